Background: an optimization exercise with open tools, aiming at small area. Do not read the settings as production practice.
RTL that was checked went through simulation tests only; none was proved equivalent to the original.
The runs stand in the order in which they began. Some may have run side by side, so a run need not build on the results above it, and the first need not be the original design.
Not every run is shown, and edits may drop behaviour that the tests do not exercise.
No functional check of the RTL was part of runs 2 to 6.
Power is estimated from default activity; no workload was simulated.

[flow/config.mk]
export PLATFORM = sky130hd
export DESIGN_NAME = NV_soDLA_CACC_calculator_gate
export DESIGN_NICKNAME = NV_soDLA_CACC_calculator_gate
export VERILOG_FILES = /design/flow/design.v
export SDC_FILE = /design/flow/constraint.sdc
export NUM_CORES = 8
export LEC_CHECK = 0
export CAP_MARGIN = 20
export CORE_AREA = 4 4 1396 1396
export DIE_AREA = 0 0 1400 1400
export PLACE_DENSITY = 0.3
export SLEW_MARGIN = 20
[flow/run.sh]
#!/bin/bash
# synth_recipe.tcl (not shown) runs the flow's synth.tcl, then flattens the netlist and writes it again
# the make line also repeats each setting of config.mk as NAME=value (left out here)
make -C /OpenROAD-flow-scripts/flow DESIGN_CONFIG=/design/flow/config.mk WORK_HOME=/design/flow/orfs CLKGATE_MAP_FILE= SYNTH_SCRIPT=/design/flow/synth_recipe.tcl finish
[flow/design.v]
module NV_soDLA_CACC_CALC_int8_gate(  
  input         io_nvdla_core_clk,  
  input         io_nvdla_core_rstn,  
  input  [4:0]  io_cfg_truncate,  
  input  [21:0] io_in_data,  
  input  [33:0] io_in_op,  
  input         io_in_op_valid,  
  input         io_in_sel,  
  input         io_in_valid,  
  output [31:0] io_out_final_data,  
  output        io_out_final_sat,  
  output        io_out_final_valid,  
  output [33:0] io_out_partial_data,  
  output        io_out_partial_valid  
);
  wire  _T_32;  
  reg  i_sat_vld;  
  reg [31:0] _RAND_0;
  reg  i_sat_sel;  
  reg [31:0] _RAND_1;
  reg [34:0] i_sum_pd;  
  reg [63:0] _RAND_2;
  wire [21:0] _T_38;  
  wire [33:0] _T_40;  
  wire [33:0] _T_41;  
  wire [33:0] _GEN_5;  
  wire [34:0] _T_42;  
  wire [34:0] _T_43;  
  wire  _GEN_0;  
  wire  i_sum_sign;  
  wire  i_sum_msb;  
  wire  _T_46;  
  wire  _T_47;  
  wire [32:0] _T_51;  
  wire [32:0] _T_52;  
  wire [32:0] i_sat_bits;  
  wire [33:0] i_sat_pd;  
  wire [33:0] i_pre_sft_pd;  
  wire [49:0] _T_61;  
  wire [49:0] _T_62;  
  wire [49:0] i_pre_sft_pd_pack;  
  wire [49:0] _T_63;  
  wire [33:0] i_sft_pd;  
  wire  i_guide;  
  wire [14:0] i_stick;  
  wire [1:0] _T_66;  
  wire [1:0] _T_67;  
  wire  _T_69;  
  wire  _T_70;  
  wire  _T_71;  
  wire  _T_75;  
  wire  _T_76;  
  wire  _T_77;  
  wire [30:0] _T_79;  
  wire  _T_92;  
  wire  _T_95;  
  wire  _T_96;  
  wire  i_point5;  
  wire [31:0] _T_80;  
  wire [31:0] _T_81;  
  wire  _T_83;  
  wire  _T_84;  
  wire  i_sft_need_sat;  
  wire [31:0] i_sft_max;  
  wire [31:0] _T_98;  
  wire [31:0] _GEN_6;  
  wire [32:0] _T_99;  
  wire [31:0] i_pos_pd;  
  wire [31:0] i_final_result;  
  wire  _T_100;  
  wire  i_partial_vld;  
  wire  i_final_vld;  
  reg  _T_103;  
  reg [31:0] _RAND_3;
  reg [33:0] _T_105;  
  reg [63:0] _RAND_4;
  reg  _T_108;  
  reg [31:0] _RAND_5;
  wire  _T_109;  
  reg  _T_112;  
  reg [31:0] _RAND_6;
  reg [31:0] _T_114;  
  reg [31:0] _RAND_7;
  assign _T_32 = io_nvdla_core_rstn == 1'h0;  
  assign _T_38 = $signed(io_in_data);  
  assign _T_40 = io_in_op_valid ? io_in_op : 34'h0;  
  assign _T_41 = $signed(_T_40);  
  assign _GEN_5 = {{12{_T_38[21]}},_T_38};  
  assign _T_42 = $signed(_GEN_5) + $signed(_T_41);  
  assign _T_43 = $unsigned(_T_42);  
  assign _GEN_0 = io_in_valid ? io_in_sel : i_sat_sel;  
  assign i_sum_sign = i_sum_pd[34];  
  assign i_sum_msb = i_sum_pd[33];  
  assign _T_46 = i_sum_sign ^ i_sum_msb;  
  assign _T_47 = ~ i_sum_sign;  
  assign _T_51 = _T_47 ? 33'h1ffffffff : 33'h0;  
  assign _T_52 = i_sum_pd[32:0];  
  assign i_sat_bits = _T_46 ? _T_51 : _T_52;  
  assign i_sat_pd = {i_sum_sign,i_sat_bits};  
  assign i_pre_sft_pd = i_sat_sel ? i_sat_pd : 34'h0;  
  assign _T_61 = {i_pre_sft_pd,16'h0};  
  assign _T_62 = $signed(_T_61);  
  assign i_pre_sft_pd_pack = $signed(_T_62) >>> io_cfg_truncate;  
  assign _T_63 = $unsigned(i_pre_sft_pd_pack);  
  assign i_sft_pd = _T_63[49:16];  
  assign i_guide = _T_63[15];  
  assign i_stick = _T_63[14:0];  
  assign _T_66 = i_sft_pd[32:31];  
  assign _T_67 = ~ _T_66;  
  assign _T_69 = _T_67 == 2'h0;  
  assign _T_70 = ~ _T_69;  
  assign _T_71 = i_sum_sign & _T_70;  
  assign _T_75 = _T_66 != 2'h0;  
  assign _T_76 = _T_47 & _T_75;  
  assign _T_77 = _T_71 | _T_76;  
  assign _T_79 = i_sft_pd[30:0];  
  assign _T_92 = i_sat_sel & i_guide;  
  assign _T_95 = i_stick != 15'h0;  
  assign _T_96 = _T_47 | _T_95;  
  assign i_point5 = _T_92 & _T_96;  
  assign _T_80 = {_T_79,i_point5};  
  assign _T_81 = ~ _T_80;  
  assign _T_83 = _T_81 == 32'h0;  
  assign _T_84 = _T_47 & _T_83;  
  assign i_sft_need_sat = _T_77 | _T_84;  
  assign i_sft_max = i_sum_sign ? 32'h80000000 : 32'h7fffffff;  
  assign _T_98 = i_sft_pd[31:0];  
  assign _GEN_6 = {{31'd0}, i_point5};  
  assign _T_99 = _T_98 + _GEN_6;  
  assign i_pos_pd = _T_98 + _GEN_6;  
  assign i_final_result = i_sft_need_sat ? i_sft_max : i_pos_pd;  
  assign _T_100 = ~ i_sat_sel;  
  assign i_partial_vld = i_sat_vld & _T_100;  
  assign i_final_vld = i_sat_vld & i_sat_sel;  
  assign _T_109 = i_final_vld & i_sft_need_sat;  
  assign io_out_final_data = _T_114;  
  assign io_out_final_sat = _T_112;  
  assign io_out_final_valid = _T_108;  
  assign io_out_partial_data = _T_105;  
  assign io_out_partial_valid = _T_103;  
  always @(posedge io_nvdla_core_clk) begin
    if (_T_32) begin
      i_sat_vld <= 1'h0;
    end else begin
      i_sat_vld <= io_in_valid;
    end
    if (_T_32) begin
      i_sat_sel <= 1'h0;
    end else begin
      if (io_in_valid) begin
        i_sat_sel <= io_in_sel;
      end
    end
    if (io_in_valid) begin
      i_sum_pd <= _T_43;
    end
    if (_T_32) begin
      _T_103 <= 1'h0;
    end else begin
      _T_103 <= i_partial_vld;
    end
    if (i_partial_vld) begin
      _T_105 <= i_sat_pd;
    end
    if (_T_32) begin
      _T_108 <= 1'h0;
    end else begin
      _T_108 <= i_final_vld;
    end
    if (_T_32) begin
      _T_112 <= 1'h0;
    end else begin
      _T_112 <= _T_109;
    end
    if (i_final_vld) begin
      if (i_sft_need_sat) begin
        if (i_sum_sign) begin
          _T_114 <= 32'h80000000;
        end else begin
          _T_114 <= 32'h7fffffff;
        end
      end else begin
        _T_114 <= i_pos_pd;
      end
    end
  end
endmodule
module NV_soDLA_CACC_calculator_gate(  
  input           io_nvdla_core_clk,  
  input           io_nvdla_core_rstn,  
  input  [1087:0] io_abuf_rd_data,  
  output          io_abuf_wr_addr_valid,  
  output [5:0]    io_abuf_wr_addr_bits,  
  output [1087:0] io_abuf_wr_data,  
  output          io_dlv_valid,  
  output          io_dlv_mask,  
  output [1023:0] io_dlv_data,  
  output [1:0]    io_dlv_pd,  
  input           io_accu_ctrl_valid,  
  input  [12:0]   io_accu_ctrl_pd,  
  input           io_accu_ctrl_ram_valid,  
  input  [4:0]    io_cfg_truncate,  
  input  [21:0]   io_mac_a2accu_data_0,  
  input  [21:0]   io_mac_a2accu_data_1,  
  input  [21:0]   io_mac_a2accu_data_2,  
  input  [21:0]   io_mac_a2accu_data_3,  
  input  [21:0]   io_mac_a2accu_data_4,  
  input  [21:0]   io_mac_a2accu_data_5,  
  input  [21:0]   io_mac_a2accu_data_6,  
  input  [21:0]   io_mac_a2accu_data_7,  
  input  [21:0]   io_mac_a2accu_data_8,  
  input  [21:0]   io_mac_a2accu_data_9,  
  input  [21:0]   io_mac_a2accu_data_10,  
  input  [21:0]   io_mac_a2accu_data_11,  
  input  [21:0]   io_mac_a2accu_data_12,  
  input  [21:0]   io_mac_a2accu_data_13,  
  input  [21:0]   io_mac_a2accu_data_14,  
  input  [21:0]   io_mac_a2accu_data_15,  
  input  [15:0]   io_mac_a2accu_mask,  
  input           io_mac_a2accu_pvld,  
  input  [21:0]   io_mac_b2accu_data_0,  
  input  [21:0]   io_mac_b2accu_data_1,  
  input  [21:0]   io_mac_b2accu_data_2,  
  input  [21:0]   io_mac_b2accu_data_3,  
  input  [21:0]   io_mac_b2accu_data_4,  
  input  [21:0]   io_mac_b2accu_data_5,  
  input  [21:0]   io_mac_b2accu_data_6,  
  input  [21:0]   io_mac_b2accu_data_7,  
  input  [21:0]   io_mac_b2accu_data_8,  
  input  [21:0]   io_mac_b2accu_data_9,  
  input  [21:0]   io_mac_b2accu_data_10,  
  input  [21:0]   io_mac_b2accu_data_11,  
  input  [21:0]   io_mac_b2accu_data_12,  
  input  [21:0]   io_mac_b2accu_data_13,  
  input  [21:0]   io_mac_b2accu_data_14,  
  input  [21:0]   io_mac_b2accu_data_15,  
  input  [15:0]   io_mac_b2accu_mask,  
  input           io_mac_b2accu_pvld,  
  output [31:0]   io_dp2reg_sat_count  
);
  wire  NV_soDLA_CACC_CALC_int8_gate_io_nvdla_core_clk;  
  wire  NV_soDLA_CACC_CALC_int8_gate_io_nvdla_core_rstn;  
  wire [4:0] NV_soDLA_CACC_CALC_int8_gate_io_cfg_truncate;  
  wire [21:0] NV_soDLA_CACC_CALC_int8_gate_io_in_data;  
  wire [33:0] NV_soDLA_CACC_CALC_int8_gate_io_in_op;  
  wire  NV_soDLA_CACC_CALC_int8_gate_io_in_op_valid;  
  wire  NV_soDLA_CACC_CALC_int8_gate_io_in_sel;  
  wire  NV_soDLA_CACC_CALC_int8_gate_io_in_valid;  
  wire [31:0] NV_soDLA_CACC_CALC_int8_gate_io_out_final_data;  
  wire  NV_soDLA_CACC_CALC_int8_gate_io_out_final_sat;  
  wire  NV_soDLA_CACC_CALC_int8_gate_io_out_final_valid;  
  wire [33:0] NV_soDLA_CACC_CALC_int8_gate_io_out_partial_data;  
  wire  NV_soDLA_CACC_CALC_int8_gate_io_out_partial_valid;  
  wire  NV_soDLA_CACC_CALC_int8_gate_1_io_nvdla_core_clk;  
  wire  NV_soDLA_CACC_CALC_int8_gate_1_io_nvdla_core_rstn;  
  wire [4:0] NV_soDLA_CACC_CALC_int8_gate_1_io_cfg_truncate;  
  wire [21:0] NV_soDLA_CACC_CALC_int8_gate_1_io_in_data;  
  wire [33:0] NV_soDLA_CACC_CALC_int8_gate_1_io_in_op;  
  wire  NV_soDLA_CACC_CALC_int8_gate_1_io_in_op_valid;  
  wire  NV_soDLA_CACC_CALC_int8_gate_1_io_in_sel;  
  wire  NV_soDLA_CACC_CALC_int8_gate_1_io_in_valid;  
  wire [31:0] NV_soDLA_CACC_CALC_int8_gate_1_io_out_final_data;  
  wire  NV_soDLA_CACC_CALC_int8_gate_1_io_out_final_sat;  
  wire  NV_soDLA_CACC_CALC_int8_gate_1_io_out_final_valid;  
  wire [33:0] NV_soDLA_CACC_CALC_int8_gate_1_io_out_partial_data;  
  wire  NV_soDLA_CACC_CALC_int8_gate_1_io_out_partial_valid;  
  wire  NV_soDLA_CACC_CALC_int8_gate_2_io_nvdla_core_clk;  
  wire  NV_soDLA_CACC_CALC_int8_gate_2_io_nvdla_core_rstn;  
  wire [4:0] NV_soDLA_CACC_CALC_int8_gate_2_io_cfg_truncate;  
  wire [21:0] NV_soDLA_CACC_CALC_int8_gate_2_io_in_data;  
  wire [33:0] NV_soDLA_CACC_CALC_int8_gate_2_io_in_op;  
  wire  NV_soDLA_CACC_CALC_int8_gate_2_io_in_op_valid;  
  wire  NV_soDLA_CACC_CALC_int8_gate_2_io_in_sel;  
  wire  NV_soDLA_CACC_CALC_int8_gate_2_io_in_valid;  
  wire [31:0] NV_soDLA_CACC_CALC_int8_gate_2_io_out_final_data;  
  wire  NV_soDLA_CACC_CALC_int8_gate_2_io_out_final_sat;  
  wire  NV_soDLA_CACC_CALC_int8_gate_2_io_out_final_valid;  
  wire [33:0] NV_soDLA_CACC_CALC_int8_gate_2_io_out_partial_data;  
  wire  NV_soDLA_CACC_CALC_int8_gate_2_io_out_partial_valid;  
  wire  NV_soDLA_CACC_CALC_int8_gate_3_io_nvdla_core_clk;  
  wire  NV_soDLA_CACC_CALC_int8_gate_3_io_nvdla_core_rstn;  
  wire [4:0] NV_soDLA_CACC_CALC_int8_gate_3_io_cfg_truncate;  
  wire [21:0] NV_soDLA_CACC_CALC_int8_gate_3_io_in_data;  
  wire [33:0] NV_soDLA_CACC_CALC_int8_gate_3_io_in_op;  
  wire  NV_soDLA_CACC_CALC_int8_gate_3_io_in_op_valid;  
  wire  NV_soDLA_CACC_CALC_int8_gate_3_io_in_sel;  
  wire  NV_soDLA_CACC_CALC_int8_gate_3_io_in_valid;  
  wire [31:0] NV_soDLA_CACC_CALC_int8_gate_3_io_out_final_data;  
  wire  NV_soDLA_CACC_CALC_int8_gate_3_io_out_final_sat;  
  wire  NV_soDLA_CACC_CALC_int8_gate_3_io_out_final_valid;  
  wire [33:0] NV_soDLA_CACC_CALC_int8_gate_3_io_out_partial_data;  
  wire  NV_soDLA_CACC_CALC_int8_gate_3_io_out_partial_valid;  
  wire  NV_soDLA_CACC_CALC_int8_gate_4_io_nvdla_core_clk;  
  wire  NV_soDLA_CACC_CALC_int8_gate_4_io_nvdla_core_rstn;  
  wire [4:0] NV_soDLA_CACC_CALC_int8_gate_4_io_cfg_truncate;  
  wire [21:0] NV_soDLA_CACC_CALC_int8_gate_4_io_in_data;  
  wire [33:0] NV_soDLA_CACC_CALC_int8_gate_4_io_in_op;  
  wire  NV_soDLA_CACC_CALC_int8_gate_4_io_in_op_valid;  
  wire  NV_soDLA_CACC_CALC_int8_gate_4_io_in_sel;  
  wire  NV_soDLA_CACC_CALC_int8_gate_4_io_in_valid;  
  wire [31:0] NV_soDLA_CACC_CALC_int8_gate_4_io_out_final_data;  
  wire  NV_soDLA_CACC_CALC_int8_gate_4_io_out_final_sat;  
  wire  NV_soDLA_CACC_CALC_int8_gate_4_io_out_final_valid;  
  wire [33:0] NV_soDLA_CACC_CALC_int8_gate_4_io_out_partial_data;  
  wire  NV_soDLA_CACC_CALC_int8_gate_4_io_out_partial_valid;  
  wire  NV_soDLA_CACC_CALC_int8_gate_5_io_nvdla_core_clk;  
  wire  NV_soDLA_CACC_CALC_int8_gate_5_io_nvdla_core_rstn;  
  wire [4:0] NV_soDLA_CACC_CALC_int8_gate_5_io_cfg_truncate;  
  wire [21:0] NV_soDLA_CACC_CALC_int8_gate_5_io_in_data;  
  wire [33:0] NV_soDLA_CACC_CALC_int8_gate_5_io_in_op;  
  wire  NV_soDLA_CACC_CALC_int8_gate_5_io_in_op_valid;  
  wire  NV_soDLA_CACC_CALC_int8_gate_5_io_in_sel;  
  wire  NV_soDLA_CACC_CALC_int8_gate_5_io_in_valid;  
  wire [31:0] NV_soDLA_CACC_CALC_int8_gate_5_io_out_final_data;  
  wire  NV_soDLA_CACC_CALC_int8_gate_5_io_out_final_sat;  
  wire  NV_soDLA_CACC_CALC_int8_gate_5_io_out_final_valid;  
  wire [33:0] NV_soDLA_CACC_CALC_int8_gate_5_io_out_partial_data;  
  wire  NV_soDLA_CACC_CALC_int8_gate_5_io_out_partial_valid;  
  wire  NV_soDLA_CACC_CALC_int8_gate_6_io_nvdla_core_clk;  
  wire  NV_soDLA_CACC_CALC_int8_gate_6_io_nvdla_core_rstn;  
  wire [4:0] NV_soDLA_CACC_CALC_int8_gate_6_io_cfg_truncate;  
  wire [21:0] NV_soDLA_CACC_CALC_int8_gate_6_io_in_data;  
  wire [33:0] NV_soDLA_CACC_CALC_int8_gate_6_io_in_op;  
  wire  NV_soDLA_CACC_CALC_int8_gate_6_io_in_op_valid;  
  wire  NV_soDLA_CACC_CALC_int8_gate_6_io_in_sel;  
  wire  NV_soDLA_CACC_CALC_int8_gate_6_io_in_valid;  
  wire [31:0] NV_soDLA_CACC_CALC_int8_gate_6_io_out_final_data;  
  wire  NV_soDLA_CACC_CALC_int8_gate_6_io_out_final_sat;  
  wire  NV_soDLA_CACC_CALC_int8_gate_6_io_out_final_valid;  
  wire [33:0] NV_soDLA_CACC_CALC_int8_gate_6_io_out_partial_data;  
  wire  NV_soDLA_CACC_CALC_int8_gate_6_io_out_partial_valid;  
  wire  NV_soDLA_CACC_CALC_int8_gate_7_io_nvdla_core_clk;  
  wire  NV_soDLA_CACC_CALC_int8_gate_7_io_nvdla_core_rstn;  
  wire [4:0] NV_soDLA_CACC_CALC_int8_gate_7_io_cfg_truncate;  
  wire [21:0] NV_soDLA_CACC_CALC_int8_gate_7_io_in_data;  
  wire [33:0] NV_soDLA_CACC_CALC_int8_gate_7_io_in_op;  
  wire  NV_soDLA_CACC_CALC_int8_gate_7_io_in_op_valid;  
  wire  NV_soDLA_CACC_CALC_int8_gate_7_io_in_sel;  
  wire  NV_soDLA_CACC_CALC_int8_gate_7_io_in_valid;  
  wire [31:0] NV_soDLA_CACC_CALC_int8_gate_7_io_out_final_data;  
  wire  NV_soDLA_CACC_CALC_int8_gate_7_io_out_final_sat;  
  wire  NV_soDLA_CACC_CALC_int8_gate_7_io_out_final_valid;  
  wire [33:0] NV_soDLA_CACC_CALC_int8_gate_7_io_out_partial_data;  
  wire  NV_soDLA_CACC_CALC_int8_gate_7_io_out_partial_valid;  
  wire  NV_soDLA_CACC_CALC_int8_gate_8_io_nvdla_core_clk;  
  wire  NV_soDLA_CACC_CALC_int8_gate_8_io_nvdla_core_rstn;  
  wire [4:0] NV_soDLA_CACC_CALC_int8_gate_8_io_cfg_truncate;  
  wire [21:0] NV_soDLA_CACC_CALC_int8_gate_8_io_in_data;  
  wire [33:0] NV_soDLA_CACC_CALC_int8_gate_8_io_in_op;  
  wire  NV_soDLA_CACC_CALC_int8_gate_8_io_in_op_valid;  
  wire  NV_soDLA_CACC_CALC_int8_gate_8_io_in_sel;  
  wire  NV_soDLA_CACC_CALC_int8_gate_8_io_in_valid;  
  wire [31:0] NV_soDLA_CACC_CALC_int8_gate_8_io_out_final_data;  
  wire  NV_soDLA_CACC_CALC_int8_gate_8_io_out_final_sat;  
  wire  NV_soDLA_CACC_CALC_int8_gate_8_io_out_final_valid;  
  wire [33:0] NV_soDLA_CACC_CALC_int8_gate_8_io_out_partial_data;  
  wire  NV_soDLA_CACC_CALC_int8_gate_8_io_out_partial_valid;  
  wire  NV_soDLA_CACC_CALC_int8_gate_9_io_nvdla_core_clk;  
  wire  NV_soDLA_CACC_CALC_int8_gate_9_io_nvdla_core_rstn;  
  wire [4:0] NV_soDLA_CACC_CALC_int8_gate_9_io_cfg_truncate;  
  wire [21:0] NV_soDLA_CACC_CALC_int8_gate_9_io_in_data;  
  wire [33:0] NV_soDLA_CACC_CALC_int8_gate_9_io_in_op;  
  wire  NV_soDLA_CACC_CALC_int8_gate_9_io_in_op_valid;  
  wire  NV_soDLA_CACC_CALC_int8_gate_9_io_in_sel;  
  wire  NV_soDLA_CACC_CALC_int8_gate_9_io_in_valid;  
  wire [31:0] NV_soDLA_CACC_CALC_int8_gate_9_io_out_final_data;  
  wire  NV_soDLA_CACC_CALC_int8_gate_9_io_out_final_sat;  
  wire  NV_soDLA_CACC_CALC_int8_gate_9_io_out_final_valid;  
  wire [33:0] NV_soDLA_CACC_CALC_int8_gate_9_io_out_partial_data;  
  wire  NV_soDLA_CACC_CALC_int8_gate_9_io_out_partial_valid;  
  wire  NV_soDLA_CACC_CALC_int8_gate_10_io_nvdla_core_clk;  
  wire  NV_soDLA_CACC_CALC_int8_gate_10_io_nvdla_core_rstn;  
  wire [4:0] NV_soDLA_CACC_CALC_int8_gate_10_io_cfg_truncate;  
  wire [21:0] NV_soDLA_CACC_CALC_int8_gate_10_io_in_data;  
  wire [33:0] NV_soDLA_CACC_CALC_int8_gate_10_io_in_op;  
  wire  NV_soDLA_CACC_CALC_int8_gate_10_io_in_op_valid;  
  wire  NV_soDLA_CACC_CALC_int8_gate_10_io_in_sel;  
  wire  NV_soDLA_CACC_CALC_int8_gate_10_io_in_valid;  
  wire [31:0] NV_soDLA_CACC_CALC_int8_gate_10_io_out_final_data;  
  wire  NV_soDLA_CACC_CALC_int8_gate_10_io_out_final_sat;  
  wire  NV_soDLA_CACC_CALC_int8_gate_10_io_out_final_valid;  
  wire [33:0] NV_soDLA_CACC_CALC_int8_gate_10_io_out_partial_data;  
  wire  NV_soDLA_CACC_CALC_int8_gate_10_io_out_partial_valid;  
  wire  NV_soDLA_CACC_CALC_int8_gate_11_io_nvdla_core_clk;  
  wire  NV_soDLA_CACC_CALC_int8_gate_11_io_nvdla_core_rstn;  
  wire [4:0] NV_soDLA_CACC_CALC_int8_gate_11_io_cfg_truncate;  
  wire [21:0] NV_soDLA_CACC_CALC_int8_gate_11_io_in_data;  
  wire [33:0] NV_soDLA_CACC_CALC_int8_gate_11_io_in_op;  
  wire  NV_soDLA_CACC_CALC_int8_gate_11_io_in_op_valid;  
  wire  NV_soDLA_CACC_CALC_int8_gate_11_io_in_sel;  
  wire  NV_soDLA_CACC_CALC_int8_gate_11_io_in_valid;  
  wire [31:0] NV_soDLA_CACC_CALC_int8_gate_11_io_out_final_data;  
  wire  NV_soDLA_CACC_CALC_int8_gate_11_io_out_final_sat;  
  wire  NV_soDLA_CACC_CALC_int8_gate_11_io_out_final_valid;  
  wire [33:0] NV_soDLA_CACC_CALC_int8_gate_11_io_out_partial_data;  
  wire  NV_soDLA_CACC_CALC_int8_gate_11_io_out_partial_valid;  
  wire  NV_soDLA_CACC_CALC_int8_gate_12_io_nvdla_core_clk;  
  wire  NV_soDLA_CACC_CALC_int8_gate_12_io_nvdla_core_rstn;  
  wire [4:0] NV_soDLA_CACC_CALC_int8_gate_12_io_cfg_truncate;  
  wire [21:0] NV_soDLA_CACC_CALC_int8_gate_12_io_in_data;  
  wire [33:0] NV_soDLA_CACC_CALC_int8_gate_12_io_in_op;  
  wire  NV_soDLA_CACC_CALC_int8_gate_12_io_in_op_valid;  
  wire  NV_soDLA_CACC_CALC_int8_gate_12_io_in_sel;  
  wire  NV_soDLA_CACC_CALC_int8_gate_12_io_in_valid;  
  wire [31:0] NV_soDLA_CACC_CALC_int8_gate_12_io_out_final_data;  
  wire  NV_soDLA_CACC_CALC_int8_gate_12_io_out_final_sat;  
  wire  NV_soDLA_CACC_CALC_int8_gate_12_io_out_final_valid;  
  wire [33:0] NV_soDLA_CACC_CALC_int8_gate_12_io_out_partial_data;  
  wire  NV_soDLA_CACC_CALC_int8_gate_12_io_out_partial_valid;  
  wire  NV_soDLA_CACC_CALC_int8_gate_13_io_nvdla_core_clk;  
  wire  NV_soDLA_CACC_CALC_int8_gate_13_io_nvdla_core_rstn;  
  wire [4:0] NV_soDLA_CACC_CALC_int8_gate_13_io_cfg_truncate;  
  wire [21:0] NV_soDLA_CACC_CALC_int8_gate_13_io_in_data;  
  wire [33:0] NV_soDLA_CACC_CALC_int8_gate_13_io_in_op;  
  wire  NV_soDLA_CACC_CALC_int8_gate_13_io_in_op_valid;  
  wire  NV_soDLA_CACC_CALC_int8_gate_13_io_in_sel;  
  wire  NV_soDLA_CACC_CALC_int8_gate_13_io_in_valid;  
  wire [31:0] NV_soDLA_CACC_CALC_int8_gate_13_io_out_final_data;  
  wire  NV_soDLA_CACC_CALC_int8_gate_13_io_out_final_sat;  
  wire  NV_soDLA_CACC_CALC_int8_gate_13_io_out_final_valid;  
  wire [33:0] NV_soDLA_CACC_CALC_int8_gate_13_io_out_partial_data;  
  wire  NV_soDLA_CACC_CALC_int8_gate_13_io_out_partial_valid;  
  wire  NV_soDLA_CACC_CALC_int8_gate_14_io_nvdla_core_clk;  
  wire  NV_soDLA_CACC_CALC_int8_gate_14_io_nvdla_core_rstn;  
  wire [4:0] NV_soDLA_CACC_CALC_int8_gate_14_io_cfg_truncate;  
  wire [21:0] NV_soDLA_CACC_CALC_int8_gate_14_io_in_data;  
  wire [33:0] NV_soDLA_CACC_CALC_int8_gate_14_io_in_op;  
  wire  NV_soDLA_CACC_CALC_int8_gate_14_io_in_op_valid;  
  wire  NV_soDLA_CACC_CALC_int8_gate_14_io_in_sel;  
  wire  NV_soDLA_CACC_CALC_int8_gate_14_io_in_valid;  
  wire [31:0] NV_soDLA_CACC_CALC_int8_gate_14_io_out_final_data;  
  wire  NV_soDLA_CACC_CALC_int8_gate_14_io_out_final_sat;  
  wire  NV_soDLA_CACC_CALC_int8_gate_14_io_out_final_valid;  
  wire [33:0] NV_soDLA_CACC_CALC_int8_gate_14_io_out_partial_data;  
  wire  NV_soDLA_CACC_CALC_int8_gate_14_io_out_partial_valid;  
  wire  NV_soDLA_CACC_CALC_int8_gate_15_io_nvdla_core_clk;  
  wire  NV_soDLA_CACC_CALC_int8_gate_15_io_nvdla_core_rstn;  
  wire [4:0] NV_soDLA_CACC_CALC_int8_gate_15_io_cfg_truncate;  
  wire [21:0] NV_soDLA_CACC_CALC_int8_gate_15_io_in_data;  
  wire [33:0] NV_soDLA_CACC_CALC_int8_gate_15_io_in_op;  
  wire  NV_soDLA_CACC_CALC_int8_gate_15_io_in_op_valid;  
  wire  NV_soDLA_CACC_CALC_int8_gate_15_io_in_sel;  
  wire  NV_soDLA_CACC_CALC_int8_gate_15_io_in_valid;  
  wire [31:0] NV_soDLA_CACC_CALC_int8_gate_15_io_out_final_data;  
  wire  NV_soDLA_CACC_CALC_int8_gate_15_io_out_final_sat;  
  wire  NV_soDLA_CACC_CALC_int8_gate_15_io_out_final_valid;  
  wire [33:0] NV_soDLA_CACC_CALC_int8_gate_15_io_out_partial_data;  
  wire  NV_soDLA_CACC_CALC_int8_gate_15_io_out_partial_valid;  
  wire  NV_soDLA_CACC_CALC_int8_gate_16_io_nvdla_core_clk;  
  wire  NV_soDLA_CACC_CALC_int8_gate_16_io_nvdla_core_rstn;  
  wire [4:0] NV_soDLA_CACC_CALC_int8_gate_16_io_cfg_truncate;  
  wire [21:0] NV_soDLA_CACC_CALC_int8_gate_16_io_in_data;  
  wire [33:0] NV_soDLA_CACC_CALC_int8_gate_16_io_in_op;  
  wire  NV_soDLA_CACC_CALC_int8_gate_16_io_in_op_valid;  
  wire  NV_soDLA_CACC_CALC_int8_gate_16_io_in_sel;  
  wire  NV_soDLA_CACC_CALC_int8_gate_16_io_in_valid;  
  wire [31:0] NV_soDLA_CACC_CALC_int8_gate_16_io_out_final_data;  
  wire  NV_soDLA_CACC_CALC_int8_gate_16_io_out_final_sat;  
  wire  NV_soDLA_CACC_CALC_int8_gate_16_io_out_final_valid;  
  wire [33:0] NV_soDLA_CACC_CALC_int8_gate_16_io_out_partial_data;  
  wire  NV_soDLA_CACC_CALC_int8_gate_16_io_out_partial_valid;  
  wire  NV_soDLA_CACC_CALC_int8_gate_17_io_nvdla_core_clk;  
  wire  NV_soDLA_CACC_CALC_int8_gate_17_io_nvdla_core_rstn;  
  wire [4:0] NV_soDLA_CACC_CALC_int8_gate_17_io_cfg_truncate;  
  wire [21:0] NV_soDLA_CACC_CALC_int8_gate_17_io_in_data;  
  wire [33:0] NV_soDLA_CACC_CALC_int8_gate_17_io_in_op;  
  wire  NV_soDLA_CACC_CALC_int8_gate_17_io_in_op_valid;  
  wire  NV_soDLA_CACC_CALC_int8_gate_17_io_in_sel;  
  wire  NV_soDLA_CACC_CALC_int8_gate_17_io_in_valid;  
  wire [31:0] NV_soDLA_CACC_CALC_int8_gate_17_io_out_final_data;  
  wire  NV_soDLA_CACC_CALC_int8_gate_17_io_out_final_sat;  
  wire  NV_soDLA_CACC_CALC_int8_gate_17_io_out_final_valid;  
  wire [33:0] NV_soDLA_CACC_CALC_int8_gate_17_io_out_partial_data;  
  wire  NV_soDLA_CACC_CALC_int8_gate_17_io_out_partial_valid;  
  wire  NV_soDLA_CACC_CALC_int8_gate_18_io_nvdla_core_clk;  
  wire  NV_soDLA_CACC_CALC_int8_gate_18_io_nvdla_core_rstn;  
  wire [4:0] NV_soDLA_CACC_CALC_int8_gate_18_io_cfg_truncate;  
  wire [21:0] NV_soDLA_CACC_CALC_int8_gate_18_io_in_data;  
  wire [33:0] NV_soDLA_CACC_CALC_int8_gate_18_io_in_op;  
  wire  NV_soDLA_CACC_CALC_int8_gate_18_io_in_op_valid;  
  wire  NV_soDLA_CACC_CALC_int8_gate_18_io_in_sel;  
  wire  NV_soDLA_CACC_CALC_int8_gate_18_io_in_valid;  
  wire [31:0] NV_soDLA_CACC_CALC_int8_gate_18_io_out_final_data;  
  wire  NV_soDLA_CACC_CALC_int8_gate_18_io_out_final_sat;  
  wire  NV_soDLA_CACC_CALC_int8_gate_18_io_out_final_valid;  
  wire [33:0] NV_soDLA_CACC_CALC_int8_gate_18_io_out_partial_data;  
  wire  NV_soDLA_CACC_CALC_int8_gate_18_io_out_partial_valid;  
  wire  NV_soDLA_CACC_CALC_int8_gate_19_io_nvdla_core_clk;  
  wire  NV_soDLA_CACC_CALC_int8_gate_19_io_nvdla_core_rstn;  
  wire [4:0] NV_soDLA_CACC_CALC_int8_gate_19_io_cfg_truncate;  
  wire [21:0] NV_soDLA_CACC_CALC_int8_gate_19_io_in_data;  
  wire [33:0] NV_soDLA_CACC_CALC_int8_gate_19_io_in_op;  
  wire  NV_soDLA_CACC_CALC_int8_gate_19_io_in_op_valid;  
  wire  NV_soDLA_CACC_CALC_int8_gate_19_io_in_sel;  
  wire  NV_soDLA_CACC_CALC_int8_gate_19_io_in_valid;  
  wire [31:0] NV_soDLA_CACC_CALC_int8_gate_19_io_out_final_data;  
  wire  NV_soDLA_CACC_CALC_int8_gate_19_io_out_final_sat;  
  wire  NV_soDLA_CACC_CALC_int8_gate_19_io_out_final_valid;  
  wire [33:0] NV_soDLA_CACC_CALC_int8_gate_19_io_out_partial_data;  
  wire  NV_soDLA_CACC_CALC_int8_gate_19_io_out_partial_valid;  
  wire  NV_soDLA_CACC_CALC_int8_gate_20_io_nvdla_core_clk;  
  wire  NV_soDLA_CACC_CALC_int8_gate_20_io_nvdla_core_rstn;  
  wire [4:0] NV_soDLA_CACC_CALC_int8_gate_20_io_cfg_truncate;  
  wire [21:0] NV_soDLA_CACC_CALC_int8_gate_20_io_in_data;  
  wire [33:0] NV_soDLA_CACC_CALC_int8_gate_20_io_in_op;  
  wire  NV_soDLA_CACC_CALC_int8_gate_20_io_in_op_valid;  
  wire  NV_soDLA_CACC_CALC_int8_gate_20_io_in_sel;  
  wire  NV_soDLA_CACC_CALC_int8_gate_20_io_in_valid;  
  wire [31:0] NV_soDLA_CACC_CALC_int8_gate_20_io_out_final_data;  
  wire  NV_soDLA_CACC_CALC_int8_gate_20_io_out_final_sat;  
  wire  NV_soDLA_CACC_CALC_int8_gate_20_io_out_final_valid;  
  wire [33:0] NV_soDLA_CACC_CALC_int8_gate_20_io_out_partial_data;  
  wire  NV_soDLA_CACC_CALC_int8_gate_20_io_out_partial_valid;  
  wire  NV_soDLA_CACC_CALC_int8_gate_21_io_nvdla_core_clk;  
  wire  NV_soDLA_CACC_CALC_int8_gate_21_io_nvdla_core_rstn;  
  wire [4:0] NV_soDLA_CACC_CALC_int8_gate_21_io_cfg_truncate;  
  wire [21:0] NV_soDLA_CACC_CALC_int8_gate_21_io_in_data;  
  wire [33:0] NV_soDLA_CACC_CALC_int8_gate_21_io_in_op;  
  wire  NV_soDLA_CACC_CALC_int8_gate_21_io_in_op_valid;  
  wire  NV_soDLA_CACC_CALC_int8_gate_21_io_in_sel;  
  wire  NV_soDLA_CACC_CALC_int8_gate_21_io_in_valid;  
  wire [31:0] NV_soDLA_CACC_CALC_int8_gate_21_io_out_final_data;  
  wire  NV_soDLA_CACC_CALC_int8_gate_21_io_out_final_sat;  
  wire  NV_soDLA_CACC_CALC_int8_gate_21_io_out_final_valid;  
  wire [33:0] NV_soDLA_CACC_CALC_int8_gate_21_io_out_partial_data;  
  wire  NV_soDLA_CACC_CALC_int8_gate_21_io_out_partial_valid;  
  wire  NV_soDLA_CACC_CALC_int8_gate_22_io_nvdla_core_clk;  
  wire  NV_soDLA_CACC_CALC_int8_gate_22_io_nvdla_core_rstn;  
  wire [4:0] NV_soDLA_CACC_CALC_int8_gate_22_io_cfg_truncate;  
  wire [21:0] NV_soDLA_CACC_CALC_int8_gate_22_io_in_data;  
  wire [33:0] NV_soDLA_CACC_CALC_int8_gate_22_io_in_op;  
  wire  NV_soDLA_CACC_CALC_int8_gate_22_io_in_op_valid;  
  wire  NV_soDLA_CACC_CALC_int8_gate_22_io_in_sel;  
  wire  NV_soDLA_CACC_CALC_int8_gate_22_io_in_valid;  
  wire [31:0] NV_soDLA_CACC_CALC_int8_gate_22_io_out_final_data;  
  wire  NV_soDLA_CACC_CALC_int8_gate_22_io_out_final_sat;  
  wire  NV_soDLA_CACC_CALC_int8_gate_22_io_out_final_valid;  
  wire [33:0] NV_soDLA_CACC_CALC_int8_gate_22_io_out_partial_data;  
  wire  NV_soDLA_CACC_CALC_int8_gate_22_io_out_partial_valid;  
  wire  NV_soDLA_CACC_CALC_int8_gate_23_io_nvdla_core_clk;  
  wire  NV_soDLA_CACC_CALC_int8_gate_23_io_nvdla_core_rstn;  
  wire [4:0] NV_soDLA_CACC_CALC_int8_gate_23_io_cfg_truncate;  
  wire [21:0] NV_soDLA_CACC_CALC_int8_gate_23_io_in_data;  
  wire [33:0] NV_soDLA_CACC_CALC_int8_gate_23_io_in_op;  
  wire  NV_soDLA_CACC_CALC_int8_gate_23_io_in_op_valid;  
  wire  NV_soDLA_CACC_CALC_int8_gate_23_io_in_sel;  
  wire  NV_soDLA_CACC_CALC_int8_gate_23_io_in_valid;  
  wire [31:0] NV_soDLA_CACC_CALC_int8_gate_23_io_out_final_data;  
  wire  NV_soDLA_CACC_CALC_int8_gate_23_io_out_final_sat;  
  wire  NV_soDLA_CACC_CALC_int8_gate_23_io_out_final_valid;  
  wire [33:0] NV_soDLA_CACC_CALC_int8_gate_23_io_out_partial_data;  
  wire  NV_soDLA_CACC_CALC_int8_gate_23_io_out_partial_valid;  
  wire  NV_soDLA_CACC_CALC_int8_gate_24_io_nvdla_core_clk;  
  wire  NV_soDLA_CACC_CALC_int8_gate_24_io_nvdla_core_rstn;  
  wire [4:0] NV_soDLA_CACC_CALC_int8_gate_24_io_cfg_truncate;  
  wire [21:0] NV_soDLA_CACC_CALC_int8_gate_24_io_in_data;  
  wire [33:0] NV_soDLA_CACC_CALC_int8_gate_24_io_in_op;  
  wire  NV_soDLA_CACC_CALC_int8_gate_24_io_in_op_valid;  
  wire  NV_soDLA_CACC_CALC_int8_gate_24_io_in_sel;  
  wire  NV_soDLA_CACC_CALC_int8_gate_24_io_in_valid;  
  wire [31:0] NV_soDLA_CACC_CALC_int8_gate_24_io_out_final_data;  
  wire  NV_soDLA_CACC_CALC_int8_gate_24_io_out_final_sat;  
  wire  NV_soDLA_CACC_CALC_int8_gate_24_io_out_final_valid;  
  wire [33:0] NV_soDLA_CACC_CALC_int8_gate_24_io_out_partial_data;  
  wire  NV_soDLA_CACC_CALC_int8_gate_24_io_out_partial_valid;  
  wire  NV_soDLA_CACC_CALC_int8_gate_25_io_nvdla_core_clk;  
  wire  NV_soDLA_CACC_CALC_int8_gate_25_io_nvdla_core_rstn;  
  wire [4:0] NV_soDLA_CACC_CALC_int8_gate_25_io_cfg_truncate;  
  wire [21:0] NV_soDLA_CACC_CALC_int8_gate_25_io_in_data;  
  wire [33:0] NV_soDLA_CACC_CALC_int8_gate_25_io_in_op;  
  wire  NV_soDLA_CACC_CALC_int8_gate_25_io_in_op_valid;  
  wire  NV_soDLA_CACC_CALC_int8_gate_25_io_in_sel;  
  wire  NV_soDLA_CACC_CALC_int8_gate_25_io_in_valid;  
  wire [31:0] NV_soDLA_CACC_CALC_int8_gate_25_io_out_final_data;  
  wire  NV_soDLA_CACC_CALC_int8_gate_25_io_out_final_sat;  
  wire  NV_soDLA_CACC_CALC_int8_gate_25_io_out_final_valid;  
  wire [33:0] NV_soDLA_CACC_CALC_int8_gate_25_io_out_partial_data;  
  wire  NV_soDLA_CACC_CALC_int8_gate_25_io_out_partial_valid;  
  wire  NV_soDLA_CACC_CALC_int8_gate_26_io_nvdla_core_clk;  
  wire  NV_soDLA_CACC_CALC_int8_gate_26_io_nvdla_core_rstn;  
  wire [4:0] NV_soDLA_CACC_CALC_int8_gate_26_io_cfg_truncate;  
  wire [21:0] NV_soDLA_CACC_CALC_int8_gate_26_io_in_data;  
  wire [33:0] NV_soDLA_CACC_CALC_int8_gate_26_io_in_op;  
  wire  NV_soDLA_CACC_CALC_int8_gate_26_io_in_op_valid;  
  wire  NV_soDLA_CACC_CALC_int8_gate_26_io_in_sel;  
  wire  NV_soDLA_CACC_CALC_int8_gate_26_io_in_valid;  
  wire [31:0] NV_soDLA_CACC_CALC_int8_gate_26_io_out_final_data;  
  wire  NV_soDLA_CACC_CALC_int8_gate_26_io_out_final_sat;  
  wire  NV_soDLA_CACC_CALC_int8_gate_26_io_out_final_valid;  
  wire [33:0] NV_soDLA_CACC_CALC_int8_gate_26_io_out_partial_data;  
  wire  NV_soDLA_CACC_CALC_int8_gate_26_io_out_partial_valid;  
  wire  NV_soDLA_CACC_CALC_int8_gate_27_io_nvdla_core_clk;  
  wire  NV_soDLA_CACC_CALC_int8_gate_27_io_nvdla_core_rstn;  
  wire [4:0] NV_soDLA_CACC_CALC_int8_gate_27_io_cfg_truncate;  
  wire [21:0] NV_soDLA_CACC_CALC_int8_gate_27_io_in_data;  
  wire [33:0] NV_soDLA_CACC_CALC_int8_gate_27_io_in_op;  
  wire  NV_soDLA_CACC_CALC_int8_gate_27_io_in_op_valid;  
  wire  NV_soDLA_CACC_CALC_int8_gate_27_io_in_sel;  
  wire  NV_soDLA_CACC_CALC_int8_gate_27_io_in_valid;  
  wire [31:0] NV_soDLA_CACC_CALC_int8_gate_27_io_out_final_data;  
  wire  NV_soDLA_CACC_CALC_int8_gate_27_io_out_final_sat;  
  wire  NV_soDLA_CACC_CALC_int8_gate_27_io_out_final_valid;  
  wire [33:0] NV_soDLA_CACC_CALC_int8_gate_27_io_out_partial_data;  
  wire  NV_soDLA_CACC_CALC_int8_gate_27_io_out_partial_valid;  
  wire  NV_soDLA_CACC_CALC_int8_gate_28_io_nvdla_core_clk;  
  wire  NV_soDLA_CACC_CALC_int8_gate_28_io_nvdla_core_rstn;  
  wire [4:0] NV_soDLA_CACC_CALC_int8_gate_28_io_cfg_truncate;  
  wire [21:0] NV_soDLA_CACC_CALC_int8_gate_28_io_in_data;  
  wire [33:0] NV_soDLA_CACC_CALC_int8_gate_28_io_in_op;  
  wire  NV_soDLA_CACC_CALC_int8_gate_28_io_in_op_valid;  
  wire  NV_soDLA_CACC_CALC_int8_gate_28_io_in_sel;  
  wire  NV_soDLA_CACC_CALC_int8_gate_28_io_in_valid;  
  wire [31:0] NV_soDLA_CACC_CALC_int8_gate_28_io_out_final_data;  
  wire  NV_soDLA_CACC_CALC_int8_gate_28_io_out_final_sat;  
  wire  NV_soDLA_CACC_CALC_int8_gate_28_io_out_final_valid;  
  wire [33:0] NV_soDLA_CACC_CALC_int8_gate_28_io_out_partial_data;  
  wire  NV_soDLA_CACC_CALC_int8_gate_28_io_out_partial_valid;  
  wire  NV_soDLA_CACC_CALC_int8_gate_29_io_nvdla_core_clk;  
  wire  NV_soDLA_CACC_CALC_int8_gate_29_io_nvdla_core_rstn;  
  wire [4:0] NV_soDLA_CACC_CALC_int8_gate_29_io_cfg_truncate;  
  wire [21:0] NV_soDLA_CACC_CALC_int8_gate_29_io_in_data;  
  wire [33:0] NV_soDLA_CACC_CALC_int8_gate_29_io_in_op;  
  wire  NV_soDLA_CACC_CALC_int8_gate_29_io_in_op_valid;  
  wire  NV_soDLA_CACC_CALC_int8_gate_29_io_in_sel;  
  wire  NV_soDLA_CACC_CALC_int8_gate_29_io_in_valid;  
  wire [31:0] NV_soDLA_CACC_CALC_int8_gate_29_io_out_final_data;  
  wire  NV_soDLA_CACC_CALC_int8_gate_29_io_out_final_sat;  
  wire  NV_soDLA_CACC_CALC_int8_gate_29_io_out_final_valid;  
  wire [33:0] NV_soDLA_CACC_CALC_int8_gate_29_io_out_partial_data;  
  wire  NV_soDLA_CACC_CALC_int8_gate_29_io_out_partial_valid;  
  wire  NV_soDLA_CACC_CALC_int8_gate_30_io_nvdla_core_clk;  
  wire  NV_soDLA_CACC_CALC_int8_gate_30_io_nvdla_core_rstn;  
  wire [4:0] NV_soDLA_CACC_CALC_int8_gate_30_io_cfg_truncate;  
  wire [21:0] NV_soDLA_CACC_CALC_int8_gate_30_io_in_data;  
  wire [33:0] NV_soDLA_CACC_CALC_int8_gate_30_io_in_op;  
  wire  NV_soDLA_CACC_CALC_int8_gate_30_io_in_op_valid;  
  wire  NV_soDLA_CACC_CALC_int8_gate_30_io_in_sel;  
  wire  NV_soDLA_CACC_CALC_int8_gate_30_io_in_valid;  
  wire [31:0] NV_soDLA_CACC_CALC_int8_gate_30_io_out_final_data;  
  wire  NV_soDLA_CACC_CALC_int8_gate_30_io_out_final_sat;  
  wire  NV_soDLA_CACC_CALC_int8_gate_30_io_out_final_valid;  
  wire [33:0] NV_soDLA_CACC_CALC_int8_gate_30_io_out_partial_data;  
  wire  NV_soDLA_CACC_CALC_int8_gate_30_io_out_partial_valid;  
  wire  NV_soDLA_CACC_CALC_int8_gate_31_io_nvdla_core_clk;  
  wire  NV_soDLA_CACC_CALC_int8_gate_31_io_nvdla_core_rstn;  
  wire [4:0] NV_soDLA_CACC_CALC_int8_gate_31_io_cfg_truncate;  
  wire [21:0] NV_soDLA_CACC_CALC_int8_gate_31_io_in_data;  
  wire [33:0] NV_soDLA_CACC_CALC_int8_gate_31_io_in_op;  
  wire  NV_soDLA_CACC_CALC_int8_gate_31_io_in_op_valid;  
  wire  NV_soDLA_CACC_CALC_int8_gate_31_io_in_sel;  
  wire  NV_soDLA_CACC_CALC_int8_gate_31_io_in_valid;  
  wire [31:0] NV_soDLA_CACC_CALC_int8_gate_31_io_out_final_data;  
  wire  NV_soDLA_CACC_CALC_int8_gate_31_io_out_final_sat;  
  wire  NV_soDLA_CACC_CALC_int8_gate_31_io_out_final_valid;  
  wire [33:0] NV_soDLA_CACC_CALC_int8_gate_31_io_out_partial_data;  
  wire  NV_soDLA_CACC_CALC_int8_gate_31_io_out_partial_valid;  
  wire  _T_130;  
  reg [12:0] accu_ctrl_pd_d1;  
  reg [31:0] _RAND_0;
  wire [12:0] _GEN_0;  
  reg  _T_204;  
  reg [31:0] _RAND_1;
  reg  _T_206;  
  reg [31:0] _RAND_2;
  reg  calc_valid;  
  reg [31:0] _RAND_3;
  wire [5:0] calc_addr;  
  wire  calc_stripe_end;  
  wire  calc_channel_end;  
  wire  calc_layer_end;  
  wire  calc_in_mask_0;  
  wire  calc_in_mask_16;  
  wire  calc_in_mask_1;  
  wire  calc_in_mask_17;  
  wire  calc_in_mask_2;  
  wire  calc_in_mask_18;  
  wire  calc_in_mask_3;  
  wire  calc_in_mask_19;  
  wire  calc_in_mask_4;  
  wire  calc_in_mask_20;  
  wire  calc_in_mask_5;  
  wire  calc_in_mask_21;  
  wire  calc_in_mask_6;  
  wire  calc_in_mask_22;  
  wire  calc_in_mask_7;  
  wire  calc_in_mask_23;  
  wire  calc_in_mask_8;  
  wire  calc_in_mask_24;  
  wire  calc_in_mask_9;  
  wire  calc_in_mask_25;  
  wire  calc_in_mask_10;  
  wire  calc_in_mask_26;  
  wire  calc_in_mask_11;  
  wire  calc_in_mask_27;  
  wire  calc_in_mask_12;  
  wire  calc_in_mask_28;  
  wire  calc_in_mask_13;  
  wire  calc_in_mask_29;  
  wire  calc_in_mask_14;  
  wire  calc_in_mask_30;  
  wire  calc_in_mask_15;  
  wire  calc_in_mask_31;  
  wire  calc_dlv_valid;  
  wire  _T_420;  
  wire  calc_wr_en;  
  reg  _T_610;  
  reg [31:0] _RAND_4;
  reg  _T_617;  
  reg [31:0] _RAND_5;
  reg  calc_wr_en_out;  
  reg [31:0] _RAND_6;
  reg [5:0] _T_624;  
  reg [31:0] _RAND_7;
  reg [5:0] calc_addr_out;  
  reg [31:0] _RAND_8;
  wire [5:0] _GEN_4;  
  wire [5:0] _GEN_5;  
  reg  _T_631;  
  reg [31:0] _RAND_9;
  reg  calc_dlv_valid_out;  
  reg [31:0] _RAND_10;
  reg  _T_638;  
  reg [31:0] _RAND_11;
  reg  calc_stripe_end_out;  
  reg [31:0] _RAND_12;
  reg  _T_645;  
  reg [31:0] _RAND_13;
  reg  calc_layer_end_out;  
  reg [31:0] _RAND_14;
  wire  _GEN_6;  
  wire  _GEN_7;  
  wire  _GEN_8;  
  wire  _GEN_9;  
  wire  calc_pout_vld_0;  
  wire [33:0] _T_688;  
  wire [33:0] calc_pout_sum_0;  
  wire [33:0] calc_pout_0;  
  wire  calc_pout_vld_1;  
  wire [33:0] _T_693;  
  wire [33:0] calc_pout_sum_1;  
  wire [33:0] calc_pout_1;  
  wire  calc_pout_vld_2;  
  wire [33:0] _T_698;  
  wire [33:0] calc_pout_sum_2;  
  wire [33:0] calc_pout_2;  
  wire  calc_pout_vld_3;  
  wire [33:0] _T_703;  
  wire [33:0] calc_pout_sum_3;  
  wire [33:0] calc_pout_3;  
  wire  calc_pout_vld_4;  
  wire [33:0] _T_708;  
  wire [33:0] calc_pout_sum_4;  
  wire [33:0] calc_pout_4;  
  wire  calc_pout_vld_5;  
  wire [33:0] _T_713;  
  wire [33:0] calc_pout_sum_5;  
  wire [33:0] calc_pout_5;  
  wire  calc_pout_vld_6;  
  wire [33:0] _T_718;  
  wire [33:0] calc_pout_sum_6;  
  wire [33:0] calc_pout_6;  
  wire  calc_pout_vld_7;  
  wire [33:0] _T_723;  
  wire [33:0] calc_pout_sum_7;  
  wire [33:0] calc_pout_7;  
  wire  calc_pout_vld_8;  
  wire [33:0] _T_728;  
  wire [33:0] calc_pout_sum_8;  
  wire [33:0] calc_pout_8;  
  wire  calc_pout_vld_9;  
  wire [33:0] _T_733;  
  wire [33:0] calc_pout_sum_9;  
  wire [33:0] calc_pout_9;  
  wire  calc_pout_vld_10;  
  wire [33:0] _T_738;  
  wire [33:0] calc_pout_sum_10;  
  wire [33:0] calc_pout_10;  
  wire  calc_pout_vld_11;  
  wire [33:0] _T_743;  
  wire [33:0] calc_pout_sum_11;  
  wire [33:0] calc_pout_11;  
  wire  calc_pout_vld_12;  
  wire [33:0] _T_748;  
  wire [33:0] calc_pout_sum_12;  
  wire [33:0] calc_pout_12;  
  wire  calc_pout_vld_13;  
  wire [33:0] _T_753;  
  wire [33:0] calc_pout_sum_13;  
  wire [33:0] calc_pout_13;  
  wire  calc_pout_vld_14;  
  wire [33:0] _T_758;  
  wire [33:0] calc_pout_sum_14;  
  wire [33:0] calc_pout_14;  
  wire  calc_pout_vld_15;  
  wire [33:0] _T_763;  
  wire [33:0] calc_pout_sum_15;  
  wire [33:0] calc_pout_15;  
  wire  calc_pout_vld_16;  
  wire [33:0] _T_768;  
  wire [33:0] calc_pout_sum_16;  
  wire [33:0] calc_pout_16;  
  wire  calc_pout_vld_17;  
  wire [33:0] _T_773;  
  wire [33:0] calc_pout_sum_17;  
  wire [33:0] calc_pout_17;  
  wire  calc_pout_vld_18;  
  wire [33:0] _T_778;  
  wire [33:0] calc_pout_sum_18;  
  wire [33:0] calc_pout_18;  
  wire  calc_pout_vld_19;  
  wire [33:0] _T_783;  
  wire [33:0] calc_pout_sum_19;  
  wire [33:0] calc_pout_19;  
  wire  calc_pout_vld_20;  
  wire [33:0] _T_788;  
  wire [33:0] calc_pout_sum_20;  
  wire [33:0] calc_pout_20;  
  wire  calc_pout_vld_21;  
  wire [33:0] _T_793;  
  wire [33:0] calc_pout_sum_21;  
  wire [33:0] calc_pout_21;  
  wire  calc_pout_vld_22;  
  wire [33:0] _T_798;  
  wire [33:0] calc_pout_sum_22;  
  wire [33:0] calc_pout_22;  
  wire  calc_pout_vld_23;  
  wire [33:0] _T_803;  
  wire [33:0] calc_pout_sum_23;  
  wire [33:0] calc_pout_23;  
  wire  calc_pout_vld_24;  
  wire [33:0] _T_808;  
  wire [33:0] calc_pout_sum_24;  
  wire [33:0] calc_pout_24;  
  wire  calc_pout_vld_25;  
  wire [33:0] _T_813;  
  wire [33:0] calc_pout_sum_25;  
  wire [33:0] calc_pout_25;  
  wire  calc_pout_vld_26;  
  wire [33:0] _T_818;  
  wire [33:0] calc_pout_sum_26;  
  wire [33:0] calc_pout_26;  
  wire  calc_pout_vld_27;  
  wire [33:0] _T_823;  
  wire [33:0] calc_pout_sum_27;  
  wire [33:0] calc_pout_27;  
  wire  calc_pout_vld_28;  
  wire [33:0] _T_828;  
  wire [33:0] calc_pout_sum_28;  
  wire [33:0] calc_pout_28;  
  wire  calc_pout_vld_29;  
  wire [33:0] _T_833;  
  wire [33:0] calc_pout_sum_29;  
  wire [33:0] calc_pout_29;  
  wire  calc_pout_vld_30;  
  wire [33:0] _T_838;  
  wire [33:0] calc_pout_sum_30;  
  wire [33:0] calc_pout_30;  
  wire  calc_pout_vld_31;  
  wire [33:0] _T_843;  
  wire [33:0] calc_pout_sum_31;  
  wire [33:0] calc_pout_31;  
  wire  calc_fout_vld_0;  
  wire [31:0] _T_885;  
  wire [31:0] calc_fout_sum_0;  
  wire [31:0] calc_fout_0;  
  wire  calc_fout_vld_1;  
  wire [31:0] _T_890;  
  wire [31:0] calc_fout_sum_1;  
  wire [31:0] calc_fout_1;  
  wire  calc_fout_vld_2;  
  wire [31:0] _T_895;  
  wire [31:0] calc_fout_sum_2;  
  wire [31:0] calc_fout_2;  
  wire  calc_fout_vld_3;  
  wire [31:0] _T_900;  
  wire [31:0] calc_fout_sum_3;  
  wire [31:0] calc_fout_3;  
  wire  calc_fout_vld_4;  
  wire [31:0] _T_905;  
  wire [31:0] calc_fout_sum_4;  
  wire [31:0] calc_fout_4;  
  wire  calc_fout_vld_5;  
  wire [31:0] _T_910;  
  wire [31:0] calc_fout_sum_5;  
  wire [31:0] calc_fout_5;  
  wire  calc_fout_vld_6;  
  wire [31:0] _T_915;  
  wire [31:0] calc_fout_sum_6;  
  wire [31:0] calc_fout_6;  
  wire  calc_fout_vld_7;  
  wire [31:0] _T_920;  
  wire [31:0] calc_fout_sum_7;  
  wire [31:0] calc_fout_7;  
  wire  calc_fout_vld_8;  
  wire [31:0] _T_925;  
  wire [31:0] calc_fout_sum_8;  
  wire [31:0] calc_fout_8;  
  wire  calc_fout_vld_9;  
  wire [31:0] _T_930;  
  wire [31:0] calc_fout_sum_9;  
  wire [31:0] calc_fout_9;  
  wire  calc_fout_vld_10;  
  wire [31:0] _T_935;  
  wire [31:0] calc_fout_sum_10;  
  wire [31:0] calc_fout_10;  
  wire  calc_fout_vld_11;  
  wire [31:0] _T_940;  
  wire [31:0] calc_fout_sum_11;  
  wire [31:0] calc_fout_11;  
  wire  calc_fout_vld_12;  
  wire [31:0] _T_945;  
  wire [31:0] calc_fout_sum_12;  
  wire [31:0] calc_fout_12;  
  wire  calc_fout_vld_13;  
  wire [31:0] _T_950;  
  wire [31:0] calc_fout_sum_13;  
  wire [31:0] calc_fout_13;  
  wire  calc_fout_vld_14;  
  wire [31:0] _T_955;  
  wire [31:0] calc_fout_sum_14;  
  wire [31:0] calc_fout_14;  
  wire  calc_fout_vld_15;  
  wire [31:0] _T_960;  
  wire [31:0] calc_fout_sum_15;  
  wire [31:0] calc_fout_15;  
  wire  calc_fout_vld_16;  
  wire [31:0] _T_965;  
  wire [31:0] calc_fout_sum_16;  
  wire [31:0] calc_fout_16;  
  wire  calc_fout_vld_17;  
  wire [31:0] _T_970;  
  wire [31:0] calc_fout_sum_17;  
  wire [31:0] calc_fout_17;  
  wire  calc_fout_vld_18;  
  wire [31:0] _T_975;  
  wire [31:0] calc_fout_sum_18;  
  wire [31:0] calc_fout_18;  
  wire  calc_fout_vld_19;  
  wire [31:0] _T_980;  
  wire [31:0] calc_fout_sum_19;  
  wire [31:0] calc_fout_19;  
  wire  calc_fout_vld_20;  
  wire [31:0] _T_985;  
  wire [31:0] calc_fout_sum_20;  
  wire [31:0] calc_fout_20;  
  wire  calc_fout_vld_21;  
  wire [31:0] _T_990;  
  wire [31:0] calc_fout_sum_21;  
  wire [31:0] calc_fout_21;  
  wire  calc_fout_vld_22;  
  wire [31:0] _T_995;  
  wire [31:0] calc_fout_sum_22;  
  wire [31:0] calc_fout_22;  
  wire  calc_fout_vld_23;  
  wire [31:0] _T_1000;  
  wire [31:0] calc_fout_sum_23;  
  wire [31:0] calc_fout_23;  
  wire  calc_fout_vld_24;  
  wire [31:0] _T_1005;  
  wire [31:0] calc_fout_sum_24;  
  wire [31:0] calc_fout_24;  
  wire  calc_fout_vld_25;  
  wire [31:0] _T_1010;  
  wire [31:0] calc_fout_sum_25;  
  wire [31:0] calc_fout_25;  
  wire  calc_fout_vld_26;  
  wire [31:0] _T_1015;  
  wire [31:0] calc_fout_sum_26;  
  wire [31:0] calc_fout_26;  
  wire  calc_fout_vld_27;  
  wire [31:0] _T_1020;  
  wire [31:0] calc_fout_sum_27;  
  wire [31:0] calc_fout_27;  
  wire  calc_fout_vld_28;  
  wire [31:0] _T_1025;  
  wire [31:0] calc_fout_sum_28;  
  wire [31:0] calc_fout_28;  
  wire  calc_fout_vld_29;  
  wire [31:0] _T_1030;  
  wire [31:0] calc_fout_sum_29;  
  wire [31:0] calc_fout_29;  
  wire  calc_fout_vld_30;  
  wire [31:0] _T_1035;  
  wire [31:0] calc_fout_sum_30;  
  wire [31:0] calc_fout_30;  
  wire  calc_fout_vld_31;  
  wire [31:0] _T_1040;  
  wire [31:0] calc_fout_sum_31;  
  wire [31:0] calc_fout_31;  
  reg  _T_1044;  
  reg [31:0] _RAND_15;
  reg [5:0] _T_1047;  
  reg [31:0] _RAND_16;
  wire [5:0] _GEN_10;  
  wire [271:0] _T_1054;  
  wire [543:0] _T_1062;  
  wire [271:0] _T_1069;  
  wire [1087:0] _T_1078;  
  reg [1087:0] _T_1080;  
  reg [1087:0] _RAND_17;
  wire [255:0] _T_1087;  
  wire [511:0] _T_1095;  
  wire [255:0] _T_1102;  
  wire [1023:0] _T_1111;  
  reg [1023:0] _T_1113;  
  reg [1023:0] _RAND_18;
  reg  _T_1116;  
  reg [31:0] _RAND_19;
  reg  _T_1119;  
  reg [31:0] _RAND_20;
  reg  dlv_stripe_end;  
  reg [31:0] _RAND_21;
  wire  _GEN_13;  
  reg  dlv_layer_end;  
  reg [31:0] _RAND_22;
  wire  _GEN_14;  
  reg  dlv_sat_vld_d1;  
  reg [31:0] _RAND_23;
  reg  dlv_sat_end_d1;  
  reg [31:0] _RAND_24;
  reg  dlv_sat_bit_d1_0;  
  reg [31:0] _RAND_25;
  reg  dlv_sat_bit_d1_1;  
  reg [31:0] _RAND_26;
  reg  dlv_sat_bit_d1_2;  
  reg [31:0] _RAND_27;
  reg  dlv_sat_bit_d1_3;  
  reg [31:0] _RAND_28;
  reg  dlv_sat_bit_d1_4;  
  reg [31:0] _RAND_29;
  reg  dlv_sat_bit_d1_5;  
  reg [31:0] _RAND_30;
  reg  dlv_sat_bit_d1_6;  
  reg [31:0] _RAND_31;
  reg  dlv_sat_bit_d1_7;  
  reg [31:0] _RAND_32;
  reg  dlv_sat_bit_d1_8;  
  reg [31:0] _RAND_33;
  reg  dlv_sat_bit_d1_9;  
  reg [31:0] _RAND_34;
  reg  dlv_sat_bit_d1_10;  
  reg [31:0] _RAND_35;
  reg  dlv_sat_bit_d1_11;  
  reg [31:0] _RAND_36;
  reg  dlv_sat_bit_d1_12;  
  reg [31:0] _RAND_37;
  reg  dlv_sat_bit_d1_13;  
  reg [31:0] _RAND_38;
  reg  dlv_sat_bit_d1_14;  
  reg [31:0] _RAND_39;
  reg  dlv_sat_bit_d1_15;  
  reg [31:0] _RAND_40;
  reg  dlv_sat_bit_d1_16;  
  reg [31:0] _RAND_41;
  reg  dlv_sat_bit_d1_17;  
  reg [31:0] _RAND_42;
  reg  dlv_sat_bit_d1_18;  
  reg [31:0] _RAND_43;
  reg  dlv_sat_bit_d1_19;  
  reg [31:0] _RAND_44;
  reg  dlv_sat_bit_d1_20;  
  reg [31:0] _RAND_45;
  reg  dlv_sat_bit_d1_21;  
  reg [31:0] _RAND_46;
  reg  dlv_sat_bit_d1_22;  
  reg [31:0] _RAND_47;
  reg  dlv_sat_bit_d1_23;  
  reg [31:0] _RAND_48;
  reg  dlv_sat_bit_d1_24;  
  reg [31:0] _RAND_49;
  reg  dlv_sat_bit_d1_25;  
  reg [31:0] _RAND_50;
  reg  dlv_sat_bit_d1_26;  
  reg [31:0] _RAND_51;
  reg  dlv_sat_bit_d1_27;  
  reg [31:0] _RAND_52;
  reg  dlv_sat_bit_d1_28;  
  reg [31:0] _RAND_53;
  reg  dlv_sat_bit_d1_29;  
  reg [31:0] _RAND_54;
  reg  dlv_sat_bit_d1_30;  
  reg [31:0] _RAND_55;
  reg  dlv_sat_bit_d1_31;  
  reg [31:0] _RAND_56;
  reg  dlv_sat_clr_d1;  
  reg [31:0] _RAND_57;
  wire  dlv_sat_end;  
  wire  _T_1369;  
  wire  _T_1370;  
  wire  dlv_sat_clr;  
  wire  _GEN_15;  
  wire  calc_fout_sat_0;  
  wire  _GEN_16;  
  wire  calc_fout_sat_1;  
  wire  _GEN_17;  
  wire  calc_fout_sat_2;  
  wire  _GEN_18;  
  wire  calc_fout_sat_3;  
  wire  _GEN_19;  
  wire  calc_fout_sat_4;  
  wire  _GEN_20;  
  wire  calc_fout_sat_5;  
  wire  _GEN_21;  
  wire  calc_fout_sat_6;  
  wire  _GEN_22;  
  wire  calc_fout_sat_7;  
  wire  _GEN_23;  
  wire  calc_fout_sat_8;  
  wire  _GEN_24;  
  wire  calc_fout_sat_9;  
  wire  _GEN_25;  
  wire  calc_fout_sat_10;  
  wire  _GEN_26;  
  wire  calc_fout_sat_11;  
  wire  _GEN_27;  
  wire  calc_fout_sat_12;  
  wire  _GEN_28;  
  wire  calc_fout_sat_13;  
  wire  _GEN_29;  
  wire  calc_fout_sat_14;  
  wire  _GEN_30;  
  wire  calc_fout_sat_15;  
  wire  _GEN_31;  
  wire  calc_fout_sat_16;  
  wire  _GEN_32;  
  wire  calc_fout_sat_17;  
  wire  _GEN_33;  
  wire  calc_fout_sat_18;  
  wire  _GEN_34;  
  wire  calc_fout_sat_19;  
  wire  _GEN_35;  
  wire  calc_fout_sat_20;  
  wire  _GEN_36;  
  wire  calc_fout_sat_21;  
  wire  _GEN_37;  
  wire  calc_fout_sat_22;  
  wire  _GEN_38;  
  wire  calc_fout_sat_23;  
  wire  _GEN_39;  
  wire  calc_fout_sat_24;  
  wire  _GEN_40;  
  wire  calc_fout_sat_25;  
  wire  _GEN_41;  
  wire  calc_fout_sat_26;  
  wire  _GEN_42;  
  wire  calc_fout_sat_27;  
  wire  _GEN_43;  
  wire  calc_fout_sat_28;  
  wire  _GEN_44;  
  wire  calc_fout_sat_29;  
  wire  _GEN_45;  
  wire  calc_fout_sat_30;  
  wire  _GEN_46;  
  wire  calc_fout_sat_31;  
  wire  _GEN_47;  
  wire [1:0] _T_1409;  
  wire [1:0] _GEN_49;  
  wire [2:0] _T_1410;  
  wire [2:0] _GEN_50;  
  wire [3:0] _T_1411;  
  wire [3:0] _GEN_51;  
  wire [4:0] _T_1412;  
  wire [4:0] _GEN_52;  
  wire [5:0] _T_1413;  
  wire [5:0] _GEN_53;  
  wire [6:0] _T_1414;  
  wire [6:0] _GEN_54;  
  wire [7:0] _T_1415;  
  wire [7:0] _GEN_55;  
  wire [8:0] _T_1416;  
  wire [8:0] _GEN_56;  
  wire [9:0] _T_1417;  
  wire [9:0] _GEN_57;  
  wire [10:0] _T_1418;  
  wire [10:0] _GEN_58;  
  wire [11:0] _T_1419;  
  wire [11:0] _GEN_59;  
  wire [12:0] _T_1420;  
  wire [12:0] _GEN_60;  
  wire [13:0] _T_1421;  
  wire [13:0] _GEN_61;  
  wire [14:0] _T_1422;  
  wire [14:0] _GEN_62;  
  wire [15:0] _T_1423;  
  wire [15:0] _GEN_63;  
  wire [16:0] _T_1424;  
  wire [16:0] _GEN_64;  
  wire [17:0] _T_1425;  
  wire [17:0] _GEN_65;  
  wire [18:0] _T_1426;  
  wire [18:0] _GEN_66;  
  wire [19:0] _T_1427;  
  wire [19:0] _GEN_67;  
  wire [20:0] _T_1428;  
  wire [20:0] _GEN_68;  
  wire [21:0] _T_1429;  
  wire [21:0] _GEN_69;  
  wire [22:0] _T_1430;  
  wire [22:0] _GEN_70;  
  wire [23:0] _T_1431;  
  wire [23:0] _GEN_71;  
  wire [24:0] _T_1432;  
  wire [24:0] _GEN_72;  
  wire [25:0] _T_1433;  
  wire [25:0] _GEN_73;  
  wire [26:0] _T_1434;  
  wire [26:0] _GEN_74;  
  wire [27:0] _T_1435;  
  wire [27:0] _GEN_75;  
  wire [28:0] _T_1436;  
  wire [28:0] _GEN_76;  
  wire [29:0] _T_1437;  
  wire [29:0] _GEN_77;  
  wire [30:0] _T_1438;  
  wire [30:0] _GEN_78;  
  wire [31:0] sat_sum;  
  reg [31:0] sat_count;  
  reg [31:0] _RAND_58;
  wire [32:0] _T_1441;  
  wire [31:0] sat_count_inc;  
  wire  sat_carry;  
  wire [31:0] _T_1448;  
  wire [31:0] sat_count_w;  
  wire  _T_1450;  
  wire  _T_1451;  
  wire  sat_reg_en;  
  wire [31:0] _GEN_48;  
  NV_soDLA_CACC_CALC_int8_gate NV_soDLA_CACC_CALC_int8_gate (  
    .io_nvdla_core_clk(NV_soDLA_CACC_CALC_int8_gate_io_nvdla_core_clk),
    .io_nvdla_core_rstn(NV_soDLA_CACC_CALC_int8_gate_io_nvdla_core_rstn),
    .io_cfg_truncate(NV_soDLA_CACC_CALC_int8_gate_io_cfg_truncate),
    .io_in_data(NV_soDLA_CACC_CALC_int8_gate_io_in_data),
    .io_in_op(NV_soDLA_CACC_CALC_int8_gate_io_in_op),
    .io_in_op_valid(NV_soDLA_CACC_CALC_int8_gate_io_in_op_valid),
    .io_in_sel(NV_soDLA_CACC_CALC_int8_gate_io_in_sel),
    .io_in_valid(NV_soDLA_CACC_CALC_int8_gate_io_in_valid),
    .io_out_final_data(NV_soDLA_CACC_CALC_int8_gate_io_out_final_data),
    .io_out_final_sat(NV_soDLA_CACC_CALC_int8_gate_io_out_final_sat),
    .io_out_final_valid(NV_soDLA_CACC_CALC_int8_gate_io_out_final_valid),
    .io_out_partial_data(NV_soDLA_CACC_CALC_int8_gate_io_out_partial_data),
    .io_out_partial_valid(NV_soDLA_CACC_CALC_int8_gate_io_out_partial_valid)
  );
  NV_soDLA_CACC_CALC_int8_gate NV_soDLA_CACC_CALC_int8_gate_1 (  
    .io_nvdla_core_clk(NV_soDLA_CACC_CALC_int8_gate_1_io_nvdla_core_clk),
    .io_nvdla_core_rstn(NV_soDLA_CACC_CALC_int8_gate_1_io_nvdla_core_rstn),
    .io_cfg_truncate(NV_soDLA_CACC_CALC_int8_gate_1_io_cfg_truncate),
    .io_in_data(NV_soDLA_CACC_CALC_int8_gate_1_io_in_data),
    .io_in_op(NV_soDLA_CACC_CALC_int8_gate_1_io_in_op),
    .io_in_op_valid(NV_soDLA_CACC_CALC_int8_gate_1_io_in_op_valid),
    .io_in_sel(NV_soDLA_CACC_CALC_int8_gate_1_io_in_sel),
    .io_in_valid(NV_soDLA_CACC_CALC_int8_gate_1_io_in_valid),
    .io_out_final_data(NV_soDLA_CACC_CALC_int8_gate_1_io_out_final_data),
    .io_out_final_sat(NV_soDLA_CACC_CALC_int8_gate_1_io_out_final_sat),
    .io_out_final_valid(NV_soDLA_CACC_CALC_int8_gate_1_io_out_final_valid),
    .io_out_partial_data(NV_soDLA_CACC_CALC_int8_gate_1_io_out_partial_data),
    .io_out_partial_valid(NV_soDLA_CACC_CALC_int8_gate_1_io_out_partial_valid)
  );
  NV_soDLA_CACC_CALC_int8_gate NV_soDLA_CACC_CALC_int8_gate_2 (  
    .io_nvdla_core_clk(NV_soDLA_CACC_CALC_int8_gate_2_io_nvdla_core_clk),
    .io_nvdla_core_rstn(NV_soDLA_CACC_CALC_int8_gate_2_io_nvdla_core_rstn),
    .io_cfg_truncate(NV_soDLA_CACC_CALC_int8_gate_2_io_cfg_truncate),
    .io_in_data(NV_soDLA_CACC_CALC_int8_gate_2_io_in_data),
    .io_in_op(NV_soDLA_CACC_CALC_int8_gate_2_io_in_op),
    .io_in_op_valid(NV_soDLA_CACC_CALC_int8_gate_2_io_in_op_valid),
    .io_in_sel(NV_soDLA_CACC_CALC_int8_gate_2_io_in_sel),
    .io_in_valid(NV_soDLA_CACC_CALC_int8_gate_2_io_in_valid),
    .io_out_final_data(NV_soDLA_CACC_CALC_int8_gate_2_io_out_final_data),
    .io_out_final_sat(NV_soDLA_CACC_CALC_int8_gate_2_io_out_final_sat),
    .io_out_final_valid(NV_soDLA_CACC_CALC_int8_gate_2_io_out_final_valid),
    .io_out_partial_data(NV_soDLA_CACC_CALC_int8_gate_2_io_out_partial_data),
    .io_out_partial_valid(NV_soDLA_CACC_CALC_int8_gate_2_io_out_partial_valid)
  );
  NV_soDLA_CACC_CALC_int8_gate NV_soDLA_CACC_CALC_int8_gate_3 (  
    .io_nvdla_core_clk(NV_soDLA_CACC_CALC_int8_gate_3_io_nvdla_core_clk),
    .io_nvdla_core_rstn(NV_soDLA_CACC_CALC_int8_gate_3_io_nvdla_core_rstn),
    .io_cfg_truncate(NV_soDLA_CACC_CALC_int8_gate_3_io_cfg_truncate),
    .io_in_data(NV_soDLA_CACC_CALC_int8_gate_3_io_in_data),
    .io_in_op(NV_soDLA_CACC_CALC_int8_gate_3_io_in_op),
    .io_in_op_valid(NV_soDLA_CACC_CALC_int8_gate_3_io_in_op_valid),
    .io_in_sel(NV_soDLA_CACC_CALC_int8_gate_3_io_in_sel),
    .io_in_valid(NV_soDLA_CACC_CALC_int8_gate_3_io_in_valid),
    .io_out_final_data(NV_soDLA_CACC_CALC_int8_gate_3_io_out_final_data),
    .io_out_final_sat(NV_soDLA_CACC_CALC_int8_gate_3_io_out_final_sat),
    .io_out_final_valid(NV_soDLA_CACC_CALC_int8_gate_3_io_out_final_valid),
    .io_out_partial_data(NV_soDLA_CACC_CALC_int8_gate_3_io_out_partial_data),
    .io_out_partial_valid(NV_soDLA_CACC_CALC_int8_gate_3_io_out_partial_valid)
  );
  NV_soDLA_CACC_CALC_int8_gate NV_soDLA_CACC_CALC_int8_gate_4 (  
    .io_nvdla_core_clk(NV_soDLA_CACC_CALC_int8_gate_4_io_nvdla_core_clk),
    .io_nvdla_core_rstn(NV_soDLA_CACC_CALC_int8_gate_4_io_nvdla_core_rstn),
    .io_cfg_truncate(NV_soDLA_CACC_CALC_int8_gate_4_io_cfg_truncate),
    .io_in_data(NV_soDLA_CACC_CALC_int8_gate_4_io_in_data),
    .io_in_op(NV_soDLA_CACC_CALC_int8_gate_4_io_in_op),
    .io_in_op_valid(NV_soDLA_CACC_CALC_int8_gate_4_io_in_op_valid),
    .io_in_sel(NV_soDLA_CACC_CALC_int8_gate_4_io_in_sel),
    .io_in_valid(NV_soDLA_CACC_CALC_int8_gate_4_io_in_valid),
    .io_out_final_data(NV_soDLA_CACC_CALC_int8_gate_4_io_out_final_data),
    .io_out_final_sat(NV_soDLA_CACC_CALC_int8_gate_4_io_out_final_sat),
    .io_out_final_valid(NV_soDLA_CACC_CALC_int8_gate_4_io_out_final_valid),
    .io_out_partial_data(NV_soDLA_CACC_CALC_int8_gate_4_io_out_partial_data),
    .io_out_partial_valid(NV_soDLA_CACC_CALC_int8_gate_4_io_out_partial_valid)
  );
  NV_soDLA_CACC_CALC_int8_gate NV_soDLA_CACC_CALC_int8_gate_5 (  
    .io_nvdla_core_clk(NV_soDLA_CACC_CALC_int8_gate_5_io_nvdla_core_clk),
    .io_nvdla_core_rstn(NV_soDLA_CACC_CALC_int8_gate_5_io_nvdla_core_rstn),
    .io_cfg_truncate(NV_soDLA_CACC_CALC_int8_gate_5_io_cfg_truncate),
    .io_in_data(NV_soDLA_CACC_CALC_int8_gate_5_io_in_data),
    .io_in_op(NV_soDLA_CACC_CALC_int8_gate_5_io_in_op),
    .io_in_op_valid(NV_soDLA_CACC_CALC_int8_gate_5_io_in_op_valid),
    .io_in_sel(NV_soDLA_CACC_CALC_int8_gate_5_io_in_sel),
    .io_in_valid(NV_soDLA_CACC_CALC_int8_gate_5_io_in_valid),
    .io_out_final_data(NV_soDLA_CACC_CALC_int8_gate_5_io_out_final_data),
    .io_out_final_sat(NV_soDLA_CACC_CALC_int8_gate_5_io_out_final_sat),
    .io_out_final_valid(NV_soDLA_CACC_CALC_int8_gate_5_io_out_final_valid),
    .io_out_partial_data(NV_soDLA_CACC_CALC_int8_gate_5_io_out_partial_data),
    .io_out_partial_valid(NV_soDLA_CACC_CALC_int8_gate_5_io_out_partial_valid)
  );
  NV_soDLA_CACC_CALC_int8_gate NV_soDLA_CACC_CALC_int8_gate_6 (  
    .io_nvdla_core_clk(NV_soDLA_CACC_CALC_int8_gate_6_io_nvdla_core_clk),
    .io_nvdla_core_rstn(NV_soDLA_CACC_CALC_int8_gate_6_io_nvdla_core_rstn),
    .io_cfg_truncate(NV_soDLA_CACC_CALC_int8_gate_6_io_cfg_truncate),
    .io_in_data(NV_soDLA_CACC_CALC_int8_gate_6_io_in_data),
    .io_in_op(NV_soDLA_CACC_CALC_int8_gate_6_io_in_op),
    .io_in_op_valid(NV_soDLA_CACC_CALC_int8_gate_6_io_in_op_valid),
    .io_in_sel(NV_soDLA_CACC_CALC_int8_gate_6_io_in_sel),
    .io_in_valid(NV_soDLA_CACC_CALC_int8_gate_6_io_in_valid),
    .io_out_final_data(NV_soDLA_CACC_CALC_int8_gate_6_io_out_final_data),
    .io_out_final_sat(NV_soDLA_CACC_CALC_int8_gate_6_io_out_final_sat),
    .io_out_final_valid(NV_soDLA_CACC_CALC_int8_gate_6_io_out_final_valid),
    .io_out_partial_data(NV_soDLA_CACC_CALC_int8_gate_6_io_out_partial_data),
    .io_out_partial_valid(NV_soDLA_CACC_CALC_int8_gate_6_io_out_partial_valid)
  );
  NV_soDLA_CACC_CALC_int8_gate NV_soDLA_CACC_CALC_int8_gate_7 (  
    .io_nvdla_core_clk(NV_soDLA_CACC_CALC_int8_gate_7_io_nvdla_core_clk),
    .io_nvdla_core_rstn(NV_soDLA_CACC_CALC_int8_gate_7_io_nvdla_core_rstn),
    .io_cfg_truncate(NV_soDLA_CACC_CALC_int8_gate_7_io_cfg_truncate),
    .io_in_data(NV_soDLA_CACC_CALC_int8_gate_7_io_in_data),
    .io_in_op(NV_soDLA_CACC_CALC_int8_gate_7_io_in_op),
    .io_in_op_valid(NV_soDLA_CACC_CALC_int8_gate_7_io_in_op_valid),
    .io_in_sel(NV_soDLA_CACC_CALC_int8_gate_7_io_in_sel),
    .io_in_valid(NV_soDLA_CACC_CALC_int8_gate_7_io_in_valid),
    .io_out_final_data(NV_soDLA_CACC_CALC_int8_gate_7_io_out_final_data),
    .io_out_final_sat(NV_soDLA_CACC_CALC_int8_gate_7_io_out_final_sat),
    .io_out_final_valid(NV_soDLA_CACC_CALC_int8_gate_7_io_out_final_valid),
    .io_out_partial_data(NV_soDLA_CACC_CALC_int8_gate_7_io_out_partial_data),
    .io_out_partial_valid(NV_soDLA_CACC_CALC_int8_gate_7_io_out_partial_valid)
  );
  NV_soDLA_CACC_CALC_int8_gate NV_soDLA_CACC_CALC_int8_gate_8 (  
    .io_nvdla_core_clk(NV_soDLA_CACC_CALC_int8_gate_8_io_nvdla_core_clk),
    .io_nvdla_core_rstn(NV_soDLA_CACC_CALC_int8_gate_8_io_nvdla_core_rstn),
    .io_cfg_truncate(NV_soDLA_CACC_CALC_int8_gate_8_io_cfg_truncate),
    .io_in_data(NV_soDLA_CACC_CALC_int8_gate_8_io_in_data),
    .io_in_op(NV_soDLA_CACC_CALC_int8_gate_8_io_in_op),
    .io_in_op_valid(NV_soDLA_CACC_CALC_int8_gate_8_io_in_op_valid),
    .io_in_sel(NV_soDLA_CACC_CALC_int8_gate_8_io_in_sel),
    .io_in_valid(NV_soDLA_CACC_CALC_int8_gate_8_io_in_valid),
    .io_out_final_data(NV_soDLA_CACC_CALC_int8_gate_8_io_out_final_data),
    .io_out_final_sat(NV_soDLA_CACC_CALC_int8_gate_8_io_out_final_sat),
    .io_out_final_valid(NV_soDLA_CACC_CALC_int8_gate_8_io_out_final_valid),
    .io_out_partial_data(NV_soDLA_CACC_CALC_int8_gate_8_io_out_partial_data),
    .io_out_partial_valid(NV_soDLA_CACC_CALC_int8_gate_8_io_out_partial_valid)
  );
  NV_soDLA_CACC_CALC_int8_gate NV_soDLA_CACC_CALC_int8_gate_9 (  
    .io_nvdla_core_clk(NV_soDLA_CACC_CALC_int8_gate_9_io_nvdla_core_clk),
    .io_nvdla_core_rstn(NV_soDLA_CACC_CALC_int8_gate_9_io_nvdla_core_rstn),
    .io_cfg_truncate(NV_soDLA_CACC_CALC_int8_gate_9_io_cfg_truncate),
    .io_in_data(NV_soDLA_CACC_CALC_int8_gate_9_io_in_data),
    .io_in_op(NV_soDLA_CACC_CALC_int8_gate_9_io_in_op),
    .io_in_op_valid(NV_soDLA_CACC_CALC_int8_gate_9_io_in_op_valid),
    .io_in_sel(NV_soDLA_CACC_CALC_int8_gate_9_io_in_sel),
    .io_in_valid(NV_soDLA_CACC_CALC_int8_gate_9_io_in_valid),
    .io_out_final_data(NV_soDLA_CACC_CALC_int8_gate_9_io_out_final_data),
    .io_out_final_sat(NV_soDLA_CACC_CALC_int8_gate_9_io_out_final_sat),
    .io_out_final_valid(NV_soDLA_CACC_CALC_int8_gate_9_io_out_final_valid),
    .io_out_partial_data(NV_soDLA_CACC_CALC_int8_gate_9_io_out_partial_data),
    .io_out_partial_valid(NV_soDLA_CACC_CALC_int8_gate_9_io_out_partial_valid)
  );
  NV_soDLA_CACC_CALC_int8_gate NV_soDLA_CACC_CALC_int8_gate_10 (  
    .io_nvdla_core_clk(NV_soDLA_CACC_CALC_int8_gate_10_io_nvdla_core_clk),
    .io_nvdla_core_rstn(NV_soDLA_CACC_CALC_int8_gate_10_io_nvdla_core_rstn),
    .io_cfg_truncate(NV_soDLA_CACC_CALC_int8_gate_10_io_cfg_truncate),
    .io_in_data(NV_soDLA_CACC_CALC_int8_gate_10_io_in_data),
    .io_in_op(NV_soDLA_CACC_CALC_int8_gate_10_io_in_op),
    .io_in_op_valid(NV_soDLA_CACC_CALC_int8_gate_10_io_in_op_valid),
    .io_in_sel(NV_soDLA_CACC_CALC_int8_gate_10_io_in_sel),
    .io_in_valid(NV_soDLA_CACC_CALC_int8_gate_10_io_in_valid),
    .io_out_final_data(NV_soDLA_CACC_CALC_int8_gate_10_io_out_final_data),
    .io_out_final_sat(NV_soDLA_CACC_CALC_int8_gate_10_io_out_final_sat),
    .io_out_final_valid(NV_soDLA_CACC_CALC_int8_gate_10_io_out_final_valid),
    .io_out_partial_data(NV_soDLA_CACC_CALC_int8_gate_10_io_out_partial_data),
    .io_out_partial_valid(NV_soDLA_CACC_CALC_int8_gate_10_io_out_partial_valid)
  );
  NV_soDLA_CACC_CALC_int8_gate NV_soDLA_CACC_CALC_int8_gate_11 (  
    .io_nvdla_core_clk(NV_soDLA_CACC_CALC_int8_gate_11_io_nvdla_core_clk),
    .io_nvdla_core_rstn(NV_soDLA_CACC_CALC_int8_gate_11_io_nvdla_core_rstn),
    .io_cfg_truncate(NV_soDLA_CACC_CALC_int8_gate_11_io_cfg_truncate),
    .io_in_data(NV_soDLA_CACC_CALC_int8_gate_11_io_in_data),
    .io_in_op(NV_soDLA_CACC_CALC_int8_gate_11_io_in_op),
    .io_in_op_valid(NV_soDLA_CACC_CALC_int8_gate_11_io_in_op_valid),
    .io_in_sel(NV_soDLA_CACC_CALC_int8_gate_11_io_in_sel),
    .io_in_valid(NV_soDLA_CACC_CALC_int8_gate_11_io_in_valid),
    .io_out_final_data(NV_soDLA_CACC_CALC_int8_gate_11_io_out_final_data),
    .io_out_final_sat(NV_soDLA_CACC_CALC_int8_gate_11_io_out_final_sat),
    .io_out_final_valid(NV_soDLA_CACC_CALC_int8_gate_11_io_out_final_valid),
    .io_out_partial_data(NV_soDLA_CACC_CALC_int8_gate_11_io_out_partial_data),
    .io_out_partial_valid(NV_soDLA_CACC_CALC_int8_gate_11_io_out_partial_valid)
  );
  NV_soDLA_CACC_CALC_int8_gate NV_soDLA_CACC_CALC_int8_gate_12 (  
    .io_nvdla_core_clk(NV_soDLA_CACC_CALC_int8_gate_12_io_nvdla_core_clk),
    .io_nvdla_core_rstn(NV_soDLA_CACC_CALC_int8_gate_12_io_nvdla_core_rstn),
    .io_cfg_truncate(NV_soDLA_CACC_CALC_int8_gate_12_io_cfg_truncate),
    .io_in_data(NV_soDLA_CACC_CALC_int8_gate_12_io_in_data),
    .io_in_op(NV_soDLA_CACC_CALC_int8_gate_12_io_in_op),
    .io_in_op_valid(NV_soDLA_CACC_CALC_int8_gate_12_io_in_op_valid),
    .io_in_sel(NV_soDLA_CACC_CALC_int8_gate_12_io_in_sel),
    .io_in_valid(NV_soDLA_CACC_CALC_int8_gate_12_io_in_valid),
    .io_out_final_data(NV_soDLA_CACC_CALC_int8_gate_12_io_out_final_data),
    .io_out_final_sat(NV_soDLA_CACC_CALC_int8_gate_12_io_out_final_sat),
    .io_out_final_valid(NV_soDLA_CACC_CALC_int8_gate_12_io_out_final_valid),
    .io_out_partial_data(NV_soDLA_CACC_CALC_int8_gate_12_io_out_partial_data),
    .io_out_partial_valid(NV_soDLA_CACC_CALC_int8_gate_12_io_out_partial_valid)
  );
  NV_soDLA_CACC_CALC_int8_gate NV_soDLA_CACC_CALC_int8_gate_13 (  
    .io_nvdla_core_clk(NV_soDLA_CACC_CALC_int8_gate_13_io_nvdla_core_clk),
    .io_nvdla_core_rstn(NV_soDLA_CACC_CALC_int8_gate_13_io_nvdla_core_rstn),
    .io_cfg_truncate(NV_soDLA_CACC_CALC_int8_gate_13_io_cfg_truncate),
    .io_in_data(NV_soDLA_CACC_CALC_int8_gate_13_io_in_data),
    .io_in_op(NV_soDLA_CACC_CALC_int8_gate_13_io_in_op),
    .io_in_op_valid(NV_soDLA_CACC_CALC_int8_gate_13_io_in_op_valid),
    .io_in_sel(NV_soDLA_CACC_CALC_int8_gate_13_io_in_sel),
    .io_in_valid(NV_soDLA_CACC_CALC_int8_gate_13_io_in_valid),
    .io_out_final_data(NV_soDLA_CACC_CALC_int8_gate_13_io_out_final_data),
    .io_out_final_sat(NV_soDLA_CACC_CALC_int8_gate_13_io_out_final_sat),
    .io_out_final_valid(NV_soDLA_CACC_CALC_int8_gate_13_io_out_final_valid),
    .io_out_partial_data(NV_soDLA_CACC_CALC_int8_gate_13_io_out_partial_data),
    .io_out_partial_valid(NV_soDLA_CACC_CALC_int8_gate_13_io_out_partial_valid)
  );
  NV_soDLA_CACC_CALC_int8_gate NV_soDLA_CACC_CALC_int8_gate_14 (  
    .io_nvdla_core_clk(NV_soDLA_CACC_CALC_int8_gate_14_io_nvdla_core_clk),
    .io_nvdla_core_rstn(NV_soDLA_CACC_CALC_int8_gate_14_io_nvdla_core_rstn),
    .io_cfg_truncate(NV_soDLA_CACC_CALC_int8_gate_14_io_cfg_truncate),
    .io_in_data(NV_soDLA_CACC_CALC_int8_gate_14_io_in_data),
    .io_in_op(NV_soDLA_CACC_CALC_int8_gate_14_io_in_op),
    .io_in_op_valid(NV_soDLA_CACC_CALC_int8_gate_14_io_in_op_valid),
    .io_in_sel(NV_soDLA_CACC_CALC_int8_gate_14_io_in_sel),
    .io_in_valid(NV_soDLA_CACC_CALC_int8_gate_14_io_in_valid),
    .io_out_final_data(NV_soDLA_CACC_CALC_int8_gate_14_io_out_final_data),
    .io_out_final_sat(NV_soDLA_CACC_CALC_int8_gate_14_io_out_final_sat),
    .io_out_final_valid(NV_soDLA_CACC_CALC_int8_gate_14_io_out_final_valid),
    .io_out_partial_data(NV_soDLA_CACC_CALC_int8_gate_14_io_out_partial_data),
    .io_out_partial_valid(NV_soDLA_CACC_CALC_int8_gate_14_io_out_partial_valid)
  );
  NV_soDLA_CACC_CALC_int8_gate NV_soDLA_CACC_CALC_int8_gate_15 (  
    .io_nvdla_core_clk(NV_soDLA_CACC_CALC_int8_gate_15_io_nvdla_core_clk),
    .io_nvdla_core_rstn(NV_soDLA_CACC_CALC_int8_gate_15_io_nvdla_core_rstn),
    .io_cfg_truncate(NV_soDLA_CACC_CALC_int8_gate_15_io_cfg_truncate),
    .io_in_data(NV_soDLA_CACC_CALC_int8_gate_15_io_in_data),
    .io_in_op(NV_soDLA_CACC_CALC_int8_gate_15_io_in_op),
    .io_in_op_valid(NV_soDLA_CACC_CALC_int8_gate_15_io_in_op_valid),
    .io_in_sel(NV_soDLA_CACC_CALC_int8_gate_15_io_in_sel),
    .io_in_valid(NV_soDLA_CACC_CALC_int8_gate_15_io_in_valid),
    .io_out_final_data(NV_soDLA_CACC_CALC_int8_gate_15_io_out_final_data),
    .io_out_final_sat(NV_soDLA_CACC_CALC_int8_gate_15_io_out_final_sat),
    .io_out_final_valid(NV_soDLA_CACC_CALC_int8_gate_15_io_out_final_valid),
    .io_out_partial_data(NV_soDLA_CACC_CALC_int8_gate_15_io_out_partial_data),
    .io_out_partial_valid(NV_soDLA_CACC_CALC_int8_gate_15_io_out_partial_valid)
  );
  NV_soDLA_CACC_CALC_int8_gate NV_soDLA_CACC_CALC_int8_gate_16 (  
    .io_nvdla_core_clk(NV_soDLA_CACC_CALC_int8_gate_16_io_nvdla_core_clk),
    .io_nvdla_core_rstn(NV_soDLA_CACC_CALC_int8_gate_16_io_nvdla_core_rstn),
    .io_cfg_truncate(NV_soDLA_CACC_CALC_int8_gate_16_io_cfg_truncate),
    .io_in_data(NV_soDLA_CACC_CALC_int8_gate_16_io_in_data),
    .io_in_op(NV_soDLA_CACC_CALC_int8_gate_16_io_in_op),
    .io_in_op_valid(NV_soDLA_CACC_CALC_int8_gate_16_io_in_op_valid),
    .io_in_sel(NV_soDLA_CACC_CALC_int8_gate_16_io_in_sel),
    .io_in_valid(NV_soDLA_CACC_CALC_int8_gate_16_io_in_valid),
    .io_out_final_data(NV_soDLA_CACC_CALC_int8_gate_16_io_out_final_data),
    .io_out_final_sat(NV_soDLA_CACC_CALC_int8_gate_16_io_out_final_sat),
    .io_out_final_valid(NV_soDLA_CACC_CALC_int8_gate_16_io_out_final_valid),
    .io_out_partial_data(NV_soDLA_CACC_CALC_int8_gate_16_io_out_partial_data),
    .io_out_partial_valid(NV_soDLA_CACC_CALC_int8_gate_16_io_out_partial_valid)
  );
  NV_soDLA_CACC_CALC_int8_gate NV_soDLA_CACC_CALC_int8_gate_17 (  
    .io_nvdla_core_clk(NV_soDLA_CACC_CALC_int8_gate_17_io_nvdla_core_clk),
    .io_nvdla_core_rstn(NV_soDLA_CACC_CALC_int8_gate_17_io_nvdla_core_rstn),
    .io_cfg_truncate(NV_soDLA_CACC_CALC_int8_gate_17_io_cfg_truncate),
    .io_in_data(NV_soDLA_CACC_CALC_int8_gate_17_io_in_data),
    .io_in_op(NV_soDLA_CACC_CALC_int8_gate_17_io_in_op),
    .io_in_op_valid(NV_soDLA_CACC_CALC_int8_gate_17_io_in_op_valid),
    .io_in_sel(NV_soDLA_CACC_CALC_int8_gate_17_io_in_sel),
    .io_in_valid(NV_soDLA_CACC_CALC_int8_gate_17_io_in_valid),
    .io_out_final_data(NV_soDLA_CACC_CALC_int8_gate_17_io_out_final_data),
    .io_out_final_sat(NV_soDLA_CACC_CALC_int8_gate_17_io_out_final_sat),
    .io_out_final_valid(NV_soDLA_CACC_CALC_int8_gate_17_io_out_final_valid),
    .io_out_partial_data(NV_soDLA_CACC_CALC_int8_gate_17_io_out_partial_data),
    .io_out_partial_valid(NV_soDLA_CACC_CALC_int8_gate_17_io_out_partial_valid)
  );
  NV_soDLA_CACC_CALC_int8_gate NV_soDLA_CACC_CALC_int8_gate_18 (  
    .io_nvdla_core_clk(NV_soDLA_CACC_CALC_int8_gate_18_io_nvdla_core_clk),
    .io_nvdla_core_rstn(NV_soDLA_CACC_CALC_int8_gate_18_io_nvdla_core_rstn),
    .io_cfg_truncate(NV_soDLA_CACC_CALC_int8_gate_18_io_cfg_truncate),
    .io_in_data(NV_soDLA_CACC_CALC_int8_gate_18_io_in_data),
    .io_in_op(NV_soDLA_CACC_CALC_int8_gate_18_io_in_op),
    .io_in_op_valid(NV_soDLA_CACC_CALC_int8_gate_18_io_in_op_valid),
    .io_in_sel(NV_soDLA_CACC_CALC_int8_gate_18_io_in_sel),
    .io_in_valid(NV_soDLA_CACC_CALC_int8_gate_18_io_in_valid),
    .io_out_final_data(NV_soDLA_CACC_CALC_int8_gate_18_io_out_final_data),
    .io_out_final_sat(NV_soDLA_CACC_CALC_int8_gate_18_io_out_final_sat),
    .io_out_final_valid(NV_soDLA_CACC_CALC_int8_gate_18_io_out_final_valid),
    .io_out_partial_data(NV_soDLA_CACC_CALC_int8_gate_18_io_out_partial_data),
    .io_out_partial_valid(NV_soDLA_CACC_CALC_int8_gate_18_io_out_partial_valid)
  );
  NV_soDLA_CACC_CALC_int8_gate NV_soDLA_CACC_CALC_int8_gate_19 (  
    .io_nvdla_core_clk(NV_soDLA_CACC_CALC_int8_gate_19_io_nvdla_core_clk),
    .io_nvdla_core_rstn(NV_soDLA_CACC_CALC_int8_gate_19_io_nvdla_core_rstn),
    .io_cfg_truncate(NV_soDLA_CACC_CALC_int8_gate_19_io_cfg_truncate),
    .io_in_data(NV_soDLA_CACC_CALC_int8_gate_19_io_in_data),
    .io_in_op(NV_soDLA_CACC_CALC_int8_gate_19_io_in_op),
    .io_in_op_valid(NV_soDLA_CACC_CALC_int8_gate_19_io_in_op_valid),
    .io_in_sel(NV_soDLA_CACC_CALC_int8_gate_19_io_in_sel),
    .io_in_valid(NV_soDLA_CACC_CALC_int8_gate_19_io_in_valid),
    .io_out_final_data(NV_soDLA_CACC_CALC_int8_gate_19_io_out_final_data),
    .io_out_final_sat(NV_soDLA_CACC_CALC_int8_gate_19_io_out_final_sat),
    .io_out_final_valid(NV_soDLA_CACC_CALC_int8_gate_19_io_out_final_valid),
    .io_out_partial_data(NV_soDLA_CACC_CALC_int8_gate_19_io_out_partial_data),
    .io_out_partial_valid(NV_soDLA_CACC_CALC_int8_gate_19_io_out_partial_valid)
  );
  NV_soDLA_CACC_CALC_int8_gate NV_soDLA_CACC_CALC_int8_gate_20 (  
    .io_nvdla_core_clk(NV_soDLA_CACC_CALC_int8_gate_20_io_nvdla_core_clk),
    .io_nvdla_core_rstn(NV_soDLA_CACC_CALC_int8_gate_20_io_nvdla_core_rstn),
    .io_cfg_truncate(NV_soDLA_CACC_CALC_int8_gate_20_io_cfg_truncate),
    .io_in_data(NV_soDLA_CACC_CALC_int8_gate_20_io_in_data),
    .io_in_op(NV_soDLA_CACC_CALC_int8_gate_20_io_in_op),
    .io_in_op_valid(NV_soDLA_CACC_CALC_int8_gate_20_io_in_op_valid),
    .io_in_sel(NV_soDLA_CACC_CALC_int8_gate_20_io_in_sel),
    .io_in_valid(NV_soDLA_CACC_CALC_int8_gate_20_io_in_valid),
    .io_out_final_data(NV_soDLA_CACC_CALC_int8_gate_20_io_out_final_data),
    .io_out_final_sat(NV_soDLA_CACC_CALC_int8_gate_20_io_out_final_sat),
    .io_out_final_valid(NV_soDLA_CACC_CALC_int8_gate_20_io_out_final_valid),
    .io_out_partial_data(NV_soDLA_CACC_CALC_int8_gate_20_io_out_partial_data),
    .io_out_partial_valid(NV_soDLA_CACC_CALC_int8_gate_20_io_out_partial_valid)
  );
  NV_soDLA_CACC_CALC_int8_gate NV_soDLA_CACC_CALC_int8_gate_21 (  
    .io_nvdla_core_clk(NV_soDLA_CACC_CALC_int8_gate_21_io_nvdla_core_clk),
    .io_nvdla_core_rstn(NV_soDLA_CACC_CALC_int8_gate_21_io_nvdla_core_rstn),
    .io_cfg_truncate(NV_soDLA_CACC_CALC_int8_gate_21_io_cfg_truncate),
    .io_in_data(NV_soDLA_CACC_CALC_int8_gate_21_io_in_data),
    .io_in_op(NV_soDLA_CACC_CALC_int8_gate_21_io_in_op),
    .io_in_op_valid(NV_soDLA_CACC_CALC_int8_gate_21_io_in_op_valid),
    .io_in_sel(NV_soDLA_CACC_CALC_int8_gate_21_io_in_sel),
    .io_in_valid(NV_soDLA_CACC_CALC_int8_gate_21_io_in_valid),
    .io_out_final_data(NV_soDLA_CACC_CALC_int8_gate_21_io_out_final_data),
    .io_out_final_sat(NV_soDLA_CACC_CALC_int8_gate_21_io_out_final_sat),
    .io_out_final_valid(NV_soDLA_CACC_CALC_int8_gate_21_io_out_final_valid),
    .io_out_partial_data(NV_soDLA_CACC_CALC_int8_gate_21_io_out_partial_data),
    .io_out_partial_valid(NV_soDLA_CACC_CALC_int8_gate_21_io_out_partial_valid)
  );
  NV_soDLA_CACC_CALC_int8_gate NV_soDLA_CACC_CALC_int8_gate_22 (  
    .io_nvdla_core_clk(NV_soDLA_CACC_CALC_int8_gate_22_io_nvdla_core_clk),
    .io_nvdla_core_rstn(NV_soDLA_CACC_CALC_int8_gate_22_io_nvdla_core_rstn),
    .io_cfg_truncate(NV_soDLA_CACC_CALC_int8_gate_22_io_cfg_truncate),
    .io_in_data(NV_soDLA_CACC_CALC_int8_gate_22_io_in_data),
    .io_in_op(NV_soDLA_CACC_CALC_int8_gate_22_io_in_op),
    .io_in_op_valid(NV_soDLA_CACC_CALC_int8_gate_22_io_in_op_valid),
    .io_in_sel(NV_soDLA_CACC_CALC_int8_gate_22_io_in_sel),
    .io_in_valid(NV_soDLA_CACC_CALC_int8_gate_22_io_in_valid),
    .io_out_final_data(NV_soDLA_CACC_CALC_int8_gate_22_io_out_final_data),
    .io_out_final_sat(NV_soDLA_CACC_CALC_int8_gate_22_io_out_final_sat),
    .io_out_final_valid(NV_soDLA_CACC_CALC_int8_gate_22_io_out_final_valid),
    .io_out_partial_data(NV_soDLA_CACC_CALC_int8_gate_22_io_out_partial_data),
    .io_out_partial_valid(NV_soDLA_CACC_CALC_int8_gate_22_io_out_partial_valid)
  );
  NV_soDLA_CACC_CALC_int8_gate NV_soDLA_CACC_CALC_int8_gate_23 (  
    .io_nvdla_core_clk(NV_soDLA_CACC_CALC_int8_gate_23_io_nvdla_core_clk),
    .io_nvdla_core_rstn(NV_soDLA_CACC_CALC_int8_gate_23_io_nvdla_core_rstn),
    .io_cfg_truncate(NV_soDLA_CACC_CALC_int8_gate_23_io_cfg_truncate),
    .io_in_data(NV_soDLA_CACC_CALC_int8_gate_23_io_in_data),
    .io_in_op(NV_soDLA_CACC_CALC_int8_gate_23_io_in_op),
    .io_in_op_valid(NV_soDLA_CACC_CALC_int8_gate_23_io_in_op_valid),
    .io_in_sel(NV_soDLA_CACC_CALC_int8_gate_23_io_in_sel),
    .io_in_valid(NV_soDLA_CACC_CALC_int8_gate_23_io_in_valid),
    .io_out_final_data(NV_soDLA_CACC_CALC_int8_gate_23_io_out_final_data),
    .io_out_final_sat(NV_soDLA_CACC_CALC_int8_gate_23_io_out_final_sat),
    .io_out_final_valid(NV_soDLA_CACC_CALC_int8_gate_23_io_out_final_valid),
    .io_out_partial_data(NV_soDLA_CACC_CALC_int8_gate_23_io_out_partial_data),
    .io_out_partial_valid(NV_soDLA_CACC_CALC_int8_gate_23_io_out_partial_valid)
  );
  NV_soDLA_CACC_CALC_int8_gate NV_soDLA_CACC_CALC_int8_gate_24 (  
    .io_nvdla_core_clk(NV_soDLA_CACC_CALC_int8_gate_24_io_nvdla_core_clk),
    .io_nvdla_core_rstn(NV_soDLA_CACC_CALC_int8_gate_24_io_nvdla_core_rstn),
    .io_cfg_truncate(NV_soDLA_CACC_CALC_int8_gate_24_io_cfg_truncate),
    .io_in_data(NV_soDLA_CACC_CALC_int8_gate_24_io_in_data),
    .io_in_op(NV_soDLA_CACC_CALC_int8_gate_24_io_in_op),
    .io_in_op_valid(NV_soDLA_CACC_CALC_int8_gate_24_io_in_op_valid),
    .io_in_sel(NV_soDLA_CACC_CALC_int8_gate_24_io_in_sel),
    .io_in_valid(NV_soDLA_CACC_CALC_int8_gate_24_io_in_valid),
    .io_out_final_data(NV_soDLA_CACC_CALC_int8_gate_24_io_out_final_data),
    .io_out_final_sat(NV_soDLA_CACC_CALC_int8_gate_24_io_out_final_sat),
    .io_out_final_valid(NV_soDLA_CACC_CALC_int8_gate_24_io_out_final_valid),
    .io_out_partial_data(NV_soDLA_CACC_CALC_int8_gate_24_io_out_partial_data),
    .io_out_partial_valid(NV_soDLA_CACC_CALC_int8_gate_24_io_out_partial_valid)
  );
  NV_soDLA_CACC_CALC_int8_gate NV_soDLA_CACC_CALC_int8_gate_25 (  
    .io_nvdla_core_clk(NV_soDLA_CACC_CALC_int8_gate_25_io_nvdla_core_clk),
    .io_nvdla_core_rstn(NV_soDLA_CACC_CALC_int8_gate_25_io_nvdla_core_rstn),
    .io_cfg_truncate(NV_soDLA_CACC_CALC_int8_gate_25_io_cfg_truncate),
    .io_in_data(NV_soDLA_CACC_CALC_int8_gate_25_io_in_data),
    .io_in_op(NV_soDLA_CACC_CALC_int8_gate_25_io_in_op),
    .io_in_op_valid(NV_soDLA_CACC_CALC_int8_gate_25_io_in_op_valid),
    .io_in_sel(NV_soDLA_CACC_CALC_int8_gate_25_io_in_sel),
    .io_in_valid(NV_soDLA_CACC_CALC_int8_gate_25_io_in_valid),
    .io_out_final_data(NV_soDLA_CACC_CALC_int8_gate_25_io_out_final_data),
    .io_out_final_sat(NV_soDLA_CACC_CALC_int8_gate_25_io_out_final_sat),
    .io_out_final_valid(NV_soDLA_CACC_CALC_int8_gate_25_io_out_final_valid),
    .io_out_partial_data(NV_soDLA_CACC_CALC_int8_gate_25_io_out_partial_data),
    .io_out_partial_valid(NV_soDLA_CACC_CALC_int8_gate_25_io_out_partial_valid)
  );
  NV_soDLA_CACC_CALC_int8_gate NV_soDLA_CACC_CALC_int8_gate_26 (  
    .io_nvdla_core_clk(NV_soDLA_CACC_CALC_int8_gate_26_io_nvdla_core_clk),
    .io_nvdla_core_rstn(NV_soDLA_CACC_CALC_int8_gate_26_io_nvdla_core_rstn),
    .io_cfg_truncate(NV_soDLA_CACC_CALC_int8_gate_26_io_cfg_truncate),
    .io_in_data(NV_soDLA_CACC_CALC_int8_gate_26_io_in_data),
    .io_in_op(NV_soDLA_CACC_CALC_int8_gate_26_io_in_op),
    .io_in_op_valid(NV_soDLA_CACC_CALC_int8_gate_26_io_in_op_valid),
    .io_in_sel(NV_soDLA_CACC_CALC_int8_gate_26_io_in_sel),
    .io_in_valid(NV_soDLA_CACC_CALC_int8_gate_26_io_in_valid),
    .io_out_final_data(NV_soDLA_CACC_CALC_int8_gate_26_io_out_final_data),
    .io_out_final_sat(NV_soDLA_CACC_CALC_int8_gate_26_io_out_final_sat),
    .io_out_final_valid(NV_soDLA_CACC_CALC_int8_gate_26_io_out_final_valid),
    .io_out_partial_data(NV_soDLA_CACC_CALC_int8_gate_26_io_out_partial_data),
    .io_out_partial_valid(NV_soDLA_CACC_CALC_int8_gate_26_io_out_partial_valid)
  );
  NV_soDLA_CACC_CALC_int8_gate NV_soDLA_CACC_CALC_int8_gate_27 (  
    .io_nvdla_core_clk(NV_soDLA_CACC_CALC_int8_gate_27_io_nvdla_core_clk),
    .io_nvdla_core_rstn(NV_soDLA_CACC_CALC_int8_gate_27_io_nvdla_core_rstn),
    .io_cfg_truncate(NV_soDLA_CACC_CALC_int8_gate_27_io_cfg_truncate),
    .io_in_data(NV_soDLA_CACC_CALC_int8_gate_27_io_in_data),
    .io_in_op(NV_soDLA_CACC_CALC_int8_gate_27_io_in_op),
    .io_in_op_valid(NV_soDLA_CACC_CALC_int8_gate_27_io_in_op_valid),
    .io_in_sel(NV_soDLA_CACC_CALC_int8_gate_27_io_in_sel),
    .io_in_valid(NV_soDLA_CACC_CALC_int8_gate_27_io_in_valid),
    .io_out_final_data(NV_soDLA_CACC_CALC_int8_gate_27_io_out_final_data),
    .io_out_final_sat(NV_soDLA_CACC_CALC_int8_gate_27_io_out_final_sat),
    .io_out_final_valid(NV_soDLA_CACC_CALC_int8_gate_27_io_out_final_valid),
    .io_out_partial_data(NV_soDLA_CACC_CALC_int8_gate_27_io_out_partial_data),
    .io_out_partial_valid(NV_soDLA_CACC_CALC_int8_gate_27_io_out_partial_valid)
  );
  NV_soDLA_CACC_CALC_int8_gate NV_soDLA_CACC_CALC_int8_gate_28 (  
    .io_nvdla_core_clk(NV_soDLA_CACC_CALC_int8_gate_28_io_nvdla_core_clk),
    .io_nvdla_core_rstn(NV_soDLA_CACC_CALC_int8_gate_28_io_nvdla_core_rstn),
    .io_cfg_truncate(NV_soDLA_CACC_CALC_int8_gate_28_io_cfg_truncate),
    .io_in_data(NV_soDLA_CACC_CALC_int8_gate_28_io_in_data),
    .io_in_op(NV_soDLA_CACC_CALC_int8_gate_28_io_in_op),
    .io_in_op_valid(NV_soDLA_CACC_CALC_int8_gate_28_io_in_op_valid),
    .io_in_sel(NV_soDLA_CACC_CALC_int8_gate_28_io_in_sel),
    .io_in_valid(NV_soDLA_CACC_CALC_int8_gate_28_io_in_valid),
    .io_out_final_data(NV_soDLA_CACC_CALC_int8_gate_28_io_out_final_data),
    .io_out_final_sat(NV_soDLA_CACC_CALC_int8_gate_28_io_out_final_sat),
    .io_out_final_valid(NV_soDLA_CACC_CALC_int8_gate_28_io_out_final_valid),
    .io_out_partial_data(NV_soDLA_CACC_CALC_int8_gate_28_io_out_partial_data),
    .io_out_partial_valid(NV_soDLA_CACC_CALC_int8_gate_28_io_out_partial_valid)
  );
  NV_soDLA_CACC_CALC_int8_gate NV_soDLA_CACC_CALC_int8_gate_29 (  
    .io_nvdla_core_clk(NV_soDLA_CACC_CALC_int8_gate_29_io_nvdla_core_clk),
    .io_nvdla_core_rstn(NV_soDLA_CACC_CALC_int8_gate_29_io_nvdla_core_rstn),
    .io_cfg_truncate(NV_soDLA_CACC_CALC_int8_gate_29_io_cfg_truncate),
    .io_in_data(NV_soDLA_CACC_CALC_int8_gate_29_io_in_data),
    .io_in_op(NV_soDLA_CACC_CALC_int8_gate_29_io_in_op),
    .io_in_op_valid(NV_soDLA_CACC_CALC_int8_gate_29_io_in_op_valid),
    .io_in_sel(NV_soDLA_CACC_CALC_int8_gate_29_io_in_sel),
    .io_in_valid(NV_soDLA_CACC_CALC_int8_gate_29_io_in_valid),
    .io_out_final_data(NV_soDLA_CACC_CALC_int8_gate_29_io_out_final_data),
    .io_out_final_sat(NV_soDLA_CACC_CALC_int8_gate_29_io_out_final_sat),
    .io_out_final_valid(NV_soDLA_CACC_CALC_int8_gate_29_io_out_final_valid),
    .io_out_partial_data(NV_soDLA_CACC_CALC_int8_gate_29_io_out_partial_data),
    .io_out_partial_valid(NV_soDLA_CACC_CALC_int8_gate_29_io_out_partial_valid)
  );
  NV_soDLA_CACC_CALC_int8_gate NV_soDLA_CACC_CALC_int8_gate_30 (  
    .io_nvdla_core_clk(NV_soDLA_CACC_CALC_int8_gate_30_io_nvdla_core_clk),
    .io_nvdla_core_rstn(NV_soDLA_CACC_CALC_int8_gate_30_io_nvdla_core_rstn),
    .io_cfg_truncate(NV_soDLA_CACC_CALC_int8_gate_30_io_cfg_truncate),
    .io_in_data(NV_soDLA_CACC_CALC_int8_gate_30_io_in_data),
    .io_in_op(NV_soDLA_CACC_CALC_int8_gate_30_io_in_op),
    .io_in_op_valid(NV_soDLA_CACC_CALC_int8_gate_30_io_in_op_valid),
    .io_in_sel(NV_soDLA_CACC_CALC_int8_gate_30_io_in_sel),
    .io_in_valid(NV_soDLA_CACC_CALC_int8_gate_30_io_in_valid),
    .io_out_final_data(NV_soDLA_CACC_CALC_int8_gate_30_io_out_final_data),
    .io_out_final_sat(NV_soDLA_CACC_CALC_int8_gate_30_io_out_final_sat),
    .io_out_final_valid(NV_soDLA_CACC_CALC_int8_gate_30_io_out_final_valid),
    .io_out_partial_data(NV_soDLA_CACC_CALC_int8_gate_30_io_out_partial_data),
    .io_out_partial_valid(NV_soDLA_CACC_CALC_int8_gate_30_io_out_partial_valid)
  );
  NV_soDLA_CACC_CALC_int8_gate NV_soDLA_CACC_CALC_int8_gate_31 (  
    .io_nvdla_core_clk(NV_soDLA_CACC_CALC_int8_gate_31_io_nvdla_core_clk),
    .io_nvdla_core_rstn(NV_soDLA_CACC_CALC_int8_gate_31_io_nvdla_core_rstn),
    .io_cfg_truncate(NV_soDLA_CACC_CALC_int8_gate_31_io_cfg_truncate),
    .io_in_data(NV_soDLA_CACC_CALC_int8_gate_31_io_in_data),
    .io_in_op(NV_soDLA_CACC_CALC_int8_gate_31_io_in_op),
    .io_in_op_valid(NV_soDLA_CACC_CALC_int8_gate_31_io_in_op_valid),
    .io_in_sel(NV_soDLA_CACC_CALC_int8_gate_31_io_in_sel),
    .io_in_valid(NV_soDLA_CACC_CALC_int8_gate_31_io_in_valid),
    .io_out_final_data(NV_soDLA_CACC_CALC_int8_gate_31_io_out_final_data),
    .io_out_final_sat(NV_soDLA_CACC_CALC_int8_gate_31_io_out_final_sat),
    .io_out_final_valid(NV_soDLA_CACC_CALC_int8_gate_31_io_out_final_valid),
    .io_out_partial_data(NV_soDLA_CACC_CALC_int8_gate_31_io_out_partial_data),
    .io_out_partial_valid(NV_soDLA_CACC_CALC_int8_gate_31_io_out_partial_valid)
  );
  assign _T_130 = io_nvdla_core_rstn == 1'h0;  
  assign _GEN_0 = io_accu_ctrl_valid ? io_accu_ctrl_pd : accu_ctrl_pd_d1;  
  assign calc_addr = accu_ctrl_pd_d1[5:0];  
  assign calc_stripe_end = accu_ctrl_pd_d1[9];  
  assign calc_channel_end = accu_ctrl_pd_d1[10];  
  assign calc_layer_end = accu_ctrl_pd_d1[11];  
  assign calc_in_mask_0 = io_mac_a2accu_mask[0];  
  assign calc_in_mask_16 = io_mac_b2accu_mask[0];  
  assign calc_in_mask_1 = io_mac_a2accu_mask[1];  
  assign calc_in_mask_17 = io_mac_b2accu_mask[1];  
  assign calc_in_mask_2 = io_mac_a2accu_mask[2];  
  assign calc_in_mask_18 = io_mac_b2accu_mask[2];  
  assign calc_in_mask_3 = io_mac_a2accu_mask[3];  
  assign calc_in_mask_19 = io_mac_b2accu_mask[3];  
  assign calc_in_mask_4 = io_mac_a2accu_mask[4];  
  assign calc_in_mask_20 = io_mac_b2accu_mask[4];  
  assign calc_in_mask_5 = io_mac_a2accu_mask[5];  
  assign calc_in_mask_21 = io_mac_b2accu_mask[5];  
  assign calc_in_mask_6 = io_mac_a2accu_mask[6];  
  assign calc_in_mask_22 = io_mac_b2accu_mask[6];  
  assign calc_in_mask_7 = io_mac_a2accu_mask[7];  
  assign calc_in_mask_23 = io_mac_b2accu_mask[7];  
  assign calc_in_mask_8 = io_mac_a2accu_mask[8];  
  assign calc_in_mask_24 = io_mac_b2accu_mask[8];  
  assign calc_in_mask_9 = io_mac_a2accu_mask[9];  
  assign calc_in_mask_25 = io_mac_b2accu_mask[9];  
  assign calc_in_mask_10 = io_mac_a2accu_mask[10];  
  assign calc_in_mask_26 = io_mac_b2accu_mask[10];  
  assign calc_in_mask_11 = io_mac_a2accu_mask[11];  
  assign calc_in_mask_27 = io_mac_b2accu_mask[11];  
  assign calc_in_mask_12 = io_mac_a2accu_mask[12];  
  assign calc_in_mask_28 = io_mac_b2accu_mask[12];  
  assign calc_in_mask_13 = io_mac_a2accu_mask[13];  
  assign calc_in_mask_29 = io_mac_b2accu_mask[13];  
  assign calc_in_mask_14 = io_mac_a2accu_mask[14];  
  assign calc_in_mask_30 = io_mac_b2accu_mask[14];  
  assign calc_in_mask_15 = io_mac_a2accu_mask[15];  
  assign calc_in_mask_31 = io_mac_b2accu_mask[15];  
  assign calc_dlv_valid = calc_valid & calc_channel_end;  
  assign _T_420 = ~ calc_channel_end;  
  assign calc_wr_en = calc_valid & _T_420;  
  assign _GEN_4 = calc_valid ? calc_addr : _T_624;  
  assign _GEN_5 = _T_610 ? _T_624 : calc_addr_out;  
  assign _GEN_6 = calc_dlv_valid ? calc_stripe_end : _T_638;  
  assign _GEN_7 = calc_dlv_valid ? calc_layer_end : _T_645;  
  assign _GEN_8 = _T_631 ? _T_638 : calc_stripe_end_out;  
  assign _GEN_9 = _T_631 ? _T_645 : calc_layer_end_out;  
  assign calc_pout_vld_0 = NV_soDLA_CACC_CALC_int8_gate_io_out_partial_valid;  
  assign _T_688 = calc_pout_vld_0 ? 34'h3ffffffff : 34'h0;  
  assign calc_pout_sum_0 = NV_soDLA_CACC_CALC_int8_gate_io_out_partial_data;  
  assign calc_pout_0 = _T_688 & calc_pout_sum_0;  
  assign calc_pout_vld_1 = NV_soDLA_CACC_CALC_int8_gate_1_io_out_partial_valid;  
  assign _T_693 = calc_pout_vld_1 ? 34'h3ffffffff : 34'h0;  
  assign calc_pout_sum_1 = NV_soDLA_CACC_CALC_int8_gate_1_io_out_partial_data;  
  assign calc_pout_1 = _T_693 & calc_pout_sum_1;  
  assign calc_pout_vld_2 = NV_soDLA_CACC_CALC_int8_gate_2_io_out_partial_valid;  
  assign _T_698 = calc_pout_vld_2 ? 34'h3ffffffff : 34'h0;  
  assign calc_pout_sum_2 = NV_soDLA_CACC_CALC_int8_gate_2_io_out_partial_data;  
  assign calc_pout_2 = _T_698 & calc_pout_sum_2;  
  assign calc_pout_vld_3 = NV_soDLA_CACC_CALC_int8_gate_3_io_out_partial_valid;  
  assign _T_703 = calc_pout_vld_3 ? 34'h3ffffffff : 34'h0;  
  assign calc_pout_sum_3 = NV_soDLA_CACC_CALC_int8_gate_3_io_out_partial_data;  
  assign calc_pout_3 = _T_703 & calc_pout_sum_3;  
  assign calc_pout_vld_4 = NV_soDLA_CACC_CALC_int8_gate_4_io_out_partial_valid;  
  assign _T_708 = calc_pout_vld_4 ? 34'h3ffffffff : 34'h0;  
  assign calc_pout_sum_4 = NV_soDLA_CACC_CALC_int8_gate_4_io_out_partial_data;  
  assign calc_pout_4 = _T_708 & calc_pout_sum_4;  
  assign calc_pout_vld_5 = NV_soDLA_CACC_CALC_int8_gate_5_io_out_partial_valid;  
  assign _T_713 = calc_pout_vld_5 ? 34'h3ffffffff : 34'h0;  
  assign calc_pout_sum_5 = NV_soDLA_CACC_CALC_int8_gate_5_io_out_partial_data;  
  assign calc_pout_5 = _T_713 & calc_pout_sum_5;  
  assign calc_pout_vld_6 = NV_soDLA_CACC_CALC_int8_gate_6_io_out_partial_valid;  
  assign _T_718 = calc_pout_vld_6 ? 34'h3ffffffff : 34'h0;  
  assign calc_pout_sum_6 = NV_soDLA_CACC_CALC_int8_gate_6_io_out_partial_data;  
  assign calc_pout_6 = _T_718 & calc_pout_sum_6;  
  assign calc_pout_vld_7 = NV_soDLA_CACC_CALC_int8_gate_7_io_out_partial_valid;  
  assign _T_723 = calc_pout_vld_7 ? 34'h3ffffffff : 34'h0;  
  assign calc_pout_sum_7 = NV_soDLA_CACC_CALC_int8_gate_7_io_out_partial_data;  
  assign calc_pout_7 = _T_723 & calc_pout_sum_7;  
  assign calc_pout_vld_8 = NV_soDLA_CACC_CALC_int8_gate_8_io_out_partial_valid;  
  assign _T_728 = calc_pout_vld_8 ? 34'h3ffffffff : 34'h0;  
  assign calc_pout_sum_8 = NV_soDLA_CACC_CALC_int8_gate_8_io_out_partial_data;  
  assign calc_pout_8 = _T_728 & calc_pout_sum_8;  
  assign calc_pout_vld_9 = NV_soDLA_CACC_CALC_int8_gate_9_io_out_partial_valid;  
  assign _T_733 = calc_pout_vld_9 ? 34'h3ffffffff : 34'h0;  
  assign calc_pout_sum_9 = NV_soDLA_CACC_CALC_int8_gate_9_io_out_partial_data;  
  assign calc_pout_9 = _T_733 & calc_pout_sum_9;  
  assign calc_pout_vld_10 = NV_soDLA_CACC_CALC_int8_gate_10_io_out_partial_valid;  
  assign _T_738 = calc_pout_vld_10 ? 34'h3ffffffff : 34'h0;  
  assign calc_pout_sum_10 = NV_soDLA_CACC_CALC_int8_gate_10_io_out_partial_data;  
  assign calc_pout_10 = _T_738 & calc_pout_sum_10;  
  assign calc_pout_vld_11 = NV_soDLA_CACC_CALC_int8_gate_11_io_out_partial_valid;  
  assign _T_743 = calc_pout_vld_11 ? 34'h3ffffffff : 34'h0;  
  assign calc_pout_sum_11 = NV_soDLA_CACC_CALC_int8_gate_11_io_out_partial_data;  
  assign calc_pout_11 = _T_743 & calc_pout_sum_11;  
  assign calc_pout_vld_12 = NV_soDLA_CACC_CALC_int8_gate_12_io_out_partial_valid;  
  assign _T_748 = calc_pout_vld_12 ? 34'h3ffffffff : 34'h0;  
  assign calc_pout_sum_12 = NV_soDLA_CACC_CALC_int8_gate_12_io_out_partial_data;  
  assign calc_pout_12 = _T_748 & calc_pout_sum_12;  
  assign calc_pout_vld_13 = NV_soDLA_CACC_CALC_int8_gate_13_io_out_partial_valid;  
  assign _T_753 = calc_pout_vld_13 ? 34'h3ffffffff : 34'h0;  
  assign calc_pout_sum_13 = NV_soDLA_CACC_CALC_int8_gate_13_io_out_partial_data;  
  assign calc_pout_13 = _T_753 & calc_pout_sum_13;  
  assign calc_pout_vld_14 = NV_soDLA_CACC_CALC_int8_gate_14_io_out_partial_valid;  
  assign _T_758 = calc_pout_vld_14 ? 34'h3ffffffff : 34'h0;  
  assign calc_pout_sum_14 = NV_soDLA_CACC_CALC_int8_gate_14_io_out_partial_data;  
  assign calc_pout_14 = _T_758 & calc_pout_sum_14;  
  assign calc_pout_vld_15 = NV_soDLA_CACC_CALC_int8_gate_15_io_out_partial_valid;  
  assign _T_763 = calc_pout_vld_15 ? 34'h3ffffffff : 34'h0;  
  assign calc_pout_sum_15 = NV_soDLA_CACC_CALC_int8_gate_15_io_out_partial_data;  
  assign calc_pout_15 = _T_763 & calc_pout_sum_15;  
  assign calc_pout_vld_16 = NV_soDLA_CACC_CALC_int8_gate_16_io_out_partial_valid;  
  assign _T_768 = calc_pout_vld_16 ? 34'h3ffffffff : 34'h0;  
  assign calc_pout_sum_16 = NV_soDLA_CACC_CALC_int8_gate_16_io_out_partial_data;  
  assign calc_pout_16 = _T_768 & calc_pout_sum_16;  
  assign calc_pout_vld_17 = NV_soDLA_CACC_CALC_int8_gate_17_io_out_partial_valid;  
  assign _T_773 = calc_pout_vld_17 ? 34'h3ffffffff : 34'h0;  
  assign calc_pout_sum_17 = NV_soDLA_CACC_CALC_int8_gate_17_io_out_partial_data;  
  assign calc_pout_17 = _T_773 & calc_pout_sum_17;  
  assign calc_pout_vld_18 = NV_soDLA_CACC_CALC_int8_gate_18_io_out_partial_valid;  
  assign _T_778 = calc_pout_vld_18 ? 34'h3ffffffff : 34'h0;  
  assign calc_pout_sum_18 = NV_soDLA_CACC_CALC_int8_gate_18_io_out_partial_data;  
  assign calc_pout_18 = _T_778 & calc_pout_sum_18;  
  assign calc_pout_vld_19 = NV_soDLA_CACC_CALC_int8_gate_19_io_out_partial_valid;  
  assign _T_783 = calc_pout_vld_19 ? 34'h3ffffffff : 34'h0;  
  assign calc_pout_sum_19 = NV_soDLA_CACC_CALC_int8_gate_19_io_out_partial_data;  
  assign calc_pout_19 = _T_783 & calc_pout_sum_19;  
  assign calc_pout_vld_20 = NV_soDLA_CACC_CALC_int8_gate_20_io_out_partial_valid;  
  assign _T_788 = calc_pout_vld_20 ? 34'h3ffffffff : 34'h0;  
  assign calc_pout_sum_20 = NV_soDLA_CACC_CALC_int8_gate_20_io_out_partial_data;  
  assign calc_pout_20 = _T_788 & calc_pout_sum_20;  
  assign calc_pout_vld_21 = NV_soDLA_CACC_CALC_int8_gate_21_io_out_partial_valid;  
  assign _T_793 = calc_pout_vld_21 ? 34'h3ffffffff : 34'h0;  
  assign calc_pout_sum_21 = NV_soDLA_CACC_CALC_int8_gate_21_io_out_partial_data;  
  assign calc_pout_21 = _T_793 & calc_pout_sum_21;  
  assign calc_pout_vld_22 = NV_soDLA_CACC_CALC_int8_gate_22_io_out_partial_valid;  
  assign _T_798 = calc_pout_vld_22 ? 34'h3ffffffff : 34'h0;  
  assign calc_pout_sum_22 = NV_soDLA_CACC_CALC_int8_gate_22_io_out_partial_data;  
  assign calc_pout_22 = _T_798 & calc_pout_sum_22;  
  assign calc_pout_vld_23 = NV_soDLA_CACC_CALC_int8_gate_23_io_out_partial_valid;  
  assign _T_803 = calc_pout_vld_23 ? 34'h3ffffffff : 34'h0;  
  assign calc_pout_sum_23 = NV_soDLA_CACC_CALC_int8_gate_23_io_out_partial_data;  
  assign calc_pout_23 = _T_803 & calc_pout_sum_23;  
  assign calc_pout_vld_24 = NV_soDLA_CACC_CALC_int8_gate_24_io_out_partial_valid;  
  assign _T_808 = calc_pout_vld_24 ? 34'h3ffffffff : 34'h0;  
  assign calc_pout_sum_24 = NV_soDLA_CACC_CALC_int8_gate_24_io_out_partial_data;  
  assign calc_pout_24 = _T_808 & calc_pout_sum_24;  
  assign calc_pout_vld_25 = NV_soDLA_CACC_CALC_int8_gate_25_io_out_partial_valid;  
  assign _T_813 = calc_pout_vld_25 ? 34'h3ffffffff : 34'h0;  
  assign calc_pout_sum_25 = NV_soDLA_CACC_CALC_int8_gate_25_io_out_partial_data;  
  assign calc_pout_25 = _T_813 & calc_pout_sum_25;  
  assign calc_pout_vld_26 = NV_soDLA_CACC_CALC_int8_gate_26_io_out_partial_valid;  
  assign _T_818 = calc_pout_vld_26 ? 34'h3ffffffff : 34'h0;  
  assign calc_pout_sum_26 = NV_soDLA_CACC_CALC_int8_gate_26_io_out_partial_data;  
  assign calc_pout_26 = _T_818 & calc_pout_sum_26;  
  assign calc_pout_vld_27 = NV_soDLA_CACC_CALC_int8_gate_27_io_out_partial_valid;  
  assign _T_823 = calc_pout_vld_27 ? 34'h3ffffffff : 34'h0;  
  assign calc_pout_sum_27 = NV_soDLA_CACC_CALC_int8_gate_27_io_out_partial_data;  
  assign calc_pout_27 = _T_823 & calc_pout_sum_27;  
  assign calc_pout_vld_28 = NV_soDLA_CACC_CALC_int8_gate_28_io_out_partial_valid;  
  assign _T_828 = calc_pout_vld_28 ? 34'h3ffffffff : 34'h0;  
  assign calc_pout_sum_28 = NV_soDLA_CACC_CALC_int8_gate_28_io_out_partial_data;  
  assign calc_pout_28 = _T_828 & calc_pout_sum_28;  
  assign calc_pout_vld_29 = NV_soDLA_CACC_CALC_int8_gate_29_io_out_partial_valid;  
  assign _T_833 = calc_pout_vld_29 ? 34'h3ffffffff : 34'h0;  
  assign calc_pout_sum_29 = NV_soDLA_CACC_CALC_int8_gate_29_io_out_partial_data;  
  assign calc_pout_29 = _T_833 & calc_pout_sum_29;  
  assign calc_pout_vld_30 = NV_soDLA_CACC_CALC_int8_gate_30_io_out_partial_valid;  
  assign _T_838 = calc_pout_vld_30 ? 34'h3ffffffff : 34'h0;  
  assign calc_pout_sum_30 = NV_soDLA_CACC_CALC_int8_gate_30_io_out_partial_data;  
  assign calc_pout_30 = _T_838 & calc_pout_sum_30;  
  assign calc_pout_vld_31 = NV_soDLA_CACC_CALC_int8_gate_31_io_out_partial_valid;  
  assign _T_843 = calc_pout_vld_31 ? 34'h3ffffffff : 34'h0;  
  assign calc_pout_sum_31 = NV_soDLA_CACC_CALC_int8_gate_31_io_out_partial_data;  
  assign calc_pout_31 = _T_843 & calc_pout_sum_31;  
  assign calc_fout_vld_0 = NV_soDLA_CACC_CALC_int8_gate_io_out_final_valid;  
  assign _T_885 = calc_fout_vld_0 ? 32'hffffffff : 32'h0;  
  assign calc_fout_sum_0 = NV_soDLA_CACC_CALC_int8_gate_io_out_final_data;  
  assign calc_fout_0 = _T_885 & calc_fout_sum_0;  
  assign calc_fout_vld_1 = NV_soDLA_CACC_CALC_int8_gate_1_io_out_final_valid;  
  assign _T_890 = calc_fout_vld_1 ? 32'hffffffff : 32'h0;  
  assign calc_fout_sum_1 = NV_soDLA_CACC_CALC_int8_gate_1_io_out_final_data;  
  assign calc_fout_1 = _T_890 & calc_fout_sum_1;  
  assign calc_fout_vld_2 = NV_soDLA_CACC_CALC_int8_gate_2_io_out_final_valid;  
  assign _T_895 = calc_fout_vld_2 ? 32'hffffffff : 32'h0;  
  assign calc_fout_sum_2 = NV_soDLA_CACC_CALC_int8_gate_2_io_out_final_data;  
  assign calc_fout_2 = _T_895 & calc_fout_sum_2;  
  assign calc_fout_vld_3 = NV_soDLA_CACC_CALC_int8_gate_3_io_out_final_valid;  
  assign _T_900 = calc_fout_vld_3 ? 32'hffffffff : 32'h0;  
  assign calc_fout_sum_3 = NV_soDLA_CACC_CALC_int8_gate_3_io_out_final_data;  
  assign calc_fout_3 = _T_900 & calc_fout_sum_3;  
  assign calc_fout_vld_4 = NV_soDLA_CACC_CALC_int8_gate_4_io_out_final_valid;  
  assign _T_905 = calc_fout_vld_4 ? 32'hffffffff : 32'h0;  
  assign calc_fout_sum_4 = NV_soDLA_CACC_CALC_int8_gate_4_io_out_final_data;  
  assign calc_fout_4 = _T_905 & calc_fout_sum_4;  
  assign calc_fout_vld_5 = NV_soDLA_CACC_CALC_int8_gate_5_io_out_final_valid;  
  assign _T_910 = calc_fout_vld_5 ? 32'hffffffff : 32'h0;  
  assign calc_fout_sum_5 = NV_soDLA_CACC_CALC_int8_gate_5_io_out_final_data;  
  assign calc_fout_5 = _T_910 & calc_fout_sum_5;  
  assign calc_fout_vld_6 = NV_soDLA_CACC_CALC_int8_gate_6_io_out_final_valid;  
  assign _T_915 = calc_fout_vld_6 ? 32'hffffffff : 32'h0;  
  assign calc_fout_sum_6 = NV_soDLA_CACC_CALC_int8_gate_6_io_out_final_data;  
  assign calc_fout_6 = _T_915 & calc_fout_sum_6;  
  assign calc_fout_vld_7 = NV_soDLA_CACC_CALC_int8_gate_7_io_out_final_valid;  
  assign _T_920 = calc_fout_vld_7 ? 32'hffffffff : 32'h0;  
  assign calc_fout_sum_7 = NV_soDLA_CACC_CALC_int8_gate_7_io_out_final_data;  
  assign calc_fout_7 = _T_920 & calc_fout_sum_7;  
  assign calc_fout_vld_8 = NV_soDLA_CACC_CALC_int8_gate_8_io_out_final_valid;  
  assign _T_925 = calc_fout_vld_8 ? 32'hffffffff : 32'h0;  
  assign calc_fout_sum_8 = NV_soDLA_CACC_CALC_int8_gate_8_io_out_final_data;  
  assign calc_fout_8 = _T_925 & calc_fout_sum_8;  
  assign calc_fout_vld_9 = NV_soDLA_CACC_CALC_int8_gate_9_io_out_final_valid;  
  assign _T_930 = calc_fout_vld_9 ? 32'hffffffff : 32'h0;  
  assign calc_fout_sum_9 = NV_soDLA_CACC_CALC_int8_gate_9_io_out_final_data;  
  assign calc_fout_9 = _T_930 & calc_fout_sum_9;  
  assign calc_fout_vld_10 = NV_soDLA_CACC_CALC_int8_gate_10_io_out_final_valid;  
  assign _T_935 = calc_fout_vld_10 ? 32'hffffffff : 32'h0;  
  assign calc_fout_sum_10 = NV_soDLA_CACC_CALC_int8_gate_10_io_out_final_data;  
  assign calc_fout_10 = _T_935 & calc_fout_sum_10;  
  assign calc_fout_vld_11 = NV_soDLA_CACC_CALC_int8_gate_11_io_out_final_valid;  
  assign _T_940 = calc_fout_vld_11 ? 32'hffffffff : 32'h0;  
  assign calc_fout_sum_11 = NV_soDLA_CACC_CALC_int8_gate_11_io_out_final_data;  
  assign calc_fout_11 = _T_940 & calc_fout_sum_11;  
  assign calc_fout_vld_12 = NV_soDLA_CACC_CALC_int8_gate_12_io_out_final_valid;  
  assign _T_945 = calc_fout_vld_12 ? 32'hffffffff : 32'h0;  
  assign calc_fout_sum_12 = NV_soDLA_CACC_CALC_int8_gate_12_io_out_final_data;  
  assign calc_fout_12 = _T_945 & calc_fout_sum_12;  
  assign calc_fout_vld_13 = NV_soDLA_CACC_CALC_int8_gate_13_io_out_final_valid;  
  assign _T_950 = calc_fout_vld_13 ? 32'hffffffff : 32'h0;  
  assign calc_fout_sum_13 = NV_soDLA_CACC_CALC_int8_gate_13_io_out_final_data;  
  assign calc_fout_13 = _T_950 & calc_fout_sum_13;  
  assign calc_fout_vld_14 = NV_soDLA_CACC_CALC_int8_gate_14_io_out_final_valid;  
  assign _T_955 = calc_fout_vld_14 ? 32'hffffffff : 32'h0;  
  assign calc_fout_sum_14 = NV_soDLA_CACC_CALC_int8_gate_14_io_out_final_data;  
  assign calc_fout_14 = _T_955 & calc_fout_sum_14;  
  assign calc_fout_vld_15 = NV_soDLA_CACC_CALC_int8_gate_15_io_out_final_valid;  
  assign _T_960 = calc_fout_vld_15 ? 32'hffffffff : 32'h0;  
  assign calc_fout_sum_15 = NV_soDLA_CACC_CALC_int8_gate_15_io_out_final_data;  
  assign calc_fout_15 = _T_960 & calc_fout_sum_15;  
  assign calc_fout_vld_16 = NV_soDLA_CACC_CALC_int8_gate_16_io_out_final_valid;  
  assign _T_965 = calc_fout_vld_16 ? 32'hffffffff : 32'h0;  
  assign calc_fout_sum_16 = NV_soDLA_CACC_CALC_int8_gate_16_io_out_final_data;  
  assign calc_fout_16 = _T_965 & calc_fout_sum_16;  
  assign calc_fout_vld_17 = NV_soDLA_CACC_CALC_int8_gate_17_io_out_final_valid;  
  assign _T_970 = calc_fout_vld_17 ? 32'hffffffff : 32'h0;  
  assign calc_fout_sum_17 = NV_soDLA_CACC_CALC_int8_gate_17_io_out_final_data;  
  assign calc_fout_17 = _T_970 & calc_fout_sum_17;  
  assign calc_fout_vld_18 = NV_soDLA_CACC_CALC_int8_gate_18_io_out_final_valid;  
  assign _T_975 = calc_fout_vld_18 ? 32'hffffffff : 32'h0;  
  assign calc_fout_sum_18 = NV_soDLA_CACC_CALC_int8_gate_18_io_out_final_data;  
  assign calc_fout_18 = _T_975 & calc_fout_sum_18;  
  assign calc_fout_vld_19 = NV_soDLA_CACC_CALC_int8_gate_19_io_out_final_valid;  
  assign _T_980 = calc_fout_vld_19 ? 32'hffffffff : 32'h0;  
  assign calc_fout_sum_19 = NV_soDLA_CACC_CALC_int8_gate_19_io_out_final_data;  
  assign calc_fout_19 = _T_980 & calc_fout_sum_19;  
  assign calc_fout_vld_20 = NV_soDLA_CACC_CALC_int8_gate_20_io_out_final_valid;  
  assign _T_985 = calc_fout_vld_20 ? 32'hffffffff : 32'h0;  
  assign calc_fout_sum_20 = NV_soDLA_CACC_CALC_int8_gate_20_io_out_final_data;  
  assign calc_fout_20 = _T_985 & calc_fout_sum_20;  
  assign calc_fout_vld_21 = NV_soDLA_CACC_CALC_int8_gate_21_io_out_final_valid;  
  assign _T_990 = calc_fout_vld_21 ? 32'hffffffff : 32'h0;  
  assign calc_fout_sum_21 = NV_soDLA_CACC_CALC_int8_gate_21_io_out_final_data;  
  assign calc_fout_21 = _T_990 & calc_fout_sum_21;  
  assign calc_fout_vld_22 = NV_soDLA_CACC_CALC_int8_gate_22_io_out_final_valid;  
  assign _T_995 = calc_fout_vld_22 ? 32'hffffffff : 32'h0;  
  assign calc_fout_sum_22 = NV_soDLA_CACC_CALC_int8_gate_22_io_out_final_data;  
  assign calc_fout_22 = _T_995 & calc_fout_sum_22;  
  assign calc_fout_vld_23 = NV_soDLA_CACC_CALC_int8_gate_23_io_out_final_valid;  
  assign _T_1000 = calc_fout_vld_23 ? 32'hffffffff : 32'h0;  
  assign calc_fout_sum_23 = NV_soDLA_CACC_CALC_int8_gate_23_io_out_final_data;  
  assign calc_fout_23 = _T_1000 & calc_fout_sum_23;  
  assign calc_fout_vld_24 = NV_soDLA_CACC_CALC_int8_gate_24_io_out_final_valid;  
  assign _T_1005 = calc_fout_vld_24 ? 32'hffffffff : 32'h0;  
  assign calc_fout_sum_24 = NV_soDLA_CACC_CALC_int8_gate_24_io_out_final_data;  
  assign calc_fout_24 = _T_1005 & calc_fout_sum_24;  
  assign calc_fout_vld_25 = NV_soDLA_CACC_CALC_int8_gate_25_io_out_final_valid;  
  assign _T_1010 = calc_fout_vld_25 ? 32'hffffffff : 32'h0;  
  assign calc_fout_sum_25 = NV_soDLA_CACC_CALC_int8_gate_25_io_out_final_data;  
  assign calc_fout_25 = _T_1010 & calc_fout_sum_25;  
  assign calc_fout_vld_26 = NV_soDLA_CACC_CALC_int8_gate_26_io_out_final_valid;  
  assign _T_1015 = calc_fout_vld_26 ? 32'hffffffff : 32'h0;  
  assign calc_fout_sum_26 = NV_soDLA_CACC_CALC_int8_gate_26_io_out_final_data;  
  assign calc_fout_26 = _T_1015 & calc_fout_sum_26;  
  assign calc_fout_vld_27 = NV_soDLA_CACC_CALC_int8_gate_27_io_out_final_valid;  
  assign _T_1020 = calc_fout_vld_27 ? 32'hffffffff : 32'h0;  
  assign calc_fout_sum_27 = NV_soDLA_CACC_CALC_int8_gate_27_io_out_final_data;  
  assign calc_fout_27 = _T_1020 & calc_fout_sum_27;  
  assign calc_fout_vld_28 = NV_soDLA_CACC_CALC_int8_gate_28_io_out_final_valid;  
  assign _T_1025 = calc_fout_vld_28 ? 32'hffffffff : 32'h0;  
  assign calc_fout_sum_28 = NV_soDLA_CACC_CALC_int8_gate_28_io_out_final_data;  
  assign calc_fout_28 = _T_1025 & calc_fout_sum_28;  
  assign calc_fout_vld_29 = NV_soDLA_CACC_CALC_int8_gate_29_io_out_final_valid;  
  assign _T_1030 = calc_fout_vld_29 ? 32'hffffffff : 32'h0;  
  assign calc_fout_sum_29 = NV_soDLA_CACC_CALC_int8_gate_29_io_out_final_data;  
  assign calc_fout_29 = _T_1030 & calc_fout_sum_29;  
  assign calc_fout_vld_30 = NV_soDLA_CACC_CALC_int8_gate_30_io_out_final_valid;  
  assign _T_1035 = calc_fout_vld_30 ? 32'hffffffff : 32'h0;  
  assign calc_fout_sum_30 = NV_soDLA_CACC_CALC_int8_gate_30_io_out_final_data;  
  assign calc_fout_30 = _T_1035 & calc_fout_sum_30;  
  assign calc_fout_vld_31 = NV_soDLA_CACC_CALC_int8_gate_31_io_out_final_valid;  
  assign _T_1040 = calc_fout_vld_31 ? 32'hffffffff : 32'h0;  
  assign calc_fout_sum_31 = NV_soDLA_CACC_CALC_int8_gate_31_io_out_final_data;  
  assign calc_fout_31 = _T_1040 & calc_fout_sum_31;  
  assign _GEN_10 = calc_wr_en_out ? calc_addr_out : _T_1047;  
  assign _T_1054 = {calc_pout_7,calc_pout_6,calc_pout_5,calc_pout_4,calc_pout_3,calc_pout_2,calc_pout_1,calc_pout_0};  
  assign _T_1062 = {calc_pout_15,calc_pout_14,calc_pout_13,calc_pout_12,calc_pout_11,calc_pout_10,calc_pout_9,calc_pout_8,_T_1054};  
  assign _T_1069 = {calc_pout_23,calc_pout_22,calc_pout_21,calc_pout_20,calc_pout_19,calc_pout_18,calc_pout_17,calc_pout_16};  
  assign _T_1078 = {calc_pout_31,calc_pout_30,calc_pout_29,calc_pout_28,calc_pout_27,calc_pout_26,calc_pout_25,calc_pout_24,_T_1069,_T_1062};  
  assign _T_1087 = {calc_fout_7,calc_fout_6,calc_fout_5,calc_fout_4,calc_fout_3,calc_fout_2,calc_fout_1,calc_fout_0};  
  assign _T_1095 = {calc_fout_15,calc_fout_14,calc_fout_13,calc_fout_12,calc_fout_11,calc_fout_10,calc_fout_9,calc_fout_8,_T_1087};  
  assign _T_1102 = {calc_fout_23,calc_fout_22,calc_fout_21,calc_fout_20,calc_fout_19,calc_fout_18,calc_fout_17,calc_fout_16};  
  assign _T_1111 = {calc_fout_31,calc_fout_30,calc_fout_29,calc_fout_28,calc_fout_27,calc_fout_26,calc_fout_25,calc_fout_24,_T_1102,_T_1095};  
  assign _GEN_13 = calc_dlv_valid_out ? calc_stripe_end_out : dlv_stripe_end;  
  assign _GEN_14 = calc_dlv_valid_out ? calc_layer_end_out : dlv_layer_end;  
  assign dlv_sat_end = calc_layer_end_out & calc_stripe_end_out;  
  assign _T_1369 = ~ dlv_sat_end;  
  assign _T_1370 = calc_dlv_valid_out & _T_1369;  
  assign dlv_sat_clr = _T_1370 & dlv_sat_end_d1;  
  assign _GEN_15 = calc_dlv_valid_out ? dlv_sat_end : dlv_sat_end_d1;  
  assign calc_fout_sat_0 = NV_soDLA_CACC_CALC_int8_gate_io_out_final_sat;  
  assign _GEN_16 = calc_dlv_valid_out ? calc_fout_sat_0 : dlv_sat_bit_d1_0;  
  assign calc_fout_sat_1 = NV_soDLA_CACC_CALC_int8_gate_1_io_out_final_sat;  
  assign _GEN_17 = calc_dlv_valid_out ? calc_fout_sat_1 : dlv_sat_bit_d1_1;  
  assign calc_fout_sat_2 = NV_soDLA_CACC_CALC_int8_gate_2_io_out_final_sat;  
  assign _GEN_18 = calc_dlv_valid_out ? calc_fout_sat_2 : dlv_sat_bit_d1_2;  
  assign calc_fout_sat_3 = NV_soDLA_CACC_CALC_int8_gate_3_io_out_final_sat;  
  assign _GEN_19 = calc_dlv_valid_out ? calc_fout_sat_3 : dlv_sat_bit_d1_3;  
  assign calc_fout_sat_4 = NV_soDLA_CACC_CALC_int8_gate_4_io_out_final_sat;  
  assign _GEN_20 = calc_dlv_valid_out ? calc_fout_sat_4 : dlv_sat_bit_d1_4;  
  assign calc_fout_sat_5 = NV_soDLA_CACC_CALC_int8_gate_5_io_out_final_sat;  
  assign _GEN_21 = calc_dlv_valid_out ? calc_fout_sat_5 : dlv_sat_bit_d1_5;  
  assign calc_fout_sat_6 = NV_soDLA_CACC_CALC_int8_gate_6_io_out_final_sat;  
  assign _GEN_22 = calc_dlv_valid_out ? calc_fout_sat_6 : dlv_sat_bit_d1_6;  
  assign calc_fout_sat_7 = NV_soDLA_CACC_CALC_int8_gate_7_io_out_final_sat;  
  assign _GEN_23 = calc_dlv_valid_out ? calc_fout_sat_7 : dlv_sat_bit_d1_7;  
  assign calc_fout_sat_8 = NV_soDLA_CACC_CALC_int8_gate_8_io_out_final_sat;  
  assign _GEN_24 = calc_dlv_valid_out ? calc_fout_sat_8 : dlv_sat_bit_d1_8;  
  assign calc_fout_sat_9 = NV_soDLA_CACC_CALC_int8_gate_9_io_out_final_sat;  
  assign _GEN_25 = calc_dlv_valid_out ? calc_fout_sat_9 : dlv_sat_bit_d1_9;  
  assign calc_fout_sat_10 = NV_soDLA_CACC_CALC_int8_gate_10_io_out_final_sat;  
  assign _GEN_26 = calc_dlv_valid_out ? calc_fout_sat_10 : dlv_sat_bit_d1_10;  
  assign calc_fout_sat_11 = NV_soDLA_CACC_CALC_int8_gate_11_io_out_final_sat;  
  assign _GEN_27 = calc_dlv_valid_out ? calc_fout_sat_11 : dlv_sat_bit_d1_11;  
  assign calc_fout_sat_12 = NV_soDLA_CACC_CALC_int8_gate_12_io_out_final_sat;  
  assign _GEN_28 = calc_dlv_valid_out ? calc_fout_sat_12 : dlv_sat_bit_d1_12;  
  assign calc_fout_sat_13 = NV_soDLA_CACC_CALC_int8_gate_13_io_out_final_sat;  
  assign _GEN_29 = calc_dlv_valid_out ? calc_fout_sat_13 : dlv_sat_bit_d1_13;  
  assign calc_fout_sat_14 = NV_soDLA_CACC_CALC_int8_gate_14_io_out_final_sat;  
  assign _GEN_30 = calc_dlv_valid_out ? calc_fout_sat_14 : dlv_sat_bit_d1_14;  
  assign calc_fout_sat_15 = NV_soDLA_CACC_CALC_int8_gate_15_io_out_final_sat;  
  assign _GEN_31 = calc_dlv_valid_out ? calc_fout_sat_15 : dlv_sat_bit_d1_15;  
  assign calc_fout_sat_16 = NV_soDLA_CACC_CALC_int8_gate_16_io_out_final_sat;  
  assign _GEN_32 = calc_dlv_valid_out ? calc_fout_sat_16 : dlv_sat_bit_d1_16;  
  assign calc_fout_sat_17 = NV_soDLA_CACC_CALC_int8_gate_17_io_out_final_sat;  
  assign _GEN_33 = calc_dlv_valid_out ? calc_fout_sat_17 : dlv_sat_bit_d1_17;  
  assign calc_fout_sat_18 = NV_soDLA_CACC_CALC_int8_gate_18_io_out_final_sat;  
  assign _GEN_34 = calc_dlv_valid_out ? calc_fout_sat_18 : dlv_sat_bit_d1_18;  
  assign calc_fout_sat_19 = NV_soDLA_CACC_CALC_int8_gate_19_io_out_final_sat;  
  assign _GEN_35 = calc_dlv_valid_out ? calc_fout_sat_19 : dlv_sat_bit_d1_19;  
  assign calc_fout_sat_20 = NV_soDLA_CACC_CALC_int8_gate_20_io_out_final_sat;  
  assign _GEN_36 = calc_dlv_valid_out ? calc_fout_sat_20 : dlv_sat_bit_d1_20;  
  assign calc_fout_sat_21 = NV_soDLA_CACC_CALC_int8_gate_21_io_out_final_sat;  
  assign _GEN_37 = calc_dlv_valid_out ? calc_fout_sat_21 : dlv_sat_bit_d1_21;  
  assign calc_fout_sat_22 = NV_soDLA_CACC_CALC_int8_gate_22_io_out_final_sat;  
  assign _GEN_38 = calc_dlv_valid_out ? calc_fout_sat_22 : dlv_sat_bit_d1_22;  
  assign calc_fout_sat_23 = NV_soDLA_CACC_CALC_int8_gate_23_io_out_final_sat;  
  assign _GEN_39 = calc_dlv_valid_out ? calc_fout_sat_23 : dlv_sat_bit_d1_23;  
  assign calc_fout_sat_24 = NV_soDLA_CACC_CALC_int8_gate_24_io_out_final_sat;  
  assign _GEN_40 = calc_dlv_valid_out ? calc_fout_sat_24 : dlv_sat_bit_d1_24;  
  assign calc_fout_sat_25 = NV_soDLA_CACC_CALC_int8_gate_25_io_out_final_sat;  
  assign _GEN_41 = calc_dlv_valid_out ? calc_fout_sat_25 : dlv_sat_bit_d1_25;  
  assign calc_fout_sat_26 = NV_soDLA_CACC_CALC_int8_gate_26_io_out_final_sat;  
  assign _GEN_42 = calc_dlv_valid_out ? calc_fout_sat_26 : dlv_sat_bit_d1_26;  
  assign calc_fout_sat_27 = NV_soDLA_CACC_CALC_int8_gate_27_io_out_final_sat;  
  assign _GEN_43 = calc_dlv_valid_out ? calc_fout_sat_27 : dlv_sat_bit_d1_27;  
  assign calc_fout_sat_28 = NV_soDLA_CACC_CALC_int8_gate_28_io_out_final_sat;  
  assign _GEN_44 = calc_dlv_valid_out ? calc_fout_sat_28 : dlv_sat_bit_d1_28;  
  assign calc_fout_sat_29 = NV_soDLA_CACC_CALC_int8_gate_29_io_out_final_sat;  
  assign _GEN_45 = calc_dlv_valid_out ? calc_fout_sat_29 : dlv_sat_bit_d1_29;  
  assign calc_fout_sat_30 = NV_soDLA_CACC_CALC_int8_gate_30_io_out_final_sat;  
  assign _GEN_46 = calc_dlv_valid_out ? calc_fout_sat_30 : dlv_sat_bit_d1_30;  
  assign calc_fout_sat_31 = NV_soDLA_CACC_CALC_int8_gate_31_io_out_final_sat;  
  assign _GEN_47 = calc_dlv_valid_out ? calc_fout_sat_31 : dlv_sat_bit_d1_31;  
  assign _T_1409 = dlv_sat_bit_d1_0 + dlv_sat_bit_d1_1;  
  assign _GEN_49 = {{1'd0}, dlv_sat_bit_d1_2};  
  assign _T_1410 = _T_1409 + _GEN_49;  
  assign _GEN_50 = {{2'd0}, dlv_sat_bit_d1_3};  
  assign _T_1411 = _T_1410 + _GEN_50;  
  assign _GEN_51 = {{3'd0}, dlv_sat_bit_d1_4};  
  assign _T_1412 = _T_1411 + _GEN_51;  
  assign _GEN_52 = {{4'd0}, dlv_sat_bit_d1_5};  
  assign _T_1413 = _T_1412 + _GEN_52;  
  assign _GEN_53 = {{5'd0}, dlv_sat_bit_d1_6};  
  assign _T_1414 = _T_1413 + _GEN_53;  
  assign _GEN_54 = {{6'd0}, dlv_sat_bit_d1_7};  
  assign _T_1415 = _T_1414 + _GEN_54;  
  assign _GEN_55 = {{7'd0}, dlv_sat_bit_d1_8};  
  assign _T_1416 = _T_1415 + _GEN_55;  
  assign _GEN_56 = {{8'd0}, dlv_sat_bit_d1_9};  
  assign _T_1417 = _T_1416 + _GEN_56;  
  assign _GEN_57 = {{9'd0}, dlv_sat_bit_d1_10};  
  assign _T_1418 = _T_1417 + _GEN_57;  
  assign _GEN_58 = {{10'd0}, dlv_sat_bit_d1_11};  
  assign _T_1419 = _T_1418 + _GEN_58;  
  assign _GEN_59 = {{11'd0}, dlv_sat_bit_d1_12};  
  assign _T_1420 = _T_1419 + _GEN_59;  
  assign _GEN_60 = {{12'd0}, dlv_sat_bit_d1_13};  
  assign _T_1421 = _T_1420 + _GEN_60;  
  assign _GEN_61 = {{13'd0}, dlv_sat_bit_d1_14};  
  assign _T_1422 = _T_1421 + _GEN_61;  
  assign _GEN_62 = {{14'd0}, dlv_sat_bit_d1_15};  
  assign _T_1423 = _T_1422 + _GEN_62;  
  assign _GEN_63 = {{15'd0}, dlv_sat_bit_d1_16};  
  assign _T_1424 = _T_1423 + _GEN_63;  
  assign _GEN_64 = {{16'd0}, dlv_sat_bit_d1_17};  
  assign _T_1425 = _T_1424 + _GEN_64;  
  assign _GEN_65 = {{17'd0}, dlv_sat_bit_d1_18};  
  assign _T_1426 = _T_1425 + _GEN_65;  
  assign _GEN_66 = {{18'd0}, dlv_sat_bit_d1_19};  
  assign _T_1427 = _T_1426 + _GEN_66;  
  assign _GEN_67 = {{19'd0}, dlv_sat_bit_d1_20};  
  assign _T_1428 = _T_1427 + _GEN_67;  
  assign _GEN_68 = {{20'd0}, dlv_sat_bit_d1_21};  
  assign _T_1429 = _T_1428 + _GEN_68;  
  assign _GEN_69 = {{21'd0}, dlv_sat_bit_d1_22};  
  assign _T_1430 = _T_1429 + _GEN_69;  
  assign _GEN_70 = {{22'd0}, dlv_sat_bit_d1_23};  
  assign _T_1431 = _T_1430 + _GEN_70;  
  assign _GEN_71 = {{23'd0}, dlv_sat_bit_d1_24};  
  assign _T_1432 = _T_1431 + _GEN_71;  
  assign _GEN_72 = {{24'd0}, dlv_sat_bit_d1_25};  
  assign _T_1433 = _T_1432 + _GEN_72;  
  assign _GEN_73 = {{25'd0}, dlv_sat_bit_d1_26};  
  assign _T_1434 = _T_1433 + _GEN_73;  
  assign _GEN_74 = {{26'd0}, dlv_sat_bit_d1_27};  
  assign _T_1435 = _T_1434 + _GEN_74;  
  assign _GEN_75 = {{27'd0}, dlv_sat_bit_d1_28};  
  assign _T_1436 = _T_1435 + _GEN_75;  
  assign _GEN_76 = {{28'd0}, dlv_sat_bit_d1_29};  
  assign _T_1437 = _T_1436 + _GEN_76;  
  assign _GEN_77 = {{29'd0}, dlv_sat_bit_d1_30};  
  assign _T_1438 = _T_1437 + _GEN_77;  
  assign _GEN_78 = {{30'd0}, dlv_sat_bit_d1_31};  
  assign sat_sum = _T_1438 + _GEN_78;  
  assign _T_1441 = sat_count + sat_sum;  
  assign sat_count_inc = _T_1441[31:0];  
  assign sat_carry = _T_1441[32];  
  assign _T_1448 = sat_carry ? 32'hffffffff : sat_count_inc;  
  assign sat_count_w = dlv_sat_clr_d1 ? sat_sum : _T_1448;  
  assign _T_1450 = sat_sum != 32'h0;  
  assign _T_1451 = _T_1450 | dlv_sat_clr_d1;  
  assign sat_reg_en = dlv_sat_vld_d1 & _T_1451;  
  assign _GEN_48 = sat_reg_en ? sat_count_w : sat_count;  
  assign io_abuf_wr_addr_valid = _T_1044;  
  assign io_abuf_wr_addr_bits = _T_1047;  
  assign io_abuf_wr_data = _T_1080;  
  assign io_dlv_valid = _T_1116;  
  assign io_dlv_mask = _T_1119;  
  assign io_dlv_data = _T_1113;  
  assign io_dlv_pd = {dlv_layer_end,dlv_stripe_end};  
  assign io_dp2reg_sat_count = sat_count;  
  assign NV_soDLA_CACC_CALC_int8_gate_io_nvdla_core_clk = io_nvdla_core_clk;  
  assign NV_soDLA_CACC_CALC_int8_gate_io_nvdla_core_rstn = io_nvdla_core_rstn;  
  assign NV_soDLA_CACC_CALC_int8_gate_io_cfg_truncate = io_cfg_truncate;  
  assign NV_soDLA_CACC_CALC_int8_gate_io_in_data = io_mac_a2accu_data_0;  
  assign NV_soDLA_CACC_CALC_int8_gate_io_in_op = io_abuf_rd_data[33:0];  
  assign NV_soDLA_CACC_CALC_int8_gate_io_in_op_valid = calc_in_mask_0 & io_accu_ctrl_ram_valid;  
  assign NV_soDLA_CACC_CALC_int8_gate_io_in_sel = calc_valid & calc_channel_end;  
  assign NV_soDLA_CACC_CALC_int8_gate_io_in_valid = io_mac_a2accu_mask[0];  
  assign NV_soDLA_CACC_CALC_int8_gate_1_io_nvdla_core_clk = io_nvdla_core_clk;  
  assign NV_soDLA_CACC_CALC_int8_gate_1_io_nvdla_core_rstn = io_nvdla_core_rstn;  
  assign NV_soDLA_CACC_CALC_int8_gate_1_io_cfg_truncate = io_cfg_truncate;  
  assign NV_soDLA_CACC_CALC_int8_gate_1_io_in_data = io_mac_a2accu_data_1;  
  assign NV_soDLA_CACC_CALC_int8_gate_1_io_in_op = io_abuf_rd_data[67:34];  
  assign NV_soDLA_CACC_CALC_int8_gate_1_io_in_op_valid = calc_in_mask_1 & io_accu_ctrl_ram_valid;  
  assign NV_soDLA_CACC_CALC_int8_gate_1_io_in_sel = calc_valid & calc_channel_end;  
  assign NV_soDLA_CACC_CALC_int8_gate_1_io_in_valid = io_mac_a2accu_mask[1];  
  assign NV_soDLA_CACC_CALC_int8_gate_2_io_nvdla_core_clk = io_nvdla_core_clk;  
  assign NV_soDLA_CACC_CALC_int8_gate_2_io_nvdla_core_rstn = io_nvdla_core_rstn;  
  assign NV_soDLA_CACC_CALC_int8_gate_2_io_cfg_truncate = io_cfg_truncate;  
  assign NV_soDLA_CACC_CALC_int8_gate_2_io_in_data = io_mac_a2accu_data_2;  
  assign NV_soDLA_CACC_CALC_int8_gate_2_io_in_op = io_abuf_rd_data[101:68];  
  assign NV_soDLA_CACC_CALC_int8_gate_2_io_in_op_valid = calc_in_mask_2 & io_accu_ctrl_ram_valid;  
  assign NV_soDLA_CACC_CALC_int8_gate_2_io_in_sel = calc_valid & calc_channel_end;  
  assign NV_soDLA_CACC_CALC_int8_gate_2_io_in_valid = io_mac_a2accu_mask[2];  
  assign NV_soDLA_CACC_CALC_int8_gate_3_io_nvdla_core_clk = io_nvdla_core_clk;  
  assign NV_soDLA_CACC_CALC_int8_gate_3_io_nvdla_core_rstn = io_nvdla_core_rstn;  
  assign NV_soDLA_CACC_CALC_int8_gate_3_io_cfg_truncate = io_cfg_truncate;  
  assign NV_soDLA_CACC_CALC_int8_gate_3_io_in_data = io_mac_a2accu_data_3;  
  assign NV_soDLA_CACC_CALC_int8_gate_3_io_in_op = io_abuf_rd_data[135:102];  
  assign NV_soDLA_CACC_CALC_int8_gate_3_io_in_op_valid = calc_in_mask_3 & io_accu_ctrl_ram_valid;  
  assign NV_soDLA_CACC_CALC_int8_gate_3_io_in_sel = calc_valid & calc_channel_end;  
  assign NV_soDLA_CACC_CALC_int8_gate_3_io_in_valid = io_mac_a2accu_mask[3];  
  assign NV_soDLA_CACC_CALC_int8_gate_4_io_nvdla_core_clk = io_nvdla_core_clk;  
  assign NV_soDLA_CACC_CALC_int8_gate_4_io_nvdla_core_rstn = io_nvdla_core_rstn;  
  assign NV_soDLA_CACC_CALC_int8_gate_4_io_cfg_truncate = io_cfg_truncate;  
  assign NV_soDLA_CACC_CALC_int8_gate_4_io_in_data = io_mac_a2accu_data_4;  
  assign NV_soDLA_CACC_CALC_int8_gate_4_io_in_op = io_abuf_rd_data[169:136];  
  assign NV_soDLA_CACC_CALC_int8_gate_4_io_in_op_valid = calc_in_mask_4 & io_accu_ctrl_ram_valid;  
  assign NV_soDLA_CACC_CALC_int8_gate_4_io_in_sel = calc_valid & calc_channel_end;  
  assign NV_soDLA_CACC_CALC_int8_gate_4_io_in_valid = io_mac_a2accu_mask[4];  
  assign NV_soDLA_CACC_CALC_int8_gate_5_io_nvdla_core_clk = io_nvdla_core_clk;  
  assign NV_soDLA_CACC_CALC_int8_gate_5_io_nvdla_core_rstn = io_nvdla_core_rstn;  
  assign NV_soDLA_CACC_CALC_int8_gate_5_io_cfg_truncate = io_cfg_truncate;  
  assign NV_soDLA_CACC_CALC_int8_gate_5_io_in_data = io_mac_a2accu_data_5;  
  assign NV_soDLA_CACC_CALC_int8_gate_5_io_in_op = io_abuf_rd_data[203:170];  
  assign NV_soDLA_CACC_CALC_int8_gate_5_io_in_op_valid = calc_in_mask_5 & io_accu_ctrl_ram_valid;  
  assign NV_soDLA_CACC_CALC_int8_gate_5_io_in_sel = calc_valid & calc_channel_end;  
  assign NV_soDLA_CACC_CALC_int8_gate_5_io_in_valid = io_mac_a2accu_mask[5];  
  assign NV_soDLA_CACC_CALC_int8_gate_6_io_nvdla_core_clk = io_nvdla_core_clk;  
  assign NV_soDLA_CACC_CALC_int8_gate_6_io_nvdla_core_rstn = io_nvdla_core_rstn;  
  assign NV_soDLA_CACC_CALC_int8_gate_6_io_cfg_truncate = io_cfg_truncate;  
  assign NV_soDLA_CACC_CALC_int8_gate_6_io_in_data = io_mac_a2accu_data_6;  
  assign NV_soDLA_CACC_CALC_int8_gate_6_io_in_op = io_abuf_rd_data[237:204];  
  assign NV_soDLA_CACC_CALC_int8_gate_6_io_in_op_valid = calc_in_mask_6 & io_accu_ctrl_ram_valid;  
  assign NV_soDLA_CACC_CALC_int8_gate_6_io_in_sel = calc_valid & calc_channel_end;  
  assign NV_soDLA_CACC_CALC_int8_gate_6_io_in_valid = io_mac_a2accu_mask[6];  
  assign NV_soDLA_CACC_CALC_int8_gate_7_io_nvdla_core_clk = io_nvdla_core_clk;  
  assign NV_soDLA_CACC_CALC_int8_gate_7_io_nvdla_core_rstn = io_nvdla_core_rstn;  
  assign NV_soDLA_CACC_CALC_int8_gate_7_io_cfg_truncate = io_cfg_truncate;  
  assign NV_soDLA_CACC_CALC_int8_gate_7_io_in_data = io_mac_a2accu_data_7;  
  assign NV_soDLA_CACC_CALC_int8_gate_7_io_in_op = io_abuf_rd_data[271:238];  
  assign NV_soDLA_CACC_CALC_int8_gate_7_io_in_op_valid = calc_in_mask_7 & io_accu_ctrl_ram_valid;  
  assign NV_soDLA_CACC_CALC_int8_gate_7_io_in_sel = calc_valid & calc_channel_end;  
  assign NV_soDLA_CACC_CALC_int8_gate_7_io_in_valid = io_mac_a2accu_mask[7];  
  assign NV_soDLA_CACC_CALC_int8_gate_8_io_nvdla_core_clk = io_nvdla_core_clk;  
  assign NV_soDLA_CACC_CALC_int8_gate_8_io_nvdla_core_rstn = io_nvdla_core_rstn;  
  assign NV_soDLA_CACC_CALC_int8_gate_8_io_cfg_truncate = io_cfg_truncate;  
  assign NV_soDLA_CACC_CALC_int8_gate_8_io_in_data = io_mac_a2accu_data_8;  
  assign NV_soDLA_CACC_CALC_int8_gate_8_io_in_op = io_abuf_rd_data[305:272];  
  assign NV_soDLA_CACC_CALC_int8_gate_8_io_in_op_valid = calc_in_mask_8 & io_accu_ctrl_ram_valid;  
  assign NV_soDLA_CACC_CALC_int8_gate_8_io_in_sel = calc_valid & calc_channel_end;  
  assign NV_soDLA_CACC_CALC_int8_gate_8_io_in_valid = io_mac_a2accu_mask[8];  
  assign NV_soDLA_CACC_CALC_int8_gate_9_io_nvdla_core_clk = io_nvdla_core_clk;  
  assign NV_soDLA_CACC_CALC_int8_gate_9_io_nvdla_core_rstn = io_nvdla_core_rstn;  
  assign NV_soDLA_CACC_CALC_int8_gate_9_io_cfg_truncate = io_cfg_truncate;  
  assign NV_soDLA_CACC_CALC_int8_gate_9_io_in_data = io_mac_a2accu_data_9;  
  assign NV_soDLA_CACC_CALC_int8_gate_9_io_in_op = io_abuf_rd_data[339:306];  
  assign NV_soDLA_CACC_CALC_int8_gate_9_io_in_op_valid = calc_in_mask_9 & io_accu_ctrl_ram_valid;  
  assign NV_soDLA_CACC_CALC_int8_gate_9_io_in_sel = calc_valid & calc_channel_end;  
  assign NV_soDLA_CACC_CALC_int8_gate_9_io_in_valid = io_mac_a2accu_mask[9];  
  assign NV_soDLA_CACC_CALC_int8_gate_10_io_nvdla_core_clk = io_nvdla_core_clk;  
  assign NV_soDLA_CACC_CALC_int8_gate_10_io_nvdla_core_rstn = io_nvdla_core_rstn;  
  assign NV_soDLA_CACC_CALC_int8_gate_10_io_cfg_truncate = io_cfg_truncate;  
  assign NV_soDLA_CACC_CALC_int8_gate_10_io_in_data = io_mac_a2accu_data_10;  
  assign NV_soDLA_CACC_CALC_int8_gate_10_io_in_op = io_abuf_rd_data[373:340];  
  assign NV_soDLA_CACC_CALC_int8_gate_10_io_in_op_valid = calc_in_mask_10 & io_accu_ctrl_ram_valid;  
  assign NV_soDLA_CACC_CALC_int8_gate_10_io_in_sel = calc_valid & calc_channel_end;  
  assign NV_soDLA_CACC_CALC_int8_gate_10_io_in_valid = io_mac_a2accu_mask[10];  
  assign NV_soDLA_CACC_CALC_int8_gate_11_io_nvdla_core_clk = io_nvdla_core_clk;  
  assign NV_soDLA_CACC_CALC_int8_gate_11_io_nvdla_core_rstn = io_nvdla_core_rstn;  
  assign NV_soDLA_CACC_CALC_int8_gate_11_io_cfg_truncate = io_cfg_truncate;  
  assign NV_soDLA_CACC_CALC_int8_gate_11_io_in_data = io_mac_a2accu_data_11;  
  assign NV_soDLA_CACC_CALC_int8_gate_11_io_in_op = io_abuf_rd_data[407:374];  
  assign NV_soDLA_CACC_CALC_int8_gate_11_io_in_op_valid = calc_in_mask_11 & io_accu_ctrl_ram_valid;  
  assign NV_soDLA_CACC_CALC_int8_gate_11_io_in_sel = calc_valid & calc_channel_end;  
  assign NV_soDLA_CACC_CALC_int8_gate_11_io_in_valid = io_mac_a2accu_mask[11];  
  assign NV_soDLA_CACC_CALC_int8_gate_12_io_nvdla_core_clk = io_nvdla_core_clk;  
  assign NV_soDLA_CACC_CALC_int8_gate_12_io_nvdla_core_rstn = io_nvdla_core_rstn;  
  assign NV_soDLA_CACC_CALC_int8_gate_12_io_cfg_truncate = io_cfg_truncate;  
  assign NV_soDLA_CACC_CALC_int8_gate_12_io_in_data = io_mac_a2accu_data_12;  
  assign NV_soDLA_CACC_CALC_int8_gate_12_io_in_op = io_abuf_rd_data[441:408];  
  assign NV_soDLA_CACC_CALC_int8_gate_12_io_in_op_valid = calc_in_mask_12 & io_accu_ctrl_ram_valid;  
  assign NV_soDLA_CACC_CALC_int8_gate_12_io_in_sel = calc_valid & calc_channel_end;  
  assign NV_soDLA_CACC_CALC_int8_gate_12_io_in_valid = io_mac_a2accu_mask[12];  
  assign NV_soDLA_CACC_CALC_int8_gate_13_io_nvdla_core_clk = io_nvdla_core_clk;  
  assign NV_soDLA_CACC_CALC_int8_gate_13_io_nvdla_core_rstn = io_nvdla_core_rstn;  
  assign NV_soDLA_CACC_CALC_int8_gate_13_io_cfg_truncate = io_cfg_truncate;  
  assign NV_soDLA_CACC_CALC_int8_gate_13_io_in_data = io_mac_a2accu_data_13;  
  assign NV_soDLA_CACC_CALC_int8_gate_13_io_in_op = io_abuf_rd_data[475:442];  
  assign NV_soDLA_CACC_CALC_int8_gate_13_io_in_op_valid = calc_in_mask_13 & io_accu_ctrl_ram_valid;  
  assign NV_soDLA_CACC_CALC_int8_gate_13_io_in_sel = calc_valid & calc_channel_end;  
  assign NV_soDLA_CACC_CALC_int8_gate_13_io_in_valid = io_mac_a2accu_mask[13];  
  assign NV_soDLA_CACC_CALC_int8_gate_14_io_nvdla_core_clk = io_nvdla_core_clk;  
  assign NV_soDLA_CACC_CALC_int8_gate_14_io_nvdla_core_rstn = io_nvdla_core_rstn;  
  assign NV_soDLA_CACC_CALC_int8_gate_14_io_cfg_truncate = io_cfg_truncate;  
  assign NV_soDLA_CACC_CALC_int8_gate_14_io_in_data = io_mac_a2accu_data_14;  
  assign NV_soDLA_CACC_CALC_int8_gate_14_io_in_op = io_abuf_rd_data[509:476];  
  assign NV_soDLA_CACC_CALC_int8_gate_14_io_in_op_valid = calc_in_mask_14 & io_accu_ctrl_ram_valid;  
  assign NV_soDLA_CACC_CALC_int8_gate_14_io_in_sel = calc_valid & calc_channel_end;  
  assign NV_soDLA_CACC_CALC_int8_gate_14_io_in_valid = io_mac_a2accu_mask[14];  
  assign NV_soDLA_CACC_CALC_int8_gate_15_io_nvdla_core_clk = io_nvdla_core_clk;  
  assign NV_soDLA_CACC_CALC_int8_gate_15_io_nvdla_core_rstn = io_nvdla_core_rstn;  
  assign NV_soDLA_CACC_CALC_int8_gate_15_io_cfg_truncate = io_cfg_truncate;  
  assign NV_soDLA_CACC_CALC_int8_gate_15_io_in_data = io_mac_a2accu_data_15;  
  assign NV_soDLA_CACC_CALC_int8_gate_15_io_in_op = io_abuf_rd_data[543:510];  
  assign NV_soDLA_CACC_CALC_int8_gate_15_io_in_op_valid = calc_in_mask_15 & io_accu_ctrl_ram_valid;  
  assign NV_soDLA_CACC_CALC_int8_gate_15_io_in_sel = calc_valid & calc_channel_end;  
  assign NV_soDLA_CACC_CALC_int8_gate_15_io_in_valid = io_mac_a2accu_mask[15];  
  assign NV_soDLA_CACC_CALC_int8_gate_16_io_nvdla_core_clk = io_nvdla_core_clk;  
  assign NV_soDLA_CACC_CALC_int8_gate_16_io_nvdla_core_rstn = io_nvdla_core_rstn;  
  assign NV_soDLA_CACC_CALC_int8_gate_16_io_cfg_truncate = io_cfg_truncate;  
  assign NV_soDLA_CACC_CALC_int8_gate_16_io_in_data = io_mac_b2accu_data_0;  
  assign NV_soDLA_CACC_CALC_int8_gate_16_io_in_op = io_abuf_rd_data[577:544];  
  assign NV_soDLA_CACC_CALC_int8_gate_16_io_in_op_valid = calc_in_mask_16 & io_accu_ctrl_ram_valid;  
  assign NV_soDLA_CACC_CALC_int8_gate_16_io_in_sel = calc_valid & calc_channel_end;  
  assign NV_soDLA_CACC_CALC_int8_gate_16_io_in_valid = io_mac_b2accu_mask[0];  
  assign NV_soDLA_CACC_CALC_int8_gate_17_io_nvdla_core_clk = io_nvdla_core_clk;  
  assign NV_soDLA_CACC_CALC_int8_gate_17_io_nvdla_core_rstn = io_nvdla_core_rstn;  
  assign NV_soDLA_CACC_CALC_int8_gate_17_io_cfg_truncate = io_cfg_truncate;  
  assign NV_soDLA_CACC_CALC_int8_gate_17_io_in_data = io_mac_b2accu_data_1;  
  assign NV_soDLA_CACC_CALC_int8_gate_17_io_in_op = io_abuf_rd_data[611:578];  
  assign NV_soDLA_CACC_CALC_int8_gate_17_io_in_op_valid = calc_in_mask_17 & io_accu_ctrl_ram_valid;  
  assign NV_soDLA_CACC_CALC_int8_gate_17_io_in_sel = calc_valid & calc_channel_end;  
  assign NV_soDLA_CACC_CALC_int8_gate_17_io_in_valid = io_mac_b2accu_mask[1];  
  assign NV_soDLA_CACC_CALC_int8_gate_18_io_nvdla_core_clk = io_nvdla_core_clk;  
  assign NV_soDLA_CACC_CALC_int8_gate_18_io_nvdla_core_rstn = io_nvdla_core_rstn;  
  assign NV_soDLA_CACC_CALC_int8_gate_18_io_cfg_truncate = io_cfg_truncate;  
  assign NV_soDLA_CACC_CALC_int8_gate_18_io_in_data = io_mac_b2accu_data_2;  
  assign NV_soDLA_CACC_CALC_int8_gate_18_io_in_op = io_abuf_rd_data[645:612];  
  assign NV_soDLA_CACC_CALC_int8_gate_18_io_in_op_valid = calc_in_mask_18 & io_accu_ctrl_ram_valid;  
  assign NV_soDLA_CACC_CALC_int8_gate_18_io_in_sel = calc_valid & calc_channel_end;  
  assign NV_soDLA_CACC_CALC_int8_gate_18_io_in_valid = io_mac_b2accu_mask[2];  
  assign NV_soDLA_CACC_CALC_int8_gate_19_io_nvdla_core_clk = io_nvdla_core_clk;  
  assign NV_soDLA_CACC_CALC_int8_gate_19_io_nvdla_core_rstn = io_nvdla_core_rstn;  
  assign NV_soDLA_CACC_CALC_int8_gate_19_io_cfg_truncate = io_cfg_truncate;  
  assign NV_soDLA_CACC_CALC_int8_gate_19_io_in_data = io_mac_b2accu_data_3;  
  assign NV_soDLA_CACC_CALC_int8_gate_19_io_in_op = io_abuf_rd_data[679:646];  
  assign NV_soDLA_CACC_CALC_int8_gate_19_io_in_op_valid = calc_in_mask_19 & io_accu_ctrl_ram_valid;  
  assign NV_soDLA_CACC_CALC_int8_gate_19_io_in_sel = calc_valid & calc_channel_end;  
  assign NV_soDLA_CACC_CALC_int8_gate_19_io_in_valid = io_mac_b2accu_mask[3];  
  assign NV_soDLA_CACC_CALC_int8_gate_20_io_nvdla_core_clk = io_nvdla_core_clk;  
  assign NV_soDLA_CACC_CALC_int8_gate_20_io_nvdla_core_rstn = io_nvdla_core_rstn;  
  assign NV_soDLA_CACC_CALC_int8_gate_20_io_cfg_truncate = io_cfg_truncate;  
  assign NV_soDLA_CACC_CALC_int8_gate_20_io_in_data = io_mac_b2accu_data_4;  
  assign NV_soDLA_CACC_CALC_int8_gate_20_io_in_op = io_abuf_rd_data[713:680];  
  assign NV_soDLA_CACC_CALC_int8_gate_20_io_in_op_valid = calc_in_mask_20 & io_accu_ctrl_ram_valid;  
  assign NV_soDLA_CACC_CALC_int8_gate_20_io_in_sel = calc_valid & calc_channel_end;  
  assign NV_soDLA_CACC_CALC_int8_gate_20_io_in_valid = io_mac_b2accu_mask[4];  
  assign NV_soDLA_CACC_CALC_int8_gate_21_io_nvdla_core_clk = io_nvdla_core_clk;  
  assign NV_soDLA_CACC_CALC_int8_gate_21_io_nvdla_core_rstn = io_nvdla_core_rstn;  
  assign NV_soDLA_CACC_CALC_int8_gate_21_io_cfg_truncate = io_cfg_truncate;  
  assign NV_soDLA_CACC_CALC_int8_gate_21_io_in_data = io_mac_b2accu_data_5;  
  assign NV_soDLA_CACC_CALC_int8_gate_21_io_in_op = io_abuf_rd_data[747:714];  
  assign NV_soDLA_CACC_CALC_int8_gate_21_io_in_op_valid = calc_in_mask_21 & io_accu_ctrl_ram_valid;  
  assign NV_soDLA_CACC_CALC_int8_gate_21_io_in_sel = calc_valid & calc_channel_end;  
  assign NV_soDLA_CACC_CALC_int8_gate_21_io_in_valid = io_mac_b2accu_mask[5];  
  assign NV_soDLA_CACC_CALC_int8_gate_22_io_nvdla_core_clk = io_nvdla_core_clk;  
  assign NV_soDLA_CACC_CALC_int8_gate_22_io_nvdla_core_rstn = io_nvdla_core_rstn;  
  assign NV_soDLA_CACC_CALC_int8_gate_22_io_cfg_truncate = io_cfg_truncate;  
  assign NV_soDLA_CACC_CALC_int8_gate_22_io_in_data = io_mac_b2accu_data_6;  
  assign NV_soDLA_CACC_CALC_int8_gate_22_io_in_op = io_abuf_rd_data[781:748];  
  assign NV_soDLA_CACC_CALC_int8_gate_22_io_in_op_valid = calc_in_mask_22 & io_accu_ctrl_ram_valid;  
  assign NV_soDLA_CACC_CALC_int8_gate_22_io_in_sel = calc_valid & calc_channel_end;  
  assign NV_soDLA_CACC_CALC_int8_gate_22_io_in_valid = io_mac_b2accu_mask[6];  
  assign NV_soDLA_CACC_CALC_int8_gate_23_io_nvdla_core_clk = io_nvdla_core_clk;  
  assign NV_soDLA_CACC_CALC_int8_gate_23_io_nvdla_core_rstn = io_nvdla_core_rstn;  
  assign NV_soDLA_CACC_CALC_int8_gate_23_io_cfg_truncate = io_cfg_truncate;  
  assign NV_soDLA_CACC_CALC_int8_gate_23_io_in_data = io_mac_b2accu_data_7;  
  assign NV_soDLA_CACC_CALC_int8_gate_23_io_in_op = io_abuf_rd_data[815:782];  
  assign NV_soDLA_CACC_CALC_int8_gate_23_io_in_op_valid = calc_in_mask_23 & io_accu_ctrl_ram_valid;  
  assign NV_soDLA_CACC_CALC_int8_gate_23_io_in_sel = calc_valid & calc_channel_end;  
  assign NV_soDLA_CACC_CALC_int8_gate_23_io_in_valid = io_mac_b2accu_mask[7];  
  assign NV_soDLA_CACC_CALC_int8_gate_24_io_nvdla_core_clk = io_nvdla_core_clk;  
  assign NV_soDLA_CACC_CALC_int8_gate_24_io_nvdla_core_rstn = io_nvdla_core_rstn;  
  assign NV_soDLA_CACC_CALC_int8_gate_24_io_cfg_truncate = io_cfg_truncate;  
  assign NV_soDLA_CACC_CALC_int8_gate_24_io_in_data = io_mac_b2accu_data_8;  
  assign NV_soDLA_CACC_CALC_int8_gate_24_io_in_op = io_abuf_rd_data[849:816];  
  assign NV_soDLA_CACC_CALC_int8_gate_24_io_in_op_valid = calc_in_mask_24 & io_accu_ctrl_ram_valid;  
  assign NV_soDLA_CACC_CALC_int8_gate_24_io_in_sel = calc_valid & calc_channel_end;  
  assign NV_soDLA_CACC_CALC_int8_gate_24_io_in_valid = io_mac_b2accu_mask[8];  
  assign NV_soDLA_CACC_CALC_int8_gate_25_io_nvdla_core_clk = io_nvdla_core_clk;  
  assign NV_soDLA_CACC_CALC_int8_gate_25_io_nvdla_core_rstn = io_nvdla_core_rstn;  
  assign NV_soDLA_CACC_CALC_int8_gate_25_io_cfg_truncate = io_cfg_truncate;  
  assign NV_soDLA_CACC_CALC_int8_gate_25_io_in_data = io_mac_b2accu_data_9;  
  assign NV_soDLA_CACC_CALC_int8_gate_25_io_in_op = io_abuf_rd_data[883:850];  
  assign NV_soDLA_CACC_CALC_int8_gate_25_io_in_op_valid = calc_in_mask_25 & io_accu_ctrl_ram_valid;  
  assign NV_soDLA_CACC_CALC_int8_gate_25_io_in_sel = calc_valid & calc_channel_end;  
  assign NV_soDLA_CACC_CALC_int8_gate_25_io_in_valid = io_mac_b2accu_mask[9];  
  assign NV_soDLA_CACC_CALC_int8_gate_26_io_nvdla_core_clk = io_nvdla_core_clk;  
  assign NV_soDLA_CACC_CALC_int8_gate_26_io_nvdla_core_rstn = io_nvdla_core_rstn;  
  assign NV_soDLA_CACC_CALC_int8_gate_26_io_cfg_truncate = io_cfg_truncate;  
  assign NV_soDLA_CACC_CALC_int8_gate_26_io_in_data = io_mac_b2accu_data_10;  
  assign NV_soDLA_CACC_CALC_int8_gate_26_io_in_op = io_abuf_rd_data[917:884];  
  assign NV_soDLA_CACC_CALC_int8_gate_26_io_in_op_valid = calc_in_mask_26 & io_accu_ctrl_ram_valid;  
  assign NV_soDLA_CACC_CALC_int8_gate_26_io_in_sel = calc_valid & calc_channel_end;  
  assign NV_soDLA_CACC_CALC_int8_gate_26_io_in_valid = io_mac_b2accu_mask[10];  
  assign NV_soDLA_CACC_CALC_int8_gate_27_io_nvdla_core_clk = io_nvdla_core_clk;  
  assign NV_soDLA_CACC_CALC_int8_gate_27_io_nvdla_core_rstn = io_nvdla_core_rstn;  
  assign NV_soDLA_CACC_CALC_int8_gate_27_io_cfg_truncate = io_cfg_truncate;  
  assign NV_soDLA_CACC_CALC_int8_gate_27_io_in_data = io_mac_b2accu_data_11;  
  assign NV_soDLA_CACC_CALC_int8_gate_27_io_in_op = io_abuf_rd_data[951:918];  
  assign NV_soDLA_CACC_CALC_int8_gate_27_io_in_op_valid = calc_in_mask_27 & io_accu_ctrl_ram_valid;  
  assign NV_soDLA_CACC_CALC_int8_gate_27_io_in_sel = calc_valid & calc_channel_end;  
  assign NV_soDLA_CACC_CALC_int8_gate_27_io_in_valid = io_mac_b2accu_mask[11];  
  assign NV_soDLA_CACC_CALC_int8_gate_28_io_nvdla_core_clk = io_nvdla_core_clk;  
  assign NV_soDLA_CACC_CALC_int8_gate_28_io_nvdla_core_rstn = io_nvdla_core_rstn;  
  assign NV_soDLA_CACC_CALC_int8_gate_28_io_cfg_truncate = io_cfg_truncate;  
  assign NV_soDLA_CACC_CALC_int8_gate_28_io_in_data = io_mac_b2accu_data_12;  
  assign NV_soDLA_CACC_CALC_int8_gate_28_io_in_op = io_abuf_rd_data[985:952];  
  assign NV_soDLA_CACC_CALC_int8_gate_28_io_in_op_valid = calc_in_mask_28 & io_accu_ctrl_ram_valid;  
  assign NV_soDLA_CACC_CALC_int8_gate_28_io_in_sel = calc_valid & calc_channel_end;  
  assign NV_soDLA_CACC_CALC_int8_gate_28_io_in_valid = io_mac_b2accu_mask[12];  
  assign NV_soDLA_CACC_CALC_int8_gate_29_io_nvdla_core_clk = io_nvdla_core_clk;  
  assign NV_soDLA_CACC_CALC_int8_gate_29_io_nvdla_core_rstn = io_nvdla_core_rstn;  
  assign NV_soDLA_CACC_CALC_int8_gate_29_io_cfg_truncate = io_cfg_truncate;  
  assign NV_soDLA_CACC_CALC_int8_gate_29_io_in_data = io_mac_b2accu_data_13;  
  assign NV_soDLA_CACC_CALC_int8_gate_29_io_in_op = io_abuf_rd_data[1019:986];  
  assign NV_soDLA_CACC_CALC_int8_gate_29_io_in_op_valid = calc_in_mask_29 & io_accu_ctrl_ram_valid;  
  assign NV_soDLA_CACC_CALC_int8_gate_29_io_in_sel = calc_valid & calc_channel_end;  
  assign NV_soDLA_CACC_CALC_int8_gate_29_io_in_valid = io_mac_b2accu_mask[13];  
  assign NV_soDLA_CACC_CALC_int8_gate_30_io_nvdla_core_clk = io_nvdla_core_clk;  
  assign NV_soDLA_CACC_CALC_int8_gate_30_io_nvdla_core_rstn = io_nvdla_core_rstn;  
  assign NV_soDLA_CACC_CALC_int8_gate_30_io_cfg_truncate = io_cfg_truncate;  
  assign NV_soDLA_CACC_CALC_int8_gate_30_io_in_data = io_mac_b2accu_data_14;  
  assign NV_soDLA_CACC_CALC_int8_gate_30_io_in_op = io_abuf_rd_data[1053:1020];  
  assign NV_soDLA_CACC_CALC_int8_gate_30_io_in_op_valid = calc_in_mask_30 & io_accu_ctrl_ram_valid;  
  assign NV_soDLA_CACC_CALC_int8_gate_30_io_in_sel = calc_valid & calc_channel_end;  
  assign NV_soDLA_CACC_CALC_int8_gate_30_io_in_valid = io_mac_b2accu_mask[14];  
  assign NV_soDLA_CACC_CALC_int8_gate_31_io_nvdla_core_clk = io_nvdla_core_clk;  
  assign NV_soDLA_CACC_CALC_int8_gate_31_io_nvdla_core_rstn = io_nvdla_core_rstn;  
  assign NV_soDLA_CACC_CALC_int8_gate_31_io_cfg_truncate = io_cfg_truncate;  
  assign NV_soDLA_CACC_CALC_int8_gate_31_io_in_data = io_mac_b2accu_data_15;  
  assign NV_soDLA_CACC_CALC_int8_gate_31_io_in_op = io_abuf_rd_data[1087:1054];  
  assign NV_soDLA_CACC_CALC_int8_gate_31_io_in_op_valid = calc_in_mask_31 & io_accu_ctrl_ram_valid;  
  assign NV_soDLA_CACC_CALC_int8_gate_31_io_in_sel = calc_valid & calc_channel_end;  
  assign NV_soDLA_CACC_CALC_int8_gate_31_io_in_valid = io_mac_b2accu_mask[15];  
  always @(posedge io_nvdla_core_clk) begin
    if (_T_130) begin
      accu_ctrl_pd_d1 <= 13'h0;
    end else begin
      if (io_accu_ctrl_valid) begin
        accu_ctrl_pd_d1 <= io_accu_ctrl_pd;
      end
    end
    _T_204 <= io_mac_b2accu_pvld | io_mac_a2accu_pvld;
    _T_206 <= _T_204;
    calc_valid <= _T_206;
    if (_T_130) begin
      _T_610 <= 1'h0;
    end else begin
      _T_610 <= calc_valid;
    end
    if (_T_130) begin
      _T_617 <= 1'h0;
    end else begin
      _T_617 <= calc_wr_en;
    end
    if (_T_130) begin
      calc_wr_en_out <= 1'h0;
    end else begin
      calc_wr_en_out <= _T_617;
    end
    if (_T_130) begin
      _T_624 <= 6'h0;
    end else begin
      if (calc_valid) begin
        _T_624 <= calc_addr;
      end
    end
    if (_T_130) begin
      calc_addr_out <= 6'h0;
    end else begin
      if (_T_610) begin
        calc_addr_out <= _T_624;
      end
    end
    if (_T_130) begin
      _T_631 <= 1'h0;
    end else begin
      _T_631 <= calc_dlv_valid;
    end
    if (_T_130) begin
      calc_dlv_valid_out <= 1'h0;
    end else begin
      calc_dlv_valid_out <= _T_631;
    end
    if (_T_130) begin
      _T_638 <= 1'h0;
    end else begin
      if (calc_dlv_valid) begin
        _T_638 <= calc_stripe_end;
      end
    end
    if (_T_130) begin
      calc_stripe_end_out <= 1'h0;
    end else begin
      if (_T_631) begin
        calc_stripe_end_out <= _T_638;
      end
    end
    if (_T_130) begin
      _T_645 <= 1'h0;
    end else begin
      if (calc_dlv_valid) begin
        _T_645 <= calc_layer_end;
      end
    end
    if (_T_130) begin
      calc_layer_end_out <= 1'h0;
    end else begin
      if (_T_631) begin
        calc_layer_end_out <= _T_645;
      end
    end
    if (_T_130) begin
      _T_1044 <= 1'h0;
    end else begin
      _T_1044 <= calc_wr_en_out;
    end
    if (_T_130) begin
      _T_1047 <= 6'h0;
    end else begin
      if (calc_wr_en_out) begin
        _T_1047 <= calc_addr_out;
      end
    end
    if (calc_wr_en_out) begin
      _T_1080 <= _T_1078;
    end
    if (calc_dlv_valid_out) begin
      _T_1113 <= _T_1111;
    end
    if (_T_130) begin
      _T_1116 <= 1'h0;
    end else begin
      _T_1116 <= calc_dlv_valid_out;
    end
    if (_T_130) begin
      _T_1119 <= 1'h0;
    end else begin
      _T_1119 <= calc_dlv_valid_out;
    end
    if (_T_130) begin
      dlv_stripe_end <= 1'h0;
    end else begin
      if (calc_dlv_valid_out) begin
        dlv_stripe_end <= calc_stripe_end_out;
      end
    end
    if (_T_130) begin
      dlv_layer_end <= 1'h0;
    end else begin
      if (calc_dlv_valid_out) begin
        dlv_layer_end <= calc_layer_end_out;
      end
    end
    if (_T_130) begin
      dlv_sat_vld_d1 <= 1'h0;
    end else begin
      dlv_sat_vld_d1 <= calc_dlv_valid_out;
    end
    if (_T_130) begin
      dlv_sat_end_d1 <= 1'h1;
    end else begin
      if (calc_dlv_valid_out) begin
        dlv_sat_end_d1 <= dlv_sat_end;
      end
    end
    if (_T_130) begin
      dlv_sat_bit_d1_0 <= 1'h0;
    end else begin
      if (calc_dlv_valid_out) begin
        dlv_sat_bit_d1_0 <= calc_fout_sat_0;
      end
    end
    if (_T_130) begin
      dlv_sat_bit_d1_1 <= 1'h0;
    end else begin
      if (calc_dlv_valid_out) begin
        dlv_sat_bit_d1_1 <= calc_fout_sat_1;
      end
    end
    if (_T_130) begin
      dlv_sat_bit_d1_2 <= 1'h0;
    end else begin
      if (calc_dlv_valid_out) begin
        dlv_sat_bit_d1_2 <= calc_fout_sat_2;
      end
    end
    if (_T_130) begin
      dlv_sat_bit_d1_3 <= 1'h0;
    end else begin
      if (calc_dlv_valid_out) begin
        dlv_sat_bit_d1_3 <= calc_fout_sat_3;
      end
    end
    if (_T_130) begin
      dlv_sat_bit_d1_4 <= 1'h0;
    end else begin
      if (calc_dlv_valid_out) begin
        dlv_sat_bit_d1_4 <= calc_fout_sat_4;
      end
    end
    if (_T_130) begin
      dlv_sat_bit_d1_5 <= 1'h0;
    end else begin
      if (calc_dlv_valid_out) begin
        dlv_sat_bit_d1_5 <= calc_fout_sat_5;
      end
    end
    if (_T_130) begin
      dlv_sat_bit_d1_6 <= 1'h0;
    end else begin
      if (calc_dlv_valid_out) begin
        dlv_sat_bit_d1_6 <= calc_fout_sat_6;
      end
    end
    if (_T_130) begin
      dlv_sat_bit_d1_7 <= 1'h0;
    end else begin
      if (calc_dlv_valid_out) begin
        dlv_sat_bit_d1_7 <= calc_fout_sat_7;
      end
    end
    if (_T_130) begin
      dlv_sat_bit_d1_8 <= 1'h0;
    end else begin
      if (calc_dlv_valid_out) begin
        dlv_sat_bit_d1_8 <= calc_fout_sat_8;
      end
    end
    if (_T_130) begin
      dlv_sat_bit_d1_9 <= 1'h0;
    end else begin
      if (calc_dlv_valid_out) begin
        dlv_sat_bit_d1_9 <= calc_fout_sat_9;
      end
    end
    if (_T_130) begin
      dlv_sat_bit_d1_10 <= 1'h0;
    end else begin
      if (calc_dlv_valid_out) begin
        dlv_sat_bit_d1_10 <= calc_fout_sat_10;
      end
    end
    if (_T_130) begin
      dlv_sat_bit_d1_11 <= 1'h0;
    end else begin
      if (calc_dlv_valid_out) begin
        dlv_sat_bit_d1_11 <= calc_fout_sat_11;
      end
    end
    if (_T_130) begin
      dlv_sat_bit_d1_12 <= 1'h0;
    end else begin
      if (calc_dlv_valid_out) begin
        dlv_sat_bit_d1_12 <= calc_fout_sat_12;
      end
    end
    if (_T_130) begin
      dlv_sat_bit_d1_13 <= 1'h0;
    end else begin
      if (calc_dlv_valid_out) begin
        dlv_sat_bit_d1_13 <= calc_fout_sat_13;
      end
    end
    if (_T_130) begin
      dlv_sat_bit_d1_14 <= 1'h0;
    end else begin
      if (calc_dlv_valid_out) begin
        dlv_sat_bit_d1_14 <= calc_fout_sat_14;
      end
    end
    if (_T_130) begin
      dlv_sat_bit_d1_15 <= 1'h0;
    end else begin
      if (calc_dlv_valid_out) begin
        dlv_sat_bit_d1_15 <= calc_fout_sat_15;
      end
    end
    if (_T_130) begin
      dlv_sat_bit_d1_16 <= 1'h0;
    end else begin
      if (calc_dlv_valid_out) begin
        dlv_sat_bit_d1_16 <= calc_fout_sat_16;
      end
    end
    if (_T_130) begin
      dlv_sat_bit_d1_17 <= 1'h0;
    end else begin
      if (calc_dlv_valid_out) begin
        dlv_sat_bit_d1_17 <= calc_fout_sat_17;
      end
    end
    if (_T_130) begin
      dlv_sat_bit_d1_18 <= 1'h0;
    end else begin
      if (calc_dlv_valid_out) begin
        dlv_sat_bit_d1_18 <= calc_fout_sat_18;
      end
    end
    if (_T_130) begin
      dlv_sat_bit_d1_19 <= 1'h0;
    end else begin
      if (calc_dlv_valid_out) begin
        dlv_sat_bit_d1_19 <= calc_fout_sat_19;
      end
    end
    if (_T_130) begin
      dlv_sat_bit_d1_20 <= 1'h0;
    end else begin
      if (calc_dlv_valid_out) begin
        dlv_sat_bit_d1_20 <= calc_fout_sat_20;
      end
    end
    if (_T_130) begin
      dlv_sat_bit_d1_21 <= 1'h0;
    end else begin
      if (calc_dlv_valid_out) begin
        dlv_sat_bit_d1_21 <= calc_fout_sat_21;
      end
    end
    if (_T_130) begin
      dlv_sat_bit_d1_22 <= 1'h0;
    end else begin
      if (calc_dlv_valid_out) begin
        dlv_sat_bit_d1_22 <= calc_fout_sat_22;
      end
    end
    if (_T_130) begin
      dlv_sat_bit_d1_23 <= 1'h0;
    end else begin
      if (calc_dlv_valid_out) begin
        dlv_sat_bit_d1_23 <= calc_fout_sat_23;
      end
    end
    if (_T_130) begin
      dlv_sat_bit_d1_24 <= 1'h0;
    end else begin
      if (calc_dlv_valid_out) begin
        dlv_sat_bit_d1_24 <= calc_fout_sat_24;
      end
    end
    if (_T_130) begin
      dlv_sat_bit_d1_25 <= 1'h0;
    end else begin
      if (calc_dlv_valid_out) begin
        dlv_sat_bit_d1_25 <= calc_fout_sat_25;
      end
    end
    if (_T_130) begin
      dlv_sat_bit_d1_26 <= 1'h0;
    end else begin
      if (calc_dlv_valid_out) begin
        dlv_sat_bit_d1_26 <= calc_fout_sat_26;
      end
    end
    if (_T_130) begin
      dlv_sat_bit_d1_27 <= 1'h0;
    end else begin
      if (calc_dlv_valid_out) begin
        dlv_sat_bit_d1_27 <= calc_fout_sat_27;
      end
    end
    if (_T_130) begin
      dlv_sat_bit_d1_28 <= 1'h0;
    end else begin
      if (calc_dlv_valid_out) begin
        dlv_sat_bit_d1_28 <= calc_fout_sat_28;
      end
    end
    if (_T_130) begin
      dlv_sat_bit_d1_29 <= 1'h0;
    end else begin
      if (calc_dlv_valid_out) begin
        dlv_sat_bit_d1_29 <= calc_fout_sat_29;
      end
    end
    if (_T_130) begin
      dlv_sat_bit_d1_30 <= 1'h0;
    end else begin
      if (calc_dlv_valid_out) begin
        dlv_sat_bit_d1_30 <= calc_fout_sat_30;
      end
    end
    if (_T_130) begin
      dlv_sat_bit_d1_31 <= 1'h0;
    end else begin
      if (calc_dlv_valid_out) begin
        dlv_sat_bit_d1_31 <= calc_fout_sat_31;
      end
    end
    if (_T_130) begin
      dlv_sat_clr_d1 <= 1'h0;
    end else begin
      dlv_sat_clr_d1 <= dlv_sat_clr;
    end
    if (_T_130) begin
      sat_count <= 32'h0;
    end else begin
      if (sat_reg_en) begin
        if (dlv_sat_clr_d1) begin
          sat_count <= sat_sum;
        end else begin
          if (sat_carry) begin
            sat_count <= 32'hffffffff;
          end else begin
            sat_count <= sat_count_inc;
          end
        end
      end
    end
  end
endmodule
[flow/constraint.sdc]
create_clock -name core_clock -period 10.0 [get_ports {io_nvdla_core_clk}]
set_input_delay 2.0000 -clock core_clock [delete_from_list [all_inputs] [get_ports {io_nvdla_core_clk}]]
set_output_delay 2.0000 -clock core_clock [all_outputs]
set_load 0.01 [all_outputs]
==> out/metrics.cfg, run 1 <==
[run_status]
status=no timing/DRC/antenna violations

[clock_tree]
insertion_delay_ns=1.24
clockRootBuffer=clkbuf_16
cts-buffers-inserted=752
hold_buffers=0
htreeDepth=6
cts_sinks=5613
clk_pin_slew_ns=0.08
ctsResizeCount=0
clk_path_buf_depth=5
post_cts_buffers=0
cts_tree=yes

[worst_setup_path]
arrival_ns=9.01
cp.required_ns=11.07
worstSetupStartpointType=flip-flop
critPathMaxFanout=14
rrSetupSlack_ns=2.06
cp-end-kind=flip-flop
critPathKind=reg2reg

[floorplanning]
die_x_mm=1.400
fp.dieArea_sq_um=1960000
ios=4003
rows=511
start_util_pct=19.26
die_y_mm=1.400
core_sq_um=1934000

[pwr]
swShare_pct=32.86
p_clk_share_pct=37.7
leakage_nw=161.7
seqPwrFrac_pct=40.4
powerDensity_nw_per_um2=156.8
p_int_mw=49.25
p_comb_share_pct=21.9
max-vdd-ir-drop_v=0.0001617
p_sw_mw=24.11
total_power_mw=73.36

[synth]
yosysSeqAreaShare_pct=44.53
synthCells=34970
synth-seq-cells=5613
synth_cell_types=130
ys_warn_count=2
synth-edff-count=5344
async_flop_share_pct=0
syn_area_sq_um=372500
ys.flop_type=edfxtp_1
avgSynthCellArea_sq_um=10.65

[final_layout]
n_fill_cell=206100
final_cell_mix=edfxtp_1, clkdlybuf4s50_1, o21ai_0
final_area_sq_um=467800
area_growth_syn_to_layout_pct=25.61
nets=41160
layout_commonest_cell=edfxtp_1
top_regs=_T_1080 (1088), _T_1113 (1024)
largest_reg_flops=1088
regMostFlops=_T_1080
drive_gt1_share_pct=9.922

[sta]
finalHoldViolations=0
rsz0062_at_grt=no
slew_viol_final=0
fin_crit_ns=7.936
fin_tns_setup_ns=0
worstMarginPinSlew_ns=1.376
setup_violations=0
fmax_ghz=0.1260
skew_ns=0.1518
fin_crit_sh_pct=79.36
max-slew-margin-rel_pct=7.650

[drt]
post_drt_wl_per_cell_um=39.34
postRouteAntennaNets=0
viasPerCell=4.831
vias=314300
wl_mm=2560
initialDrtViolationCount=29500
drc=0
drtPass1Iterations=14

[grt]
grt_pass1_wl_mm=3270
grt.total_usage_pct=24.97
antenna_found_initial=733
grt_overflow=0
grt_pass1_vias=308800
grt_start_max_net_pins=145

[placement]
place_hpwl_mm=2102
gp_congestion=0.9874
io_buffers=3998
dpl-instance-area_sq_um=441300

[job]
maxCapViolCount=0

[min_path]
holdCritPathClass=reg2reg

## cells in the mapped netlist, types with 203 or more instances
library cell / n / area, sq um
mux2i_1: 785 / 7858
xor2_1: 624 / 5465
nor3_1: 559 / 2798
a31oi_1: 325 / 2033
inv_1: 622 / 2335
buf_1: 319 / 1197
o211ai_1: 256 / 1922
mux4_2: 822 / 18510
and3_1: 1325 / 8289
clkbuf_1: 1617 / 6070
a21o_1: 452 / 3393
edfxtp_1: 5344 / 160500
mux2_2: 426 / 4797
o21a_1: 298 / 2237
xnor2_1: 1179 / 10330
a211oi_1: 276 / 2072
dfxtp_1: 269 / 5385
mux4_1: 203 / 5334
a21oi_1: 2005 / 10030
nor2_1: 2159 / 8104
and2_1: 2431 / 15210
nand2b_1: 344 / 2152
buf_2: 290 / 1451
nand3_1: 740 / 3704
o21ai_0: 2610 / 13060
maj3_1: 1413 / 14140
nor2b_1: 407 / 2546
ha_1: 1165 / 14580
nand2_1: 2455 / 9215
## critical path, stage by stage (launching register included)
cell	delay (ns)
dfxtp_1	0.33
inv_1	0.06
fa_1	0.58
fa_1	0.44
fa_1	0.53
fa_1	0.43
fa_1	0.52
fa_1	0.41
inv_1	0.07
ha_1	0.18
inv_1	0.07
fa_1	1.01
inv_1	0.18
fa_1	0.45
a21oi_1	0.17
nor2_1	0.06
nor2_1	0.16
o21bai_1	0.10
a21oi_1	0.19
buf_4	0.19
nor3_1	0.08
nand3_1	0.26
nor2_1	0.16
nand2_1	0.48
buf_4	0.32
a41oi_1	0.13
o221a_2	0.26
## power by group through the flow
stage                     Clock [mW]  Sequential [mW]  Combinational (mW)
final                           27.7             29.6                16.0
after detailed placement           0             30.1                16.0
after global placement             0             30.1                16.0
after CTS                       28.7             29.7                16.1
after global routing            29.5             29.7                17.0
after floorplan                    0             28.9                8.61
## cell type report
class,instances,area [sq um],area share [%]
Tap cell,25650,32090,6.860
Sequential cell,5613,165900,35.46
Timing Repair Buffer,4919,48540,10.38
Clock buffer,936,19790,4.229
Multi-Input combinational cell,26150,192500,41.14
Antenna cell,696,1742,0.3723
Inverter,656,2500,0.5344
Clock inverter,436,4778,1.021
## final timing paths
check                    start       endpoint  depth (start not counted)
min                     _T_206     calc_valid                          0
max          dlv_sat_bit_d1_11  sat_count[29]                         26
min reg2reg             _T_206     calc_valid                          0
max reg2reg  dlv_sat_bit_d1_11  sat_count[29]                         26
## kinds of logic after synthesis
logic type                 count (synthesis)  synth area share [%]
buffers and inverters                   3204                 3.993
AOI/OAI and AO/OA                       8219                 13.86
DFF                                     5613                 44.53
and+or+nand+nor                        11260                 15.54
muxes                                   2238                 9.811
adders and majority gates               2635                 8.017
xor gates and xnor gates                1804                 4.244
## layer usage
| metal | global-route usage [%] | part of all wire, % |
|---|---|---|
| met4 | 14.84 | 7.1 |
| met2 | 41.03 | 47 |
| met1 | 30.58 | 40 |
| met3 | 4.439 | 5.7 |
| met5 | 0 | 0.035 |
## stage by stage
| stage | std cells | hold slack, ns | util (%) | setup slack, ns |
|---|---|---|---|---|
| 6_report | 65060 | 0.3291 | 24.19 | 2.064 |
| 5_1_grt | 64730 | 0.3426 | 24.15 | 1.542 |
| 3_5_place_dp | 62980 | 0.3128 | 22.82 | 0.8623 |
| 2_1_floorplan | 34970 | 0.3096 | - | 0.6392 |
| 4_1_cts | 64350 | 0.3257 | 24.09 | 1.860 |
| 3_3_place_gp | 62960 | 0.3151 | 22.80 | 0.9273 |
==> inputs of run 2 (changes only) <==
==> flow/design.v (replaced) <==
module cacc_lane(
  input         clk,
  input  [21:0] data,
  input  [33:0] op,
  input         mask,
  input         rv,
  input  [4:0]  tq,      
  input  [29:0] smask,   
  input         f0,      
  input         f1,
  input         f2,
  output        ns,      
  output [33:0] res
);
  wire [34:0] sum = {{13{data[21]}}, data} + {op[33] & rv, op & {34{rv}}};
  wire        ovf = sum[34] ^ sum[33];
  wire [33:0] sat = ovf ? {sum[34], {33{~sum[34]}}} : sum[33:0];
  reg  [33:0] r1;
  always @(posedge clk) r1 <= mask ? sat : 34'h0;
  wire        sign = r1[33];
  wire [34:0] z = $signed({r1, 1'b0}) >>> tq;
  wire        guide = z[0];
  wire [31:0] sft = z[32:1];
  wire        sticky = |(r1[29:0] & smask);
  wire        point5 = guide & (~sign | sticky);
  wire        ones = &r1[31:1];
  assign ns = f0 & ((r1[32] ^ sign) | (r1[31] ^ sign)) |
              f1 & ((r1[32] ^ sign) | (~sign & ones & r1[0])) |
              f2 & (~sign & ones & r1[32]);
  wire [31:0] fin = ns ? {sign, {31{~sign}}} : sft + {31'h0, point5};
  reg  [33:0] r2, r3;
  always @(posedge clk) begin
    r2 <= {r1[33:32], fin};
    r3 <= r2;
  end
  assign res = r3;
endmodule
module NV_soDLA_CACC_calculator_gate(
  input           io_nvdla_core_clk,
  input           io_nvdla_core_rstn,
  input  [1087:0] io_abuf_rd_data,
  output          io_abuf_wr_addr_valid,
  output [5:0]    io_abuf_wr_addr_bits,
  output [1087:0] io_abuf_wr_data,
  output          io_dlv_valid,
  output          io_dlv_mask,
  output [1023:0] io_dlv_data,
  output [1:0]    io_dlv_pd,
  input           io_accu_ctrl_valid,
  input  [12:0]   io_accu_ctrl_pd,
  input           io_accu_ctrl_ram_valid,
  input  [4:0]    io_cfg_truncate,
  input  [21:0]   io_mac_a2accu_data_0,
  input  [21:0]   io_mac_a2accu_data_1,
  input  [21:0]   io_mac_a2accu_data_2,
  input  [21:0]   io_mac_a2accu_data_3,
  input  [21:0]   io_mac_a2accu_data_4,
  input  [21:0]   io_mac_a2accu_data_5,
  input  [21:0]   io_mac_a2accu_data_6,
  input  [21:0]   io_mac_a2accu_data_7,
  input  [21:0]   io_mac_a2accu_data_8,
  input  [21:0]   io_mac_a2accu_data_9,
  input  [21:0]   io_mac_a2accu_data_10,
  input  [21:0]   io_mac_a2accu_data_11,
  input  [21:0]   io_mac_a2accu_data_12,
  input  [21:0]   io_mac_a2accu_data_13,
  input  [21:0]   io_mac_a2accu_data_14,
  input  [21:0]   io_mac_a2accu_data_15,
  input  [15:0]   io_mac_a2accu_mask,
  input           io_mac_a2accu_pvld,
  input  [21:0]   io_mac_b2accu_data_0,
  input  [21:0]   io_mac_b2accu_data_1,
  input  [21:0]   io_mac_b2accu_data_2,
  input  [21:0]   io_mac_b2accu_data_3,
  input  [21:0]   io_mac_b2accu_data_4,
  input  [21:0]   io_mac_b2accu_data_5,
  input  [21:0]   io_mac_b2accu_data_6,
  input  [21:0]   io_mac_b2accu_data_7,
  input  [21:0]   io_mac_b2accu_data_8,
  input  [21:0]   io_mac_b2accu_data_9,
  input  [21:0]   io_mac_b2accu_data_10,
  input  [21:0]   io_mac_b2accu_data_11,
  input  [21:0]   io_mac_b2accu_data_12,
  input  [21:0]   io_mac_b2accu_data_13,
  input  [21:0]   io_mac_b2accu_data_14,
  input  [21:0]   io_mac_b2accu_data_15,
  input  [15:0]   io_mac_b2accu_mask,
  input           io_mac_b2accu_pvld,
  output [31:0]   io_dp2reg_sat_count
);
  wire clk = io_nvdla_core_clk;
  wire rst = ~io_nvdla_core_rstn;
  reg  [5:0] pd_addr;
  reg        pd_stripe, pd_chend, pd_layer;
  always @(posedge clk) begin
    if (rst) begin
      pd_addr <= 6'h0; pd_stripe <= 1'b0; pd_chend <= 1'b0; pd_layer <= 1'b0;
    end else if (io_accu_ctrl_valid) begin
      pd_addr <= io_accu_ctrl_pd[5:0];
      pd_stripe <= io_accu_ctrl_pd[9];
      pd_chend <= io_accu_ctrl_pd[10];
      pd_layer <= io_accu_ctrl_pd[11];
    end
  end
  reg pv1, pv2, calc_valid;
  always @(posedge clk) begin
    pv1 <= io_mac_a2accu_pvld | io_mac_b2accu_pvld;
    pv2 <= pv1;
    calc_valid <= pv2;
  end
  reg wr1, wr2, wr3, dl1, dl2, dl3;
  always @(posedge clk) begin
    if (rst) begin
      wr1 <= 1'b0; wr2 <= 1'b0; wr3 <= 1'b0; dl1 <= 1'b0; dl2 <= 1'b0; dl3 <= 1'b0;
    end else begin
      wr1 <= calc_valid & ~pd_chend; wr2 <= wr1; wr3 <= wr2;
      dl1 <= calc_valid & pd_chend; dl2 <= dl1; dl3 <= dl2;
    end
  end
  reg [5:0] addr1, addr2, addr3;
  reg [1:0] pe1, pe2, pe3;
  always @(posedge clk) begin
    addr1 <= pd_addr; addr2 <= addr1;
    pe1 <= {pd_layer, pd_stripe}; pe2 <= pe1;
    if (rst) begin
      addr3 <= 6'h0; pe3 <= 2'h0;
    end else begin
      if (wr2) addr3 <= addr2;
      if (dl2) pe3 <= pe2;
    end
  end
  assign io_abuf_wr_addr_valid = wr3;
  assign io_abuf_wr_addr_bits = addr3;
  assign io_dlv_valid = dl3;
  assign io_dlv_mask = dl3;
  assign io_dlv_pd = pe3;
  wire [4:0] t = io_cfg_truncate;
  wire [4:0] tq = dl1 ? t : 5'h0;
  wire f0 = dl1 & (t == 5'd0);
  wire f1 = dl1 & (t == 5'd1);
  wire f2 = dl1 & (t == 5'd2);
  wire [29:0] smask;
  genvar j;
  generate
    for (j = 0; j < 30; j = j + 1) begin : g_sm
      assign smask[j] = ({1'b0, t} >= j + 2) && ({1'b0, t} <= j + 16);
    end
  endgenerate
  wire [351:0] adata = {io_mac_a2accu_data_15, io_mac_a2accu_data_14, io_mac_a2accu_data_13, io_mac_a2accu_data_12, io_mac_a2accu_data_11, io_mac_a2accu_data_10, io_mac_a2accu_data_9, io_mac_a2accu_data_8, io_mac_a2accu_data_7, io_mac_a2accu_data_6, io_mac_a2accu_data_5, io_mac_a2accu_data_4, io_mac_a2accu_data_3, io_mac_a2accu_data_2, io_mac_a2accu_data_1, io_mac_a2accu_data_0};
  wire [351:0] bdata = {io_mac_b2accu_data_15, io_mac_b2accu_data_14, io_mac_b2accu_data_13, io_mac_b2accu_data_12, io_mac_b2accu_data_11, io_mac_b2accu_data_10, io_mac_b2accu_data_9, io_mac_b2accu_data_8, io_mac_b2accu_data_7, io_mac_b2accu_data_6, io_mac_b2accu_data_5, io_mac_b2accu_data_4, io_mac_b2accu_data_3, io_mac_b2accu_data_2, io_mac_b2accu_data_1, io_mac_b2accu_data_0};
  wire [703:0] ldata = {bdata, adata};
  wire [31:0]  lmask = {io_mac_b2accu_mask, io_mac_a2accu_mask};
  wire [31:0]  lns;
  genvar k;
  generate
    for (k = 0; k < 32; k = k + 1) begin : g_lane
      wire [33:0] res;
      cacc_lane u (
        .clk(clk), .data(ldata[22*k +: 22]), .op(io_abuf_rd_data[34*k +: 34]),
        .mask(lmask[k]), .rv(io_accu_ctrl_ram_valid), .tq(tq), .smask(smask),
        .f0(f0), .f1(f1), .f2(f2), .ns(lns[k]), .res(res));
      assign io_abuf_wr_data[34*k +: 34] = res;
      assign io_dlv_data[32*k +: 32] = res[31:0];
    end
  endgenerate
  wire [5:0] n1 = $countones(lns);
  reg  [5:0] n2, n3;
  always @(posedge clk) begin
    n2 <= n1;
    n3 <= n2;
  end
  reg end_d1, clr3;
  reg [31:0] sat_count;
  wire end_now = &pe2;
  wire [32:0] sat_inc = {1'b0, sat_count} + {27'h0, n3};
  always @(posedge clk) begin
    if (rst) begin
      end_d1 <= 1'b1; clr3 <= 1'b0; sat_count <= 32'h0;
    end else begin
      if (dl2) end_d1 <= end_now;
      clr3 <= dl2 & ~end_now & end_d1;
      if (dl3 & ((n3 != 6'h0) | clr3))
        sat_count <= clr3 ? {26'h0, n3} : sat_inc[32] ? 32'hffffffff : sat_inc[31:0];
    end
  end
  assign io_dp2reg_sat_count = sat_count;
endmodule
==> run 2 against run 1 <==
  * The layout now fails its checks (antenna violations, max-capacitance violations, max-slew violations)
  * Clock-buffer cell count fell by 358
  * Sequential share of layout area down 17 points
  * Fmax shrank 7.1%
  * Synthesized area down 27%
  * Hold slack lost 0.10 ns
  * Power is 4.7% higher
  * First-iteration DRC count up 73%
  * Highest routed layer unchanged
  * Final cell count is essentially flat
  * Final area decreased by 21%
  * Clock skew is 0.0068 ns higher
  * Routed wire length rose by 27%
  * Non-clock buffer count up 1831
==> out/metrics.cfg, run 2 <==
[run_status]
status=failed layout checks
check.faults=antenna violations, max-capacitance violations, max-slew violations

[floorplanning]
fp.dieArea_sq_um=1960000  ; unchanged
ios=4003  ; unchanged
die_y_mm=1.400  ; unchanged
start_util_pct=14.02  ; -5.2 points
rows=511  ; unchanged
core_sq_um=1934000  ; unchanged
die_x_mm=1.400  ; unchanged

[clock_tree]
cts-buffers-inserted=451  ; -40%
htreeDepth=5  ; -1
cts_tree=yes
cts_sinks=3352  ; -40%
ctsResizeCount=0  ; unchanged
insertion_delay_ns=1.26  ; +0.02 ns
hold_buffers=0  ; unchanged
clockRootBuffer=clkbuf_16
clk_path_buf_depth=5  ; unchanged
clk_pin_slew_ns=0.10  ; +0.02 ns
post_cts_buffers=0  ; unchanged

[sta]
worstMarginPinSlew_ns=1.517  ; +0.1406 ns
fin_tns_setup_ns=0  ; unchanged
fin_crit_sh_pct=85.41  ; +6.0 points
max-slew-margin-rel_pct=-1.297  ; -8.9 points
rsz0062_at_grt=no
fin_crit_ns=8.541  ; +0.6041 ns
slew_viol_final=3  ; +3
skew_ns=0.1586  ; +0.006843 ns
setup_violations=0  ; unchanged
fmax_ghz=0.1171  ; -7.1%
holdWs_ns=0.2253  ; -0.1038 ns
finalHoldViolations=0  ; unchanged

[pwr]
max-vdd-ir-drop_v=0.0001815  ; +12%
powerDensity_nw_per_um2=208.5  ; +33%
leakage_nw=141.1  ; -13%

[drt]
wl_met3_mm=373.1  ; +150%
drtPass1Iterations=10  ; -4
post_drt_wl_per_cell_um=49.87  ; +27%
viasPerCell=4.996  ; +3.4%
initialDrtViolationCount=51130  ; +73%
top_layer=met5
postRouteAntennaNets=1  ; +1
vias=325200  ; +3.5%
drc=0  ; unchanged
met2WireLength_mm=1202  ; +0.49%
met1Wirelength_mm=1442  ; +39%
wl_mm=3245  ; +27%

[final_layout]
multiInputGateArea_sq_um=183000  ; -4.9%
seqCellArea_sq_um=67160  ; -60%
top_regs=g_lane.u.r1 (1088), g_lane.u.r2 (1088), g_lane.u.r3 (1088)
area_growth_syn_to_layout_pct=35.85
drive_gt1_share_pct=14.01  ; +4.1 points
nets=40330  ; -2.0%
n_fill_cell=216400  ; +5.0%
final_cell_mix=clkdlybuf4s50_1, dfxtp_1, a21oi_1
layout_commonest_cell=clkdlybuf4s50_1

[synth]
yosysSeqAreaShare_pct=24.75  ; -20 points
async_flop_share_pct=0  ; unchanged
avgSynthCellArea_sq_um=8.032  ; -25%
synth-seq-cells=3352  ; -40%
synth_common_cells=dfxtp_1, a21oi_1, nand2_1
synth_compound_area_share_pct=27.37  ; +14 points
synthSimpleGateAreaFrac_pct=19.70  ; +4.2 points
synth_xor_area_share_pct=4.777  ; +0.53 points
synthMuxAreaShare_pct=9.075  ; -0.74 points
yosysTopAreaCellShare_pct=24.75  ; -18 points
ys.flop_type=dfxtp_1
synth_top_family_by_area=compound AO/OA/AOI/OAI gates
synth_top_area_cell=dfxtp_1
ys_warn_count=2  ; unchanged
ys_top_cells_by_area=dfxtp_1, ha_1, a21oi_1, o21ai_0, mux2i_1
syn_area_sq_um=271200  ; -27%
synth_cell_types=133  ; +2.3%
synth_fa_ha_area_share_pct=5.800  ; -2.2 points
synth-edff-count=0  ; -100%
yosysMostFrequentCell=dfxtp_1
synthCells=33760  ; -3.4%

[grt]
grt_pass1_wl_mm=3894  ; +19%
grt_overflow=0  ; unchanged
grt_pass1_vias=288700  ; -6.5%
grt_start_max_net_pins=133  ; -8.3%
grt.total_usage_pct=31.37  ; +6.4 points
antenna_found_initial=1434  ; +96%

[worst_setup_path]
worstSetupStartpointType=primary input
critPathMaxFanout=62  ; +48
r2r-start=g_lane[21].u.r1[13]
reg2reg_to=n2[4]
r2r_cells=25  ; -3.8%
cp-end-kind=flip-flop
arrival_ns=9.59  ; +0.58 ns
cp.required_ns=11.05  ; -0.02 ns
critPathKind=in2reg
rrSetupSlack_ns=1.81  ; -0.25 ns

[placement]
place_hpwl_mm=2786  ; +33%
gp_congestion=1.028  ; +4.1%
io_buffers=3998  ; unchanged

[min_path]
min_to=g_lane[13].u.r3[31]
hold_depth=0  ; unchanged
hp-start=g_lane[13].u.r2[31]
holdCritPathClass=reg2reg

[job]
maxCapViolCount=1  ; +1

-- run 2: changes by cell type in the layout (fill, tap and decap cells not counted), moves of 402 or more --
cell	before	now
a22oi_1	92	494
a21oi_1	2003	2553
diode_2	696	1798
and2_1	2417	1254
buf_4	797	2544
o21ai_0	2591	2173
o22ai_1	141	557
mux4_2	822	408
and3_1	1325	378
dfxtp_1	227	3313
edfxtp_1	5344	0
maj3_1	1413	1
a21o_1	452	941
-- run 2: cell families (layout without fill, tap and decap cells) --
logic type / count (synthesis) / after routing
flops: 3352 / 3352
compound gates: 11160 / 11160
buf+inv: 4378 / 8243
simple gates: 10280 / 10280
xor+xnor: 1479 / 1479
fa+ha+maj: 1223 / 1223
other cells: 0 / 1798
mux: 1896 / 1896
-- run 2: per-layer routing --
| layer | vias to the layer above | GRT usage, % |
|---|---|---|
| li1 | 133300 | - |
| met1 | 164800 | 42.61 |
| met2 | 22830 | 40.60 |
| met3 | 3927 | 13.05 |
| met4 | 306 | 18.22 |
| met5 | - | 0.4514 |
-- run 2: power by group --
part           leakage [nW]  total (mW)  switching [mW]  internal, mW
combinational           105        35.4            23.9          11.5
sequential             28.1        23.8            7.52          16.3
clock                  7.60        17.6            7.53          10.1
-- run 2: area by class of cell --
| type | instances | area share (%) |
|---|---|---|
| Antenna cell | 1798 | 1.221 |
| Clock buffer | 578 | 3.392 |
| Clock inverter | 245 | 0.8607 |
| Inverter | 670 | 0.6895 |
| Multi-Input combinational cell | 26030 | 49.68 |
| Sequential cell | 3352 | 18.23 |
| Tap cell | 25650 | 8.712 |
| Timing Repair Buffer | 6750 | 17.22 |
-- run 2: worst max path at each step --
stage	endpoint	start	cells past startpoint	slack [ns]
2_1_floorplan	n2[4]	io_cfg_truncate[0]	43	0.04
3_3_place_gp	g_lane[26].u.r2[29]	io_cfg_truncate[2]	18	0.32
3_5_place_dp	g_lane[27].u.r2[24]	io_cfg_truncate[0]	24	0.89
4_1_cts	n2[4]	g_lane[21].u.r1[13]	25	2.18
5_1_grt	g_lane[27].u.r2[24]	io_cfg_truncate[0]	24	1.79
6_report	g_lane[27].u.r2[8]	io_cfg_truncate[0]	21	1.46
-- run 2: per-stage QoR --
| step | total power [mW] | cells | setup slack [ns] | instance area (sq um) | util [%] |
|---|---|---|---|---|---|
| floorplan | 31.70 | 33760 | 0.03785 | 271200 | - |
| global placement | 57.60 | 62430 | 0.3220 | 347700 | 17.98 |
| detailed placement | 57.53 | 62450 | 0.8920 | 348000 | 17.99 |
| CTS | 75.47 | 63270 | 2.180 | 363700 | 18.80 |
| global route | 77.87 | 64620 | 1.793 | 367200 | 18.99 |
| finish | 76.82 | 65080 | 1.459 | 368400 | 19.05 |
-- run 2: worst max-delay path: stages --
cell and delay, ns:
buf_16 0.19, buf_12 0.37, buf_4 0.38, and2_4 0.76
buf_12 0.34, a22oi_1 0.13, o221ai_1 0.77, o21ai_0 0.36
a21oi_1 0.24, buf_4 0.21, nor2_1 0.18, a31oi_1 0.78
buf_4 0.30, ha_1 0.32, ha_1 0.23, nand2b_1 0.08
buf_4 0.15, or3b_2 0.47, xnor2_1 0.26, buf_4 0.20
a21oi_1 0.54
==> inputs of run 3 (changes only) <==
--- a/flow/design.v
+++ b/flow/design.v
@@ -4,6 +4,8 @@
   input  [33:0] op,
   input         mask,
   input         rv,
+  input         sel1,    
+  input         sel2,    
   input  [4:0]  tq,      
   input  [29:0] smask,   
   input         f0,      
@@ -12,27 +14,78 @@
   output        ns,      
   output [33:0] res
 );
-  wire [34:0] sum = {{13{data[21]}}, data} + {op[33] & rv, op & {34{rv}}};
+  genvar i;
+  wire [33:0] b = op & {34{rv}};
+  wire [10:0] sa;
+  wire [11:0] ca;
+  assign ca[0] = 1'b0;
+  generate for (i = 0; i < 11; i = i + 1) begin : g_a
+    assign sa[i] = data[i] ^ b[i] ^ ca[i];
+    assign ca[i+1] = (data[i] & b[i]) | (ca[i] & (data[i] ^ b[i]));
+  end endgenerate
+  wire [10:0] sb;
+  wire [11:0] cb;
+  assign cb[0] = 1'b0;
+  generate for (i = 0; i < 11; i = i + 1) begin : g_b
+    assign sb[i] = data[11+i] ^ b[11+i] ^ cb[i];
+    assign cb[i+1] = (data[11+i] & b[11+i]) | (cb[i] & (data[11+i] ^ b[11+i]));
+  end endgenerate
+  wire [12:0] u = {b[33], b[33:22]};
+  wire [12:0] sc;
+  wire [13:0] zc;    
+  assign zc[0] = 1'b1;
+  generate for (i = 0; i < 13; i = i + 1) begin : g_c
+    assign sc[i] = u[i] ^ (data[21] & zc[i]);
+    assign zc[i+1] = zc[i] & ~u[i];
+  end endgenerate
+  reg [10:0] r_sa, r_sb;
+  reg        r_ca, r_cb, r_m;
+  reg [12:0] r_sc;
+  always @(posedge clk) begin
+    r_sa <= sa; r_ca <= ca[11];
+    r_sb <= sb; r_cb <= cb[11];
+    r_sc <= sc; r_m <= mask;
+  end
+  wire [10:0] mb;
+  wire [11:0] cm;
+  assign cm[0] = r_ca;
+  generate for (i = 0; i < 11; i = i + 1) begin : g_mb
+    assign mb[i] = r_sb[i] ^ cm[i];
+    assign cm[i+1] = r_sb[i] & cm[i];
+  end endgenerate
+  wire c22 = r_cb | cm[11];
+  wire [12:0] mc;
+  wire [13:0] oc;    
+  assign oc[0] = 1'b1;
+  generate for (i = 0; i < 13; i = i + 1) begin : g_mc
+    assign mc[i] = r_sc[i] ^ (c22 & oc[i]);
+    assign oc[i+1] = oc[i] & r_sc[i];
+  end endgenerate
+  wire [34:0] sum = {mc, mb, r_sa};
   wire        ovf = sum[34] ^ sum[33];
-  wire [33:0] sat = ovf ? {sum[34], {33{~sum[34]}}} : sum[33:0];
-  reg  [33:0] r1;
-  always @(posedge clk) r1 <= mask ? sat : 34'h0;
-  wire        sign = r1[33];
-  wire [34:0] z = $signed({r1, 1'b0}) >>> tq;
+  wire [33:0] s = r_m ? (ovf ? {sum[34], {33{~sum[34]}}} : sum[33:0]) : 34'h0;
+  wire        sign = s[33];
+  wire [34:0] z = $signed({s, 1'b0}) >>> tq;
   wire        guide = z[0];
-  wire [31:0] sft = z[32:1];
-  wire        sticky = |(r1[29:0] & smask);
+  wire        sticky = |(s[29:0] & smask);
   wire        point5 = guide & (~sign | sticky);
-  wire        ones = &r1[31:1];
-  assign ns = f0 & ((r1[32] ^ sign) | (r1[31] ^ sign)) |
-              f1 & ((r1[32] ^ sign) | (~sign & ones & r1[0])) |
-              f2 & (~sign & ones & r1[32]);
-  wire [31:0] fin = ns ? {sign, {31{~sign}}} : sft + {31'h0, point5};
-  reg  [33:0] r2, r3;
-  always @(posedge clk) begin
-    r2 <= {r1[33:32], fin};
-    r3 <= r2;
-  end
+  wire        ones = &s[31:1];
+  assign ns = f0 & ((s[32] ^ sign) | (s[31] ^ sign)) |
+              f1 & ((s[32] ^ sign) | (~sign & ones & s[0])) |
+              f2 & (~sign & ones & s[32]);
+  reg [33:0] r2;
+  always @(posedge clk)
+    r2 <= {sign, sel1 ? point5 & ~ns : s[32], ns ? {sign, {31{~sign}}} : z[32:1]};
+  wire        p5 = sel2 & r2[32];
+  wire [31:0] fin;
+  wire [32:0] ci;
+  assign ci[0] = p5;
+  generate for (i = 0; i < 32; i = i + 1) begin : g_inc
+    assign fin[i] = r2[i] ^ ci[i];
+    assign ci[i+1] = r2[i] & ci[i];
+  end endgenerate
+  reg [33:0] r3;
+  always @(posedge clk) r3 <= {r2[33:32], fin};
   assign res = r3;
 endmodule
 module NV_soDLA_CACC_calculator_gate(
@@ -157,7 +210,7 @@
       wire [33:0] res;
       cacc_lane u (
         .clk(clk), .data(ldata[22*k +: 22]), .op(io_abuf_rd_data[34*k +: 34]),
-        .mask(lmask[k]), .rv(io_accu_ctrl_ram_valid), .tq(tq), .smask(smask),
+        .mask(lmask[k]), .rv(io_accu_ctrl_ram_valid), .sel1(dl1), .sel2(dl2), .tq(tq), .smask(smask),
         .f0(f0), .f1(f1), .f2(f2), .ns(lns[k]), .res(res));
       assign io_abuf_wr_data[34*k +: 34] = res;
       assign io_dlv_data[32*k +: 32] = res[31:0];
==> flow/flow/run.sh (new file) <==
#!/bin/bash
# Standard layout, with the smallest buffer on the ports.
set -o pipefail
cp standard.sh standard.sh.txt
export BUFFER_PORTS_ARGS="-buffer_cell sky130_fd_sc_hd__buf_1"
bash standard.sh > standard.log 2>&1
==> flow/standard.sh (new file) <==
#!/bin/bash
# synth_recipe.tcl (not shown) runs the flow's synth.tcl, then flattens the netlist and writes it again
# the make line also repeats each setting of config.mk as NAME=value (left out here)
make -C /OpenROAD-flow-scripts/flow DESIGN_CONFIG=/design/flow/config.mk WORK_HOME=/design/flow/orfs CLKGATE_MAP_FILE= SYNTH_SCRIPT=/design/flow/synth_recipe.tcl "${@:-finish}"
--- a/flow/config.mk
+++ b/flow/config.mk
@@ -5,6 +5,7 @@
 export SDC_FILE = /design/flow/constraint.sdc
 export NUM_CORES = 8
 export LEC_CHECK = 0
+export ABC_AREA = 1
 export CAP_MARGIN = 20
 export CORE_AREA = 4 4 1396 1396
 export DIE_AREA = 0 0 1400 1400
removed: flow/run.sh
==> run 3 against run 2 <==
  * Setup slack worse by 0.92 ns
  * Power is 22% lower
  * Final area is 23% lower
  * The layout fails its checks (antenna violations)
  * Sequential power is 16% lower
  * Core utilization fell by 4.3 points
  * Sequential share of layout area up 6.2 points
  * Fmax is 9.8% lower
  * Combinational power decreased by 39%
==> out/metrics.cfg, run 3 <==
[run_status]
status=failed layout checks
check.faults=antenna violations

[synth]
ys.flop_type=dfxtp_1
synth_xor_area_share_pct=1.106  ; -3.7 points
synthSimpleGateAreaFrac_pct=39.49  ; +20 points
synth_fa_ha_area_share_pct=14.40  ; +8.6 points
synth_common_cells=nand2_1, nand3_1, dfxtp_1
yosysMostFrequentCell=nand2_1
async_flop_share_pct=0  ; unchanged
avgSynthCellArea_sq_um=6.847  ; -15%
ys_warn_count=2  ; unchanged
yosysSeqAreaShare_pct=30.67  ; +5.9 points
synthMuxAreaShare_pct=0  ; -9.1 points
yosysTopAreaCellShare_pct=30.67  ; +5.9 points
synth_compound_area_share_pct=2.859  ; -25 points
synth_top_family_by_area=simple AND/OR/NAND/NOR gates
synth-seq-cells=3480  ; +3.8%
synth_cell_types=65  ; -51%
synth-edff-count=0  ; unchanged
synthCells=33170  ; -1.8%
ys_top_cells_by_area=dfxtp_1, nand2_1, nand3_1, ha_1, fa_1
synth_top_area_cell=dfxtp_1
syn_area_sq_um=227100  ; -16%

[sta]
fmax_ghz=0.1057  ; -9.8%
worstMarginPinSlew_ns=1.423  ; -0.09321 ns
setup_violations=0  ; unchanged
skew_ns=0.1479  ; -0.01073 ns
rsz0062_at_grt=no
max-slew-margin-rel_pct=5.497  ; +6.8 points
finalWorstSetupSlack_ns=0.5354  ; -0.9241 ns
slew_viol_final=0  ; -3
fin_crit_ns=9.465  ; +0.9241 ns
fin_crit_sh_pct=94.65  ; +9.2 points
finalHoldViolations=0  ; unchanged
fin_tns_setup_ns=0  ; unchanged

[floorplanning]
core_sq_um=1934000  ; unchanged
start_util_pct=11.74  ; -2.3 points
fp.dieArea_sq_um=1960000  ; unchanged
rows=511  ; unchanged
die_x_mm=1.400  ; unchanged
die_y_mm=1.400  ; unchanged
ios=4003  ; unchanged

[final_layout]
area_growth_syn_to_layout_pct=25.62
n_fill_cell=225100  ; +4.0%
final_cell_mix=nand2_1, nand3_1, buf_1
layout_commonest_cell=nand2_1
nets=39610  ; -1.8%
drive_gt1_share_pct=7.654  ; -6.4 points
final_area_sq_um=285300  ; -23%
top_regs=g_lane.u.r2 (1088), g_lane.u.r3 (1088), g_lane.u.r_sc (416)
post-route-util_pct=14.75  ; -4.3 points
multiInputGateArea_sq_um=132000  ; -28%
seqCellArea_sq_um=69680  ; +3.8%

[drt]
post_drt_wl_per_cell_um=41.64  ; -17%
wl_mm=2600  ; -20%
vias=250500  ; -23%
drc=0  ; unchanged
postRouteAntennaNets=2  ; +1
drtPass1Iterations=8  ; -2
viasPerCell=4.012  ; -20%
initialDrtViolationCount=33670  ; -34%

[pwr]
p_clk_share_pct=30.5  ; +7.6 points
swShare_pct=47.57  ; -3.1 points
p_comb_share_pct=35.9  ; -10 points
p_int_mw=31.36  ; -17%
powerDensity_nw_per_um2=209.7  ; +0.54%
max-vdd-ir-drop_v=0.0001689  ; -6.9%
leakage_nw=135.3  ; -4.1%
seqPwrFrac_pct=33.6  ; +2.6 points
p_sw_mw=28.45  ; -27%

[clock_tree]
clockRootBuffer=clkbuf_16
htreeDepth=5  ; unchanged
cts_sinks=3480  ; +3.8%
clk_pin_slew_ns=0.06  ; -0.04 ns
hold_buffers=0  ; unchanged
cts-buffers-inserted=467  ; +3.5%
cts_tree=yes
insertion_delay_ns=1.30  ; +0.04 ns
clk_path_buf_depth=5  ; unchanged

[placement]
gp_congestion=0.9966  ; -3.1%
place_hpwl_mm=2311  ; -17%
place_ws_ns=0.06864  ; -0.8234 ns
io_buffers=3998  ; unchanged
dpl-instance-area_sq_um=266700  ; -23%

[worst_setup_path]
crit_slowest_cell=fa_1
cp.required_ns=11.09  ; +0.04 ns
slowest_delay_ns=0.63  ; -0.15 ns
critPathKind=reg2reg
rrSetupSlack_ns=0.54  ; -1.27 ns
arrival_ns=10.56  ; +0.97 ns
cp-end-kind=flip-flop
worstSetupStartpointType=flip-flop
critPathMaxFanout=20  ; -68%
crit_top_cell=ha_1

[job]
maxCapViolCount=0  ; -1

[grt]
grt_overflow=0  ; unchanged
grt_pass1_wl_mm=3103  ; -20%
grt_pass1_vias=225100  ; -22%
grt_start_max_net_pins=175  ; +32%
grt.total_usage_pct=25.35  ; -6.0 points
antenna_found_initial=1221  ; -15%

[min_path]
holdCritPathClass=reg2reg

run 3: cell types whose count changed after synthesis, moves of 494 or more:
cell / previous run / this run
xnor2_1: 826 / 82
clkbuf_1: 1584 / 871
a21oi_1: 2592 / 484
o22ai_1: 561 / 0
and2_1: 1259 / 24
a21o_1: 941 / 4
a211oi_1: 518 / 2
a22oi_1: 494 / 0
o21ai_0: 2233 / 357
nand2_1: 2328 / 10151
inv_1: 653 / 2581
fa_1: 57 / 665
nand3_1: 781 / 6589
mux2i_1: 1071 / 0
run 3: critical path: cells and delay by family, from the launching register on:
family	cells	cell delay, ns
simple gates	17	1.94
buf+inv	9	0.97
flops	1	0.30
compound gates	2	0.35
fa+ha+maj	19	5.83
run 3: path summary, 6_finish.rpt:
path	start	endpoint	cells after the start
setup / recovery	g_lane[9].u.r_ca	n2[5]	47
hold reg to reg	g_lane[24].u.r2[32]	g_lane[24].u.r3[32]	0
hold / removal	g_lane[24].u.r2[32]	g_lane[24].u.r3[32]	0
setup reg to reg	g_lane[9].u.r_ca	n2[5]	47
run 3: what timing repair did:
action / 4_1_cts / 5_1_grt
endpoints found under the hold margin: 0 / 0
setup buffers: 0 / 3
resized for setup: 0 / 47
endpoints found under the setup margin: 0 / 5
run 3: routing by layer:
metal  up-vias  global-route usage (%)  routed length, um
li1     111700                       -                  -
met1    122500                   37.28            1255000
met2     13350                   33.76             983600
met3      2455                   9.332             267700
met4       446                   7.112              89100
met5         -                  0.2839               4076
run 3: logic make-up after synthesis:
family / Yosys count
XOR/XNOR: 286
AND/OR/NAND/NOR: 20440
flip-flops: 3480
buffers and inverters: 5579
AO/OA/AOI/OAI: 1169
adder cells (fa/ha/maj): 2214
run 3: metrics by stage:
stage / hold slack (ns) / std cells / total power, mW
final: 0.2978 / 62440 / 59.81
after global routing: 0.2700 / 61890 / 61.80
after CTS: 0.2554 / 61590 / 60.13
after detailed placement: 0.3121 / 60720 / 41.45
after global placement: 0.3138 / 60720 / 41.60
after floorplan: 0.3096 / 33170 / 25.68
run 3: area by class of cell:
type | instances | share of cell area [%]
multi-input combinational | 24110 | 46.25
sequential | 3480 | 24.43
tap | 25650 | 11.25
timing repair buffer | 4772 | 8.039
clock buffer | 618 | 4.622
inverter | 2713 | 3.597
clock inverter | 246 | 1.066
antenna | 850 | 0.7456
run 3: power by group through the flow:
stage          Clock [mW]  Sequential, mW  Combinational (mW)
2_1_floorplan           0            17.6                8.06
3_3_place_gp            0            20.4                21.2
3_5_place_dp            0            20.4                21.0
4_1_cts              18.9            20.1                21.1
5_1_grt              19.3            20.2                22.3
6_report             18.2            20.1                21.5
==> inputs of run 4 (changes only) <==
--- a/flow/design.v
+++ b/flow/design.v
@@ -4,15 +4,14 @@
   input  [33:0] op,
   input         mask,
   input         rv,
-  input         sel1,    
-  input         sel2,    
-  input  [4:0]  tq,      
-  input  [29:0] smask,   
   input         f0,      
   input         f1,
   input         f2,
-  output        ns,      
-  output [33:0] res
+  input  [4:0]  ts,      
+  input  [4:0]  tsn,     
+  input  [29:0] smask,   
+  output reg    ns,      
+  output [33:0] res      
 );
   genvar i;
   wire [33:0] b = op & {34{rv}};
@@ -53,39 +52,65 @@
     assign mb[i] = r_sb[i] ^ cm[i];
     assign cm[i+1] = r_sb[i] & cm[i];
   end endgenerate
-  wire c22 = r_cb | cm[11];
   wire [12:0] mc;
-  wire [13:0] oc;    
-  assign oc[0] = 1'b1;
+  wire [13:0] cu;
+  assign cu[0] = r_cb | cm[11];
   generate for (i = 0; i < 13; i = i + 1) begin : g_mc
-    assign mc[i] = r_sc[i] ^ (c22 & oc[i]);
-    assign oc[i+1] = oc[i] & r_sc[i];
+    assign mc[i] = r_sc[i] ^ cu[i];
+    assign cu[i+1] = r_sc[i] & cu[i];
   end endgenerate
   wire [34:0] sum = {mc, mb, r_sa};
+  wire        sign = sum[34];
   wire        ovf = sum[34] ^ sum[33];
-  wire [33:0] s = r_m ? (ovf ? {sum[34], {33{~sum[34]}}} : sum[33:0]) : 34'h0;
-  wire        sign = s[33];
-  wire [34:0] z = $signed({s, 1'b0}) >>> tq;
+  wire        ones = &sum[31:1];
+  wire        nf0 = ovf | (sign ^ sum[32]) | (sign ^ sum[31]);
+  wire        nf1 = ovf | (sign ^ sum[32]) | (~sign & ones & sum[0]);
+  wire        nf2 = ~sign & (ovf | (ones & sum[32]));
+  wire        ns1 = r_m & (f0 & nf0 | f1 & nf1 | f2 & nf2);
+  wire        ovr = ovf | ns1;
+  wire        k1 = r_m & ~ovr;
+  wire        k2 = r_m & ovr;
+  wire [33:0] pat;
+  assign pat[33] = sign;
+  assign pat[32] = (ns1 & (f0 | f1)) ? sign : ~sign;
+  assign pat[31] = (ns1 & f0) ? sign : ~sign;
+  assign pat[30:2] = {29{~sign}};
+  assign pat[1] = ~sign & ~(ns1 & f2);
+  assign pat[0] = ~sign & ~(ns1 & (f1 | f2));
+  wire [33:0] s1 = (sum[33:0] & {34{k1}}) | (pat & {34{k2}});
+  reg  [33:0] sn;    
+  always @(posedge clk) begin
+    sn <= ~s1;
+    ns <= ns1;
+  end
+  wire [33:0] s = ~sn;
+  wire        sg = s[33];
+  wire [34:0] l0 = {sn, 1'b1};
+  wire [34:0] l1, l2, l3, l4, l5;
+  generate for (i = 0; i < 35; i = i + 1) begin : g_sh
+    assign l1[i] = ~(((i + 1  < 35 ? l0[(i + 1)  % 35] : ~sg) | tsn[0]) & (l0[i] | ts[0]));
+    assign l2[i] = ~(((i + 2  < 35 ? l1[(i + 2)  % 35] :  sg) | tsn[1]) & (l1[i] | ts[1]));
+    assign l3[i] = ~(((i + 4  < 35 ? l2[(i + 4)  % 35] : ~sg) | tsn[2]) & (l2[i] | ts[2]));
+    assign l4[i] = ~(((i + 8  < 35 ? l3[(i + 8)  % 35] :  sg) | tsn[3]) & (l3[i] | ts[3]));
+    assign l5[i] = ~(((i + 16 < 35 ? l4[(i + 16) % 35] : ~sg) | tsn[4]) & (l4[i] | ts[4]));
+  end endgenerate
+  wire [34:0] z = l5;
   wire        guide = z[0];
   wire        sticky = |(s[29:0] & smask);
-  wire        point5 = guide & (~sign | sticky);
-  wire        ones = &s[31:1];
-  assign ns = f0 & ((s[32] ^ sign) | (s[31] ^ sign)) |
-              f1 & ((s[32] ^ sign) | (~sign & ones & s[0])) |
-              f2 & (~sign & ones & s[32]);
-  reg [33:0] r2;
-  always @(posedge clk)
-    r2 <= {sign, sel1 ? point5 & ~ns : s[32], ns ? {sign, {31{~sign}}} : z[32:1]};
-  wire        p5 = sel2 & r2[32];
+  wire        point5 = guide & (~sg | sticky);
+  wire [31:0] sft = z[32:1];
+  wire [32:0] ci;
   wire [31:0] fin;
-  wire [32:0] ci;
-  assign ci[0] = p5;
+  assign ci[0] = point5;
   generate for (i = 0; i < 32; i = i + 1) begin : g_inc
-    assign fin[i] = r2[i] ^ ci[i];
-    assign ci[i+1] = r2[i] & ci[i];
-  end endgenerate
-  reg [33:0] r3;
-  always @(posedge clk) r3 <= {r2[33:32], fin};
+    assign fin[i] = sft[i] ^ ci[i];
+    if (i == 15)
+      assign ci[i+1] = point5 & (&sft[15:0]);
+    else
+      assign ci[i+1] = sft[i] & ci[i];
+  end endgenerate
+  reg  [33:0] r3;
+  always @(posedge clk) r3 <= {s[33:32], fin};
   assign res = r3;
 endmodule
 module NV_soDLA_CACC_calculator_gate(
@@ -187,11 +212,16 @@
   assign io_dlv_valid = dl3;
   assign io_dlv_mask = dl3;
   assign io_dlv_pd = pe3;
-  wire [4:0] t = io_cfg_truncate;
-  wire [4:0] tq = dl1 ? t : 5'h0;
-  wire f0 = dl1 & (t == 5'd0);
-  wire f1 = dl1 & (t == 5'd1);
-  wire f2 = dl1 & (t == 5'd2);
+  wire [4:0] t1 = dl1 ? io_cfg_truncate : 5'h0;
+  reg  [4:0] ts, tsn;
+  always @(posedge clk) begin
+    ts <= t1;
+    tsn <= ~t1;
+  end
+  wire [4:0] t = ts;
+  wire f0 = dl1 & (io_cfg_truncate == 5'd0);
+  wire f1 = dl1 & (io_cfg_truncate == 5'd1);
+  wire f2 = dl1 & (io_cfg_truncate == 5'd2);
   wire [29:0] smask;
   genvar j;
   generate
@@ -210,30 +240,38 @@
       wire [33:0] res;
       cacc_lane u (
         .clk(clk), .data(ldata[22*k +: 22]), .op(io_abuf_rd_data[34*k +: 34]),
-        .mask(lmask[k]), .rv(io_accu_ctrl_ram_valid), .sel1(dl1), .sel2(dl2), .tq(tq), .smask(smask),
+        .mask(lmask[k]), .rv(io_accu_ctrl_ram_valid), .ts(ts), .tsn(tsn), .smask(smask),
         .f0(f0), .f1(f1), .f2(f2), .ns(lns[k]), .res(res));
       assign io_abuf_wr_data[34*k +: 34] = res;
       assign io_dlv_data[32*k +: 32] = res[31:0];
     end
   endgenerate
-  wire [5:0] n1 = $countones(lns);
-  reg  [5:0] n2, n3;
-  always @(posedge clk) begin
-    n2 <= n1;
-    n3 <= n2;
-  end
+  wire [5:0] n2 = $countones(lns);
+  reg  [5:0] n3;
+  always @(posedge clk) n3 <= n2;
   reg end_d1, clr3;
   reg [31:0] sat_count;
   wire end_now = &pe2;
-  wire [32:0] sat_inc = {1'b0, sat_count} + {27'h0, n3};
+  wire [32:0] sc_c;
+  wire [31:0] sc_s;
+  assign sc_c[0] = 1'b0;
+  genvar m;
+  generate for (m = 0; m < 32; m = m + 1) begin : g_cnt
+    if (m < 6) begin
+      assign sc_s[m] = sat_count[m] ^ n3[m] ^ sc_c[m];
+      assign sc_c[m+1] = (sat_count[m] & n3[m]) | (sc_c[m] & (sat_count[m] ^ n3[m]));
+    end else begin
+      assign sc_s[m] = sat_count[m] ^ sc_c[m];
+      assign sc_c[m+1] = sat_count[m] & sc_c[m];
+    end
+  end endgenerate
   always @(posedge clk) begin
     if (rst) begin
       end_d1 <= 1'b1; clr3 <= 1'b0; sat_count <= 32'h0;
     end else begin
       if (dl2) end_d1 <= end_now;
       clr3 <= dl2 & ~end_now & end_d1;
-      if (dl3 & ((n3 != 6'h0) | clr3))
-        sat_count <= clr3 ? {26'h0, n3} : sat_inc[32] ? 32'hffffffff : sat_inc[31:0];
+      sat_count <= clr3 ? {26'h0, n3} : sc_s | {32{sc_c[32]}};
     end
   end
   assign io_dp2reg_sat_count = sat_count;
==> flow/flow/run.sh (replaced) <==
#!/bin/bash
# The standard layout with these changes:
#  - synthesis maps with an area-oriented ABC script (flow/abc_area.script,
#    ABC's &nf mapper) in place of ORFS's; everything else in synthesis is
#    the standard synthesis, so the registers are the same;
#  - the ports are buffered with the smallest buffer, buf_1;
#  - clock tree synthesis uses the arguments in flow/cts_args.txt (no dummy
#    loads, smaller clusters of a smaller buffer).
# Each step's full output goes to a log file in this folder.
set -o pipefail
here=$(pwd)
rm -rf scripts_nf
cp -r "$FLOW_HOME/scripts" scripts_nf
cp flow/abc_area.script scripts_nf/abc_area.script
SCRIPTS_DIR=$here/scripts_nf bash standard.sh synth > synth.log 2>&1 || exit 1
rm -rf scripts_nf
export BUFFER_PORTS_ARGS="-buffer_cell sky130_fd_sc_hd__buf_1"
if [ -f flow/cts_args.txt ]; then export CTS_ARGS="$(cat flow/cts_args.txt)"; fi
bash standard.sh > layout.log 2>&1
==> flow/flow/abc_area.script (new file) <==
strash
&get -n
&syn2
&dch -f
&nf -R 1000 -p -k
&put
==> flow/flow/cts_args.txt (new file) <==
-sink_clustering_enable -repair_clock_nets -dont_use_dummy_load -sink_clustering_size 15 -sink_clustering_max_diameter 60 -buf_list sky130_fd_sc_hd__clkbuf_8
--- a/flow/config.mk
+++ b/flow/config.mk
@@ -7,7 +7,7 @@
 export LEC_CHECK = 0
 export ABC_AREA = 1
 export CAP_MARGIN = 20
-export CORE_AREA = 4 4 1396 1396
-export DIE_AREA = 0 0 1400 1400
-export PLACE_DENSITY = 0.3
+export CORE_AREA = 4 4 1146 1146
+export DIE_AREA = 0 0 1150 1150
+export PLACE_DENSITY = 0.5
 export SLEW_MARGIN = 20
==> run 4 against run 3 <==
  * The layout still fails its checks (antenna violations)
  * Final cell count is 33% lower
  * Clock-buffer cell count down 172
  * Setup slack improved by 1.5 ns
  * Sequential share of layout area up 5.3 points
  * Hold slack got worse by 0.052 ns
  * Non-clock buffer count decreased by 407
  * Clock power down 47%
  * Register-to-register slack better by 1.5 ns
  * Sequential cell count rose by 36
  * Power decreased by 24%
  * Core utilization up 3.5 points
  * Synthesized cell count decreased by 43%
  * Critical endpoint is now g_lane[8].u.sn[0]
==> out/metrics.cfg, run 4 <==
[min_path]
hold_depth=1  ; +1
holdCritPathClass=reg2reg

[synth]
avgSynthCellArea_sq_um=9.671  ; +41%
syn_area_sq_um=182600  ; -20%
async_flop_share_pct=0  ; unchanged
yosysMostFrequentCell=o22ai_1
yosysSeqAreaShare_pct=38.55  ; +7.9 points
synth_top_area_cell=dfxtp_1
synth-seq-cells=3516  ; +1.0%
synth_common_cells=o22ai_1, dfxtp_1, ha_1
ys.flop_type=dfxtp_1
synthCells=18880  ; -43%
ys_top_cells_by_area=dfxtp_1, o22ai_1, ha_1, fa_1, buf_4
yosysTopAreaCellShare_pct=38.55  ; +7.9 points
synth_cell_types=52  ; -20%
synth-edff-count=0  ; unchanged
ys_warn_count=2  ; unchanged

[grt]
grt_pass1_vias=176000  ; -22%
grt_pass1_wl_mm=2243  ; -28%
grt.total_usage_pct=26.99  ; +1.6 points
antenna_found_initial=966  ; -21%
grt_start_max_net_pins=190  ; +8.6%
grt_overflow=0  ; unchanged

[sta]
skew_ns=0.2559  ; +0.1080 ns
fin_crit_sh_pct=79.28  ; -15 points
slew_viol_final=0  ; unchanged
finalHoldViolations=0  ; unchanged
fin_tns_setup_ns=0  ; unchanged
setup_violations=0  ; unchanged
worstMarginPinSlew_ns=1.418  ; -0.004885 ns
fin_crit_ns=7.928  ; -1.536 ns
fmax_ghz=0.1261  ; +19%
holdWs_ns=0.2462  ; -0.05162 ns
max-slew-margin-rel_pct=5.821  ; +0.32 points
rsz0062_at_grt=no

[worst_setup_path]
crit_slowest_cell=and3_1
cp-end-kind=flip-flop
crit_top_cell=ha_1
r2r_cells=32  ; -32%
critPathMaxFanout=31  ; +55%
slowest_delay_ns=0.95  ; +0.32 ns
arrival_ns=8.95  ; -1.61 ns
critPathKind=reg2reg
cp.required_ns=11.02  ; -0.07 ns
worstSetupStartpointType=flip-flop

[final_layout]
multiInputGateArea_sq_um=112900  ; -14%
final_cell_mix=o22ai_1, buf_1, dfxtp_1
layout_commonest_cell=o22ai_1
n_fill_cell=147400  ; -35%
seqCellArea_sq_um=70430  ; +1.1%
drive_gt1_share_pct=8.992  ; +1.3 points
top_regs=g_lane.u.r3 (1088), g_lane.u.sn (1088), g_lane.u.r_sc (416)
final_area_sq_um=237300  ; -17%
nets=27010  ; -32%
area_growth_syn_to_layout_pct=29.97

[floorplanning]
die_x_mm=1.150  ; -18%
fp.dieArea_sq_um=1323000  ; -33%
core_sq_um=1301000  ; -33%
die_y_mm=1.150  ; -18%
start_util_pct=14.03  ; +2.3 points
rows=419  ; -18%
ios=4003  ; unchanged

[placement]
gp_congestion=1.309  ; +31%
place_hpwl_mm=1627  ; -30%
dpl-instance-area_sq_um=226600  ; -15%
io_buffers=3998  ; unchanged

[drt]
drc=0  ; unchanged
postRouteAntennaNets=3  ; +1
vias=196800  ; -21%
viasPerCell=4.724  ; +18%
post_drt_wl_per_cell_um=45.14  ; +8.4%
initialDrtViolationCount=29040  ; -14%
drtPass1Iterations=7  ; -1
wl_mm=1880  ; -28%

[clock_tree]
htreeDepth=5  ; unchanged
cts_tree=yes
post_cts_buffers=0  ; unchanged
ctsResizeCount=0  ; unchanged
cts-buffers-inserted=446  ; -4.5%
clk_path_buf_depth=5  ; unchanged
hold_buffers=0  ; unchanged
clockRootBuffer=clkbuf_8
cts_sinks=3516  ; +1.0%
insertion_delay_ns=1.37  ; +0.07 ns
clk_pin_slew_ns=0.10  ; +0.04 ns

[pwr]
total_power_mw=45.32  ; -24%
max-vdd-ir-drop_v=0.0001570  ; -7.0%
powerDensity_nw_per_um2=191.0  ; -8.9%
leakage_nw=81.52  ; -40%

[run_status]
check.faults=antenna violations
status=failed layout checks

[job]
maxCapViolCount=0  ; unchanged

run 4: cell count changes in the layout (fill, tap and decap cells not counted), moves of 656 or more:
cell | before | now
diode_2 | 850 | 1737
a21oi_1 | 470 | 1138
o22ai_1 | 0 | 4571
nand2_1 | 10143 | 790
ha_4 | 4 | 803
nand3_1 | 6584 | 217
inv_1 | 2565 | 0
clkinv_1 | 30 | 686
nor2_1 | 2126 | 718
run 4: power by group:
part,switching (mW),internal [mW],leakage [nW]
clock,5.69,3.90,3.22
sequential,3.53,16.3,29.4
combinational,11.8,4.09,48.9
run 4: final timing paths:
| check | start | to | slack [ns] |
|---|---|---|---|
| setup reg to reg | g_lane[8].u.r_ca | g_lane[8].u.sn[0] | 2.07 |
| setup / recovery | g_lane[8].u.r_ca | g_lane[8].u.sn[0] | 2.07 |
| hold reg to reg | g_lane[0].u.r_sa[8] | g_lane[0].u.sn[8] | 0.25 |
| hold / removal | g_lane[0].u.r_sa[8] | g_lane[0].u.sn[8] | 0.25 |
run 4: worst max-delay path: cells and delay by family, from the launching register on:
family | cells | cell delay [ns]
flip-flops | 1 | 0.31
AO/OA/AOI/OAI | 5 | 0.95
adder cells (fa/ha/maj) | 21 | 4.17
AND/OR/NAND/NOR | 6 | 2.35
run 4: cell families after synthesis:
family	Yosys count	synth area share, %
flops	3516	38.55
simple gates	3467	9.646
compound gates	7350	24.69
mux	8	0.04386
fa+ha+maj	2495	19.85
buf+inv	1711	5.625
xor+xnor	331	1.588
run 4: metrics by stage:
step / utilization (%) / setup slack, ns / instances
finish: 18.24 / 2.072 / 41660
global route: 18.12 / 1.595 / 41070
CTS: 17.89 / 1.858 / 39920
detailed placement: 17.42 / 1.861 / 39480
global placement: 17.41 / 1.939 / 39470
floorplan: - / -3.902 / 18880
run 4: area by class of cell:
type / count / share of cell area (%)
clock buffer: 446 / 2.587
inverter: 686 / 1.085
timing repair buffer: 4365 / 8.142
sequential: 3516 / 29.68
antenna: 1737 / 1.832
multi-input combinational: 13650 / 47.57
tap: 17260 / 9.102
run 4: routing by layer:
| layer | global-route usage [%] | share of wire [%] |
|---|---|---|
| met1 | 28.71 | 35 |
| met2 | 37.27 | 40 |
| met3 | 15.72 | 14 |
| met4 | 24.73 | 11 |
| met5 | 0.2008 | 0.13 |
==> inputs of run 5 (changes only) <==
==> flow/flow/cts_args.txt (replaced) <==
-sink_clustering_enable -repair_clock_nets -dont_use_dummy_load -sink_clustering_size 20 -sink_clustering_max_diameter 60 -buf_list sky130_fd_sc_hd__clkbuf_16
==> run 5 against run 4 <==
  * The layout still fails its checks (antenna violations)
  * Register-to-register slack worse by 0.03 ns
  * Sequential power hardly changed
  * Fmax shrank 0.35%
  * Clock power grew 42%
  * Sequential share of layout area is 0.58 points lower
  * Power rose by 8.9%
  * Clock-buffer cell count down 17
  * Core utilization up 0.37 points
  * First-iteration DRC count is 1.0% lower
  * Synthesized cell count unchanged
  * Hold slack better by 0.068 ns
  * Critical endpoint unchanged
  * Highest routed layer unchanged
==> out/metrics.cfg, run 5 <==
[run_status]
status=failed layout checks
check.faults=antenna violations

[floorplanning]
core_sq_um=1301000  ; unchanged
start_util_pct=14.03  ; unchanged
ios=4003  ; unchanged
die_x_mm=1.150  ; unchanged
rows=419  ; unchanged
die_y_mm=1.150  ; unchanged
fp.dieArea_sq_um=1323000  ; unchanged

[final_layout]
n_fill_cell=146900  ; -0.32%
layout_commonest_cell=o22ai_1
nets=26990  ; -0.063%
finalNonFillerCells=41710  ; +0.12%
final_cell_mix=o22ai_1, buf_1, dfxtp_1
top_regs=g_lane.u.r3 (1088), g_lane.u.sn (1088), g_lane.u.r_sc (416)
area_growth_syn_to_layout_pct=32.57
drive_gt1_share_pct=8.893  ; -0.099 points

[clock_tree]
insertion_delay_ns=1.18  ; -0.19 ns
hold_buffers=0  ; unchanged
clockRootBuffer=clkbuf_16
cts_tree=yes
cts-buffers-inserted=429  ; -3.8%
clk_pin_slew_ns=0.07  ; -0.03 ns
ctsResizeCount=0  ; unchanged
cts_sinks=3516  ; unchanged
post_cts_buffers=0  ; unchanged
clk_path_buf_depth=5  ; unchanged
htreeDepth=5  ; unchanged

[sta]
skew_ns=0.2503  ; -0.005605 ns
fin_crit_ns=7.956  ; +0.02752 ns
fin_crit_sh_pct=79.56  ; +0.28 points
finalWorstSetupSlack_ns=2.044  ; -0.02752 ns
finalHoldViolations=0  ; unchanged
rsz0062_at_grt=no
worstMarginPinSlew_ns=1.331  ; -0.08734 ns
setup_violations=0  ; unchanged
max-slew-margin-rel_pct=11.62  ; +5.8 points
slew_viol_final=0  ; unchanged
fmax_ghz=0.1257  ; -0.35%

[grt]
grt_pass1_wl_mm=2235  ; -0.33%
antenna_found_initial=955  ; -1.1%
grt.total_usage_pct=26.90  ; -0.098 points
grt_overflow=0  ; unchanged
grt_start_max_net_pins=190  ; unchanged
grt_pass1_vias=175900  ; -0.074%

[synth]
ys_top_cells_by_area=dfxtp_1, o22ai_1, ha_1, fa_1, buf_4
yosysMostFrequentCell=o22ai_1
yosysTopAreaCellShare_pct=38.55  ; unchanged
syn_area_sq_um=182600  ; unchanged
synthCells=18880  ; unchanged
ys_warn_count=2  ; unchanged
async_flop_share_pct=0  ; unchanged
avgSynthCellArea_sq_um=9.671  ; unchanged
synth_common_cells=o22ai_1, dfxtp_1, ha_1
ys.flop_type=dfxtp_1
synth-edff-count=0  ; unchanged
yosysSeqAreaShare_pct=38.55  ; unchanged
synth-seq-cells=3516  ; unchanged
synth_top_area_cell=dfxtp_1
synth_cell_types=52  ; unchanged

[drt]
met1Wirelength_mm=654.2  ; -1.1%
met2WireLength_mm=745.7  ; -0.43%
postRouteAntennaNets=6  ; +3
drtPass1Iterations=12  ; +5
viasPerCell=4.743  ; +0.41%
post_drt_wl_per_cell_um=44.95  ; -0.42%
vias=197900  ; +0.54%
initialDrtViolationCount=28740  ; -1.0%
wl_met3_mm=269.9  ; +1.0%
drc=0  ; unchanged
wl_mm=1875  ; -0.29%
top_layer=met5

[job]
maxCapViolCount=0  ; unchanged

[placement]
io_buffers=3998  ; unchanged
place_inst=39480  ; unchanged
place_hpwl_mm=1627  ; unchanged
gp_congestion=1.309  ; unchanged
place_ws_ns=1.861  ; unchanged

[worst_setup_path]
reg2reg_to=g_lane[8].u.sn[0]
crit_top_cell=ha_1
critPathMaxFanout=31  ; unchanged
r2r_cells=32  ; unchanged
crit_slowest_cell=and3_1
worstSetupStartpointType=flip-flop
arrival_ns=8.77  ; -0.18 ns
r2r-start=g_lane[8].u.r_ca
slowest_delay_ns=0.94  ; about the same
critPathKind=reg2reg
cp.required_ns=10.81  ; -0.21 ns
rrSetupSlack_ns=2.04  ; -0.03 ns
cp-end-kind=flip-flop

[min_path]
hp-start=pd_addr[4]
hold_depth=0  ; -1
holdCritPathClass=reg2reg
min_to=addr1[4]

[pwr]
powerDensity_nw_per_um2=203.9  ; +6.8%
max-vdd-ir-drop_v=0.0001601  ; +1.9%
leakage_nw=83.58  ; +2.5%

## run 5: cell count changes in the layout (fill, tap and decap cells not counted)
cell       before   now
buf_1        3771  3777
clkbuf_8      446     0
clkbuf_2      110   104
clkbuf_16       0   429
dfxtp_2         3     2
dfxtp_1      3503  3504
diode_2      1737  1806
## run 5: cell families (layout without fill, tap and decap cells)
family	after synthesis	in the layout	share of synthesized area, %
AO/OA/AOI/OAI	7350	7350	24.69
XOR/XNOR	331	331	1.588
adder cells (fa/ha/maj)	2495	2495	19.85
buffers and inverters	1711	5480	5.625
flip-flops	3516	3516	38.55
multiplexers	8	8	0.04386
other	0	1806	0
AND/OR/NAND/NOR	3467	3467	9.646
## run 5: worst max-delay path by stage
stage / from / to / cells after the start
global route: g_lane[9].u.r_ca / g_lane[9].u.sn[4] / 34
detailed placement: g_lane[10].u.r_ca / g_lane[10].u.sn[0] / 33
CTS: g_lane[10].u.r_ca / g_lane[10].u.sn[27] / 33
finish: g_lane[8].u.r_ca / g_lane[8].u.sn[0] / 32
global placement: g_lane[10].u.r_ca / g_lane[10].u.sn[0] / 33
floorplan: ts[1] / g_lane[24].u.r3[31] / 24
## run 5: metrics by stage
stage          hold WS [ns]  instance area, sq um  util [%]  power [mW]  TNS (ns)
3_3_place_gp         0.3119                226500     17.41       35.45         0
3_5_place_dp         0.3121                226600     17.42       35.30         0
6_report             0.3143                242000     18.60       49.35         0
2_1_floorplan        0.3096                192900         -       25.04  -2468.63
4_1_cts              0.3028                237400     18.24       49.05         0
5_1_grt              0.3196                240600     18.49       50.57         0
## run 5: cell type report
| class | count | area [sq um] | share of cell area, % |
|---|---|---|---|
| Timing Repair Buffer | 4365 | 19310 | 7.979 |
| Tap cell | 17260 | 21600 | 8.923 |
| Clock buffer | 429 | 10740 | 4.435 |
| Multi-Input combinational cell | 13650 | 112900 | 46.63 |
| Antenna cell | 1806 | 4519 | 1.867 |
| Inverter | 686 | 2575 | 1.064 |
| Sequential cell | 3516 | 70430 | 29.10 |
## run 5: layer usage
metal | track usage, % | up-vias
met5 | 0.5164 | -
met4 | 25.09 | 295
met3 | 16.08 | 4364
met2 | 36.95 | 15060
met1 | 28.30 | 96660
li1 | - | 81480
## run 5: where the power goes
group	internal (mW)	leakage [nW]	switching [mW]
registers	16.3	29.4	3.52
logic	4.09	48.9	11.8
clock network	7.40	5.30	6.20
total	27.8	83.6	21.6
## run 5: critical path: cells and delay by family, from the launching register on
| kind | cells | cell delay, ns |
|---|---|---|
| flip-flops | 1 | 0.31 |
| AND/OR/NAND/NOR | 6 | 2.31 |
| adder cells (fa/ha/maj) | 21 | 4.17 |
| AO/OA/AOI/OAI | 5 | 0.95 |
==> inputs of run 6 (changes only) <==
--- a/flow/design.v
+++ b/flow/design.v
@@ -78,10 +78,13 @@
   assign pat[1] = ~sign & ~(ns1 & f2);
   assign pat[0] = ~sign & ~(ns1 & (f1 | f2));
   wire [33:0] s1 = (sum[33:0] & {34{k1}}) | (pat & {34{k2}});
+  wire        sp1 = ~sign | (|(sum[29:0] & smask));
   reg  [33:0] sn;    
+  reg         sp;
   always @(posedge clk) begin
     sn <= ~s1;
     ns <= ns1;
+    sp <= sp1;
   end
   wire [33:0] s = ~sn;
   wire        sg = s[33];
@@ -96,8 +99,7 @@
   end endgenerate
   wire [34:0] z = l5;
   wire        guide = z[0];
-  wire        sticky = |(s[29:0] & smask);
-  wire        point5 = guide & (~sg | sticky);
+  wire        point5 = guide & sp;
   wire [31:0] sft = z[32:1];
   wire [32:0] ci;
   wire [31:0] fin;
@@ -226,7 +228,7 @@
   genvar j;
   generate
     for (j = 0; j < 30; j = j + 1) begin : g_sm
-      assign smask[j] = ({1'b0, t} >= j + 2) && ({1'b0, t} <= j + 16);
+      assign smask[j] = ({1'b0, io_cfg_truncate} >= j + 2) && ({1'b0, io_cfg_truncate} <= j + 16);
     end
   endgenerate
   wire [351:0] adata = {io_mac_a2accu_data_15, io_mac_a2accu_data_14, io_mac_a2accu_data_13, io_mac_a2accu_data_12, io_mac_a2accu_data_11, io_mac_a2accu_data_10, io_mac_a2accu_data_9, io_mac_a2accu_data_8, io_mac_a2accu_data_7, io_mac_a2accu_data_6, io_mac_a2accu_data_5, io_mac_a2accu_data_4, io_mac_a2accu_data_3, io_mac_a2accu_data_2, io_mac_a2accu_data_1, io_mac_a2accu_data_0};
==> flow/flow/run.sh (replaced) <==
#!/bin/bash
# The standard layout with these changes:
#  - synthesis maps with an area-oriented ABC script (flow/abc_area.script,
#    ABC's &nf mapper) in place of ORFS's, and skips the generic ABC pass
#    inside Yosys's synth (SYNTH_ARGS=-noabc) so that the adders written as
#    full and half adders map to those cells without extra inverters;
#    everything else is the standard synthesis, so the registers are
#    the same;
#  - floorplanning removes synthesis buffers instead of upsizing gates for
#    timing before placement (REMOVE_ABC_BUFFERS=1);
#  - the ports are buffered with the smallest buffer, buf_1;
#  - clock tree synthesis uses the arguments in flow/cts_args.txt (no dummy
#    loads, smaller clusters of a smaller buffer);
#  - before pin placement, flow/pins.tcl keeps each lane's ports together on
#    one stretch of the die edge, so that each lane sits next to its ports.
# Each step's full output goes to a log file in this folder.
set -o pipefail
here=$(pwd)
rm -rf scripts_nf
cp -r "$FLOW_HOME/scripts" scripts_nf
cp flow/abc_area.script scripts_nf/abc_area.script
SCRIPTS_DIR=$here/scripts_nf SYNTH_ARGS=-noabc bash standard.sh synth > synth.log 2>&1 || exit 1
rm -rf scripts_nf
export REMOVE_ABC_BUFFERS=1
# more rounds of antenna repair after detailed routing (the default 5 can
# leave a few violations)
export MAX_REPAIR_ANTENNAS_ITER_DRT=15
export BUFFER_PORTS_ARGS="-buffer_cell sky130_fd_sc_hd__buf_1"
if [ -f flow/cts_args.txt ]; then export CTS_ARGS="$(cat flow/cts_args.txt)"; fi
export PRE_IO_PLACEMENT_TCL=$here/flow/pins.tcl
bash standard.sh > layout.log 2>&1
==> flow/flow/cts_args.txt (replaced) <==
-sink_clustering_enable -repair_clock_nets -dont_use_dummy_load -sink_clustering_size 15 -sink_clustering_max_diameter 60 -buf_list sky130_fd_sc_hd__clkbuf_8
==> flow/flow/pins.tcl (new file) <==
# Pin plan: each lane's ports sit together on one stretch of the die edge,
# in bit order (operand, data, partial result, final result for bit 0, then
# bit 1, ...), so that each lane is laid out next to its own ports.
# Lanes 0..9 on the bottom edge, 10..15 on the right, 16..25 on the top,
# 26..31 on the left; the remaining ports go where place_pins puts them.
proc cacc_lane_pins {k} {
  if {$k < 16} {
    set d io_mac_a2accu_data_$k
    set m "io_mac_a2accu_mask\[$k\]"
  } else {
    set d io_mac_b2accu_data_[expr {$k - 16}]
    set m "io_mac_b2accu_mask\[[expr {$k - 16}]\]"
  }
  set pins [list $m]
  for {set i 0} {$i < 34} {incr i} {
    lappend pins "io_abuf_rd_data\[[expr {34 * $k + $i}]\]"
    if {$i < 22} { lappend pins "$d\[$i\]" }
    lappend pins "io_abuf_wr_data\[[expr {34 * $k + $i}]\]"
    if {$i < 32} { lappend pins "io_dlv_data\[[expr {32 * $k + $i}]\]" }
  }
  return $pins
}
set cacc_block [ord::get_db_block]
set cacc_dbu [$cacc_block getDbUnitsPerMicron]
set cacc_die [$cacc_block getDieArea]
set cacc_w [expr {double([$cacc_die dx]) / $cacc_dbu}]
set cacc_h [expr {double([$cacc_die dy]) / $cacc_dbu}]
# lanes per edge, in the order bottom, right, top, left
set cacc_edges {bottom 10 right 6 top 10 left 6}
set cacc_k 0
foreach {edge n} $cacc_edges {
  set len [expr {$edge eq "bottom" || $edge eq "top" ? $cacc_w : $cacc_h}]
  # leave room at the corners and, on the left and right edges, in the middle
  set margin 20.0
  set span [expr {($len - 2 * $margin) / $n}]
  for {set j 0} {$j < $n} {incr j} {
    set a [expr {$margin + $j * $span + 1.0}]
    set b [expr {$margin + ($j + 1) * $span - 1.0}]
    set_io_pin_constraint -pin_names [cacc_lane_pins $cacc_k] -region $edge:$a-$b
    set_io_pin_constraint -pin_names [cacc_lane_pins $cacc_k] -group -order
    incr cacc_k
  }
}
--- a/flow/config.mk
+++ b/flow/config.mk
@@ -7,7 +7,7 @@
 export LEC_CHECK = 0
 export ABC_AREA = 1
 export CAP_MARGIN = 20
-export CORE_AREA = 4 4 1146 1146
-export DIE_AREA = 0 0 1150 1150
-export PLACE_DENSITY = 0.5
+export CORE_AREA = 4 4 1196 1196
+export DIE_AREA = 0 0 1200 1200
+export PLACE_DENSITY = 0.45
 export SLEW_MARGIN = 20
==> run 6 against run 5 <==
  * The run now finishes clean
  * Synthesized cell count down 3.4%
  * Final cell count shrank 1.6%
  * Combinational power fell by 35%
  * Largest power group unchanged
  * Fmax is 5.8% lower
  * Critical endpoint is now g_lane[23].u.sn[0]
  * Clock power fell by 37%
  * Clock skew down 0.015 ns
  * Critical path type unchanged
  * Sequential power is 11% lower
  * Die area grew 8.9%
==> out/metrics.cfg, run 6 <==
[worst_setup_path]
crit_top_cell=ha_1
arrival_ns=9.32  ; +0.55 ns
r2r_cells=31  ; -3.1%
worstSetupStartpointType=flip-flop
cp.required_ns=10.88  ; +0.07 ns
r2r-start=g_lane[23].u.r_ca
critPathMaxFanout=31  ; unchanged
cp_num_cells=31  ; -3.1%
critical-path-top-delay-family=adder cells
cp-end-kind=flip-flop
critPathKind=reg2reg
worstSetupStartpoint=g_lane[23].u.r_ca
crit_slowest_cell=o211a_1
path_buf_inv=0  ; unchanged
slowest_delay_ns=0.91  ; -0.03 ns

[final_layout]
area_growth_syn_to_layout_pct=22.81
drive_gt1_share_pct=4.133  ; -4.8 points
nets=26360  ; -2.3%
layout_commonest_cell=o22ai_1
n_fill_cell=161000  ; +9.6%
post-route-util_pct=15.72  ; -2.9 points
final_cell_mix=o22ai_1, buf_1, dfxtp_1
top_regs=g_lane.u.r3 (1088), g_lane.u.sn (1088), g_lane.u.r_sc (416)

[sta]
fin_tns_setup_ns=0  ; unchanged
fin_crit_ns=8.445  ; +0.4893 ns
fmax_ghz=0.1184  ; -5.8%
rsz0062_at_grt=no
skew_ns=0.2357  ; -0.01457 ns
finalWorstSetupSlack_ns=1.555  ; -0.4893 ns
fin_crit_sh_pct=84.45  ; +4.9 points
setup_violations=0  ; unchanged
slew_viol_final=0  ; unchanged
worstMarginPinSlew_ns=1.400  ; +0.06881 ns
max-slew-margin-rel_pct=6.673  ; -4.9 points
finalHoldViolations=0  ; unchanged

[floorplanning]
core_sq_um=1417000  ; +8.9%
die_x_mm=1.200  ; +4.3%
rows=437  ; +4.3%
start_util_pct=12.80  ; -1.2 points
die_y_mm=1.200  ; +4.3%
ios=4003  ; unchanged
fp.dieArea_sq_um=1440000  ; +8.9%

[clock_tree]
cts_sinks=3548  ; +0.91%
ctsResizeCount=0  ; unchanged
cts-buffers-inserted=387  ; -9.8%
clockRootBuffer=clkbuf_8
htreeDepth=5  ; unchanged
post_cts_buffers=0  ; unchanged
insertion_delay_ns=1.28  ; +0.10 ns
hold_buffers=0  ; unchanged
clk_pin_slew_ns=0.08  ; about the same
cts_tree=yes
clk_path_buf_depth=5  ; unchanged

[drt]
wl_mm=878.5  ; -53%
drc=0  ; unchanged
postRouteAntennaNets=0  ; -6
drtPass1Iterations=10  ; -2
viasPerCell=4.148  ; -13%
post_drt_wl_per_cell_um=21.39  ; -52%
initialDrtViolationCount=18630  ; -35%
vias=170300  ; -14%

[run_status]
status=no timing/DRC/antenna violations

[synth]
ys.flop_type=dfxtp_1
yosysSeqAreaShare_pct=39.17  ; +0.62 points
yosysTopAreaCellShare_pct=39.17  ; +0.62 points
async_flop_share_pct=0  ; unchanged
avgSynthCellArea_sq_um=9.941  ; +2.8%
ys_warn_count=2  ; unchanged
ys_top_cells_by_area=dfxtp_1, o22ai_1, ha_1, fa_1, buf_4
synthCells=18240  ; -3.4%
syn_area_sq_um=181300  ; -0.69%
synth_top_area_cell=dfxtp_1
synth-edff-count=0  ; unchanged
synth_cell_types=50  ; -3.8%
synth_common_cells=o22ai_1, dfxtp_1, ha_1
synth-seq-cells=3548  ; +0.91%
yosysMostFrequentCell=o22ai_1

[pwr]
max-vdd-ir-drop_v=0.0001288  ; -20%
swShare_pct=36.67  ; -7.0 points
p_comb_share_pct=28.4  ; -3.9 points
p_clk_share_pct=23.5  ; -4.1 points
powerDensity_nw_per_um2=164.8  ; -19%
p_int_mw=23.24  ; -16%
leakage_nw=82.09  ; -1.8%
seqPwrFrac_pct=48.0  ; +7.9 points
p_sw_mw=13.46  ; -38%

[grt]
antenna_found_initial=124  ; -87%
grt.total_usage_pct=11.35  ; -16 points
grt_start_max_net_pins=151  ; -21%
grt_pass1_wl_mm=1184  ; -47%
grt_overflow=0  ; unchanged
grt_pass1_vias=159200  ; -9.5%

[min_path]
hp-start=pv1
holdCritPathClass=reg2reg
hold_depth=0  ; unchanged

[placement]
gp_congestion=0.8720  ; -33%
place_hpwl_mm=701.2  ; -57%
io_buffers=3998  ; unchanged
place_ws_ns=1.740  ; -0.1211 ns

[job]
maxCapViolCount=0  ; unchanged

-- run 6: final cells by class --
cell class                 count  area (sq um)  area share, %
inverter                     136         510.5         0.2293
tap                        18880         23620          10.61
multi-input combinational  13530        102600          46.09
clock buffer                 387          5326          2.392
timing repair buffer        4415         19080          8.571
sequential                  3548         71070          31.92
antenna                      172         430.4         0.1933
-- run 6: logic make-up (layout without fill, tap and decap cells) --
kind of cell    after synthesis  count (layout)  synth area share [%]
compound gates             7191            7191                 24.63
xor+xnor                    298             298                 1.440
fa+ha+maj                  2496            2496                 19.99
buf+inv                    1161            4938                 4.526
flops                      3548            3548                 39.17
mux                           3               3               0.01656
other cells                   0             172                     0
simple gates               3542            3542                 10.22
-- run 6: final timing paths --
| kind | to | slack [ns] |
|---|---|---|
| max | g_lane[23].u.sn[0] | 1.55 |
| min | pv2 | 0.32 |
| max reg2reg | g_lane[23].u.sn[0] | 1.55 |
| min reg2reg | pv2 | 0.32 |
-- run 6: metrics by stage --
step	hold slack, ns	cell area [sq um]	std cells	total power, mW
4_1_cts	0.3285	222200	40890	37.07
3_3_place_gp	0.3102	216800	40500	28.38
5_1_grt	0.3277	222300	40920	38.60
2_1_floorplan	0.3096	173600	17210	23.36
6_report	0.3242	222700	41070	36.70
3_5_place_dp	0.3121	216900	40510	28.22
-- run 6: power by group through the flow --
stage,sequential (mW),combinational [mW],clock [mW]
global route,17.8,11.3,9.48
detailed placement,18.0,10.3,0
global placement,18.0,10.4,0
floorplan,18.3,5.07,0
CTS,17.7,10.4,9.06
finish,17.6,10.4,8.63
-- run 6: layer usage --
layer	track usage, %	share of wire (%)	vias to the layer above	wire length, um
met3	2.954	8.7	1551	76830
met5	0	0.014	-	123
met1	14.03	40	81510	353700
li1	-	-	78180	-
met2	18.41	46	9093	404400
met4	5.304	4.9	4	43480
==> inputs of run 7 (changes only) <==
--- a/flow/design.v
+++ b/flow/design.v
@@ -15,19 +15,19 @@
 );
   genvar i;
   wire [33:0] b = op & {34{rv}};
-  wire [10:0] sa;
-  wire [11:0] ca;
+  wire [13:0] sa;
+  wire [14:0] ca;
   assign ca[0] = 1'b0;
-  generate for (i = 0; i < 11; i = i + 1) begin : g_a
+  generate for (i = 0; i < 14; i = i + 1) begin : g_a
     assign sa[i] = data[i] ^ b[i] ^ ca[i];
     assign ca[i+1] = (data[i] & b[i]) | (ca[i] & (data[i] ^ b[i]));
   end endgenerate
-  wire [10:0] sb;
-  wire [11:0] cb;
+  wire [7:0] sb;
+  wire [8:0] cb;
   assign cb[0] = 1'b0;
-  generate for (i = 0; i < 11; i = i + 1) begin : g_b
-    assign sb[i] = data[11+i] ^ b[11+i] ^ cb[i];
-    assign cb[i+1] = (data[11+i] & b[11+i]) | (cb[i] & (data[11+i] ^ b[11+i]));
+  generate for (i = 0; i < 8; i = i + 1) begin : g_b
+    assign sb[i] = data[14+i] ^ b[14+i] ^ cb[i];
+    assign cb[i+1] = (data[14+i] & b[14+i]) | (cb[i] & (data[14+i] ^ b[14+i]));
   end endgenerate
   wire [12:0] u = {b[33], b[33:22]};
   wire [12:0] sc;
@@ -37,24 +37,25 @@
     assign sc[i] = u[i] ^ (data[21] & zc[i]);
     assign zc[i+1] = zc[i] & ~u[i];
   end endgenerate
-  reg [10:0] r_sa, r_sb;
+  reg [13:0] r_sa;
+  reg [7:0]  r_sb;
   reg        r_ca, r_cb, r_m;
   reg [12:0] r_sc;
   always @(posedge clk) begin
-    r_sa <= sa; r_ca <= ca[11];
-    r_sb <= sb; r_cb <= cb[11];
+    r_sa <= sa; r_ca <= ca[14];
+    r_sb <= sb; r_cb <= cb[8];
     r_sc <= sc; r_m <= mask;
   end
-  wire [10:0] mb;
-  wire [11:0] cm;
+  wire [7:0] mb;
+  wire [8:0] cm;
   assign cm[0] = r_ca;
-  generate for (i = 0; i < 11; i = i + 1) begin : g_mb
+  generate for (i = 0; i < 8; i = i + 1) begin : g_mb
     assign mb[i] = r_sb[i] ^ cm[i];
     assign cm[i+1] = r_sb[i] & cm[i];
   end endgenerate
   wire [12:0] mc;
   wire [13:0] cu;
-  assign cu[0] = r_cb | cm[11];
+  assign cu[0] = r_cb | cm[8];
   generate for (i = 0; i < 13; i = i + 1) begin : g_mc
     assign mc[i] = r_sc[i] ^ cu[i];
     assign cu[i+1] = r_sc[i] & cu[i];
@@ -115,6 +116,77 @@
   always @(posedge clk) r3 <= {s[33:32], fin};
   assign res = r3;
 endmodule
+module cacc_popcount32(input [31:0] x, output [5:0] y);
+  wire t1, t2, t3, t4, t5, t6, t7, t8, t9, t10, t11, t12, t13, t14, t15, t16, t17, t18, t19, t20, t21, t22, t23, t24, t25, t26, t27, t28, t29, t30, t31, t32, t33, t34, t35, t36, t37, t38, t39, t40, t41, t42, t43, t44, t45, t46, t47, t48, t49, t50, t51, t52, t53, t54, t55, t56, t57, t58, t59, t60, t61, t62;
+  assign t1 = x[0] ^ x[1] ^ x[2];
+  assign t2 = (x[0] & x[1]) | (x[2] & (x[0] ^ x[1]));
+  assign t3 = x[3] ^ x[4] ^ x[5];
+  assign t4 = (x[3] & x[4]) | (x[5] & (x[3] ^ x[4]));
+  assign t5 = x[6] ^ x[7] ^ x[8];
+  assign t6 = (x[6] & x[7]) | (x[8] & (x[6] ^ x[7]));
+  assign t7 = x[9] ^ x[10] ^ x[11];
+  assign t8 = (x[9] & x[10]) | (x[11] & (x[9] ^ x[10]));
+  assign t9 = x[12] ^ x[13] ^ x[14];
+  assign t10 = (x[12] & x[13]) | (x[14] & (x[12] ^ x[13]));
+  assign t11 = x[15] ^ x[16] ^ x[17];
+  assign t12 = (x[15] & x[16]) | (x[17] & (x[15] ^ x[16]));
+  assign t13 = x[18] ^ x[19] ^ x[20];
+  assign t14 = (x[18] & x[19]) | (x[20] & (x[18] ^ x[19]));
+  assign t15 = x[21] ^ x[22] ^ x[23];
+  assign t16 = (x[21] & x[22]) | (x[23] & (x[21] ^ x[22]));
+  assign t17 = x[24] ^ x[25] ^ x[26];
+  assign t18 = (x[24] & x[25]) | (x[26] & (x[24] ^ x[25]));
+  assign t19 = x[27] ^ x[28] ^ x[29];
+  assign t20 = (x[27] & x[28]) | (x[29] & (x[27] ^ x[28]));
+  assign t21 = x[30] ^ x[31] ^ t1;
+  assign t22 = (x[30] & x[31]) | (t1 & (x[30] ^ x[31]));
+  assign t23 = t3 ^ t5 ^ t7;
+  assign t24 = (t3 & t5) | (t7 & (t3 ^ t5));
+  assign t25 = t9 ^ t11 ^ t13;
+  assign t26 = (t9 & t11) | (t13 & (t9 ^ t11));
+  assign t27 = t15 ^ t17 ^ t19;
+  assign t28 = (t15 & t17) | (t19 & (t15 ^ t17));
+  assign t29 = t21 ^ t23 ^ t25;
+  assign t30 = (t21 & t23) | (t25 & (t21 ^ t23));
+  assign t31 = t27 ^ t29;
+  assign t32 = t27 & t29;
+  assign y[0] = t31;
+  assign t33 = t2 ^ t4 ^ t6;
+  assign t34 = (t2 & t4) | (t6 & (t2 ^ t4));
+  assign t35 = t8 ^ t10 ^ t12;
+  assign t36 = (t8 & t10) | (t12 & (t8 ^ t10));
+  assign t37 = t14 ^ t16 ^ t18;
+  assign t38 = (t14 & t16) | (t18 & (t14 ^ t16));
+  assign t39 = t20 ^ t22 ^ t24;
+  assign t40 = (t20 & t22) | (t24 & (t20 ^ t22));
+  assign t41 = t26 ^ t28 ^ t30;
+  assign t42 = (t26 & t28) | (t30 & (t26 ^ t28));
+  assign t43 = t32 ^ t33 ^ t35;
+  assign t44 = (t32 & t33) | (t35 & (t32 ^ t33));
+  assign t45 = t37 ^ t39 ^ t41;
+  assign t46 = (t37 & t39) | (t41 & (t37 ^ t39));
+  assign t47 = t43 ^ t45;
+  assign t48 = t43 & t45;
+  assign y[1] = t47;
+  assign t49 = t34 ^ t36 ^ t38;
+  assign t50 = (t34 & t36) | (t38 & (t34 ^ t36));
+  assign t51 = t40 ^ t42 ^ t44;
+  assign t52 = (t40 & t42) | (t44 & (t40 ^ t42));
+  assign t53 = t46 ^ t48 ^ t49;
+  assign t54 = (t46 & t48) | (t49 & (t46 ^ t48));
+  assign t55 = t51 ^ t53;
+  assign t56 = t51 & t53;
+  assign y[2] = t55;
+  assign t57 = t50 ^ t52 ^ t54;
+  assign t58 = (t50 & t52) | (t54 & (t50 ^ t52));
+  assign t59 = t56 ^ t57;
+  assign t60 = t56 & t57;
+  assign y[3] = t59;
+  assign t61 = t58 ^ t60;
+  assign t62 = t58 & t60;
+  assign y[4] = t61;
+  assign y[5] = t62;
+endmodule
 module NV_soDLA_CACC_calculator_gate(
   input           io_nvdla_core_clk,
   input           io_nvdla_core_rstn,
@@ -248,7 +320,8 @@
       assign io_dlv_data[32*k +: 32] = res[31:0];
     end
   endgenerate
-  wire [5:0] n2 = $countones(lns);
+  wire [5:0] n2;
+  cacc_popcount32 u_pc (.x(lns), .y(n2));
   reg  [5:0] n3;
   always @(posedge clk) n3 <= n2;
   reg end_d1, clr3;
--- a/flow/flow/run.sh
+++ b/flow/flow/run.sh
@@ -12,7 +12,9 @@
 #  - clock tree synthesis uses the arguments in flow/cts_args.txt (no dummy
 #    loads, smaller clusters of a smaller buffer);
 #  - before pin placement, flow/pins.tcl keeps each lane's ports together on
-#    one stretch of the die edge, so that each lane sits next to its ports.
+#    one stretch of the die edge, so that each lane sits next to its ports;
+#  - after global routing, flow/grt_post.tcl repairs antennas once more with
+#    a margin, to save rounds of antenna repair after detailed routing.
 # Each step's full output goes to a log file in this folder.
 set -o pipefail
 here=$(pwd)
@@ -28,4 +30,5 @@
 export BUFFER_PORTS_ARGS="-buffer_cell sky130_fd_sc_hd__buf_1"
 if [ -f flow/cts_args.txt ]; then export CTS_ARGS="$(cat flow/cts_args.txt)"; fi
 export PRE_IO_PLACEMENT_TCL=$here/flow/pins.tcl
+export POST_GLOBAL_ROUTE_TCL=$here/flow/grt_post.tcl
 bash standard.sh > layout.log 2>&1
==> flow/flow/grt_post.tcl (new file) <==
# After global routing: repair antennas again with a margin on the ratios,
# so that fewer violations are left for the rounds after detailed routing,
# each of which reroutes the whole design; then rewrite the route guides
# for the detailed router.
repair_antennas -ratio_margin 30 -iterations 5
write_guides $::env(RESULTS_DIR)/route.guide
==> run 7 against run 6 <==
  * Non-clock buffer count grew 2
  * Global-route usage down 0.20 points
  * Clock skew shrank 0.0064 ns
  * Fmax is 4.0% lower
  * Setup slack got worse by 0.35 ns
  * Power is 0.35% lower
  * Final area shrank 0.56%
  * Critical path depth up 3
  * Register-to-register slack worse by 0.35 ns
  * Synthesized area fell by 0.69%
  * Final cell count decreased by 0.26%
==> out/metrics.cfg, run 7 <==
[placement]
io_buffers=3998  ; unchanged
dpl-instance-area_sq_um=215700  ; -0.56%
place_inst=40390  ; -0.29%
gp_congestion=0.8680  ; -0.46%
place_hpwl_mm=700.1  ; -0.16%

[worst_setup_path]
r2r_cells=34  ; +9.7%
slowest_delay_ns=0.53  ; -0.38 ns
arrival_ns=9.89  ; +0.57 ns
cp.required_ns=11.09  ; +0.21 ns
critPathMaxFanout=22  ; -29%
crit_top_cell=ha_1
worstSetupStartpointType=flip-flop
crit_slowest_cell=ha_1
critPathKind=reg2reg
cp-end-kind=flip-flop

[grt]
grt_overflow=0  ; unchanged
grt_pass1_wl_mm=1171  ; -1.1%
grt.total_usage_pct=11.15  ; -0.20 points
grt_pass1_vias=159500  ; +0.15%
antenna_found_initial=94  ; -24%
grt_start_max_net_pins=164  ; +8.6%

[synth]
async_flop_share_pct=0  ; unchanged
yosysSeqAreaShare_pct=39.45  ; +0.27 points
yosysMostFrequentCell=o22ai_1
synth_common_cells=o22ai_1, dfxtp_1, ha_1
synth_top_area_cell=dfxtp_1
ys.flop_type=dfxtp_1
ys_top_cells_by_area=dfxtp_1, o22ai_1, ha_1, fa_1, buf_4
avgSynthCellArea_sq_um=9.937  ; about the same
synthCells=18120  ; -0.65%
syn_area_sq_um=180100  ; -0.69%
yosysTopAreaCellShare_pct=39.45  ; +0.27 points
synth-seq-cells=3548  ; unchanged
synth_cell_types=48  ; -4.0%
ys_warn_count=2  ; unchanged
synth-edff-count=0  ; unchanged

[final_layout]
multiInputGateArea_sq_um=101400  ; -1.2%
top_regs=g_lane.u.r3 (1088), g_lane.u.sn (1088), g_lane.u.r_sa (448)
drive_gt1_share_pct=4.119  ; -0.014 points
area_growth_syn_to_layout_pct=22.97
n_fill_cell=161400  ; +0.26%
finalNonFillerCells=40960  ; -0.26%
nets=26150  ; -0.82%
final_cell_mix=o22ai_1, buf_1, dfxtp_1
layout_commonest_cell=o22ai_1
final_area_sq_um=221400  ; -0.56%
seqCellArea_sq_um=71070  ; about the same

[clock_tree]
htreeDepth=5  ; unchanged
cts-buffers-inserted=385  ; -0.52%
ctsResizeCount=0  ; unchanged
clk_path_buf_depth=5  ; unchanged
cts_sinks=3548  ; unchanged
clk_pin_slew_ns=0.09  ; about the same
hold_buffers=0  ; unchanged
cts_tree=yes
insertion_delay_ns=1.28  ; about the same
post_cts_buffers=0  ; unchanged
clockRootBuffer=clkbuf_8

[sta]
fin_crit_ns=8.800  ; +0.3549 ns
holdWs_ns=0.2904  ; -0.03384 ns
fmax_ghz=0.1136  ; -4.0%
finalHoldViolations=0  ; unchanged
worstMarginPinSlew_ns=1.177  ; -0.2226 ns
fin_crit_sh_pct=88.00  ; +3.5 points
skew_ns=0.2293  ; -0.006443 ns
slew_viol_final=0  ; unchanged
max-slew-margin-rel_pct=21.51  ; +15 points
setup_violations=0  ; unchanged
fin_tns_setup_ns=0  ; unchanged

[floorplanning]
fp.dieArea_sq_um=1440000  ; unchanged
core_sq_um=1417000  ; unchanged
ios=4003  ; unchanged
rows=437  ; unchanged
die_x_mm=1.200  ; unchanged
start_util_pct=12.71  ; -0.089 points
die_y_mm=1.200  ; unchanged

[run_status]
status=no timing/DRC/antenna violations

[drt]
drc=0  ; unchanged
vias=169500  ; -0.47%
wl_mm=864.8  ; -1.6%
initialDrtViolationCount=18880  ; +1.3%
post_drt_wl_per_cell_um=21.11  ; -1.3%
viasPerCell=4.139  ; -0.21%
drtPass1Iterations=10  ; unchanged
postRouteAntennaNets=0  ; unchanged

[pwr]
max-vdd-ir-drop_v=0.0001152  ; -11%
leakage_nw=81.30  ; -0.95%
powerDensity_nw_per_um2=165.2  ; +0.20%
total_power_mw=36.57  ; -0.35%

[min_path]
hold_depth=0  ; unchanged
holdCritPathClass=reg2reg

[job]
maxCapViolCount=0  ; unchanged

## run 7: cells by family (layout without fill, tap and decap cells)
kind of cell | after synthesis | count (layout) | synth area share [%]
simple gates | 3596 | 3596 | 10.39
other cells | 0 | 185 | 0
compound gates | 7118 | 7118 | 24.65
fa+ha+maj | 2400 | 2400 | 19.47
xor+xnor | 303 | 303 | 1.474
flops | 3548 | 3548 | 39.45
mux | 3 | 3 | 0.01668
buf+inv | 1152 | 4929 | 4.538
## run 7: per-layer routing
layer	up-vias	track usage, %	share of wire (%)
met3	1477	3.283	9.4
li1	77710	-	-
met1	81560	13.60	40
met5	-	0.1586	0.023
met2	8782	18.37	47
met4	16	4.487	4.4
## run 7: metrics by stage
stage	util (%)	worst slack, ns
floorplan	-	-20.62
global placement	15.22	0.8091
detailed placement	15.22	0.7591
CTS	15.60	1.097
finish	15.63	1.200
## run 7: cell type report
class	instances	share of cell area [%]
sequential	3548	32.10
antenna	185	0.2091
timing repair buffer	4417	8.639
clock buffer	385	2.393
multi-input combinational	13420	45.78
tap	18880	10.67
inverter	127	0.2153
## run 7: path summary, 6_finish.rpt
check	start	to	slack [ns]
min reg2reg	pe1[1]	pe2[1]	0.29
max reg2reg	sat_count[0]	sat_count[2]	1.20
max	sat_count[0]	sat_count[2]	1.20
min	pe1[1]	pe2[1]	0.29
## run 7: worst max-delay path: cells and delay by family, from the launching register on
kind                       cells  cell delay (ns)
buffers and inverters          1             0.32
DFF                            1             0.31
adders and majority gates     32             7.69
AOI/OAI and AO/OA              1             0.34
## run 7: power by group
part | switching, mW | internal, mW
logic | 6.64 | 3.58
clock network | 5.18 | 3.40
registers | 1.59 | 16.2
total | 13.4 | 23.2
==> inputs of run 8 (changes only) <==
--- a/flow/design.v
+++ b/flow/design.v
@@ -15,19 +15,19 @@
 );
   genvar i;
   wire [33:0] b = op & {34{rv}};
-  wire [13:0] sa;
-  wire [14:0] ca;
+  wire [10:0] sa;
+  wire [11:0] ca;
   assign ca[0] = 1'b0;
-  generate for (i = 0; i < 14; i = i + 1) begin : g_a
+  generate for (i = 0; i < 11; i = i + 1) begin : g_a
     assign sa[i] = data[i] ^ b[i] ^ ca[i];
     assign ca[i+1] = (data[i] & b[i]) | (ca[i] & (data[i] ^ b[i]));
   end endgenerate
-  wire [7:0] sb;
-  wire [8:0] cb;
+  wire [10:0] sb;
+  wire [11:0] cb;
   assign cb[0] = 1'b0;
-  generate for (i = 0; i < 8; i = i + 1) begin : g_b
-    assign sb[i] = data[14+i] ^ b[14+i] ^ cb[i];
-    assign cb[i+1] = (data[14+i] & b[14+i]) | (cb[i] & (data[14+i] ^ b[14+i]));
+  generate for (i = 0; i < 11; i = i + 1) begin : g_b
+    assign sb[i] = data[11+i] ^ b[11+i] ^ cb[i];
+    assign cb[i+1] = (data[11+i] & b[11+i]) | (cb[i] & (data[11+i] ^ b[11+i]));
   end endgenerate
   wire [12:0] u = {b[33], b[33:22]};
   wire [12:0] sc;
@@ -37,25 +37,24 @@
     assign sc[i] = u[i] ^ (data[21] & zc[i]);
     assign zc[i+1] = zc[i] & ~u[i];
   end endgenerate
-  reg [13:0] r_sa;
-  reg [7:0]  r_sb;
+  reg [10:0] r_sa, r_sb;
   reg        r_ca, r_cb, r_m;
   reg [12:0] r_sc;
   always @(posedge clk) begin
-    r_sa <= sa; r_ca <= ca[14];
-    r_sb <= sb; r_cb <= cb[8];
+    r_sa <= sa; r_ca <= ca[11];
+    r_sb <= sb; r_cb <= cb[11];
     r_sc <= sc; r_m <= mask;
   end
-  wire [7:0] mb;
-  wire [8:0] cm;
+  wire [10:0] mb;
+  wire [11:0] cm;
   assign cm[0] = r_ca;
-  generate for (i = 0; i < 8; i = i + 1) begin : g_mb
+  generate for (i = 0; i < 11; i = i + 1) begin : g_mb
     assign mb[i] = r_sb[i] ^ cm[i];
     assign cm[i+1] = r_sb[i] & cm[i];
   end endgenerate
   wire [12:0] mc;
   wire [13:0] cu;
-  assign cu[0] = r_cb | cm[8];
+  assign cu[0] = r_cb | cm[11];
   generate for (i = 0; i < 13; i = i + 1) begin : g_mc
     assign mc[i] = r_sc[i] ^ cu[i];
     assign cu[i+1] = r_sc[i] & cu[i];
--- a/flow/flow/run.sh
+++ b/flow/flow/run.sh
@@ -12,9 +12,7 @@
 #  - clock tree synthesis uses the arguments in flow/cts_args.txt (no dummy
 #    loads, smaller clusters of a smaller buffer);
 #  - before pin placement, flow/pins.tcl keeps each lane's ports together on
-#    one stretch of the die edge, so that each lane sits next to its ports;
-#  - after global routing, flow/grt_post.tcl repairs antennas once more with
-#    a margin, to save rounds of antenna repair after detailed routing.
+#    one stretch of the die edge, so that each lane sits next to its ports.
 # Each step's full output goes to a log file in this folder.
 set -o pipefail
 here=$(pwd)
@@ -30,5 +28,4 @@
 export BUFFER_PORTS_ARGS="-buffer_cell sky130_fd_sc_hd__buf_1"
 if [ -f flow/cts_args.txt ]; then export CTS_ARGS="$(cat flow/cts_args.txt)"; fi
 export PRE_IO_PLACEMENT_TCL=$here/flow/pins.tcl
-export POST_GLOBAL_ROUTE_TCL=$here/flow/grt_post.tcl
 bash standard.sh > layout.log 2>&1
removed: flow/flow/grt_post.tcl
==> run 8 against run 7 <==
  * Still clean
  * Synthesized cell count rose by 0.58%
  * Clock power rose by 2%
  * Die area did not move
  * Final cell count rose by 0.40%
  * Sequential power barely moved
  * Synthesized area rose by 0.66%
  * Non-clock buffer count rose by 32
  * Register-to-register slack improved by 0.05 ns
  * Fmax rose by 0.59%
  * Via count rose by 0.40%
  * Power rose by 0.65%
  * Critical path type unchanged
==> out/metrics.cfg, run 8 <==
[drt]
initialDrtViolationCount=18030  ; -4.5%
postRouteAntennaNets=0  ; unchanged
post_drt_wl_per_cell_um=21.51  ; +1.9%
drtPass1Iterations=7  ; -3
drc=0  ; unchanged
viasPerCell=4.139  ; about the same
wl_mm=884.7  ; +2.3%
vias=170200  ; +0.40%

[synth]
ys_warn_count=2  ; unchanged
synth-edff-count=0  ; unchanged
synthCells=18230  ; +0.58%
synth_top_area_cell=dfxtp_1
synth_top_family_by_area=compound AO/OA/AOI/OAI gates
syn_area_sq_um=181200  ; +0.66%
synth_fa_ha_area_share_pct=20.01  ; +0.54 points
async_flop_share_pct=0  ; unchanged
avgSynthCellArea_sq_um=9.944  ; about the same
synth-seq-cells=3548  ; unchanged
synth_cell_types=47  ; -2.1%
synth_xor_area_share_pct=1.416  ; -0.058 points
ys.flop_type=dfxtp_1
yosysMostFrequentCell=o22ai_1
yosysTopAreaCellShare_pct=39.19  ; -0.26 points
synthMuxAreaShare_pct=0.02209  ; +0.0054 points
ys_top_cells_by_area=dfxtp_1, o22ai_1, ha_1, fa_1, buf_4
synth_common_cells=o22ai_1, dfxtp_1, ha_1
synthSimpleGateAreaFrac_pct=10.29  ; -0.10 points
synth_compound_area_share_pct=24.55  ; -0.11 points
yosysSeqAreaShare_pct=39.19  ; -0.26 points

[worst_setup_path]
reg2reg_to=sat_count[5]
critPathMaxFanout=31  ; +41%
cp-end-kind=flip-flop
arrival_ns=9.93  ; +0.04 ns
cp.required_ns=11.18  ; +0.09 ns
crit_slowest_cell=fa_1
critPathKind=reg2reg
worstSetupStartpoint=sat_count[0]
crit_top_cell=ha_1
r2r-start=sat_count[0]
slowest_delay_ns=0.68  ; +0.15 ns
r2r_cells=33  ; -2.9%
worstSetupStartpointType=flip-flop
rrSetupSlack_ns=1.25  ; +0.05 ns
crit_end=sat_count[5]

[grt]
grt.total_usage_pct=11.43  ; +0.28 points
grt_start_max_net_pins=177  ; +7.9%
grt_pass1_vias=160100  ; +0.42%
antenna_found_initial=120  ; +28%
grt_pass1_wl_mm=1192  ; +1.8%
grt_overflow=0  ; unchanged

[sta]
max-slew-margin-rel_pct=7.749  ; -14 points
fin_crit_sh_pct=87.48  ; -0.52 points
holdWs_ns=0.2149  ; -0.07550 ns
finalHoldViolations=0  ; unchanged
fmax_ghz=0.1143  ; +0.59%
setup_violations=0  ; unchanged
slew_viol_final=0  ; unchanged
fin_crit_ns=8.748  ; -0.05179 ns
rsz0062_at_grt=no
skew_ns=0.2928  ; +0.06355 ns
fin_tns_setup_ns=0  ; unchanged
worstMarginPinSlew_ns=1.384  ; +0.2064 ns

[floorplanning]
die_y_mm=1.200  ; unchanged
die_x_mm=1.200  ; unchanged
ios=4003  ; unchanged
start_util_pct=12.79  ; +0.084 points
fp.dieArea_sq_um=1440000  ; unchanged
rows=437  ; unchanged
core_sq_um=1417000  ; unchanged

[pwr]
leakage_nw=82.26  ; +1.2%
powerDensity_nw_per_um2=165.1  ; about the same
max-vdd-ir-drop_v=0.0001218  ; +5.7%

[placement]
place_hpwl_mm=719.1  ; +2.7%
gp_congestion=0.8712  ; +0.37%
io_buffers=3998  ; unchanged

[clock_tree]
clk_pin_slew_ns=0.09  ; about the same
cts_sinks=3548  ; unchanged
clockRootBuffer=clkbuf_8
hold_buffers=0  ; unchanged
insertion_delay_ns=1.32  ; +0.04 ns
cts-buffers-inserted=397  ; +3.1%
clk_path_buf_depth=5  ; unchanged
post_cts_buffers=0  ; unchanged
cts_tree=yes
ctsResizeCount=0  ; unchanged
htreeDepth=5  ; unchanged

[job]
maxCapViolCount=0  ; unchanged

[final_layout]
nets=26390  ; +0.94%
drive_gt1_share_pct=4.354  ; +0.24 points
final_cell_mix=o22ai_1, buf_1, dfxtp_1
top_regs=g_lane.u.r3 (1088), g_lane.u.sn (1088), g_lane.u.r_sc (416)
layout_commonest_cell=o22ai_1
post-route-util_pct=15.74  ; +0.11 points
area_growth_syn_to_layout_pct=23.05  ; about the same
n_fill_cell=161300  ; -0.070%

[min_path]
holdCritPathClass=reg2reg
hold_depth=1  ; +1

[run_status]
status=no timing/DRC/antenna violations

run 8: changes by cell type in the layout (fill, tap and decap cells not counted), moves of 14 or more:
| cell | change |
|---|---|
| a211oi_1 | -29 |
| a21boi_0 | +15 |
| a21oi_1 | +40 |
| buf_4 | +49 |
| diode_2 | +14 |
| ha_1 | +95 |
| nand2b_1 | +16 |
| nand4_1 | -20 |
| nor2_1 | -26 |
| nor3_1 | -16 |
| o21ai_0 | +32 |
| o22ai_1 | +22 |
| xor2_1 | -18 |
run 8: stage by stage:
step                      instances  power [mW]  instance area, sq um  worst slack [ns]
after CTS                     40920       37.22                222500             1.216
after global routing          40970       38.77                222600            0.8966
after floorplan               17200       23.37                173500            -20.74
final                         41120       36.81                223000             1.252
after detailed placement      40530       28.21                217000             1.255
after global placement        40530       28.35                217000             1.298
run 8: cells by family (layout without fill, tap and decap cells):
family          Yosys count  in the layout
compound gates         7164           7164
buf+inv                1159           4980
other cells               0            199
flops                  3548           3548
xor+xnor                293            293
simple gates           3562           3562
fa+ha+maj              2496           2496
mux                       4              4
run 8: routing by layer:
metal / wire, um / share of wire (%) / global-route usage (%)
met1: 348100 / 39 / 13.87
met2: 417100 / 47 / 19.19
met3: 74650 / 8.4 / 2.759
met4: 44640 / 5.0 / 5.032
met5: 176 / 0.020 / 0
run 8: area by class of cell:
type	instances	area, sq um	share of cell area [%]
Antenna cell	199	498.0	0.2233
Clock buffer	397	5464	2.450
Inverter	134	503.0	0.2255
Multi-Input combinational cell	13520	102600	45.99
Sequential cell	3548	71070	31.87
Tap cell	18880	23620	10.59
Timing Repair Buffer	4449	19290	8.650
run 8: worst min path at each step:
| stage | start | to |
|---|---|---|
| CTS | pd_addr[4] | addr1[4] |
| finish | g_lane[7].u.sn[32] | g_lane[7].u.r3[32] |
| global placement | addr1[3] | addr2[3] |
| detailed placement | addr1[3] | addr2[3] |
| floorplan | addr1[0] | addr2[0] |
| global route | pd_addr[4] | addr1[4] |
run 8: power by group:
part / internal (mW) / switching, mW
Clock: 3.49 / 5.26
Combinational: 3.64 / 6.76
Sequential: 16.2 / 1.46
Total: 23.3 / 13.5
run 8: worst max-delay path: cells and delay by family, from the launching register on:
family | cells | cell delay [ns]
AOI/OAI and AO/OA | 1 | 0.47
DFF | 1 | 0.35
adders and majority gates | 32 | 7.76
==> inputs of run 9 (changes only) <==
--- a/flow/design.v
+++ b/flow/design.v
@@ -15,19 +15,19 @@
 );
   genvar i;
   wire [33:0] b = op & {34{rv}};
-  wire [10:0] sa;
-  wire [11:0] ca;
+  wire [13:0] sa;
+  wire [14:0] ca;
   assign ca[0] = 1'b0;
-  generate for (i = 0; i < 11; i = i + 1) begin : g_a
+  generate for (i = 0; i < 14; i = i + 1) begin : g_a
     assign sa[i] = data[i] ^ b[i] ^ ca[i];
     assign ca[i+1] = (data[i] & b[i]) | (ca[i] & (data[i] ^ b[i]));
   end endgenerate
-  wire [10:0] sb;
-  wire [11:0] cb;
+  wire [7:0] sb;
+  wire [8:0] cb;
   assign cb[0] = 1'b0;
-  generate for (i = 0; i < 11; i = i + 1) begin : g_b
-    assign sb[i] = data[11+i] ^ b[11+i] ^ cb[i];
-    assign cb[i+1] = (data[11+i] & b[11+i]) | (cb[i] & (data[11+i] ^ b[11+i]));
+  generate for (i = 0; i < 8; i = i + 1) begin : g_b
+    assign sb[i] = data[14+i] ^ b[14+i] ^ cb[i];
+    assign cb[i+1] = (data[14+i] & b[14+i]) | (cb[i] & (data[14+i] ^ b[14+i]));
   end endgenerate
   wire [12:0] u = {b[33], b[33:22]};
   wire [12:0] sc;
@@ -37,24 +37,25 @@
     assign sc[i] = u[i] ^ (data[21] & zc[i]);
     assign zc[i+1] = zc[i] & ~u[i];
   end endgenerate
-  reg [10:0] r_sa, r_sb;
+  reg [13:0] r_sa;
+  reg [7:0]  r_sb;
   reg        r_ca, r_cb, r_m;
   reg [12:0] r_sc;
   always @(posedge clk) begin
-    r_sa <= sa; r_ca <= ca[11];
-    r_sb <= sb; r_cb <= cb[11];
+    r_sa <= sa; r_ca <= ca[14];
+    r_sb <= sb; r_cb <= cb[8];
     r_sc <= sc; r_m <= mask;
   end
-  wire [10:0] mb;
-  wire [11:0] cm;
+  wire [7:0] mb;
+  wire [8:0] cm;
   assign cm[0] = r_ca;
-  generate for (i = 0; i < 11; i = i + 1) begin : g_mb
+  generate for (i = 0; i < 8; i = i + 1) begin : g_mb
     assign mb[i] = r_sb[i] ^ cm[i];
     assign cm[i+1] = r_sb[i] & cm[i];
   end endgenerate
   wire [12:0] mc;
   wire [13:0] cu;
-  assign cu[0] = r_cb | cm[11];
+  assign cu[0] = r_cb | cm[8];
   generate for (i = 0; i < 13; i = i + 1) begin : g_mc
     assign mc[i] = r_sc[i] ^ cu[i];
     assign cu[i+1] = r_sc[i] & cu[i];
==> flow/flow/run.sh (replaced) <==
#!/bin/bash
# The standard layout with these changes:
#  - synthesis is the standard synthesis (bash standard.sh synth);
#  - floorplanning removes synthesis buffers instead of upsizing gates for
#    timing before placement (REMOVE_ABC_BUFFERS=1);
#  - the ports are buffered with the smallest buffer, buf_1;
#  - clock tree synthesis uses the arguments in flow/cts_args.txt (no dummy
#    loads, smaller clusters of a smaller buffer);
#  - before pin placement, flow/pins.tcl keeps each lane's ports together on
#    one stretch of the die edge, so that each lane sits next to its ports;
#  - after global routing, flow/grt_post.tcl repairs antennas once more with
#    a margin, to save rounds of antenna repair after detailed routing.
# Each step's full output goes to a log file in this folder.
set -o pipefail
here=$(pwd)
bash standard.sh synth > synth.log 2>&1 || exit 1
export REMOVE_ABC_BUFFERS=1
# more rounds of antenna repair after detailed routing (the default 5 can
# leave a few violations)
export MAX_REPAIR_ANTENNAS_ITER_DRT=15
export BUFFER_PORTS_ARGS="-buffer_cell sky130_fd_sc_hd__buf_1"
if [ -f flow/cts_args.txt ]; then export CTS_ARGS="$(cat flow/cts_args.txt)"; fi
export PRE_IO_PLACEMENT_TCL=$here/flow/pins.tcl
export POST_GLOBAL_ROUTE_TCL=$here/flow/grt_post.tcl
bash standard.sh > layout.log 2>&1
==> flow/flow/grt_post.tcl (new file) <==
# After global routing: repair antennas again with a margin on the ratios,
# so that fewer violations are left for the rounds after detailed routing,
# each of which reroutes the whole design; then rewrite the route guides
# for the detailed router.
repair_antennas -ratio_margin 30 -iterations 5
write_guides $::env(RESULTS_DIR)/route.guide
removed: flow/flow/abc_area.script
==> run 9 against run 8 <==
  * Clock power increased by 5.0%
  * Synthesized cell count increased by 66%
  * Sequential power increased by 3%
  * Critical path depth increased by 2
  * Sequential share of layout area decreased by 4.2 points
  * Routed wire length increased by 29%
  * Hold slack improved by 0.069 ns
  * Combinational power increased by 16%
  * Setup slack improved by 0.89 ns
  * Clock-buffer cell count increased by 30
  * Non-clock buffer count increased by 2
  * Clock skew decreased by 0.088 ns
  * Critical endpoint is now sat_count[8]
==> out/metrics.cfg, run 9 <==
[worst_setup_path]
worstSetupStartpointType=flip-flop
rrSetupSlack_ns=2.14  ; +0.89 ns
reg2reg_to=sat_count[8]
cp.required_ns=11.03  ; -0.15 ns
critPathKind=reg2reg
crit_top_cell=ha_1
slowest_delay_ns=0.59  ; -0.09 ns
arrival_ns=8.89  ; -1.04 ns
critPathMaxFanout=31  ; unchanged
r2r-start=sat_count[0]
crit_slowest_cell=nand2_2
cp-end-kind=flip-flop
r2r_cells=35  ; +6.1%

[pwr]
powerDensity_nw_per_um2=153.6  ; -6.9%
swShare_pct=39.47  ; +2.8 points
p_sw_mw=15.57  ; +15%
p_comb_share_pct=30.8  ; +2.5 points
leakage_nw=117.4  ; +43%
max-vdd-ir-drop_v=0.0001041  ; -15%
p_int_mw=23.88  ; +2.4%
p_clk_share_pct=23.3  ; -0.5 points
seqPwrFrac_pct=45.9  ; -2.0 points

[min_path]
holdCritPathClass=reg2reg
hp-start=pe1[1]
min_to=pe2[1]
hold_depth=0  ; -1

[sta]
max-slew-margin-rel_pct=13.22  ; +5.5 points
worstMarginPinSlew_ns=1.302  ; -0.08211 ns
fin_tns_setup_ns=0  ; unchanged
setup_violations=0  ; unchanged
fin_crit_ns=7.862  ; -0.8860 ns
fin_crit_sh_pct=78.62  ; -8.9 points
fmax_ghz=0.1272  ; +11%
skew_ns=0.2051  ; -0.08774 ns
holdWs_ns=0.2840  ; +0.06915 ns
slew_viol_final=0  ; unchanged
finalHoldViolations=0  ; unchanged

[floorplanning]
core_sq_um=1417000  ; unchanged
rows=437  ; unchanged
fp.dieArea_sq_um=1440000  ; unchanged
die_x_mm=1.200  ; unchanged
ios=4003  ; unchanged
start_util_pct=15.67  ; +2.9 points
die_y_mm=1.200  ; unchanged

[synth]
synth_top_area_cell=dfxtp_1
synthCells=30210  ; +66%
avgSynthCellArea_sq_um=7.347  ; -26%
ys_warn_count=2  ; unchanged
synth_common_cells=nand3_1, nand2_1, dfxtp_1
syn_area_sq_um=222000  ; +22%
ys.flop_type=dfxtp_1
synth-seq-cells=3548  ; unchanged
yosysSeqAreaShare_pct=32.00  ; -7.2 points
yosysMostFrequentCell=nand3_1
ys_top_cells_by_area=dfxtp_1, nand3_1, ha_1, nand2_1, o211ai_1
yosysTopAreaCellShare_pct=32.00  ; -7.2 points
async_flop_share_pct=0  ; unchanged
synth_cell_types=52  ; +11%
synth-edff-count=0  ; unchanged

[drt]
postRouteAntennaNets=0  ; unchanged
initialDrtViolationCount=24010  ; +33%
drc=0  ; unchanged
drtPass1Iterations=7  ; unchanged
viasPerCell=4.251  ; +2.7%
vias=218600  ; +28%
wl_mm=1143  ; +29%
post_drt_wl_per_cell_um=22.22  ; +3.3%

[clock_tree]
htreeDepth=5  ; unchanged
hold_buffers=0  ; unchanged
clockRootBuffer=clkbuf_8
cts-buffers-inserted=427  ; +7.6%
insertion_delay_ns=1.28  ; -0.04 ns
ctsResizeCount=0  ; unchanged
clk_path_buf_depth=5  ; unchanged
clk_pin_slew_ns=0.10  ; about the same
cts_tree=yes
cts_sinks=3548  ; unchanged
post_cts_buffers=0  ; unchanged

[grt]
grt_start_max_net_pins=192  ; +8.5%
grt_pass1_wl_mm=1546  ; +30%
antenna_found_initial=159  ; +33%
grt_overflow=0  ; unchanged
grt.total_usage_pct=14.97  ; +3.5 points
grt_pass1_vias=204700  ; +28%

[run_status]
status=no timing/DRC/antenna violations

[job]
maxCapViolCount=0  ; unchanged

[placement]
place_hpwl_mm=905.1  ; +26%
io_buffers=3998  ; unchanged
gp_congestion=0.8672  ; -0.46%

[final_layout]
final_cell_mix=nand3_1, nand2_1, buf_1
top_regs=g_lane.u.r3 (1088), g_lane.u.sn (1088), g_lane.u.r_sa (448)
area_growth_syn_to_layout_pct=15.70
nets=36550  ; +38%
layout_commonest_cell=nand3_1
drive_gt1_share_pct=4.743  ; +0.39 points

[run 9: cell count changes after synthesis, sizes merged, moves of 258 or more]
cell / before / now
a21oi: 1219 / 264
and2: 749 / 1
buf: 1025 / 1784
clkbuf: 0 / 1005
inv: 0 / 3350
nand2: 575 / 5214
nand3: 247 / 5826
nand4: 408 / 138
nor2: 785 / 3116
o211ai: 49 / 1987
o21ai: 845 / 401
o22ai: 4103 / 212
o32ai: 258 / 0
or2: 65 / 436
[run 9: worst max-delay path, delay by kind of cell, from the launching register on]
| family | cells | cell delay, ns |
|---|---|---|
| and+or+nand+nor | 1 | 0.59 |
| buffers and inverters | 2 | 0.13 |
| adders and majority gates | 31 | 6.46 |
| AOI/OAI and AO/OA | 1 | 0.12 |
| DFF | 1 | 0.32 |
[run 9: through the flow]
step | power (mW) | std cells | utilization, % | setup slack, ns | cell area (sq um)
after floorplan | 24.83 | 27420 | - | -41.40 | 206900
after global placement | 30.66 | 50750 | 17.67 | 1.066 | 250300
after detailed placement | 30.54 | 50750 | 17.67 | 1.072 | 250300
after CTS | 40.05 | 51180 | 18.08 | 2.022 | 256200
final | 39.46 | 51420 | 18.13 | 2.138 | 256800
[run 9: how the worst max path moves through the flow]
stage	from	endpoint	depth (start not counted)
2_1_floorplan	ts[0]	g_lane[12].u.r3[31]	27
3_3_place_gp	io_accu_ctrl_ram_valid	g_lane[15].u.r_sa[13]	23
3_5_place_dp	io_accu_ctrl_ram_valid	g_lane[12].u.r_sa[13]	23
4_1_cts	sat_count[0]	sat_count[4]	35
6_report	sat_count[0]	sat_count[8]	35
[run 9: power groups by stage]
stage               registers, mW  clock network [mW]  logic, mW
floorplan                    18.6                   0       6.27
global placement             18.5                   0       12.2
detailed placement           18.4                   0       12.1
CTS                          18.2                9.69       12.2
finish                       18.1                9.20       12.1
[run 9: kinds of logic after synthesis]
logic type | count (synthesis) | synth area share (%)
xor gates and xnor gates | 252 | 1.001
DFF | 3548 | 32.00
AOI/OAI and AO/OA | 3047 | 9.548
and+or+nand+nor | 14810 | 29.19
adders and majority gates | 2398 | 15.79
buffers and inverters | 6159 | 12.47
[run 9: metal layers]
metal | routed length [um] | track usage, %
met5 | 614 | 0
met4 | 62390 | 7.262
met3 | 95700 | 3.211
met2 | 541800 | 25.32
met1 | 442200 | 17.99
[run 9: cell type report]
cell class | instances | area (sq um)
fill | 163100 | 1160000
multi-input combinational | 20510 | 123600
sequential | 3548 | 71060
tap | 18880 | 23620
timing repair buffer | 4451 | 19230
inverter | 3370 | 12860
clock buffer | 427 | 5877
antenna | 243 | 608.1
==> inputs of run 10 (changes only) <==
--- a/flow/design.v
+++ b/flow/design.v
@@ -8,7 +8,6 @@
   input         f1,
   input         f2,
   input  [4:0]  ts,      
-  input  [4:0]  tsn,     
   input  [29:0] smask,   
   output reg    ns,      
   output [33:0] res      
@@ -89,16 +88,7 @@
   end
   wire [33:0] s = ~sn;
   wire        sg = s[33];
-  wire [34:0] l0 = {sn, 1'b1};
-  wire [34:0] l1, l2, l3, l4, l5;
-  generate for (i = 0; i < 35; i = i + 1) begin : g_sh
-    assign l1[i] = ~(((i + 1  < 35 ? l0[(i + 1)  % 35] : ~sg) | tsn[0]) & (l0[i] | ts[0]));
-    assign l2[i] = ~(((i + 2  < 35 ? l1[(i + 2)  % 35] :  sg) | tsn[1]) & (l1[i] | ts[1]));
-    assign l3[i] = ~(((i + 4  < 35 ? l2[(i + 4)  % 35] : ~sg) | tsn[2]) & (l2[i] | ts[2]));
-    assign l4[i] = ~(((i + 8  < 35 ? l3[(i + 8)  % 35] :  sg) | tsn[3]) & (l3[i] | ts[3]));
-    assign l5[i] = ~(((i + 16 < 35 ? l4[(i + 16) % 35] : ~sg) | tsn[4]) & (l4[i] | ts[4]));
-  end endgenerate
-  wire [34:0] z = l5;
+  wire [34:0] z = ~($signed({sn, 1'b1}) >>> ts);
   wire        guide = z[0];
   wire        point5 = guide & sp;
   wire [31:0] sft = z[32:1];
@@ -286,12 +276,8 @@
   assign io_dlv_valid = dl3;
   assign io_dlv_mask = dl3;
   assign io_dlv_pd = pe3;
-  wire [4:0] t1 = dl1 ? io_cfg_truncate : 5'h0;
-  reg  [4:0] ts, tsn;
-  always @(posedge clk) begin
-    ts <= t1;
-    tsn <= ~t1;
-  end
+  reg  [4:0] ts;
+  always @(posedge clk) ts <= dl1 ? io_cfg_truncate : 5'h0;
   wire [4:0] t = ts;
   wire f0 = dl1 & (io_cfg_truncate == 5'd0);
   wire f1 = dl1 & (io_cfg_truncate == 5'd1);
@@ -314,7 +300,7 @@
       wire [33:0] res;
       cacc_lane u (
         .clk(clk), .data(ldata[22*k +: 22]), .op(io_abuf_rd_data[34*k +: 34]),
-        .mask(lmask[k]), .rv(io_accu_ctrl_ram_valid), .ts(ts), .tsn(tsn), .smask(smask),
+        .mask(lmask[k]), .rv(io_accu_ctrl_ram_valid), .ts(ts), .smask(smask),
         .f0(f0), .f1(f1), .f2(f2), .ns(lns[k]), .res(res));
       assign io_abuf_wr_data[34*k +: 34] = res;
       assign io_dlv_data[32*k +: 32] = res[31:0];
--- a/flow/flow/run.sh
+++ b/flow/flow/run.sh
@@ -1,6 +1,11 @@
 #!/bin/bash
 # The standard layout with these changes:
-#  - synthesis is the standard synthesis (bash standard.sh synth);
+#  - synthesis maps with an area-oriented ABC script (flow/abc_area.script,
+#    ABC's &nf mapper) in place of ORFS's, and skips the generic ABC pass
+#    inside Yosys's synth (SYNTH_ARGS=-noabc) so that the adders written as
+#    full and half adders map to those cells without extra inverters;
+#    everything else is the standard synthesis, so the registers are
+#    the same;
 #  - floorplanning removes synthesis buffers instead of upsizing gates for
 #    timing before placement (REMOVE_ABC_BUFFERS=1);
 #  - the ports are buffered with the smallest buffer, buf_1;
@@ -13,7 +18,11 @@
 # Each step's full output goes to a log file in this folder.
 set -o pipefail
 here=$(pwd)
-bash standard.sh synth > synth.log 2>&1 || exit 1
+rm -rf scripts_nf
+cp -r "$FLOW_HOME/scripts" scripts_nf
+cp flow/abc_area.script scripts_nf/abc_area.script
+SCRIPTS_DIR=$here/scripts_nf SYNTH_ARGS=-noabc bash standard.sh synth > synth.log 2>&1 || exit 1
+rm -rf scripts_nf
 export REMOVE_ABC_BUFFERS=1
 # more rounds of antenna repair after detailed routing (the default 5 can
 # leave a few violations)
==> flow/flow/abc_area.script (new file) <==
strash
&get -n
&syn2
&dch -f
&nf -R 1000 -p -k
&put
==> run 10 against run 9 <==
  * Core utilization down 1.6 points
  * Largest cell class unchanged
  * Non-clock buffer count down 20
  * Synthesized area down 13%
==> out/metrics.cfg, run 10 <==
[run_status]
status=no timing/DRC/antenna violations

[job]
maxCapViolCount=0  ; unchanged

[sta]
fin_tns_setup_ns=0  ; unchanged
finalHoldViolations=0  ; unchanged
slew_viol_final=0  ; unchanged
fin_crit_sh_pct=86.06  ; +7.4 points
max-slew-margin-rel_pct=17.58  ; +4.4 points
skew_ns=0.2272  ; +0.02213 ns
worstMarginPinSlew_ns=1.236  ; -0.06539 ns
holdWs_ns=0.2625  ; -0.02147 ns
setup_violations=0  ; unchanged
fin_crit_ns=8.606  ; +0.7435 ns
fmax_ghz=0.1162  ; -8.6%

[worst_setup_path]
critPathKind=reg2reg
cp.required_ns=11.08  ; +0.05 ns
reg2reg_to=sat_count[2]
r2r_cells=33  ; -5.7%
worstSetupStartpointType=flip-flop
worstSetupStartpoint=sat_count[0]
crit_top_cell=ha_1
critPathMaxFanout=31  ; unchanged
cp-end-kind=flip-flop
crit_end=sat_count[2]
rrSetupSlack_ns=1.39  ; -0.74 ns
arrival_ns=9.69  ; +0.80 ns
slowest_delay_ns=0.69  ; +0.10 ns
crit_slowest_cell=fa_1
r2r-start=sat_count[0]

[synth]
ys.flop_type=dfxtp_1
yosysSeqAreaShare_pct=36.72  ; +4.7 points
async_flop_share_pct=0  ; unchanged
yosysMostFrequentCell=dfxtp_1
syn_area_sq_um=193100  ; -13%
yosysTopAreaCellShare_pct=36.72  ; +4.7 points
synthCells=20500  ; -32%
synth_cell_types=61  ; +17%
synth_common_cells=dfxtp_1, a21oi_1, nand2_1
synth-seq-cells=3543  ; -0.14%
ys_warn_count=2  ; unchanged
ys_top_cells_by_area=dfxtp_1, ha_1, fa_1, a21oi_1, mux2i_1
synth_top_area_cell=dfxtp_1
avgSynthCellArea_sq_um=9.422  ; +28%
synth-edff-count=0  ; unchanged

[placement]
place_inst=42780  ; -16%
io_buffers=3998  ; unchanged
place_hpwl_mm=746.7  ; -17%
gp_congestion=0.8688  ; +0.18%

[drt]
vias=173300  ; -21%
initialDrtViolationCount=19250  ; -20%
drc=0  ; unchanged
drtPass1Iterations=9  ; +2
post_drt_wl_per_cell_um=21.37  ; -3.8%
postRouteAntennaNets=0  ; unchanged
wl_mm=925.8  ; -19%
viasPerCell=4.002  ; -5.9%

[grt]
grt_pass1_wl_mm=1249  ; -19%
grt_pass1_vias=165900  ; -19%
grt_overflow=0  ; unchanged
grt.total_usage_pct=12.05  ; -2.9 points
grt_start_max_net_pins=173  ; -9.9%
antenna_found_initial=116  ; -27%

[min_path]
holdCritPathClass=reg2reg

[clock_tree]
cts-buffers-inserted=392  ; -8.2%
post_cts_buffers=0  ; unchanged
ctsResizeCount=0  ; unchanged
cts_tree=yes
clk_pin_slew_ns=0.09  ; about the same
htreeDepth=5  ; unchanged
clockRootBuffer=clkbuf_8
hold_buffers=0  ; unchanged
clk_path_buf_depth=5  ; unchanged
cts_sinks=3543  ; -0.14%
insertion_delay_ns=1.28  ; about the same

[pwr]
leakage_nw=90.37  ; -23%
total_power_mw=37.70  ; -4.4%
max-vdd-ir-drop_v=0.00009529  ; -8.5%
powerDensity_nw_per_um2=160.8  ; +4.7%

[floorplanning]
ios=4003  ; unchanged
die_x_mm=1.200  ; unchanged
die_y_mm=1.200  ; unchanged
rows=437  ; unchanged
fp.dieArea_sq_um=1440000  ; unchanged
start_util_pct=13.63  ; -2.0 points
core_sq_um=1417000  ; unchanged

[final_layout]
final_cell_mix=buf_1, dfxtp_1, a21oi_1
layout_commonest_cell=buf_1
area_growth_syn_to_layout_pct=21.41
top_regs=g_lane.u.r3 (1088), g_lane.u.sn (1088), g_lane.u.r_sa (448)
finalNonFillerCells=43310  ; -16%
drive_gt1_share_pct=3.968  ; -0.78 points
post-route-util_pct=16.55  ; -1.6 points
nets=28550  ; -22%

run 10: cell types whose count changed after synthesis, sizes merged, moves of 384 or more:
cell / change
a21oi: +2348
and2: +784
buf: -759
clkbuf: -1005
inv: -3350
mux2: +491
mux2i: +969
nand2: -3209
nand3: -5585
nor2: -1316
o211ai: -1893
o21ai: +1163
or2: -384
run 10: where the power goes:
part	internal (mW)	switching (mW)	total, mW	leakage, nW
clock	3.46	5.25	8.71	2.82
combinational	3.77	7.29	11.1	57.9
sequential	16.3	1.66	17.9	29.6
total	23.5	14.2	37.7	90.4
run 10: cell type report:
type / instances / area (sq um)
antenna: 139 / 347.8
clock buffer: 392 / 5395
fill: 161400 / 1182000
inverter: 150 / 593.1
multi-input combinational: 15780 / 114400
sequential: 3543 / 70950
tap: 18880 / 23620
timing repair buffer: 4431 / 19150
run 10: critical path: cells and delay by family (launching register included):
kind                       cells  cell delay (ns)
DFF                            1             0.32
adders and majority gates     32             7.67
AOI/OAI and AO/OA              1             0.45
run 10: cells by family (layout without fill, tap and decap cells):
family / count (synthesis) / in the layout / synth area share (%)
buf+inv: 1175 / 4973 / 4.276
mux: 1484 / 1484 / 8.165
fa+ha+maj: 2400 / 2400 / 18.16
simple gates: 5960 / 5960 / 14.34
other cells: 0 / 139 / 0
compound gates: 5623 / 5623 / 16.92
xor+xnor: 314 / 314 / 1.424
flops: 3543 / 3543 / 36.72
run 10: worst min path at each step:
stage | from | end | cells after the start
3_3_place_gp | addr1[5] | addr2[5] | 0
2_1_floorplan | addr1[0] | addr2[0] | 0
3_5_place_dp | addr1[5] | addr2[5] | 0
4_1_cts | pe1[1] | pe2[1] | 0
6_report | pe1[1] | pe2[1] | 0
run 10: per-stage QoR:
| stage | instance area [sq um] | setup slack (ns) |
|---|---|---|
| global placement | 228600 | 0.8359 |
| detailed placement | 228700 | 0.7967 |
| CTS | 234100 | 1.313 |
| finish | 234500 | 1.394 |
| floorplan | 185400 | -46.45 |
run 10: routing by layer:
| layer | track usage (%) | share of wire (%) | routed length (um) | up-vias |
|---|---|---|---|---|
| met5 | 0 | 0.059 | 542 | - |
| met4 | 5.160 | 4.7 | 43350 | 42 |
| met3 | 2.735 | 8.6 | 79270 | 1491 |
| met2 | 20.07 | 47 | 433400 | 8271 |
| met1 | 14.90 | 40 | 369200 | 82560 |
| li1 | - | - | - | 80980 |
==> inputs of run 11 (changes only) <==
--- a/flow/design.v
+++ b/flow/design.v
@@ -88,7 +88,14 @@
   end
   wire [33:0] s = ~sn;
   wire        sg = s[33];
-  wire [34:0] z = ~($signed({sn, 1'b1}) >>> ts);
+  wire [34:0] l0 = {sn, 1'b1};
+  wire [34:0] l1, l2, l3, l4, l5;
+  cacc_shift_level #(.K(1))  u_l1 (.x(l0), .fill(~sg), .s(ts[0]), .y(l1));
+  cacc_shift_level #(.K(2))  u_l2 (.x(l1), .fill(sg),  .s(ts[1]), .y(l2));
+  cacc_shift_level #(.K(4))  u_l3 (.x(l2), .fill(~sg), .s(ts[2]), .y(l3));
+  cacc_shift_level #(.K(8))  u_l4 (.x(l3), .fill(sg),  .s(ts[3]), .y(l4));
+  cacc_shift_level #(.K(16)) u_l5 (.x(l4), .fill(~sg), .s(ts[4]), .y(l5));
+  wire [34:0] z = l5;
   wire        guide = z[0];
   wire        point5 = guide & sp;
   wire [31:0] sft = z[32:1];
@@ -106,6 +113,15 @@
   always @(posedge clk) r3 <= {s[33:32], fin};
   assign res = r3;
 endmodule
+module cacc_shift_level #(parameter K = 1) (
+  input  [34:0] x,
+  input         fill,
+  input         s,
+  output [34:0] y
+);
+  wire [69:0] xe = {{35{fill}}, x};
+  assign y = ~(s ? xe[K +: 35] : x);
+endmodule
 module cacc_popcount32(input [31:0] x, output [5:0] y);
   wire t1, t2, t3, t4, t5, t6, t7, t8, t9, t10, t11, t12, t13, t14, t15, t16, t17, t18, t19, t20, t21, t22, t23, t24, t25, t26, t27, t28, t29, t30, t31, t32, t33, t34, t35, t36, t37, t38, t39, t40, t41, t42, t43, t44, t45, t46, t47, t48, t49, t50, t51, t52, t53, t54, t55, t56, t57, t58, t59, t60, t61, t62;
   assign t1 = x[0] ^ x[1] ^ x[2];
--- a/flow/flow/run.sh
+++ b/flow/flow/run.sh
@@ -1,5 +1,9 @@
 #!/bin/bash
 # The standard layout with these changes:
+#  - synthesis reads flow/shift_cells.v in place of the RTL module
+#    cacc_shift_level: the same function, each bit one o22ai cell, so that
+#    each shifter level maps to that cell (ABC alone maps it to larger
+#    muxes);
 #  - synthesis maps with an area-oriented ABC script (flow/abc_area.script,
 #    ABC's &nf mapper) in place of ORFS's, and skips the generic ABC pass
 #    inside Yosys's synth (SYNTH_ARGS=-noabc) so that the adders written as
@@ -21,7 +25,16 @@
 rm -rf scripts_nf
 cp -r "$FLOW_HOME/scripts" scripts_nf
 cp flow/abc_area.script scripts_nf/abc_area.script
-SCRIPTS_DIR=$here/scripts_nf SYNTH_ARGS=-noabc bash standard.sh synth > synth.log 2>&1 || exit 1
+# the design for synthesis: design.v with the shifter level in cells
+awk '/^module cacc_shift_level/{skip=1} !skip{print} skip&&/^endmodule/{skip=0}' design.v > design_synth.v
+cat flow/shift_cells.v >> design_synth.v
+if [ "$(grep -c '^module cacc_shift_level' design_synth.v)" != 1 ] || grep -q 'xe\[K' design_synth.v; then
+  echo "run.sh: could not replace cacc_shift_level" >&2; exit 1
+fi
+sed "s|^export VERILOG_FILES = .*|export VERILOG_FILES = $here/design_synth.v|" config.mk > config_synth.mk
+sed "s|DESIGN_CONFIG=[^ ]*|DESIGN_CONFIG=$here/config_synth.mk|" standard.sh > standard_synth.sh
+grep -q "DESIGN_CONFIG=$here/config_synth.mk" standard_synth.sh || { echo "run.sh: could not point synthesis at config_synth.mk" >&2; exit 1; }
+SCRIPTS_DIR=$here/scripts_nf SYNTH_ARGS=-noabc bash standard_synth.sh synth > synth.log 2>&1 || exit 1
 rm -rf scripts_nf
 export REMOVE_ABC_BUFFERS=1
 # more rounds of antenna repair after detailed routing (the default 5 can
==> flow/flow/shift_cells.v (new file) <==
// Cell-level form of the lanes' shifter level, read by synthesis in place of
// the RTL module of the same name: y = ~(s ? x >> K : x), each bit one
// sky130 o22ai, ~((a | ~s) & (b | s)), with one inverter making ~s.
module cacc_shift_level #(parameter K = 1) (
  input  [34:0] x,
  input         fill,
  input         s,
  output [34:0] y
);
  wire sn;
  sky130_fd_sc_hd__inv_1 u_sn (.A(s), .Y(sn));
  genvar i;
  generate for (i = 0; i < 35; i = i + 1) begin : g
    sky130_fd_sc_hd__o22ai_1 u (
      .A1(i + K < 35 ? x[(i + K) % 35] : fill), .A2(sn),
      .B1(x[i]), .B2(s), .Y(y[i]));
  end endgenerate
endmodule
==> run 11 against run 10 <==
  * Routed wire length fell by 11%
  * Die area did not move
  * Fmax rose by 5.3%
  * Clock skew fell by 0.0081 ns
  * Core utilization fell by 0.97 points
  * Clock-buffer cell count fell by 7
  * Via count fell by 3.2%
  * Power fell by 1.1%
  * Final cell count fell by 5.8%
  * Global-route usage fell by 1.5 points
  * Setup slack improved by 0.43 ns
  * Combinational power barely moved
  * Critical endpoint is now g_lane[13].u.r_sa[13]
  * Highest routed layer unchanged
==> out/metrics.cfg, run 11 <==
[pwr]
leakage_nw=80.17  ; -11%
powerDensity_nw_per_um2=169.0  ; +5.1%
max-vdd-ir-drop_v=0.0001167  ; +23%

[job]
maxCapViolCount=0  ; unchanged

[grt]
grt_pass1_vias=156900  ; -5.4%
grt_pass1_wl_mm=1122  ; -10%
grt.total_usage_pct=10.57  ; -1.5 points
grt_overflow=0  ; unchanged
grt_start_max_net_pins=158  ; -8.7%
antenna_found_initial=96  ; -17%

[final_layout]
final_cell_mix=o22ai_1, buf_1, dfxtp_1
final_area_sq_um=220700  ; -5.9%
n_fill_cell=160900  ; -0.31%
layout_commonest_cell=o22ai_1
area_growth_syn_to_layout_pct=22.50
nets=25890  ; -9.3%
drive_gt1_share_pct=3.844  ; -0.12 points
top_regs=g_lane.u.r3 (1088), g_lane.u.sn (1088), g_lane.u.r_sa (448)

[placement]
dpl-instance-area_sq_um=214700  ; -6.1%
gp_congestion=0.8638  ; -0.58%
io_buffers=3998  ; unchanged
place_hpwl_mm=662.9  ; -11%

[clock_tree]
cts_tree=yes
post_cts_buffers=0  ; unchanged
insertion_delay_ns=1.30  ; +0.02 ns
clk_path_buf_depth=5  ; unchanged
hold_buffers=0  ; unchanged
htreeDepth=5  ; unchanged
clockRootBuffer=clkbuf_8
ctsResizeCount=0  ; unchanged
cts-buffers-inserted=385  ; -1.8%
cts_sinks=3543  ; unchanged
clk_pin_slew_ns=0.09  ; about the same

[drt]
drc=0  ; unchanged
drtPass1Iterations=10  ; +1
viasPerCell=4.113  ; +2.8%
vias=167800  ; -3.2%
initialDrtViolationCount=17940  ; -6.8%
postRouteAntennaNets=0  ; unchanged
post_drt_wl_per_cell_um=20.14  ; -5.8%
wl_mm=821.6  ; -11%

[sta]
skew_ns=0.2191  ; -0.008085 ns
setup_violations=0  ; unchanged
fin_tns_setup_ns=0  ; unchanged
fin_crit_ns=8.175  ; -0.4305 ns
max-slew-margin-rel_pct=4.134  ; -13 points
worstMarginPinSlew_ns=1.438  ; +0.2017 ns
finalHoldViolations=0  ; unchanged
slew_viol_final=0  ; unchanged
fmax_ghz=0.1223  ; +5.3%
fin_crit_sh_pct=81.75  ; -4.3 points

[floorplanning]
start_util_pct=12.72  ; -0.91 points
core_sq_um=1417000  ; unchanged
die_y_mm=1.200  ; unchanged
fp.dieArea_sq_um=1440000  ; unchanged
ios=4003  ; unchanged
rows=437  ; unchanged
die_x_mm=1.200  ; unchanged

[synth]
async_flop_share_pct=0  ; unchanged
synth_cell_types=44  ; -28%
synth-edff-count=0  ; unchanged
avgSynthCellArea_sq_um=10.06  ; +6.7%
synth-seq-cells=3543  ; unchanged
ys_warn_count=2  ; unchanged
yosysMostFrequentCell=o22ai_1
synth_common_cells=o22ai_1, dfxtp_1, ha_1
yosysTopAreaCellShare_pct=39.37  ; +2.6 points
yosysSeqAreaShare_pct=39.37  ; +2.6 points
ys.flop_type=dfxtp_1
synthCells=17920  ; -13%
synth_top_area_cell=dfxtp_1
syn_area_sq_um=180200  ; -6.7%
ys_top_cells_by_area=dfxtp_1, o22ai_1, ha_1, fa_1, buf_4

[worst_setup_path]
arrival_ns=9.18  ; -0.51 ns
cp.required_ns=11.01  ; -0.07 ns
critPathMaxFanout=123  ; +300%
cp-end-kind=flip-flop
critPathKind=in2reg
worstSetupStartpointType=primary input

[min_path]
holdCritPathClass=reg2reg

[run_status]
status=no timing/DRC/antenna violations

==> run 11: changes by cell type after synthesis, moves of 49 or more <==
cell	change
a211oi_1	-215
a21oi_1	-1436
a22oi_1	-85
inv_1	+160
mux2_1	-491
mux2i_1	-968
nand2_1	-1327
nand3_1	-49
nor2_1	-1653
o211ai_1	-59
o21a_1	-121
o21ai_0	-1467
o22ai_1	+5520
==> run 11: kinds of logic (layout without fill, tap and decap cells) <==
group,Yosys count,count (layout),share of synthesized area [%]
adder cells (fa/ha/maj),2400,2400,19.46
multiplexers,1,1,0.005556
flip-flops,3543,3543,39.37
XOR/XNOR,319,319,1.551
AND/OR/NAND/NOR,2831,2831,8.666
buffers and inverters,1301,4997,4.846
AO/OA/AOI/OAI,7520,7520,26.10
other,1,305,0.002081
==> run 11: critical path, stage by stage <==
cell and delay [ns]:
clkbuf_4 0.14, buf_12 0.16, buf_12 0.41, and2_0 0.25, ha_1 0.20, fa_1 0.42
fa_1 0.42, fa_1 0.42, fa_1 0.44, fa_1 0.43, fa_1 0.42, fa_1 0.42
fa_1 0.43, fa_1 0.43, fa_1 0.43, fa_1 0.43, fa_1 0.42, fa_1 0.47
==> run 11: final cells by class <==
type / count / area (sq um) / area share [%]
timing repair buffer: 4336 / 18080 / 8.190
clock buffer: 385 / 5299 / 2.401
inverter: 276 / 1036 / 0.4694
multi-input combinational: 13100 / 101100 / 45.78
sequential: 3543 / 70950 / 32.14
antenna: 273 / 683.2 / 0.3095
tap: 18880 / 23620 / 10.70
==> run 11: power breakdown <==
| group | switching [mW] | total (mW) | internal (mW) | leakage (nW) |
|---|---|---|---|---|
| Combinational | 6.98 | 10.8 | 3.79 | 47.8 |
| Clock | 5.18 | 8.58 | 3.40 | 2.77 |
| Sequential | 1.65 | 18.0 | 16.3 | 29.6 |
==> run 11: final timing paths <==
path,start,endpoint,slack (ns),cells past startpoint
max,io_accu_ctrl_ram_valid,g_lane[13].u.r_sa[13],1.82,18
min,g_lane[30].u.sn[32],g_lane[30].u.r3[32],0.29,1
max reg2reg,n3[0],sat_count[4],2.02,33
min reg2reg,g_lane[30].u.sn[32],g_lane[30].u.r3[32],0.29,1
==> run 11: per-layer routing <==
layer	wire [um]	GRT usage, %
met4	41640	5.061
met5	499	0.2445
met2	391800	17.87
met1	319200	12.41
met3	68440	2.765
==> run 11: metrics by stage <==
step	util (%)	power (mW)	hold slack (ns)	setup WS [ns]	cells
3_3_place_gp	15.15	29.08	0.3103	0.8003	40130
6_report	15.58	37.31	0.2863	1.825	40790
4_1_cts	15.53	37.76	0.2593	1.963	40520
3_5_place_dp	15.15	28.93	0.3121	0.7350	40130
2_1_floorplan	-	23.97	0.3096	-24.64	16920
==> inputs of run 12 (changes only) <==
--- a/flow/config.mk
+++ b/flow/config.mk
@@ -9,5 +9,5 @@
 export CAP_MARGIN = 20
 export CORE_AREA = 4 4 1196 1196
 export DIE_AREA = 0 0 1200 1200
-export PLACE_DENSITY = 0.45
+export PLACE_DENSITY = 0.6
 export SLEW_MARGIN = 20
==> run 12 against run 11 <==
  * Synthesized area did not move
  * Still clean
  * Sequential share of layout area increased by 0.055 points
  * Final area shrank 0.17%
  * Global-route usage down 0.73 points
  * Sequential power about the same
  * Setup slack lost 0.085 ns
  * Sequential cell count did not move
  * Synthesized cell count is the same
  * Largest cell class unchanged
  * Power down 1.5%
  * Clock-buffer cell count fell by 16
==> out/metrics.cfg, run 12 <==
[run_status]
status=no timing/DRC/antenna violations

[clock_tree]
ctsResizeCount=0  ; unchanged
clk_path_buf_depth=5  ; unchanged
htreeDepth=5  ; unchanged
insertion_delay_ns=1.26  ; -0.04 ns
cts_tree=yes
clk_pin_slew_ns=0.09  ; about the same
clockRootBuffer=clkbuf_8
cts-buffers-inserted=369  ; -4.2%
post_cts_buffers=0  ; unchanged
cts_sinks=3543  ; unchanged
hold_buffers=0  ; unchanged

[sta]
finalHoldViolations=0  ; unchanged
fin_tns_setup_ns=0  ; unchanged
max-slew-margin-rel_pct=10.65  ; +6.5 points
fmax_ghz=0.1211  ; -1.0%
worstMarginPinSlew_ns=1.340  ; -0.09779 ns
slew_viol_final=0  ; unchanged
fin_crit_ns=8.260  ; +0.08472 ns
setup_violations=0  ; unchanged
skew_ns=0.2123  ; -0.006787 ns
fin_crit_sh_pct=82.60  ; +0.85 points

[synth]
synth_xor_area_share_pct=1.551  ; unchanged
synth_fa_ha_area_share_pct=19.46  ; unchanged
synthSimpleGateAreaFrac_pct=8.666  ; unchanged
synth_top_family_by_area=compound AO/OA/AOI/OAI gates
async_flop_share_pct=0  ; unchanged
synth_top_area_cell=dfxtp_1
synth-edff-count=0  ; unchanged
yosysTopAreaCellShare_pct=39.37  ; unchanged
synth_compound_area_share_pct=26.10  ; unchanged
avgSynthCellArea_sq_um=10.06  ; unchanged
synthCells=17920  ; unchanged
synth_common_cells=o22ai_1, dfxtp_1, ha_1
synth-seq-cells=3543  ; unchanged
syn_area_sq_um=180200  ; unchanged
ys_warn_count=2  ; unchanged
ys.flop_type=dfxtp_1
synthMuxAreaShare_pct=0.005555  ; unchanged
yosysSeqAreaShare_pct=39.37  ; unchanged
synth_cell_types=44  ; unchanged
ys_top_cells_by_area=dfxtp_1, o22ai_1, ha_1, fa_1, buf_4
yosysMostFrequentCell=o22ai_1

[final_layout]
n_fill_cell=160400  ; -0.33%
layout_commonest_cell=o22ai_1
nets=25850  ; -0.18%
top_regs=g_lane.u.r3 (1088), g_lane.u.sn (1088), g_lane.u.r_sa (448)
finalNonFillerCells=40710  ; -0.19%
final_cell_mix=o22ai_1, buf_1, dfxtp_1
drive_gt1_share_pct=3.621  ; -0.22 points
area_growth_syn_to_layout_pct=22.29

[floorplanning]
start_util_pct=12.72  ; unchanged
die_y_mm=1.200  ; unchanged
core_sq_um=1417000  ; unchanged
ios=4003  ; unchanged
die_x_mm=1.200  ; unchanged
rows=437  ; unchanged
fp.dieArea_sq_um=1440000  ; unchanged

[grt]
grt_use_met1_pct=11.63  ; -0.78 points
grt_start_max_net_pins=150  ; -5.1%
grt.total_usage_pct=9.845  ; -0.73 points
grt_busiest_layer=met2
antenna_found_initial=81  ; -16%
use_met3_pct=3.395  ; +0.63 points
grt_pass1_wl_mm=1055  ; -6.0%
grt_use_met2_pct=15.71  ; -2.2 points
grt_overflow=0  ; unchanged
grt_pass1_vias=154600  ; -1.5%

[drt]
drtPass1Iterations=13  ; +3
vias=170000  ; +1.3%
initialDrtViolationCount=23570  ; +31%
postRouteAntennaNets=0  ; unchanged
wl_mm=770.7  ; -6.2%
viasPerCell=4.175  ; +1.5%
post_drt_wl_per_cell_um=18.93  ; -6.0%
drc=0  ; unchanged

[placement]
gp_congestion=0.9227  ; +6.8%
place_inst=40100  ; -0.080%
place_hpwl_mm=619.1  ; -6.6%
io_buffers=3998  ; unchanged

[min_path]
holdCritPathClass=reg2reg

[worst_setup_path]
worstSetupStartpointType=flip-flop
arrival_ns=9.31  ; +0.13 ns
critical-path-top-delay-family=adder cells
crit_top_cell=ha_1
cp.required_ns=11.05  ; +0.04 ns
critPathMaxFanout=31  ; -75%
path_buf_inv=0  ; -3
cp-end-kind=flip-flop
crit_slowest_cell=ha_1
slowest_delay_ns=0.56  ; +0.09 ns
critPathKind=reg2reg

[pwr]
max-vdd-ir-drop_v=0.0001119  ; -4.2%
total_power_mw=36.74  ; -1.5%
leakage_nw=79.99  ; -0.23%
powerDensity_nw_per_um2=166.8  ; -1.3%

[job]
maxCapViolCount=0  ; unchanged

run 12: cell counts after synthesis:
Identical to the previous run, type by type.
run 12: where the power goes:
part           internal [mW]  total [mW]  switching (mW)
registers               16.3        17.9            1.57
clock network           3.26        8.27            5.01
logic                   3.75        10.6            6.84
run 12: cell type report:
type	count	area [sq um]	area share, %
Clock buffer	369	5079	2.305
Tap cell	18880	23620	10.72
Inverter	276	1036	0.4702
Multi-Input combinational cell	13100	101200	45.91
Timing Repair Buffer	4305	17900	8.124
Sequential cell	3543	70950	32.20
Antenna cell	241	603.1	0.2737
run 12: metrics by stage:
step / hold WS (ns) / util [%] / instance area (sq um) / setup slack (ns)
after floorplan: 0.3096 / - / 172600 / -24.64
after global placement: 0.3107 / 15.14 / 214500 / 0.8972
after CTS: 0.2423 / 15.50 / 219600 / 1.686
final: 0.2325 / 15.55 / 220300 / 1.740
after detailed placement: 0.3121 / 15.14 / 214600 / 0.8535
run 12: cell families (layout without fill, tap and decap cells):
kind of cell,after synthesis,count (layout)
flip-flops,3543,3543
other,1,273
buffers and inverters,1301,4950
XOR/XNOR,319,319
adder cells (fa/ha/maj),2400,2400
AO/OA/AOI/OAI,7520,7520
multiplexers,1,1
AND/OR/NAND/NOR,2831,2831
run 12: layer usage:
layer  share of wire [%]  vias up  routed length, um
met3                  11     1895              86470
met1                  38    79410             290100
met2                  45    10480             346200
li1                    -    78150                  -
met5                0.19        -               1497
met4                 6.0       47              46430
run 12: final timing paths:
kind | depth (start not counted) | start | slack (ns) | to
setup / recovery | 33 | sat_count[0] | 1.74 | sat_count[1]
hold / removal | 0 | pd_addr[1] | 0.23 | addr1[1]
setup reg to reg | 33 | sat_count[0] | 1.74 | sat_count[1]
hold reg to reg | 0 | pd_addr[1] | 0.23 | addr1[1]
==> inputs of run 13 (changes only) <==
--- a/flow/design.v
+++ b/flow/design.v
@@ -14,19 +14,19 @@
 );
   genvar i;
   wire [33:0] b = op & {34{rv}};
-  wire [13:0] sa;
-  wire [14:0] ca;
+  wire [14:0] sa;
+  wire [15:0] ca;
   assign ca[0] = 1'b0;
-  generate for (i = 0; i < 14; i = i + 1) begin : g_a
+  generate for (i = 0; i < 15; i = i + 1) begin : g_a
     assign sa[i] = data[i] ^ b[i] ^ ca[i];
     assign ca[i+1] = (data[i] & b[i]) | (ca[i] & (data[i] ^ b[i]));
   end endgenerate
-  wire [7:0] sb;
-  wire [8:0] cb;
+  wire [6:0] sb;
+  wire [7:0] cb;
   assign cb[0] = 1'b0;
-  generate for (i = 0; i < 8; i = i + 1) begin : g_b
-    assign sb[i] = data[14+i] ^ b[14+i] ^ cb[i];
-    assign cb[i+1] = (data[14+i] & b[14+i]) | (cb[i] & (data[14+i] ^ b[14+i]));
+  generate for (i = 0; i < 7; i = i + 1) begin : g_b
+    assign sb[i] = data[15+i] ^ b[15+i] ^ cb[i];
+    assign cb[i+1] = (data[15+i] & b[15+i]) | (cb[i] & (data[15+i] ^ b[15+i]));
   end endgenerate
   wire [12:0] u = {b[33], b[33:22]};
   wire [12:0] sc;
@@ -36,25 +36,25 @@
     assign sc[i] = u[i] ^ (data[21] & zc[i]);
     assign zc[i+1] = zc[i] & ~u[i];
   end endgenerate
-  reg [13:0] r_sa;
-  reg [7:0]  r_sb;
+  reg [14:0] r_sa;
+  reg [6:0]  r_sb;
   reg        r_ca, r_cb, r_m;
   reg [12:0] r_sc;
   always @(posedge clk) begin
-    r_sa <= sa; r_ca <= ca[14];
-    r_sb <= sb; r_cb <= cb[8];
+    r_sa <= sa; r_ca <= ca[15];
+    r_sb <= sb; r_cb <= cb[7];
     r_sc <= sc; r_m <= mask;
   end
-  wire [7:0] mb;
-  wire [8:0] cm;
+  wire [6:0] mb;
+  wire [7:0] cm;
   assign cm[0] = r_ca;
-  generate for (i = 0; i < 8; i = i + 1) begin : g_mb
+  generate for (i = 0; i < 7; i = i + 1) begin : g_mb
     assign mb[i] = r_sb[i] ^ cm[i];
     assign cm[i+1] = r_sb[i] & cm[i];
   end endgenerate
   wire [12:0] mc;
   wire [13:0] cu;
-  assign cu[0] = r_cb | cm[8];
+  assign cu[0] = r_cb | cm[7];
   generate for (i = 0; i < 13; i = i + 1) begin : g_mc
     assign mc[i] = r_sc[i] ^ cu[i];
     assign cu[i+1] = r_sc[i] & cu[i];
==> run 13 against run 12 <==
  * Largest power group unchanged
  * Clock-buffer cell count down 6
  * Core utilization barely moved
  * Synthesized cell count decreased by 0.40%
  * Critical path depth unchanged
  * Combinational power hardly changed
  * Power increased by 0.19%
  * Sequential power about the same
  * Routed wire length shrank 0.66%
  * Sequential share of layout area about the same
  * Register-to-register slack lost 0.44 ns
==> out/metrics.cfg, run 13 <==
[run_status]
status=no timing/DRC/antenna violations

[sta]
fin_crit_ns=8.700  ; +0.4405 ns
setup_violations=0  ; unchanged
finalHoldViolations=0  ; unchanged
skew_ns=0.2104  ; -0.001883 ns
slew_viol_final=0  ; unchanged
fin_crit_sh_pct=87.00  ; +4.4 points
fmax_ghz=0.1149  ; -5.1%
fin_tns_setup_ns=0  ; unchanged
max-slew-margin-rel_pct=2.055  ; -8.6 points
worstMarginPinSlew_ns=1.469  ; +0.1290 ns

[floorplanning]
fp.dieArea_sq_um=1440000  ; unchanged
start_util_pct=12.69  ; -0.030 points
die_x_mm=1.200  ; unchanged
rows=437  ; unchanged
ios=4003  ; unchanged
core_sq_um=1417000  ; unchanged
die_y_mm=1.200  ; unchanged

[placement]
place_hpwl_mm=614.2  ; -0.78%
gp_congestion=0.9217  ; -0.11%
io_buffers=3998  ; unchanged

[worst_setup_path]
slowest_delay_ns=0.72  ; +0.16 ns
worstSetupStartpointType=flip-flop
cp-end-kind=flip-flop
rrSetupSlack_ns=1.30  ; -0.44 ns
critPathMaxFanout=7  ; -77%
crit_top_cell=ha_1
crit_slowest_cell=fa_1
critPathKind=reg2reg
cp.required_ns=10.96  ; -0.09 ns
arrival_ns=9.67  ; +0.36 ns

[clock_tree]
cts-buffers-inserted=363  ; -1.6%
ctsResizeCount=0  ; unchanged
cts_sinks=3543  ; unchanged
hold_buffers=0  ; unchanged
clockRootBuffer=clkbuf_8
post_cts_buffers=0  ; unchanged
insertion_delay_ns=1.28  ; +0.02 ns
htreeDepth=5  ; unchanged
clk_path_buf_depth=5  ; unchanged
cts_tree=yes
clk_pin_slew_ns=0.09  ; about the same

[synth]
synth-seq-cells=3543  ; unchanged
yosysSeqAreaShare_pct=39.46  ; +0.092 points
synth_fa_ha_area_share_pct=19.54  ; +0.079 points
ys.flop_type=dfxtp_1
synth_compound_area_share_pct=26.04  ; -0.061 points
ys_warn_count=2  ; unchanged
ys_top_cells_by_area=dfxtp_1, o22ai_1, ha_1, fa_1, buf_4
synth-edff-count=0  ; unchanged
synthMuxAreaShare_pct=0  ; -0.0056 points
synth_xor_area_share_pct=1.666  ; +0.12 points
synthSimpleGateAreaFrac_pct=8.447  ; -0.22 points
syn_area_sq_um=179800  ; -0.23%
synth_common_cells=o22ai_1, dfxtp_1, ha_1
synth_top_family_by_area=compound AO/OA/AOI/OAI gates
async_flop_share_pct=0  ; unchanged
synth_cell_types=48  ; +9.1%
yosysTopAreaCellShare_pct=39.46  ; +0.092 points
synth_top_area_cell=dfxtp_1
avgSynthCellArea_sq_um=10.07  ; +0.17%
yosysMostFrequentCell=o22ai_1
synthCells=17840  ; -0.40%

[final_layout]
final_cell_mix=o22ai_1, buf_1, dfxtp_1
top_regs=g_lane.u.r3 (1088), g_lane.u.sn (1088), g_lane.u.r_sa (480)
nets=25770  ; -0.31%
layout_commonest_cell=o22ai_1
n_fill_cell=160100  ; -0.20%
area_growth_syn_to_layout_pct=22.49
drive_gt1_share_pct=3.676  ; +0.054 points

[grt]
grt_overflow=0  ; unchanged
grt_pass1_wl_mm=1044  ; -0.99%
grt_start_max_net_pins=145  ; -3.3%
grt.total_usage_pct=9.763  ; -0.082 points
grt_pass1_vias=153100  ; -0.94%
antenna_found_initial=76  ; -6.2%

[pwr]
seqPwrFrac_pct=48.7  ; about the same
p_sw_mw=13.49  ; +0.51%
p_int_mw=23.32  ; about the same
max-vdd-ir-drop_v=0.0001269  ; +13%
p_clk_share_pct=22.4  ; about the same
powerDensity_nw_per_um2=167.2  ; +0.26%
total_power_mw=36.81  ; +0.19%
swShare_pct=36.65  ; +0.12 points
leakage_nw=79.40  ; -0.73%
p_comb_share_pct=29.0  ; +0.2 points

[drt]
drc=0  ; unchanged
postRouteAntennaNets=0  ; unchanged
initialDrtViolationCount=23110  ; -2.0%
wl_mm=765.6  ; -0.66%
viasPerCell=4.188  ; +0.32%
post_drt_wl_per_cell_um=18.79  ; -0.75%
vias=170700  ; +0.41%
drtPass1Iterations=13  ; unchanged

[min_path]
holdCritPathClass=reg2reg

[job]
maxCapViolCount=0  ; unchanged

run 13: changes by cell type after synthesis, sizes merged, moves of 32 or more:
cell    delta
nand2b    -47
o21ai     -36
maj3      +46
ha        -32
a21oi     -34
run 13: layout make-up:
| class | instances | area, sq um | share of cell area (%) |
|---|---|---|---|
| sequential | 3543 | 70950 | 32.22 |
| tap | 18880 | 23620 | 10.73 |
| timing repair buffer | 4335 | 18120 | 8.229 |
| antenna | 325 | 813.3 | 0.3694 |
| multi-input combinational | 13040 | 100700 | 45.72 |
| inverter | 270 | 1013 | 0.4603 |
| clock buffer | 363 | 4996 | 2.269 |
run 13: critical path: cells and delay by family (launching register included):
family                     cells  cell delay [ns]
AOI/OAI and AO/OA              1             0.39
adders and majority gates     32             7.82
DFF                            1             0.32
run 13: kinds of logic (layout without fill, tap and decap cells):
group                      after synthesis  count (layout)
AOI/OAI and AO/OA                     7468            7468
xor gates and xnor gates               342             342
adders and majority gates             2414            2414
buffers and inverters                 1295            4968
DFF                                   3543            3543
other                                    1             357
and+or+nand+nor                       2781            2781
run 13: worst paths after layout:
check,startpoint,end,cells after the start
worst max-delay path,sat_count[0],sat_count[2],33
worst min-delay path,g_lane[14].u.sn[32],g_lane[14].u.r3[32],1
worst max register to register,sat_count[0],sat_count[2],33
worst min register to register,g_lane[14].u.sn[32],g_lane[14].u.r3[32],1
run 13: power groups by stage:
stage	logic (mW)	clock network [mW]	registers, mW
3_3_place_gp	10.4	0	18.2
6_report	10.7	8.23	17.9
3_5_place_dp	10.4	0	18.2
2_1_floorplan	5.48	0	18.6
4_1_cts	10.5	8.64	17.9
run 13: per-stage QoR:
step                      instances  hold WS (ns)  util (%)  worst slack (ns)  instance area (sq um)
after floorplan               16850        0.3096         -            -24.64                 172200
after global placement        40050        0.3123     15.11            0.4075                 214100
after detailed placement      40060        0.3121     15.12            0.3549                 214300
after CTS                     40420        0.2994     15.48             1.066                 219300
final                         40750        0.2839     15.54             1.300                 220200
run 13: routing by layer:
metal | track usage [%] | wire, um
met3 | 3.363 | 85710
met5 | 0.1057 | 1685
met4 | 5.064 | 42310
met1 | 11.43 | 286800
met2 | 15.75 | 349100

static timing again, ports no longer ideal:
No port has a modelled driver above. Below, the same layouts with a new extraction and two added sets of constraints.
Step 1 (the two cells are an assumption about what drives the block):
set clk [get_ports {io_nvdla_core_clk}]
set_driving_cell -lib_cell sky130_fd_sc_hd__clkbuf_16 $clk
set_driving_cell -lib_cell sky130_fd_sc_hd__buf_2 [delete_from_list [all_inputs] $clk]
Step 2, shift: input delay + t, output delay - t, t = (earliest + latest rising clock arrival at the registers) / 2. This alone moves slack from input paths to output paths.
a / b / c = ideal / step 1 / step 2; a / b = the first two.
| run | t (ns) | setup WS [ns] | pins driven straight from the clock port |
|---|---|---|---|
| run 1 | 1.365 | 2.064 / 2.064 / 0.829 | 1 |
| run 2 | 1.299 | 1.459 / 1.485 / 0.186 | 1 |
| run 3 | 1.421 | 0.535 / 0.535 / 0.535 | 1 |
| run 4 | 1.376 | 2.072 / 2.072 / 1.929 | 1 |
| run 5 | 1.222 | 2.044 / 2.044 / 1.974 | 1 |
| run 6 | 1.297 | 1.555 / 1.555 / 1.555 | 1 |
| run 7 | 1.319 | 1.200 / 1.200 / 0.730 | 1 |
| run 8 | 1.290 | 1.252 / 1.252 / 1.252 | 1 |
| run 9 | 1.315 | 2.138 / 2.138 / 1.207 | 1 |
| run 10 | 1.290 | 1.394 / 1.394 / 0.755 | 1 |
| run 11 | 1.280 | 1.825 / 1.918 / 0.638 | 1 |
| run 12 | 1.256 | 1.740 / 1.740 / 0.767 | 1 |
| run 13 | 1.261 | 1.300 / 1.300 / 0.346 | 1 |
For run 2, which loses most, drivers alone change the setup slack by +0.026 ns; drivers and shift together by -1.273 ns.
